What follows belongs to an exercise in optimizing a design on an open flow for small area and a short achievable clock period; a production flow would make more cautious choices. At most, simulation tests tie the RTL to the original design; equivalence was not proved. Order is by start time. A run may have started before the one above it ended, and the first run may already hold edits. Some runs may be left out. An edit can pass the tests and still lose a function that they never use. No functional check of the RTL was part of runs 2 to 4, 10 to 12 and 15.

<file path="flow/design.v">
`timescale 1ns / 1ns
module Sqrt2
          (In,
           Out, clk, reset);
  input   [14:0] In;   
  input clk, reset;
  output reg [14:0] Out;   
  wire [39:0] C5_out1;   
  wire [54:0] Product5_mul_temp;   
  wire [36:0] Product5_out1;   
  wire signed [36:0] C4_out1;   
  wire signed [37:0] Sum4_add_cast;   
  wire signed [37:0] Sum4_add_cast_1;   
  wire signed [37:0] Sum4_out1;   
  wire signed [15:0] Product4_cast;   
  wire signed [53:0] Product4_mul_temp;   
  wire signed [29:0] Product4_out1;   
  wire [22:0] C3_out1;   
  wire signed [29:0] Sum3_add_cast;   
  wire signed [29:0] Sum3_add_temp;   
  wire [28:0] Sum3_out1;   
  wire [43:0] Product3_mul_temp;   
  wire [22:0] Product3_out1;   
  wire signed [23:0] C2_out1;   
  wire signed [23:0] Sum2_add_cast;   
  wire signed [23:0] Sum2_out1;   
  wire signed [15:0] Product2_cast;   
  wire signed [39:0] Product2_mul_temp;   
  wire signed [17:0] Product2_out1;   
  wire [16:0] C1_out1;   
  wire signed [17:0] Sum1_add_cast;   
  wire signed [17:0] Sum1_add_temp;   
  wire [16:0] Sum1_out1;   
  wire [31:0] Product1_mul_temp;   
  wire [14:0] Product1_out1;   
  wire [9:0] C0_out1;   
  wire [14:0] Sum0_add_cast;   
  wire [14:0] Sum0_out1;   
  reg [14:0] In_reg;
  assign C5_out1 = 40'h0000003057;
  assign Product5_mul_temp = In_reg * C5_out1;
  assign Product5_out1 = Product5_mul_temp[47:11];
  assign C4_out1 = 37'sh1FFFFCC305;
  assign Sum4_add_cast = {1'b0, Product5_out1};
  assign Sum4_add_cast_1 = {C4_out1, 1'b0};
  assign Sum4_out1 = Sum4_add_cast + Sum4_add_cast_1;
  assign Product4_cast = {1'b0, In_reg};
  assign Product4_mul_temp = Product4_cast * Sum4_out1;
  assign Product4_out1 = Product4_mul_temp[45:16];
  assign C3_out1 = 23'b00000000000101001000101;
  assign Sum3_add_cast = {1'b0, {C3_out1, 6'b000000}};
  assign Sum3_add_temp = Product4_out1 + Sum3_add_cast;
  assign Sum3_out1 = Sum3_add_temp[28:0];
  assign Product3_mul_temp = In_reg * Sum3_out1;
  assign Product3_out1 = Product3_mul_temp[36:14];
  assign C2_out1 = 24'sb111111100001101010110101;
  assign Sum2_add_cast = {1'b0, Product3_out1};
  assign Sum2_out1 = Sum2_add_cast + C2_out1;
  assign Product2_cast = {1'b0, In_reg};
  assign Product2_mul_temp = Product2_cast * Sum2_out1;
  assign Product2_out1 = Product2_mul_temp[31:14];
  assign C1_out1 = 17'b01100111111011101;
  assign Sum1_add_cast = {1'b0, C1_out1};
  assign Sum1_add_temp = Product2_out1 + Sum1_add_cast;
  assign Sum1_out1 = Sum1_add_temp[16:0];
  assign Product1_mul_temp = In_reg * Sum1_out1;
  assign Product1_out1 = Product1_mul_temp[28:14];
  assign C0_out1 = 10'b0101101101;
  assign Sum0_add_cast = {4'b0, {C0_out1, 1'b0}};
  assign Sum0_out1 = Product1_out1 + Sum0_add_cast;
    always @(posedge clk)
    begin
   if (reset)
begin
   In_reg <= 15'b0;
   Out <= 15'b0;	
end
   else
   begin
  In_reg <= In;
  Out <= Sum0_out1;
   end
   end
endmodule   
</file>
<file path="flow/run.sh">
#!/bin/bash
# synth_recipe.tcl (not shown) runs the flow's synth.tcl, then flattens the netlist and writes it again
# the make line also repeats each setting of config.mk as NAME=value (left out here)
make -C /OpenROAD-flow-scripts/flow DESIGN_CONFIG=/design/flow/config.mk WORK_HOME=/design/flow/orfs CLKGATE_MAP_FILE= SYNTH_SCRIPT=/design/flow/synth_recipe.tcl finish
</file>
<file path="flow/config.mk">
export PLATFORM = sky130hd
export DESIGN_NAME = Sqrt2
export DESIGN_NICKNAME = Sqrt2
export VERILOG_FILES = /design/flow/design.v
export SDC_FILE = /design/flow/constraint.sdc
export NUM_CORES = 4
export LEC_CHECK = 0
export CAP_MARGIN = 20
export CORE_MARGIN = 2
export CORE_UTILIZATION = 40
export SLEW_MARGIN = 20
</file>
<file path="flow/constraint.sdc">
create_clock -name core_clock -period 35.0 [get_ports {clk}]
set_input_delay 7.0000 -clock core_clock [delete_from_list [all_inputs] [get_ports {clk}]]
set_output_delay 7.0000 -clock core_clock [all_outputs]
set_load 0.01 [all_outputs]
</file>
==> impl_results.md, run 1 <==
- Status: timing/DRC/antenna clean
- Hold Path Class: reg2reg
- CP required: between 30 and 40 ns
- Flops & latches, synth: 30
- Final WL: 129500 µm
- Synth Area in XOR/XNOR: 0.03952
- CTS Root Cell: clkbuf_16
- Reg2Reg Setup Slack: 1.54 ns
- Post-synthesis sequential area ratio: 0.01289
- Synth Instances: 5228
- Unique cell type count in the Yosys netlist: slightly below 100
- Post-Synth Adder-Cell Area: 0.6027
- Gr usage total: 0.2265
- Fmax: 29.89 MHz
- Highest-count cells in the layout ignoring fill and taps: 1162 x inv_1, 1118 x fa_1, 628 x nand2_1
- Final Hold Fails: 0
- Antenna violation net count after detailed routing: 0
- Wirelength per Cell: 19.26 µm
- Post-synth EDFFs: 0
- DIE AREA: between 100000 and 150000 µm²
- DRC violations left: 0
- Syn nets: 6818
- Arr. time, crit path: between 30 and 40 ns
- Max cap viols: 0
- Hold Worst Slack: approximately 1.1 ns
- Inserted Diodes: 0
- Skew final: 0.02959 ns
- # fillers: 11370
- Total number of vias: 34510
- Final GP Congestion: 0.8925
- Max-slew violations: 0
- Synth warn: 1
- Worst-path clk slew: 0.09 ns
- H-tree depth: 2
- # rows: 125
- Core Box Area: ~120000 µm²
- Commonest non-fill, non-tap cell in the layout: inv_1
- Dpl hpwl: 101900 µm
- Fraction of registers with async set/reset: 0
- Later-pin clock latency in the skew report: 0.35 ns
- Number of CTS-inserted buffers: 5
- TritonRoute pass-1 iters: 6
- TNS Setup: 0 ns
- Slew at the pin closest to its max-slew limit: 1.092 ns
- First-pass GRT wire length: around 210000 µm
- Die W: 345.3 µm
- Compound-cell area share of the yosys netlist: 0.05818
- Iteration-0 DRC Markers: 2100
- Crit Path Category: reg2reg
- Top_reg_cell synth: dfxtp_1
- GRT overflow: 0
- Layout cells sized above 1: 0.06327
- Min Tclk post-route: between 30 and 40 ns
- Initial antenna violation count: 4
- CTS Hold Bufs: 0
- Final period utilization: 0.9559
- Slew HR: 0.2665
- PortBufs: 31
- Die Ht: 345.3 µm
- Largest family of logic cells by synthesized area: adder cells
- CTS tree: yes
- Post-Synth Simple-Gate Area: 0.1714
- CTS sink count: 30
- Largest net degree at the start of global routing: between 80 and 90
- Post-Syn Area per Cell: 8.913 µm²
- Final nets: 6790
- Mux share of post-synthesis cell area: 0.002846
- Starting density of the core: 0.4021
- CP Launch Type: flip-flop
- Area added between synthesis and finish: 7.403%
- Worst setup EP type: flip-flop
- Clock Path Buffers: 2
- Max incr delay on CP: 0.60 ns
- Most frequent CP cell: fa_1
- Via density: slightly above 5
- IO Count: 32
- Crit-path slowest cell: fa_1
- Vias in the first global route: between 30000 and 40000
- Syn Std Cell Area: between 40000 and 50000 µm²
- Final setup viols: 0
- Worst Path Max Fanout: 15
-- synthesized netlist by cell type (4+ instances only) --
master / n / area (µm²)
o211ai_1: 10 / 75.07
nor3_1: 37 / 185.2
ha_1: 455 / 5693
xnor2_1: 130 / 1139
o21a_1: 15 / 112.6
nor3_2: 5 / 50.05
a21o_1: 57 / 427.9
a211oi_1: 14 / 105.1
and4_1: 5 / 43.79
fa_1: 1118 / 22380
nand2_1: 629 / 2361
inv_1: 1162 / 4362
and3_1: 28 / 175.2
a21oi_1: 122 / 610.6
nand4_1: 19 / 118.9
a31oi_1: 10 / 62.56
nand2b_1: 38 / 237.7
o21ai_0: 58 / 290.3
a21oi_2: 6 / 52.55
a211o_1: 9 / 78.83
nor2_1: 216 / 810.8
o21ai_1: 6 / 30.03
a2111oi_0: 4 / 35.03
o22ai_1: 4 / 25.02
o21bai_1: 17 / 127.6
nor2b_1: 48 / 300.3
a41oi_1: 4 / 35.03
a221oi_1: 4 / 35.03
or2_2: 12 / 75.07
and2_1: 492 / 3078
nor4_1: 5 / 31.28
or3_1: 10 / 62.56
dfxtp_1: 30 / 600.6
o31ai_1: 7 / 52.55
mux2i_1: 11 / 110.1
clkbuf_1: 222 / 833.3
nor4b_1: 4 / 35.03
nand3_1: 40 / 200.2
a22oi_1: 4 / 30.03
nor3b_1: 8 / 60.06
xor2_1: 65 / 569.3
o21ba_2: 4 / 40.04
-- per-stage QoR --
stage	cell area [µm²]	std cells	util	setup slack [ns]
after global placement	49110	6697	0.4238	0.2057
after floorplan	46600	5228	-	0.9827
after global routing	50050	6724	0.4319	-0.1815
after CTS	49320	6704	0.4256	0.04811
after detailed placement	49120	6697	0.4239	-0.09291
final	50050	6724	0.4319	1.544
-- layer usage --
metal | track usage | vias to the layer above | part of all wire
li1 | - | 15520 | -
met1 | 0.3038 | 17800 | 0.43
met2 | 0.3777 | 978 | 0.47
met3 | 0.04120 | 205 | 0.070
met4 | 0.05791 | 6 | 0.030
met5 | 0 | - | 0.00032
-- path summary, 6_finish.rpt --
kind | from | end | cells after the start
max | In_reg[5] | Out[14] | 137
min | In_reg[12] | Out[14] | 3
max reg2reg | In_reg[5] | Out[14] | 137
min reg2reg | In_reg[12] | Out[14] | 3
-- critical path: cells and delay by family (launching register included) --
kind / cells / cell delay, ns
compound gates: 46 / 9.15
xor+xnor: 7 / 1.30
fa+ha+maj: 37 / 16.38
buf+inv: 23 / 2.06
simple gates: 24 / 4.00
flops: 1 / 0.37
-- cells by family after synthesis --
kind of cell / Yosys count
buffers and inverters: 1393
xor gates and xnor gates: 202
muxes: 13
adders and majority gates: 1574
AOI/OAI and AO/OA: 402
DFF: 30
and+or+nand+nor: 1614
-- area by class of cell --
cell class	instances	area (µm²)	area share
Clock buffer	7	163.9	0.003275
Inverter	1166	4377	0.08745
Multi-Input combinational cell	3805	41390	0.8270
Sequential cell	30	646.9	0.01292
Tap cell	1524	1907	0.03810
Timing Repair Buffer	192	1565	0.03127
-- repair_timing --
action,4_1_cts,5_1_grt
gates resized for setup,7,107
setup buffers,0,20
pin swaps,0,22
setup endpoints to repair,1,13
gates cloned,0,0
Power of run 1 is left out: the tool's default activity adds up to more than one toggle a clock period on the data nets, which glitch-free logic cannot reach.
--- run 2: outline of the changes from run 1 ---
flow/design.v: 84 -> 3758 lines; modules unchanged: 0
  Sqrt2: edited, 83 -> 3758 lines, shown in part
  code outside the modules changed too, not shown
==> module Sqrt2 as of run 2, first 60 of 3758 lines <==
module Sqrt2 (In, Out, clk, reset);
  input  [14:0] In;    
  input  clk, reset;
  output [14:0] Out;   
  reg [23:0] d1;    
  reg [18:0] n4r;
  reg [23:0] d2;
  reg [15:0] s1r;
  reg        rz;
  wire [14:0] xg;
  assign xg = reset ? 15'd0 : In;
  wire b0_one0;
  wire b0_two0;
  wire b0_neg0;
  assign b0_one0 = xg[0] ^ 1'b0;
  assign b0_two0 = (xg[1] & ~xg[0] & ~1'b0) | (~xg[1] & xg[0] & 1'b0);
  assign b0_neg0 = xg[1];
  wire b0_one1;
  wire b0_two1;
  wire b0_neg1;
  assign b0_one1 = xg[2] ^ xg[1];
  assign b0_two1 = (xg[3] & ~xg[2] & ~xg[1]) | (~xg[3] & xg[2] & xg[1]);
  assign b0_neg1 = xg[3];
  wire b0_one2;
  wire b0_two2;
  wire b0_neg2;
  assign b0_one2 = xg[4] ^ xg[3];
  assign b0_two2 = (xg[5] & ~xg[4] & ~xg[3]) | (~xg[5] & xg[4] & xg[3]);
  assign b0_neg2 = xg[5];
  wire b0_one3;
  wire b0_two3;
  wire b0_neg3;
  assign b0_one3 = xg[6] ^ xg[5];
  assign b0_two3 = (xg[7] & ~xg[6] & ~xg[5]) | (~xg[7] & xg[6] & xg[5]);
  assign b0_neg3 = xg[7];
  wire b0_one4;
  wire b0_two4;
  wire b0_neg4;
  assign b0_one4 = xg[8] ^ xg[7];
  assign b0_two4 = (xg[9] & ~xg[8] & ~xg[7]) | (~xg[9] & xg[8] & xg[7]);
  assign b0_neg4 = xg[9];
  wire b0_one5;
  wire b0_two5;
  wire b0_neg5;
  assign b0_one5 = xg[10] ^ xg[9];
  assign b0_two5 = (xg[11] & ~xg[10] & ~xg[9]) | (~xg[11] & xg[10] & xg[9]);
  assign b0_neg5 = xg[11];
  wire b0_one6;
  wire b0_two6;
  wire b0_neg6;
  assign b0_one6 = xg[12] ^ xg[11];
  assign b0_two6 = (xg[13] & ~xg[12] & ~xg[11]) | (~xg[13] & xg[12] & xg[11]);
  assign b0_neg6 = xg[13];
  wire b0_one7;
  wire b0_two7;
  wire b0_neg7;
  assign b0_one7 = xg[14] ^ xg[13];
  assign b0_two7 = (1'b0 & ~xg[14] & ~xg[13]) | (~1'b0 & xg[14] & xg[13]);
  assign b0_neg7 = 1'b0;
  wire [23:0] dg;
--- a/flow/config.mk
+++ b/flow/config.mk
@@ -7,2 +7,3 @@
 export LEC_CHECK = 0
+export ABC_AREA = 1
 export CAP_MARGIN = 20
==> run 2 against run 1 <==
Sequential share of layout area up 3.8 points; first-iteration DRC count up 22%; design area is 36% lower; clock-buffer cell count is 4 higher; non-clock buffer count is 114 lower; cell count shrank 29%; sequential cell count increased by 52; register-to-register slack improved by 18 ns; critical path depth down 81; synthesized cell count down 26%; clock skew decreased by 0.013 ns; critical path type unchanged; highest routed layer unchanged.
==> impl_results.md, run 2 <==
- Final WL: 99830 µm (-23%)
- Post-CTS Setup Inserts: 0 (unchanged)
- Synth warn: 1 (unchanged)
- Iteration-0 DRC Markers: 2572 (+22%)
- Post-layout util: 0.4222 (-0.009697)
- Final setup viols: 0 (unchanged)
- Top_reg_cell synth: dfxtp_1
- Synth Instances: 3857 (-26%)
- CTS Hold Bufs: 0 (unchanged)
- Min Tclk post-route: 14.99 ns (-18.46 ns)
- Slew at the pin closest to its max-slew limit: 1.059 ns (-0.03316 ns)
- Flops & latches, synth: 82 (+170%)
- RSZ-0062 raised after global routing: no
- Clock Path Buffers: 2 (unchanged)
- Skew final: 0.01639 ns (-0.01320 ns)
- Post-Syn Area per Cell: 8.012 µm² (-10%)
- Dpl hpwl: 74190 µm (-27%)
- Final period utilization: 0.4283 (-0.5276)
- PortBufs: 31 (unchanged)
- Synth top area share: 0.2844 (-0.1959)
- Reg2Reg Setup Slack: 20.01 ns (+18.46 ns)
- IO Count: 32 (unchanged)
- Syn nets: 4579 (-33%)
- Max incr delay on CP: 0.82 ns (+0.22 ns)
- Register area: 1650 µm² (+160%)
- Reg-to-Reg Start: d1[5]
- Number of CTS-inserted buffers: 9 (+4)
- Starting density of the core: 0.4055 (+0.003419)
- Most frequent CP cell: fa_1
- Multi-input gate area: 25600 µm² (-38%)
- Via density: 5.677 (+11%)
- Worst r2r path cells: 56 (-59%)
- CTS sink count: 82 (+170%)
- Antenna violation net count after detailed routing: 0 (unchanged)
- Final GP Congestion: 0.9172 (+2.8%)
- Post-synthesis sequential area ratio: 0.05312 (+0.04024)
- # rows: 101 (-19%)
- Crit-path slowest cell: xor2_2
- Initial antenna violation count: 1 (-3)
- Fmax: 66.71 MHz (+120%)
- Arr. time, crit path: 15.24 ns (-18.45 ns)
- Die W: 281.9 µm (-18%)
- DRC violations left: 0 (unchanged)
- Layout cells sized above 1: 0.04855 (-0.01472)
- Post-CTS Resized: 0 (-7)
- Status: timing/DRC/antenna clean
- First-pass GRT wire length: 157300 µm (-26%)
- Unique cell type count in the Yosys netlist: 61 (-37%)
- CTS Root Cell: clkbuf_16
- Commonest non-fill, non-tap cell in the layout: inv_1
- TNS Setup: 0 ns (unchanged)
- Synth area leaders: fa_1 28%, xor2_1 15%, ha_1 11%
- Core Box Area: 76200 µm² (-34%)
- Later-pin clock latency in the skew report: 0.36 ns (about the same)
- WHS Endpoint: d2[13]
- Area added between synthesis and finish: 4.106%
- Die Ht: 281.9 µm (-18%)
- GRT overflow: 0 (unchanged)
- CTS tree: yes
- Slew HR: 0.2903 (+0.02386)
- Top post-synthesis cells by count: 687 x inv_1, 538 x xor2_1, 466 x o22ai_1
- Final nets: 4445 (-35%)
- Vias in the first global route: 27540 (-28%)
- Worst-path clk slew: 0.08 ns (about the same)
- Hold Path Class: reg2reg
- Yosys top cell by area: fa_1
- R2R Path End: s1r[15]
- DIE AREA: 79490 µm² (-33%)
- Hold Path Origin: d1[13]
- Worst Path Max Fanout: 41 (+26)
- Fraction of registers with async set/reset: 0 (unchanged)
- Max-slew violations: 0 (unchanged)
- Largest net degree at the start of global routing: 51 (-43%)
- Wirelength per Cell: 20.98 µm (+8.9%)
- CP Launch Type: flip-flop
- Worst setup EP type: flip-flop
- H-tree depth: 3 (+1)
- # fillers: 7722 (-32%)
- Syn Std Cell Area: 30900 µm² (-34%)
- Final Hold Fails: 0 (unchanged)
- Crit Path Category: reg2reg
- TritonRoute pass-1 iters: 6 (unchanged)
- Total number of vias: 27020 (-22%)
- Highest-count cells in the layout ignoring fill and taps: 681 x inv_1, 538 x xor2_1, 466 x o22ai_1
- Post-synth EDFFs: 0 (unchanged)
- Hold path depth: 0 (-3)
- CP required: 35.25 ns (about the same)
- Max cap viols: 0 (unchanged)
- Gr usage total: 0.2530 (+0.02651)
- Top-count cell post-synth: inv_1
## run 2: changes by cell type after synthesis, sizes merged, moves of 111 or more
| cell | previous run | this run |
|---|---|---|
| fa | 1118 | 439 |
| and2 | 493 | 0 |
| o22ai | 4 | 492 |
| xor2 | 68 | 543 |
| inv | 1165 | 705 |
| nand2 | 630 | 384 |
| ha | 455 | 266 |
| xnor2 | 131 | 20 |
## run 2: per-stage QoR
stage	hold slack (ns)	cells	setup WS, ns	cell area, µm²
global placement	0.4177	4742	20.33	31860
detailed placement	0.4429	4742	20.18	31860
CTS	0.4443	4758	20.12	32170
floorplan	0.3290	3857	22.01	30900
global route	0.4540	4758	19.06	32170
finish	0.4398	4759	20.01	32170
## run 2: area by class of cell
class | count | share of cell area
antenna | 1 | 0.00007779
clock buffer | 11 | 0.007545
clock inverter | 5 | 0.001906
inverter | 707 | 0.08257
multi-input combinational | 2845 | 0.7959
sequential | 82 | 0.05130
tap | 1030 | 0.04006
timing repair buffer | 78 | 0.02061
## run 2: logic make-up after synthesis
kind of cell | count (synthesis) | share of synthesized area
flops | 82 | 0.05312
buf+inv | 930 | 0.1183
simple gates | 718 | 0.1013
compound gates | 859 | 0.1726
xor+xnor | 563 | 0.1626
fa+ha+maj | 705 | 0.3921
## run 2: metal layers
metal / up-vias / GRT usage / wire [µm]
met2: 1270 / 0.4152 / 45390
met3: 276 / 0.04135 / 8024
li1: 12320 / - / -
met4: 2 / 0.08729 / 4053
met1: 13160 / 0.3370 / 42350
met5: - / 0 / 13
## run 2: critical path, delay by kind of cell, from the launching register on
family                   cells  cell delay [ns]
flip-flops                   1             0.77
XOR/XNOR                     4             1.34
buffers and inverters        9             1.60
AND/OR/NAND/NOR             11             1.23
adder cells (fa/ha/maj)     15             6.52
AO/OA/AOI/OAI               17             3.39
## run 2: how the worst max path moves through the flow
stage	from	to
floorplan	d1[6]	s1r[13]
global placement	d1[5]	s1r[13]
detailed placement	d1[5]	s1r[15]
CTS	d1[5]	s1r[15]
global route	d1[5]	s1r[15]
finish	d1[5]	s1r[15]
Power of run 2 is left out for the same reason.
==> run 3: too many edits to list; what changed since run 2 <==
flow/design.v: 3758 -> 3732 lines; modules unchanged: 0
  Sqrt2: edited, 3758 -> 3732 lines, shown in part
==> module Sqrt2, changes in run 3, first 57 of 2639 lines <==
@@ -6,3 +6,3 @@
   reg [18:0] n4r;
-  reg [23:0] d2;
+  reg [23:0] d2;    
   reg [15:0] s1r;
@@ -60,3 +60,3 @@
   wire [23:0] dg;
-  assign dg = {b0_one7, b0_two7, b0_neg7, b0_one6, b0_two6, b0_neg6, b0_one5, b0_two5, b0_neg5, b0_one4, b0_two4, b0_neg4, b0_one3, b0_two3, b0_neg3, b0_one2, b0_two2, b0_neg2, b0_one1, b0_two1, b0_neg1, b0_one0, b0_two0, b0_neg0};
+  assign dg = {b0_one7, b0_two7, ~b0_neg7, b0_one6, b0_two6, ~b0_neg6, b0_one5, b0_two5, ~b0_neg5, b0_one4, b0_two4, ~b0_neg4, b0_one3, b0_two3, ~b0_neg3, b0_one2, b0_two2, ~b0_neg2, b0_one1, b0_two1, ~b0_neg1, b0_one0, b0_two0, ~b0_neg0};
   wire sa_s0;
@@ -322,3 +322,3 @@
   wire pb_n0;
-  assign pb_n0 = ~d1[0];
+  assign pb_n0 = d1[0];
   wire pb_p0_0;
@@ -366,3 +366,3 @@
   wire pb_n1;
-  assign pb_n1 = ~d1[3];
+  assign pb_n1 = d1[3];
   wire pb_p1_0;
@@ -410,3 +410,3 @@
   wire pb_n2;
-  assign pb_n2 = ~d1[6];
+  assign pb_n2 = d1[6];
   wire pb_p2_0;
@@ -454,3 +454,3 @@
   wire pb_n3;
-  assign pb_n3 = ~d1[9];
+  assign pb_n3 = d1[9];
   wire pb_p3_0;
@@ -498,3 +498,3 @@
   wire pb_n4;
-  assign pb_n4 = ~d1[12];
+  assign pb_n4 = d1[12];
   wire pb_p4_0;
@@ -542,3 +542,3 @@
   wire pb_n5;
-  assign pb_n5 = ~d1[15];
+  assign pb_n5 = d1[15];
   wire pb_p5_0;
@@ -586,3 +586,3 @@
   wire pb_n6;
-  assign pb_n6 = ~d1[18];
+  assign pb_n6 = d1[18];
   wire pb_p6_0;
@@ -629,44 +629,42 @@
   assign pb_nb6 = ~pb_n6;
-  wire pb_n7;
-  assign pb_n7 = ~d1[21];
   wire pb_p7_0;
-  assign pb_p7_0 = ((d1[23] & n4r[0])) ^ pb_n7;
+  assign pb_p7_0 = ~((d1[23] & n4r[0]));
   wire pb_p7_1;
-  assign pb_p7_1 = ((d1[23] & n4r[1]) | (d1[22] & n4r[0])) ^ pb_n7;
+  assign pb_p7_1 = ~((d1[23] & n4r[1]) | (d1[22] & n4r[0]));
   wire pb_p7_2;
-  assign pb_p7_2 = ((d1[23] & n4r[2]) | (d1[22] & n4r[1])) ^ pb_n7;
removed: flow/run.sh
==> flow/flow/run.sh (new file) <==
#!/bin/bash
# Layout flow: the standard ORFS flow (standard.sh) unchanged, except that
# the resizer's setup repair (floorplan, CTS and global-route stages) aims for
# a setup-slack margin of 22 ns, so that the design is sized for speed. The
# clock period and all constraints stay the design's own.
set -o pipefail
bash standard.sh SETUP_SLACK_MARGIN=22 finish > standard.log 2>&1
==> flow/standard.sh (new file) <==
#!/bin/bash
# synth_recipe.tcl (not shown) runs the flow's synth.tcl, then flattens the netlist and writes it again
# the make line also repeats each setting of config.mk as NAME=value (left out here)
make -C /OpenROAD-flow-scripts/flow DESIGN_CONFIG=/design/flow/config.mk WORK_HOME=/design/flow/orfs CLKGATE_MAP_FILE= SYNTH_SCRIPT=/design/flow/synth_recipe.tcl "${@:-finish}"
==> run 3 against run 2 <==
Still clean; area after synthesis shrank 1.3%; cell count grew 2.5%; core utilization grew 6.2 points; clock-buffer cell count shrank 2; register-to-register slack gained 2.2 ns; global-route usage grew 2.2 points; hold slack gained 0.0012 ns; sequential cell count is the same; sequential share of layout area shrank 0.36 points; fmax grew 17%; worst setup slack gained 2.1 ns; critical endpoint is now Out[10]; largest cell class unchanged.
==> impl_results.md, run 3 <==
- Worst-path clk slew: 0.07 ns (about the same)
- PortBufs: 31 (unchanged)
- Most frequent CP cell: fa_1
- Number of CTS-inserted buffers: 9 (unchanged)
- Synth warn: 1 (unchanged)
- Die Ht: 280.1 µm (-0.65%)
- Largest net degree at the start of global routing: 34 (-33%)
- Final setup viols: 0 (unchanged)
- Via density: 5.804 (+2.2%)
- TritonRoute pass-1 iters: 10 (+4)
- Fraction of registers with async set/reset: 0 (unchanged)
- CTS tree: yes
- Slew at the pin closest to its max-slew limit: 0.9850 ns (-0.07428 ns)
- Final period utilization: 0.3672 (-0.06108)
- Arr. time, crit path: 5.85 ns (-9.39 ns)
- Dpl hpwl: 72490 µm (-2.3%)
- Syn Std Cell Area: 30500 µm² (-1.3%)
- Max incr delay on CP: 0.60 ns (-0.22 ns)
- Vias in the first global route: 28790 (+4.5%)
- # rows: 101 (unchanged)
- DIE AREA: 78470 µm² (-1.3%)
- Die W: 280.1 µm (-0.65%)
- Area added between synthesis and finish: 20.23%
- GRT overflow: 0 (unchanged)
- Crit Path Category: reg2out
- Later-pin clock latency in the skew report: 0.38 ns (+0.02 ns)
- Synth Instances: 3782 (-1.9%)
- Starting density of the core: 0.4029 (-0.002631)
- Inst Count DP: 4619 (-2.6%)
- Fin worst setup slack: 22.15 ns (+2.138 ns)
- Worst Path Max Fanout: 5 (-88%)
- Top_reg_cell synth: dfxtp_1
- Total number of vias: 28320 (+4.8%)
- H-tree depth: 3 (unchanged)
- RSZ-0062 raised after global routing: yes
- Yosys top cell by area: fa_1
- Min Tclk post-route: 12.85 ns (-2.138 ns)
- Buf/Inv on CP: 4 (-5)
- Core Box Area: 75700 µm² (-0.66%)
- Status: timing/DRC/antenna clean
- Unique cell type count in the Yosys netlist: 60 (-1.6%)
- Design area: 36670 µm² (+14%)
- CTS Root Cell: clkbuf_16
- Hold path depth: 0 (unchanged)
- Top-count cell post-synth: inv_1
- Worst slack, placed: 19.74 ns (-0.4393 ns)
- Final nets: 4616 (+3.8%)
- Worst setup EP type: output port
- Flops & latches, synth: 82 (unchanged)
- Syn nets: 4503 (-1.7%)
- Post-synthesis sequential area ratio: 0.05383 (+0.0007040)
- Final GP Congestion: 0.9260 (+0.96%)
- CP required: 28.00 ns (-7.25 ns)
- Synth top area share: 0.2875 (+0.003112)
- Placed cell area: 31450 µm² (-1.3%)
- Levels on crit path: 19 (-66%)
- Layout cells sized above 1: 0.1772 (+0.1286)
- Highest-count cells in the layout ignoring fill and taps: 641 x inv_1, 525 x xor2_1, 462 x o22ai_1
- Final Hold Fails: 0 (unchanged)
- Gr usage total: 0.2753 (+0.02230)
- CTS sink count: 82 (unchanged)
- Top post-synthesis cells by count: 687 x inv_1, 537 x xor2_1, 488 x o22ai_1
- IO Count: 32 (unchanged)
- Commonest non-fill, non-tap cell in the layout: inv_1
- Max-slew violations: 0 (unchanged)
- Worst r2r path cells: 51 (-8.9%)
- Fmax: 77.80 MHz (+17%)
- Max cap viols: 0 (unchanged)
- Fin cells: 4879 (+2.5%)
- First-pass GRT wire length: 167700 µm (+6.6%)
- Skew final: 0.02941 ns (+0.01302 ns)
- Crit-path slowest cell: clkdlybuf4s50_1
- TNS Setup: 0 ns (unchanged)
- Post-Syn Area per Cell: 8.064 µm² (+0.65%)
- Synth area leaders: fa_1 29%, xor2_1 15%, ha_1 11%
- Worst path cell trace: clkinvlp_4 -> buf_4 -> o22ai_1 -> xor2_1 -> fa_1 -> fa_1 -> inv_1 -> fa_1 -> fa_1 -> ha_1 -> a21oi_1 -> nor2_1 -> a211oi_2 -> o21ai_4 -> a21o_1 -> a21oi_2 -> o21ai_0 -> a21oi_1 -> clkdlybuf4s50_1
- Clock Path Buffers: 2 (unchanged)
- DRC violations left: 0 (unchanged)
- Wirelength per Cell: 22.51 µm (+7.3%)
- Initial antenna violation count: 0 (-1)
- CP Launch Type: flip-flop
- CTS Hold Bufs: 0 (unchanged)
- Critical path's top delay family: adder cells
- Post-synth EDFFs: 0 (unchanged)
- Hold Path Class: reg2reg
- Slew HR: 0.3409 (+0.05057)
- Antenna violation net count after detailed routing: 0 (unchanged)
- Iteration-0 DRC Markers: 3052 (+19%)
- Final WL: 109800 µm (+10%)
[run 3: cell types whose count changed after synthesis, sizes merged, moves of 8 or more]
cell | before | now
nor2 | 168 | 145
o21bai | 5 | 13
o21ai | 110 | 90
clkinv | 2 | 15
o22ai | 492 | 506
nand2 | 384 | 343
o21a | 20 | 11
nand3 | 102 | 93
a21oi | 181 | 160
[run 3: cell type report]
cell class | count | area (µm²)
fillers | 7129 | 39030
repair inverters | 6 | 30.03
inverters | 713 | 2948
clock inverters | 7 | 108.9
well taps | 978 | 1224
clock buffers | 9 | 225.2
diodes | 1 | 2.502
multi-input cells | 2766 | 26660
repair buffers | 317 | 3717
flip-flops and latches | 82 | 1750
[run 3: kinds of logic (layout without fill, tap and decap cells)]
family,Yosys count,after routing,share of synthesized area
fa+ha+maj,704,704,0.3967
other cells,0,1,0
buf+inv,934,1052,0.1205
simple gates,651,651,0.09305
flops,82,82,0.05383
xor+xnor,560,560,0.1627
compound gates,851,851,0.1733
[run 3: path summary, 6_finish.rpt]
check / from / to / slack [ns]
setup / recovery: d2[5] / Out[10] / 22.15
hold reg to reg: d1[16] / d2[16] / 0.44
hold / removal: d1[16] / d2[16] / 0.44
setup reg to reg: d1[6] / s1r[4] / 22.23
[run 3: through the flow]
stage                       util  hold WS (ns)
final                     0.4844        0.4410
after CTS                 0.4596        0.4355
after global placement    0.4154        0.3853
after global routing      0.4843        0.4488
after floorplan                -        0.3683
after detailed placement  0.4154        0.4144
[run 3: routing by layer]
metal / part of all wire / vias to the layer above / track usage
li1: - / 12640 / -
met2: 0.45 / 1618 / 0.4370
met4: 0.057 / 0 / 0.1283
met1: 0.39 / 13650 / 0.3501
met3: 0.10 / 412 / 0.07078
met5: 0 / - / 0
[run 3: timing repair]
item                       in CTS  in global routing
gates resized for setup       300                239
gates cloned                   24                  9
setup endpoints to repair      24                 24
pin swaps                      29                 94
setup buffers                 126                 84
Power of run 3 is left out for the same reason.
==> run 4, diff against run 3 <==
==> flow/flow/run.sh (replaced) <==
#!/bin/bash
# Layout flow: the standard ORFS flow (standard.sh) unchanged, except that
# the resizer's setup repair (floorplan, CTS and global-route stages) aims for
# a setup-slack margin of 20 ns, so that the design is sized for speed. The
# clock period and all constraints stay the design's own.
set -o pipefail
bash standard.sh SETUP_SLACK_MARGIN=20 finish > standard.log 2>&1
==> run 4 against run 3 <==
Register-to-register slack got worse by 1.6 ns; core utilization fell by 6.1 points; clock skew fell by 0.0075 ns; critical endpoint is now s1r[15]; largest cell class unchanged.
==> impl_results.md, run 4 <==
- Status: timing/DRC/antenna clean
- Max cap viols: 0 (unchanged)
- First-pass GRT wire length: 156600 µm (-6.6%)
- GRT overflow: 0 (unchanged)
- Met1 Use GR: 0.3348 (-0.01526)
- Gr usage total: 0.2532 (-0.02214)
- Hold Path Origin: d1[16]
- Min Tclk post-route: 14.40 ns (+1.549 ns)
- Critical path startpoint: d1[9]
- Synth warn: 1 (unchanged)
- Fraction of registers with async set/reset: 0 (unchanged)
- Worst-path clk slew: 0.08 ns (about the same)
- Synth top area share: 0.2875 (unchanged)
- RSZ-0062 raised after global routing: no
- # fillers: 7629 (+7.0%)
- Top_reg_cell synth: dfxtp_1
- Final WL: 98710 µm (-10%)
- Final nets: 4390 (-4.9%)
- Met2 usage: 0.4250 (-0.01206)
- CTS tree: yes
- Reg-to-Reg Start: d1[9]
- Synth Instances: 3782 (unchanged)
- CP required: 35.27 ns (+7.27 ns)
- Worst Path Max Fanout: 28 (+23)
- Worst slack, placed: 19.44 ns (-0.3047 ns)
- Arr. time, crit path: 14.68 ns (+8.83 ns)
- TritonRoute pass-1 iters: 5 (-5)
- TNS Setup: 0 ns (unchanged)
- Critical Path End: s1r[15]
- Register area: 1653 µm² (-5.6%)
- Die W: 280.1 µm (unchanged)
- Core Box Area: 75700 µm² (unchanged)
- Layout cells sized above 1: 0.05035 (-0.1268)
- Number of CTS-inserted buffers: 9 (unchanged)
- IO Count: 32 (unchanged)
- Post-synth EDFFs: 0 (unchanged)
- Flops & latches, synth: 82 (unchanged)
- Dpl hpwl: 73240 µm (+1.0%)
- Most used routing layer: met2
- Post-Syn Area per Cell: 8.064 µm² (unchanged)
- Later-pin clock latency in the skew report: 0.38 ns (about the same)
- Yosys top cell by area: fa_1
- Fin worst setup slack: 20.60 ns (-1.549 ns)
- Final period utilization: 0.4115 (+0.04425)
- CP Launch Type: flip-flop
- Worst setup EP type: flip-flop
- Top-count cell post-synth: inv_1
- Syn nets: 4503 (unchanged)
- Top post-synthesis cells by count: 687 x inv_1, 537 x xor2_1, 488 x o22ai_1
- Multi-input gate area: 25240 µm² (-5.3%)
- Final setup viols: 0 (unchanged)
- Skew final: 0.02196 ns (-0.007455 ns)
- Final Hold Fails: 0 (unchanged)
- CTS Hold Bufs: 0 (unchanged)
- Total number of vias: 26600 (-6.1%)
- Hold Worst Slack: 0.4549 ns (+0.01386 ns)
- Die Ht: 280.1 µm (unchanged)
- Starting density of the core: 0.4029 (unchanged)
- Largest net degree at the start of global routing: 53 (+56%)
- Reg2Reg Setup Slack: 20.60 ns (-1.63 ns)
- Synth area leaders: fa_1 29%, xor2_1 15%, ha_1 11%
- Most frequent CP cell: fa_1
- Hold Path Class: reg2reg
- Antenna violation net count after detailed routing: 0 (unchanged)
- Max incr delay on CP: 0.52 ns (-0.08 ns)
- Clock Path Buffers: 2 (unchanged)
- Area added between synthesis and finish: 5.030%
- Post-synthesis sequential area ratio: 0.05383 (unchanged)
- Fmax: 69.43 MHz (-11%)
- CTS sink count: 82 (unchanged)
- Via density: 5.717 (-1.5%)
- Final GP Congestion: 0.9275 (+0.16%)
- R2R Path End: s1r[15]
- Wirelength per Cell: 21.22 µm (-5.7%)
- # rows: 101 (unchanged)
- Highest-count cells in the layout ignoring fill and taps: 682 x inv_1, 537 x xor2_1, 488 x o22ai_1
- Initial antenna violation count: 0 (unchanged)
- Inserted Diodes: 0 (-1)
- H-tree depth: 3 (unchanged)
- Commonest non-fill, non-tap cell in the layout: inv_1
- Unique cell type count in the Yosys netlist: 60 (unchanged)
- PortBufs: 31 (unchanged)
- Slew at the pin closest to its max-slew limit: 0.8645 ns (-0.1205 ns)
- Slew HR: 0.4229 (+0.08199)
- Crit Path Category: reg2reg
- CTS Root Cell: clkbuf_16
- Vias in the first global route: 27210 (-5.5%)
- Max-slew violations: 0 (unchanged)
- DRC violations left: 0 (unchanged)
- DIE AREA: 78470 µm² (unchanged)
- Syn Std Cell Area: 30500 µm² (unchanged)
- Worst r2r path cells: 54 (+5.9%)
- Met3 Usage GRT: 0.03148 (-0.03930)
- Iteration-0 DRC Markers: 2160 (-29%)
- Crit-path slowest cell: nor4b_1
==> run 4: kinds of logic (layout without fill, tap and decap cells) <==
family                     after synthesis  in the layout  synth area share
AOI/OAI and AO/OA                      851            851            0.1733
DFF                                     82             82           0.05383
adders and majority gates              704            704            0.3967
xor gates and xnor gates               560            560            0.1627
buffers and inverters                  934            826            0.1205
and+or+nand+nor                        651            651           0.09305
==> run 4: layout make-up <==
type                    count  area share
repair buffers             97     0.02805
inverters                 713     0.08488
clock buffers              10    0.007148
flip-flops and latches     82     0.05160
multi-input cells        2766      0.7879
well taps                 978     0.03820
clock inverters             6    0.002266
==> run 4: worst min path at each step <==
| stage | endpoint | cells past startpoint |
|---|---|---|
| 5_1_grt | d2[16] | 0 |
| 6_report | d2[16] | 0 |
| 3_5_place_dp | d2[16] | 0 |
| 3_3_place_gp | d2[8] | 0 |
| 2_1_floorplan | d2[10] | 0 |
| 4_1_cts | d2[13] | 0 |
==> run 4: worst max-delay path: cells and delay by family, from the launching register on <==
| kind | cells | cell delay [ns] |
|---|---|---|
| adder cells (fa/ha/maj) | 15 | 6.56 |
| AND/OR/NAND/NOR | 13 | 2.04 |
| flip-flops | 1 | 0.32 |
| XOR/XNOR | 4 | 0.93 |
| AO/OA/AOI/OAI | 13 | 2.81 |
| buffers and inverters | 9 | 1.59 |
==> run 4: stage by stage <==
step	std cells	util	area (µm²)
global route	4652	0.4231	32030
CTS	4638	0.4195	31760
detailed placement	4622	0.4152	31430
finish	4652	0.4231	32030
global placement	4622	0.4152	31430
floorplan	3782	-	30500
==> run 4: layer usage <==
| metal | share of wire | up-vias |
|---|---|---|
| met5 | 0 | - |
| met2 | 0.47 | 1122 |
| met4 | 0.036 | 0 |
| li1 | - | 12160 |
| met3 | 0.073 | 197 |
| met1 | 0.42 | 13120 |
==> run 4: timing repair <==
item	CTS	global route
endpoints found under the setup margin	14	16
pin swaps	0	1
resized for setup	12	54
buffers inserted	0	14
Power of run 4 is left out for the same reason.
==> run 5, diff against run 4 <==
--- a/flow/design.v
+++ b/flow/design.v
@@ -318,3 +318,349 @@
   assign sa_r1 = {1'b0, ~xg[14], ~xg[13], sa_s62, sa_s61, sa_s60, sa_s59, sa_s58, sa_s57, sa_s56, sa_s55, sa_s54, sa_s53, sa_s52, sa_s51, sa_s50, sa_s49, sa_s48, sa_s47, sa_s46, sa_s45, sa_s44, sa_s43, sa_s42, sa_s41, sa_s40, xg[0], xg[2], xg[1], xg[0]};
-  assign sa_z = sa_r0 + sa_r1;
+  wire sa_g0;
+  wire sa_t0;
+  assign sa_g0 = 1'b1 & xg[0];
+  assign sa_t0 = 1'b1 ^ xg[0];
+  wire sa_g1;
+  wire sa_t1;
+  assign sa_g1 = 1'b1 & xg[1];
+  assign sa_t1 = 1'b1 ^ xg[1];
+  wire sa_g2;
+  wire sa_t2;
+  assign sa_g2 = 1'b1 & xg[2];
+  assign sa_t2 = 1'b1 ^ xg[2];
+  wire sa_g3;
+  wire sa_t3;
+  assign sa_g3 = sa_s39 & xg[0];
+  assign sa_t3 = sa_s39 ^ xg[0];
+  wire sa_g4;
+  wire sa_t4;
+  assign sa_g4 = sa_c39 & sa_s40;
+  assign sa_t4 = sa_c39 ^ sa_s40;
+  wire sa_g5;
+  wire sa_t5;
+  assign sa_g5 = sa_c40 & sa_s41;
+  assign sa_t5 = sa_c40 ^ sa_s41;
+  wire sa_g6;
+  wire sa_t6;
+  assign sa_g6 = sa_c41 & sa_s42;
+  assign sa_t6 = sa_c41 ^ sa_s42;
+  wire sa_g7;
+  wire sa_t7;
+  assign sa_g7 = sa_c42 & sa_s43;
+  assign sa_t7 = sa_c42 ^ sa_s43;
+  wire sa_g8;
+  wire sa_t8;
+  assign sa_g8 = sa_c43 & sa_s44;
+  assign sa_t8 = sa_c43 ^ sa_s44;
+  wire sa_g9;
+  wire sa_t9;
+  assign sa_g9 = sa_c44 & sa_s45;
+  assign sa_t9 = sa_c44 ^ sa_s45;
+  wire sa_g10;
+  wire sa_t10;
+  assign sa_g10 = sa_c45 & sa_s46;
+  assign sa_t10 = sa_c45 ^ sa_s46;
+  wire sa_g11;
+  wire sa_t11;
+  assign sa_g11 = sa_c46 & sa_s47;
+  assign sa_t11 = sa_c46 ^ sa_s47;
+  wire sa_g12;
+  wire sa_t12;
+  assign sa_g12 = sa_c47 & sa_s48;
+  assign sa_t12 = sa_c47 ^ sa_s48;
+  wire sa_g13;
+  wire sa_t13;
+  assign sa_g13 = sa_c48 & sa_s49;
+  assign sa_t13 = sa_c48 ^ sa_s49;
+  wire sa_g14;
+  wire sa_t14;
+  assign sa_g14 = sa_c49 & sa_s50;
+  assign sa_t14 = sa_c49 ^ sa_s50;
+  wire sa_g15;
+  wire sa_t15;
+  assign sa_g15 = sa_c50 & sa_s51;
+  assign sa_t15 = sa_c50 ^ sa_s51;
+  wire sa_g16;
+  wire sa_t16;
+  assign sa_g16 = sa_c51 & sa_s52;
+  assign sa_t16 = sa_c51 ^ sa_s52;
+  wire sa_g17;
+  wire sa_t17;
+  assign sa_g17 = sa_c52 & sa_s53;
+  assign sa_t17 = sa_c52 ^ sa_s53;
+  wire sa_g18;
+  wire sa_t18;
+  assign sa_g18 = sa_c53 & sa_s54;
+  assign sa_t18 = sa_c53 ^ sa_s54;
+  wire sa_g19;
+  wire sa_t19;
+  assign sa_g19 = sa_c54 & sa_s55;
+  assign sa_t19 = sa_c54 ^ sa_s55;
+  wire sa_g20;
+  wire sa_t20;
+  assign sa_g20 = sa_c55 & sa_s56;
+  assign sa_t20 = sa_c55 ^ sa_s56;
+  wire sa_g21;
+  wire sa_t21;
+  assign sa_g21 = sa_c56 & sa_s57;
+  assign sa_t21 = sa_c56 ^ sa_s57;
+  wire sa_g22;
+  wire sa_t22;
+  assign sa_g22 = sa_c57 & sa_s58;
+  assign sa_t22 = sa_c57 ^ sa_s58;
+  wire sa_g23;
+  wire sa_t23;
+  assign sa_g23 = sa_c58 & sa_s59;
+  assign sa_t23 = sa_c58 ^ sa_s59;
+  wire sa_g24;
+  wire sa_t24;
+  assign sa_g24 = sa_c59 & sa_s60;
+  assign sa_t24 = sa_c59 ^ sa_s60;
+  wire sa_g25;
+  wire sa_t25;
+  assign sa_g25 = sa_c60 & sa_s61;
+  assign sa_t25 = sa_c60 ^ sa_s61;
+  wire sa_g26;
+  wire sa_t26;
+  assign sa_g26 = sa_c61 & sa_s62;
+  assign sa_t26 = sa_c61 ^ sa_s62;
+  wire sa_g27;
+  wire sa_t27;
+  assign sa_g27 = sa_c62 & ~xg[13];
+  assign sa_t27 = sa_c62 ^ ~xg[13];
+  wire sa_g28;
+  wire sa_t28;
+  assign sa_g28 = 1'b1 & ~xg[14];
+  assign sa_t28 = 1'b1 ^ ~xg[14];
+  wire sa_g29;
+  wire sa_t29;
+  assign sa_g29 = 1'b0 & 1'b0;
+  assign sa_t29 = 1'b0 ^ 1'b0;
+  wire sa_G0_1;
+  assign sa_G0_1 = sa_g1 | (sa_t1 & sa_g0);
+  wire sa_G0_3;
+  assign sa_G0_3 = sa_g3 | (sa_t3 & sa_g2);
+  wire sa_P0_3;
+  assign sa_P0_3 = sa_t3 & sa_t2;
+  wire sa_G0_5;
+  assign sa_G0_5 = sa_g5 | (sa_t5 & sa_g4);
+  wire sa_P0_5;
+  assign sa_P0_5 = sa_t5 & sa_t4;
+  wire sa_G0_7;
+  assign sa_G0_7 = sa_g7 | (sa_t7 & sa_g6);
+  wire sa_P0_7;
+  assign sa_P0_7 = sa_t7 & sa_t6;
+  wire sa_G0_9;
+  assign sa_G0_9 = sa_g9 | (sa_t9 & sa_g8);
+  wire sa_P0_9;
+  assign sa_P0_9 = sa_t9 & sa_t8;
+  wire sa_G0_11;
+  assign sa_G0_11 = sa_g11 | (sa_t11 & sa_g10);
+  wire sa_P0_11;
+  assign sa_P0_11 = sa_t11 & sa_t10;
+  wire sa_G0_13;
+  assign sa_G0_13 = sa_g13 | (sa_t13 & sa_g12);
+  wire sa_P0_13;
+  assign sa_P0_13 = sa_t13 & sa_t12;
+  wire sa_G0_15;
+  assign sa_G0_15 = sa_g15 | (sa_t15 & sa_g14);
+  wire sa_P0_15;
+  assign sa_P0_15 = sa_t15 & sa_t14;
+  wire sa_G0_17;
+  assign sa_G0_17 = sa_g17 | (sa_t17 & sa_g16);
+  wire sa_P0_17;
+  assign sa_P0_17 = sa_t17 & sa_t16;
+  wire sa_G0_19;
+  assign sa_G0_19 = sa_g19 | (sa_t19 & sa_g18);
+  wire sa_P0_19;
+  assign sa_P0_19 = sa_t19 & sa_t18;
+  wire sa_G0_21;
+  assign sa_G0_21 = sa_g21 | (sa_t21 & sa_g20);
+  wire sa_P0_21;
+  assign sa_P0_21 = sa_t21 & sa_t20;
+  wire sa_G0_23;
+  assign sa_G0_23 = sa_g23 | (sa_t23 & sa_g22);
+  wire sa_P0_23;
+  assign sa_P0_23 = sa_t23 & sa_t22;
+  wire sa_G0_25;
+  assign sa_G0_25 = sa_g25 | (sa_t25 & sa_g24);
+  wire sa_P0_25;
+  assign sa_P0_25 = sa_t25 & sa_t24;
+  wire sa_G0_27;
+  assign sa_G0_27 = sa_g27 | (sa_t27 & sa_g26);
+  wire sa_P0_27;
+  assign sa_P0_27 = sa_t27 & sa_t26;
+  wire sa_G0_29;
+  assign sa_G0_29 = sa_g29 | (sa_t29 & sa_g28);
+  wire sa_P0_29;
+  assign sa_P0_29 = sa_t29 & sa_t28;
+  wire sa_G1_2;
+  assign sa_G1_2 = sa_g2 | (sa_t2 & sa_G0_1);
+  wire sa_G1_3;
+  assign sa_G1_3 = sa_G0_3 | (sa_P0_3 & sa_G0_1);
+  wire sa_G1_6;
+  assign sa_G1_6 = sa_g6 | (sa_t6 & sa_G0_5);
+  wire sa_P1_6;
+  assign sa_P1_6 = sa_t6 & sa_P0_5;
+  wire sa_G1_7;
+  assign sa_G1_7 = sa_G0_7 | (sa_P0_7 & sa_G0_5);
+  wire sa_P1_7;
+  assign sa_P1_7 = sa_P0_7 & sa_P0_5;
+  wire sa_G1_10;
+  assign sa_G1_10 = sa_g10 | (sa_t10 & sa_G0_9);
+  wire sa_P1_10;
+  assign sa_P1_10 = sa_t10 & sa_P0_9;
+  wire sa_G1_11;
+  assign sa_G1_11 = sa_G0_11 | (sa_P0_11 & sa_G0_9);
+  wire sa_P1_11;
+  assign sa_P1_11 = sa_P0_11 & sa_P0_9;
+  wire sa_G1_14;
+  assign sa_G1_14 = sa_g14 | (sa_t14 & sa_G0_13);
+  wire sa_P1_14;
+  assign sa_P1_14 = sa_t14 & sa_P0_13;
+  wire sa_G1_15;
+  assign sa_G1_15 = sa_G0_15 | (sa_P0_15 & sa_G0_13);
+  wire sa_P1_15;
+  assign sa_P1_15 = sa_P0_15 & sa_P0_13;
+  wire sa_G1_18;
+  assign sa_G1_18 = sa_g18 | (sa_t18 & sa_G0_17);
+  wire sa_P1_18;
+  assign sa_P1_18 = sa_t18 & sa_P0_17;
+  wire sa_G1_19;
+  assign sa_G1_19 = sa_G0_19 | (sa_P0_19 & sa_G0_17);
+  wire sa_P1_19;
+  assign sa_P1_19 = sa_P0_19 & sa_P0_17;
+  wire sa_G1_22;
+  assign sa_G1_22 = sa_g22 | (sa_t22 & sa_G0_21);
+  wire sa_P1_22;
+  assign sa_P1_22 = sa_t22 & sa_P0_21;
+  wire sa_G1_23;
+  assign sa_G1_23 = sa_G0_23 | (sa_P0_23 & sa_G0_21);
+  wire sa_P1_23;
+  assign sa_P1_23 = sa_P0_23 & sa_P0_21;
+  wire sa_G1_26;
+  assign sa_G1_26 = sa_g26 | (sa_t26 & sa_G0_25);
+  wire sa_P1_26;
+  assign sa_P1_26 = sa_t26 & sa_P0_25;
+  wire sa_G1_27;
+  assign sa_G1_27 = sa_G0_27 | (sa_P0_27 & sa_G0_25);
+  wire sa_P1_27;
+  assign sa_P1_27 = sa_P0_27 & sa_P0_25;
+  wire sa_G2_4;
+  assign sa_G2_4 = sa_g4 | (sa_t4 & sa_G1_3);
+  wire sa_G2_5;
+  assign sa_G2_5 = sa_G0_5 | (sa_P0_5 & sa_G1_3);
+  wire sa_G2_6;
+  assign sa_G2_6 = sa_G1_6 | (sa_P1_6 & sa_G1_3);
+  wire sa_G2_7;
+  assign sa_G2_7 = sa_G1_7 | (sa_P1_7 & sa_G1_3);
+  wire sa_G2_12;
+  assign sa_G2_12 = sa_g12 | (sa_t12 & sa_G1_11);
+  wire sa_P2_12;
+  assign sa_P2_12 = sa_t12 & sa_P1_11;
+  wire sa_G2_13;
+  assign sa_G2_13 = sa_G0_13 | (sa_P0_13 & sa_G1_11);
+  wire sa_P2_13;
+  assign sa_P2_13 = sa_P0_13 & sa_P1_11;
+  wire sa_G2_14;
+  assign sa_G2_14 = sa_G1_14 | (sa_P1_14 & sa_G1_11);
+  wire sa_P2_14;
+  assign sa_P2_14 = sa_P1_14 & sa_P1_11;
+  wire sa_G2_15;
+  assign sa_G2_15 = sa_G1_15 | (sa_P1_15 & sa_G1_11);
+  wire sa_P2_15;
+  assign sa_P2_15 = sa_P1_15 & sa_P1_11;
+  wire sa_G2_20;
+  assign sa_G2_20 = sa_g20 | (sa_t20 & sa_G1_19);
+  wire sa_P2_20;
+  assign sa_P2_20 = sa_t20 & sa_P1_19;
+  wire sa_G2_21;
+  assign sa_G2_21 = sa_G0_21 | (sa_P0_21 & sa_G1_19);
+  wire sa_P2_21;
+  assign sa_P2_21 = sa_P0_21 & sa_P1_19;
+  wire sa_G2_22;
+  assign sa_G2_22 = sa_G1_22 | (sa_P1_22 & sa_G1_19);
+  wire sa_P2_22;
+  assign sa_P2_22 = sa_P1_22 & sa_P1_19;
+  wire sa_G2_23;
+  assign sa_G2_23 = sa_G1_23 | (sa_P1_23 & sa_G1_19);
+  wire sa_P2_23;
+  assign sa_P2_23 = sa_P1_23 & sa_P1_19;
+  wire sa_G2_28;
+  assign sa_G2_28 = sa_g28 | (sa_t28 & sa_G1_27);
+  wire sa_P2_28;
+  assign sa_P2_28 = sa_t28 & sa_P1_27;
+  wire sa_G2_29;
+  assign sa_G2_29 = sa_G0_29 | (sa_P0_29 & sa_G1_27);
+  wire sa_P2_29;
+  assign sa_P2_29 = sa_P0_29 & sa_P1_27;
+  wire sa_G3_8;
+  assign sa_G3_8 = sa_g8 | (sa_t8 & sa_G2_7);
+  wire sa_G3_9;
+  assign sa_G3_9 = sa_G0_9 | (sa_P0_9 & sa_G2_7);
+  wire sa_G3_10;
+  assign sa_G3_10 = sa_G1_10 | (sa_P1_10 & sa_G2_7);
+  wire sa_G3_11;
+  assign sa_G3_11 = sa_G1_11 | (sa_P1_11 & sa_G2_7);
+  wire sa_G3_12;
+  assign sa_G3_12 = sa_G2_12 | (sa_P2_12 & sa_G2_7);
+  wire sa_G3_13;
+  assign sa_G3_13 = sa_G2_13 | (sa_P2_13 & sa_G2_7);
+  wire sa_G3_14;
+  assign sa_G3_14 = sa_G2_14 | (sa_P2_14 & sa_G2_7);
+  wire sa_G3_15;
+  assign sa_G3_15 = sa_G2_15 | (sa_P2_15 & sa_G2_7);
+  wire sa_G3_24;
+  assign sa_G3_24 = sa_g24 | (sa_t24 & sa_G2_23);
+  wire sa_P3_24;
+  assign sa_P3_24 = sa_t24 & sa_P2_23;
+  wire sa_G3_25;
+  assign sa_G3_25 = sa_G0_25 | (sa_P0_25 & sa_G2_23);
+  wire sa_P3_25;
+  assign sa_P3_25 = sa_P0_25 & sa_P2_23;
+  wire sa_G3_26;
+  assign sa_G3_26 = sa_G1_26 | (sa_P1_26 & sa_G2_23);
+  wire sa_P3_26;
+  assign sa_P3_26 = sa_P1_26 & sa_P2_23;
+  wire sa_G3_27;
+  assign sa_G3_27 = sa_G1_27 | (sa_P1_27 & sa_G2_23);
+  wire sa_P3_27;
+  assign sa_P3_27 = sa_P1_27 & sa_P2_23;
+  wire sa_G3_28;
+  assign sa_G3_28 = sa_G2_28 | (sa_P2_28 & sa_G2_23);
+  wire sa_P3_28;
+  assign sa_P3_28 = sa_P2_28 & sa_P2_23;
+  wire sa_G3_29;
+  assign sa_G3_29 = sa_G2_29 | (sa_P2_29 & sa_G2_23);
+  wire sa_P3_29;
+  assign sa_P3_29 = sa_P2_29 & sa_P2_23;
+  wire sa_G4_16;
+  assign sa_G4_16 = sa_g16 | (sa_t16 & sa_G3_15);
+  wire sa_G4_17;
+  assign sa_G4_17 = sa_G0_17 | (sa_P0_17 & sa_G3_15);
+  wire sa_G4_18;
+  assign sa_G4_18 = sa_G1_18 | (sa_P1_18 & sa_G3_15);
+  wire sa_G4_19;
+  assign sa_G4_19 = sa_G1_19 | (sa_P1_19 & sa_G3_15);
+  wire sa_G4_20;
+  assign sa_G4_20 = sa_G2_20 | (sa_P2_20 & sa_G3_15);
+  wire sa_G4_21;
+  assign sa_G4_21 = sa_G2_21 | (sa_P2_21 & sa_G3_15);
+  wire sa_G4_22;
+  assign sa_G4_22 = sa_G2_22 | (sa_P2_22 & sa_G3_15);
+  wire sa_G4_23;
+  assign sa_G4_23 = sa_G2_23 | (sa_P2_23 & sa_G3_15);
+  wire sa_G4_24;
+  assign sa_G4_24 = sa_G3_24 | (sa_P3_24 & sa_G3_15);
+  wire sa_G4_25;
+  assign sa_G4_25 = sa_G3_25 | (sa_P3_25 & sa_G3_15);
+  wire sa_G4_26;
+  assign sa_G4_26 = sa_G3_26 | (sa_P3_26 & sa_G3_15);
+  wire sa_G4_27;
+  assign sa_G4_27 = sa_G3_27 | (sa_P3_27 & sa_G3_15);
+  wire sa_G4_28;
+  assign sa_G4_28 = sa_G3_28 | (sa_P3_28 & sa_G3_15);
+  wire sa_G4_29;
+  assign sa_G4_29 = sa_G3_29 | (sa_P3_29 & sa_G3_15);
+  assign sa_z = {(sa_t29 ^ sa_G4_28), (sa_t28 ^ sa_G4_27), (sa_t27 ^ sa_G4_26), (sa_t26 ^ sa_G4_25), (sa_t25 ^ sa_G4_24), (sa_t24 ^ sa_G4_23), (sa_t23 ^ sa_G4_22), (sa_t22 ^ sa_G4_21), (sa_t21 ^ sa_G4_20), (sa_t20 ^ sa_G4_19), (sa_t19 ^ sa_G4_18), (sa_t18 ^ sa_G4_17), (sa_t17 ^ sa_G4_16), (sa_t16 ^ sa_G3_15), (sa_t15 ^ sa_G3_14), (sa_t14 ^ sa_G3_13), (sa_t13 ^ sa_G3_12), (sa_t12 ^ sa_G3_11), (sa_t11 ^ sa_G3_10), (sa_t10 ^ sa_G3_9), (sa_t9 ^ sa_G3_8), (sa_t8 ^ sa_G2_7), (sa_t7 ^ sa_G2_6), (sa_t6 ^ sa_G2_5), (sa_t5 ^ sa_G2_4), (sa_t4 ^ sa_G1_3), (sa_t3 ^ sa_G1_2), (sa_t2 ^ sa_G0_1), (sa_t1 ^ sa_g0), sa_t0};
   wire [18:0] n4c;
@@ -1238,3 +1584,405 @@
   assign sb_r1 = {pb_p7_19, sb_s140, sb_s139, sb_s138, sb_s137, sb_s136, sb_s135, sb_s134, sb_s133, sb_s132, sb_s131, sb_s130, sb_s129, sb_s128, sb_s127, sb_s126, sb_s125, sb_s124, sb_s123, sb_s122, sb_s121, sb_s120, sb_s119, sb_s118, sb_s117, sb_s116, sb_s115, sb_s114, sb_s113, sb_s112, sb_s111, pb_p1_0, 1'b0, pb_p0_0};
-  assign sb_z = sb_r0 + sb_r1;
+  wire sb_g0;
+  wire sb_t0;
+  assign sb_g0 = pb_n0 & pb_p0_0;
+  assign sb_t0 = pb_n0 ^ pb_p0_0;
+  wire sb_g1;
+  wire sb_t1;
+  assign sb_g1 = pb_p0_1 & 1'b0;
+  assign sb_t1 = pb_p0_1 ^ 1'b0;
+  wire sb_g2;
+  wire sb_t2;
+  assign sb_g2 = sb_s110 & pb_p1_0;
+  assign sb_t2 = sb_s110 ^ pb_p1_0;
+  wire sb_g3;
+  wire sb_t3;
+  assign sb_g3 = sb_c110 & sb_s111;
+  assign sb_t3 = sb_c110 ^ sb_s111;
+  wire sb_g4;
+  wire sb_t4;
+  assign sb_g4 = sb_c111 & sb_s112;
+  assign sb_t4 = sb_c111 ^ sb_s112;
+  wire sb_g5;
+  wire sb_t5;
+  assign sb_g5 = sb_c112 & sb_s113;
+  assign sb_t5 = sb_c112 ^ sb_s113;
+  wire sb_g6;
+  wire sb_t6;
+  assign sb_g6 = sb_c113 & sb_s114;
+  assign sb_t6 = sb_c113 ^ sb_s114;
+  wire sb_g7;
+  wire sb_t7;
+  assign sb_g7 = sb_c114 & sb_s115;
+  assign sb_t7 = sb_c114 ^ sb_s115;
+  wire sb_g8;
+  wire sb_t8;
+  assign sb_g8 = sb_c115 & sb_s116;
+  assign sb_t8 = sb_c115 ^ sb_s116;
+  wire sb_g9;
+  wire sb_t9;
+  assign sb_g9 = sb_c116 & sb_s117;
+  assign sb_t9 = sb_c116 ^ sb_s117;
+  wire sb_g10;
+  wire sb_t10;
+  assign sb_g10 = sb_c117 & sb_s118;
+  assign sb_t10 = sb_c117 ^ sb_s118;
+  wire sb_g11;
+  wire sb_t11;
+  assign sb_g11 = sb_c118 & sb_s119;
+  assign sb_t11 = sb_c118 ^ sb_s119;
+  wire sb_g12;
+  wire sb_t12;
+  assign sb_g12 = sb_c119 & sb_s120;
+  assign sb_t12 = sb_c119 ^ sb_s120;
+  wire sb_g13;
+  wire sb_t13;
+  assign sb_g13 = sb_c120 & sb_s121;
+  assign sb_t13 = sb_c120 ^ sb_s121;
+  wire sb_g14;
+  wire sb_t14;
+  assign sb_g14 = sb_c121 & sb_s122;
+  assign sb_t14 = sb_c121 ^ sb_s122;
+  wire sb_g15;
+  wire sb_t15;
+  assign sb_g15 = sb_c122 & sb_s123;
+  assign sb_t15 = sb_c122 ^ sb_s123;
+  wire sb_g16;
+  wire sb_t16;
+  assign sb_g16 = sb_c123 & sb_s124;
+  assign sb_t16 = sb_c123 ^ sb_s124;
+  wire sb_g17;
+  wire sb_t17;
+  assign sb_g17 = sb_c124 & sb_s125;
+  assign sb_t17 = sb_c124 ^ sb_s125;
+  wire sb_g18;
+  wire sb_t18;
+  assign sb_g18 = sb_c125 & sb_s126;
+  assign sb_t18 = sb_c125 ^ sb_s126;
+  wire sb_g19;
+  wire sb_t19;
+  assign sb_g19 = sb_c126 & sb_s127;
+  assign sb_t19 = sb_c126 ^ sb_s127;
+  wire sb_g20;
+  wire sb_t20;
+  assign sb_g20 = sb_c127 & sb_s128;
+  assign sb_t20 = sb_c127 ^ sb_s128;
+  wire sb_g21;
+  wire sb_t21;
+  assign sb_g21 = sb_c128 & sb_s129;
+  assign sb_t21 = sb_c128 ^ sb_s129;
+  wire sb_g22;
+  wire sb_t22;
+  assign sb_g22 = sb_c129 & sb_s130;
+  assign sb_t22 = sb_c129 ^ sb_s130;
+  wire sb_g23;
+  wire sb_t23;
+  assign sb_g23 = sb_c130 & sb_s131;
+  assign sb_t23 = sb_c130 ^ sb_s131;
+  wire sb_g24;
+  wire sb_t24;
+  assign sb_g24 = sb_c131 & sb_s132;
+  assign sb_t24 = sb_c131 ^ sb_s132;
+  wire sb_g25;
+  wire sb_t25;
+  assign sb_g25 = sb_c132 & sb_s133;
+  assign sb_t25 = sb_c132 ^ sb_s133;
+  wire sb_g26;
+  wire sb_t26;
+  assign sb_g26 = sb_c133 & sb_s134;
+  assign sb_t26 = sb_c133 ^ sb_s134;
+  wire sb_g27;
+  wire sb_t27;
+  assign sb_g27 = sb_c134 & sb_s135;
+  assign sb_t27 = sb_c134 ^ sb_s135;
+  wire sb_g28;
+  wire sb_t28;
+  assign sb_g28 = sb_c135 & sb_s136;
+  assign sb_t28 = sb_c135 ^ sb_s136;
+  wire sb_g29;
+  wire sb_t29;
+  assign sb_g29 = sb_c136 & sb_s137;
+  assign sb_t29 = sb_c136 ^ sb_s137;
+  wire sb_g30;
+  wire sb_t30;
+  assign sb_g30 = sb_c137 & sb_s138;
+  assign sb_t30 = sb_c137 ^ sb_s138;
+  wire sb_g31;
+  wire sb_t31;
+  assign sb_g31 = sb_c138 & sb_s139;
+  assign sb_t31 = sb_c138 ^ sb_s139;
+  wire sb_g32;
+  wire sb_t32;
+  assign sb_g32 = sb_c139 & sb_s140;
+  assign sb_t32 = sb_c139 ^ sb_s140;
+  wire sb_g33;
+  wire sb_t33;
+  assign sb_g33 = sb_c140 & pb_p7_19;
+  assign sb_t33 = sb_c140 ^ pb_p7_19;
+  wire sb_G0_1;
+  assign sb_G0_1 = sb_g1 | (sb_t1 & sb_g0);
+  wire sb_G0_3;
+  assign sb_G0_3 = sb_g3 | (sb_t3 & sb_g2);
+  wire sb_P0_3;
+  assign sb_P0_3 = sb_t3 & sb_t2;
+  wire sb_G0_5;
+  assign sb_G0_5 = sb_g5 | (sb_t5 & sb_g4);
+  wire sb_P0_5;
+  assign sb_P0_5 = sb_t5 & sb_t4;
+  wire sb_G0_7;
+  assign sb_G0_7 = sb_g7 | (sb_t7 & sb_g6);
+  wire sb_P0_7;
+  assign sb_P0_7 = sb_t7 & sb_t6;
+  wire sb_G0_9;
+  assign sb_G0_9 = sb_g9 | (sb_t9 & sb_g8);
+  wire sb_P0_9;
+  assign sb_P0_9 = sb_t9 & sb_t8;
+  wire sb_G0_11;
+  assign sb_G0_11 = sb_g11 | (sb_t11 & sb_g10);
+  wire sb_P0_11;
+  assign sb_P0_11 = sb_t11 & sb_t10;
+  wire sb_G0_13;
+  assign sb_G0_13 = sb_g13 | (sb_t13 & sb_g12);
+  wire sb_P0_13;
+  assign sb_P0_13 = sb_t13 & sb_t12;
+  wire sb_G0_15;
+  assign sb_G0_15 = sb_g15 | (sb_t15 & sb_g14);
+  wire sb_P0_15;
+  assign sb_P0_15 = sb_t15 & sb_t14;
+  wire sb_G0_17;
+  assign sb_G0_17 = sb_g17 | (sb_t17 & sb_g16);
+  wire sb_P0_17;
+  assign sb_P0_17 = sb_t17 & sb_t16;
+  wire sb_G0_19;
+  assign sb_G0_19 = sb_g19 | (sb_t19 & sb_g18);
+  wire sb_P0_19;
+  assign sb_P0_19 = sb_t19 & sb_t18;
+  wire sb_G0_21;
+  assign sb_G0_21 = sb_g21 | (sb_t21 & sb_g20);
+  wire sb_P0_21;
+  assign sb_P0_21 = sb_t21 & sb_t20;
+  wire sb_G0_23;
+  assign sb_G0_23 = sb_g23 | (sb_t23 & sb_g22);
+  wire sb_P0_23;
+  assign sb_P0_23 = sb_t23 & sb_t22;
+  wire sb_G0_25;
+  assign sb_G0_25 = sb_g25 | (sb_t25 & sb_g24);
+  wire sb_P0_25;
+  assign sb_P0_25 = sb_t25 & sb_t24;
+  wire sb_G0_27;
+  assign sb_G0_27 = sb_g27 | (sb_t27 & sb_g26);
+  wire sb_P0_27;
+  assign sb_P0_27 = sb_t27 & sb_t26;
+  wire sb_G0_29;
+  assign sb_G0_29 = sb_g29 | (sb_t29 & sb_g28);
+  wire sb_P0_29;
+  assign sb_P0_29 = sb_t29 & sb_t28;
+  wire sb_G0_31;
+  assign sb_G0_31 = sb_g31 | (sb_t31 & sb_g30);
+  wire sb_P0_31;
+  assign sb_P0_31 = sb_t31 & sb_t30;
+  wire sb_G0_33;
+  assign sb_G0_33 = sb_g33 | (sb_t33 & sb_g32);
+  wire sb_P0_33;
+  assign sb_P0_33 = sb_t33 & sb_t32;
+  wire sb_G1_2;
+  assign sb_G1_2 = sb_g2 | (sb_t2 & sb_G0_1);
+  wire sb_G1_3;
+  assign sb_G1_3 = sb_G0_3 | (sb_P0_3 & sb_G0_1);
+  wire sb_G1_6;
+  assign sb_G1_6 = sb_g6 | (sb_t6 & sb_G0_5);
+  wire sb_P1_6;
+  assign sb_P1_6 = sb_t6 & sb_P0_5;
+  wire sb_G1_7;
+  assign sb_G1_7 = sb_G0_7 | (sb_P0_7 & sb_G0_5);
+  wire sb_P1_7;
+  assign sb_P1_7 = sb_P0_7 & sb_P0_5;
+  wire sb_G1_10;
+  assign sb_G1_10 = sb_g10 | (sb_t10 & sb_G0_9);
+  wire sb_P1_10;
+  assign sb_P1_10 = sb_t10 & sb_P0_9;
+  wire sb_G1_11;
+  assign sb_G1_11 = sb_G0_11 | (sb_P0_11 & sb_G0_9);
+  wire sb_P1_11;
+  assign sb_P1_11 = sb_P0_11 & sb_P0_9;
+  wire sb_G1_14;
+  assign sb_G1_14 = sb_g14 | (sb_t14 & sb_G0_13);
+  wire sb_P1_14;
+  assign sb_P1_14 = sb_t14 & sb_P0_13;
+  wire sb_G1_15;
+  assign sb_G1_15 = sb_G0_15 | (sb_P0_15 & sb_G0_13);
+  wire sb_P1_15;
+  assign sb_P1_15 = sb_P0_15 & sb_P0_13;
+  wire sb_G1_18;
+  assign sb_G1_18 = sb_g18 | (sb_t18 & sb_G0_17);
+  wire sb_P1_18;
+  assign sb_P1_18 = sb_t18 & sb_P0_17;
+  wire sb_G1_19;
+  assign sb_G1_19 = sb_G0_19 | (sb_P0_19 & sb_G0_17);
+  wire sb_P1_19;
+  assign sb_P1_19 = sb_P0_19 & sb_P0_17;
+  wire sb_G1_22;
+  assign sb_G1_22 = sb_g22 | (sb_t22 & sb_G0_21);
+  wire sb_P1_22;
+  assign sb_P1_22 = sb_t22 & sb_P0_21;
+  wire sb_G1_23;
+  assign sb_G1_23 = sb_G0_23 | (sb_P0_23 & sb_G0_21);
+  wire sb_P1_23;
+  assign sb_P1_23 = sb_P0_23 & sb_P0_21;
+  wire sb_G1_26;
+  assign sb_G1_26 = sb_g26 | (sb_t26 & sb_G0_25);
+  wire sb_P1_26;
+  assign sb_P1_26 = sb_t26 & sb_P0_25;
+  wire sb_G1_27;
+  assign sb_G1_27 = sb_G0_27 | (sb_P0_27 & sb_G0_25);
+  wire sb_P1_27;
+  assign sb_P1_27 = sb_P0_27 & sb_P0_25;
+  wire sb_G1_30;
+  assign sb_G1_30 = sb_g30 | (sb_t30 & sb_G0_29);
+  wire sb_P1_30;
+  assign sb_P1_30 = sb_t30 & sb_P0_29;
+  wire sb_G1_31;
+  assign sb_G1_31 = sb_G0_31 | (sb_P0_31 & sb_G0_29);
+  wire sb_P1_31;
+  assign sb_P1_31 = sb_P0_31 & sb_P0_29;
+  wire sb_G2_4;
+  assign sb_G2_4 = sb_g4 | (sb_t4 & sb_G1_3);
+  wire sb_G2_5;
+  assign sb_G2_5 = sb_G0_5 | (sb_P0_5 & sb_G1_3);
+  wire sb_G2_6;
+  assign sb_G2_6 = sb_G1_6 | (sb_P1_6 & sb_G1_3);
+  wire sb_G2_7;
+  assign sb_G2_7 = sb_G1_7 | (sb_P1_7 & sb_G1_3);
+  wire sb_G2_12;
+  assign sb_G2_12 = sb_g12 | (sb_t12 & sb_G1_11);
+  wire sb_P2_12;
+  assign sb_P2_12 = sb_t12 & sb_P1_11;
+  wire sb_G2_13;
+  assign sb_G2_13 = sb_G0_13 | (sb_P0_13 & sb_G1_11);
+  wire sb_P2_13;
+  assign sb_P2_13 = sb_P0_13 & sb_P1_11;
+  wire sb_G2_14;
+  assign sb_G2_14 = sb_G1_14 | (sb_P1_14 & sb_G1_11);
+  wire sb_P2_14;
+  assign sb_P2_14 = sb_P1_14 & sb_P1_11;
+  wire sb_G2_15;
+  assign sb_G2_15 = sb_G1_15 | (sb_P1_15 & sb_G1_11);
+  wire sb_P2_15;
+  assign sb_P2_15 = sb_P1_15 & sb_P1_11;
+  wire sb_G2_20;
+  assign sb_G2_20 = sb_g20 | (sb_t20 & sb_G1_19);
+  wire sb_P2_20;
+  assign sb_P2_20 = sb_t20 & sb_P1_19;
+  wire sb_G2_21;
+  assign sb_G2_21 = sb_G0_21 | (sb_P0_21 & sb_G1_19);
+  wire sb_P2_21;
+  assign sb_P2_21 = sb_P0_21 & sb_P1_19;
+  wire sb_G2_22;
+  assign sb_G2_22 = sb_G1_22 | (sb_P1_22 & sb_G1_19);
+  wire sb_P2_22;
+  assign sb_P2_22 = sb_P1_22 & sb_P1_19;
+  wire sb_G2_23;
+  assign sb_G2_23 = sb_G1_23 | (sb_P1_23 & sb_G1_19);
+  wire sb_P2_23;
+  assign sb_P2_23 = sb_P1_23 & sb_P1_19;
+  wire sb_G2_28;
+  assign sb_G2_28 = sb_g28 | (sb_t28 & sb_G1_27);
+  wire sb_P2_28;
+  assign sb_P2_28 = sb_t28 & sb_P1_27;
+  wire sb_G2_29;
+  assign sb_G2_29 = sb_G0_29 | (sb_P0_29 & sb_G1_27);
+  wire sb_P2_29;
+  assign sb_P2_29 = sb_P0_29 & sb_P1_27;
+  wire sb_G2_30;
+  assign sb_G2_30 = sb_G1_30 | (sb_P1_30 & sb_G1_27);
+  wire sb_P2_30;
+  assign sb_P2_30 = sb_P1_30 & sb_P1_27;
+  wire sb_G2_31;
+  assign sb_G2_31 = sb_G1_31 | (sb_P1_31 & sb_G1_27);
+  wire sb_P2_31;
+  assign sb_P2_31 = sb_P1_31 & sb_P1_27;
+  wire sb_G3_8;
+  assign sb_G3_8 = sb_g8 | (sb_t8 & sb_G2_7);
+  wire sb_G3_9;
+  assign sb_G3_9 = sb_G0_9 | (sb_P0_9 & sb_G2_7);
+  wire sb_G3_10;
+  assign sb_G3_10 = sb_G1_10 | (sb_P1_10 & sb_G2_7);
+  wire sb_G3_11;
+  assign sb_G3_11 = sb_G1_11 | (sb_P1_11 & sb_G2_7);
+  wire sb_G3_12;
+  assign sb_G3_12 = sb_G2_12 | (sb_P2_12 & sb_G2_7);
+  wire sb_G3_13;
+  assign sb_G3_13 = sb_G2_13 | (sb_P2_13 & sb_G2_7);
+  wire sb_G3_14;
+  assign sb_G3_14 = sb_G2_14 | (sb_P2_14 & sb_G2_7);
+  wire sb_G3_15;
+  assign sb_G3_15 = sb_G2_15 | (sb_P2_15 & sb_G2_7);
+  wire sb_G3_24;
+  assign sb_G3_24 = sb_g24 | (sb_t24 & sb_G2_23);
+  wire sb_P3_24;
+  assign sb_P3_24 = sb_t24 & sb_P2_23;
+  wire sb_G3_25;
+  assign sb_G3_25 = sb_G0_25 | (sb_P0_25 & sb_G2_23);
+  wire sb_P3_25;
+  assign sb_P3_25 = sb_P0_25 & sb_P2_23;
+  wire sb_G3_26;
+  assign sb_G3_26 = sb_G1_26 | (sb_P1_26 & sb_G2_23);
+  wire sb_P3_26;
+  assign sb_P3_26 = sb_P1_26 & sb_P2_23;
+  wire sb_G3_27;
+  assign sb_G3_27 = sb_G1_27 | (sb_P1_27 & sb_G2_23);
+  wire sb_P3_27;
+  assign sb_P3_27 = sb_P1_27 & sb_P2_23;
+  wire sb_G3_28;
+  assign sb_G3_28 = sb_G2_28 | (sb_P2_28 & sb_G2_23);
+  wire sb_P3_28;
+  assign sb_P3_28 = sb_P2_28 & sb_P2_23;
+  wire sb_G3_29;
+  assign sb_G3_29 = sb_G2_29 | (sb_P2_29 & sb_G2_23);
+  wire sb_P3_29;
+  assign sb_P3_29 = sb_P2_29 & sb_P2_23;
+  wire sb_G3_30;
+  assign sb_G3_30 = sb_G2_30 | (sb_P2_30 & sb_G2_23);
+  wire sb_P3_30;
+  assign sb_P3_30 = sb_P2_30 & sb_P2_23;
+  wire sb_G3_31;
+  assign sb_G3_31 = sb_G2_31 | (sb_P2_31 & sb_G2_23);
+  wire sb_P3_31;
+  assign sb_P3_31 = sb_P2_31 & sb_P2_23;
+  wire sb_G4_16;
+  assign sb_G4_16 = sb_g16 | (sb_t16 & sb_G3_15);
+  wire sb_G4_17;
+  assign sb_G4_17 = sb_G0_17 | (sb_P0_17 & sb_G3_15);
+  wire sb_G4_18;
+  assign sb_G4_18 = sb_G1_18 | (sb_P1_18 & sb_G3_15);
+  wire sb_G4_19;
+  assign sb_G4_19 = sb_G1_19 | (sb_P1_19 & sb_G3_15);
+  wire sb_G4_20;
+  assign sb_G4_20 = sb_G2_20 | (sb_P2_20 & sb_G3_15);
+  wire sb_G4_21;
+  assign sb_G4_21 = sb_G2_21 | (sb_P2_21 & sb_G3_15);
+  wire sb_G4_22;
+  assign sb_G4_22 = sb_G2_22 | (sb_P2_22 & sb_G3_15);
+  wire sb_G4_23;
+  assign sb_G4_23 = sb_G2_23 | (sb_P2_23 & sb_G3_15);
+  wire sb_G4_24;
+  assign sb_G4_24 = sb_G3_24 | (sb_P3_24 & sb_G3_15);
+  wire sb_G4_25;
+  assign sb_G4_25 = sb_G3_25 | (sb_P3_25 & sb_G3_15);
+  wire sb_G4_26;
+  assign sb_G4_26 = sb_G3_26 | (sb_P3_26 & sb_G3_15);
+  wire sb_G4_27;
+  assign sb_G4_27 = sb_G3_27 | (sb_P3_27 & sb_G3_15);
+  wire sb_G4_28;
+  assign sb_G4_28 = sb_G3_28 | (sb_P3_28 & sb_G3_15);
+  wire sb_G4_29;
+  assign sb_G4_29 = sb_G3_29 | (sb_P3_29 & sb_G3_15);
+  wire sb_G4_30;
+  assign sb_G4_30 = sb_G3_30 | (sb_P3_30 & sb_G3_15);
+  wire sb_G4_31;
+  assign sb_G4_31 = sb_G3_31 | (sb_P3_31 & sb_G3_15);
+  wire sb_G5_32;
+  assign sb_G5_32 = sb_g32 | (sb_t32 & sb_G4_31);
+  wire sb_G5_33;
+  assign sb_G5_33 = sb_G0_33 | (sb_P0_33 & sb_G4_31);
+  assign sb_z = {(sb_t33 ^ sb_G5_32), (sb_t32 ^ sb_G4_31), (sb_t31 ^ sb_G4_30), (sb_t30 ^ sb_G4_29), (sb_t29 ^ sb_G4_28), (sb_t28 ^ sb_G4_27), (sb_t27 ^ sb_G4_26), (sb_t26 ^ sb_G4_25), (sb_t25 ^ sb_G4_24), (sb_t24 ^ sb_G4_23), (sb_t23 ^ sb_G4_22), (sb_t22 ^ sb_G4_21), (sb_t21 ^ sb_G4_20), (sb_t20 ^ sb_G4_19), (sb_t19 ^ sb_G4_18), (sb_t18 ^ sb_G4_17), (sb_t17 ^ sb_G4_16), (sb_t16 ^ sb_G3_15), (sb_t15 ^ sb_G3_14), (sb_t14 ^ sb_G3_13), (sb_t13 ^ sb_G3_12), (sb_t12 ^ sb_G3_11), (sb_t11 ^ sb_G3_10), (sb_t10 ^ sb_G3_9), (sb_t9 ^ sb_G3_8), (sb_t8 ^ sb_G2_7), (sb_t7 ^ sb_G2_6), (sb_t6 ^ sb_G2_5), (sb_t5 ^ sb_G2_4), (sb_t4 ^ sb_G1_3), (sb_t3 ^ sb_G1_2), (sb_t2 ^ sb_G0_1), (sb_t1 ^ sb_g0), sb_t0};
   wire [17:0] s3;
@@ -2144,3 +2892,367 @@
   assign sc_r1 = {sc_s142, sc_s141, sc_s140, sc_s139, sc_s138, sc_s137, sc_s136, sc_s135, sc_s134, sc_s133, sc_s132, sc_s131, sc_s130, sc_s129, sc_s128, sc_s127, sc_s126, sc_s125, sc_s124, sc_s123, sc_s122, sc_s121, sc_s120, sc_s119, sc_s118, sc_s117, sc_s116, sc_s115, sc_s114, sc_s113, pc_p0_0};
-  assign sc_z = sc_r0 + sc_r1;
+  wire sc_g0;
+  wire sc_t0;
+  assign sc_g0 = sc_s112 & pc_p0_0;
+  assign sc_t0 = sc_s112 ^ pc_p0_0;
+  wire sc_g1;
+  wire sc_t1;
+  assign sc_g1 = sc_c112 & sc_s113;
+  assign sc_t1 = sc_c112 ^ sc_s113;
+  wire sc_g2;
+  wire sc_t2;
+  assign sc_g2 = sc_c113 & sc_s114;
+  assign sc_t2 = sc_c113 ^ sc_s114;
+  wire sc_g3;
+  wire sc_t3;
+  assign sc_g3 = sc_c114 & sc_s115;
+  assign sc_t3 = sc_c114 ^ sc_s115;
+  wire sc_g4;
+  wire sc_t4;
+  assign sc_g4 = sc_c115 & sc_s116;
+  assign sc_t4 = sc_c115 ^ sc_s116;
+  wire sc_g5;
+  wire sc_t5;
+  assign sc_g5 = sc_c116 & sc_s117;
+  assign sc_t5 = sc_c116 ^ sc_s117;
+  wire sc_g6;
+  wire sc_t6;
+  assign sc_g6 = sc_c117 & sc_s118;
+  assign sc_t6 = sc_c117 ^ sc_s118;
+  wire sc_g7;
+  wire sc_t7;
+  assign sc_g7 = sc_c118 & sc_s119;
+  assign sc_t7 = sc_c118 ^ sc_s119;
+  wire sc_g8;
+  wire sc_t8;
+  assign sc_g8 = sc_c119 & sc_s120;
+  assign sc_t8 = sc_c119 ^ sc_s120;
+  wire sc_g9;
+  wire sc_t9;
+  assign sc_g9 = sc_c120 & sc_s121;
+  assign sc_t9 = sc_c120 ^ sc_s121;
+  wire sc_g10;
+  wire sc_t10;
+  assign sc_g10 = sc_c121 & sc_s122;
+  assign sc_t10 = sc_c121 ^ sc_s122;
+  wire sc_g11;
+  wire sc_t11;
+  assign sc_g11 = sc_c122 & sc_s123;
+  assign sc_t11 = sc_c122 ^ sc_s123;
+  wire sc_g12;
+  wire sc_t12;
+  assign sc_g12 = sc_c123 & sc_s124;
+  assign sc_t12 = sc_c123 ^ sc_s124;
+  wire sc_g13;
+  wire sc_t13;
+  assign sc_g13 = sc_c124 & sc_s125;
+  assign sc_t13 = sc_c124 ^ sc_s125;
+  wire sc_g14;
+  wire sc_t14;
+  assign sc_g14 = sc_c125 & sc_s126;
+  assign sc_t14 = sc_c125 ^ sc_s126;
+  wire sc_g15;
+  wire sc_t15;
+  assign sc_g15 = sc_c126 & sc_s127;
+  assign sc_t15 = sc_c126 ^ sc_s127;
+  wire sc_g16;
+  wire sc_t16;
+  assign sc_g16 = sc_c127 & sc_s128;
+  assign sc_t16 = sc_c127 ^ sc_s128;
+  wire sc_g17;
+  wire sc_t17;
+  assign sc_g17 = sc_c128 & sc_s129;
+  assign sc_t17 = sc_c128 ^ sc_s129;
+  wire sc_g18;
+  wire sc_t18;
+  assign sc_g18 = sc_c129 & sc_s130;
+  assign sc_t18 = sc_c129 ^ sc_s130;
+  wire sc_g19;
+  wire sc_t19;
+  assign sc_g19 = sc_c130 & sc_s131;
+  assign sc_t19 = sc_c130 ^ sc_s131;
+  wire sc_g20;
+  wire sc_t20;
+  assign sc_g20 = sc_c131 & sc_s132;
+  assign sc_t20 = sc_c131 ^ sc_s132;
+  wire sc_g21;
+  wire sc_t21;
+  assign sc_g21 = sc_c132 & sc_s133;
+  assign sc_t21 = sc_c132 ^ sc_s133;
+  wire sc_g22;
+  wire sc_t22;
+  assign sc_g22 = sc_c133 & sc_s134;
+  assign sc_t22 = sc_c133 ^ sc_s134;
+  wire sc_g23;
+  wire sc_t23;
+  assign sc_g23 = sc_c134 & sc_s135;
+  assign sc_t23 = sc_c134 ^ sc_s135;
+  wire sc_g24;
+  wire sc_t24;
+  assign sc_g24 = sc_c135 & sc_s136;
+  assign sc_t24 = sc_c135 ^ sc_s136;
+  wire sc_g25;
+  wire sc_t25;
+  assign sc_g25 = sc_c136 & sc_s137;
+  assign sc_t25 = sc_c136 ^ sc_s137;
+  wire sc_g26;
+  wire sc_t26;
+  assign sc_g26 = sc_c137 & sc_s138;
+  assign sc_t26 = sc_c137 ^ sc_s138;
+  wire sc_g27;
+  wire sc_t27;
+  assign sc_g27 = sc_c138 & sc_s139;
+  assign sc_t27 = sc_c138 ^ sc_s139;
+  wire sc_g28;
+  wire sc_t28;
+  assign sc_g28 = sc_c139 & sc_s140;
+  assign sc_t28 = sc_c139 ^ sc_s140;
+  wire sc_g29;
+  wire sc_t29;
+  assign sc_g29 = sc_c140 & sc_s141;
+  assign sc_t29 = sc_c140 ^ sc_s141;
+  wire sc_g30;
+  wire sc_t30;
+  assign sc_g30 = sc_c141 & sc_s142;
+  assign sc_t30 = sc_c141 ^ sc_s142;
+  wire sc_G0_1;
+  assign sc_G0_1 = sc_g1 | (sc_t1 & sc_g0);
+  wire sc_G0_3;
+  assign sc_G0_3 = sc_g3 | (sc_t3 & sc_g2);
+  wire sc_P0_3;
+  assign sc_P0_3 = sc_t3 & sc_t2;
+  wire sc_G0_5;
+  assign sc_G0_5 = sc_g5 | (sc_t5 & sc_g4);
+  wire sc_P0_5;
+  assign sc_P0_5 = sc_t5 & sc_t4;
+  wire sc_G0_7;
+  assign sc_G0_7 = sc_g7 | (sc_t7 & sc_g6);
+  wire sc_P0_7;
+  assign sc_P0_7 = sc_t7 & sc_t6;
+  wire sc_G0_9;
+  assign sc_G0_9 = sc_g9 | (sc_t9 & sc_g8);
+  wire sc_P0_9;
+  assign sc_P0_9 = sc_t9 & sc_t8;
+  wire sc_G0_11;
+  assign sc_G0_11 = sc_g11 | (sc_t11 & sc_g10);
+  wire sc_P0_11;
+  assign sc_P0_11 = sc_t11 & sc_t10;
+  wire sc_G0_13;
+  assign sc_G0_13 = sc_g13 | (sc_t13 & sc_g12);
+  wire sc_P0_13;
+  assign sc_P0_13 = sc_t13 & sc_t12;
+  wire sc_G0_15;
+  assign sc_G0_15 = sc_g15 | (sc_t15 & sc_g14);
+  wire sc_P0_15;
+  assign sc_P0_15 = sc_t15 & sc_t14;
+  wire sc_G0_17;
+  assign sc_G0_17 = sc_g17 | (sc_t17 & sc_g16);
+  wire sc_P0_17;
+  assign sc_P0_17 = sc_t17 & sc_t16;
+  wire sc_G0_19;
+  assign sc_G0_19 = sc_g19 | (sc_t19 & sc_g18);
+  wire sc_P0_19;
+  assign sc_P0_19 = sc_t19 & sc_t18;
+  wire sc_G0_21;
+  assign sc_G0_21 = sc_g21 | (sc_t21 & sc_g20);
+  wire sc_P0_21;
+  assign sc_P0_21 = sc_t21 & sc_t20;
+  wire sc_G0_23;
+  assign sc_G0_23 = sc_g23 | (sc_t23 & sc_g22);
+  wire sc_P0_23;
+  assign sc_P0_23 = sc_t23 & sc_t22;
+  wire sc_G0_25;
+  assign sc_G0_25 = sc_g25 | (sc_t25 & sc_g24);
+  wire sc_P0_25;
+  assign sc_P0_25 = sc_t25 & sc_t24;
+  wire sc_G0_27;
+  assign sc_G0_27 = sc_g27 | (sc_t27 & sc_g26);
+  wire sc_P0_27;
+  assign sc_P0_27 = sc_t27 & sc_t26;
+  wire sc_G0_29;
+  assign sc_G0_29 = sc_g29 | (sc_t29 & sc_g28);
+  wire sc_P0_29;
+  assign sc_P0_29 = sc_t29 & sc_t28;
+  wire sc_G1_2;
+  assign sc_G1_2 = sc_g2 | (sc_t2 & sc_G0_1);
+  wire sc_G1_3;
+  assign sc_G1_3 = sc_G0_3 | (sc_P0_3 & sc_G0_1);
+  wire sc_G1_6;
+  assign sc_G1_6 = sc_g6 | (sc_t6 & sc_G0_5);
+  wire sc_P1_6;
+  assign sc_P1_6 = sc_t6 & sc_P0_5;
+  wire sc_G1_7;
+  assign sc_G1_7 = sc_G0_7 | (sc_P0_7 & sc_G0_5);
+  wire sc_P1_7;
+  assign sc_P1_7 = sc_P0_7 & sc_P0_5;
+  wire sc_G1_10;
+  assign sc_G1_10 = sc_g10 | (sc_t10 & sc_G0_9);
+  wire sc_P1_10;
+  assign sc_P1_10 = sc_t10 & sc_P0_9;
+  wire sc_G1_11;
+  assign sc_G1_11 = sc_G0_11 | (sc_P0_11 & sc_G0_9);
+  wire sc_P1_11;
+  assign sc_P1_11 = sc_P0_11 & sc_P0_9;
+  wire sc_G1_14;
+  assign sc_G1_14 = sc_g14 | (sc_t14 & sc_G0_13);
+  wire sc_P1_14;
+  assign sc_P1_14 = sc_t14 & sc_P0_13;
+  wire sc_G1_15;
+  assign sc_G1_15 = sc_G0_15 | (sc_P0_15 & sc_G0_13);
+  wire sc_P1_15;
+  assign sc_P1_15 = sc_P0_15 & sc_P0_13;
+  wire sc_G1_18;
+  assign sc_G1_18 = sc_g18 | (sc_t18 & sc_G0_17);
+  wire sc_P1_18;
+  assign sc_P1_18 = sc_t18 & sc_P0_17;
+  wire sc_G1_19;
+  assign sc_G1_19 = sc_G0_19 | (sc_P0_19 & sc_G0_17);
+  wire sc_P1_19;
+  assign sc_P1_19 = sc_P0_19 & sc_P0_17;
+  wire sc_G1_22;
+  assign sc_G1_22 = sc_g22 | (sc_t22 & sc_G0_21);
+  wire sc_P1_22;
+  assign sc_P1_22 = sc_t22 & sc_P0_21;
+  wire sc_G1_23;
+  assign sc_G1_23 = sc_G0_23 | (sc_P0_23 & sc_G0_21);
+  wire sc_P1_23;
+  assign sc_P1_23 = sc_P0_23 & sc_P0_21;
+  wire sc_G1_26;
+  assign sc_G1_26 = sc_g26 | (sc_t26 & sc_G0_25);
+  wire sc_P1_26;
+  assign sc_P1_26 = sc_t26 & sc_P0_25;
+  wire sc_G1_27;
+  assign sc_G1_27 = sc_G0_27 | (sc_P0_27 & sc_G0_25);
+  wire sc_P1_27;
+  assign sc_P1_27 = sc_P0_27 & sc_P0_25;
+  wire sc_G1_30;
+  assign sc_G1_30 = sc_g30 | (sc_t30 & sc_G0_29);
+  wire sc_P1_30;
+  assign sc_P1_30 = sc_t30 & sc_P0_29;
+  wire sc_G2_4;
+  assign sc_G2_4 = sc_g4 | (sc_t4 & sc_G1_3);
+  wire sc_G2_5;
+  assign sc_G2_5 = sc_G0_5 | (sc_P0_5 & sc_G1_3);
+  wire sc_G2_6;
+  assign sc_G2_6 = sc_G1_6 | (sc_P1_6 & sc_G1_3);
+  wire sc_G2_7;
+  assign sc_G2_7 = sc_G1_7 | (sc_P1_7 & sc_G1_3);
+  wire sc_G2_12;
+  assign sc_G2_12 = sc_g12 | (sc_t12 & sc_G1_11);
+  wire sc_P2_12;
+  assign sc_P2_12 = sc_t12 & sc_P1_11;
+  wire sc_G2_13;
+  assign sc_G2_13 = sc_G0_13 | (sc_P0_13 & sc_G1_11);
+  wire sc_P2_13;
+  assign sc_P2_13 = sc_P0_13 & sc_P1_11;
+  wire sc_G2_14;
+  assign sc_G2_14 = sc_G1_14 | (sc_P1_14 & sc_G1_11);
+  wire sc_P2_14;
+  assign sc_P2_14 = sc_P1_14 & sc_P1_11;
+  wire sc_G2_15;
+  assign sc_G2_15 = sc_G1_15 | (sc_P1_15 & sc_G1_11);
+  wire sc_P2_15;
+  assign sc_P2_15 = sc_P1_15 & sc_P1_11;
+  wire sc_G2_20;
+  assign sc_G2_20 = sc_g20 | (sc_t20 & sc_G1_19);
+  wire sc_P2_20;
+  assign sc_P2_20 = sc_t20 & sc_P1_19;
+  wire sc_G2_21;
+  assign sc_G2_21 = sc_G0_21 | (sc_P0_21 & sc_G1_19);
+  wire sc_P2_21;
+  assign sc_P2_21 = sc_P0_21 & sc_P1_19;
+  wire sc_G2_22;
+  assign sc_G2_22 = sc_G1_22 | (sc_P1_22 & sc_G1_19);
+  wire sc_P2_22;
+  assign sc_P2_22 = sc_P1_22 & sc_P1_19;
+  wire sc_G2_23;
+  assign sc_G2_23 = sc_G1_23 | (sc_P1_23 & sc_G1_19);
+  wire sc_P2_23;
+  assign sc_P2_23 = sc_P1_23 & sc_P1_19;
+  wire sc_G2_28;
+  assign sc_G2_28 = sc_g28 | (sc_t28 & sc_G1_27);
+  wire sc_P2_28;
+  assign sc_P2_28 = sc_t28 & sc_P1_27;
+  wire sc_G2_29;
+  assign sc_G2_29 = sc_G0_29 | (sc_P0_29 & sc_G1_27);
+  wire sc_P2_29;
+  assign sc_P2_29 = sc_P0_29 & sc_P1_27;
+  wire sc_G2_30;
+  assign sc_G2_30 = sc_G1_30 | (sc_P1_30 & sc_G1_27);
+  wire sc_P2_30;
+  assign sc_P2_30 = sc_P1_30 & sc_P1_27;
+  wire sc_G3_8;
+  assign sc_G3_8 = sc_g8 | (sc_t8 & sc_G2_7);
+  wire sc_G3_9;
+  assign sc_G3_9 = sc_G0_9 | (sc_P0_9 & sc_G2_7);
+  wire sc_G3_10;
+  assign sc_G3_10 = sc_G1_10 | (sc_P1_10 & sc_G2_7);
+  wire sc_G3_11;
+  assign sc_G3_11 = sc_G1_11 | (sc_P1_11 & sc_G2_7);
+  wire sc_G3_12;
+  assign sc_G3_12 = sc_G2_12 | (sc_P2_12 & sc_G2_7);
+  wire sc_G3_13;
+  assign sc_G3_13 = sc_G2_13 | (sc_P2_13 & sc_G2_7);
+  wire sc_G3_14;
+  assign sc_G3_14 = sc_G2_14 | (sc_P2_14 & sc_G2_7);
+  wire sc_G3_15;
+  assign sc_G3_15 = sc_G2_15 | (sc_P2_15 & sc_G2_7);
+  wire sc_G3_24;
+  assign sc_G3_24 = sc_g24 | (sc_t24 & sc_G2_23);
+  wire sc_P3_24;
+  assign sc_P3_24 = sc_t24 & sc_P2_23;
+  wire sc_G3_25;
+  assign sc_G3_25 = sc_G0_25 | (sc_P0_25 & sc_G2_23);
+  wire sc_P3_25;
+  assign sc_P3_25 = sc_P0_25 & sc_P2_23;
+  wire sc_G3_26;
+  assign sc_G3_26 = sc_G1_26 | (sc_P1_26 & sc_G2_23);
+  wire sc_P3_26;
+  assign sc_P3_26 = sc_P1_26 & sc_P2_23;
+  wire sc_G3_27;
+  assign sc_G3_27 = sc_G1_27 | (sc_P1_27 & sc_G2_23);
+  wire sc_P3_27;
+  assign sc_P3_27 = sc_P1_27 & sc_P2_23;
+  wire sc_G3_28;
+  assign sc_G3_28 = sc_G2_28 | (sc_P2_28 & sc_G2_23);
+  wire sc_P3_28;
+  assign sc_P3_28 = sc_P2_28 & sc_P2_23;
+  wire sc_G3_29;
+  assign sc_G3_29 = sc_G2_29 | (sc_P2_29 & sc_G2_23);
+  wire sc_P3_29;
+  assign sc_P3_29 = sc_P2_29 & sc_P2_23;
+  wire sc_G3_30;
+  assign sc_G3_30 = sc_G2_30 | (sc_P2_30 & sc_G2_23);
+  wire sc_P3_30;
+  assign sc_P3_30 = sc_P2_30 & sc_P2_23;
+  wire sc_G4_16;
+  assign sc_G4_16 = sc_g16 | (sc_t16 & sc_G3_15);
+  wire sc_G4_17;
+  assign sc_G4_17 = sc_G0_17 | (sc_P0_17 & sc_G3_15);
+  wire sc_G4_18;
+  assign sc_G4_18 = sc_G1_18 | (sc_P1_18 & sc_G3_15);
+  wire sc_G4_19;
+  assign sc_G4_19 = sc_G1_19 | (sc_P1_19 & sc_G3_15);
+  wire sc_G4_20;
+  assign sc_G4_20 = sc_G2_20 | (sc_P2_20 & sc_G3_15);
+  wire sc_G4_21;
+  assign sc_G4_21 = sc_G2_21 | (sc_P2_21 & sc_G3_15);
+  wire sc_G4_22;
+  assign sc_G4_22 = sc_G2_22 | (sc_P2_22 & sc_G3_15);
+  wire sc_G4_23;
+  assign sc_G4_23 = sc_G2_23 | (sc_P2_23 & sc_G3_15);
+  wire sc_G4_24;
+  assign sc_G4_24 = sc_G3_24 | (sc_P3_24 & sc_G3_15);
+  wire sc_G4_25;
+  assign sc_G4_25 = sc_G3_25 | (sc_P3_25 & sc_G3_15);
+  wire sc_G4_26;
+  assign sc_G4_26 = sc_G3_26 | (sc_P3_26 & sc_G3_15);
+  wire sc_G4_27;
+  assign sc_G4_27 = sc_G3_27 | (sc_P3_27 & sc_G3_15);
+  wire sc_G4_28;
+  assign sc_G4_28 = sc_G3_28 | (sc_P3_28 & sc_G3_15);
+  wire sc_G4_29;
+  assign sc_G4_29 = sc_G3_29 | (sc_P3_29 & sc_G3_15);
+  wire sc_G4_30;
+  assign sc_G4_30 = sc_G3_30 | (sc_P3_30 & sc_G3_15);
+  assign sc_z = {(sc_t30 ^ sc_G4_29), (sc_t29 ^ sc_G4_28), (sc_t28 ^ sc_G4_27), (sc_t27 ^ sc_G4_26), (sc_t26 ^ sc_G4_25), (sc_t25 ^ sc_G4_24), (sc_t24 ^ sc_G4_23), (sc_t23 ^ sc_G4_22), (sc_t22 ^ sc_G4_21), (sc_t21 ^ sc_G4_20), (sc_t20 ^ sc_G4_19), (sc_t19 ^ sc_G4_18), (sc_t18 ^ sc_G4_17), (sc_t17 ^ sc_G4_16), (sc_t16 ^ sc_G3_15), (sc_t15 ^ sc_G3_14), (sc_t14 ^ sc_G3_13), (sc_t13 ^ sc_G3_12), (sc_t12 ^ sc_G3_11), (sc_t11 ^ sc_G3_10), (sc_t10 ^ sc_G3_9), (sc_t9 ^ sc_G3_8), (sc_t8 ^ sc_G2_7), (sc_t7 ^ sc_G2_6), (sc_t6 ^ sc_G2_5), (sc_t5 ^ sc_G2_4), (sc_t4 ^ sc_G1_3), (sc_t3 ^ sc_G1_2), (sc_t2 ^ sc_G0_1), (sc_t1 ^ sc_g0), sc_t0};
   wire [16:0] n2;
@@ -2958,3 +4070,349 @@
   assign sd_r1 = {sd_s123, sd_s122, sd_s121, sd_s120, sd_s119, sd_s118, sd_s117, sd_s116, sd_s115, sd_s114, sd_s113, sd_s112, sd_s111, sd_s110, sd_s109, sd_s108, sd_s107, sd_s106, sd_s105, sd_s104, sd_s103, sd_s102, sd_s101, sd_s100, sd_s99, sd_s98, sd_s97, pd_p1_0, 1'b0, pd_p0_0};
-  assign sd_z = sd_r0 + sd_r1;
+  wire sd_g0;
+  wire sd_t0;
+  assign sd_g0 = pd_n0 & pd_p0_0;
+  assign sd_t0 = pd_n0 ^ pd_p0_0;
+  wire sd_g1;
+  wire sd_t1;
+  assign sd_g1 = pd_p0_1 & 1'b0;
+  assign sd_t1 = pd_p0_1 ^ 1'b0;
+  wire sd_g2;
+  wire sd_t2;
+  assign sd_g2 = sd_s96 & pd_p1_0;
+  assign sd_t2 = sd_s96 ^ pd_p1_0;
+  wire sd_g3;
+  wire sd_t3;
+  assign sd_g3 = sd_c96 & sd_s97;
+  assign sd_t3 = sd_c96 ^ sd_s97;
+  wire sd_g4;
+  wire sd_t4;
+  assign sd_g4 = sd_c97 & sd_s98;
+  assign sd_t4 = sd_c97 ^ sd_s98;
+  wire sd_g5;
+  wire sd_t5;
+  assign sd_g5 = sd_c98 & sd_s99;
+  assign sd_t5 = sd_c98 ^ sd_s99;
+  wire sd_g6;
+  wire sd_t6;
+  assign sd_g6 = sd_c99 & sd_s100;
+  assign sd_t6 = sd_c99 ^ sd_s100;
+  wire sd_g7;
+  wire sd_t7;
+  assign sd_g7 = sd_c100 & sd_s101;
+  assign sd_t7 = sd_c100 ^ sd_s101;
+  wire sd_g8;
+  wire sd_t8;
+  assign sd_g8 = sd_c101 & sd_s102;
+  assign sd_t8 = sd_c101 ^ sd_s102;
+  wire sd_g9;
+  wire sd_t9;
+  assign sd_g9 = sd_c102 & sd_s103;
+  assign sd_t9 = sd_c102 ^ sd_s103;
+  wire sd_g10;
+  wire sd_t10;
+  assign sd_g10 = sd_c103 & sd_s104;
+  assign sd_t10 = sd_c103 ^ sd_s104;
+  wire sd_g11;
+  wire sd_t11;
+  assign sd_g11 = sd_c104 & sd_s105;
+  assign sd_t11 = sd_c104 ^ sd_s105;
+  wire sd_g12;
+  wire sd_t12;
+  assign sd_g12 = sd_c105 & sd_s106;
+  assign sd_t12 = sd_c105 ^ sd_s106;
+  wire sd_g13;
+  wire sd_t13;
+  assign sd_g13 = sd_c106 & sd_s107;
+  assign sd_t13 = sd_c106 ^ sd_s107;
+  wire sd_g14;
+  wire sd_t14;
+  assign sd_g14 = sd_c107 & sd_s108;
+  assign sd_t14 = sd_c107 ^ sd_s108;
+  wire sd_g15;
+  wire sd_t15;
+  assign sd_g15 = sd_c108 & sd_s109;
+  assign sd_t15 = sd_c108 ^ sd_s109;
+  wire sd_g16;
+  wire sd_t16;
+  assign sd_g16 = sd_c109 & sd_s110;
+  assign sd_t16 = sd_c109 ^ sd_s110;
+  wire sd_g17;
+  wire sd_t17;
+  assign sd_g17 = sd_c110 & sd_s111;
+  assign sd_t17 = sd_c110 ^ sd_s111;
+  wire sd_g18;
+  wire sd_t18;
+  assign sd_g18 = sd_c111 & sd_s112;
+  assign sd_t18 = sd_c111 ^ sd_s112;
+  wire sd_g19;
+  wire sd_t19;
+  assign sd_g19 = sd_c112 & sd_s113;
+  assign sd_t19 = sd_c112 ^ sd_s113;
+  wire sd_g20;
+  wire sd_t20;
+  assign sd_g20 = sd_c113 & sd_s114;
+  assign sd_t20 = sd_c113 ^ sd_s114;
+  wire sd_g21;
+  wire sd_t21;
+  assign sd_g21 = sd_c114 & sd_s115;
+  assign sd_t21 = sd_c114 ^ sd_s115;
+  wire sd_g22;
+  wire sd_t22;
+  assign sd_g22 = sd_c115 & sd_s116;
+  assign sd_t22 = sd_c115 ^ sd_s116;
+  wire sd_g23;
+  wire sd_t23;
+  assign sd_g23 = sd_c116 & sd_s117;
+  assign sd_t23 = sd_c116 ^ sd_s117;
+  wire sd_g24;
+  wire sd_t24;
+  assign sd_g24 = sd_c117 & sd_s118;
+  assign sd_t24 = sd_c117 ^ sd_s118;
+  wire sd_g25;
+  wire sd_t25;
+  assign sd_g25 = sd_c118 & sd_s119;
+  assign sd_t25 = sd_c118 ^ sd_s119;
+  wire sd_g26;
+  wire sd_t26;
+  assign sd_g26 = sd_c119 & sd_s120;
+  assign sd_t26 = sd_c119 ^ sd_s120;
+  wire sd_g27;
+  wire sd_t27;
+  assign sd_g27 = sd_c120 & sd_s121;
+  assign sd_t27 = sd_c120 ^ sd_s121;
+  wire sd_g28;
+  wire sd_t28;
+  assign sd_g28 = sd_c121 & sd_s122;
+  assign sd_t28 = sd_c121 ^ sd_s122;
+  wire sd_g29;
+  wire sd_t29;
+  assign sd_g29 = sd_c122 & sd_s123;
+  assign sd_t29 = sd_c122 ^ sd_s123;
+  wire sd_G0_1;
+  assign sd_G0_1 = sd_g1 | (sd_t1 & sd_g0);
+  wire sd_G0_3;
+  assign sd_G0_3 = sd_g3 | (sd_t3 & sd_g2);
+  wire sd_P0_3;
+  assign sd_P0_3 = sd_t3 & sd_t2;
+  wire sd_G0_5;
+  assign sd_G0_5 = sd_g5 | (sd_t5 & sd_g4);
+  wire sd_P0_5;
+  assign sd_P0_5 = sd_t5 & sd_t4;
+  wire sd_G0_7;
+  assign sd_G0_7 = sd_g7 | (sd_t7 & sd_g6);
+  wire sd_P0_7;
+  assign sd_P0_7 = sd_t7 & sd_t6;
+  wire sd_G0_9;
+  assign sd_G0_9 = sd_g9 | (sd_t9 & sd_g8);
+  wire sd_P0_9;
+  assign sd_P0_9 = sd_t9 & sd_t8;
+  wire sd_G0_11;
+  assign sd_G0_11 = sd_g11 | (sd_t11 & sd_g10);
+  wire sd_P0_11;
+  assign sd_P0_11 = sd_t11 & sd_t10;
+  wire sd_G0_13;
+  assign sd_G0_13 = sd_g13 | (sd_t13 & sd_g12);
+  wire sd_P0_13;
+  assign sd_P0_13 = sd_t13 & sd_t12;
+  wire sd_G0_15;
+  assign sd_G0_15 = sd_g15 | (sd_t15 & sd_g14);
+  wire sd_P0_15;
+  assign sd_P0_15 = sd_t15 & sd_t14;
+  wire sd_G0_17;
+  assign sd_G0_17 = sd_g17 | (sd_t17 & sd_g16);
+  wire sd_P0_17;
+  assign sd_P0_17 = sd_t17 & sd_t16;
+  wire sd_G0_19;
+  assign sd_G0_19 = sd_g19 | (sd_t19 & sd_g18);
+  wire sd_P0_19;
+  assign sd_P0_19 = sd_t19 & sd_t18;
+  wire sd_G0_21;
+  assign sd_G0_21 = sd_g21 | (sd_t21 & sd_g20);
+  wire sd_P0_21;
+  assign sd_P0_21 = sd_t21 & sd_t20;
+  wire sd_G0_23;
+  assign sd_G0_23 = sd_g23 | (sd_t23 & sd_g22);
+  wire sd_P0_23;
+  assign sd_P0_23 = sd_t23 & sd_t22;
+  wire sd_G0_25;
+  assign sd_G0_25 = sd_g25 | (sd_t25 & sd_g24);
+  wire sd_P0_25;
+  assign sd_P0_25 = sd_t25 & sd_t24;
+  wire sd_G0_27;
+  assign sd_G0_27 = sd_g27 | (sd_t27 & sd_g26);
+  wire sd_P0_27;
+  assign sd_P0_27 = sd_t27 & sd_t26;
+  wire sd_G0_29;
+  assign sd_G0_29 = sd_g29 | (sd_t29 & sd_g28);
+  wire sd_P0_29;
+  assign sd_P0_29 = sd_t29 & sd_t28;
+  wire sd_G1_2;
+  assign sd_G1_2 = sd_g2 | (sd_t2 & sd_G0_1);
+  wire sd_G1_3;
+  assign sd_G1_3 = sd_G0_3 | (sd_P0_3 & sd_G0_1);
+  wire sd_G1_6;
+  assign sd_G1_6 = sd_g6 | (sd_t6 & sd_G0_5);
+  wire sd_P1_6;
+  assign sd_P1_6 = sd_t6 & sd_P0_5;
+  wire sd_G1_7;
+  assign sd_G1_7 = sd_G0_7 | (sd_P0_7 & sd_G0_5);
+  wire sd_P1_7;
+  assign sd_P1_7 = sd_P0_7 & sd_P0_5;
+  wire sd_G1_10;
+  assign sd_G1_10 = sd_g10 | (sd_t10 & sd_G0_9);
+  wire sd_P1_10;
+  assign sd_P1_10 = sd_t10 & sd_P0_9;
+  wire sd_G1_11;
+  assign sd_G1_11 = sd_G0_11 | (sd_P0_11 & sd_G0_9);
+  wire sd_P1_11;
+  assign sd_P1_11 = sd_P0_11 & sd_P0_9;
+  wire sd_G1_14;
+  assign sd_G1_14 = sd_g14 | (sd_t14 & sd_G0_13);
+  wire sd_P1_14;
+  assign sd_P1_14 = sd_t14 & sd_P0_13;
+  wire sd_G1_15;
+  assign sd_G1_15 = sd_G0_15 | (sd_P0_15 & sd_G0_13);
+  wire sd_P1_15;
+  assign sd_P1_15 = sd_P0_15 & sd_P0_13;
+  wire sd_G1_18;
+  assign sd_G1_18 = sd_g18 | (sd_t18 & sd_G0_17);
+  wire sd_P1_18;
+  assign sd_P1_18 = sd_t18 & sd_P0_17;
+  wire sd_G1_19;
+  assign sd_G1_19 = sd_G0_19 | (sd_P0_19 & sd_G0_17);
+  wire sd_P1_19;
+  assign sd_P1_19 = sd_P0_19 & sd_P0_17;
+  wire sd_G1_22;
+  assign sd_G1_22 = sd_g22 | (sd_t22 & sd_G0_21);
+  wire sd_P1_22;
+  assign sd_P1_22 = sd_t22 & sd_P0_21;
+  wire sd_G1_23;
+  assign sd_G1_23 = sd_G0_23 | (sd_P0_23 & sd_G0_21);
+  wire sd_P1_23;
+  assign sd_P1_23 = sd_P0_23 & sd_P0_21;
+  wire sd_G1_26;
+  assign sd_G1_26 = sd_g26 | (sd_t26 & sd_G0_25);
+  wire sd_P1_26;
+  assign sd_P1_26 = sd_t26 & sd_P0_25;
+  wire sd_G1_27;
+  assign sd_G1_27 = sd_G0_27 | (sd_P0_27 & sd_G0_25);
+  wire sd_P1_27;
+  assign sd_P1_27 = sd_P0_27 & sd_P0_25;
+  wire sd_G2_4;
+  assign sd_G2_4 = sd_g4 | (sd_t4 & sd_G1_3);
+  wire sd_G2_5;
+  assign sd_G2_5 = sd_G0_5 | (sd_P0_5 & sd_G1_3);
+  wire sd_G2_6;
+  assign sd_G2_6 = sd_G1_6 | (sd_P1_6 & sd_G1_3);
+  wire sd_G2_7;
+  assign sd_G2_7 = sd_G1_7 | (sd_P1_7 & sd_G1_3);
+  wire sd_G2_12;
+  assign sd_G2_12 = sd_g12 | (sd_t12 & sd_G1_11);
+  wire sd_P2_12;
+  assign sd_P2_12 = sd_t12 & sd_P1_11;
+  wire sd_G2_13;
+  assign sd_G2_13 = sd_G0_13 | (sd_P0_13 & sd_G1_11);
+  wire sd_P2_13;
+  assign sd_P2_13 = sd_P0_13 & sd_P1_11;
+  wire sd_G2_14;
+  assign sd_G2_14 = sd_G1_14 | (sd_P1_14 & sd_G1_11);
+  wire sd_P2_14;
+  assign sd_P2_14 = sd_P1_14 & sd_P1_11;
+  wire sd_G2_15;
+  assign sd_G2_15 = sd_G1_15 | (sd_P1_15 & sd_G1_11);
+  wire sd_P2_15;
+  assign sd_P2_15 = sd_P1_15 & sd_P1_11;
+  wire sd_G2_20;
+  assign sd_G2_20 = sd_g20 | (sd_t20 & sd_G1_19);
+  wire sd_P2_20;
+  assign sd_P2_20 = sd_t20 & sd_P1_19;
+  wire sd_G2_21;
+  assign sd_G2_21 = sd_G0_21 | (sd_P0_21 & sd_G1_19);
+  wire sd_P2_21;
+  assign sd_P2_21 = sd_P0_21 & sd_P1_19;
+  wire sd_G2_22;
+  assign sd_G2_22 = sd_G1_22 | (sd_P1_22 & sd_G1_19);
+  wire sd_P2_22;
+  assign sd_P2_22 = sd_P1_22 & sd_P1_19;
+  wire sd_G2_23;
+  assign sd_G2_23 = sd_G1_23 | (sd_P1_23 & sd_G1_19);
+  wire sd_P2_23;
+  assign sd_P2_23 = sd_P1_23 & sd_P1_19;
+  wire sd_G2_28;
+  assign sd_G2_28 = sd_g28 | (sd_t28 & sd_G1_27);
+  wire sd_P2_28;
+  assign sd_P2_28 = sd_t28 & sd_P1_27;
+  wire sd_G2_29;
+  assign sd_G2_29 = sd_G0_29 | (sd_P0_29 & sd_G1_27);
+  wire sd_P2_29;
+  assign sd_P2_29 = sd_P0_29 & sd_P1_27;
+  wire sd_G3_8;
+  assign sd_G3_8 = sd_g8 | (sd_t8 & sd_G2_7);
+  wire sd_G3_9;
+  assign sd_G3_9 = sd_G0_9 | (sd_P0_9 & sd_G2_7);
+  wire sd_G3_10;
+  assign sd_G3_10 = sd_G1_10 | (sd_P1_10 & sd_G2_7);
+  wire sd_G3_11;
+  assign sd_G3_11 = sd_G1_11 | (sd_P1_11 & sd_G2_7);
+  wire sd_G3_12;
+  assign sd_G3_12 = sd_G2_12 | (sd_P2_12 & sd_G2_7);
+  wire sd_G3_13;
+  assign sd_G3_13 = sd_G2_13 | (sd_P2_13 & sd_G2_7);
+  wire sd_G3_14;
+  assign sd_G3_14 = sd_G2_14 | (sd_P2_14 & sd_G2_7);
+  wire sd_G3_15;
+  assign sd_G3_15 = sd_G2_15 | (sd_P2_15 & sd_G2_7);
+  wire sd_G3_24;
+  assign sd_G3_24 = sd_g24 | (sd_t24 & sd_G2_23);
+  wire sd_P3_24;
+  assign sd_P3_24 = sd_t24 & sd_P2_23;
+  wire sd_G3_25;
+  assign sd_G3_25 = sd_G0_25 | (sd_P0_25 & sd_G2_23);
+  wire sd_P3_25;
+  assign sd_P3_25 = sd_P0_25 & sd_P2_23;
+  wire sd_G3_26;
+  assign sd_G3_26 = sd_G1_26 | (sd_P1_26 & sd_G2_23);
+  wire sd_P3_26;
+  assign sd_P3_26 = sd_P1_26 & sd_P2_23;
+  wire sd_G3_27;
+  assign sd_G3_27 = sd_G1_27 | (sd_P1_27 & sd_G2_23);
+  wire sd_P3_27;
+  assign sd_P3_27 = sd_P1_27 & sd_P2_23;
+  wire sd_G3_28;
+  assign sd_G3_28 = sd_G2_28 | (sd_P2_28 & sd_G2_23);
+  wire sd_P3_28;
+  assign sd_P3_28 = sd_P2_28 & sd_P2_23;
+  wire sd_G3_29;
+  assign sd_G3_29 = sd_G2_29 | (sd_P2_29 & sd_G2_23);
+  wire sd_P3_29;
+  assign sd_P3_29 = sd_P2_29 & sd_P2_23;
+  wire sd_G4_16;
+  assign sd_G4_16 = sd_g16 | (sd_t16 & sd_G3_15);
+  wire sd_G4_17;
+  assign sd_G4_17 = sd_G0_17 | (sd_P0_17 & sd_G3_15);
+  wire sd_G4_18;
+  assign sd_G4_18 = sd_G1_18 | (sd_P1_18 & sd_G3_15);
+  wire sd_G4_19;
+  assign sd_G4_19 = sd_G1_19 | (sd_P1_19 & sd_G3_15);
+  wire sd_G4_20;
+  assign sd_G4_20 = sd_G2_20 | (sd_P2_20 & sd_G3_15);
+  wire sd_G4_21;
+  assign sd_G4_21 = sd_G2_21 | (sd_P2_21 & sd_G3_15);
+  wire sd_G4_22;
+  assign sd_G4_22 = sd_G2_22 | (sd_P2_22 & sd_G3_15);
+  wire sd_G4_23;
+  assign sd_G4_23 = sd_G2_23 | (sd_P2_23 & sd_G3_15);
+  wire sd_G4_24;
+  assign sd_G4_24 = sd_G3_24 | (sd_P3_24 & sd_G3_15);
+  wire sd_G4_25;
+  assign sd_G4_25 = sd_G3_25 | (sd_P3_25 & sd_G3_15);
+  wire sd_G4_26;
+  assign sd_G4_26 = sd_G3_26 | (sd_P3_26 & sd_G3_15);
+  wire sd_G4_27;
+  assign sd_G4_27 = sd_G3_27 | (sd_P3_27 & sd_G3_15);
+  wire sd_G4_28;
+  assign sd_G4_28 = sd_G3_28 | (sd_P3_28 & sd_G3_15);
+  wire sd_G4_29;
+  assign sd_G4_29 = sd_G3_29 | (sd_P3_29 & sd_G3_15);
+  assign sd_z = {(sd_t29 ^ sd_G4_28), (sd_t28 ^ sd_G4_27), (sd_t27 ^ sd_G4_26), (sd_t26 ^ sd_G4_25), (sd_t25 ^ sd_G4_24), (sd_t24 ^ sd_G4_23), (sd_t23 ^ sd_G4_22), (sd_t22 ^ sd_G4_21), (sd_t21 ^ sd_G4_20), (sd_t20 ^ sd_G4_19), (sd_t19 ^ sd_G4_18), (sd_t18 ^ sd_G4_17), (sd_t17 ^ sd_G4_16), (sd_t16 ^ sd_G3_15), (sd_t15 ^ sd_G3_14), (sd_t14 ^ sd_G3_13), (sd_t13 ^ sd_G3_12), (sd_t12 ^ sd_G3_11), (sd_t11 ^ sd_G3_10), (sd_t10 ^ sd_G3_9), (sd_t9 ^ sd_G3_8), (sd_t8 ^ sd_G2_7), (sd_t7 ^ sd_G2_6), (sd_t6 ^ sd_G2_5), (sd_t5 ^ sd_G2_4), (sd_t4 ^ sd_G1_3), (sd_t3 ^ sd_G1_2), (sd_t2 ^ sd_G0_1), (sd_t1 ^ sd_g0), sd_t0};
   wire [15:0] s1c;
@@ -3722,3 +5180,331 @@
   assign se_r1 = {se_s114, se_s113, se_s112, se_s111, se_s110, se_s109, se_s108, se_s107, se_s106, se_s105, se_s104, se_s103, se_s102, se_s101, se_s100, se_s99, se_s98, se_s97, se_s96, se_s95, se_s94, se_s93, se_s92, se_s91, se_s90, se_s89, pe_p1_0, 1'b0, pe_p0_0};
-  assign se_z = se_r0 + se_r1;
+  wire se_g0;
+  wire se_t0;
+  assign se_g0 = pe_n0 & pe_p0_0;
+  assign se_t0 = pe_n0 ^ pe_p0_0;
+  wire se_g1;
+  wire se_t1;
+  assign se_g1 = pe_p0_1 & 1'b0;
+  assign se_t1 = pe_p0_1 ^ 1'b0;
+  wire se_g2;
+  wire se_t2;
+  assign se_g2 = se_s88 & pe_p1_0;
+  assign se_t2 = se_s88 ^ pe_p1_0;
+  wire se_g3;
+  wire se_t3;
+  assign se_g3 = se_c88 & se_s89;
+  assign se_t3 = se_c88 ^ se_s89;
+  wire se_g4;
+  wire se_t4;
+  assign se_g4 = se_c89 & se_s90;
+  assign se_t4 = se_c89 ^ se_s90;
+  wire se_g5;
+  wire se_t5;
+  assign se_g5 = se_c90 & se_s91;
+  assign se_t5 = se_c90 ^ se_s91;
+  wire se_g6;
+  wire se_t6;
+  assign se_g6 = se_c91 & se_s92;
+  assign se_t6 = se_c91 ^ se_s92;
+  wire se_g7;
+  wire se_t7;
+  assign se_g7 = se_c92 & se_s93;
+  assign se_t7 = se_c92 ^ se_s93;
+  wire se_g8;
+  wire se_t8;
+  assign se_g8 = se_c93 & se_s94;
+  assign se_t8 = se_c93 ^ se_s94;
+  wire se_g9;
+  wire se_t9;
+  assign se_g9 = se_c94 & se_s95;
+  assign se_t9 = se_c94 ^ se_s95;
+  wire se_g10;
+  wire se_t10;
+  assign se_g10 = se_c95 & se_s96;
+  assign se_t10 = se_c95 ^ se_s96;
+  wire se_g11;
+  wire se_t11;
+  assign se_g11 = se_c96 & se_s97;
+  assign se_t11 = se_c96 ^ se_s97;
+  wire se_g12;
+  wire se_t12;
+  assign se_g12 = se_c97 & se_s98;
+  assign se_t12 = se_c97 ^ se_s98;
+  wire se_g13;
+  wire se_t13;
+  assign se_g13 = se_c98 & se_s99;
+  assign se_t13 = se_c98 ^ se_s99;
+  wire se_g14;
+  wire se_t14;
+  assign se_g14 = se_c99 & se_s100;
+  assign se_t14 = se_c99 ^ se_s100;
+  wire se_g15;
+  wire se_t15;
+  assign se_g15 = se_c100 & se_s101;
+  assign se_t15 = se_c100 ^ se_s101;
+  wire se_g16;
+  wire se_t16;
+  assign se_g16 = se_c101 & se_s102;
+  assign se_t16 = se_c101 ^ se_s102;
+  wire se_g17;
+  wire se_t17;
+  assign se_g17 = se_c102 & se_s103;
+  assign se_t17 = se_c102 ^ se_s103;
+  wire se_g18;
+  wire se_t18;
+  assign se_g18 = se_c103 & se_s104;
+  assign se_t18 = se_c103 ^ se_s104;
+  wire se_g19;
+  wire se_t19;
+  assign se_g19 = se_c104 & se_s105;
+  assign se_t19 = se_c104 ^ se_s105;
+  wire se_g20;
+  wire se_t20;
+  assign se_g20 = se_c105 & se_s106;
+  assign se_t20 = se_c105 ^ se_s106;
+  wire se_g21;
+  wire se_t21;
+  assign se_g21 = se_c106 & se_s107;
+  assign se_t21 = se_c106 ^ se_s107;
+  wire se_g22;
+  wire se_t22;
+  assign se_g22 = se_c107 & se_s108;
+  assign se_t22 = se_c107 ^ se_s108;
+  wire se_g23;
+  wire se_t23;
+  assign se_g23 = se_c108 & se_s109;
+  assign se_t23 = se_c108 ^ se_s109;
+  wire se_g24;
+  wire se_t24;
+  assign se_g24 = se_c109 & se_s110;
+  assign se_t24 = se_c109 ^ se_s110;
+  wire se_g25;
+  wire se_t25;
+  assign se_g25 = se_c110 & se_s111;
+  assign se_t25 = se_c110 ^ se_s111;
+  wire se_g26;
+  wire se_t26;
+  assign se_g26 = se_c111 & se_s112;
+  assign se_t26 = se_c111 ^ se_s112;
+  wire se_g27;
+  wire se_t27;
+  assign se_g27 = se_c112 & se_s113;
+  assign se_t27 = se_c112 ^ se_s113;
+  wire se_g28;
+  wire se_t28;
+  assign se_g28 = se_c113 & se_s114;
+  assign se_t28 = se_c113 ^ se_s114;
+  wire se_G0_1;
+  assign se_G0_1 = se_g1 | (se_t1 & se_g0);
+  wire se_G0_3;
+  assign se_G0_3 = se_g3 | (se_t3 & se_g2);
+  wire se_P0_3;
+  assign se_P0_3 = se_t3 & se_t2;
+  wire se_G0_5;
+  assign se_G0_5 = se_g5 | (se_t5 & se_g4);
+  wire se_P0_5;
+  assign se_P0_5 = se_t5 & se_t4;
+  wire se_G0_7;
+  assign se_G0_7 = se_g7 | (se_t7 & se_g6);
+  wire se_P0_7;
+  assign se_P0_7 = se_t7 & se_t6;
+  wire se_G0_9;
+  assign se_G0_9 = se_g9 | (se_t9 & se_g8);
+  wire se_P0_9;
+  assign se_P0_9 = se_t9 & se_t8;
+  wire se_G0_11;
+  assign se_G0_11 = se_g11 | (se_t11 & se_g10);
+  wire se_P0_11;
+  assign se_P0_11 = se_t11 & se_t10;
+  wire se_G0_13;
+  assign se_G0_13 = se_g13 | (se_t13 & se_g12);
+  wire se_P0_13;
+  assign se_P0_13 = se_t13 & se_t12;
+  wire se_G0_15;
+  assign se_G0_15 = se_g15 | (se_t15 & se_g14);
+  wire se_P0_15;
+  assign se_P0_15 = se_t15 & se_t14;
+  wire se_G0_17;
+  assign se_G0_17 = se_g17 | (se_t17 & se_g16);
+  wire se_P0_17;
+  assign se_P0_17 = se_t17 & se_t16;
+  wire se_G0_19;
+  assign se_G0_19 = se_g19 | (se_t19 & se_g18);
+  wire se_P0_19;
+  assign se_P0_19 = se_t19 & se_t18;
+  wire se_G0_21;
+  assign se_G0_21 = se_g21 | (se_t21 & se_g20);
+  wire se_P0_21;
+  assign se_P0_21 = se_t21 & se_t20;
+  wire se_G0_23;
+  assign se_G0_23 = se_g23 | (se_t23 & se_g22);
+  wire se_P0_23;
+  assign se_P0_23 = se_t23 & se_t22;
+  wire se_G0_25;
+  assign se_G0_25 = se_g25 | (se_t25 & se_g24);
+  wire se_P0_25;
+  assign se_P0_25 = se_t25 & se_t24;
+  wire se_G0_27;
+  assign se_G0_27 = se_g27 | (se_t27 & se_g26);
+  wire se_P0_27;
+  assign se_P0_27 = se_t27 & se_t26;
+  wire se_G1_2;
+  assign se_G1_2 = se_g2 | (se_t2 & se_G0_1);
+  wire se_G1_3;
+  assign se_G1_3 = se_G0_3 | (se_P0_3 & se_G0_1);
+  wire se_G1_6;
+  assign se_G1_6 = se_g6 | (se_t6 & se_G0_5);
+  wire se_P1_6;
+  assign se_P1_6 = se_t6 & se_P0_5;
+  wire se_G1_7;
+  assign se_G1_7 = se_G0_7 | (se_P0_7 & se_G0_5);
+  wire se_P1_7;
+  assign se_P1_7 = se_P0_7 & se_P0_5;
+  wire se_G1_10;
+  assign se_G1_10 = se_g10 | (se_t10 & se_G0_9);
+  wire se_P1_10;
+  assign se_P1_10 = se_t10 & se_P0_9;
+  wire se_G1_11;
+  assign se_G1_11 = se_G0_11 | (se_P0_11 & se_G0_9);
+  wire se_P1_11;
+  assign se_P1_11 = se_P0_11 & se_P0_9;
+  wire se_G1_14;
+  assign se_G1_14 = se_g14 | (se_t14 & se_G0_13);
+  wire se_P1_14;
+  assign se_P1_14 = se_t14 & se_P0_13;
+  wire se_G1_15;
+  assign se_G1_15 = se_G0_15 | (se_P0_15 & se_G0_13);
+  wire se_P1_15;
+  assign se_P1_15 = se_P0_15 & se_P0_13;
+  wire se_G1_18;
+  assign se_G1_18 = se_g18 | (se_t18 & se_G0_17);
+  wire se_P1_18;
+  assign se_P1_18 = se_t18 & se_P0_17;
+  wire se_G1_19;
+  assign se_G1_19 = se_G0_19 | (se_P0_19 & se_G0_17);
+  wire se_P1_19;
+  assign se_P1_19 = se_P0_19 & se_P0_17;
+  wire se_G1_22;
+  assign se_G1_22 = se_g22 | (se_t22 & se_G0_21);
+  wire se_P1_22;
+  assign se_P1_22 = se_t22 & se_P0_21;
+  wire se_G1_23;
+  assign se_G1_23 = se_G0_23 | (se_P0_23 & se_G0_21);
+  wire se_P1_23;
+  assign se_P1_23 = se_P0_23 & se_P0_21;
+  wire se_G1_26;
+  assign se_G1_26 = se_g26 | (se_t26 & se_G0_25);
+  wire se_P1_26;
+  assign se_P1_26 = se_t26 & se_P0_25;
+  wire se_G1_27;
+  assign se_G1_27 = se_G0_27 | (se_P0_27 & se_G0_25);
+  wire se_P1_27;
+  assign se_P1_27 = se_P0_27 & se_P0_25;
+  wire se_G2_4;
+  assign se_G2_4 = se_g4 | (se_t4 & se_G1_3);
+  wire se_G2_5;
+  assign se_G2_5 = se_G0_5 | (se_P0_5 & se_G1_3);
+  wire se_G2_6;
+  assign se_G2_6 = se_G1_6 | (se_P1_6 & se_G1_3);
+  wire se_G2_7;
+  assign se_G2_7 = se_G1_7 | (se_P1_7 & se_G1_3);
+  wire se_G2_12;
+  assign se_G2_12 = se_g12 | (se_t12 & se_G1_11);
+  wire se_P2_12;
+  assign se_P2_12 = se_t12 & se_P1_11;
+  wire se_G2_13;
+  assign se_G2_13 = se_G0_13 | (se_P0_13 & se_G1_11);
+  wire se_P2_13;
+  assign se_P2_13 = se_P0_13 & se_P1_11;
+  wire se_G2_14;
+  assign se_G2_14 = se_G1_14 | (se_P1_14 & se_G1_11);
+  wire se_P2_14;
+  assign se_P2_14 = se_P1_14 & se_P1_11;
+  wire se_G2_15;
+  assign se_G2_15 = se_G1_15 | (se_P1_15 & se_G1_11);
+  wire se_P2_15;
+  assign se_P2_15 = se_P1_15 & se_P1_11;
+  wire se_G2_20;
+  assign se_G2_20 = se_g20 | (se_t20 & se_G1_19);
+  wire se_P2_20;
+  assign se_P2_20 = se_t20 & se_P1_19;
+  wire se_G2_21;
+  assign se_G2_21 = se_G0_21 | (se_P0_21 & se_G1_19);
+  wire se_P2_21;
+  assign se_P2_21 = se_P0_21 & se_P1_19;
+  wire se_G2_22;
+  assign se_G2_22 = se_G1_22 | (se_P1_22 & se_G1_19);
+  wire se_P2_22;
+  assign se_P2_22 = se_P1_22 & se_P1_19;
+  wire se_G2_23;
+  assign se_G2_23 = se_G1_23 | (se_P1_23 & se_G1_19);
+  wire se_P2_23;
+  assign se_P2_23 = se_P1_23 & se_P1_19;
+  wire se_G2_28;
+  assign se_G2_28 = se_g28 | (se_t28 & se_G1_27);
+  wire se_P2_28;
+  assign se_P2_28 = se_t28 & se_P1_27;
+  wire se_G3_8;
+  assign se_G3_8 = se_g8 | (se_t8 & se_G2_7);
+  wire se_G3_9;
+  assign se_G3_9 = se_G0_9 | (se_P0_9 & se_G2_7);
+  wire se_G3_10;
+  assign se_G3_10 = se_G1_10 | (se_P1_10 & se_G2_7);
+  wire se_G3_11;
+  assign se_G3_11 = se_G1_11 | (se_P1_11 & se_G2_7);
+  wire se_G3_12;
+  assign se_G3_12 = se_G2_12 | (se_P2_12 & se_G2_7);
+  wire se_G3_13;
+  assign se_G3_13 = se_G2_13 | (se_P2_13 & se_G2_7);
+  wire se_G3_14;
+  assign se_G3_14 = se_G2_14 | (se_P2_14 & se_G2_7);
+  wire se_G3_15;
+  assign se_G3_15 = se_G2_15 | (se_P2_15 & se_G2_7);
+  wire se_G3_24;
+  assign se_G3_24 = se_g24 | (se_t24 & se_G2_23);
+  wire se_P3_24;
+  assign se_P3_24 = se_t24 & se_P2_23;
+  wire se_G3_25;
+  assign se_G3_25 = se_G0_25 | (se_P0_25 & se_G2_23);
+  wire se_P3_25;
+  assign se_P3_25 = se_P0_25 & se_P2_23;
+  wire se_G3_26;
+  assign se_G3_26 = se_G1_26 | (se_P1_26 & se_G2_23);
+  wire se_P3_26;
+  assign se_P3_26 = se_P1_26 & se_P2_23;
+  wire se_G3_27;
+  assign se_G3_27 = se_G1_27 | (se_P1_27 & se_G2_23);
+  wire se_P3_27;
+  assign se_P3_27 = se_P1_27 & se_P2_23;
+  wire se_G3_28;
+  assign se_G3_28 = se_G2_28 | (se_P2_28 & se_G2_23);
+  wire se_P3_28;
+  assign se_P3_28 = se_P2_28 & se_P2_23;
+  wire se_G4_16;
+  assign se_G4_16 = se_g16 | (se_t16 & se_G3_15);
+  wire se_G4_17;
+  assign se_G4_17 = se_G0_17 | (se_P0_17 & se_G3_15);
+  wire se_G4_18;
+  assign se_G4_18 = se_G1_18 | (se_P1_18 & se_G3_15);
+  wire se_G4_19;
+  assign se_G4_19 = se_G1_19 | (se_P1_19 & se_G3_15);
+  wire se_G4_20;
+  assign se_G4_20 = se_G2_20 | (se_P2_20 & se_G3_15);
+  wire se_G4_21;
+  assign se_G4_21 = se_G2_21 | (se_P2_21 & se_G3_15);
+  wire se_G4_22;
+  assign se_G4_22 = se_G2_22 | (se_P2_22 & se_G3_15);
+  wire se_G4_23;
+  assign se_G4_23 = se_G2_23 | (se_P2_23 & se_G3_15);
+  wire se_G4_24;
+  assign se_G4_24 = se_G3_24 | (se_P3_24 & se_G3_15);
+  wire se_G4_25;
+  assign se_G4_25 = se_G3_25 | (se_P3_25 & se_G3_15);
+  wire se_G4_26;
+  assign se_G4_26 = se_G3_26 | (se_P3_26 & se_G3_15);
+  wire se_G4_27;
+  assign se_G4_27 = se_G3_27 | (se_P3_27 & se_G3_15);
+  wire se_G4_28;
+  assign se_G4_28 = se_G3_28 | (se_P3_28 & se_G3_15);
+  assign se_z = {(se_t28 ^ se_G4_27), (se_t27 ^ se_G4_26), (se_t26 ^ se_G4_25), (se_t25 ^ se_G4_24), (se_t24 ^ se_G4_23), (se_t23 ^ se_G4_22), (se_t22 ^ se_G4_21), (se_t21 ^ se_G4_20), (se_t20 ^ se_G4_19), (se_t19 ^ se_G4_18), (se_t18 ^ se_G4_17), (se_t17 ^ se_G4_16), (se_t16 ^ se_G3_15), (se_t15 ^ se_G3_14), (se_t14 ^ se_G3_13), (se_t13 ^ se_G3_12), (se_t12 ^ se_G3_11), (se_t11 ^ se_G3_10), (se_t10 ^ se_G3_9), (se_t9 ^ se_G3_8), (se_t8 ^ se_G2_7), (se_t7 ^ se_G2_6), (se_t6 ^ se_G2_5), (se_t5 ^ se_G2_4), (se_t4 ^ se_G1_3), (se_t3 ^ se_G1_2), (se_t2 ^ se_G0_1), (se_t1 ^ se_g0), se_t0};
   assign Out = rz ? 15'd0 : se_z[28:14];
==> run 5 against run 4 <==
Register-to-register slack better by 0.26 ns; first-iteration DRC count decreased by 6.3%; global-route usage down 1.1 points; still clean on timing, DRC and antenna; via count is 5.9% lower; critical path depth up 9; die area fell by 3.1%; synthesized cell count is 1.7% lower; sequential cell count is the same; critical endpoint unchanged.
==> impl_results.md, run 5 <==
- R2R Path End: s1r[15]
- CTS Hold Bufs: 0 (unchanged)
- Syn Std Cell Area: 29540 µm² (-3.1%)
- Crit Path Category: reg2reg
- Fmax: 70.73 MHz (+1.9%)
- Worst Path Max Fanout: 35 (+25%)
- # rows: 99 (-2.0%)
- H-tree depth: 3 (unchanged)
- CP required: 35.30 ns (+0.03 ns)
- Flops & latches, synth: 82 (unchanged)
- Synth Instances: 3719 (-1.7%)
- Min Tclk post-route: 14.14 ns (-0.2640 ns)
- Reg2Reg Setup Slack: 20.86 ns (+0.26 ns)
- Hold Path Class: reg2reg
- Reg-to-Reg Start: d1[10]
- Post-Synth Simple-Gate Area: 0.1116 (+0.01856)
- Clock Path Buffers: 2 (unchanged)
- Antenna violation net count after detailed routing: 0 (unchanged)
- Die Ht: 275.7 µm (-1.6%)
- Largest family of logic cells by synthesized area: adder cells
- Via density: 5.484 (-4.1%)
- Compound-cell area share of the yosys netlist: 0.1407 (-0.03258)
- Synth Area in XOR/XNOR: 0.1491 (-0.01361)
- RSZ-0062 raised after global routing: yes
- Iteration-0 DRC Markers: 2024 (-6.3%)
- Syn nets: 4440 (-1.4%)
- PortBufs: 31 (unchanged)
- Total number of vias: 25030 (-5.9%)
- Worst setup EP type: flip-flop
- Final Hold Fails: 0 (unchanged)
- Max-slew violations: 0 (unchanged)
- Top-count cell post-synth: inv_1
- Synth area leaders: fa_1 30%, xor2_1 14%, ha_1 11%
- Final setup viols: 0 (unchanged)
- Initial antenna violation count: 0 (unchanged)
- Later-pin clock latency in the skew report: 0.36 ns (-0.02 ns)
- Final WL: 90390 µm (-8.4%)
- Worst r2r path cells: 63 (+17%)
- Final nets: 4321 (-1.6%)
- Slew HR: 0.3618 (-0.06109)
- TNS Setup: 0 ns (unchanged)
- DIE AREA: 76040 µm² (-3.1%)
- Commonest non-fill, non-tap cell in the layout: inv_1
- Synth top area share: 0.3009 (+0.01340)
- First-pass GRT wire length: 144300 µm (-7.8%)
- Worst-path clk slew: 0.07 ns (about the same)
- CTS sink count: 82 (unchanged)
- Core Box Area: 73080 µm² (-3.5%)
- Layout cells sized above 1: 0.05354 (+0.003183)
- Dpl hpwl: 64520 µm (-12%)
- Inserted Diodes: 0 (unchanged)
- Unique cell type count in the Yosys netlist: 53 (-12%)
- Post-synth EDFFs: 0 (unchanged)
- Post-synthesis sequential area ratio: 0.05557 (+0.001747)
- CTS tree: yes
- Yosys top cell by area: fa_1
- Hold Path Origin: d1[5]
- Highest-count cells in the layout ignoring fill and taps: 734 x inv_1, 479 x nand2_1, 478 x xor2_1
- Area added between synthesis and finish: 4.973% (about the same)
- Starting density of the core: 0.4042 (+0.001295)
- Gr usage total: 0.2418 (-0.01136)
- Status: timing/DRC/antenna clean
- Max incr delay on CP: 0.53 ns (about the same)
- Final period utilization: 0.4039 (-0.007543)
- Post-Syn Area per Cell: 7.943 µm² (-1.5%)
- CTS Root Cell: clkbuf_16
- GRT overflow: 0 (unchanged)
- Slew at the pin closest to its max-slew limit: 0.9560 ns (+0.09150 ns)
- Die W: 275.7 µm (-1.6%)
- WHS Endpoint: d2[5]
- IO Count: 32 (unchanged)
- CP Launch Type: flip-flop
- Crit-path slowest cell: fa_1
- Top post-synthesis cells by count: 738 x inv_1, 484 x nand2_1, 478 x xor2_1
- Max cap viols: 0 (unchanged)
- DRC violations left: 0 (unchanged)
- Skew final: 0.007529 ns (-0.01443 ns)
- Hold path depth: 1 (+1)
- Arr. time, crit path: 14.44 ns (-0.24 ns)
- Fraction of registers with async set/reset: 0 (unchanged)
- # fillers: 7459 (-2.2%)
- Vias in the first global route: 25330 (-6.9%)
- Wirelength per Cell: 19.80 µm (-6.7%)
- TritonRoute pass-1 iters: 22 (+17)
- Synth warn: 1 (unchanged)
- Mux share of post-synthesis cell area: 0.0003389 (+0.0003389)
- Top_reg_cell synth: dfxtp_1
- Largest net degree at the start of global routing: 50 (-5.7%)
- Final GP Congestion: 0.8916 (-3.9%)
- Post-Synth Adder-Cell Area: 0.4110 (+0.01439)
- Number of CTS-inserted buffers: 9 (unchanged)
run 5: critical path: cells and delay by family, from the launching register on:
family          cells  cell delay (ns)
compound gates     10             1.97
buf+inv            15             1.98
flops               1             0.30
xor+xnor            2             0.38
simple gates       21             3.14
fa+ha+maj          15             6.28
run 5: kinds of logic (layout without fill, tap and decap cells):
logic type / Yosys count / count (layout)
buf+inv: 1000 / 886
simple gates: 778 / 778
fa+ha+maj: 704 / 704
compound gates: 659 / 659
mux: 1 / 1
flops: 82 / 82
xor+xnor: 495 / 495
run 5: timing repair:
action,CTS,global route
buffers inserted,0,9
hold endpoints to repair,0,0
gates resized for setup,0,47
setup endpoints to repair,0,14
run 5: per-layer routing:
metal  vias up  part of all wire  wire length (µm)  GRT usage
li1      11590                 -                 -          -
met1     12080              0.43             38570     0.3248
met2      1105              0.45             40970     0.3940
met3       251             0.082              7389    0.04054
met4         0             0.038              3455    0.08277
met5         -                 0                 0          0
run 5: layout make-up:
type	count	area, µm²	area share
Clock buffer	10	239.0	0.007707
Clock inverter	6	66.31	0.002139
Inverter	772	2915	0.09402
Multi-Input combinational cell	2637	24030	0.7748
Sequential cell	82	1652	0.05326
Tap cell	959	1200	0.03870
Timing Repair Buffer	98	909.6	0.02934
run 5: metrics by stage:
stage               hold WS, ns    util  worst slack (ns)  instances  cell area (µm²)
floorplan                0.3258       -             21.58       3719            29540
global placement         0.4760  0.4174             20.22       4539            30500
detailed placement       0.4930  0.4174             20.05       4539            30500
CTS                      0.5085  0.4215             20.02       4555            30810
global route             0.5324  0.4243             19.92       4564            31010
finish                   0.5262  0.4243             20.86       4564            31010
run 5: worst max-delay path by stage:
stage | slack [ns] | to | startpoint
final | 20.86 | s1r[15] | d1[10]
after global routing | 19.92 | s1r[15] | d1[13]
after CTS | 20.02 | s1r[15] | d1[5]
after detailed placement | 20.05 | s1r[15] | d1[15]
after global placement | 20.22 | s1r[15] | d1[15]
after floorplan | 21.58 | s1r[15] | d1[3]
Power of run 5 is left out for the same reason.
==> run 6, diff against run 5 <==
==> flow/flow/run.sh (replaced) <==
#!/bin/bash
# Layout flow: the standard ORFS flow (standard.sh) unchanged, except that
# the resizer's setup repair (floorplan, CTS and global-route stages) aims for
# a setup-slack margin of 21 ns, so that the design is sized for speed. The
# clock period and all constraints stay the design's own.
set -o pipefail
bash standard.sh SETUP_SLACK_MARGIN=21 finish > standard.log 2>&1
==> run 6 against run 5 <==
Fmax up 4.1%; register-to-register slack improved by 0.77 ns; die area unchanged; critical path depth decreased by 47; clock skew is 0.0023 ns lower; sequential share of layout area fell by 0.085 points; worst setup slack better by 0.56 ns; synthesized cell count did not move; non-clock buffer count increased by 22; via count increased by 0.74%; core utilization is 0.72 points higher; sequential cell count unchanged; critical path type is now reg2out.
==> impl_results.md, run 6 <==
- GRT overflow: 0 (unchanged)
- CP Launch Type: flip-flop
- Later-pin clock latency in the skew report: 0.35 ns (about the same)
- Starting density of the core: 0.4042 (unchanged)
- Inserted Diodes: 0 (unchanged)
- Area added between synthesis and finish: 6.765%
- Layout cells sized above 1: 0.06700 (+0.01346)
- Worst Path Max Fanout: 13 (-63%)
- Final nets: 4343 (+0.51%)
- Antenna violation net count after detailed routing: 0 (unchanged)
- First-pass GRT wire length: 144300 µm (about the same)
- Synth area leaders: fa_1 30%, xor2_1 14%, ha_1 11%
- Via density: 5.498 (+0.26%)
- CTS Hold Bufs: 0 (unchanged)
- Dpl hpwl: 64520 µm (unchanged)
- Largest net degree at the start of global routing: 50 (unchanged)
- Gr usage total: 0.2419 (about the same)
- PortBufs: 31 (unchanged)
- Final setup viols: 0 (unchanged)
- Vias in the first global route: 25370 (+0.17%)
- Hold Worst Slack: 0.5235 ns (-0.002612 ns)
- Hold Path Class: reg2reg
- Final WL: 90760 µm (+0.42%)
- Arr. time, crit path: 6.58 ns (-7.86 ns)
- Unique cell type count in the Yosys netlist: 53 (unchanged)
- Post-synth EDFFs: 0 (unchanged)
- Top post-synthesis cells by count: 738 x inv_1, 484 x nand2_1, 478 x xor2_1
- Final Hold Fails: 0 (unchanged)
- Post-Syn Area per Cell: 7.943 µm² (unchanged)
- Iteration-0 DRC Markers: 2069 (+2.2%)
- # rows: 99 (unchanged)
- Syn nets: 4440 (unchanged)
- Core Box Area: 73080 µm² (unchanged)
- Number of CTS-inserted buffers: 9 (unchanged)
- Wirelength per Cell: 19.79 µm (about the same)
- Crit Path Category: reg2out
- Worst setup EP type: output port
- Fmax: 73.65 MHz (+4.1%)
- DIE AREA: 76040 µm² (unchanged)
- Commonest non-fill, non-tap cell in the layout: inv_1
- Post-synthesis sequential area ratio: 0.05557 (unchanged)
- Clock Path Buffers: 2 (unchanged)
- Worst-path clk slew: 0.07 ns (about the same)
- Synth top area share: 0.3009 (unchanged)
- Die Ht: 275.7 µm (unchanged)
- Min Tclk post-route: 13.58 ns (-0.5601 ns)
- Slew HR: 0.3629 (+0.001054)
- Total number of vias: 25210 (+0.74%)
- Multi-input gate area: 24170 µm² (+0.62%)
- IO Count: 32 (unchanged)
- Max-slew violations: 0 (unchanged)
- H-tree depth: 3 (unchanged)
- Die W: 275.7 µm (unchanged)
- RSZ-0062 raised after global routing: no
- TritonRoute pass-1 iters: 23 (+4.5%)
- Highest-count cells in the layout ignoring fill and taps: 732 x inv_1, 478 x xor2_1, 469 x nand2_1
- Placed cell area: 30500 µm² (unchanged)
- Max cap viols: 0 (unchanged)
- Synth Instances: 3719 (unchanged)
- CTS Root Cell: clkbuf_16
- DRC violations left: 0 (unchanged)
- Initial antenna violation count: 0 (unchanged)
- Top_reg_cell synth: dfxtp_1
- CTS sink count: 82 (unchanged)
- Status: timing/DRC/antenna clean
- Top-count cell post-synth: inv_1
- Post-layout util: 0.4315 (+0.007242)
- Design area: 31540 µm² (+1.7%)
- TNS Setup: 0 ns (unchanged)
- CP required: 28.00 ns (-7.30 ns)
- Syn Std Cell Area: 29540 µm² (unchanged)
- Skew final: 0.005219 ns (-0.002310 ns)
- Fraction of registers with async set/reset: 0 (unchanged)
- CTS tree: yes
- # fillers: 7439 (-0.27%)
- Slew at the pin closest to its max-slew limit: 0.9544 ns (-0.001579 ns)
- Final period utilization: 0.3879 (-0.01600)
- Register area: 1653 µm² (about the same)
- Synth warn: 1 (unchanged)
- Final GP Congestion: 0.8916 (unchanged)
- Flops & latches, synth: 82 (unchanged)
- Yosys top cell by area: fa_1
-- run 6: cell types whose count changed in the layout (fill, tap and decap cells not counted), moves of 3 or more --
cell / delta
buf_12: +13
buf_4: +9
buf_6: -3
clkbuf_8: +3
clkinvlp_4: +3
inv_2: -6
nand2_1: -10
nand2_4: +6
o21ai_0: -3
-- run 6: metal layers --
metal,share of wire,track usage
met5,0,0
met4,0.035,0.07796
met3,0.088,0.04445
met2,0.46,0.3961
met1,0.42,0.3229
-- run 6: cell families after synthesis --
kind of cell,share of synthesized area
buffers and inverters,0.1317
and+or+nand+nor,0.1116
adders and majority gates,0.4110
AOI/OAI and AO/OA,0.1407
xor gates and xnor gates,0.1491
DFF,0.05557
muxes,0.0003389
-- run 6: per-stage QoR --
stage / setup WS, ns / std cells
floorplan: 21.58 / 3719
global placement: 20.22 / 4539
detailed placement: 20.05 / 4539
CTS: 20.99 / 4557
global route: 20.98 / 4586
finish: 21.42 / 4586
-- run 6: timing repair --
item	in CTS	in global routing
buffers inserted	2	29
resized for setup	24	117
endpoints found under the setup margin	14	19
endpoints found under the hold margin	0	0
pin swaps	0	6
-- run 6: layout make-up --
class                   count  share of cell area
clock inverters             6            0.002103
clock buffers              10            0.007578
flip-flops and latches     82             0.05241
multi-input cells        2637              0.7666
inverters                 772             0.09383
repair buffers            120             0.03948
well taps                 959             0.03805
-- run 6: worst paths after layout --
| check | from | endpoint | slack [ns] | cells past startpoint |
|---|---|---|---|---|
| setup / recovery | d2[12] | Out[13] | 21.42 | 16 |
| hold / removal | d1[5] | d2[5] | 0.52 | 1 |
| setup reg to reg | d1[13] | s1r[3] | 21.63 | 58 |
| hold reg to reg | d1[5] | d2[5] | 0.52 | 1 |
-- run 6: critical path, stage by stage, from the launching register on --
cell and delay [ns]:
dfxtp_1 0.68, clkinvlp_4 0.56, xor2_1 0.35, fa_1 0.47, fa_1 0.44, inv_1 0.09
fa_1 0.42, fa_1 0.49, ha_1 0.36, a21oi_1 0.25, nor2_1 0.06, a211oi_1 0.54
o221ai_1 0.34, a221oi_1 0.39, a21oi_1 0.11, nor2_1 0.12, clkdlybuf4s50_1 0.54
Power of run 6 is left out for the same reason.
==> run 7, diff against run 6 <==
==> flow/flow/run.sh (replaced) <==
#!/bin/bash
# Layout flow: the standard ORFS flow (standard.sh) unchanged, except that
# the resizer's setup repair (floorplan, CTS and global-route stages) aims for
# a setup-slack margin of 22 ns, so that the design is sized for speed. The
# clock period and all constraints stay the design's own.
set -o pipefail
bash standard.sh SETUP_SLACK_MARGIN=22 finish > standard.log 2>&1
==> run 7 against run 6 <==
Cell count is 4.9% higher; register-to-register slack improved by 0.82 ns; non-clock buffer count up 222; critical endpoint is now Out[11]; largest cell class unchanged; via count is 5.1% higher; fmax increased by 6.9%; critical path depth grew 3; sequential share of layout area decreased by 0.40 points; design area is 11% higher; clock skew up 0.0033 ns; synthesized cell count is the same.
==> impl_results.md, run 7 <==
- Crit Path Category: reg2out
- Largest net degree at the start of global routing: 48 (-4.0%)
- Post-synthesis sequential area ratio: 0.05557 (unchanged)
- Clock Path Buffers: 2 (unchanged)
- Max-slew violations: 0 (unchanged)
- Synth Instances: 3719 (unchanged)
- Hold Path Class: reg2reg
- # fillers: 7070 (-5.0%)
- Yosys top cell by area: fa_1
- Post-Syn Area per Cell: 7.943 µm² (unchanged)
- Synth area leaders: fa_1 30%, xor2_1 14%, ha_1 11%
- Vias in the first global route: 25300 (-0.30%)
- Area added between synthesis and finish: 18.19%
- Post-synth EDFFs: 0 (unchanged)
- Syn Std Cell Area: 29540 µm² (unchanged)
- Top_reg_cell synth: dfxtp_1
- Via density: 5.508 (+0.19%)
- Iteration-0 DRC Markers: 2473 (+20%)
- H-tree depth: 3 (unchanged)
- Commonest non-fill, non-tap cell in the layout: inv_1
- TNS Setup: 0 ns (unchanged)
- Design area: 34910 µm² (+11%)
- Fraction of registers with async set/reset: 0 (unchanged)
- Final period utilization: 0.3629 (-0.02507)
- Synth top area share: 0.3009 (unchanged)
- Arr. time, crit path: 5.70 ns (-0.88 ns)
- Unique cell type count in the Yosys netlist: 53 (unchanged)
- Status: timing/DRC/antenna clean
- Die W: 275.7 µm (unchanged)
- Die Ht: 275.7 µm (unchanged)
- CP required: 28.00 ns (about the same)
- First-pass GRT wire length: 144500 µm (+0.17%)
- Wirelength per Cell: 19.94 µm (+0.73%)
- Dpl hpwl: 64570 µm (about the same)
- Starting density of the core: 0.4042 (unchanged)
- DIE AREA: 76040 µm² (unchanged)
- Final GP Congestion: 0.8630 (-3.2%)
- Placed cell area: 30490 µm² (about the same)
- Worst-path clk slew: 0.06 ns (about the same)
- RSZ-0062 raised after global routing: yes
- Later-pin clock latency in the skew report: 0.35 ns (about the same)
- Max cap viols: 0 (unchanged)
- Flops & latches, synth: 82 (unchanged)
- Layout cells sized above 1: 0.1704 (+0.1034)
- Final Hold Fails: 0 (unchanged)
- Fmax: 78.74 MHz (+6.9%)
- Fin worst setup slack: 22.30 ns (+0.8773 ns)
- CTS tree: yes
- DRC violations left: 0 (unchanged)
- Total number of vias: 26490 (+5.1%)
- Synth warn: 1 (unchanged)
- Syn nets: 4440 (unchanged)
- Final setup viols: 0 (unchanged)
- Antenna violation net count after detailed routing: 0 (unchanged)
- CP Launch Type: flip-flop
- Min Tclk post-route: 12.70 ns (-0.8773 ns)
- TritonRoute pass-1 iters: 21 (-8.7%)
- # rows: 99 (unchanged)
- IO Count: 32 (unchanged)
- Initial antenna violation count: 0 (unchanged)
- Core Box Area: 73080 µm² (unchanged)
- GRT overflow: 0 (unchanged)
- Worst slack, placed: 20.19 ns (+0.1462 ns)
- Worst setup EP type: output port
- Final WL: 95870 µm (+5.6%)
- Worst r2r path cells: 62 (+6.9%)
- CTS sink count: 82 (unchanged)
- Top post-synthesis cells by count: 738 x inv_1, 484 x nand2_1, 478 x xor2_1
- PortBufs: 31 (unchanged)
- Final nets: 4566 (+5.1%)
- Skew final: 0.008478 ns (+0.003259 ns)
- Slew HR: 0.3935 (+0.03065)
- Fin cells: 4809 (+4.9%)
- CTS Root Cell: clkbuf_16
- Inst Count DP: 4537 (-0.044%)
- Gr usage total: 0.2433 (+0.001311)
- Number of CTS-inserted buffers: 9 (unchanged)
- Hold path depth: 0 (-1)
- Worst Path Max Fanout: 11 (-2)
- Highest-count cells in the layout ignoring fill and taps: 677 x inv_1, 468 x xor2_1, 454 x nand2_1
- Top-count cell post-synth: inv_1
- Inserted Diodes: 0 (unchanged)
- Slew at the pin closest to its max-slew limit: 0.9064 ns (-0.04802 ns)
-- run 7: worst paths after layout --
| kind | startpoint | to | slack, ns |
|---|---|---|---|
| max | d2[3] | Out[11] | 22.30 |
| min | d1[22] | d2[22] | 0.45 |
| max reg2reg | d1[9] | s1r[14] | 22.45 |
| min reg2reg | d1[22] | d2[22] | 0.45 |
-- run 7: cell type report --
cell class | instances | area, µm² | share of cell area
timing repair inverter | 1 | 11.26 | 0.0003226
tap | 959 | 1200 | 0.03437
clock buffer | 11 | 232.7 | 0.006666
inverter | 772 | 3162 | 0.09057
timing repair buffer | 342 | 3513 | 0.1006
clock inverter | 5 | 55.05 | 0.001577
multi-input combinational | 2637 | 25050 | 0.7174
sequential | 82 | 1692 | 0.04846
-- run 7: cell families (layout without fill, tap and decap cells) --
logic type               after synthesis  count (layout)  share of synthesized area
buffers and inverters               1000            1131                     0.1317
AND/OR/NAND/NOR                      778             778                     0.1116
adder cells (fa/ha/maj)              704             704                     0.4110
AO/OA/AOI/OAI                        659             659                     0.1407
XOR/XNOR                             495             495                     0.1491
flip-flops                            82              82                    0.05557
multiplexers                           1               1                  0.0003389
-- run 7: worst max-delay path: stages, from the launching register on --
cell	delay [ns]
dfxtp_2	0.57
inv_2	0.22
xor2_1	0.22
fa_1	0.49
fa_1	0.56
inv_1	0.05
fa_1	0.48
fa_1	0.49
ha_1	0.36
a21oi_1	0.26
nor2_1	0.09
a211oi_2	0.20
buf_4	0.16
o221ai_2	0.14
inv_1	0.10
a21oi_1	0.09
o21ai_0	0.17
nand2_1	0.07
nor2_1	0.10
clkdlybuf4s50_1	0.54
-- run 7: metrics by stage --
stage	utilization	hold slack (ns)
6_report	0.4777	0.4530
5_1_grt	0.4777	0.4442
4_1_cts	0.4330	0.4873
3_5_place_dp	0.4172	0.5179
3_3_place_gp	0.4172	0.5013
2_1_floorplan	-	0.3258
-- run 7: metal layers --
layer,share of wire,up-vias,track usage
met5,0,-,0
met4,0.037,0,0.08107
met3,0.092,256,0.03358
met2,0.46,1325,0.4015
met1,0.41,12840,0.3280
li1,-,12070,-
-- run 7: what timing repair did --
action                                  CTS  global route
gates resized for setup                 136           285
hold buffers                              0             0
pin swaps                                 9            78
endpoints found under the hold margin     0             0
gates cloned                              3            11
buffers inserted                         34           208
endpoints found under the setup margin   29            26
Power of run 7 is left out for the same reason.
==> run 8, diff against run 7 <==
==> flow/flow/run.sh (replaced) <==
#!/bin/bash
# Layout flow: the standard ORFS flow (standard.sh) unchanged, except that
# the resizer's setup repair (floorplan, CTS and global-route stages) aims for
# a setup-slack margin of 21 ns, so that the design is sized for speed. The
# clock period and all constraints stay the design's own.
set -o pipefail
bash standard.sh SETUP_SLACK_MARGIN=21 finish > standard.log 2>&1
--- a/flow/config.mk
+++ b/flow/config.mk
@@ -10,3 +10,3 @@
 export CORE_MARGIN = 2
-export CORE_UTILIZATION = 40
+export CORE_UTILIZATION = 60
 export SLEW_MARGIN = 20
==> run 8 against run 7 <==
Critical path type is now reg2reg; sequential share of layout area up 0.48 points; non-clock buffer count is 209 lower; largest cell class unchanged; sequential cell count unchanged; synthesized cell count unchanged.
==> impl_results.md, run 8 <==
- H-tree depth: 3 (unchanged)
- Critical path's top delay family: adder cells
- Synth top area share: 0.3009 (unchanged)
- Syn Std Cell Area: 29540 µm² (unchanged)
- CTS sink count: 82 (unchanged)
- Yosys top cell by area: fa_1
- Final Hold Fails: 0 (unchanged)
- Antenna violation net count after detailed routing: 0 (unchanged)
- Flops & latches, synth: 82 (unchanged)
- Crit Path Category: reg2reg
- Highest-count cells in the layout ignoring fill and taps: 726 x inv_1, 478 x xor2_1, 469 x nand2_1
- CTS tree: yes
- Status: timing/DRC/antenna clean
- Slew HR: 0.3503 (-0.04326)
- CP required: 35.27 ns (+7.27 ns)
- Later-pin clock latency in the skew report: 0.37 ns (+0.02 ns)
- Core Box Area: 48750 µm² (-33%)
- Largest net degree at the start of global routing: 50 (+4.2%)
- R2R Path End: s1r[15]
- Syn nets: 4440 (unchanged)
- Arr. time, crit path: 13.75 ns (+8.05 ns)
- Via density: 6.163 (+12%)
- Final setup viols: 0 (unchanged)
- CP Launch Type: flip-flop
- CTS Root Cell: clkbuf_16
- Min Tclk post-route: 13.48 ns (+0.7772 ns)
- Fraction of registers with async set/reset: 0 (unchanged)
- Final WL: 95320 µm (-0.58%)
- Crit-path slowest cell: fa_1
- CTS Hold Bufs: 0 (unchanged)
- Synth area leaders: fa_1 30%, xor2_1 14%, ha_1 11%
- Synth warn: 1 (unchanged)
- Worst-path clk slew: 0.08 ns (+0.02 ns)
- Levels on crit path: 64 (+45)
- Starting density of the core: 0.6059 (+0.2018)
- Iteration-0 DRC Markers: 2806 (+13%)
- Critical path startpoint: n4r[15]
- Final GP Congestion: 0.9223 (+6.9%)
- # rows: 81 (-18%)
- Worst setup EP type: flip-flop
- Die W: 225.9 µm (-18%)
- Hold Path Class: reg2reg
- Layout cells sized above 1: 0.07604 (-0.09435)
- Synth Instances: 3719 (unchanged)
- Buf/Inv on CP: 10 (+5)
- Hold path depth: 0 (unchanged)
- Max incr delay on CP: 0.62 ns (+0.05 ns)
- Slew at the pin closest to its max-slew limit: 0.9733 ns (+0.06691 ns)
- Reg2Reg Setup Slack: 21.52 ns (-0.93 ns)
- Unique cell type count in the Yosys netlist: 53 (unchanged)
- Max cap viols: 0 (unchanged)
- Final nets: 4359 (-4.5%)
- Worst Path Max Fanout: 16 (+5)
- Post-synthesis sequential area ratio: 0.05557 (unchanged)
- Max-slew violations: 0 (unchanged)
- Final period utilization: 0.3851 (+0.02221)
- Top post-synthesis cells by count: 738 x inv_1, 484 x nand2_1, 478 x xor2_1
- Worst r2r path cells: 64 (+3.2%)
- Fmax: 74.20 MHz (-5.8%)
- Gr usage total: 0.3782 (+0.1350)
- RSZ-0062 raised after global routing: no
- Total number of vias: 26560 (+0.26%)
- Post-Syn Area per Cell: 7.943 µm² (unchanged)
- First-pass GRT wire length: 148100 µm (+2.5%)
- GRT overflow: 0 (unchanged)
- TritonRoute pass-1 iters: 9 (-57%)
- Placed cell area: 30040 µm² (-1.5%)
- Vias in the first global route: 26740 (+5.7%)
- Number of CTS-inserted buffers: 9 (unchanged)
- DRC violations left: 0 (unchanged)
- Most frequent CP cell: nand2_1
- TNS Setup: 0 ns (unchanged)
- Hold Path Origin: d1[22]
- Initial antenna violation count: 6 (+6)
- Area added between synthesis and finish: 6.489%
- Design area: 31460 µm² (-9.9%)
- Wirelength per Cell: 22.12 µm (+11%)
- Skew final: 0.01890 ns (+0.01042 ns)
- Dpl hpwl: 67170 µm (+4.0%)
- PortBufs: 31 (unchanged)
- DIE AREA: 51020 µm² (-33%)
- Die Ht: 225.9 µm (-18%)
- Top-count cell post-synth: inv_1
- Post-synth EDFFs: 0 (unchanged)
- Commonest non-fill, non-tap cell in the layout: inv_1
- WHS Endpoint: d2[22]
- Top_reg_cell synth: dfxtp_1
- Reg-to-Reg Start: n4r[15]
- Clock Path Buffers: 2 (unchanged)
- IO Count: 32 (unchanged)
-- run 8: cell counts after synthesis --
Identical to the previous run, type by type.
-- run 8: cells by family after synthesis --
family,synth area share
AOI/OAI and AO/OA,0.1407
xor gates and xnor gates,0.1491
adders and majority gates,0.4110
buffers and inverters,0.1317
DFF,0.05557
muxes,0.0003389
and+or+nand+nor,0.1116
-- run 8: per-layer routing --
metal / routed length (µm) / global-route usage / up-vias
met2: 43940 / 0.6120 / 1542
li1: - / - / 11690
met5: 0 / 0 / -
met1: 37170 / 0.4960 / 12970
met4: 4903 / 0.1824 / 0
met3: 9310 / 0.05907 / 348
-- run 8: worst max path at each step --
stage | to | slack [ns]
finish | s1r[15] | 21.52
floorplan | s1r[15] | 21.58
global route | s1r[15] | 20.91
detailed placement | s1r[15] | 19.51
CTS | s1r[15] | 21.04
global placement | s1r[15] | 19.77
-- run 8: worst register-to-register path, delay by kind of cell, from the launching register on --
kind	cells	cell delay (ns)
xor+xnor	3	0.53
simple gates	26	2.67
compound gates	9	1.41
fa+ha+maj	16	7.22
buf+inv	10	1.25
flops	1	0.30
-- run 8: layout make-up --
class                   instances  area [µm²]
repair buffers                133        1375
fillers                      4327       17290
inverters                     772        2997
repair inverters                3       17.52
clock inverters                 7       132.6
clock buffers                   9       225.2
flip-flops and latches         82        1675
diodes                          2       5.005
multi-input cells            2637       24200
well taps                     664       830.8
-- run 8: repair_timing --
action                                  CTS  global route
endpoints found under the hold margin     0             0
buffers inserted                         18            38
gates cloned                              3             1
resized for setup                        67            87
endpoints found under the setup margin   16            21
pin swaps                                 0             4
-- run 8: stage by stage --
stage | worst slack (ns) | hold slack (ns) | instances | utilization
floorplan | 21.58 | 0.3258 | 3719 | -
global placement | 19.77 | 0.5285 | 4231 | 0.6161
detailed placement | 19.51 | 0.5385 | 4231 | 0.6161
CTS | 21.04 | 0.5180 | 4268 | 0.6312
global route | 20.91 | 0.4913 | 4307 | 0.6452
finish | 21.52 | 0.4909 | 4309 | 0.6453
Power of run 8 is left out for the same reason.
==> run 9, diff against run 8 <==
==> flow/flow/run.sh (replaced) <==
#!/bin/bash
# Layout flow: the standard ORFS flow (standard.sh), with two changes:
#  1. after the standard synthesis, flow/invpush.py re-polarises full-adder
#     cells (FA(~a,~b,~c) = ~FA(a,b,c)) and swaps xor2/xnor2 cells so that
#     fewer inverters are needed; the function and all registers (names,
#     count, cell types) are unchanged;
#  2. the resizer's setup repair aims for a setup-slack margin of 21 ns, so
#     that the design is sized for speed.
# The clock period and all constraints stay the design's own.
set -euo pipefail
R="$PWD/orfs/results/$FLOW_PLATFORM/Sqrt2/base"
bash standard.sh SETUP_SLACK_MARGIN=21 synth > synth.log 2>&1
cp "$R/1_2_yosys.v" 1_2_yosys_standard.v
python3 flow/invpush.py 1_2_yosys_standard.v "$R/1_2_yosys.v" > invpush.log 2>&1
rm -f "$R/1_synth.odb" "$R/1_synth.sdc"
bash standard.sh SETUP_SLACK_MARGIN=21 finish > standard.log 2>&1
==> flow/flow/invpush.py (new file) <==
#!/usr/bin/env python3
"""Re-polarise full adders in a Yosys gate-level netlist to remove inverters.

FA(~a, ~b, ~c) = (~cout, ~sum), so a full-adder cell may be "flipped": fed
with the complements of its inputs, its outputs then carry the complements
of the original values. The script chooses flips that minimise the number of
inverters needed, then rewires: every signal is taken from its root (the net
at the start of its inverter chain) and one inverter per root is kept for
the loads that need the complement. Function is unchanged.
usage: invpush.py in.v out.v
"""
import re, sys

src = open(sys.argv[1]).read()
cell_re = re.compile(r'^  (sky130_fd_sc_hd__\w+) (\S+)\s+\((.*?)\n  \);\n', re.S | re.M)
pin_re = re.compile(r'\.(\w+)\((.*?)\)(?:,|\s*$)', re.S | re.M)

cells = []
for m in cell_re.finditer(src):
    typ, name, body = m.group(1), m.group(2), m.group(3)
    pins = [(p, n.strip()) for p, n in pin_re.findall(body)]
    cells.append({'typ': typ, 'name': name, 'pins': pins, 'span': m.span()})

OUTPINS = {'X', 'Y', 'Q', 'SUM', 'COUT', 'HI', 'LO', 'Q_N'}
is_inv = lambda c: re.match(r'sky130_fd_sc_hd__(clk)?inv(lp)?_\d+$', c['typ']) is not None
is_fa = lambda c: re.match(r'sky130_fd_sc_hd__fa_\d+$', c['typ']) is not None

hdr = src[:cells[0]['span'][0]]
ports = set()
for m in re.finditer(r'^\s*output\s+(\[(\d+):(\d+)\]\s+)?(\S+);', hdr, re.M):
    if m.group(1):
        for i in range(int(m.group(3)), int(m.group(2)) + 1): ports.add(f"{m.group(4)}[{i}]")
    else: ports.add(m.group(4))
tail = src[cells[-1]['span'][1]:]
assigned = set(re.findall(r'assign\s+(.*?)\s*=\s*(.*?);', tail))
keep_nets = set(ports)
for l, r in assigned: keep_nets.add(l.strip()); keep_nets.add(r.strip())

drv = {}
for ci, c in enumerate(cells):
    for p, n in c['pins']:
        if p in OUTPINS and n: drv[n] = (ci, p)

# removable inverters: output not a kept net
rem_inv = set(ci for ci, c in enumerate(cells) if is_inv(c)
              and dict(c['pins'])['Y'] not in keep_nets)

def root(n):
    """follow removable inverters back: returns (root_net, parity)"""
    par = 0
    while n in drv and drv[n][0] in rem_inv:
        n = dict(cells[drv[n][0]]['pins'])['A']; par ^= 1
    return n, par

is_x = lambda c: re.match(r'sky130_fd_sc_hd__x(n)?or2_\d+$', c['typ']) is not None
fas = [ci for ci, c in enumerate(cells) if is_fa(c) or is_x(c)]
fa_index = {ci: k for k, ci in enumerate(fas)}
flip = [0] * len(fas)

# load pins (excluding removable inverters): (cell, pin, root, parity)
loads = []
for ci, c in enumerate(cells):
    if ci in rem_inv: continue
    for pi, (p, n) in enumerate(c['pins']):
        if p in OUTPINS or not n or n.startswith("1'"): continue
        r, par = root(n)
        loads.append((ci, pi, r, par))
# output port nets driven by removable inverter chains are kept (not in rem_inv)
by_root = {}
for li, (ci, pi, r, par) in enumerate(loads): by_root.setdefault(r, []).append(li)

def phi_drv(r):
    if r in drv and drv[r][0] in fa_index: return flip[fa_index[drv[r][0]]]
    return 0
def phi_load(ci):
    return flip[fa_index[ci]] if ci in fa_index and is_fa(cells[ci]) else 0
def need(r):
    pd = phi_drv(r)
    return any((loads[li][3] ^ phi_load(loads[li][0]) ^ pd) for li in by_root.get(r, []))
def cost(): return sum(1 for r in by_root if need(r))

# roots touched by each FA
touch = {}
for ci in fas:
    rs = set()
    for p, n in cells[ci]['pins']:
        if not n or n.startswith("1'"): continue
        if p in OUTPINS: rs.add(n)
        elif is_fa(cells[ci]): rs.add(root(n)[0])
    touch[ci] = rs

before = cost()
improved = True; it = 0
while improved and it < 50:
    improved = False; it += 1
    for ci in fas:
        rs = touch[ci]
        c0 = sum(need(r) for r in rs)
        flip[fa_index[ci]] ^= 1
        c1 = sum(need(r) for r in rs)
        if c1 < c0: improved = True
        else: flip[fa_index[ci]] ^= 1
after = cost()
print(f"inverters (roots needing complement): {before} -> {after}; flipped {sum(flip)} of {len(fas)} FAs; removable inverters {len(rem_inv)}", file=sys.stderr)

esc = lambda n: n + " " if n.startswith("\\") else n
# rewrite
newpins = {}
inv_needed = {}
for li, (ci, pi, r, par) in enumerate(loads):
    pol = par ^ phi_load(ci) ^ phi_drv(r)
    net = r
    if pol:
        if r not in inv_needed: inv_needed[r] = f"_invp{len(inv_needed)}_"
        net = inv_needed[r]
    newpins[(ci, pi)] = net

out = []; pos = 0
wires = []
for ci, c in enumerate(cells):
    s, e = c['span']
    out.append(src[pos:s]); pos = e
    if ci in rem_inv: continue
    pins = []
    xsw = ci in fa_index and is_x(c) and flip[fa_index[ci]]
    for pi, (p, n) in enumerate(c['pins']):
        if xsw and p in ('X', 'Y'): p = 'Y' if p == 'X' else 'X'
        pins.append(f"    .{p}({esc(newpins.get((ci, pi), n))})")
    typ = c['typ']
    if ci in fa_index and is_x(c) and flip[fa_index[ci]]:
        typ = typ.replace('xnor2', 'XOR2') if 'xnor2' in typ else typ.replace('xor2', 'xnor2')
        typ = typ.replace('XOR2', 'xor2')
    out.append(f"  {typ} {esc(c['name'])} (\n" + ",\n".join(pins) + "\n  );\n")
for k, (r, w) in enumerate(inv_needed.items()):
    out.append(f"  sky130_fd_sc_hd__inv_1 _invpc{k}_ (\n    .A({esc(r)}),\n    .Y({w})\n  );\n")
    wires.append(f"  wire {w};\n")
out.append(src[pos:])
txt = "".join(out)
# declare new wires after the module header's last wire declaration
i = txt.index(cells[0]['typ'] if False else "  sky130_fd_sc_hd__")
txt = txt[:i] + "".join(wires) + txt[i:]
open(sys.argv[2], "w").write(txt)
--- a/flow/config.mk
+++ b/flow/config.mk
@@ -10,3 +10,3 @@
 export CORE_MARGIN = 2
-export CORE_UTILIZATION = 60
+export CORE_UTILIZATION = 40
 export SLEW_MARGIN = 20
==> run 9 against run 8 <==
Core utilization is 22 points lower; wire length is 7.7% lower; via count down 8.7%; first-iteration DRC count fell by 6.8%; synthesized cell count decreased by 6.4%; register-to-register slack improved by 0.14 ns; design area decreased by 2.7%; largest cell class unchanged; sequential cell count stayed put.
==> impl_results.md, run 9 <==
- Critical path's top delay family: adder cells
- PortBufs: 31 (unchanged)
- Final setup viols: 0 (unchanged)
- Via density: 5.581 (-9.4%)
- Hold Path Class: reg2reg
- Hold Path Origin: d1[8]
- Gr usage total: 0.2377 (-0.1405)
- Antenna violation net count after detailed routing: 0 (unchanged)
- Max-slew violations: 0 (unchanged)
- Initial antenna violation count: 0 (-6)
- Fin worst setup slack: 21.65 ns (+0.1272 ns)
- Largest net degree at the start of global routing: 49 (-2.0%)
- Final GP Congestion: 0.8802 (-4.6%)
- Synth Instances: 3482 (-6.4%)
- RSZ-0062 raised after global routing: yes
- H-tree depth: 3 (unchanged)
- Wirelength per Cell: 20.25 µm (-8.4%)
- Highest-count cells in the layout ignoring fill and taps: 516 x inv_1, 471 x nand2_1, 451 x xor2_1
- Final Hold Fails: 0 (unchanged)
- DRC violations left: 0 (unchanged)
- Final WL: 87970 µm (-7.7%)
- Worst path cell trace: inv_1 -> xor2_1 -> fa_1 -> fa_1 -> inv_1 -> fa_1 -> fa_1 -> ha_1 -> a21oi_1 -> nor2_1 -> a211oi_2 -> o221ai_1 -> a221oi_1 -> a21oi_1 -> nor2_1 -> clkdlybuf4s50_1
- Max cap viols: 0 (unchanged)
- Iteration-0 DRC Markers: 2614 (-6.8%)
- CP Launch Type: flip-flop
- Skew final: 0.01291 ns (-0.005987 ns)
- # rows: 98 (+21%)
- Post-Syn Area per Cell: 8.228 µm² (+3.6%)
- Vias in the first global route: 24320 (-9.0%)
- First-pass GRT wire length: 138600 µm (-6.4%)
- Synth warn: 1 (unchanged)
- Final period utilization: 0.3814 (-0.003634)
- IO Count: 32 (unchanged)
- CTS Hold Bufs: 0 (unchanged)
- Crit Path Category: reg2out
- Min Tclk post-route: 13.35 ns (-0.1272 ns)
- Fmax: 74.90 MHz (+0.95%)
- Number of CTS-inserted buffers: 9 (unchanged)
- Starting density of the core: 0.4021 (-0.2038)
- Core Box Area: 71240 µm² (+46%)
- CTS sink count: 82 (unchanged)
- Die W: 271.6 µm (+20%)
- Worst setup EP type: output port
- DIE AREA: 73780 µm² (+45%)
- Syn nets: 4203 (-5.3%)
- CTS Root Cell: clkbuf_16
- Dpl hpwl: 63280 µm (-5.8%)
- Most frequent CP cell: fa_1
- TritonRoute pass-1 iters: 6 (-3)
- Inst Count DP: 4283 (+1.2%)
- CP required: 28.00 ns (-7.27 ns)
- Slew HR: 0.3915 (+0.04125)
- Total number of vias: 24240 (-8.7%)
- CTS tree: yes
- TNS Setup: 0 ns (unchanged)
- Arr. time, crit path: 6.35 ns (-7.40 ns)
- Fin cells: 4343 (+0.79%)
- Post-layout util: 0.4296 (-0.2157)
- Syn Std Cell Area: 28650 µm² (-3.0%)
- Reg-to-Reg Start: d1[4]
- Clock Path Buffers: 2 (unchanged)
- Final nets: 4108 (-5.8%)
- Area added between synthesis and finish: 6.822%
- Critical path startpoint: d2[9]
- Die Ht: 271.6 µm (+20%)
- Layout cells sized above 1: 0.06899 (-0.007050)
- Buf/Inv on CP: 3 (-7)
- Worst slack, placed: 19.68 ns (+0.1756 ns)
- Crit-path slowest cell: dfxtp_1
- Later-pin clock latency in the skew report: 0.37 ns (about the same)
- Max incr delay on CP: 0.80 ns (+0.18 ns)
- GRT overflow: 0 (unchanged)
- Worst-path clk slew: 0.08 ns (about the same)
- Status: timing/DRC/antenna clean
- Commonest non-fill, non-tap cell in the layout: inv_1
- Reg2Reg Setup Slack: 21.66 ns (+0.14 ns)
- Worst Path Max Fanout: 10 (-6)
- Slew at the pin closest to its max-slew limit: 0.9115 ns (-0.06180 ns)
==> run 9: metrics by stage <==
| step | cell area (µm²) | hold slack, ns |
|---|---|---|
| floorplan | 28650 | 0.3258 |
| global placement | 29530 | 0.4557 |
| detailed placement | 29530 | 0.4978 |
| CTS | 30020 | 0.4799 |
| global route | 30600 | 0.4584 |
| finish | 30600 | 0.4555 |
==> run 9: final timing paths <==
check / to / cells after the start
max: Out[13] / 16
min: d2[8] / 0
max reg2reg: s1r[13] / 63
min reg2reg: d2[8] / 0
==> run 9: cell type report <==
class | count | area, µm²
Timing Repair Buffer | 122 | 1231
Antenna cell | 1 | 2.502
Clock buffer | 9 | 225.2
Tap cell | 950 | 1189
Inverter | 535 | 2063
Multi-Input combinational cell | 2637 | 24160
Sequential cell | 82 | 1674
Clock inverter | 7 | 60.06
Fill cell | 7150 | 40640
==> run 9: layer usage <==
metal	share of wire	vias to the layer above	track usage
met1	0.42	11740	0.3219
li1	-	11170	-
met4	0.034	0	0.08097
met5	0	-	0
met2	0.46	1124	0.3909
met3	0.078	201	0.03096
==> run 9: repair_timing <==
item	in CTS	in global routing
pin swaps	0	5
gates resized for setup	41	75
endpoints found under the setup margin	16	15
buffers inserted	9	32
cloned	0	2
==> run 9: worst register-to-register path: cells and delay by family (launching register included) <==
family          cells  cell delay [ns]
buf+inv            11             1.43
simple gates       22             2.13
fa+ha+maj          16             6.79
xor+xnor            3             0.63
compound gates     11             1.90
flops               1             0.32
Power of run 9 is left out for the same reason.
==> run 10, diff against run 9 <==
--- a/flow/design.v
+++ b/flow/design.v
@@ -8,5 +8,5 @@
   reg [15:0] s1r;
-  reg        rz;
+  reg        kE;    
   wire [14:0] xg;
-  assign xg = reset ? 15'd0 : In;
+  assign xg = In;
   wire b0_one0;
@@ -60,3 +60,3 @@
   wire [23:0] dg;
-  assign dg = {b0_one7, b0_two7, ~b0_neg7, b0_one6, b0_two6, ~b0_neg6, b0_one5, b0_two5, ~b0_neg5, b0_one4, b0_two4, ~b0_neg4, b0_one3, b0_two3, ~b0_neg3, b0_one2, b0_two2, ~b0_neg2, b0_one1, b0_two1, ~b0_neg1, b0_one0, b0_two0, ~b0_neg0};
+  assign dg = {b0_one7 & ~reset, b0_two7 & ~reset, ~b0_neg7, b0_one6 & ~reset, b0_two6 & ~reset, ~b0_neg6, b0_one5 & ~reset, b0_two5 & ~reset, ~b0_neg5, b0_one4 & ~reset, b0_two4 & ~reset, ~b0_neg4, b0_one3 & ~reset, b0_two3 & ~reset, ~b0_neg3, b0_one2 & ~reset, b0_two2 & ~reset, ~b0_neg2, b0_one1 & ~reset, b0_two1 & ~reset, ~b0_neg1, b0_one0 & ~reset, b0_two0 & ~reset, ~b0_neg0};
   wire sa_s0;
@@ -4420,3 +4420,3 @@
   wire [23:0] d2c;
-  assign d2c = {d1[23], d1[22], ~1'b1, d1[20], d1[19], ~d1[18], d1[17], d1[16], ~d1[15], d1[14], d1[13], ~d1[12], d1[11], d1[10], ~d1[9], d1[8], d1[7], ~d1[6], d1[5], d1[4], ~d1[3], d1[2], d1[1], ~d1[0]};
+  assign d2c = {d1[23] & ~reset, d1[22] & ~reset, ~(1'b1 | reset), d1[20] & ~reset, d1[19] & ~reset, ~(d1[18] | reset), d1[17] & ~reset, d1[16] & ~reset, ~(d1[15] | reset), d1[14] & ~reset, d1[13] & ~reset, ~(d1[12] | reset), d1[11] & ~reset, d1[10] & ~reset, ~(d1[9] | reset), d1[8] & ~reset, d1[7] & ~reset, ~(d1[6] | reset), d1[5] & ~reset, d1[4] & ~reset, ~(d1[3] | reset), d1[2] & ~reset, d1[1] & ~reset, ~(d1[0] | reset)};
   wire pe_n0;
@@ -4717,460 +4717,488 @@
   wire se_c0;
-  assign se_s0 = pe_n5 ^ pe_p0_10;
-  assign se_c0 = pe_n5 & pe_p0_10;
+  assign se_s0 = 1'b1 ^ kE;
+  assign se_c0 = 1'b1 & kE;
   wire se_s1;
   wire se_c1;
-  assign se_s1 = pe_p0_11 ^ pe_p1_9;
-  assign se_c1 = pe_p0_11 & pe_p1_9;
+  assign se_s1 = 1'b1 ^ kE;
+  assign se_c1 = 1'b1 & kE;
   wire se_s2;
   wire se_c2;
-  assign se_s2 = pe_n6 ^ pe_p0_12 ^ pe_p1_10;
-  assign se_c2 = (pe_n6 & pe_p0_12) | (pe_n6 & pe_p1_10) | (pe_p0_12 & pe_p1_10);
+  assign se_s2 = pe_n5 ^ pe_p0_10;
+  assign se_c2 = pe_n5 & pe_p0_10;
   wire se_s3;
   wire se_c3;
-  assign se_s3 = pe_p2_8 ^ pe_p3_6;
-  assign se_c3 = pe_p2_8 & pe_p3_6;
+  assign se_s3 = pe_p0_11 ^ pe_p1_9;
+  assign se_c3 = pe_p0_11 & pe_p1_9;
   wire se_s4;
   wire se_c4;
-  assign se_s4 = pe_p0_13 ^ pe_p1_11 ^ pe_p2_9;
-  assign se_c4 = (pe_p0_13 & pe_p1_11) | (pe_p0_13 & pe_p2_9) | (pe_p1_11 & pe_p2_9);
+  assign se_s4 = pe_n6 ^ pe_p0_12 ^ pe_p1_10;
+  assign se_c4 = (pe_n6 & pe_p0_12) | (pe_n6 & pe_p1_10) | (pe_p0_12 & pe_p1_10);
   wire se_s5;
   wire se_c5;
-  assign se_s5 = pe_p3_7 ^ pe_p4_5;
-  assign se_c5 = pe_p3_7 & pe_p4_5;
+  assign se_s5 = pe_p2_8 ^ pe_p3_6;
+  assign se_c5 = pe_p2_8 & pe_p3_6;
   wire se_s6;
   wire se_c6;
-  assign se_s6 = pe_p0_14 ^ pe_p1_12 ^ pe_p2_10;
-  assign se_c6 = (pe_p0_14 & pe_p1_12) | (pe_p0_14 & pe_p2_10) | (pe_p1_12 & pe_p2_10);
+  assign se_s6 = pe_p0_13 ^ pe_p1_11 ^ pe_p2_9;
+  assign se_c6 = (pe_p0_13 & pe_p1_11) | (pe_p0_13 & pe_p2_9) | (pe_p1_11 & pe_p2_9);
   wire se_s7;
   wire se_c7;
-  assign se_s7 = pe_p3_8 ^ pe_p4_6 ^ pe_p5_4;
-  assign se_c7 = (pe_p3_8 & pe_p4_6) | (pe_p3_8 & pe_p5_4) | (pe_p4_6 & pe_p5_4);
+  assign se_s7 = pe_p3_7 ^ pe_p4_5;
+  assign se_c7 = pe_p3_7 & pe_p4_5;
   wire se_s8;
   wire se_c8;
-  assign se_s8 = 1'b1 ^ pe_p0_15 ^ pe_p1_13;
-  assign se_c8 = (1'b1 & pe_p0_15) | (1'b1 & pe_p1_13) | (pe_p0_15 & pe_p1_13);
+  assign se_s8 = pe_p0_14 ^ pe_p1_12 ^ pe_p2_10;
+  assign se_c8 = (pe_p0_14 & pe_p1_12) | (pe_p0_14 & pe_p2_10) | (pe_p1_12 & pe_p2_10);
   wire se_s9;
   wire se_c9;
-  assign se_s9 = pe_p2_11 ^ pe_p3_9 ^ pe_p4_7;
-  assign se_c9 = (pe_p2_11 & pe_p3_9) | (pe_p2_11 & pe_p4_7) | (pe_p3_9 & pe_p4_7);
+  assign se_s9 = pe_p3_8 ^ pe_p4_6 ^ pe_p5_4;
+  assign se_c9 = (pe_p3_8 & pe_p4_6) | (pe_p3_8 & pe_p5_4) | (pe_p4_6 & pe_p5_4);
   wire se_s10;
   wire se_c10;
-  assign se_s10 = pe_p5_5 ^ pe_p6_3;
-  assign se_c10 = pe_p5_5 & pe_p6_3;
+  assign se_s10 = kE ^ pe_p0_15 ^ pe_p1_13;
+  assign se_c10 = (kE & pe_p0_15) | (kE & pe_p1_13) | (pe_p0_15 & pe_p1_13);
   wire se_s11;
   wire se_c11;
-  assign se_s11 = pe_p0_16 ^ pe_p1_14 ^ pe_p2_12;
-  assign se_c11 = (pe_p0_16 & pe_p1_14) | (pe_p0_16 & pe_p2_12) | (pe_p1_14 & pe_p2_12);
+  assign se_s11 = pe_p2_11 ^ pe_p3_9 ^ pe_p4_7;
+  assign se_c11 = (pe_p2_11 & pe_p3_9) | (pe_p2_11 & pe_p4_7) | (pe_p3_9 & pe_p4_7);
   wire se_s12;
   wire se_c12;
-  assign se_s12 = pe_p3_10 ^ pe_p4_8 ^ pe_p5_6;
-  assign se_c12 = (pe_p3_10 & pe_p4_8) | (pe_p3_10 & pe_p5_6) | (pe_p4_8 & pe_p5_6);
+  assign se_s12 = pe_p5_5 ^ pe_p6_3;
+  assign se_c12 = pe_p5_5 & pe_p6_3;
   wire se_s13;
   wire se_c13;
-  assign se_s13 = pe_p6_4 ^ pe_p7_2;
-  assign se_c13 = pe_p6_4 & pe_p7_2;
+  assign se_s13 = pe_p0_16 ^ pe_p1_14 ^ pe_p2_12;
+  assign se_c13 = (pe_p0_16 & pe_p1_14) | (pe_p0_16 & pe_p2_12) | (pe_p1_14 & pe_p2_12);
   wire se_s14;
   wire se_c14;
-  assign se_s14 = pe_nb0 ^ pe_p1_15 ^ pe_p2_13;
-  assign se_c14 = (pe_nb0 & pe_p1_15) | (pe_nb0 & pe_p2_13) | (pe_p1_15 & pe_p2_13);
+  assign se_s14 = pe_p3_10 ^ pe_p4_8 ^ pe_p5_6;
+  assign se_c14 = (pe_p3_10 & pe_p4_8) | (pe_p3_10 & pe_p5_6) | (pe_p4_8 & pe_p5_6);
   wire se_s15;
   wire se_c15;
-  assign se_s15 = pe_p3_11 ^ pe_p4_9 ^ pe_p5_7;
-  assign se_c15 = (pe_p3_11 & pe_p4_9) | (pe_p3_11 & pe_p5_7) | (pe_p4_9 & pe_p5_7);
+  assign se_s15 = pe_p6_4 ^ pe_p7_2;
+  assign se_c15 = pe_p6_4 & pe_p7_2;
   wire se_s16;
   wire se_c16;
-  assign se_s16 = pe_p6_5 ^ pe_p7_3;
-  assign se_c16 = pe_p6_5 & pe_p7_3;
+  assign se_s16 = pe_nb0 ^ se_s0 ^ pe_p1_15;
+  assign se_c16 = (pe_nb0 & se_s0) | (pe_nb0 & pe_p1_15) | (se_s0 & pe_p1_15);
   wire se_s17;
   wire se_c17;
-  assign se_s17 = 1'b1 ^ pe_p1_16 ^ pe_p2_14;
-  assign se_c17 = (1'b1 & pe_p1_16) | (1'b1 & pe_p2_14) | (pe_p1_16 & pe_p2_14);
+  assign se_s17 = pe_p2_13 ^ pe_p3_11 ^ pe_p4_9;
+  assign se_c17 = (pe_p2_13 & pe_p3_11) | (pe_p2_13 & pe_p4_9) | (pe_p3_11 & pe_p4_9);
   wire se_s18;
   wire se_c18;
-  assign se_s18 = pe_p3_12 ^ pe_p4_10 ^ pe_p5_8;
-  assign se_c18 = (pe_p3_12 & pe_p4_10) | (pe_p3_12 & pe_p5_8) | (pe_p4_10 & pe_p5_8);
+  assign se_s18 = pe_p5_7 ^ pe_p6_5 ^ pe_p7_3;
+  assign se_c18 = (pe_p5_7 & pe_p6_5) | (pe_p5_7 & pe_p7_3) | (pe_p6_5 & pe_p7_3);
   wire se_s19;
   wire se_c19;
-  assign se_s19 = pe_p6_6 ^ pe_p7_4;
-  assign se_c19 = pe_p6_6 & pe_p7_4;
+  assign se_s19 = se_c0 ^ se_s1 ^ pe_p1_16;
+  assign se_c19 = (se_c0 & se_s1) | (se_c0 & pe_p1_16) | (se_s1 & pe_p1_16);
   wire se_s20;
   wire se_c20;
-  assign se_s20 = 1'b1 ^ pe_nb1 ^ pe_p2_15;
-  assign se_c20 = (1'b1 & pe_nb1) | (1'b1 & pe_p2_15) | (pe_nb1 & pe_p2_15);
+  assign se_s20 = pe_p2_14 ^ pe_p3_12 ^ pe_p4_10;
+  assign se_c20 = (pe_p2_14 & pe_p3_12) | (pe_p2_14 & pe_p4_10) | (pe_p3_12 & pe_p4_10);
   wire se_s21;
   wire se_c21;
-  assign se_s21 = pe_p3_13 ^ pe_p4_11 ^ pe_p5_9;
-  assign se_c21 = (pe_p3_13 & pe_p4_11) | (pe_p3_13 & pe_p5_9) | (pe_p4_11 & pe_p5_9);
+  assign se_s21 = pe_p5_8 ^ pe_p6_6 ^ pe_p7_4;
+  assign se_c21 = (pe_p5_8 & pe_p6_6) | (pe_p5_8 & pe_p7_4) | (pe_p6_6 & pe_p7_4);
   wire se_s22;
   wire se_c22;
-  assign se_s22 = pe_p6_7 ^ pe_p7_5;
-  assign se_c22 = pe_p6_7 & pe_p7_5;
+  assign se_s22 = pe_nb1 ^ se_c1 ^ pe_p2_15;
+  assign se_c22 = (pe_nb1 & se_c1) | (pe_nb1 & pe_p2_15) | (se_c1 & pe_p2_15);
   wire se_s23;
   wire se_c23;
-  assign se_s23 = pe_p2_16 ^ pe_p3_14 ^ pe_p4_12;
-  assign se_c23 = (pe_p2_16 & pe_p3_14) | (pe_p2_16 & pe_p4_12) | (pe_p3_14 & pe_p4_12);
+  assign se_s23 = pe_p3_13 ^ pe_p4_11 ^ pe_p5_9;
+  assign se_c23 = (pe_p3_13 & pe_p4_11) | (pe_p3_13 & pe_p5_9) | (pe_p4_11 & pe_p5_9);
   wire se_s24;
   wire se_c24;
-  assign se_s24 = pe_p5_10 ^ pe_p6_8;
-  assign se_c24 = pe_p5_10 & pe_p6_8;
+  assign se_s24 = pe_p6_7 ^ pe_p7_5;
+  assign se_c24 = pe_p6_7 & pe_p7_5;
   wire se_s25;
   wire se_c25;
-  assign se_s25 = pe_nb2 ^ pe_p3_15 ^ pe_p4_13;
-  assign se_c25 = (pe_nb2 & pe_p3_15) | (pe_nb2 & pe_p4_13) | (pe_p3_15 & pe_p4_13);
+  assign se_s25 = 1'b1 ^ kE ^ pe_p2_16;
+  assign se_c25 = (1'b1 & kE) | (1'b1 & pe_p2_16) | (kE & pe_p2_16);
   wire se_s26;
   wire se_c26;
-  assign se_s26 = pe_n3 ^ pe_p0_6;
-  assign se_c26 = pe_n3 & pe_p0_6;
+  assign se_s26 = pe_p3_14 ^ pe_p4_12 ^ pe_p5_10;
+  assign se_c26 = (pe_p3_14 & pe_p4_12) | (pe_p3_14 & pe_p5_10) | (pe_p4_12 & pe_p5_10);
   wire se_s27;
   wire se_c27;
-  assign se_s27 = pe_p0_7 ^ pe_p1_5;
-  assign se_c27 = pe_p0_7 & pe_p1_5;
+  assign se_s27 = pe_p6_8 ^ pe_p7_6;
+  assign se_c27 = pe_p6_8 & pe_p7_6;
   wire se_s28;
   wire se_c28;
-  assign se_s28 = pe_n4 ^ pe_p0_8 ^ pe_p1_6;
-  assign se_c28 = (pe_n4 & pe_p0_8) | (pe_n4 & pe_p1_6) | (pe_p0_8 & pe_p1_6);
+  assign se_s28 = kE ^ pe_nb2 ^ pe_p3_15;
+  assign se_c28 = (kE & pe_nb2) | (kE & pe_p3_15) | (pe_nb2 & pe_p3_15);
   wire se_s29;
   wire se_c29;
-  assign se_s29 = pe_p2_4 ^ pe_p3_2;
-  assign se_c29 = pe_p2_4 & pe_p3_2;
+  assign se_s29 = pe_p4_13 ^ pe_p5_11 ^ pe_p6_9;
+  assign se_c29 = (pe_p4_13 & pe_p5_11) | (pe_p4_13 & pe_p6_9) | (pe_p5_11 & pe_p6_9);
   wire se_s30;
   wire se_c30;
-  assign se_s30 = pe_p0_9 ^ pe_p1_7 ^ pe_p2_5;
-  assign se_c30 = (pe_p0_9 & pe_p1_7) | (pe_p0_9 & pe_p2_5) | (pe_p1_7 & pe_p2_5);
+  assign se_s30 = 1'b1 ^ pe_p3_16 ^ pe_p4_14;
+  assign se_c30 = (1'b1 & pe_p3_16) | (1'b1 & pe_p4_14) | (pe_p3_16 & pe_p4_14);
   wire se_s31;
   wire se_c31;
-  assign se_s31 = pe_p3_3 ^ pe_p4_1;
-  assign se_c31 = pe_p3_3 & pe_p4_1;
+  assign se_s31 = kE ^ pe_nb3;
+  assign se_c31 = kE & pe_nb3;
   wire se_s32;
   wire se_c32;
-  assign se_s32 = pe_p1_8 ^ pe_p2_6 ^ pe_p3_4;
-  assign se_c32 = (pe_p1_8 & pe_p2_6) | (pe_p1_8 & pe_p3_4) | (pe_p2_6 & pe_p3_4);
+  assign se_s32 = pe_n3 ^ pe_p0_6;
+  assign se_c32 = pe_n3 & pe_p0_6;
   wire se_s33;
   wire se_c33;
-  assign se_s33 = pe_p4_2 ^ pe_p5_0 ^ se_s0;
-  assign se_c33 = (pe_p4_2 & pe_p5_0) | (pe_p4_2 & se_s0) | (pe_p5_0 & se_s0);
+  assign se_s33 = pe_p0_7 ^ pe_p1_5;
+  assign se_c33 = pe_p0_7 & pe_p1_5;
   wire se_s34;
   wire se_c34;
-  assign se_s34 = pe_p2_7 ^ pe_p3_5 ^ pe_p4_3;
-  assign se_c34 = (pe_p2_7 & pe_p3_5) | (pe_p2_7 & pe_p4_3) | (pe_p3_5 & pe_p4_3);
+  assign se_s34 = pe_n4 ^ pe_p0_8 ^ pe_p1_6;
+  assign se_c34 = (pe_n4 & pe_p0_8) | (pe_n4 & pe_p1_6) | (pe_p0_8 & pe_p1_6);
   wire se_s35;
   wire se_c35;
-  assign se_s35 = pe_p5_1 ^ se_c0 ^ se_s1;
-  assign se_c35 = (pe_p5_1 & se_c0) | (pe_p5_1 & se_s1) | (se_c0 & se_s1);
+  assign se_s35 = pe_p2_4 ^ pe_p3_2;
+  assign se_c35 = pe_p2_4 & pe_p3_2;
   wire se_s36;
   wire se_c36;
-  assign se_s36 = pe_p4_4 ^ pe_p5_2 ^ pe_p6_0;
-  assign se_c36 = (pe_p4_4 & pe_p5_2) | (pe_p4_4 & pe_p6_0) | (pe_p5_2 & pe_p6_0);
+  assign se_s36 = pe_p0_9 ^ pe_p1_7 ^ pe_p2_5;
+  assign se_c36 = (pe_p0_9 & pe_p1_7) | (pe_p0_9 & pe_p2_5) | (pe_p1_7 & pe_p2_5);
   wire se_s37;
   wire se_c37;
-  assign se_s37 = se_c1 ^ se_s3 ^ se_s2;
-  assign se_c37 = (se_c1 & se_s3) | (se_c1 & se_s2) | (se_s3 & se_s2);
+  assign se_s37 = pe_p3_3 ^ pe_p4_1;
+  assign se_c37 = pe_p3_3 & pe_p4_1;
   wire se_s38;
   wire se_c38;
-  assign se_s38 = pe_p5_3 ^ pe_p6_1 ^ se_c3;
-  assign se_c38 = (pe_p5_3 & pe_p6_1) | (pe_p5_3 & se_c3) | (pe_p6_1 & se_c3);
+  assign se_s38 = pe_p1_8 ^ pe_p2_6 ^ pe_p3_4;
+  assign se_c38 = (pe_p1_8 & pe_p2_6) | (pe_p1_8 & pe_p3_4) | (pe_p2_6 & pe_p3_4);
   wire se_s39;
   wire se_c39;
-  assign se_s39 = se_s5 ^ se_c2 ^ se_s4;
-  assign se_c39 = (se_s5 & se_c2) | (se_s5 & se_s4) | (se_c2 & se_s4);
+  assign se_s39 = pe_p4_2 ^ pe_p5_0 ^ se_s2;
+  assign se_c39 = (pe_p4_2 & pe_p5_0) | (pe_p4_2 & se_s2) | (pe_p5_0 & se_s2);
   wire se_s40;
   wire se_c40;
-  assign se_s40 = pe_p6_2 ^ pe_p7_0 ^ se_c5;
-  assign se_c40 = (pe_p6_2 & pe_p7_0) | (pe_p6_2 & se_c5) | (pe_p7_0 & se_c5);
+  assign se_s40 = pe_p2_7 ^ pe_p3_5 ^ pe_p4_3;
+  assign se_c40 = (pe_p2_7 & pe_p3_5) | (pe_p2_7 & pe_p4_3) | (pe_p3_5 & pe_p4_3);
   wire se_s41;
   wire se_c41;
-  assign se_s41 = se_c4 ^ se_s6 ^ se_s7;
-  assign se_c41 = (se_c4 & se_s6) | (se_c4 & se_s7) | (se_s6 & se_s7);
+  assign se_s41 = pe_p5_1 ^ se_c2 ^ se_s3;
+  assign se_c41 = (pe_p5_1 & se_c2) | (pe_p5_1 & se_s3) | (se_c2 & se_s3);
   wire se_s42;
   wire se_c42;
-  assign se_s42 = pe_p7_1 ^ se_s10 ^ se_c6;
-  assign se_c42 = (pe_p7_1 & se_s10) | (pe_p7_1 & se_c6) | (se_s10 & se_c6);
+  assign se_s42 = pe_p4_4 ^ pe_p5_2 ^ pe_p6_0;
+  assign se_c42 = (pe_p4_4 & pe_p5_2) | (pe_p4_4 & pe_p6_0) | (pe_p5_2 & pe_p6_0);
   wire se_s43;
   wire se_c43;
-  assign se_s43 = se_c7 ^ se_s8 ^ se_s9;
-  assign se_c43 = (se_c7 & se_s8) | (se_c7 & se_s9) | (se_s8 & se_s9);
+  assign se_s43 = se_c3 ^ se_s5 ^ se_s4;
+  assign se_c43 = (se_c3 & se_s5) | (se_c3 & se_s4) | (se_s5 & se_s4);
   wire se_s44;
   wire se_c44;
-  assign se_s44 = se_c10 ^ se_s13 ^ se_c8;
-  assign se_c44 = (se_c10 & se_s13) | (se_c10 & se_c8) | (se_s13 & se_c8);
+  assign se_s44 = pe_p5_3 ^ pe_p6_1 ^ se_c5;
+  assign se_c44 = (pe_p5_3 & pe_p6_1) | (pe_p5_3 & se_c5) | (pe_p6_1 & se_c5);
   wire se_s45;
   wire se_c45;
-  assign se_s45 = se_c9 ^ se_s11 ^ se_s12;
-  assign se_c45 = (se_c9 & se_s11) | (se_c9 & se_s12) | (se_s11 & se_s12);
+  assign se_s45 = se_s7 ^ se_c4 ^ se_s6;
+  assign se_c45 = (se_s7 & se_c4) | (se_s7 & se_s6) | (se_c4 & se_s6);
   wire se_s46;
   wire se_c46;
-  assign se_s46 = se_c13 ^ se_s16 ^ se_c11;
-  assign se_c46 = (se_c13 & se_s16) | (se_c13 & se_c11) | (se_s16 & se_c11);
+  assign se_s46 = pe_p6_2 ^ pe_p7_0 ^ se_c7;
+  assign se_c46 = (pe_p6_2 & pe_p7_0) | (pe_p6_2 & se_c7) | (pe_p7_0 & se_c7);
   wire se_s47;
   wire se_c47;
-  assign se_s47 = se_c12 ^ se_s14 ^ se_s15;
-  assign se_c47 = (se_c12 & se_s14) | (se_c12 & se_s15) | (se_s14 & se_s15);
+  assign se_s47 = se_c6 ^ se_s8 ^ se_s9;
+  assign se_c47 = (se_c6 & se_s8) | (se_c6 & se_s9) | (se_s8 & se_s9);
   wire se_s48;
   wire se_c48;
-  assign se_s48 = se_c16 ^ se_s19 ^ se_c14;
-  assign se_c48 = (se_c16 & se_s19) | (se_c16 & se_c14) | (se_s19 & se_c14);
+  assign se_s48 = pe_p7_1 ^ se_s12 ^ se_c8;
+  assign se_c48 = (pe_p7_1 & se_s12) | (pe_p7_1 & se_c8) | (se_s12 & se_c8);
   wire se_s49;
   wire se_c49;
-  assign se_s49 = se_c15 ^ se_s17 ^ se_s18;
-  assign se_c49 = (se_c15 & se_s17) | (se_c15 & se_s18) | (se_s17 & se_s18);
+  assign se_s49 = se_c9 ^ se_s10 ^ se_s11;
+  assign se_c49 = (se_c9 & se_s10) | (se_c9 & se_s11) | (se_s10 & se_s11);
   wire se_s50;
   wire se_c50;
-  assign se_s50 = se_c19 ^ se_s22 ^ se_c17;
-  assign se_c50 = (se_c19 & se_s22) | (se_c19 & se_c17) | (se_s22 & se_c17);
+  assign se_s50 = se_c12 ^ se_s15 ^ se_c10;
+  assign se_c50 = (se_c12 & se_s15) | (se_c12 & se_c10) | (se_s15 & se_c10);
   wire se_s51;
   wire se_c51;
-  assign se_s51 = se_c18 ^ se_s20 ^ se_s21;
-  assign se_c51 = (se_c18 & se_s20) | (se_c18 & se_s21) | (se_s20 & se_s21);
+  assign se_s51 = se_c11 ^ se_s13 ^ se_s14;
+  assign se_c51 = (se_c11 & se_s13) | (se_c11 & se_s14) | (se_s13 & se_s14);
   wire se_s52;
   wire se_c52;
-  assign se_s52 = pe_p7_6 ^ se_c22 ^ se_s24;
-  assign se_c52 = (pe_p7_6 & se_c22) | (pe_p7_6 & se_s24) | (se_c22 & se_s24);
+  assign se_s52 = se_c15 ^ se_c13 ^ se_c14;
+  assign se_c52 = (se_c15 & se_c13) | (se_c15 & se_c14) | (se_c13 & se_c14);
   wire se_s53;
   wire se_c53;
-  assign se_s53 = se_c20 ^ se_c21 ^ se_s23;
-  assign se_c53 = (se_c20 & se_c21) | (se_c20 & se_s23) | (se_c21 & se_s23);
+  assign se_s53 = se_s16 ^ se_s17 ^ se_s18;
+  assign se_c53 = (se_s16 & se_s17) | (se_s16 & se_s18) | (se_s17 & se_s18);
   wire se_s54;
   wire se_c54;
-  assign se_s54 = pe_p5_11 ^ pe_p6_9 ^ pe_p7_7;
-  assign se_c54 = (pe_p5_11 & pe_p6_9) | (pe_p5_11 & pe_p7_7) | (pe_p6_9 & pe_p7_7);
+  assign se_s54 = se_c16 ^ se_c17 ^ se_c18;
+  assign se_c54 = (se_c16 & se_c17) | (se_c16 & se_c18) | (se_c17 & se_c18);
   wire se_s55;
   wire se_c55;
-  assign se_s55 = se_c24 ^ se_c23 ^ se_s25;
-  assign se_c55 = (se_c24 & se_c23) | (se_c24 & se_s25) | (se_c23 & se_s25);
+  assign se_s55 = se_s19 ^ se_s20 ^ se_s21;
+  assign se_c55 = (se_s19 & se_s20) | (se_s19 & se_s21) | (se_s20 & se_s21);
   wire se_s56;
   wire se_c56;
-  assign se_s56 = pe_p3_16 ^ pe_p4_14 ^ pe_p5_12;
-  assign se_c56 = (pe_p3_16 & pe_p4_14) | (pe_p3_16 & pe_p5_12) | (pe_p4_14 & pe_p5_12);
+  assign se_s56 = se_s24 ^ se_c19 ^ se_c20;
+  assign se_c56 = (se_s24 & se_c19) | (se_s24 & se_c20) | (se_c19 & se_c20);
   wire se_s57;
   wire se_c57;
-  assign se_s57 = pe_p6_10 ^ pe_p7_8 ^ se_c25;
-  assign se_c57 = (pe_p6_10 & pe_p7_8) | (pe_p6_10 & se_c25) | (pe_p7_8 & se_c25);
+  assign se_s57 = se_c21 ^ se_s22 ^ se_s23;
+  assign se_c57 = (se_c21 & se_s22) | (se_c21 & se_s23) | (se_s22 & se_s23);
   wire se_s58;
   wire se_c58;
-  assign se_s58 = pe_nb3 ^ pe_p4_15 ^ pe_p5_13;
-  assign se_c58 = (pe_nb3 & pe_p4_15) | (pe_nb3 & pe_p5_13) | (pe_p4_15 & pe_p5_13);
+  assign se_s58 = se_c24 ^ se_s27 ^ se_c22;
+  assign se_c58 = (se_c24 & se_s27) | (se_c24 & se_c22) | (se_s27 & se_c22);
   wire se_s59;
   wire se_c59;
-  assign se_s59 = pe_p6_11 ^ pe_p7_9;
-  assign se_c59 = pe_p6_11 & pe_p7_9;
+  assign se_s59 = se_c23 ^ se_s25 ^ se_s26;
+  assign se_c59 = (se_c23 & se_s25) | (se_c23 & se_s26) | (se_s25 & se_s26);
   wire se_s60;
   wire se_c60;
-  assign se_s60 = pe_p4_16 ^ pe_p5_14 ^ pe_p6_12;
-  assign se_c60 = (pe_p4_16 & pe_p5_14) | (pe_p4_16 & pe_p6_12) | (pe_p5_14 & pe_p6_12);
+  assign se_s60 = pe_p7_7 ^ se_c27 ^ se_c25;
+  assign se_c60 = (pe_p7_7 & se_c27) | (pe_p7_7 & se_c25) | (se_c27 & se_c25);
   wire se_s61;
   wire se_c61;
-  assign se_s61 = 1'b1 ^ pe_nb4 ^ pe_p5_15;
-  assign se_c61 = (1'b1 & pe_nb4) | (1'b1 & pe_p5_15) | (pe_nb4 & pe_p5_15);
+  assign se_s61 = se_c26 ^ se_s28 ^ se_s29;
+  assign se_c61 = (se_c26 & se_s28) | (se_c26 & se_s29) | (se_s28 & se_s29);
   wire se_s62;
   wire se_c62;
-  assign se_s62 = 1'b1 ^ pe_p5_16;
-  assign se_c62 = 1'b1 & pe_p5_16;
+  assign se_s62 = pe_p5_12 ^ pe_p6_10 ^ pe_p7_8;
+  assign se_c62 = (pe_p5_12 & pe_p6_10) | (pe_p5_12 & pe_p7_8) | (pe_p6_10 & pe_p7_8);
   wire se_s63;
   wire se_c63;
-  assign se_s63 = pe_n2 ^ pe_p0_4;
-  assign se_c63 = pe_n2 & pe_p0_4;
+  assign se_s63 = se_c28 ^ se_c29 ^ se_s30;
+  assign se_c63 = (se_c28 & se_c29) | (se_c28 & se_s30) | (se_c29 & se_s30);
   wire se_s64;
   wire se_c64;
-  assign se_s64 = pe_p0_5 ^ pe_p1_3;
-  assign se_c64 = pe_p0_5 & pe_p1_3;
+  assign se_s64 = se_s31 ^ pe_p4_15 ^ pe_p5_13;
+  assign se_c64 = (se_s31 & pe_p4_15) | (se_s31 & pe_p5_13) | (pe_p4_15 & pe_p5_13);
   wire se_s65;
   wire se_c65;
-  assign se_s65 = pe_p1_4 ^ pe_p2_2 ^ pe_p3_0;
-  assign se_c65 = (pe_p1_4 & pe_p2_2) | (pe_p1_4 & pe_p3_0) | (pe_p2_2 & pe_p3_0);
+  assign se_s65 = pe_p6_11 ^ pe_p7_9 ^ se_c30;
+  assign se_c65 = (pe_p6_11 & pe_p7_9) | (pe_p6_11 & se_c30) | (pe_p7_9 & se_c30);
   wire se_s66;
   wire se_c66;
-  assign se_s66 = pe_p2_3 ^ pe_p3_1 ^ se_c26;
-  assign se_c66 = (pe_p2_3 & pe_p3_1) | (pe_p2_3 & se_c26) | (pe_p3_1 & se_c26);
+  assign se_s66 = 1'b1 ^ se_c31 ^ pe_p4_16;
+  assign se_c66 = (1'b1 & se_c31) | (1'b1 & pe_p4_16) | (se_c31 & pe_p4_16);
   wire se_s67;
   wire se_c67;
-  assign se_s67 = pe_p4_0 ^ se_c27 ^ se_s29;
-  assign se_c67 = (pe_p4_0 & se_c27) | (pe_p4_0 & se_s29) | (se_c27 & se_s29);
+  assign se_s67 = pe_p5_14 ^ pe_p6_12 ^ pe_p7_10;
+  assign se_c67 = (pe_p5_14 & pe_p6_12) | (pe_p5_14 & pe_p7_10) | (pe_p6_12 & pe_p7_10);
   wire se_s68;
   wire se_c68;
-  assign se_s68 = se_c29 ^ se_s31 ^ se_c28;
-  assign se_c68 = (se_c29 & se_s31) | (se_c29 & se_c28) | (se_s31 & se_c28);
+  assign se_s68 = pe_nb4 ^ pe_p5_15 ^ pe_p6_13;
+  assign se_c68 = (pe_nb4 & pe_p5_15) | (pe_nb4 & pe_p6_13) | (pe_p5_15 & pe_p6_13);
   wire se_s69;
   wire se_c69;
-  assign se_s69 = se_c31 ^ se_c30 ^ se_s32;
-  assign se_c69 = (se_c31 & se_c30) | (se_c31 & se_s32) | (se_c30 & se_s32);
+  assign se_s69 = 1'b1 ^ pe_p5_16;
+  assign se_c69 = 1'b1 & pe_p5_16;
   wire se_s70;
   wire se_c70;
-  assign se_s70 = se_c32 ^ se_s34 ^ se_c33;
-  assign se_c70 = (se_c32 & se_s34) | (se_c32 & se_c33) | (se_s34 & se_c33);
+  assign se_s70 = pe_n2 ^ pe_p0_4;
+  assign se_c70 = pe_n2 & pe_p0_4;
   wire se_s71;
   wire se_c71;
-  assign se_s71 = se_c34 ^ se_s36 ^ se_c35;
-  assign se_c71 = (se_c34 & se_s36) | (se_c34 & se_c35) | (se_s36 & se_c35);
+  assign se_s71 = pe_p0_5 ^ pe_p1_3;
+  assign se_c71 = pe_p0_5 & pe_p1_3;
   wire se_s72;
   wire se_c72;
-  assign se_s72 = se_c36 ^ se_s38 ^ se_c37;
-  assign se_c72 = (se_c36 & se_s38) | (se_c36 & se_c37) | (se_s38 & se_c37);
+  assign se_s72 = pe_p1_4 ^ pe_p2_2 ^ pe_p3_0;
+  assign se_c72 = (pe_p1_4 & pe_p2_2) | (pe_p1_4 & pe_p3_0) | (pe_p2_2 & pe_p3_0);
   wire se_s73;
   wire se_c73;
-  assign se_s73 = se_c38 ^ se_s40 ^ se_c39;
-  assign se_c73 = (se_c38 & se_s40) | (se_c38 & se_c39) | (se_s40 & se_c39);
+  assign se_s73 = pe_p2_3 ^ pe_p3_1 ^ se_c32;
+  assign se_c73 = (pe_p2_3 & pe_p3_1) | (pe_p2_3 & se_c32) | (pe_p3_1 & se_c32);
   wire se_s74;
   wire se_c74;
-  assign se_s74 = se_c40 ^ se_s42 ^ se_c41;
-  assign se_c74 = (se_c40 & se_s42) | (se_c40 & se_c41) | (se_s42 & se_c41);
+  assign se_s74 = pe_p4_0 ^ se_c33 ^ se_s35;
+  assign se_c74 = (pe_p4_0 & se_c33) | (pe_p4_0 & se_s35) | (se_c33 & se_s35);
   wire se_s75;
   wire se_c75;
-  assign se_s75 = se_c42 ^ se_s44 ^ se_c43;
-  assign se_c75 = (se_c42 & se_s44) | (se_c42 & se_c43) | (se_s44 & se_c43);
+  assign se_s75 = se_c35 ^ se_s37 ^ se_c34;
+  assign se_c75 = (se_c35 & se_s37) | (se_c35 & se_c34) | (se_s37 & se_c34);
   wire se_s76;
   wire se_c76;
-  assign se_s76 = se_c44 ^ se_s46 ^ se_c45;
-  assign se_c76 = (se_c44 & se_s46) | (se_c44 & se_c45) | (se_s46 & se_c45);
+  assign se_s76 = se_c37 ^ se_c36 ^ se_s38;
+  assign se_c76 = (se_c37 & se_c36) | (se_c37 & se_s38) | (se_c36 & se_s38);
   wire se_s77;
   wire se_c77;
-  assign se_s77 = se_c46 ^ se_s48 ^ se_c47;
-  assign se_c77 = (se_c46 & se_s48) | (se_c46 & se_c47) | (se_s48 & se_c47);
+  assign se_s77 = se_c38 ^ se_s40 ^ se_c39;
+  assign se_c77 = (se_c38 & se_s40) | (se_c38 & se_c39) | (se_s40 & se_c39);
   wire se_s78;
   wire se_c78;
-  assign se_s78 = se_c48 ^ se_s50 ^ se_c49;
-  assign se_c78 = (se_c48 & se_s50) | (se_c48 & se_c49) | (se_s50 & se_c49);
+  assign se_s78 = se_c40 ^ se_s42 ^ se_c41;
+  assign se_c78 = (se_c40 & se_s42) | (se_c40 & se_c41) | (se_s42 & se_c41);
   wire se_s79;
   wire se_c79;
-  assign se_s79 = se_s52 ^ se_c50 ^ se_c51;
-  assign se_c79 = (se_s52 & se_c50) | (se_s52 & se_c51) | (se_c50 & se_c51);
+  assign se_s79 = se_c42 ^ se_s44 ^ se_c43;
+  assign se_c79 = (se_c42 & se_s44) | (se_c42 & se_c43) | (se_s44 & se_c43);
   wire se_s80;
   wire se_c80;
-  assign se_s80 = se_s54 ^ se_c52 ^ se_c53;
-  assign se_c80 = (se_s54 & se_c52) | (se_s54 & se_c53) | (se_c52 & se_c53);
+  assign se_s80 = se_c44 ^ se_s46 ^ se_c45;
+  assign se_c80 = (se_c44 & se_s46) | (se_c44 & se_c45) | (se_s46 & se_c45);
   wire se_s81;
   wire se_c81;
-  assign se_s81 = se_c54 ^ se_s56 ^ se_s57;
-  assign se_c81 = (se_c54 & se_s56) | (se_c54 & se_s57) | (se_s56 & se_s57);
+  assign se_s81 = se_c46 ^ se_s48 ^ se_c47;
+  assign se_c81 = (se_c46 & se_s48) | (se_c46 & se_c47) | (se_s48 & se_c47);
   wire se_s82;
   wire se_c82;
-  assign se_s82 = se_s59 ^ se_c56 ^ se_s58;
-  assign se_c82 = (se_s59 & se_c56) | (se_s59 & se_s58) | (se_c56 & se_s58);
+  assign se_s82 = se_c48 ^ se_s50 ^ se_c49;
+  assign se_c82 = (se_c48 & se_s50) | (se_c48 & se_c49) | (se_s50 & se_c49);
   wire se_s83;
   wire se_c83;
-  assign se_s83 = pe_p7_10 ^ se_c59 ^ se_c58;
-  assign se_c83 = (pe_p7_10 & se_c59) | (pe_p7_10 & se_c58) | (se_c59 & se_c58);
+  assign se_s83 = se_c50 ^ se_s52 ^ se_c51;
+  assign se_c83 = (se_c50 & se_s52) | (se_c50 & se_c51) | (se_s52 & se_c51);
   wire se_s84;
   wire se_c84;
-  assign se_s84 = pe_p6_13 ^ pe_p7_11 ^ se_c60;
-  assign se_c84 = (pe_p6_13 & pe_p7_11) | (pe_p6_13 & se_c60) | (pe_p7_11 & se_c60);
+  assign se_s84 = se_c52 ^ se_s54 ^ se_c53;
+  assign se_c84 = (se_c52 & se_s54) | (se_c52 & se_c53) | (se_s54 & se_c53);
   wire se_s85;
   wire se_c85;
-  assign se_s85 = pe_p6_14 ^ pe_p7_12 ^ se_s62;
-  assign se_c85 = (pe_p6_14 & pe_p7_12) | (pe_p6_14 & se_s62) | (pe_p7_12 & se_s62);
+  assign se_s85 = se_c54 ^ se_s56 ^ se_c55;
+  assign se_c85 = (se_c54 & se_s56) | (se_c54 & se_c55) | (se_s56 & se_c55);
   wire se_s86;
   wire se_c86;
-  assign se_s86 = pe_nb5 ^ pe_p6_15 ^ pe_p7_13;
-  assign se_c86 = (pe_nb5 & pe_p6_15) | (pe_nb5 & pe_p7_13) | (pe_p6_15 & pe_p7_13);
+  assign se_s86 = se_c56 ^ se_s58 ^ se_c57;
+  assign se_c86 = (se_c56 & se_s58) | (se_c56 & se_c57) | (se_s58 & se_c57);
   wire se_s87;
   wire se_c87;
-  assign se_s87 = 1'b1 ^ pe_p6_16;
-  assign se_c87 = 1'b1 & pe_p6_16;
+  assign se_s87 = se_c58 ^ se_s60 ^ se_c59;
+  assign se_c87 = (se_c58 & se_s60) | (se_c58 & se_c59) | (se_s60 & se_c59);
   wire se_s88;
   wire se_c88;
-  assign se_s88 = pe_n1 ^ pe_p0_2;
-  assign se_c88 = pe_n1 & pe_p0_2;
+  assign se_s88 = se_s62 ^ se_c60 ^ se_c61;
+  assign se_c88 = (se_s62 & se_c60) | (se_s62 & se_c61) | (se_c60 & se_c61);
   wire se_s89;
   wire se_c89;
-  assign se_s89 = pe_p0_3 ^ pe_p1_1;
-  assign se_c89 = pe_p0_3 & pe_p1_1;
+  assign se_s89 = se_c62 ^ se_s64 ^ se_s65;
+  assign se_c89 = (se_c62 & se_s64) | (se_c62 & se_s65) | (se_s64 & se_s65);
   wire se_s90;
   wire se_c90;
-  assign se_s90 = pe_p1_2 ^ pe_p2_0 ^ se_s63;
-  assign se_c90 = (pe_p1_2 & pe_p2_0) | (pe_p1_2 & se_s63) | (pe_p2_0 & se_s63);
+  assign se_s90 = se_c64 ^ se_s66 ^ se_s67;
+  assign se_c90 = (se_c64 & se_s66) | (se_c64 & se_s67) | (se_s66 & se_s67);
   wire se_s91;
   wire se_c91;
-  assign se_s91 = pe_p2_1 ^ se_c63 ^ se_s64;
-  assign se_c91 = (pe_p2_1 & se_c63) | (pe_p2_1 & se_s64) | (se_c63 & se_s64);
+  assign se_s91 = pe_p7_11 ^ se_c66 ^ se_c67;
+  assign se_c91 = (pe_p7_11 & se_c66) | (pe_p7_11 & se_c67) | (se_c66 & se_c67);
   wire se_s92;
   wire se_c92;
-  assign se_s92 = se_c64 ^ se_s26 ^ se_s65;
-  assign se_c92 = (se_c64 & se_s26) | (se_c64 & se_s65) | (se_s26 & se_s65);
+  assign se_s92 = pe_p6_14 ^ pe_p7_12 ^ se_s69;
+  assign se_c92 = (pe_p6_14 & pe_p7_12) | (pe_p6_14 & se_s69) | (pe_p7_12 & se_s69);
   wire se_s93;
   wire se_c93;
-  assign se_s93 = se_s27 ^ se_c65 ^ se_s66;
-  assign se_c93 = (se_s27 & se_c65) | (se_s27 & se_s66) | (se_c65 & se_s66);
+  assign se_s93 = pe_nb5 ^ pe_p6_15 ^ pe_p7_13;
+  assign se_c93 = (pe_nb5 & pe_p6_15) | (pe_nb5 & pe_p7_13) | (pe_p6_15 & pe_p7_13);
   wire se_s94;
   wire se_c94;
-  assign se_s94 = se_s28 ^ se_c66 ^ se_s67;
-  assign se_c94 = (se_s28 & se_c66) | (se_s28 & se_s67) | (se_c66 & se_s67);
+  assign se_s94 = 1'b1 ^ pe_p6_16;
+  assign se_c94 = 1'b1 & pe_p6_16;
   wire se_s95;
   wire se_c95;
-  assign se_s95 = se_s30 ^ se_c67 ^ se_s68;
-  assign se_c95 = (se_s30 & se_c67) | (se_s30 & se_s68) | (se_c67 & se_s68);
+  assign se_s95 = pe_n1 ^ pe_p0_2;
+  assign se_c95 = pe_n1 & pe_p0_2;
   wire se_s96;
   wire se_c96;
-  assign se_s96 = se_s33 ^ se_c68 ^ se_s69;
-  assign se_c96 = (se_s33 & se_c68) | (se_s33 & se_s69) | (se_c68 & se_s69);
+  assign se_s96 = pe_p0_3 ^ pe_p1_1;
+  assign se_c96 = pe_p0_3 & pe_p1_1;
   wire se_s97;
   wire se_c97;
-  assign se_s97 = se_s35 ^ se_c69 ^ se_s70;
-  assign se_c97 = (se_s35 & se_c69) | (se_s35 & se_s70) | (se_c69 & se_s70);
+  assign se_s97 = pe_p1_2 ^ pe_p2_0 ^ se_s70;
+  assign se_c97 = (pe_p1_2 & pe_p2_0) | (pe_p1_2 & se_s70) | (pe_p2_0 & se_s70);
   wire se_s98;
   wire se_c98;
-  assign se_s98 = se_s37 ^ se_c70 ^ se_s71;
-  assign se_c98 = (se_s37 & se_c70) | (se_s37 & se_s71) | (se_c70 & se_s71);
+  assign se_s98 = pe_p2_1 ^ se_c70 ^ se_s71;
+  assign se_c98 = (pe_p2_1 & se_c70) | (pe_p2_1 & se_s71) | (se_c70 & se_s71);
   wire se_s99;
   wire se_c99;
-  assign se_s99 = se_s39 ^ se_c71 ^ se_s72;
-  assign se_c99 = (se_s39 & se_c71) | (se_s39 & se_s72) | (se_c71 & se_s72);
+  assign se_s99 = se_c71 ^ se_s32 ^ se_s72;
+  assign se_c99 = (se_c71 & se_s32) | (se_c71 & se_s72) | (se_s32 & se_s72);
   wire se_s100;
   wire se_c100;
-  assign se_s100 = se_s41 ^ se_c72 ^ se_s73;
-  assign se_c100 = (se_s41 & se_c72) | (se_s41 & se_s73) | (se_c72 & se_s73);
+  assign se_s100 = se_s33 ^ se_c72 ^ se_s73;
+  assign se_c100 = (se_s33 & se_c72) | (se_s33 & se_s73) | (se_c72 & se_s73);
   wire se_s101;
   wire se_c101;
-  assign se_s101 = se_s43 ^ se_c73 ^ se_s74;
-  assign se_c101 = (se_s43 & se_c73) | (se_s43 & se_s74) | (se_c73 & se_s74);
+  assign se_s101 = se_s34 ^ se_c73 ^ se_s74;
+  assign se_c101 = (se_s34 & se_c73) | (se_s34 & se_s74) | (se_c73 & se_s74);
   wire se_s102;
   wire se_c102;
-  assign se_s102 = se_s45 ^ se_c74 ^ se_s75;
-  assign se_c102 = (se_s45 & se_c74) | (se_s45 & se_s75) | (se_c74 & se_s75);
+  assign se_s102 = se_s36 ^ se_c74 ^ se_s75;
+  assign se_c102 = (se_s36 & se_c74) | (se_s36 & se_s75) | (se_c74 & se_s75);
   wire se_s103;
   wire se_c103;
-  assign se_s103 = se_s47 ^ se_c75 ^ se_s76;
-  assign se_c103 = (se_s47 & se_c75) | (se_s47 & se_s76) | (se_c75 & se_s76);
+  assign se_s103 = se_s39 ^ se_c75 ^ se_s76;
+  assign se_c103 = (se_s39 & se_c75) | (se_s39 & se_s76) | (se_c75 & se_s76);
   wire se_s104;
   wire se_c104;
-  assign se_s104 = se_s49 ^ se_c76 ^ se_s77;
-  assign se_c104 = (se_s49 & se_c76) | (se_s49 & se_s77) | (se_c76 & se_s77);
+  assign se_s104 = se_s41 ^ se_c76 ^ se_s77;
+  assign se_c104 = (se_s41 & se_c76) | (se_s41 & se_s77) | (se_c76 & se_s77);
   wire se_s105;
   wire se_c105;
-  assign se_s105 = se_s51 ^ se_c77 ^ se_s78;
-  assign se_c105 = (se_s51 & se_c77) | (se_s51 & se_s78) | (se_c77 & se_s78);
+  assign se_s105 = se_s43 ^ se_c77 ^ se_s78;
+  assign se_c105 = (se_s43 & se_c77) | (se_s43 & se_s78) | (se_c77 & se_s78);
   wire se_s106;
   wire se_c106;
-  assign se_s106 = se_s53 ^ se_c78 ^ se_s79;
-  assign se_c106 = (se_s53 & se_c78) | (se_s53 & se_s79) | (se_c78 & se_s79);
+  assign se_s106 = se_s45 ^ se_c78 ^ se_s79;
+  assign se_c106 = (se_s45 & se_c78) | (se_s45 & se_s79) | (se_c78 & se_s79);
   wire se_s107;
   wire se_c107;
-  assign se_s107 = se_s55 ^ se_c79 ^ se_s80;
-  assign se_c107 = (se_s55 & se_c79) | (se_s55 & se_s80) | (se_c79 & se_s80);
+  assign se_s107 = se_s47 ^ se_c79 ^ se_s80;
+  assign se_c107 = (se_s47 & se_c79) | (se_s47 & se_s80) | (se_c79 & se_s80);
   wire se_s108;
   wire se_c108;
-  assign se_s108 = se_c55 ^ se_c80 ^ se_s81;
-  assign se_c108 = (se_c55 & se_c80) | (se_c55 & se_s81) | (se_c80 & se_s81);
+  assign se_s108 = se_s49 ^ se_c80 ^ se_s81;
+  assign se_c108 = (se_s49 & se_c80) | (se_s49 & se_s81) | (se_c80 & se_s81);
   wire se_s109;
   wire se_c109;
-  assign se_s109 = se_c57 ^ se_s82 ^ se_c81;
-  assign se_c109 = (se_c57 & se_s82) | (se_c57 & se_c81) | (se_s82 & se_c81);
+  assign se_s109 = se_s51 ^ se_c81 ^ se_s82;
+  assign se_c109 = (se_s51 & se_c81) | (se_s51 & se_s82) | (se_c81 & se_s82);
   wire se_s110;
   wire se_c110;
-  assign se_s110 = se_s60 ^ se_s83 ^ se_c82;
-  assign se_c110 = (se_s60 & se_s83) | (se_s60 & se_c82) | (se_s83 & se_c82);
+  assign se_s110 = se_s53 ^ se_c82 ^ se_s83;
+  assign se_c110 = (se_s53 & se_c82) | (se_s53 & se_s83) | (se_c82 & se_s83);
   wire se_s111;
   wire se_c111;
-  assign se_s111 = se_s61 ^ se_c83 ^ se_s84;
-  assign se_c111 = (se_s61 & se_c83) | (se_s61 & se_s84) | (se_c83 & se_s84);
+  assign se_s111 = se_s55 ^ se_c83 ^ se_s84;
+  assign se_c111 = (se_s55 & se_c83) | (se_s55 & se_s84) | (se_c83 & se_s84);
   wire se_s112;
   wire se_c112;
-  assign se_s112 = se_c61 ^ se_s85 ^ se_c84;
-  assign se_c112 = (se_c61 & se_s85) | (se_c61 & se_c84) | (se_s85 & se_c84);
+  assign se_s112 = se_s57 ^ se_c84 ^ se_s85;
+  assign se_c112 = (se_s57 & se_c84) | (se_s57 & se_s85) | (se_c84 & se_s85);
   wire se_s113;
   wire se_c113;
-  assign se_s113 = se_c62 ^ se_s86 ^ se_c85;
-  assign se_c113 = (se_c62 & se_s86) | (se_c62 & se_c85) | (se_s86 & se_c85);
+  assign se_s113 = se_s59 ^ se_c85 ^ se_s86;
+  assign se_c113 = (se_s59 & se_c85) | (se_s59 & se_s86) | (se_c85 & se_s86);
   wire se_s114;
   wire se_c114;
-  assign se_s114 = pe_p7_14 ^ se_s87 ^ se_c86;
-  assign se_c114 = (pe_p7_14 & se_s87) | (pe_p7_14 & se_c86) | (se_s87 & se_c86);
+  assign se_s114 = se_s61 ^ se_c86 ^ se_s87;
+  assign se_c114 = (se_s61 & se_c86) | (se_s61 & se_s87) | (se_c86 & se_s87);
+  wire se_s115;
+  wire se_c115;
+  assign se_s115 = se_s63 ^ se_c87 ^ se_s88;
+  assign se_c115 = (se_s63 & se_c87) | (se_s63 & se_s88) | (se_c87 & se_s88);
+  wire se_s116;
+  wire se_c116;
+  assign se_s116 = se_c63 ^ se_c88 ^ se_s89;
+  assign se_c116 = (se_c63 & se_c88) | (se_c63 & se_s89) | (se_c88 & se_s89);
+  wire se_s117;
+  wire se_c117;
+  assign se_s117 = se_c65 ^ se_s90 ^ se_c89;
+  assign se_c117 = (se_c65 & se_s90) | (se_c65 & se_c89) | (se_s90 & se_c89);
+  wire se_s118;
+  wire se_c118;
+  assign se_s118 = se_s68 ^ se_s91 ^ se_c90;
+  assign se_c118 = (se_s68 & se_s91) | (se_s68 & se_c90) | (se_s91 & se_c90);
+  wire se_s119;
+  wire se_c119;
+  assign se_s119 = se_c68 ^ se_s92 ^ se_c91;
+  assign se_c119 = (se_c68 & se_s92) | (se_c68 & se_c91) | (se_s92 & se_c91);
+  wire se_s120;
+  wire se_c120;
+  assign se_s120 = se_c69 ^ se_s93 ^ se_c92;
+  assign se_c120 = (se_c69 & se_s93) | (se_c69 & se_c92) | (se_s93 & se_c92);
+  wire se_s121;
+  wire se_c121;
+  assign se_s121 = pe_p7_14 ^ se_s94 ^ se_c93;
+  assign se_c121 = (pe_p7_14 & se_s94) | (pe_p7_14 & se_c93) | (se_s94 & se_c93);
   wire [28:0] se_r0;
@@ -5178,4 +5206,4 @@
   wire [28:0] se_z;
-  assign se_r0 = {se_c113, se_c112, se_c111, se_c110, se_c109, se_c108, se_c107, se_c106, se_c105, se_c104, se_c103, se_c102, se_c101, se_c100, se_c99, se_c98, se_c97, se_c96, se_c95, se_c94, se_c93, se_c92, se_c91, se_c90, se_c89, se_c88, se_s88, pe_p0_1, pe_n0};
-  assign se_r1 = {se_s114, se_s113, se_s112, se_s111, se_s110, se_s109, se_s108, se_s107, se_s106, se_s105, se_s104, se_s103, se_s102, se_s101, se_s100, se_s99, se_s98, se_s97, se_s96, se_s95, se_s94, se_s93, se_s92, se_s91, se_s90, se_s89, pe_p1_0, 1'b0, pe_p0_0};
+  assign se_r0 = {se_c120, se_c119, se_c118, se_c117, se_c116, se_c115, se_c114, se_c113, se_c112, se_c111, se_c110, se_c109, se_c108, se_c107, se_c106, se_c105, se_c104, se_c103, se_c102, se_c101, se_c100, se_c99, se_c98, se_c97, se_c96, se_c95, se_s95, pe_p0_1, pe_n0};
+  assign se_r1 = {se_s121, se_s120, se_s119, se_s118, se_s117, se_s116, se_s115, se_s114, se_s113, se_s112, se_s111, se_s110, se_s109, se_s108, se_s107, se_s106, se_s105, se_s104, se_s103, se_s102, se_s101, se_s100, se_s99, se_s98, se_s97, se_s96, pe_p1_0, 1'b0, pe_p0_0};
   wire se_g0;
@@ -5190,108 +5218,108 @@
   wire se_t2;
-  assign se_g2 = se_s88 & pe_p1_0;
-  assign se_t2 = se_s88 ^ pe_p1_0;
+  assign se_g2 = se_s95 & pe_p1_0;
+  assign se_t2 = se_s95 ^ pe_p1_0;
   wire se_g3;
   wire se_t3;
-  assign se_g3 = se_c88 & se_s89;
-  assign se_t3 = se_c88 ^ se_s89;
+  assign se_g3 = se_c95 & se_s96;
+  assign se_t3 = se_c95 ^ se_s96;
   wire se_g4;
   wire se_t4;
-  assign se_g4 = se_c89 & se_s90;
-  assign se_t4 = se_c89 ^ se_s90;
+  assign se_g4 = se_c96 & se_s97;
+  assign se_t4 = se_c96 ^ se_s97;
   wire se_g5;
   wire se_t5;
-  assign se_g5 = se_c90 & se_s91;
-  assign se_t5 = se_c90 ^ se_s91;
+  assign se_g5 = se_c97 & se_s98;
+  assign se_t5 = se_c97 ^ se_s98;
   wire se_g6;
   wire se_t6;
-  assign se_g6 = se_c91 & se_s92;
-  assign se_t6 = se_c91 ^ se_s92;
+  assign se_g6 = se_c98 & se_s99;
+  assign se_t6 = se_c98 ^ se_s99;
   wire se_g7;
   wire se_t7;
-  assign se_g7 = se_c92 & se_s93;
-  assign se_t7 = se_c92 ^ se_s93;
+  assign se_g7 = se_c99 & se_s100;
+  assign se_t7 = se_c99 ^ se_s100;
   wire se_g8;
   wire se_t8;
-  assign se_g8 = se_c93 & se_s94;
-  assign se_t8 = se_c93 ^ se_s94;
+  assign se_g8 = se_c100 & se_s101;
+  assign se_t8 = se_c100 ^ se_s101;
   wire se_g9;
   wire se_t9;
-  assign se_g9 = se_c94 & se_s95;
-  assign se_t9 = se_c94 ^ se_s95;
+  assign se_g9 = se_c101 & se_s102;
+  assign se_t9 = se_c101 ^ se_s102;
   wire se_g10;
   wire se_t10;
-  assign se_g10 = se_c95 & se_s96;
-  assign se_t10 = se_c95 ^ se_s96;
+  assign se_g10 = se_c102 & se_s103;
+  assign se_t10 = se_c102 ^ se_s103;
   wire se_g11;
   wire se_t11;
-  assign se_g11 = se_c96 & se_s97;
-  assign se_t11 = se_c96 ^ se_s97;
+  assign se_g11 = se_c103 & se_s104;
+  assign se_t11 = se_c103 ^ se_s104;
   wire se_g12;
   wire se_t12;
-  assign se_g12 = se_c97 & se_s98;
-  assign se_t12 = se_c97 ^ se_s98;
+  assign se_g12 = se_c104 & se_s105;
+  assign se_t12 = se_c104 ^ se_s105;
   wire se_g13;
   wire se_t13;
-  assign se_g13 = se_c98 & se_s99;
-  assign se_t13 = se_c98 ^ se_s99;
+  assign se_g13 = se_c105 & se_s106;
+  assign se_t13 = se_c105 ^ se_s106;
   wire se_g14;
   wire se_t14;
-  assign se_g14 = se_c99 & se_s100;
-  assign se_t14 = se_c99 ^ se_s100;
+  assign se_g14 = se_c106 & se_s107;
+  assign se_t14 = se_c106 ^ se_s107;
   wire se_g15;
   wire se_t15;
-  assign se_g15 = se_c100 & se_s101;
-  assign se_t15 = se_c100 ^ se_s101;
+  assign se_g15 = se_c107 & se_s108;
+  assign se_t15 = se_c107 ^ se_s108;
   wire se_g16;
   wire se_t16;
-  assign se_g16 = se_c101 & se_s102;
-  assign se_t16 = se_c101 ^ se_s102;
+  assign se_g16 = se_c108 & se_s109;
+  assign se_t16 = se_c108 ^ se_s109;
   wire se_g17;
   wire se_t17;
-  assign se_g17 = se_c102 & se_s103;
-  assign se_t17 = se_c102 ^ se_s103;
+  assign se_g17 = se_c109 & se_s110;
+  assign se_t17 = se_c109 ^ se_s110;
   wire se_g18;
   wire se_t18;
-  assign se_g18 = se_c103 & se_s104;
-  assign se_t18 = se_c103 ^ se_s104;
+  assign se_g18 = se_c110 & se_s111;
+  assign se_t18 = se_c110 ^ se_s111;
   wire se_g19;
   wire se_t19;
-  assign se_g19 = se_c104 & se_s105;
-  assign se_t19 = se_c104 ^ se_s105;
+  assign se_g19 = se_c111 & se_s112;
+  assign se_t19 = se_c111 ^ se_s112;
   wire se_g20;
   wire se_t20;
-  assign se_g20 = se_c105 & se_s106;
-  assign se_t20 = se_c105 ^ se_s106;
+  assign se_g20 = se_c112 & se_s113;
+  assign se_t20 = se_c112 ^ se_s113;
   wire se_g21;
   wire se_t21;
-  assign se_g21 = se_c106 & se_s107;
-  assign se_t21 = se_c106 ^ se_s107;
+  assign se_g21 = se_c113 & se_s114;
+  assign se_t21 = se_c113 ^ se_s114;
   wire se_g22;
   wire se_t22;
-  assign se_g22 = se_c107 & se_s108;
-  assign se_t22 = se_c107 ^ se_s108;
+  assign se_g22 = se_c114 & se_s115;
+  assign se_t22 = se_c114 ^ se_s115;
   wire se_g23;
   wire se_t23;
-  assign se_g23 = se_c108 & se_s109;
-  assign se_t23 = se_c108 ^ se_s109;
+  assign se_g23 = se_c115 & se_s116;
+  assign se_t23 = se_c115 ^ se_s116;
   wire se_g24;
   wire se_t24;
-  assign se_g24 = se_c109 & se_s110;
-  assign se_t24 = se_c109 ^ se_s110;
+  assign se_g24 = se_c116 & se_s117;
+  assign se_t24 = se_c116 ^ se_s117;
   wire se_g25;
   wire se_t25;
-  assign se_g25 = se_c110 & se_s111;
-  assign se_t25 = se_c110 ^ se_s111;
+  assign se_g25 = se_c117 & se_s118;
+  assign se_t25 = se_c117 ^ se_s118;
   wire se_g26;
   wire se_t26;
-  assign se_g26 = se_c111 & se_s112;
-  assign se_t26 = se_c111 ^ se_s112;
+  assign se_g26 = se_c118 & se_s119;
+  assign se_t26 = se_c118 ^ se_s119;
   wire se_g27;
   wire se_t27;
-  assign se_g27 = se_c112 & se_s113;
-  assign se_t27 = se_c112 ^ se_s113;
+  assign se_g27 = se_c119 & se_s120;
+  assign se_t27 = se_c119 ^ se_s120;
   wire se_g28;
   wire se_t28;
-  assign se_g28 = se_c113 & se_s114;
-  assign se_t28 = se_c113 ^ se_s114;
+  assign se_g28 = se_c120 & se_s121;
+  assign se_t28 = se_c120 ^ se_s121;
   wire se_G0_1;
@@ -5509,3 +5537,3 @@
   assign se_z = {(se_t28 ^ se_G4_27), (se_t27 ^ se_G4_26), (se_t26 ^ se_G4_25), (se_t25 ^ se_G4_24), (se_t24 ^ se_G4_23), (se_t23 ^ se_G4_22), (se_t22 ^ se_G4_21), (se_t21 ^ se_G4_20), (se_t20 ^ se_G4_19), (se_t19 ^ se_G4_18), (se_t18 ^ se_G4_17), (se_t17 ^ se_G4_16), (se_t16 ^ se_G3_15), (se_t15 ^ se_G3_14), (se_t14 ^ se_G3_13), (se_t13 ^ se_G3_12), (se_t12 ^ se_G3_11), (se_t11 ^ se_G3_10), (se_t10 ^ se_G3_9), (se_t9 ^ se_G3_8), (se_t8 ^ se_G2_7), (se_t7 ^ se_G2_6), (se_t6 ^ se_G2_5), (se_t5 ^ se_G2_4), (se_t4 ^ se_G1_3), (se_t3 ^ se_G1_2), (se_t2 ^ se_G0_1), (se_t1 ^ se_g0), se_t0};
-  assign Out = rz ? 15'd0 : se_z[28:14];
+  assign Out = se_z[28:14];
   always @(posedge clk) begin
@@ -5515,3 +5543,3 @@
     s1r <= s1c;
-    rz  <= reset;
+    kE  <= ~reset;
   end
==> run 10 against run 9 <==
Clock skew barely moved; register-to-register slack got worse by 0.13 ns; core utilization rose by 2.3 points; hold slack improved by 0.19 ns; wire length rose by 3.8%; critical path depth rose by 36; area after synthesis rose by 0.23%; worst setup slack got worse by 0.12 ns; critical path type is now reg2reg; critical endpoint is now s1r[15].
==> impl_results.md, run 10 <==
- Clock Path Buffers: 2 (unchanged)
- PortBufs: 31 (unchanged)
- Initial antenna violation count: 2 (+2)
- Slew HR: 0.1968 (-0.1947)
- Syn nets: 4120 (-2.0%)
- IO Count: 32 (unchanged)
- Crit-path slowest cell: xor2_2
- Layout cells sized above 1: 0.1159 (+0.04694)
- Final period utilization: 0.3848 (+0.003357)
- Core Box Area: 71240 µm² (unchanged)
- Critical path startpoint: d1[0]
- CTS tree: yes
- Arr. time, crit path: 13.74 ns (+7.39 ns)
- # rows: 98 (unchanged)
- Final nets: 4112 (+0.097%)
- Worst r2r path cells: 52 (-17%)
- Die W: 271.9 µm (+0.11%)
- Worst setup EP type: flip-flop
- CTS Root Cell: clkbuf_16
- Wirelength per Cell: 21.04 µm (+3.9%)
- Worst Path Max Fanout: 16 (+6)
- Crit Path Category: reg2reg
- Critical path's top delay family: adder cells
- Antenna violation net count after detailed routing: 0 (unchanged)
- DIE AREA: 73940 µm² (+0.22%)
- Largest net degree at the start of global routing: 53 (+8.2%)
- Hold Path Origin: d1[19]
- GRT overflow: 0 (unchanged)
- Register area: 1712 µm² (+2.2%)
- Starting density of the core: 0.4031 (+0.0009133)
- Highest-count cells in the layout ignoring fill and taps: 482 x inv_1, 478 x xor2_1, 469 x o22ai_1
- Status: timing/DRC/antenna clean
- Worst-path clk slew: 0.07 ns (about the same)
- Total number of vias: 24700 (+1.9%)
- Dpl hpwl: 62440 µm (-1.3%)
- Final setup viols: 0 (unchanged)
- Final WL: 91330 µm (+3.8%)
- First-pass GRT wire length: 140600 µm (+1.4%)
- TritonRoute pass-1 iters: 7 (+1)
- Levels on crit path: 52 (+36)
- Min Tclk post-route: 13.47 ns (+0.1175 ns)
- Syn Std Cell Area: 28710 µm² (+0.23%)
- Reg-to-Reg Start: d1[0]
- Final GP Congestion: 0.8733 (-0.78%)
- H-tree depth: 3 (unchanged)
- TNS Setup: 0 ns (unchanged)
- Max-slew violations: 0 (unchanged)
- Synth Instances: 3393 (-2.6%)
- Hold path depth: 2 (+2)
- Max incr delay on CP: 0.93 ns (+0.13 ns)
- Inserted Diodes: 0 (-1)
- Number of CTS-inserted buffers: 9 (unchanged)
- # fillers: 6902 (-3.5%)
- Slew at the pin closest to its max-slew limit: 1.204 ns (+0.2923 ns)
- Synth warn: 1 (unchanged)
- Max cap viols: 0 (unchanged)
- DRC violations left: 0 (unchanged)
- Gr usage total: 0.2389 (+0.001207)
- Multi-input gate area: 24470 µm² (+1.3%)
- RSZ-0062 raised after global routing: no
- Hold Path Class: reg2reg
- Iteration-0 DRC Markers: 2757 (+5.5%)
- Post-Syn Area per Cell: 8.463 µm² (+2.9%)
- Most frequent CP cell: fa_1
- CTS Hold Bufs: 0 (unchanged)
- CTS sink count: 82 (unchanged)
- CP required: 35.27 ns (+7.27 ns)
- Reg2Reg Setup Slack: 21.53 ns (-0.13 ns)
- Die Ht: 271.9 µm (+0.11%)
- CP Launch Type: flip-flop
- Buf/Inv on CP: 9 (+6)
- Vias in the first global route: 24650 (+1.4%)
- Skew final: 0.01269 ns (-0.0002239 ns)
- Via density: 5.691 (+2.0%)
- Final Hold Fails: 0 (unchanged)
- Later-pin clock latency in the skew report: 0.37 ns (about the same)
- Commonest non-fill, non-tap cell in the layout: inv_1
- Fmax: 74.25 MHz (-0.87%)
- Area added between synthesis and finish: 12.34%
## run 10: metrics by stage
step	area [µm²]	std cells	setup slack, ns	utilization	hold WS [ns]
2_1_floorplan	28720	3393	21.00	-	0.7542
3_3_place_gp	29560	4186	19.65	0.4149	0.7519
3_5_place_dp	29560	4186	19.54	0.4149	0.7532
4_1_cts	30320	4214	21.00	0.4256	0.6564
5_1_grt	32260	4340	20.92	0.4528	0.6692
6_report	32260	4340	21.53	0.4528	0.6503
## run 10: area by class of cell
class,count,share of cell area
Timing Repair inverter,4,0.0008146
Multi-Input combinational cell,2558,0.7586
Clock buffer,11,0.007525
Clock inverter,5,0.002405
Tap cell,950,0.03685
Inverter,523,0.06567
Timing Repair Buffer,207,0.07509
Sequential cell,82,0.05306
## run 10: per-layer routing
layer  vias to the layer above  global-route usage  wire length [µm]
met5                         -                   0                23
met4                         4             0.08690              3806
met3                       286             0.03747              7883
met2                      1242              0.3934             42390
met1                     12040              0.3176             37230
li1                      11120                   -                 -
## run 10: final timing paths
kind                  end
setup / recovery  s1r[15]
hold / removal     d2[19]
setup reg to reg  s1r[15]
hold reg to reg    d2[19]
## run 10: worst reg2reg max path, delay by kind of cell (launching register included)
kind / cells / cell delay [ns]
fa+ha+maj: 16 / 7.05
compound gates: 12 / 1.82
simple gates: 11 / 1.55
xor+xnor: 4 / 1.54
buf+inv: 9 / 1.04
flops: 1 / 0.36
## run 10: timing repair
| item | in CTS | in global routing |
|---|---|---|
| buffers inserted | 8 | 109 |
| pin swaps | 3 | 24 |
| cloned | 4 | 17 |
| endpoints found under the setup margin | 16 | 16 |
| endpoints found under the hold margin | 0 | 0 |
| resized for setup | 85 | 156 |
Power of run 10 is left out for the same reason.
==> run 11, diff against run 10 <==
--- a/flow/flow/invpush.py
+++ b/flow/flow/invpush.py
@@ -102,2 +102,21 @@
         else: flip[fa_index[ci]] ^= 1
+# simulated annealing (deterministic seed), keep the best assignment
+import random, math
+rng = random.Random(1)
+cur = cost(); best = cur; best_flip = list(flip)
+T0 = 1.0; N = 300000
+for k in range(N):
+    T = T0 * (1 - k / N) + 0.02
+    ci = fas[rng.randrange(len(fas))]
+    rs = touch[ci]
+    c0 = sum(need(r) for r in rs)
+    flip[fa_index[ci]] ^= 1
+    c1 = sum(need(r) for r in rs)
+    d = c1 - c0
+    if d <= 0 or rng.random() < math.exp(-d / T):
+        cur += d
+        if cur < best: best = cur; best_flip = list(flip)
+    else:
+        flip[fa_index[ci]] ^= 1
+flip[:] = best_flip
 after = cost()
==> run 11 against run 10 <==
Via count fell by 2.9%; global-route usage up 0.58 points; core utilization down 1.0 points; clock skew down 0.0017 ns; critical endpoint is now s1r[3]; register-to-register slack better by 0.02 ns; design area decreased by 4.1%; hold slack better by 0.046 ns; worst setup slack better by 0.019 ns; clock-buffer cell count fell by 2; wire length shrank 0.78%; non-clock buffer count is 52 lower; still clean on timing, DRC and antenna.
==> impl_results.md, run 11 <==
- DIE AREA: 72620 µm² (-1.8%)
- Hold Path Origin: d1[16]
- Max incr delay on CP: 0.55 ns (-0.38 ns)
- Vias in the first global route: 24720 (+0.32%)
- Die Ht: 269.5 µm (-0.90%)
- First-pass GRT wire length: 141300 µm (+0.52%)
- Die W: 269.5 µm (-0.90%)
- R2R Path End: s1r[3]
- CP required: 35.29 ns (+0.02 ns)
- Synth Instances: 3254 (-4.1%)
- # fillers: 6914 (+0.17%)
- Reg2Reg Setup Slack: 21.55 ns (+0.02 ns)
- Final period utilization: 0.3843 (-0.0005429)
- TritonRoute pass-1 iters: 5 (-2)
- Slew at the pin closest to its max-slew limit: 0.8882 ns (-0.3156 ns)
- H-tree depth: 3 (unchanged)
- Final GP Congestion: 0.9020 (+3.3%)
- Post-Syn Area per Cell: 8.664 µm² (+2.4%)
- Hold path depth: 2 (unchanged)
- Highest-count cells in the layout ignoring fill and taps: 474 x o22ai_1, 449 x fa_1, 349 x nand2_1
- Skew final: 0.01096 ns (-0.001722 ns)
- Slew HR: 0.4065 (+0.2096)
- Number of CTS-inserted buffers: 9 (unchanged)
- TNS Setup: 0 ns (unchanged)
- Wirelength per Cell: 21.91 µm (+4.1%)
- Final nets: 3919 (-4.7%)
- GRT overflow: 0 (unchanged)
- Fmax: 74.35 MHz (+0.14%)
- Design area: 30940 µm² (-4.1%)
- PortBufs: 31 (unchanged)
- Later-pin clock latency in the skew report: 0.36 ns (about the same)
- Synth warn: 1 (unchanged)
- Status: timing/DRC/antenna clean
- Syn Std Cell Area: 28190 µm² (-1.8%)
- Hold Path Class: reg2reg
- Most frequent CP cell: fa_1
- Max cap viols: 0 (unchanged)
- CTS sink count: 82 (unchanged)
- Met2 wire len: 42470 µm (+0.18%)
- Clock Path Buffers: 2 (unchanged)
- Max-slew violations: 0 (unchanged)
- IO Count: 32 (unchanged)
- Reg-to-Reg Start: n4r[16]
- Inserted Diodes: 0 (unchanged)
- Crit-path slowest cell: fa_1
- Syn nets: 3981 (-3.4%)
- Antenna violation net count after detailed routing: 0 (unchanged)
- Initial antenna violation count: 0 (-2)
- Final setup viols: 0 (unchanged)
- Layout cells sized above 1: 0.1026 (-0.01330)
- WHS Endpoint: d2[16]
- CTS Root Cell: clkbuf_16
- Worst-path clk slew: 0.06 ns (about the same)
- Min Tclk post-route: 13.45 ns (-0.01900 ns)
- Area added between synthesis and finish: 9.759%
- Total number of vias: 23980 (-2.9%)
- Fin cells: 4136 (-4.7%)
- DRT met1 WL: 36100 µm (-3.0%)
- Arr. time, crit path: 13.74 ns (about the same)
- Final Hold Fails: 0 (unchanged)
- Core Box Area: 69910 µm² (-1.9%)
- Final WL: 90620 µm (-0.78%)
- Worst r2r path cells: 62 (+19%)
- # rows: 97 (-1.0%)
- Dpl hpwl: 63160 µm (+1.1%)
- Gr usage total: 0.2447 (+0.005765)
- Worst Path Max Fanout: 13 (-3)
- Worst setup EP type: flip-flop
- Placed cell area: 29010 µm² (-1.9%)
- Highest routed layer: met4
- Largest net degree at the start of global routing: 53 (unchanged)
- Crit Path Category: reg2reg
- Inst Count DP: 4036 (-3.6%)
- Iteration-0 DRC Markers: 2035 (-26%)
- Met3 routed WL: 8068 µm (+2.3%)
- Starting density of the core: 0.4033 (about the same)
- Via density: 5.797 (+1.9%)
- RSZ-0062 raised after global routing: no
- DRC violations left: 0 (unchanged)
- CP Launch Type: flip-flop
- Commonest non-fill, non-tap cell in the layout: o22ai_1
- CTS tree: yes
run 11: worst max path at each step:
| stage | startpoint | end | slack (ns) | cells after the start |
|---|---|---|---|---|
| final | n4r[16] | s1r[3] | 21.55 | 62 |
| after detailed placement | d1[0] | s1r[15] | 19.66 | 64 |
| after floorplan | d1[15] | s1r[13] | 21.00 | 65 |
| after global routing | n4r[13] | s1r[14] | 20.93 | 62 |
| after CTS | d1[1] | s1r[13] | 20.97 | 62 |
| after global placement | d1[0] | s1r[15] | 19.87 | 62 |
run 11: final cells by class:
type,count,area [µm²],share of cell area
inverter,384,1569,0.05071
clock inverter,6,66.31,0.002143
timing repair inverter,2,10.01,0.0003235
clock buffer,9,225.2,0.007278
tap,940,1176,0.03801
timing repair buffer,155,1754,0.05669
sequential,82,1699,0.05491
multi-input combinational,2558,24440,0.7899
run 11: routing by layer:
layer | vias up | track usage
li1 | 10720 | -
met1 | 11740 | 0.3179
met2 | 1249 | 0.4124
met3 | 263 | 0.03313
met4 | 0 | 0.09591
met5 | - | 0
run 11: stage by stage:
step                      setup WS [ns]  utilization  hold WS [ns]
final                             21.55       0.4426        0.6960
after global placement            19.87       0.4149        0.8147
after detailed placement          19.66       0.4149        0.8221
after global routing              20.93       0.4426        0.7081
after floorplan                   21.00            -        0.7542
after CTS                         20.97       0.4235        0.6910
run 11: what timing repair did:
action | 4_1_cts | 5_1_grt
hold buffers | 0 | 0
setup buffers | 8 | 68
pin swaps | 0 | 16
gates cloned | 0 | 9
resized for setup | 74 | 142
setup endpoints to repair | 16 | 16
run 11: critical path: cells and delay by family (launching register included):
kind	cells	cell delay, ns
XOR/XNOR	4	0.67
AND/OR/NAND/NOR	23	2.41
buffers and inverters	10	1.13
flip-flops	1	0.41
AO/OA/AOI/OAI	8	1.22
adder cells (fa/ha/maj)	17	7.49
Power of run 11 is left out for the same reason.
==> run 12, diff against run 11 <==
--- a/flow/flow/run.sh
+++ b/flow/flow/run.sh
@@ -4,3 +4,5 @@
 #     cells (FA(~a,~b,~c) = ~FA(a,b,c)) and swaps xor2/xnor2 cells so that
-#     fewer inverters are needed; the function and all registers (names,
+#     fewer inverters are needed, and orders each full adder's inputs by
+#     estimated arrival (latest on CIN, its fastest pin); the function and
+#     all registers (names,
 #     count, cell types) are unchanged;
--- a/flow/flow/invpush.py
+++ b/flow/flow/invpush.py
@@ -136,2 +136,46 @@
 
+# timing-aware pin order for full adders: estimate arrival times (unit-ish
+# delays, flip-flops and ports at 0) and give the latest input to CIN, the
+# fastest pin, and the earliest to A
+DLY = lambda t: 0.45 if '__fa_' in t else (0.3 if '__ha_' in t else 0.15)
+ndrv = {}
+for ci, c in enumerate(cells):
+    if ci in rem_inv: continue
+    for p, n in c['pins']:
+        if p in OUTPINS and n: ndrv[n] = ci
+for k, w in enumerate(inv_needed.values()): pass
+arr = {}
+import sys as _s
+_s.setrecursionlimit(100000)
+def arrival(n):
+    if n in arr: return arr[n]
+    arr[n] = 0.0
+    ci = ndrv.get(n)
+    if ci is None or 'df' in cells[ci]['typ']: return 0.0
+    c = cells[ci]; t = 0.0
+    for pi, (p, m) in enumerate(c['pins']):
+        if p in OUTPINS or not m or m.startswith("1'"): continue
+        mm = newpins.get((ci, pi), m)
+        if mm in inv_needed.values():
+            root_ = [r for r, w in inv_needed.items() if w == mm][0]
+            t = max(t, arrival(root_) + 0.1)
+        else:
+            t = max(t, arrival(mm))
+    arr[n] = t + DLY(c['typ'])
+    return arr[n]
+inv_root = {w: r for r, w in inv_needed.items()}
+def arr_net(m):
+    if m in inv_root: return arrival(inv_root[m]) + 0.1
+    return arrival(m)
+nperm = 0
+for ci in fas:
+    c = cells[ci]
+    if not is_fa(c): continue
+    idx = {p: pi for pi, (p, n) in enumerate(c['pins'])}
+    ins = [newpins.get((ci, idx[p]), dict(c['pins'])[p]) for p in ('A', 'B', 'CIN')]
+    srt = sorted(ins, key=arr_net)
+    if srt != ins: nperm += 1
+    for p, n in zip(('A', 'B', 'CIN'), srt): newpins[(ci, idx[p])] = n
+print(f"full adders with permuted inputs: {nperm}", file=sys.stderr)
+
 out = []; pos = 0
==> run 12 against run 11 <==
Still clean; critical path depth grew 2; die area stayed put; global-route usage fell by 0.29 points; cell count shrank 0.36%; worst setup slack improved by 0.086 ns; first-iteration DRC count grew 13%; register-to-register slack gained 0.09 ns; clock-buffer cell count rose by 2; clock skew decreased by 0.0035 ns; sequential share of layout area increased by 0.064 points.
==> impl_results.md, run 12 <==
- Slew at the pin closest to its max-slew limit: 0.8316 ns (-0.05654 ns)
- Final period utilization: 0.3818 (-0.002460)
- Fmax: 74.83 MHz (+0.64%)
- Iteration-0 DRC Markers: 2296 (+13%)
- Total number of vias: 23830 (-0.59%)
- CTS sink count: 82 (unchanged)
- # fillers: 6953 (+0.56%)
- Gr usage total: 0.2418 (-0.002912)
- H-tree depth: 3 (unchanged)
- Most frequent CP cell: fa_1
- PortBufs: 31 (unchanged)
- Final GP Congestion: 0.9148 (+1.4%)
- Via density: 5.784 (-0.23%)
- Worst-path clk slew: 0.07 ns (about the same)
- RSZ-0062 raised after global routing: no
- Later-pin clock latency in the skew report: 0.36 ns (about the same)
- Critical path's top delay family: adder cells
- GRT overflow: 0 (unchanged)
- Crit-path slowest cell: fa_1
- Arr. time, crit path: 13.62 ns (-0.12 ns)
- Antenna violation net count after detailed routing: 0 (unchanged)
- DIE AREA: 72620 µm² (unchanged)
- Hold Path Class: reg2reg
- IO Count: 32 (unchanged)
- Placed cell area: 29010 µm² (unchanged)
- Max cap viols: 0 (unchanged)
- Largest net degree at the start of global routing: 53 (unchanged)
- Final WL: 90570 µm (about the same)
- Vias in the first global route: 24190 (-2.1%)
- TNS Setup: 0 ns (unchanged)
- Clock Path Buffers: 2 (unchanged)
- DRC violations left: 0 (unchanged)
- Final nets: 3903 (-0.41%)
- Synth Instances: 3254 (unchanged)
- Final Hold Fails: 0 (unchanged)
- Worst setup EP type: flip-flop
- CTS tree: yes
- Max incr delay on CP: 0.54 ns (about the same)
- Status: timing/DRC/antenna clean
- Crit Path Category: reg2reg
- Design area: 30830 µm² (-0.36%)
- Die W: 269.5 µm (unchanged)
- Min Tclk post-route: 13.36 ns (-0.08610 ns)
- Starting density of the core: 0.4033 (unchanged)
- Inserted Diodes: 0 (unchanged)
- CP required: 35.26 ns (-0.03 ns)
- Syn Std Cell Area: 28190 µm² (unchanged)
- TritonRoute pass-1 iters: 6 (+1)
- Max-slew violations: 0 (unchanged)
- CTS Root Cell: clkbuf_16
- Area added between synthesis and finish: 9.369%
- Syn nets: 3981 (unchanged)
- Final setup viols: 0 (unchanged)
- Wirelength per Cell: 21.98 µm (+0.31%)
- Slew HR: 0.4448 (+0.03837)
- Die Ht: 269.5 µm (unchanged)
- # rows: 97 (unchanged)
- Layout cells sized above 1: 0.09494 (-0.007690)
- Worst Path Max Fanout: 24 (+11)
- First-pass GRT wire length: 139400 µm (-1.4%)
- Skew final: 0.007478 ns (-0.003486 ns)
- Initial antenna violation count: 0 (unchanged)
- Highest-count cells in the layout ignoring fill and taps: 472 x o22ai_1, 450 x fa_1, 349 x nand2_1
- CTS Hold Bufs: 0 (unchanged)
- Buf/Inv on CP: 6 (-4)
- Commonest non-fill, non-tap cell in the layout: o22ai_1
- CP Launch Type: flip-flop
- Dpl hpwl: 62950 µm (-0.33%)
- Core Box Area: 69910 µm² (unchanged)
- Number of CTS-inserted buffers: 9 (unchanged)
- Synth warn: 1 (unchanged)
- Post-Syn Area per Cell: 8.664 µm² (unchanged)
- Post-layout util: 0.4411 (-0.001575)
## run 12: stage by stage
stage | hold WS (ns) | std cells | setup slack (ns)
2_1_floorplan | 0.7542 | 3254 | 21.28
3_3_place_gp | 0.7313 | 4036 | 20.08
3_5_place_dp | 0.7415 | 4036 | 19.91
4_1_cts | 0.6759 | 4053 | 21.01
5_1_grt | 0.6690 | 4121 | 20.93
6_report | 0.6559 | 4121 | 21.64
## run 12: final timing paths
path          start  endpoint  slack (ns)  cells after the start
max          d1[15]   s1r[13]       21.64                     64
min          d1[19]    d2[19]        0.66                      2
max reg2reg  d1[15]   s1r[13]       21.64                     64
min reg2reg  d1[19]    d2[19]        0.66                      2
## run 12: layout make-up
class	count	area (µm²)	area share
clock buffers	11	242.7	0.007872
clock inverters	5	86.33	0.002800
inverters	384	1577	0.05113
multi-input cells	2558	24340	0.7894
flip-flops and latches	82	1713	0.05555
well taps	940	1176	0.03814
repair buffers	140	1692	0.05486
repair inverters	1	8.758	0.0002841
## run 12: metal layers
metal  GRT usage  share of wire
met1      0.3235           0.41
met2      0.4007           0.46
met4     0.09064          0.048
met5           0              0
met3     0.02930          0.088
## run 12: repair_timing
item                       CTS  global route
setup endpoints to repair   16            16
resized for setup           58           139
cloned                       0            11
pin swaps                    0            12
setup buffers                1            57
## run 12: worst register-to-register path: cells and delay by family, from the launching register on
family	cells	cell delay [ns]
AO/OA/AOI/OAI	4	0.66
XOR/XNOR	3	0.56
adder cells (fa/ha/maj)	16	6.92
buffers and inverters	6	1.13
flip-flops	1	0.35
AND/OR/NAND/NOR	35	3.66
Power of run 12 is left out for the same reason.
==> run 13, diff against run 12 <==
==> flow/design.v: back to that of run 5 <==
==> run 13 against run 12 <==
Hold slack lost 0.19 ns; sequential cell count is the same; die area is essentially flat; cell count grew 2.5%; clock-buffer cell count is the same; area after synthesis is essentially flat; first-iteration DRC count grew 18%; critical endpoint is now Out[13].
==> impl_results.md, run 13 <==
- CTS Hold Bufs: 0 (unchanged)
- IO Count: 32 (unchanged)
- Max cap viols: 0 (unchanged)
- Antenna violation net count after detailed routing: 0 (unchanged)
- Syn nets: 4086 (+2.6%)
- Die W: 269.6 µm (about the same)
- Clock Path Buffers: 2 (unchanged)
- Hold Path Origin: d1[16]
- Slew at the pin closest to its max-slew limit: 0.9345 ns (+0.1029 ns)
- Synth Instances: 3365 (+3.4%)
- Buf/Inv on CP: 2 (-4)
- CP required: 28.00 ns (-7.26 ns)
- RSZ-0062 raised after global routing: no
- Worst-path clk slew: 0.06 ns (about the same)
- Largest net degree at the start of global routing: 48 (-9.4%)
- Final GP Congestion: 0.8748 (-4.4%)
- Total number of vias: 24060 (+0.94%)
- Worst Path Max Fanout: 10 (-58%)
- Fmax: 73.82 MHz (-1.4%)
- Status: timing/DRC/antenna clean
- Final setup viols: 0 (unchanged)
- Worst slack, placed: 20.25 ns (+0.3355 ns)
- PortBufs: 31 (unchanged)
- Final WL: 88000 µm (-2.8%)
- Crit Path Category: reg2out
- CTS tree: yes
- Layout cells sized above 1: 0.07559 (-0.01935)
- Dpl hpwl: 64640 µm (+2.7%)
- Worst setup EP type: output port
- CP Launch Type: flip-flop
- Number of CTS-inserted buffers: 9 (unchanged)
- CTS sink count: 82 (unchanged)
- Hold Path Class: reg2reg
- GRT overflow: 0 (unchanged)
- Min Tclk post-route: 13.55 ns (+0.1844 ns)
- TNS Setup: 0 ns (unchanged)
- Initial antenna violation count: 1 (+1)
- Final Hold Fails: 0 (unchanged)
- CTS Root Cell: clkbuf_16
- Core Box Area: 69910 µm² (unchanged)
- TritonRoute pass-1 iters: 8 (+2)
- Reg2Reg Setup Slack: 21.71 ns (+0.07 ns)
- Final nets: 3997 (+2.4%)
- Post-Syn Area per Cell: 8.383 µm² (-3.2%)
- Reg-to-Reg Start: d1[11]
- Iteration-0 DRC Markers: 2711 (+18%)
- Final period utilization: 0.3871 (+0.005269)
- Skew final: 0.01312 ns (+0.005646 ns)
- Syn Std Cell Area: 28210 µm² (about the same)
- DRC violations left: 0 (unchanged)
- H-tree depth: 3 (unchanged)
- Gr usage total: 0.2426 (+0.0008274)
- Crit-path slowest cell: dfxtp_1
- DIE AREA: 72670 µm² (about the same)
- Later-pin clock latency in the skew report: 0.36 ns (about the same)
- Highest-count cells in the layout ignoring fill and taps: 469 x nand2_1, 442 x fa_1, 438 x o22ai_1
- Slew HR: 0.3761 (-0.06870)
- Most frequent CP cell: fa_1
- Max incr delay on CP: 0.76 ns (+0.22 ns)
- Fin worst setup slack: 21.45 ns (-0.1844 ns)
- Starting density of the core: 0.4035 (about the same)
- Synth warn: 1 (unchanged)
- Arr. time, crit path: 6.55 ns (-7.07 ns)
- Die Ht: 269.6 µm (about the same)
- Worst path cell trace: inv_1 -> xnor2_1 -> fa_1 -> fa_1 -> fa_1 -> fa_1 -> ha_1 -> a21oi_1 -> nor2_1 -> a211oi_1 -> o221ai_1 -> a221oi_1 -> a21oi_1 -> nor2_1 -> clkdlybuf4s50_1
- First-pass GRT wire length: 140800 µm (+1.0%)
- # rows: 97 (unchanged)
- Max-slew violations: 0 (unchanged)
- Commonest non-fill, non-tap cell in the layout: nand2_1
- Via density: 5.698 (-1.5%)
- Critical path startpoint: d2[9]
- Area added between synthesis and finish: 6.737%
- Vias in the first global route: 24640 (+1.9%)
- Wirelength per Cell: 20.84 µm (-5.2%)
- Critical path's top delay family: adder cells
[run 13: cell type report]
type / count / area [µm²]
diodes: 1 / 2.502
clock buffers: 11 / 242.7
clock inverters: 5 / 53.80
fillers: 7072 / 39800
inverters: 418 / 1634
multi-input cells: 2637 / 24180
flip-flops and latches: 82 / 1669
well taps: 940 / 1176
repair buffers: 125 / 1137
repair inverters: 3 / 17.52
[run 13: routing by layer]
metal  up-vias  share of wire  global-route usage
met4         0          0.039             0.08509
li1      10950              -                   -
met1     11700           0.42              0.3325
met3       238          0.083             0.03464
met2      1172           0.46              0.3909
met5         -              0                   0
[run 13: through the flow]
step / instances / util / instance area [µm²] / hold WS (ns)
after floorplan: 3365 / - / 28210 / 0.3258
after detailed placement: 4158 / 0.4161 / 29090 / 0.5011
final: 4222 / 0.4307 / 30110 / 0.4701
after global routing: 4221 / 0.4307 / 30110 / 0.4700
after CTS: 4182 / 0.4225 / 29540 / 0.4877
after global placement: 4158 / 0.4161 / 29090 / 0.4925
[run 13: timing repair]
| item | CTS | global route |
|---|---|---|
| pin swaps | 0 | 2 |
| gates cloned | 0 | 3 |
| buffers inserted | 8 | 36 |
| endpoints found under the setup margin | 14 | 15 |
| resized for setup | 28 | 72 |
[run 13: worst reg2reg max path, delay by kind of cell, from the launching register on]
family,cells,cell delay (ns)
XOR/XNOR,3,0.55
AND/OR/NAND/NOR,20,2.05
AO/OA/AOI/OAI,10,1.66
buffers and inverters,10,1.80
flip-flops,1,0.32
adder cells (fa/ha/maj),15,6.85
[run 13: path summary, 6_finish.rpt]
path | endpoint | cells past startpoint
worst max-delay path | Out[13] | 15
worst min-delay path | d2[16] | 0
worst max register to register | s1r[15] | 58
worst min register to register | d2[16] | 0
Power of run 13 is left out for the same reason.
==> run 14, diff against run 13 <==
--- a/flow/flow/invpush.py
+++ b/flow/flow/invpush.py
@@ -1,3 +1,4 @@
 #!/usr/bin/env python3
-"""Re-polarise full adders in a Yosys gate-level netlist to remove inverters.
+"""Post-synthesis netlist clean-up: re-polarise full adders to remove
+inverters, and order full-adder inputs by estimated arrival.
 
@@ -5,6 +6,10 @@
 with the complements of its inputs, its outputs then carry the complements
-of the original values. The script chooses flips that minimise the number of
-inverters needed, then rewires: every signal is taken from its root (the net
-at the start of its inverter chain) and one inverter per root is kept for
-the loads that need the complement. Function is unchanged.
+of the original values; an xor2 cell may likewise become an xnor2 (and back)
+to complement its output. The script chooses flips that minimise the number
+of inverters needed (greedy passes, then simulated annealing with a fixed
+seed), then rewires: every signal is taken from its root (the net at the
+start of its inverter chain) and one inverter per root is kept for the loads
+that need the complement. Finally each full adder's three (symmetric) inputs
+are ordered by an estimated arrival time so that the latest one uses CIN,
+the fastest pin. The function is unchanged; flip-flops are not touched.
 usage: invpush.py in.v out.v
==> run 14 against run 13 <==
Global-route usage stayed put; register-to-register slack barely moved; sequential share of layout area did not move; design area is the same; clock-buffer cell count unchanged; non-clock buffer count did not move; sequential cell count unchanged; first-iteration DRC count did not move; fmax did not move; critical path depth stayed put; die area did not move; critical endpoint unchanged; largest cell class unchanged.
==> impl_results.md, run 14 <==
- Worst path cell trace: inv_1 -> xnor2_1 -> fa_1 -> fa_1 -> fa_1 -> fa_1 -> ha_1 -> a21oi_1 -> nor2_1 -> a211oi_1 -> o221ai_1 -> a221oi_1 -> a21oi_1 -> nor2_1 -> clkdlybuf4s50_1
- Area added between synthesis and finish: 6.737% (unchanged)
- Critical Path End: Out[13]
- TritonRoute pass-1 iters: 8 (unchanged)
- Via density: 5.698 (unchanged)
- Iteration-0 DRC Markers: 2711 (unchanged)
- R2R Path End: s1r[15]
- Final setup viols: 0 (unchanged)
- Die Ht: 269.6 µm (unchanged)
- Final period utilization: 0.3871 (unchanged)
- Reg-to-Reg Start: d1[11]
- Synth warn: 1 (unchanged)
- Total number of vias: 24060 (unchanged)
- Syn nets: 4086 (unchanged)
- Final Hold Fails: 0 (unchanged)
- Worst-path clk slew: 0.06 ns (about the same)
- Wirelength per Cell: 20.84 µm (unchanged)
- Commonest non-fill, non-tap cell in the layout: nand2_1
- Crit-path slowest cell: dfxtp_1
- CTS tree: yes
- Max incr delay on CP: 0.76 ns (about the same)
- H-tree depth: 3 (unchanged)
- Min Tclk post-route: 13.55 ns (unchanged)
- CTS Root Cell: clkbuf_16
- RSZ-0062 raised after global routing: no
- Crit Path Category: reg2out
- CTS sink count: 82 (unchanged)
- First-pass GRT wire length: 140800 µm (unchanged)
- DIE AREA: 72670 µm² (unchanged)
- Gr usage total: 0.2426 (unchanged)
- Initial antenna violation count: 1 (unchanged)
- Worst setup EP type: output port
- Die W: 269.6 µm (unchanged)
- PortBufs: 31 (unchanged)
- Arr. time, crit path: 6.55 ns (about the same)
- Critical path startpoint: d2[9]
- Syn Std Cell Area: 28210 µm² (unchanged)
- Clock Path Buffers: 2 (unchanged)
- GRT overflow: 0 (unchanged)
- Starting density of the core: 0.4035 (unchanged)
- Skew final: 0.01312 ns (unchanged)
- Hold Worst Slack: 0.4701 ns (unchanged)
- Layout cells sized above 1: 0.07559 (unchanged)
- Final WL: 88000 µm (unchanged)
- Slew at the pin closest to its max-slew limit: 0.9345 ns (unchanged)
- Hold Path Class: reg2reg
- Most frequent CP cell: fa_1
- Post-Syn Area per Cell: 8.383 µm² (unchanged)
- CP required: 28.00 ns (about the same)
- Antenna violation net count after detailed routing: 0 (unchanged)
- # rows: 97 (unchanged)
- Number of CTS-inserted buffers: 9 (unchanged)
- # fillers: 7072 (unchanged)
- DRC violations left: 0 (unchanged)
- Reg2Reg Setup Slack: 21.71 ns (about the same)
- Vias in the first global route: 24640 (unchanged)
- Worst Path Max Fanout: 10 (unchanged)
- Fmax: 73.82 MHz (unchanged)
- Core Box Area: 69910 µm² (unchanged)
- CTS Hold Bufs: 0 (unchanged)
- TNS Setup: 0 ns (unchanged)
- Final nets: 3997 (unchanged)
- Slew HR: 0.3761 (unchanged)
- Later-pin clock latency in the skew report: 0.36 ns (about the same)
- Status: timing/DRC/antenna clean
- Final GP Congestion: 0.8748 (unchanged)
- Largest net degree at the start of global routing: 48 (unchanged)
- IO Count: 32 (unchanged)
- Synth Instances: 3365 (unchanged)
- Max cap viols: 0 (unchanged)
- Worst r2r path cells: 58 (unchanged)
- CP Launch Type: flip-flop
- Highest-count cells in the layout ignoring fill and taps: 469 x nand2_1, 442 x fa_1, 438 x o22ai_1
- Max-slew violations: 0 (unchanged)
- Dpl hpwl: 64640 µm (unchanged)
[run 14: metrics by stage]
stage                     std cells  instance area (µm²)  setup WS, ns  utilization
after floorplan                3365                28210         21.89            -
after global placement         4158                29090         20.44       0.4161
after detailed placement       4158                29090         20.25       0.4161
after CTS                      4182                29540         21.00       0.4225
after global routing           4221                30110         20.93       0.4307
final                          4222                30110         21.45       0.4307
[run 14: worst max-delay path, delay by kind of cell (launching register included)]
| family | cells | cell delay (ns) |
|---|---|---|
| AOI/OAI and AO/OA | 5 | 1.67 |
| and+or+nand+nor | 2 | 0.18 |
| adders and majority gates | 5 | 2.26 |
| xor gates and xnor gates | 1 | 0.32 |
| buffers and inverters | 2 | 1.01 |
| DFF | 1 | 0.76 |
[run 14: worst min-delay path by stage]
stage / start / end / slack, ns / depth (start not counted)
4_1_cts: d1[16] / d2[16] / 0.49 / 0
3_3_place_gp: d1[8] / d2[8] / 0.49 / 0
5_1_grt: d1[16] / d2[16] / 0.47 / 0
6_report: d1[16] / d2[16] / 0.47 / 0
2_1_floorplan: d1[10] / d2[10] / 0.33 / 0
3_5_place_dp: d1[22] / d2[22] / 0.50 / 0
[run 14: layout make-up]
cell class / instances / area (µm²) / area share
multi-input combinational: 2637 / 24180 / 0.8029
tap: 940 / 1176 / 0.03906
inverter: 418 / 1634 / 0.05427
antenna: 1 / 2.502 / 0.00008311
clock inverter: 5 / 53.80 / 0.001787
sequential: 82 / 1669 / 0.05543
clock buffer: 11 / 242.7 / 0.008062
timing repair buffer: 125 / 1137 / 0.03777
timing repair inverter: 3 / 17.52 / 0.0005818
[run 14: timing repair]
item / CTS / global route
setup buffers: 8 / 36
pin swaps: 0 / 2
resized for setup: 28 / 72
setup endpoints to repair: 14 / 15
cloned: 0 / 3
[run 14: layer usage]
layer / track usage / routed length (µm)
met1: 0.3325 / 37160
met2: 0.3909 / 40160
met3: 0.03464 / 7286
met4: 0.08509 / 3389
met5: 0 / 0
Power of run 14 is left out for the same reason.
==> run 15, diff against run 14 <==
--- a/flow/design.v
+++ b/flow/design.v
@@ -637,3 +637,3 @@
   wire sa_G4_16;
-  assign sa_G4_16 = sa_g16 | (sa_t16 & sa_G3_15);
+  assign sa_G4_16 = (sa_g16 | (sa_t16 & sa_g15)) | (sa_t16 & sa_t15 & sa_G3_14);
   wire sa_G4_17;
@@ -1951,3 +1951,3 @@
   wire sb_G4_16;
-  assign sb_G4_16 = sb_g16 | (sb_t16 & sb_G3_15);
+  assign sb_G4_16 = (sb_g16 | (sb_t16 & sb_g15)) | (sb_t16 & sb_t15 & sb_G3_14);
   wire sb_G4_17;
@@ -1983,3 +1983,3 @@
   wire sb_G5_32;
-  assign sb_G5_32 = sb_g32 | (sb_t32 & sb_G4_31);
+  assign sb_G5_32 = (sb_g32 | (sb_t32 & sb_g31)) | (sb_t32 & sb_t31 & sb_G4_30);
   wire sb_G5_33;
@@ -3227,3 +3227,3 @@
   wire sc_G4_16;
-  assign sc_G4_16 = sc_g16 | (sc_t16 & sc_G3_15);
+  assign sc_G4_16 = (sc_g16 | (sc_t16 & sc_g15)) | (sc_t16 & sc_t15 & sc_G3_14);
   wire sc_G4_17;
@@ -4389,3 +4389,3 @@
   wire sd_G4_16;
-  assign sd_G4_16 = sd_g16 | (sd_t16 & sd_G3_15);
+  assign sd_G4_16 = (sd_g16 | (sd_t16 & sd_g15)) | (sd_t16 & sd_t15 & sd_G3_14);
   wire sd_G4_17;
@@ -5483,3 +5483,3 @@
   wire se_G4_16;
-  assign se_G4_16 = se_g16 | (se_t16 & se_G3_15);
+  assign se_G4_16 = (se_g16 | (se_t16 & se_g15)) | (se_t16 & se_t15 & se_G3_14);
   wire se_G4_17;
==> run 15 against run 14 <==
Still clean; sequential share of layout area decreased by 0.40 points; cell count grew 5.3%; critical path depth up 53; synthesized cell count rose by 1.7%; fmax grew 0.33%; register-to-register slack worse by 0.21 ns; area after synthesis is 0.71% lower; global-route usage grew 1.2 points; largest cell class unchanged.
==> impl_results.md, run 15 <==
- Syn Std Cell Area: 28010 µm² (-0.71%)
- Worst setup EP type: flip-flop
- CTS sink count: 82 (unchanged)
- Antenna violation net count after detailed routing: 0 (unchanged)
- Met2 usage: 0.4101 (+0.01920)
- Hold Path Origin: d1[22]
- Clock Path Buffers: 2 (unchanged)
- RSZ-0062 raised after global routing: yes
- Layout cells sized above 1: 0.1563 (+0.08072)
- IO Count: 32 (unchanged)
- # rows: 97 (unchanged)
- H-tree depth: 3 (unchanged)
- Skew final: 0.01164 ns (-0.001482 ns)
- Crit-path slowest cell: fa_1
- Area added between synthesis and finish: 17.71%
- Final period utilization: 0.3858 (-0.001271)
- Fmax: 74.06 MHz (+0.33%)
- Largest net degree at the start of global routing: 44 (-8.3%)
- Die W: 268.6 µm (-0.35%)
- Die Ht: 268.6 µm (-0.35%)
- DIE AREA: 72160 µm² (-0.70%)
- Syn nets: 4137 (+1.2%)
- Met1 Use GR: 0.3442 (+0.01170)
- Status: timing/DRC/antenna clean
- R2R Path End: s1r[15]
- Arr. time, crit path: 13.76 ns (+7.21 ns)
- Core Box Area: 69660 µm² (-0.35%)
- Reg2Reg Setup Slack: 21.50 ns (-0.21 ns)
- Number of CTS-inserted buffers: 9 (unchanged)
- Worst Path Max Fanout: 5 (-5)
- First-pass GRT wire length: 142500 µm (+1.3%)
- Critical path startpoint: n4r[7]
- Hold Worst Slack: 0.4552 ns (-0.01491 ns)
- Via density: 5.794 (+1.7%)
- Iteration-0 DRC Markers: 2758 (+1.7%)
- CP Launch Type: flip-flop
- TNS Setup: 0 ns (unchanged)
- Inserted Diodes: 0 (-1)
- Most frequent CP cell: nand2_1
- Dpl hpwl: 63830 µm (-1.3%)
- DRC violations left: 0 (unchanged)
- TritonRoute pass-1 iters: 6 (-2)
- Min Tclk post-route: 13.50 ns (-0.04450 ns)
- Critical Path End: s1r[15]
- Synth warn: 1 (unchanged)
- GRT overflow: 0 (unchanged)
- Crit Path Category: reg2reg
- CTS Root Cell: clkbuf_16
- Commonest non-fill, non-tap cell in the layout: fa_1
- Total number of vias: 25760 (+7.1%)
- Worst-path clk slew: 0.06 ns (about the same)
- Gr usage total: 0.2547 (+0.01207)
- Final GP Congestion: 0.9070 (+3.7%)
- Most used routing layer: met2
- Hold Path Class: reg2reg
- Final Hold Fails: 0 (unchanged)
- Synth Instances: 3421 (+1.7%)
- Post-Syn Area per Cell: 8.187 µm² (-2.3%)
- PortBufs: 31 (unchanged)
- Max cap viols: 0 (unchanged)
- CTS tree: yes
- Met3 Usage GRT: 0.03954 (+0.004901)
- Later-pin clock latency in the skew report: 0.36 ns (about the same)
- Hold path depth: 0 (unchanged)
- Vias in the first global route: 24450 (-0.76%)
- Slew at the pin closest to its max-slew limit: 0.8691 ns (-0.06541 ns)
- Initial antenna violation count: 0 (-1)
- Max incr delay on CP: 0.57 ns (-0.19 ns)
- Reg-to-Reg Start: n4r[7]
- Starting density of the core: 0.4021 (-0.001468)
- CTS Hold Bufs: 0 (unchanged)
- Slew HR: 0.4185 (+0.04232)
- Final nets: 4217 (+5.5%)
- Final WL: 95310 µm (+8.3%)
- Highest-count cells in the layout ignoring fill and taps: 407 x fa_1, 405 x nand2_1, 399 x o22ai_1
- Max-slew violations: 0 (unchanged)
- Final setup viols: 0 (unchanged)
- Worst r2r path cells: 68 (+17%)
- CP required: 35.26 ns (+7.26 ns)
- Wirelength per Cell: 21.44 µm (+2.9%)
run 15: critical path: cells and delay by family (launching register included):
family          cells  cell delay, ns
fa+ha+maj          15            6.34
simple gates       22            2.36
buf+inv            11            1.43
flops               1            0.43
xor+xnor            2            0.29
compound gates     18            2.57
run 15: worst min path at each step:
stage,to,slack (ns)
3_5_place_dp,d2[15],0.52
5_1_grt,d2[22],0.46
2_1_floorplan,d2[11],0.33
6_report,d2[22],0.46
4_1_cts,d2[22],0.45
3_3_place_gp,d2[22],0.52
run 15: layout make-up:
class	instances	area (µm²)
Clock buffer	10	239.0
Clock inverter	6	72.57
Fill cell	6719	36700
Inverter	424	1730
Multi-Input combinational cell	2689	24960
Sequential cell	82	1694
Tap cell	940	1176
Timing Repair Buffer	292	3079
Timing Repair inverter	3	17.52
run 15: layer usage:
metal,wire [µm],share of wire,vias up
met5,0,0,-
li1,-,-,11490
met1,37740,0.40,12430
met4,4972,0.052,0
met2,42970,0.45,1511
met3,9636,0.10,327
run 15: what timing repair did:
item | CTS | global route
cloned | 5 | 18
endpoints found under the hold margin | 0 | 0
gates resized for setup | 123 | 286
pin swaps | 5 | 96
buffers inserted | 29 | 164
setup endpoints to repair | 15 | 13
run 15: through the flow:
step	instance area, µm²	util	cells	setup slack (ns)
floorplan	28010	-	3421	21.10
global placement	29020	0.4166	4214	19.42
detailed placement	29020	0.4166	4214	19.36
CTS	30140	0.4326	4264	21.01
global route	32970	0.4733	4446	20.85
finish	32970	0.4733	4446	21.50
Power of run 15 is left out for the same reason.
==> run 16, diff against run 15 <==
--- a/flow/design.v
+++ b/flow/design.v
@@ -637,3 +637,3 @@
   wire sa_G4_16;
-  assign sa_G4_16 = (sa_g16 | (sa_t16 & sa_g15)) | (sa_t16 & sa_t15 & sa_G3_14);
+  assign sa_G4_16 = sa_g16 | (sa_t16 & sa_G3_15);
   wire sa_G4_17;
@@ -1951,3 +1951,3 @@
   wire sb_G4_16;
-  assign sb_G4_16 = (sb_g16 | (sb_t16 & sb_g15)) | (sb_t16 & sb_t15 & sb_G3_14);
+  assign sb_G4_16 = sb_g16 | (sb_t16 & sb_G3_15);
   wire sb_G4_17;
@@ -1983,3 +1983,3 @@
   wire sb_G5_32;
-  assign sb_G5_32 = (sb_g32 | (sb_t32 & sb_g31)) | (sb_t32 & sb_t31 & sb_G4_30);
+  assign sb_G5_32 = sb_g32 | (sb_t32 & sb_G4_31);
   wire sb_G5_33;
@@ -3227,3 +3227,3 @@
   wire sc_G4_16;
-  assign sc_G4_16 = (sc_g16 | (sc_t16 & sc_g15)) | (sc_t16 & sc_t15 & sc_G3_14);
+  assign sc_G4_16 = sc_g16 | (sc_t16 & sc_G3_15);
   wire sc_G4_17;
@@ -4389,3 +4389,3 @@
   wire sd_G4_16;
-  assign sd_G4_16 = (sd_g16 | (sd_t16 & sd_g15)) | (sd_t16 & sd_t15 & sd_G3_14);
+  assign sd_G4_16 = sd_g16 | (sd_t16 & sd_G3_15);
   wire sd_G4_17;
@@ -5483,3 +5483,3 @@
   wire se_G4_16;
-  assign se_G4_16 = (se_g16 | (se_t16 & se_g15)) | (se_t16 & se_t15 & se_G3_14);
+  assign se_G4_16 = se_g16 | (se_t16 & se_G3_15);
   wire se_G4_17;
--- a/flow/flow/run.sh
+++ b/flow/flow/run.sh
@@ -8,3 +8,3 @@
 #     count, cell types) are unchanged;
-#  2. the resizer's setup repair aims for a setup-slack margin of 21 ns, so
+#  2. the resizer's setup repair aims for a setup-slack margin of 20.5 ns, so
 #     that the design is sized for speed.
@@ -13,3 +13,3 @@
 R="$PWD/orfs/results/$FLOW_PLATFORM/Sqrt2/base"
-bash standard.sh SETUP_SLACK_MARGIN=21 synth > synth.log 2>&1
+bash standard.sh SETUP_SLACK_MARGIN=20.5 synth > synth.log 2>&1
 cp "$R/1_2_yosys.v" 1_2_yosys_standard.v
@@ -17,2 +17,2 @@
 rm -f "$R/1_synth.odb" "$R/1_synth.sdc"
-bash standard.sh SETUP_SLACK_MARGIN=21 finish > standard.log 2>&1
+bash standard.sh SETUP_SLACK_MARGIN=20.5 finish > standard.log 2>&1
==> run 16 against run 15 <==
Design area decreased by 9.6%; sequential share of layout area rose by 0.44 points; sequential cell count unchanged; wire length is 8.0% lower; clock skew grew 0.0039 ns; area after synthesis rose by 0.71%; non-clock buffer count fell by 182; worst setup slack lost 0.25 ns; global-route usage shrank 1.2 points; critical path type unchanged; first-iteration DRC count is 0.69% lower.
==> impl_results.md, run 16 <==
- H-tree depth: 3 (unchanged)
- Gr usage total: 0.2424 (-0.01226)
- Later-pin clock latency in the skew report: 0.36 ns (about the same)
- Dpl hpwl: 64640 µm (+1.3%)
- Reg-to-Reg Start: d1[11]
- Min Tclk post-route: 13.76 ns (+0.2531 ns)
- Via density: 5.694 (-1.7%)
- DIE AREA: 72670 µm² (+0.70%)
- CTS Root Cell: clkbuf_16
- Critical path's top delay family: adder cells
- First-pass GRT wire length: 140700 µm (-1.3%)
- Skew final: 0.01550 ns (+0.003857 ns)
- Wirelength per Cell: 20.86 µm (-2.7%)
- Number of CTS-inserted buffers: 9 (unchanged)
- Met2 usage: 0.3909 (-0.01913)
- CP Launch Type: flip-flop
- Status: timing/DRC/antenna clean
- Initial antenna violation count: 1 (+1)
- Commonest non-fill, non-tap cell in the layout: nand2_1
- CTS sink count: 82 (unchanged)
- Max-slew violations: 0 (unchanged)
- Post-Syn Area per Cell: 8.383 µm² (+2.4%)
- Largest net degree at the start of global routing: 48 (+9.1%)
- IO Count: 32 (unchanged)
- Final period utilization: 0.3930 (+0.007231)
- Fin cells: 4205 (-5.4%)
- Antenna violation net count after detailed routing: 0 (unchanged)
- Buf/Inv on CP: 8 (-3)
- Critical path startpoint: d1[11]
- Die Ht: 269.6 µm (+0.35%)
- Worst setup EP type: flip-flop
- Met1 Use GR: 0.3322 (-0.01198)
- Worst r2r path cells: 50 (-26%)
- Total number of vias: 23940 (-7.0%)
- # fillers: 7101 (+5.7%)
- Area added between synthesis and finish: 5.673%
- Final WL: 87730 µm (-8.0%)
- Syn Std Cell Area: 28210 µm² (+0.71%)
- Iteration-0 DRC Markers: 2739 (-0.69%)
- CTS Hold Bufs: 0 (unchanged)
- Starting density of the core: 0.4035 (+0.001468)
- Critical Path End: s1r[11]
- Die W: 269.6 µm (+0.35%)
- Max cap viols: 0 (unchanged)
- DRC violations left: 0 (unchanged)
- Design area: 29810 µm² (-9.6%)
- Layout cells sized above 1: 0.06432 (-0.09198)
- Post-layout util: 0.4264 (-0.04684)
- Most frequent CP cell: fa_1
- # rows: 97 (unchanged)
- Vias in the first global route: 24640 (+0.76%)
- TritonRoute pass-1 iters: 6 (unchanged)
- CP required: 35.25 ns (about the same)
- PortBufs: 31 (unchanged)
- Core Box Area: 69910 µm² (+0.35%)
- RSZ-0062 raised after global routing: no
- Syn nets: 4086 (-1.2%)
- Slew HR: 0.3651 (-0.05335)
- Clock Path Buffers: 2 (unchanged)
- Hold Path Class: reg2reg
- Crit Path Category: reg2reg
- TNS Setup: 0 ns (unchanged)
- GRT overflow: 0 (unchanged)
- Max incr delay on CP: 0.88 ns (+0.31 ns)
- CTS tree: yes
- Levels on crit path: 50 (-26%)
- Worst-path clk slew: 0.06 ns (about the same)
- Worst Path Max Fanout: 29 (+24)
- Synth Instances: 3365 (-1.6%)
- Inserted Diodes: 0 (unchanged)
- Final GP Congestion: 0.8748 (-3.6%)
- Met3 Usage GRT: 0.03482 (-0.004723)
- Final setup viols: 0 (unchanged)
- Final nets: 3981 (-5.6%)
- Synth warn: 1 (unchanged)
- Highest-count cells in the layout ignoring fill and taps: 475 x nand2_1, 443 x fa_1, 439 x o22ai_1
- Placed cell area: 29090 µm² (+0.24%)
- Inst Count DP: 4158 (-1.3%)
- Fmax: 72.70 MHz (-1.8%)
- Reg2Reg Setup Slack: 21.24 ns (-0.25 ns)
- Crit-path slowest cell: fa_1
- R2R Path End: s1r[11]
- Final Hold Fails: 0 (unchanged)
- Most used routing layer: met2
- Arr. time, crit path: 14.01 ns (+0.25 ns)
- Slew at the pin closest to its max-slew limit: 0.9510 ns (+0.08193 ns)
-- run 16: per-stage QoR --
stage          hold WS [ns]  setup WS (ns)
2_1_floorplan        0.3258          21.89
3_3_place_gp         0.4925          20.44
3_5_place_dp         0.5011          20.25
4_1_cts              0.4915          20.51
5_1_grt              0.4699          20.52
6_report             0.4661          21.24
-- run 16: final cells by class --
class,instances,area [µm²],area share
multi-input combinational,2637,24070,0.8076
sequential,82,1663,0.05578
inverter,418,1609,0.05398
tap,940,1176,0.03945
timing repair buffer,110,975.9,0.03274
clock buffer,11,242.7,0.008143
clock inverter,5,53.80,0.001805
timing repair inverter,2,15.01,0.0005037
-- run 16: layer usage --
| metal | wire, µm | part of all wire |
|---|---|---|
| met5 | 0 | 0 |
| met4 | 3296 | 0.038 |
| met3 | 7508 | 0.086 |
| met2 | 39830 | 0.45 |
| met1 | 37090 | 0.42 |
-- run 16: timing repair --
item | 4_1_cts | 5_1_grt
gates resized for setup | 13 | 42
setup buffers | 5 | 24
setup endpoints to repair | 8 | 14
hold endpoints to repair | 0 | 0
cloned | 0 | 2
-- run 16: worst min-delay path by stage --
stage	startpoint	endpoint	slack [ns]	cells after the start
CTS	d1[23]	d2[23]	0.49	0
finish	d1[16]	d2[16]	0.47	0
detailed placement	d1[22]	d2[22]	0.50	0
global placement	d1[8]	d2[8]	0.49	0
global route	d1[16]	d2[16]	0.47	0
floorplan	d1[10]	d2[10]	0.33	0
Power of run 16 is left out for the same reason.
==> run 17, diff against run 16 <==
--- a/flow/flow/run.sh
+++ b/flow/flow/run.sh
@@ -8,3 +8,3 @@
 #     count, cell types) are unchanged;
-#  2. the resizer's setup repair aims for a setup-slack margin of 20.5 ns, so
+#  2. the resizer's setup repair aims for a setup-slack margin of 21.5 ns, so
 #     that the design is sized for speed.
@@ -13,3 +13,3 @@
 R="$PWD/orfs/results/$FLOW_PLATFORM/Sqrt2/base"
-bash standard.sh SETUP_SLACK_MARGIN=20.5 synth > synth.log 2>&1
+bash standard.sh SETUP_SLACK_MARGIN=21.5 synth > synth.log 2>&1
 cp "$R/1_2_yosys.v" 1_2_yosys_standard.v
@@ -17,2 +17,2 @@
 rm -f "$R/1_synth.odb" "$R/1_synth.sdc"
-bash standard.sh SETUP_SLACK_MARGIN=20.5 finish > standard.log 2>&1
+bash standard.sh SETUP_SLACK_MARGIN=21.5 finish > standard.log 2>&1
==> run 17 against run 16 <==
Non-clock buffer count up 63; first-iteration DRC count up 0.26%; critical path type is now reg2out; highest routed layer unchanged; critical path depth fell by 34.
==> impl_results.md, run 17 <==
- Inserted Diodes: 0 (unchanged)
- Synth warn: 1 (unchanged)
- Worst path cell trace: clkinvlp_4 -> buf_4 -> xnor2_1 -> fa_1 -> fa_1 -> fa_1 -> fa_1 -> ha_1 -> a21oi_1 -> nor2_1 -> a211oi_2 -> o221ai_1 -> a221oi_1 -> a21oi_1 -> nor2_1 -> clkdlybuf4s50_1
- Crit Path Category: reg2out
- Final Hold Fails: 0 (unchanged)
- WHS Endpoint: d2[16]
- Number of CTS-inserted buffers: 9 (unchanged)
- DRC violations left: 0 (unchanged)
- Slew HR: 0.3838 (+0.01874)
- Clock Path Buffers: 2 (unchanged)
- Hold Path Class: reg2reg
- RSZ-0062 raised after global routing: yes
- Worst Path Max Fanout: 7 (-76%)
- Arr. time, crit path: 6.08 ns (-7.93 ns)
- Most frequent CP cell: fa_1
- Fin cells: 4269 (+1.5%)
- Hold Path Origin: d1[16]
- Worst setup EP type: output port
- Starting density of the core: 0.4035 (unchanged)
- CTS sink count: 82 (unchanged)
- Final setup viols: 0 (unchanged)
- Hold path depth: 0 (unchanged)
- Max incr delay on CP: 0.69 ns (-0.19 ns)
- Worst r2r path cells: 60 (+20%)
- CTS Root Cell: clkbuf_16
- Min Tclk post-route: 13.08 ns (-0.6803 ns)
- Final nets: 4045 (+1.6%)
- Syn Std Cell Area: 28210 µm² (unchanged)
- Final WL: 89170 µm (+1.6%)
- Commonest non-fill, non-tap cell in the layout: nand2_1
- Final period utilization: 0.3736 (-0.01944)
- Total number of vias: 24420 (+2.0%)
- Syn nets: 4086 (unchanged)
- Vias in the first global route: 24820 (+0.71%)
- CP Launch Type: flip-flop
- CTS tree: yes
- Final GP Congestion: 0.8748 (unchanged)
- Status: timing/DRC/antenna clean
- Via density: 5.721 (+0.48%)
- Reg-to-Reg Start: n4r[4]
- Area added between synthesis and finish: 10.01%
- Synth Instances: 3365 (unchanged)
- Fmax: 76.48 MHz (+5.2%)
- # rows: 97 (unchanged)
- Slew at the pin closest to its max-slew limit: 0.9230 ns (-0.02807 ns)
- Worst-path clk slew: 0.06 ns (about the same)
- DIE AREA: 72670 µm² (unchanged)
- IO Count: 32 (unchanged)
- Post-Syn Area per Cell: 8.383 µm² (unchanged)
- Wirelength per Cell: 20.89 µm (+0.12%)
- Core Box Area: 69910 µm² (unchanged)
- Skew final: 0.01465 ns (-0.0008503 ns)
- GRT overflow: 0 (unchanged)
- Dpl hpwl: 64640 µm (unchanged)
- Antenna violation net count after detailed routing: 0 (unchanged)
- Gr usage total: 0.2445 (+0.002151)
- Die Ht: 269.6 µm (unchanged)
- Max cap viols: 0 (unchanged)
- Inst Count DP: 4158 (unchanged)
- Max-slew violations: 0 (unchanged)
- Crit-path slowest cell: dfxtp_1
- Die W: 269.6 µm (unchanged)
- H-tree depth: 3 (unchanged)
- Reg2Reg Setup Slack: 22.02 ns (+0.78 ns)
- PortBufs: 31 (unchanged)
- Iteration-0 DRC Markers: 2746 (+0.26%)
- TNS Setup: 0 ns (unchanged)
- R2R Path End: s1r[15]
- CP required: 28.00 ns (-7.25 ns)
- TritonRoute pass-1 iters: 7 (+1)
- Initial antenna violation count: 1 (unchanged)
- CTS Hold Bufs: 0 (unchanged)
- Highest-count cells in the layout ignoring fill and taps: 467 x nand2_1, 438 x fa_1, 431 x o22ai_1
- Later-pin clock latency in the skew report: 0.36 ns (about the same)
- First-pass GRT wire length: 141800 µm (+0.78%)
- Largest net degree at the start of global routing: 48 (unchanged)
- Layout cells sized above 1: 0.1054 (+0.04112)
run 17: cell types whose count changed in the layout (fill, tap and decap cells not counted), sizes merged:
cell	change
clkinvlp	+23
clkbuf	+2
inv	-22
buf	+61
run 17: per-stage QoR:
step	area (µm²)	worst slack, ns	hold slack (ns)	utilization
finish	31030	21.92	0.4653	0.4439
global route	31030	21.38	0.4699	0.4439
CTS	29770	21.52	0.4647	0.4258
detailed placement	29090	20.25	0.5011	0.4161
global placement	29090	20.44	0.4925	0.4161
floorplan	28210	21.89	0.3258	-
run 17: final cells by class:
class	instances	area, µm²
clock buffer	11	242.7
clock inverter	5	53.80
fill	6993	38870
inverter	418	1697
multi-input combinational	2637	24410
sequential	82	1684
tap	940	1176
timing repair buffer	173	1745
timing repair inverter	3	22.52
run 17: repair_timing:
item	in CTS	in global routing
pin swaps	1	21
setup buffers	23	66
cloned	2	4
resized for setup	55	151
endpoints found under the setup margin	17	21
run 17: critical path: cells and delay by family (launching register included):
family	cells	cell delay, ns
AO/OA/AOI/OAI	5	1.38
XOR/XNOR	1	0.22
adder cells (fa/ha/maj)	5	2.09
buffers and inverters	3	1.12
flip-flops	1	0.69
AND/OR/NAND/NOR	2	0.20
run 17: how the worst max path moves through the flow:
stage | startpoint | end | slack [ns] | cells after the start
floorplan | d1[12] | s1r[15] | 21.89 | 63
global placement | d1[14] | s1r[15] | 20.44 | 58
detailed placement | d1[16] | s1r[15] | 20.25 | 60
CTS | d1[9] | s1r[15] | 21.52 | 63
global route | d1[10] | s1r[15] | 21.38 | 62
finish | d2[12] | Out[13] | 21.92 | 16
run 17: routing by layer:
layer	wire length, µm	GRT usage	up-vias	share of wire
li1	-	-	11030	-
met1	37200	0.3317	11860	0.42
met2	40200	0.3916	1240	0.45
met3	7832	0.03803	296	0.088
met4	3949	0.09488	0	0.044
met5	0	0	-	0
Power of run 17 is left out for the same reason.
==> run 18, diff against run 17 <==
--- a/flow/config.mk
+++ b/flow/config.mk
@@ -12 +12,2 @@
 export SLEW_MARGIN = 20
+export TNS_END_PERCENT = 50
==> run 18 against run 17 <==
Sequential cell count stayed put; die area stayed put; worst setup slack better by 0.021 ns; synthesized cell count stayed put; global-route usage hardly changed; register-to-register slack hardly changed; via count is 0.19% lower; wire length hardly changed; non-clock buffer count is 1 higher; hold slack better by 0.00058 ns; critical endpoint unchanged.
==> impl_results.md, run 18 <==
- CTS sink count: 82 (unchanged)
- Max-slew violations: 0 (unchanged)
- Hold Path Origin: d1[16]
- Wirelength per Cell: 20.89 µm (about the same)
- Die W: 269.6 µm (unchanged)
- Reg-to-Reg Start: d1[1]
- GRT overflow: 0 (unchanged)
- Via density: 5.709 (-0.22%)
- CTS Root Cell: clkbuf_16
- Met3 Usage GRT: 0.03767 (-0.0003562)
- Total number of vias: 24380 (-0.19%)
- CP required: 28.00 ns (about the same)
- Final nets: 4046 (+0.025%)
- Vias in the first global route: 24780 (-0.12%)
- H-tree depth: 3 (unchanged)
- Inserted Diodes: 0 (unchanged)
- CTS tree: yes
- Arr. time, crit path: 6.05 ns (-0.03 ns)
- Initial antenna violation count: 1 (unchanged)
- Most used routing layer: met2
- Final setup viols: 0 (unchanged)
- Reg2Reg Setup Slack: 22.02 ns (about the same)
- Critical path's top delay family: adder cells
- Synth warn: 1 (unchanged)
- TNS Setup: 0 ns (unchanged)
- DRC violations left: 0 (unchanged)
- WHS Endpoint: d2[16]
- Met2 usage: 0.3913 (about the same)
- Synth Instances: 3365 (unchanged)
- TritonRoute pass-1 iters: 6 (-1)
- Antenna violation net count after detailed routing: 0 (unchanged)
- RSZ-0062 raised after global routing: yes
- Worst setup EP type: output port
- Syn nets: 4086 (unchanged)
- Max cap viols: 0 (unchanged)
- Number of CTS-inserted buffers: 9 (unchanged)
- IO Count: 32 (unchanged)
- Slew HR: 0.3754 (-0.008449)
- Highest-count cells in the layout ignoring fill and taps: 467 x nand2_1, 438 x fa_1, 431 x o22ai_1
- Post-Syn Area per Cell: 8.383 µm² (unchanged)
- DIE AREA: 72670 µm² (unchanged)
- PortBufs: 31 (unchanged)
- Hold Worst Slack: 0.4658 ns (+0.0005790 ns)
- # rows: 97 (unchanged)
- Syn Std Cell Area: 28210 µm² (unchanged)
- Final Hold Fails: 0 (unchanged)
- Met1 Use GR: 0.3318 (about the same)
- Buf/Inv on CP: 2 (-1)
- Dpl hpwl: 64640 µm (unchanged)
- Core Box Area: 69910 µm² (unchanged)
- Most frequent CP cell: fa_1
- Inst Count DP: 4158 (unchanged)
- Slew at the pin closest to its max-slew limit: 0.9356 ns (+0.01266 ns)
- First-pass GRT wire length: 141600 µm (about the same)
- Final GP Congestion: 0.8748 (unchanged)
- Worst path cell trace: inv_1 -> xnor2_1 -> fa_1 -> fa_1 -> fa_1 -> fa_1 -> ha_1 -> a21oi_1 -> nor2_1 -> a211oi_2 -> o221ai_1 -> a221oi_1 -> a21oi_1 -> nor2_1 -> clkdlybuf4s50_1
- Iteration-0 DRC Markers: 2680 (-2.4%)
- Largest net degree at the start of global routing: 48 (unchanged)
- Gr usage total: 0.2444 (about the same)
- Final period utilization: 0.3730 (-0.0006143)
- Final WL: 89190 µm (about the same)
- Hold path depth: 0 (unchanged)
- Starting density of the core: 0.4035 (unchanged)
- Crit Path Category: reg2out
- Commonest non-fill, non-tap cell in the layout: nand2_1
- Fin cells: 4270 (+0.023%)
- Hold Path Class: reg2reg
- Critical path startpoint: d2[0]
- Status: timing/DRC/antenna clean
- Worst-path clk slew: 0.07 ns (about the same)
- Skew final: 0.01416 ns (-0.0004935 ns)
- Later-pin clock latency in the skew report: 0.36 ns (about the same)
- Worst Path Max Fanout: 13 (+6)
- Area added between synthesis and finish: 10.04% (about the same)
- Die Ht: 269.6 µm (unchanged)
- Fmax: 76.60 MHz (+0.16%)
- Max incr delay on CP: 0.82 ns (+0.13 ns)
- R2R Path End: s1r[15]
- Crit-path slowest cell: dfxtp_1
- Post-layout util: 0.4440 (about the same)
- Layout cells sized above 1: 0.1057 (+0.0002686)
- # fillers: 6993 (unchanged)
- CP Launch Type: flip-flop
- Clock Path Buffers: 2 (unchanged)
- Min Tclk post-route: 13.05 ns (-0.02150 ns)
- Worst r2r path cells: 62 (+3.3%)
run 18: cell type report:
class | instances | area (µm²) | share of cell area
Inverter | 418 | 1697 | 0.05466
Sequential cell | 82 | 1684 | 0.05425
Clock buffer | 11 | 242.7 | 0.007820
Clock inverter | 5 | 53.80 | 0.001733
Multi-Input combinational cell | 2637 | 24410 | 0.7865
Tap cell | 940 | 1176 | 0.03789
Timing Repair inverter | 3 | 22.52 | 0.0007255
Timing Repair Buffer | 174 | 1753 | 0.05647
run 18: worst max path at each step:
stage,slack (ns),cells past startpoint,endpoint
2_1_floorplan,21.89,63,s1r[15]
3_3_place_gp,20.44,58,s1r[15]
3_5_place_dp,20.25,60,s1r[15]
4_1_cts,21.49,15,Out[13]
5_1_grt,21.38,62,s1r[15]
6_report,21.95,15,Out[13]
run 18: worst register-to-register path: cells and delay by family, from the launching register on:
kind / cells / cell delay (ns)
and+or+nand+nor: 26 / 2.58
xor gates and xnor gates: 3 / 0.64
AOI/OAI and AO/OA: 9 / 1.40
adders and majority gates: 16 / 6.88
DFF: 1 / 0.36
buffers and inverters: 8 / 1.00
run 18: metrics by stage:
| stage | setup WS (ns) | instance area [µm²] |
|---|---|---|
| after floorplan | 21.89 | 28210 |
| after global placement | 20.44 | 29090 |
| after detailed placement | 20.25 | 29090 |
| after CTS | 21.49 | 29730 |
| after global routing | 21.38 | 31040 |
| final | 21.95 | 31040 |
run 18: metal layers:
metal  vias to the layer above  routed length (µm)
li1                      11040                   -
met1                     11840               37260
met2                      1213               40380
met3                       282                7708
met4                         0                3836
met5                         -                   0
run 18: what timing repair did:
item / CTS / global route
hold buffers: 0 / 0
endpoints found under the hold margin: 0 / 0
setup endpoints to repair: 17 / 21
gates resized for setup: 54 / 152
pin swaps: 1 / 21
setup buffers: 19 / 71
cloned: 2 / 4
Power of run 18 is left out for the same reason.
==> run 19, diff against run 18 <==
--- a/flow/config.mk
+++ b/flow/config.mk
@@ -12,2 +12,2 @@
 export SLEW_MARGIN = 20
-export TNS_END_PERCENT = 50
+export TNS_END_PERCENT = 20
==> run 19 against run 18 <==
Synthesized cell count did not move; sequential share of layout area did not move; first-iteration DRC count did not move; area after synthesis did not move; die area did not move; hold slack did not move; still clean; highest routed layer unchanged; design area did not move; sequential cell count did not move; critical path type unchanged; global-route usage did not move.
==> impl_results.md, run 19 <==
- IO Count: 32 (unchanged)
- Inst Count DP: 4158 (unchanged)
- Later-pin clock latency in the skew report: 0.36 ns (about the same)
- Final GP Congestion: 0.8748 (unchanged)
- Skew final: 0.01416 ns (unchanged)
- Post-Syn Area per Cell: 8.383 µm² (unchanged)
- Total number of vias: 24380 (unchanged)
- Synth Instances: 3365 (unchanged)
- Largest net degree at the start of global routing: 48 (unchanged)
- Worst r2r path cells: 62 (unchanged)
- Commonest non-fill, non-tap cell in the layout: nand2_1
- Met3 Usage GRT: 0.03767 (unchanged)
- Slew at the pin closest to its max-slew limit: 0.9356 ns (unchanged)
- Worst setup EP type: output port
- DRC violations left: 0 (unchanged)
- CTS Root Cell: clkbuf_16
- Wirelength per Cell: 20.89 µm (unchanged)
- H-tree depth: 3 (unchanged)
- Max cap viols: 0 (unchanged)
- Reg-to-Reg Start: d1[1]
- Worst-path clk slew: 0.07 ns (about the same)
- Final WL: 89190 µm (unchanged)
- Min Tclk post-route: 13.05 ns (unchanged)
- Arr. time, crit path: 6.05 ns (about the same)
- Fmax: 76.60 MHz (unchanged)
- GRT overflow: 0 (unchanged)
- Max-slew violations: 0 (unchanged)
- Layout cells sized above 1: 0.1057 (unchanged)
- Most used routing layer: met2
- Critical Path End: Out[13]
- Design area: 31040 µm² (unchanged)
- Final setup viols: 0 (unchanged)
- CTS tree: yes
- Met1 Use GR: 0.3318 (unchanged)
- Antenna violation net count after detailed routing: 0 (unchanged)
- Highest-count cells in the layout ignoring fill and taps: 467 x nand2_1, 438 x fa_1, 431 x o22ai_1
- Hold Worst Slack: 0.4658 ns (unchanged)
- Iteration-0 DRC Markers: 2680 (unchanged)
- Die Ht: 269.6 µm (unchanged)
- RSZ-0062 raised after global routing: yes
- CTS Hold Bufs: 0 (unchanged)
- CTS sink count: 82 (unchanged)
- # rows: 97 (unchanged)
- Syn nets: 4086 (unchanged)
- Reg2Reg Setup Slack: 22.02 ns (about the same)
- Final nets: 4046 (unchanged)
- Dpl hpwl: 64640 µm (unchanged)
- Final period utilization: 0.3730 (unchanged)
- First-pass GRT wire length: 141600 µm (unchanged)
- TNS Setup: 0 ns (unchanged)
- Vias in the first global route: 24780 (unchanged)
- CP Launch Type: flip-flop
- Placed cell area: 29090 µm² (unchanged)
- Syn Std Cell Area: 28210 µm² (unchanged)
- # fillers: 6993 (unchanged)
- Status: timing/DRC/antenna clean
- CP required: 28.00 ns (about the same)
- Area added between synthesis and finish: 10.04% (unchanged)
- Inserted Diodes: 0 (unchanged)
- Number of CTS-inserted buffers: 9 (unchanged)
- Starting density of the core: 0.4035 (unchanged)
- Core Box Area: 69910 µm² (unchanged)
- Initial antenna violation count: 1 (unchanged)
- Worst Path Max Fanout: 13 (unchanged)
- Clock Path Buffers: 2 (unchanged)
- Hold Path Class: reg2reg
- Gr usage total: 0.2444 (unchanged)
- PortBufs: 31 (unchanged)
- TritonRoute pass-1 iters: 6 (unchanged)
- Met2 usage: 0.3913 (unchanged)
- Final Hold Fails: 0 (unchanged)
- Die W: 269.6 µm (unchanged)
- Slew HR: 0.3754 (unchanged)
- Crit Path Category: reg2out
- Critical path startpoint: d2[0]
- Fin cells: 4270 (unchanged)
- Synth warn: 1 (unchanged)
- Via density: 5.709 (unchanged)
- R2R Path End: s1r[15]
- DIE AREA: 72670 µm² (unchanged)
==> run 19: what timing repair did <==
| action | in CTS | in global routing |
|---|---|---|
| endpoints found under the setup margin | 17 | 21 |
| pin swaps | 1 | 21 |
| buffers inserted | 19 | 71 |
| gates resized for setup | 54 | 152 |
| gates cloned | 2 | 4 |
==> run 19: worst min path at each step <==
stage,from,end,slack (ns),cells after the start
after floorplan,d1[10],d2[10],0.33,0
after global placement,d1[8],d2[8],0.49,0
after detailed placement,d1[22],d2[22],0.50,0
after CTS,d1[16],d2[16],0.46,0
after global routing,d1[16],d2[16],0.47,0
final,d1[16],d2[16],0.47,0
==> run 19: critical path, stage by stage, from the launching register on <==
cell and delay, ns:
dfxtp_1 0.82, inv_1 0.34, xnor2_1 0.33, fa_1 0.50, fa_1 0.44, fa_1 0.49
fa_1 0.46, ha_1 0.20, a21oi_1 0.25, nor2_1 0.09, a211oi_2 0.35, o221ai_1 0.28
a221oi_1 0.37, a21oi_1 0.12, nor2_1 0.11, clkdlybuf4s50_1 0.53
==> run 19: stage by stage <==
stage | setup WS, ns | util
after floorplan | 21.89 | -
after global placement | 20.44 | 0.4161
after detailed placement | 20.25 | 0.4161
after CTS | 21.49 | 0.4253
after global routing | 21.38 | 0.4440
final | 21.95 | 0.4440
==> run 19: final cells by class <==
cell class | count | area (µm²) | area share
clock buffer | 11 | 242.7 | 0.007820
multi-input combinational | 2637 | 24410 | 0.7865
timing repair buffer | 174 | 1753 | 0.05647
inverter | 418 | 1697 | 0.05466
tap | 940 | 1176 | 0.03789
clock inverter | 5 | 53.80 | 0.001733
timing repair inverter | 3 | 22.52 | 0.0007255
sequential | 82 | 1684 | 0.05425
==> run 19: per-layer routing <==
metal / up-vias / share of wire
li1: 11040 / -
met1: 11840 / 0.42
met2: 1213 / 0.45
met3: 282 / 0.086
met4: 0 / 0.043
met5: - / 0
Power of run 19 is left out for the same reason.
==> run 20, diff against run 19 <==
--- a/flow/config.mk
+++ b/flow/config.mk
@@ -11,3 +11,3 @@
 export CORE_UTILIZATION = 40
+export PLACE_DENSITY = 0.7
 export SLEW_MARGIN = 20
-export TNS_END_PERCENT = 20
==> run 20 against run 19 <==
Cell count rose by 0.89%; first-iteration DRC count increased by 16%; die area unchanged; via count up 4.0%; clock-buffer cell count down 1; synthesized cell count stayed put; critical path depth unchanged; non-clock buffer count rose by 34; wire length rose by 1.8%; area after synthesis stayed put; clock skew shrank 0.00057 ns; largest cell class unchanged; fmax is 0.24% lower.
==> impl_results.md, run 20 <==
- Worst-path clk slew: 0.06 ns (about the same)
- Via density: 5.884 (+3.1%)
- Die Ht: 269.6 µm (unchanged)
- Status: timing/DRC/antenna clean
- TNS Setup: 0 ns (unchanged)
- Fmax: 76.42 MHz (-0.24%)
- GRT overflow: 0 (unchanged)
- Multi-input gate area: 24490 µm² (+0.31%)
- Die W: 269.6 µm (unchanged)
- IO Count: 32 (unchanged)
- Crit-path slowest cell: dfxtp_1
- Worst setup EP type: output port
- Worst path cell trace: inv_1 -> xnor2_1 -> fa_1 -> fa_1 -> fa_1 -> fa_1 -> ha_1 -> a21oi_1 -> nor2_1 -> a211oi_2 -> o221ai_1 -> a221oi_1 -> a21oi_1 -> nor2_1 -> clkdlybuf4s50_1
- Fin cells: 4308 (+0.89%)
- Largest net degree at the start of global routing: 49 (+2.1%)
- TritonRoute pass-1 iters: 9 (+3)
- Number of CTS-inserted buffers: 9 (unchanged)
- First-pass GRT wire length: 138800 µm (-2.0%)
- Final period utilization: 0.3739 (+0.0009029)
- Dpl hpwl: 61320 µm (-5.1%)
- Area added between synthesis and finish: 12.18%
- CTS Hold Bufs: 0 (unchanged)
- Antenna violation net count after detailed routing: 0 (unchanged)
- Final setup viols: 0 (unchanged)
- Layout cells sized above 1: 0.1167 (+0.01102)
- Post-Syn Area per Cell: 8.383 µm² (unchanged)
- PortBufs: 31 (unchanged)
- DIE AREA: 72670 µm² (unchanged)
- Final GP Congestion: 0.9366 (+7.1%)
- Inst Count DP: 4154 (-0.096%)
- Crit Path Category: reg2out
- Min Tclk post-route: 13.09 ns (+0.03160 ns)
- Arr. time, crit path: 6.09 ns (+0.04 ns)
- CTS tree: yes
- Max-slew violations: 0 (unchanged)
- Register area: 1672 µm² (-0.74%)
- Iteration-0 DRC Markers: 3117 (+16%)
- Vias in the first global route: 25040 (+1.0%)
- Synth warn: 1 (unchanged)
- H-tree depth: 3 (unchanged)
- Worst Path Max Fanout: 11 (-2)
- CP required: 28.00 ns (about the same)
- Clock Path Buffers: 2 (unchanged)
- Gr usage total: 0.2383 (-0.006058)
- Total number of vias: 25350 (+4.0%)
- Skew final: 0.01358 ns (-0.0005739 ns)
- Starting density of the core: 0.4035 (unchanged)
- Final nets: 4083 (+0.91%)
- CTS Root Cell: clkbuf_16
- Wirelength per Cell: 21.08 µm (+0.91%)
- # rows: 97 (unchanged)
- Hold Worst Slack: 0.4618 ns (-0.004090 ns)
- Final Hold Fails: 0 (unchanged)
- Slew at the pin closest to its max-slew limit: 0.9281 ns (-0.007569 ns)
- RSZ-0062 raised after global routing: no
- DRC violations left: 0 (unchanged)
- CP Launch Type: flip-flop
- Hold Path Class: reg2reg
- Later-pin clock latency in the skew report: 0.36 ns (about the same)
- Core Box Area: 69910 µm² (unchanged)
- Most frequent CP cell: fa_1
- Final WL: 90800 µm (+1.8%)
- Max cap viols: 0 (unchanged)
- Syn Std Cell Area: 28210 µm² (unchanged)
- Slew HR: 0.3790 (+0.003614)
- # fillers: 6671 (-4.6%)
- CTS sink count: 82 (unchanged)
- Syn nets: 4086 (unchanged)
- Max incr delay on CP: 0.69 ns (-0.13 ns)
- Highest-count cells in the layout ignoring fill and taps: 469 x nand2_1, 440 x fa_1, 424 x o22ai_1
- Commonest non-fill, non-tap cell in the layout: nand2_1
- Initial antenna violation count: 0 (-1)
- Synth Instances: 3365 (unchanged)
-- run 20: per-stage QoR --
stage | setup WS, ns | utilization | area (µm²)
finish | 21.91 | 0.4527 | 31650
floorplan | 21.89 | - | 28210
global route | 21.32 | 0.4527 | 31640
detailed placement | 20.22 | 0.4157 | 29060
global placement | 20.48 | 0.4157 | 29060
CTS | 21.47 | 0.4264 | 29810
-- run 20: metal layers --
layer  wire [µm]  up-vias  global-route usage
met5           0        -                   0
met4        5593        0              0.1114
li1            -    11120                   -
met2       40140     1595              0.3778
met1       34010    12160              0.3102
met3       11060      472             0.05121
-- run 20: final timing paths --
path,startpoint,end,slack (ns),cells past startpoint
worst max-delay path,d2[3],Out[13],21.91,15
worst min-delay path,d1[22],d2[22],0.46,0
worst max register to register,d1[18],s1r[15],22.05,58
worst min register to register,d1[22],d2[22],0.46,0
-- run 20: worst max-delay path: cells and delay by family (launching register included) --
kind	cells	cell delay [ns]
XOR/XNOR	1	0.29
adder cells (fa/ha/maj)	5	2.25
flip-flops	1	0.69
buffers and inverters	2	0.94
AND/OR/NAND/NOR	2	0.21
AO/OA/AOI/OAI	5	1.33
-- run 20: area by class of cell --
class / instances / share of cell area
antenna: 1 / 0.00007907
clock buffer: 10 / 0.007551
clock inverter: 6 / 0.002847
inverter: 418 / 0.05361
multi-input combinational: 2637 / 0.7738
sequential: 82 / 0.05282
tap: 940 / 0.03716
timing repair buffer: 208 / 0.07105
timing repair inverter: 6 / 0.001107
-- run 20: repair_timing --
item,4_1_cts,5_1_grt
gates cloned,4,12
gates resized for setup,56,187
pin swaps,1,19
setup buffers,23,98
endpoints found under the setup margin,17,21
Power of run 20 is left out for the same reason.

==> re-timing with driven ports <==
In the flow no input, the clock included, has a driving cell. The finished layouts below were timed again as built, in two steps.
Step 1: set_driving_cell puts a clkbuf_16 on clk and a buf_2 on each other input, an assumption about the parent block.
Step 2 times the ports against the registers' clock, not the clock port: input delays grow and output delays shrink by t, the midpoint of the rising clock arrivals with the driver on.
Three values: ideal, step 1, step 2; two values: the first two.
run | shift t [ns] | setup slack, ns | worst hold slack (ns) | worst setup path after step 2 | clock arrival spread, ns
run 1 | 0.386 | 1.544 / 1.544 / 1.544 | 1.093 / 1.093 / 1.093 | register to register | 0.030 / 0.029
run 2 | 0.399 | 20.009 / 20.009 / 20.009 | 0.440 / 0.440 / 0.440 | register to register | 0.021 / 0.022
run 3 | 0.426 | 22.147 / 22.090 / 22.225 | 0.441 / 0.441 / 0.441 | register to register | 0.030 / 0.029
run 4 | 0.422 | 20.598 / 20.598 / 20.598 | 0.455 / 0.455 / 0.455 | register to register | 0.024 / 0.024
run 5 | 0.407 | 20.862 / 20.862 / 20.862 | 0.526 / 0.526 / 0.526 | register to register | 0.008 / 0.009
run 6 | 0.409 | 21.422 / 21.366 / 21.632 | 0.524 / 0.524 / 0.524 | register to register | 0.007 / 0.008
run 7 | 0.407 | 22.299 / 22.241 / 22.450 | 0.453 / 0.453 / 0.453 | register to register | 0.009 / 0.008
run 8 | 0.422 | 21.522 / 21.493 / 21.522 | 0.491 / 0.491 / 0.491 | register to register | 0.019 / 0.019
run 9 | 0.417 | 21.649 / 21.595 / 21.662 | 0.455 / 0.455 / 0.455 | register to register | 0.017 / 0.016
run 10 | 0.414 | 21.532 / 21.532 / 21.532 | 0.650 / 0.650 / 0.650 | register to register | 0.014 / 0.014
run 11 | 0.398 | 21.551 / 21.551 / 21.551 | 0.696 / 0.696 / 0.696 | register to register | 0.011 / 0.011
run 12 | 0.397 | 21.637 / 21.637 / 21.637 | 0.656 / 0.656 / 0.656 | register to register | 0.009 / 0.008
run 13 | 0.407 | 21.453 / 21.398 / 21.709 | 0.470 / 0.470 / 0.470 | register to register | 0.014 / 0.013
run 14 | 0.407 | 21.453 / 21.398 / 21.709 | 0.470 / 0.470 / 0.470 | register to register | 0.014 / 0.013
run 15 | 0.415 | 21.497 / 21.497 / 21.497 | 0.455 / 0.455 / 0.455 | register to register | 0.012 / 0.012
run 16 | 0.407 | 21.244 / 21.244 / 21.244 | 0.466 / 0.466 / 0.466 | register to register | 0.016 / 0.016
run 17 | 0.409 | 21.924 / 21.868 / 22.021 | 0.465 / 0.465 / 0.465 | register to register | 0.016 / 0.016
run 18 | 0.408 | 21.946 / 21.890 / 22.024 | 0.466 / 0.466 / 0.466 | register to register | 0.014 / 0.015
run 19 | 0.408 | 21.946 / 21.890 / 22.024 | 0.466 / 0.466 / 0.466 | register to register | 0.014 / 0.015
run 20 | 0.407 | 21.914 / 21.857 / 22.054 | 0.462 / 0.462 / 0.462 | register to register | 0.014 / 0.014
After both steps setup and hold are still met in every run listed.
